Source: an optimization exercise on an open RTL-to-GDS flow (aim: small area). Production flows keep margins and buffers that such runs may drop.
Where RTL was checked, it was by simulation tests only, not by an equivalence proof against the original.
The runs stand in the order in which they began. Some may have run side by side, so a run need not build on the results above it, and the first need not be the original design.
Some runs may be left out. An edit can pass the tests and still lose a function that they never use.
For runs 1, 2, 5, 6, 11 to 13, 16, 22, 25 and 28, only the layout was checked, not whether the RTL still works.

$ cat constraint.sdc
create_clock -name core_clock -period 12.0 [get_ports {clk}]
set_input_delay 2.4000 -clock core_clock [delete_from_list [all_inputs] [get_ports {clk}]]
set_output_delay 2.4000 -clock core_clock [all_outputs]
set_load 0.01 [all_outputs]
$ cat design.v
module rst_synch(RST_n, clk, rst_n);
input RST_n, clk;
output reg rst_n;
logic q1;  
always_ff @(negedge clk, negedge RST_n) begin
	if(!RST_n) begin
		q1 <= 1'b0;
		rst_n <= 1'b0;
	end
	else	begin
	    q1 <= 1'b1;
		rst_n <= q1;
	end
end
endmodule
module UART_rx(clk, rst_n, RX, clr_rdy, rx_data, rdy);
input clk, rst_n, RX, clr_rdy;
output reg [7:0] rx_data;
output reg rdy;
logic start,shft;  
logic [3:0] bit_cnt;
logic [11:0] baud_cnt;
logic [8:0] rx_shft_reg;  
logic set_rdy;
logic IM_1, IM_2;  
logic recieving;
typedef enum reg[1:0] {IDLE,RECIEVE} state_t;
state_t state, nxt_state;
assign shft = (baud_cnt == 0);
always_ff @(posedge clk) begin
	IM_1 <= RX;
	IM_2 <= IM_1;
end
always_ff @(posedge clk) begin
	if(shft)
		rx_shft_reg <= {IM_2, rx_shft_reg[8:1]};
end
assign rx_data = rx_shft_reg[8:0];
always_ff @(posedge clk) begin
	if(start)
		baud_cnt <= 1303;
	else if(shft)
		baud_cnt <= 2604;
	else if(recieving)
		baud_cnt <= baud_cnt -1;
end
always_ff @(posedge clk) begin
	if(start)
		bit_cnt <= 0;
	else if(shft)
		bit_cnt <= bit_cnt + 1;
end
always_comb begin
	start = 1'b0;
	nxt_state = state;
	set_rdy = 1'b0;
	recieving = 1'b0;
	case (state)
		IDLE: begin
			if(!IM_2) begin
				start = 1'b1;
				nxt_state = RECIEVE;
			end
		end
		RECIEVE: begin
			recieving = 1'b1;
			if(bit_cnt == 10) begin
				set_rdy = 1'b1;
				nxt_state = IDLE;
			end
		end
	endcase
end
always_ff @ (posedge clk, negedge rst_n) begin
	if(!rst_n)
		state <= IDLE;
	else
		state <= nxt_state;
end
always_ff @ (posedge clk, negedge rst_n) begin
	if(!rst_n) 
		rdy <= 1'b0;
	else if(clr_rdy)
		rdy <= 1'b0;
	else if(start)
		rdy <= 1'b0;
	else if(set_rdy)
		rdy <= 1'b1;
end
endmodule
module Auth_blk(clk, rst_n, RX, rider_off, pwr_up);
input clk, rst_n, RX, rider_off;
output reg pwr_up;
logic clr_rx_rdy, rx_rdy;
logic [7:0] rx_data;
UART_rx iUART(.clk, .rst_n, .RX, .clr_rdy(clr_rx_rdy), .rx_data, .rdy(rx_rdy));
typedef enum reg[1:0] {OFF,PWR1,PWR2} state_t;
state_t state, nxt_state;
always_ff @ (posedge clk, negedge rst_n) begin
	if(!rst_n)
		state <= OFF;
	else
		state <= nxt_state;
end
always_comb begin
	pwr_up = 0;
	clr_rx_rdy = 0;
	nxt_state = state;
	case(state)
		OFF:begin
			if(rx_rdy) begin
				if(rx_data == 8'h67) begin
				    pwr_up = 1;
					nxt_state = PWR1;
				end
				clr_rx_rdy = 1;
			end
		end
		PWR1:begin
			pwr_up = 1;
			if(rx_rdy) begin
				if(rx_data == 8'h73) 
					if(rider_off) begin
						nxt_state = OFF;
						pwr_up = 0;
					end
					else begin
						pwr_up = 1;
						nxt_state = PWR2;
					end
				clr_rx_rdy = 1;
			end
		end
		PWR2: begin 
			pwr_up = 1;
			if(rider_off) begin
				pwr_up = 0;
				nxt_state = OFF;
			end
			else if(rx_rdy) begin
				if(rx_data == 8'h67) begin
					pwr_up = 1;
					nxt_state = PWR1;
				end
				clr_rx_rdy = 1;
			end
		end
		default: nxt_state = OFF;
	endcase 
end
endmodule
module SPI_mnrch(clk, rst_n, MISO, wrt, wt_data, SS_n, SCLK, MOSI, done, rd_data);
input clk, rst_n;  
input MISO;
input wrt;  
input [15:0] wt_data;  
output reg SS_n, SCLK, MOSI;
output reg done;  
output [15:0]  rd_data;  
logic shft, smpl, ld_SCLK, init, done15, set_done, shift_im;
logic [3:0] SCLK_div, bit_cntr;
logic MISO_smpl;
logic [15:0] shft_reg;
typedef enum reg[1:0] {IDLE,FRONT_PORCH, WORKHORSE, BACK_PORCH} state_t;
state_t state, nxt_state;
always_ff @(posedge clk) begin
	if(ld_SCLK)
		SCLK_div <= 4'b1011;
	else
		SCLK_div <= SCLK_div + 1;
end
assign SCLK = SCLK_div[3];
assign smpl = (SCLK_div == 4'b0111);
assign shift_im = (SCLK_div == 4'b1111);
always_ff @(posedge clk) begin
	if(smpl)
		MISO_smpl <= MISO;
end
always_ff @(posedge clk) begin	
	if(init)
		shft_reg <= wt_data;
	else if(shft)
		shft_reg <= {shft_reg[14:0], MISO_smpl};
end
assign MOSI = shft_reg[15];
always_ff @(posedge clk) begin
	if(init)
		bit_cntr <= 4'h0;
	else if(shft)
		bit_cntr <= bit_cntr + 1;
end
assign done15 = &bit_cntr;
always_ff @ (posedge clk, negedge rst_n) begin
	if(!rst_n)
		state <= IDLE;
	else
		state <= nxt_state;
end
always_comb begin
	init = 1'b0;
	ld_SCLK = 1'b0;
	set_done = 1'b0;
	shft = 1'b0;
	nxt_state = state;
	case (state)
		IDLE: begin
		    ld_SCLK = 1'b1;
			if(wrt) begin
				init = 1'b1;
				nxt_state = FRONT_PORCH;
			end	
		end
		FRONT_PORCH: begin 
			if(shift_im)
				nxt_state = WORKHORSE;
		end
		WORKHORSE: begin
			shft = shift_im;
			if(done15) begin
				nxt_state = BACK_PORCH;
			end
		end
		BACK_PORCH: begin
			if(shift_im) begin
			    shft = 1'b1;
				ld_SCLK = 1'b1;
				set_done = 1'b1;
			    nxt_state = IDLE;
			end
		end
	endcase
end
always_ff @ (posedge clk, negedge rst_n) begin
	if(!rst_n)
		SS_n <= 1'b1;
	else if(init)
		SS_n <= 1'b0;
	else if(set_done)
		SS_n <= 1'b1;
end
always_ff @ (posedge clk, negedge rst_n) begin
	if(!rst_n)
		done <= 1'b0;
	else if(init)
		done <= 1'b0;
	else if(set_done)
		done <= 1'b1;
end
assign rd_data = shft_reg;
endmodule
module inertial_integrator(clk, rst_n, vld, ptch_rt, AZ, ptch);
input clk, rst_n, vld;
input signed [15:0]ptch_rt;
input signed [15:0]AZ;  
output signed [15:0]ptch;
localparam PTCH_RT_OFFSET = 16'h0050;
localparam AZ_OFFSET = 16'h00A0;
reg signed [26:0]ptch_int;  
logic signed [15:0]ptch_rt_comp;  
logic signed [25:0]ptch_acc_product;
logic signed [15:0]ptch_acc;
logic signed [26:0]fusion_ptch_offset;
logic signed [15:0] AZ_comp;
assign ptch = ptch_int[26:11];
assign ptch_rt_comp = ptch_rt - PTCH_RT_OFFSET;
assign AZ_comp = AZ - AZ_OFFSET;  
assign ptch_acc_product = AZ_comp * $signed(327);  
assign ptch_acc = {{3{ptch_acc_product[25]}}, ptch_acc_product[25:13]};  
always_comb begin  
	if(ptch_acc > ptch)  
		fusion_ptch_offset = 1024;
	else 
		fusion_ptch_offset = -1024;
end
always @(posedge clk, negedge rst_n)
	if(!rst_n)
		ptch_int <= 0;
	else if(vld)
		ptch_int <= ptch_int - {{11{ptch_rt_comp[15]}},ptch_rt_comp} + fusion_ptch_offset;
endmodule
module inert_intf(clk,rst_n,ptch,ptch_rt,vld,SS_n,SCLK,
                  MOSI,MISO,INT);
  parameter fast_sim = 1;
  input clk, rst_n;
  input MISO;					 
  input INT;					 
  output signed [15:0] ptch;	 
  output signed [15:0] ptch_rt;
  output reg vld;				 
  output SS_n,SCLK,MOSI;		 
  reg [15:0] timer;
  reg [7:0] AZh,AZl;
  reg [7:0] ptch_rt_h,ptch_rt_l;
  reg INT_ff1,INT_ff2;
  logic [15:0] cmd;				 
  logic wrt;					 
  logic clr_tmr;
  logic capture_ptchl,capture_ptchh;
  logic capture_AZl,capture_AZh;
  wire done;
  wire [15:0] inert_data;
  wire signed [15:0] ptch_rt_raw;	 
  wire signed [15:0] AZ;
  typedef enum reg [3:0] {INIT1,INIT2,INIT3,INIT4,WAIT,PTCHL,PTCHH,
                          AZL,AZH} state_t;
  state_t state,nxt_state;
  SPI_mnrch iSPI(.clk(clk),.rst_n(rst_n),.SS_n(SS_n),.SCLK(SCLK),
                  .MISO(MISO),.MOSI(MOSI),.wrt(wrt),.done(done),
				  .rd_data(inert_data),.wt_data(cmd));
  inertial_integrator iINT(.clk(clk), .rst_n(rst_n), .vld(vld),
                           .ptch_rt(ptch_rt), .AZ(AZ), .ptch(ptch));
  always_ff @(posedge clk,negedge rst_n)
    if (!rst_n) begin
	  INT_ff1 <= 1'b0;
	  INT_ff2 <= 1'b0;
	end else begin
	  INT_ff1 <= INT;
	  INT_ff2 <= INT_ff1;
	end
  always_ff @(posedge clk,negedge rst_n)
    if (!rst_n)
	  state <= INIT1;
	else
	  state <= nxt_state;
  always_ff @(posedge clk, negedge rst_n)
    if (!rst_n)
	   timer <= 0;
	 else if (clr_tmr)
	   timer <= 0;
	 else
	   timer <= timer + 1;
  always_comb begin
    clr_tmr = 0;
    cmd = 16'hxxxx;
    wrt = 0;				 
	capture_ptchl = 0;
	capture_ptchh = 0;
	capture_AZl = 0;
	capture_AZh = 0;
	vld = 0;
	nxt_state = INIT1;
	 case (state)
	   INIT1 : begin
	     cmd = 16'h0D02;		 
		  if (&timer) begin
		    wrt = 1;
		    nxt_state = INIT2;
		  end
	   end
	   INIT2 : begin
	     cmd = 16'h1053;		 
		  if (&timer[9:0]) begin
		    wrt = 1;
		    nxt_state = INIT3;
		  end else
		    nxt_state = INIT2;
	   end
	   INIT3 : begin
	     cmd = 16'h1150;		 
		  if (&timer[9:0]) begin
		    wrt = 1;
		    nxt_state = INIT4;
		  end else
		    nxt_state = INIT3;
	   end
	   INIT4 : begin
	     cmd = 16'h1460;		 
		  if (&timer[9:0]) begin
		    wrt = 1;
		    nxt_state = WAIT;
		  end else 
		    nxt_state = INIT4;
	   end
	   WAIT : begin			 
	     cmd = 16'hA200;		 
	     if (INT_ff2) begin
		    wrt = 1;
		    clr_tmr = 1;
		    nxt_state = PTCHL;
		  end else
		    nxt_state = WAIT;
	   end
	   PTCHL : begin
	     cmd = 16'hA300;		 
		  capture_ptchl = done;
		  if (&timer[9:0]) begin
		    wrt = 1;
		    nxt_state = PTCHH;
		  end else
		    nxt_state = PTCHL;
      end
	   PTCHH : begin
	     cmd = 16'hAC00;		 
		  capture_ptchh = done;
		  if (&timer[9:0]) begin
		    wrt = 1;
		    nxt_state = AZL;
		  end else
		    nxt_state = PTCHH;
      end
	   AZL : begin
	     cmd = 16'hAD00;		 
		  capture_AZl = done;
		  if (&timer[9:0]) begin
		    wrt = 1;
		    nxt_state = AZH;
		  end else
		    nxt_state = AZL;
      end
	   AZH : begin
		  capture_AZh = done;
		  if (&timer[9:0]) begin
		    vld = 1;
		    nxt_state = WAIT;
		  end else
		    nxt_state = AZH;
      end
	   default : begin
	  	  clr_tmr = 1;
	     nxt_state = INIT1;
	   end
	 endcase
  end
  always_ff @(posedge clk, negedge rst_n)
    if (!rst_n)
	  ptch_rt_l <= 8'h00;
    else if (capture_ptchl)
	  ptch_rt_l <= inert_data[7:0];
  always_ff @(posedge clk, negedge rst_n)
    if (!rst_n)
	  ptch_rt_h <= 8'h00;
    else if (capture_ptchh)
	  ptch_rt_h <= inert_data[7:0];
  always_ff @(posedge clk, negedge rst_n)
    if (!rst_n)
	  AZl <= 8'h00;
    else if (capture_AZl)
	  AZl <= inert_data[7:0];
  always_ff @(posedge clk, negedge rst_n)
    if (!rst_n)
	  AZh <= 8'h00;
    else if (capture_AZh)
	  AZh <= inert_data[7:0];	  
  assign AZ = {AZh,AZl};
  assign ptch_rt_raw = {ptch_rt_h,ptch_rt_l};
  generate if (fast_sim)
    assign ptch_rt = ptch_rt_raw;		 
  else
    assign ptch_rt = (ptch_rt_raw>$signed(16'h1F00)) ? 16'h0000 :
                     (ptch_rt_raw<$signed(-16'h1F00)) ? -16'h0000 :
				     ptch_rt_raw;
  endgenerate
endmodule
module PID(clk, rst_n, vld, pwr_up, rider_off, ptch, ptch_rt, PID_cntrl, ss_tmr);
	parameter fast_sim = 1;
	input clk, rst_n, vld, pwr_up, rider_off;
	input logic signed [15:0]ptch, ptch_rt;
	output logic signed [11:0]PID_cntrl;
	output [7:0]ss_tmr;
	logic signed [9:0] ptch_err_sat;
	localparam P_COEFF = 5'h0C; 
	logic signed [14:0] P_term;
	logic signed [14:0]I_term;
	reg signed [17:0] integrator;
	wire signed [17:0]ptch_err_sat_sext;
	wire signed [17:0]I_mux1_mux2;
	wire signed[17:0]ptch_err_sat_sext_sum;
	wire I_overflow;
	logic signed [12:0]D_term_temp;
	logic signed [12:0]D_term;
	reg [26:0]ss_tmr_27;
	logic [8:0] incrementor;
	logic signed [15:0] P_term_sext, I_term_sext, D_term_sext, PID_sum;
	always_ff @(posedge clk, negedge rst_n)begin
		if(!rst_n)
			ss_tmr_27 <= 27'h0000000;
		else if(!pwr_up)
			ss_tmr_27 <= 27'h0000000;
		else if(!(&ss_tmr_27[26:8]))
			ss_tmr_27 <= ss_tmr_27 + incrementor;
	end
	assign ss_tmr = ss_tmr_27[26:19];
	assign ptch_err_sat = (~ptch[15] && (|ptch[14:9]))?10'h1ff:
								(ptch[15] && !(&ptch[14:9]))? 10'h200:
								{ptch[15], ptch[8:0]};
	assign P_term = ptch_err_sat * $signed(P_COEFF);
	assign ptch_err_sat_sext = {{8{ptch_err_sat[9]}},ptch_err_sat};
	assign ptch_err_sat_sext_sum = ptch_err_sat_sext + integrator;
	assign I_overflow = (ptch_err_sat_sext[17] == integrator[17] && ptch_err_sat_sext_sum[17] != integrator[17])? 1:0;
	always_ff @(posedge clk, negedge rst_n)begin
		if(!rst_n)
			integrator <= 0;
		else if(rider_off)
			integrator <= 0;
		else if(vld && !I_overflow)
			integrator <= ptch_err_sat_sext_sum;
	end
	generate if(fast_sim)begin
		assign incrementor = 256;
		assign I_term = (~integrator[17] && (|integrator[17:15]))? 15'h3fff:
						(integrator[17] && ~&integrator[17:15])? 15'h4000:
						integrator[15:1];
	end
	else begin
		assign incrementor = 1;
		assign I_term = {{3{integrator[17]}}, integrator[17:6]};
	end
	endgenerate
	assign D_term_temp = {{3{ptch_rt[15]}} ,ptch_rt[15:6]};
	assign D_term = ~D_term_temp;
	assign P_term_sext = {P_term[14],P_term};
	assign I_term_sext = {I_term[14],I_term};
	assign D_term_sext = {{3{D_term[12]}},D_term};
	assign PID_sum = P_term_sext + I_term_sext + D_term_sext;
	always_ff @(posedge clk)
		PID_cntrl <= (~PID_sum[15] && (|PID_sum[14:11]))? 12'h7ff:
							(PID_sum[15] && !(&PID_sum[14:11]))? 12'h800:
							{PID_sum[15],PID_sum[10:0]};
endmodule
module SegwayMath(clk, PID_cntrl, ss_tmr,  steer_pot, en_steer, pwr_up, lft_spd, rght_spd, too_fast);
input clk;
input signed [11:0] PID_cntrl;
input [7:0] ss_tmr;
input [11:0] steer_pot;
input en_steer, pwr_up;
output reg signed [11:0]  lft_spd, rght_spd;
output reg too_fast;
localparam MIN_DUTY = 13'h3C0;
localparam LOW_TORQUE_BAND = 8'h3C;
localparam GAIN_MULT = 6'h10;
logic signed [19:0] prod_cntrl_ss;
logic signed [11:0] PID_ss;
logic [11:0] steer_pot_limited;
logic signed [11:0] steer_pot_signed;
logic signed [12:0] steer_pot_signed_eighth;
logic signed [12:0] steer_pot_signed_sixteenth;
logic signed [12:0] steer_pot_scaled;
logic signed [12:0] PID_ss_extended;
logic signed [12:0]  lft_torque, rght_torque;
logic signed [12:0] lft_torque_comp, rght_torque_comp;
logic signed [12:0]  abs_lft_torque, abs_rght_torque;
logic signed [12:0]  lft_torque_adj, rght_torque_adj;
logic signed [12:0]  lft_shaped, rght_shaped;
assign prod_cntrl_ss = PID_cntrl * $signed({1'b0,ss_tmr});
assign PID_ss = prod_cntrl_ss[19:8];
assign PID_ss_extended = {PID_ss[11], PID_ss};
assign steer_pot_limited = (steer_pot < 12'h200) ? 12'h200: 
							(steer_pot > 12'hE00) ? 12'hE00:
							 steer_pot;
assign steer_pot_signed = steer_pot_limited - 12'h7FF;
assign steer_pot_signed_eighth = {{4{steer_pot_signed[11]}}, steer_pot_signed[11:3]};
assign steer_pot_signed_sixteenth = {{5{steer_pot_signed[11]}}, steer_pot_signed[11:4]};
assign steer_pot_scaled = steer_pot_signed_eighth + steer_pot_signed_sixteenth;
assign lft_torque = (en_steer) ? (PID_ss_extended + steer_pot_scaled):
								 PID_ss_extended;
assign rght_torque = (en_steer) ? (PID_ss_extended - steer_pot_scaled):
								  PID_ss_extended;
assign lft_torque_comp = (lft_torque[12]) ? (lft_torque - MIN_DUTY):
											lft_torque + MIN_DUTY;
assign rght_torque_comp = (rght_torque[12]) ? (rght_torque - MIN_DUTY):
											rght_torque + MIN_DUTY;
assign abs_lft_torque = (lft_torque[12]) ? ~lft_torque + 1:
                         lft_torque;
assign abs_rght_torque = (rght_torque[12]) ? ~rght_torque + 1:
                         rght_torque;
assign lft_torque_adj = (abs_lft_torque > LOW_TORQUE_BAND) ? lft_torque_comp:
															  ( lft_torque*$signed(GAIN_MULT));
assign rght_torque_adj = (abs_rght_torque > LOW_TORQUE_BAND) ? rght_torque_comp:
															  ( rght_torque*$signed(GAIN_MULT));
always_ff @(posedge clk) begin
	lft_shaped <= (pwr_up) ? lft_torque_adj:
						13'h0000;
	rght_shaped <= (pwr_up) ? rght_torque_adj:
						13'h0000;
end
assign too_fast = (lft_shaped > $signed(12'd1792) || rght_shaped > $signed(12'd1792)) ? 1'b1:
																						1'b0;
assign lft_spd = (~lft_shaped[12] && (lft_shaped[11])) ? 12'h7FF: 
                              (lft_shaped[12] && !(lft_shaped[11])) ? 12'h800:
						      {lft_shaped[12], lft_shaped[10:0]};
assign rght_spd = (~rght_shaped[12] && (rght_shaped[11])) ? 12'h7FF: 
                              (rght_shaped[12] && !(rght_shaped[11])) ? 12'h800:
						      {rght_shaped[12], rght_shaped[10:0]};
endmodule
module balance_cntrl(clk,rst_n,vld,ptch,ptch_rt,pwr_up,rider_off,steer_pot,en_steer,lft_spd,rght_spd,too_fast);
parameter fast_sim = 1'b1;
input clk,rst_n;   
input vld;   
input [15:0] ptch;   
input [15:0] ptch_rt;   
input pwr_up;   
input rider_off;   
input [11:0] steer_pot;   
input en_steer;  
output signed [11:0] lft_spd;   
output signed [11:0] rght_spd;   
output too_fast;   
logic [11:0] PID_cntrl;
logic [7:0] ss_tmr;
PID #(fast_sim) iPID(.clk(clk),.rst_n(rst_n),.vld(vld),.ptch(ptch),.ptch_rt(ptch_rt), .pwr_up(pwr_up),
					.rider_off(rider_off),.PID_cntrl(PID_cntrl), .ss_tmr(ss_tmr));
SegwayMath iSegwayMath(.clk(clk), .PID_cntrl(PID_cntrl), .ss_tmr(ss_tmr),.steer_pot(steer_pot), .en_steer(en_steer), 
						.pwr_up(pwr_up), .lft_spd(lft_spd), .rght_spd(rght_spd), .too_fast(too_fast));
endmodule
module steer_en_SM(clk,rst_n,tmr_full,sum_gt_min,sum_lt_min,diff_gt_1_4,
                   diff_gt_15_16,clr_tmr,en_steer,rider_off);
 input clk;				 
  input rst_n;				 
  input tmr_full;			 
  input sum_gt_min;			 
  input sum_lt_min;			 
  input diff_gt_1_4;		 
  input diff_gt_15_16;		 
  output logic clr_tmr;		 
  output logic en_steer;	 
  output logic rider_off;	 
  typedef enum reg[1:0] {IDLE, RIDER_ON, STEER_ENABLED} state_t;
	state_t state, nxt_state;
  always_ff @(posedge clk, negedge rst_n) begin  
		if(!rst_n)
			state <= IDLE;
		else
			state <= nxt_state;
	end
  always_comb begin  
	nxt_state = state;
	clr_tmr = 1'b0;
	en_steer = 1'b0;
	rider_off = 1'b1;
	case(state)
		IDLE: begin 
				if(sum_gt_min) begin  
					rider_off = 1'b0;
					nxt_state = RIDER_ON;
					clr_tmr = 1'b1;
				end
			end	
		RIDER_ON: begin 
					if(sum_lt_min) begin  
						nxt_state = IDLE;
					end
					else if(~diff_gt_1_4 && tmr_full) begin 
						nxt_state = STEER_ENABLED;
						rider_off = 1'b0;
						en_steer = 1'b1;
						clr_tmr = 1'b1;
					end
					else if(~diff_gt_1_4) begin
						rider_off = 1'b0;
					end
					else if(tmr_full) begin
						rider_off = 1'b0;
						clr_tmr = 1'b1;
					end
					else begin  
						clr_tmr = 1'b0;
						rider_off = 1'b0;
					end
				end	
		STEER_ENABLED: begin
				if(sum_lt_min) begin  
					nxt_state = IDLE;
				end
				else if(diff_gt_15_16) begin
					nxt_state = RIDER_ON;
					clr_tmr = 1'b1;
					rider_off = 1'b0;
				end
				else begin  
					en_steer = 1'b1;
					rider_off = 1'b0;
				end
			end
		endcase
	end
endmodule
module steer_en(clk, rst_n, lft_ld, rght_ld, en_steer, rider_off);
	parameter fast_sim = 1;
	input clk, rst_n;
	input [11:0] lft_ld, rght_ld;
	output en_steer, rider_off;
	localparam MIN_RIDER_WT = 12'h200;
	localparam WT_HYSTERESIS = 8'h40;
	logic [12:0]sum;
	logic [11:0]diff;
	logic [11:0]abs_diff;
	logic [11:0]sum_15_16;
	logic [10:0]sum_1_4;
	logic clr, full;
	reg [25:0]tmr;
	reg rider_off;
	reg en_steer;
	assign sum = lft_ld + rght_ld;
	assign diff = lft_ld - rght_ld;
	assign abs_diff = (diff[11] == 1)? 1 + ~diff : diff;
	assign sum_lt_min = (sum < MIN_RIDER_WT - WT_HYSTERESIS);
	assign sum_gt_min = (sum > MIN_RIDER_WT + WT_HYSTERESIS);
	assign sum_15_16 = (sum[12:1]  + sum[12:2]   + sum[12:3]   + sum[12:4]  );
	assign sum_1_4 = sum[12:2];
	assign diff_gt_1_4 = (abs_diff > sum_1_4);
	assign diff_gt_15_16 = (abs_diff > sum_15_16);
	always @(posedge clk)
		if(clr)
			tmr <= '0;
		else
			tmr <= tmr + 1;
	generate if(fast_sim)
		assign full = &tmr[14:0];
		else
			assign full = &tmr;
	endgenerate
	steer_en_SM SM(.clk, .rst_n, .clr_tmr(clr), .tmr_full(full), .sum_gt_min, .sum_lt_min, .diff_gt_1_4, .diff_gt_15_16, .rider_off, .en_steer);
endmodule
module PWM11(clk, rst_n, duty, PWM_sig, PWM_synch, OVR_I_blank_n);
input clk, rst_n;
input [10:0] duty;
output reg PWM_sig;
output PWM_synch, OVR_I_blank_n;
logic [10:0] cnt;
logic reset, set;
always_ff @(posedge clk, negedge rst_n) begin
	if(!rst_n) 
		cnt <= 11'h000;
	else 
	    cnt <= cnt + 1;
end
assign reset = (cnt >= duty);
assign set = !(|cnt);
always_ff @(posedge clk, negedge rst_n) begin
	if(!rst_n)
		PWM_sig <= 1'b0;
	else if (reset)
		PWM_sig <= 1'b0;
	else if (set)
		PWM_sig <= 1'b1;
end
assign PWM_synch = &cnt;
assign OVR_I_blank_n = (cnt > 255);
endmodule
module mtr_drv(clk,rst_n,lft_spd,rght_spd,OVR_I_lft,OVR_I_rght,PWM1_lft,
               PWM2_lft,PWM1_rght,PWM2_rght,LED);
  input clk,rst_n;
  input [11:0] lft_spd, rght_spd;	 
  input OVR_I_lft, OVR_I_rght;
  output PWM1_lft, PWM2_lft, PWM1_rght, PWM2_rght;
  output [7:0] LED;
  reg [11:0] lft_spd_synch,rght_spd_synch;
  reg OVR_I_ff1,OVR_I_ff2,OVR_I_ff3;
  reg OVR_I_shtdwn;
  reg [6:0] OVR_I_cnt;
  reg [3:0] PWM_cycle_cnt;
  reg OVR_I_inc_blank_n;
  wire [10:0] lft_mag, rght_mag;	 
  wire PWM_lft,PWM_rght;
  wire PWM_synch;						 
  wire OVR_I_rise;
  assign LED = {OVR_I_shtdwn,7'h00};
  always_ff @(posedge clk, negedge rst_n)
    if (!rst_n) begin
	   lft_spd_synch <= 12'h000;
	   rght_spd_synch <= 12'h000;
	 end else if (PWM_synch) begin
	   lft_spd_synch <= lft_spd;
	   rght_spd_synch <= rght_spd;
	 end
  assign lft_mag = (lft_spd_synch[11]) ? ~lft_spd_synch : lft_spd_synch[10:0];		 
  assign rght_mag = (rght_spd_synch[11]) ? ~rght_spd_synch : rght_spd_synch[10:0];	 
  PWM11 iPWM_lft(.clk(clk), .rst_n(rst_n), .duty(lft_mag), .PWM_synch(PWM_synch), .OVR_I_blank_n(OVR_I_blank_n), .PWM_sig(PWM_lft)); 
  PWM11 iPWM_rght(.clk(clk), .rst_n(rst_n), .duty(rght_mag), .PWM_synch(), .OVR_I_blank_n(), .PWM_sig(PWM_rght));
  always_ff @(posedge clk, negedge rst_n)
    if (!rst_n) begin
	  OVR_I_ff1 <= 1'b0;
	  OVR_I_ff2 <= 1'b0;
	  OVR_I_ff3 <= 1'b0;
	end else begin
	  OVR_I_ff1 <= OVR_I_blank_n & (OVR_I_lft | OVR_I_rght);
	  OVR_I_ff2 <= OVR_I_ff1;
	  OVR_I_ff3 <= OVR_I_ff2;
	end
  assign OVR_I_rise = OVR_I_ff2 & ~OVR_I_ff3;
  always_ff @(posedge clk, negedge rst_n)
    if (!rst_n)
      OVR_I_cnt <= 7'h00;
    else if (OVR_I_rise & OVR_I_inc_blank_n)
      OVR_I_cnt <= OVR_I_cnt + 1;
    else if ((&PWM_cycle_cnt) & PWM_synch & (|OVR_I_cnt))
	  OVR_I_cnt <= OVR_I_cnt - 1;
  always_ff @(posedge clk)
    if (PWM_synch)
	  OVR_I_inc_blank_n <= 1'b1;		 
	else if (OVR_I_rise)
	  OVR_I_inc_blank_n <= 1'b0;
  always_ff @(posedge clk, negedge rst_n)
    if (!rst_n)
	  PWM_cycle_cnt <= 4'h0;
	else if (PWM_synch)
	  PWM_cycle_cnt <= PWM_cycle_cnt + 1;
  always_ff @(posedge clk, negedge rst_n)
    if (!rst_n)
	  OVR_I_shtdwn <= 1'b0;
	else if (&OVR_I_cnt)
	  OVR_I_shtdwn <= 1'b1;
  assign PWM1_lft = (OVR_I_ff2 | ~OVR_I_inc_blank_n | OVR_I_shtdwn) ? 1'b0 :
                    (lft_spd_synch[11]) ? 1'b0 : PWM_lft;
  assign PWM2_lft = (OVR_I_ff2 | ~OVR_I_inc_blank_n | OVR_I_shtdwn) ? 1'b0 :
                    (lft_spd_synch[11]) ? PWM_lft : 1'b0;
  assign PWM1_rght = (OVR_I_ff2 | ~OVR_I_inc_blank_n | OVR_I_shtdwn) ? 1'b0 :
                     (rght_spd_synch[11]) ? 1'b0 : PWM_rght;
  assign PWM2_rght = (OVR_I_ff2 | ~OVR_I_inc_blank_n | OVR_I_shtdwn) ? 1'b0 :
                     (rght_spd_synch[11]) ? PWM_rght : 1'b0; 
endmodule
module A2D_intf(input clk, rst_n, MISO, nxt, 
				output reg[11:0] lft_ld, rght_ld, steer_pot, batt, 
				output SS_n, SCLK, MOSI);
logic wrt, done, update;
logic[15:0] cmd, rd_data;
logic[1:0] counter;
logic en_lft, en_rght, en_steer, en_batt;
SPI_mnrch iSPI(.clk, .rst_n, .MISO, .wrt, .wt_data(cmd), .SCLK, .SS_n, .MOSI, .done, .rd_data);
always_ff @(posedge clk, negedge rst_n) begin
	if(!rst_n) lft_ld <= 12'h000;
	else if(en_lft && update) lft_ld <= rd_data[11:0];
end
always_ff @(posedge clk, negedge rst_n) begin
	if(!rst_n) rght_ld <= 12'h000;
	else if(en_rght && update) rght_ld <= rd_data[11:0];
end
always_ff @(posedge clk, negedge rst_n) begin
	if(!rst_n) steer_pot <= 12'h000;
	else if(en_steer && update) steer_pot <= rd_data[11:0];
end
always_ff @(posedge clk, negedge rst_n) begin
	if(!rst_n) batt <= 12'h000;
	else if(en_batt && update) batt <= rd_data[11:0];
end
always_ff @(posedge clk, negedge rst_n) begin
	if(!rst_n) counter <= 0;
	else if(update) counter <= counter + 1;
end
assign en_lft = (counter == 0);
assign en_rght = (counter == 1);
assign en_steer = (counter == 2);
assign en_batt = (counter == 3);
assign cmd = (counter == 0) ? {2'b0, 3'b000, 11'b0} : 
			 (counter == 1) ? {2'b0, 3'b100, 11'b0} :
			 (counter == 2) ? {2'b0, 3'b101, 11'b0} : 
			 {2'b0, 3'b110, 11'b0};
typedef enum reg[1:0] {IDLE, WRITE, READ, WAIT} state_t;
state_t state, nxt_state;
always_ff @(posedge clk, negedge rst_n) begin
	if(!rst_n) state <= IDLE;
	else state <= nxt_state;
end
always_comb begin
	wrt = 0;
	update = 0;
	nxt_state = state;
	case(state)
		IDLE: begin
			if(nxt) begin
				nxt_state = WRITE;
				wrt = 1;
			end
		end
		WRITE: begin
			if(done) begin
				nxt_state = WAIT;
			end
		end
		WAIT: begin
			wrt = 1;
			nxt_state = READ;
		end
		READ: begin
			if(done) begin
				update = 1;
				nxt_state = IDLE;
			end
		end
	endcase
end
endmodule
module piezo_drv(input clk, input rst_n, input en_steer, input too_fast, input batt_low, output piezo, output piezo_n);
parameter fast_sim = 1'b1;
logic [24:0] note_tmr, note_dur;  
logic [14:0] freq_tmr, freq;  
logic [27:0] repeat_tmr;  
logic note_tmr_full, repeat_full, rst_note_dur;  
logic[6:0] increment; 
typedef enum reg[2:0] {IDLE, NOTE1, NOTE2, NOTE3, NOTE4, NOTE5, NOTE6} state_nm;
state_nm state, nxt_state;
generate  
if(fast_sim) 
	assign increment = 7'h40;
else
	assign increment = 7'h01;
endgenerate
assign repeat_full = (repeat_tmr >= 28'h8F0D180);  
assign note_tmr_full = (note_tmr >= note_dur);
always_ff @(posedge clk, negedge rst_n) begin  
	if(!rst_n)
		repeat_tmr <= '0;
	else if(repeat_full)  
		repeat_tmr <= '0; 
	else
		repeat_tmr <= repeat_tmr + increment;
end
always_ff @(posedge clk, negedge rst_n) begin
	if(!rst_n)
		note_tmr <= '0;
	else if(rst_note_dur)  
		note_tmr <= '0;
	else if(note_tmr_full)
		note_tmr <= '0;
	else
		note_tmr <= note_tmr + increment;
end
always_ff @(posedge clk, negedge rst_n) begin
	if(!rst_n)
		freq_tmr <= '0;
	else if (freq_tmr >= freq || rst_note_dur)  
		freq_tmr <= '0;
	else
		freq_tmr <= freq_tmr + increment;	
end
assign piezo = (freq_tmr > freq[14:1])? 1:0;
assign piezo_n = ~piezo;
always_ff @(posedge clk, negedge rst_n) begin
	if(!rst_n) 
		state <= IDLE;
	else
		state <= nxt_state;
end
always_comb begin
	note_dur = 25'h0800000;
	freq = 15'h4A11;
	nxt_state = state;
	rst_note_dur = 1'b0;  
	case(state)
		IDLE: begin
			if(too_fast)
				nxt_state = NOTE1;
			else if(repeat_full) begin  
				if(batt_low)
					nxt_state = NOTE6;
				else if(en_steer)
					nxt_state = NOTE1;
			end
			rst_note_dur = 1'b1;  
		end
		NOTE1: begin
			freq = 15'h7C90;
			if(note_tmr_full) begin
				if(too_fast)
					nxt_state = NOTE2;
				else if(batt_low)
					nxt_state = IDLE;
				else if(en_steer)
					nxt_state = NOTE2;
				else 
					nxt_state = IDLE;
			end
		end
		NOTE2: begin
			freq = 15'h5D51;
			if(note_tmr_full) begin
				if(too_fast)
					nxt_state = NOTE3;
				else if(batt_low)
					nxt_state = NOTE1;
				else if(en_steer)
					nxt_state = NOTE3;
				else 
					nxt_state = IDLE;
			end
		end
		NOTE3: begin
			if(note_tmr_full) begin
				if(too_fast)
					nxt_state = NOTE1;
				else if(batt_low)
					nxt_state = NOTE2;
				else if(en_steer)
					nxt_state = NOTE4;
				else 
					nxt_state = IDLE;
			end
		end
		NOTE4: begin
			freq = 15'h3E48;
			note_dur = 25'h0C00000;
			if(note_tmr_full) begin
				if(batt_low)
					nxt_state = NOTE3;
				else if(en_steer)
					nxt_state = NOTE5;
				else 
					nxt_state = IDLE;
			end
		end
		NOTE5: begin
			note_dur = 25'h0400000;
			if(note_tmr_full) begin
				if(batt_low)
					nxt_state = NOTE4;
				else if(en_steer)
					nxt_state = NOTE6;
				else 
					nxt_state = IDLE;
			end
		end
		NOTE6: begin
			note_dur = 25'h1000000;
			freq = 15'h3E48;
			if(note_tmr_full) begin
				if(batt_low)
					nxt_state = NOTE5;
				else
					nxt_state = IDLE;
			end
		end
	endcase
end
endmodule
module Segway(clk,RST_n,INERT_SS_n,INERT_MOSI,INERT_SCLK,
              INERT_MISO,INERT_INT,A2D_SS_n,A2D_MOSI,A2D_SCLK,
			  A2D_MISO,PWM1_lft,PWM2_lft,PWM1_rght,PWM2_rght,
			  OVR_I_lft,OVR_I_rght,piezo_n,piezo,RX);
  input clk,RST_n;
  input INERT_MISO;						 
  input A2D_MISO;						 
  input INERT_INT;						 
  input OVR_I_lft,OVR_I_rght;			 
  input RX;								 
  output A2D_SS_n, INERT_SS_n;			 
  output A2D_MOSI, INERT_MOSI;			 
  output A2D_SCLK, INERT_SCLK;			 
  output PWM1_lft, PWM2_lft;  			 
  output PWM1_rght,PWM2_rght;			 
  output piezo_n,piezo;					 
  logic rst_n;							 
  logic vld;								 
  logic [15:0] ptch;						 
  logic [15:0] ptch_rt;
  logic signed [11:0] lft_spd, rght_spd;	 
  logic lft_rev, rght_rev;				 
  logic [11:0] lft_ld, rght_ld;		 
  logic [11:0] batt;						 
  logic [11:0] steer_pot;
  logic norm_mode;						 
  logic en_steer;						 
  logic rider_off;						 
  logic batt_low;
  logic too_fast;
  logic pwr_up;							 
  logic OVR_I_lft,OVR_I_rght;
  localparam BATT_THRES = 12'h800;
  localparam fast_sim = 1;
  Auth_blk iAuth(.clk(clk),.rst_n(rst_n),.RX(RX),.rider_off(rider_off),.pwr_up(pwr_up));
  inert_intf #(fast_sim) iNEMO(.clk(clk),.rst_n(rst_n),.ptch(ptch),.ptch_rt(ptch_rt),
                   .vld(vld),.SS_n(INERT_SS_n),.SCLK(INERT_SCLK),
				   .MOSI(INERT_MOSI),.MISO(INERT_MISO),
				   .INT(INERT_INT));
  balance_cntrl #(fast_sim) iBAL(.clk(clk),.rst_n(rst_n),.vld(vld),.ptch(ptch),
                     .ptch_rt(ptch_rt),.pwr_up(pwr_up),.rider_off(rider_off),
					 .steer_pot(steer_pot),.en_steer(en_steer),.lft_spd(lft_spd),
					 .rght_spd(rght_spd),.too_fast(too_fast));
  steer_en #(fast_sim) iSTR(.clk(clk),.rst_n(rst_n),.lft_ld(lft_ld),
                            .rght_ld(rght_ld),
							.en_steer(en_steer),.rider_off(rider_off));
  mtr_drv iDRV(.clk(clk),.rst_n(rst_n),.lft_spd(lft_spd),
               .rght_spd(rght_spd),.PWM1_lft(PWM1_lft),.PWM2_lft(PWM2_lft),
			   .PWM1_rght(PWM1_rght),.PWM2_rght(PWM2_rght),
			   .OVR_I_lft(OVR_I_lft),.OVR_I_rght(OVR_I_rght));
  A2D_intf iA2D(.clk(clk),.rst_n(rst_n),.nxt(vld),.lft_ld(lft_ld),.rght_ld(rght_ld),
                .batt(batt),.steer_pot(steer_pot),.SS_n(A2D_SS_n),.SCLK(A2D_SCLK),
				.MOSI(A2D_MOSI),.MISO(A2D_MISO));
  assign batt_low = (batt<BATT_THRES) ? 1'b1 : 1'b0;
  piezo_drv #(fast_sim) iBUZZ(.clk(clk),.rst_n(rst_n),.en_steer(en_steer),.too_fast(too_fast),
              .batt_low(batt_low),.piezo(piezo),.piezo_n(piezo_n));
  rst_synch iRST(.clk(clk),.RST_n(RST_n),.rst_n(rst_n));
endmodule
$ cat run.sh
#!/bin/bash
# synth_recipe.tcl (not shown) runs the flow's synth.tcl, then flattens the netlist and writes it again
# the make line also repeats each setting of config.mk as NAME=value (left out here)
make -C /OpenROAD-flow-scripts/flow DESIGN_CONFIG=/design/flow/config.mk WORK_HOME=/design/flow/orfs CLKGATE_MAP_FILE= SYNTH_SCRIPT=/design/flow/synth_recipe.tcl finish
$ cat config.mk
export PLATFORM = sky130hd
export DESIGN_NAME = Segway
export DESIGN_NICKNAME = Segway
export VERILOG_FILES = /design/flow/design.v
export SDC_FILE = /design/flow/constraint.sdc
export NUM_CORES = 4
export LEC_CHECK = 0
export CAP_MARGIN = 20
export CORE_MARGIN = 2
export CORE_UTILIZATION = 40
export SLEW_MARGIN = 20
==> results of run 1 <==
## critical path, delay by kind of cell (launching register included)
kind / cells / cell delay (ps)
compound gates: 17 / 3900
xor+xnor: 4 / 640
fa+ha+maj: 10 / 3730
buf+inv: 7 / 910
flops: 1 / 430
simple gates: 6 / 1380
## cells in the mapped netlist (38+ instances only)
| cell type | instances | area share |
|---|---|---|
| o21ai_0 | 177 | 0.025 |
| dfxtp_1 | 88 | 0.049 |
| xor2_1 | 129 | 0.031 |
| xnor2_1 | 221 | 0.054 |
| nand2_1 | 350 | 0.037 |
| mux2_2 | 65 | 0.020 |
| edfxtp_1 | 43 | 0.036 |
| nand3_1 | 114 | 0.016 |
| nor2_1 | 352 | 0.037 |
| and3_1 | 38 | 0.0066 |
| clkbuf_1 | 87 | 0.0091 |
| nand4_1 | 53 | 0.0092 |
| ha_1 | 418 | 0.15 |
| inv_1 | 443 | 0.046 |
| dfrtp_1 | 287 | 0.20 |
| nor3_1 | 73 | 0.010 |
| a21o_1 | 60 | 0.013 |
| and2_1 | 92 | 0.016 |
| a21oi_1 | 182 | 0.025 |
| fa_1 | 176 | 0.098 |
## through the flow
stage                     utilization  worst slack [ps]  hold WS, ps
after floorplan                     -             -2790          292
after global placement          0.420               742          298
after detailed placement        0.420               513          300
after CTS                       0.439               454          302
after global routing            0.439              32.9          312
final                           0.439               872          300
## metal layers
layer,up-vias,part of all wire,GRT usage
met5,-,0,0
met4,0,0.017,0.0342
met3,86,0.029,0.0200
met2,276,0.44,0.260
met1,12400,0.51,0.232
li1,13400,-,-
## cell families (layout without fill, tap and decap cells)
group,after synthesis,in the layout,synth area share
other,1,2,0.000105
muxes,98,98,0.0299
DFF,422,422,0.288
xor gates and xnor gates,350,350,0.0854
buffers and inverters,558,586,0.0604
AOI/OAI and AO/OA,691,691,0.125
and+or+nand+nor,1255,1255,0.167
adders and majority gates,594,594,0.244
## timing repair
item | CTS | global route
buffers inserted | 0 | 0
setup endpoints to repair | 0 | 4
gates resized for setup | 0 | 5
## worst max path at each step
stage          cells past startpoint                startpoint                                  end
2_1_floorplan                      0      iRST.rst_n$_DFF_NN0_            iA2D.batt[11]$_DFFE_PN0P_
3_3_place_gp                      43  iNEMO.AZl[5]$_DFFE_PN0P_  iNEMO.iINT.ptch_int[26]$_DFFE_PN0P_
3_5_place_dp                      43  iNEMO.AZl[5]$_DFFE_PN0P_  iNEMO.iINT.ptch_int[26]$_DFFE_PN0P_
4_1_cts                           43  iNEMO.AZl[5]$_DFFE_PN0P_  iNEMO.iINT.ptch_int[26]$_DFFE_PN0P_
5_1_grt                           44  iNEMO.AZl[5]$_DFFE_PN0P_  iNEMO.iINT.ptch_int[26]$_DFFE_PN0P_
6_report                          44  iNEMO.AZl[5]$_DFFE_PN0P_  iNEMO.iINT.ptch_int[26]$_DFFE_PN0P_
## area by class of cell
type / count / share of cell area
multi-input combinational: 2989 / 0.602
sequential: 422 / 0.265
inverter: 449 / 0.0433
tap: 1165 / 0.0374
clock buffer: 69 / 0.0350
timing repair buffer: 41 / 0.00977
clock inverter: 27 / 0.00710
antenna: 1 / 0.0000643
==> flow_summary.toml, run 1 <==
[floorplanning]
core_mm2 = 0.0886
start_util = 0.405
boundaryPins = 20
die_area_mm2 = 0.0921
fp.dieH_um = 304
rows = 109
die_x_um = 304

[logic_synthesis]
yosys_warnings = 25
syn_inst = 3969
synth_cell_type_count = 109
syn_area_per_cell_um2 = 9.04
synth_edf_count = 43
synth-async-reset-ratio = 0.690
ys_seq_elements = 422
synthFlopType = "dfrtp_1"
synth_fp_nets = 4571
seq_area_frac_synth = 0.288
syn_area_mm2 = 0.0359

[final_layout]
final_cell_mix = "443 x inv_1, 418 x ha_1, 351 x nor2_1, 350 x nand2_1, 287 x dfrtp_1"
fill_cells = 8623
multiInputGateArea_mm2 = 0.0234
synthToLayoutAreaGrowth_pct = 8.51
stdcell_area_mm2 = 0.0389
largest-register = "iNEMO.iINT.ptch_int"
layout.cells.non_filler = 5163
reg_top3 = "iNEMO.iINT.ptch_int: 27 flops, iBUZZ.repeat_tmr: 22 flops"
final_common_cell = "inv_1"
final_nets = 4556
largest_reg_flops = 27
drive_gt1_frac = 0.0590
seq_area_mm2 = 0.0103

[timing]
setup_tns_ps = 0
hold_viol_final = 0
period_share = 0.927
clock.fmax_mhz = 89.9
finalClockSkew_ps = 36.5
worst-slew-pin-transition_ps = 981
rsz0062_at_grt = "false"
period_minus_slack_ps = 11130
slew_headroom = 0.346
setup_violations = 0
slew_violations = 0

[worst_setup_path]
cp.required_ps = 12480
worstPathArrival_ps = 11610
endpoint_kind = "flop"
crit_top_cell = "ha_1"
cp_slowest_cell = "fa_1"
rr_endpoint = "iNEMO.iINT.ptch_int[26]$_DFFE_PN0P_"
r2r_setup_slack_ps = 870
critPathMaxStageDelay_ps = 540
worstReg2RegStart = "iNEMO.AZl[5]$_DFFE_PN0P_"
path_max_fanout = 13
r2r_cells = 44
startpoint_type = "flop"
critPathKind = "flop to flop"

[placed_design]
dp.cells = 5065
portBuffers = 19
hpwl_um = 55400
gp_congestion = 0.846
placed_area_mm2 = 0.0373

[detailed_routing]
drtIter0Drc = 1446
drc = 0
routed_wl_um = 72600
vias_per_cell = 5.07
vias = 26200
firstDrtPassIters = 5
ant_nets = 0
routedWlPerCell_um = 14.1

[clocking]
cts_hold_buffers = 0
clock-sinks = 422
clk_pin_slew_worst_paths_ps = 60
clk-insertion-delay-late_ps = 620
numCtsBuffers = 51
clockBufferDepth = 3
cts-root-buf = "clkbuf_16"
cts_tree = "yes"
htree_levels = 2

[grt]
antenna_found_initial = 0
overflow = 0
grt_max_degree = 159
track_usage = 0.161
grt_pass1_wl_um = 125000
first_global_vias = 25500

[min_path]
hold_path.class = "flop to flop"
hold-path-cell-count = 0
worstHoldStart = "iRST.q1$_DFF_NN0_"
hold_end = "iRST.rst_n$_DFF_NN0_"

[outcome]
status = "complete, no violations"

[job]
drv_cap = 0
Power of run 1 is not shown: the default activity estimate is doubtful for this run.
==> run 2: changes to the inputs <==
--- a/config.mk
+++ b/config.mk
@@ -6,4 +6,5 @@
 export NUM_CORES = 4
 export LEC_CHECK = 0
+export ABC_AREA = 1
 export CAP_MARGIN = 20
 export CORE_MARGIN = 2
==> flow_summary.toml, run 2 <==
[outcome]
status = "complete, no violations"

[job]
drv_cap = 0

[logic_synthesis]
synth_fp_nets = 5153
synth_compound_area_frac = 0.106
synth_mux_area_frac = 0.000315
syn_area_per_cell_um2 = 7.86
ys_seq_elements = 422
synth_top_family_by_area = "adder cells"
seq_area_frac_synth = 0.289
yosys_warnings = 25
syn_area_mm2 = 0.0358
synth_xor_area_frac = 0.0601
synth-simple-area-share = 0.201
synth_edf_count = 43
synthFlopType = "dfrtp_1"
synth_cell_type_count = 67
synth_top_area_share = 0.201
syn_inst = 4551
synth_top_cell_by_area = "dfrtp_1"
synth_common_cells = "876 x nand2_1, 829 x inv_1, 418 x ha_1, 367 x nor2_1, 287 x dfrtp_1"
yosysMostFrequentCell = "nand2_1"
synth-adder-area-share = 0.245
synth-async-reset-ratio = 0.690
ys_top_cells_by_area = "dfrtp_1 20%, ha_1 15%, fa_1 9.8%"

[timing]
finalClockSkew_ps = 32.1
slew_violations = 0
worst-slew-pin-transition_ps = 1040
setup_violations = 0
period_minus_slack_ps = 10780
whs_ps = 299
period_share = 0.898
hold_viol_final = 0
setup_tns_ps = 0
rsz0062_at_grt = "false"
slew_headroom = 0.305
clock.fmax_mhz = 92.7

[detailed_routing]
firstDrtPassIters = 5
drc = 0
vias_per_cell = 4.82
vias = 27700
ant_nets = 0
routedWlPerCell_um = 12.9
drtIter0Drc = 1279
routed_wl_um = 74400

[placed_design]
portBuffers = 19
placed_area_mm2 = 0.0372
gp_congestion = 0.851
hpwl_um = 58400

[worst_setup_path]
path_buf_inv = 12
critPathMaxStageDelay_ps = 710
cp_slowest_cell = "o311ai_0"
cp.required_ps = 12540
crit_top_cell = "inv_1"
worstPathArrival_ps = 11320
critPathKind = "flop to flop"
path_max_fanout = 16
crit_family = "adder cells"
startpoint_type = "flop"
endpoint_kind = "flop"

[clocking]
clk_pin_slew_worst_paths_ps = 60
ctsResizeCount = 0
clockBufferDepth = 3
htree_levels = 2
cts_hold_buffers = 0
numCtsBuffers = 48
cts_post_setup_buffers_inserted = 0
cts_tree = "yes"
clk-insertion-delay-late_ps = 620
cts-root-buf = "clkbuf_16"
clock-sinks = 422

[final_layout]
largest_reg_flops = 27
stdcell_area_mm2 = 0.0388
fill_cells = 8875
final_cell_mix = "876 x nand2_1, 828 x inv_1, 418 x ha_1, 367 x nor2_1, 287 x dfrtp_1"
drive_gt1_frac = 0.0360
final_common_cell = "nand2_1"
diodes = 0
reg_top3 = "iNEMO.iINT.ptch_int: 27 flops, iBUZZ.repeat_tmr: 22 flops"
synthToLayoutAreaGrowth_pct = 8.47
final_nets = 5149
largest-register = "iNEMO.iINT.ptch_int"

[grt]
grt_pass1_wl_um = 129000
antenna_found_initial = 0
overflow = 0
first_global_vias = 27300
track_usage = 0.167
grt_max_degree = 141

[min_path]
hold_path.class = "flop to flop"

[floorplanning]
die_area_mm2 = 0.0919
fp.dieH_um = 303
rows = 109
core_mm2 = 0.0885
start_util = 0.404
die_x_um = 303
boundaryPins = 20
-- run 2: cell count changes after synthesis, moves of 76 or more --
cell and delta:
nand3_1 +76, inv_1 +386, and2_1 -91, o21ai_0 +76
xnor2_1 -149, nand2_1 +526, a21oi_1 +85
-- run 2: final timing paths --
check	slack [ps]	to	cells after the start	startpoint
max in group asynchronous	4000	iRST.q1$_DFF_NN0_	1	RST_n
worst min-delay path	300	iRST.rst_n$_DFF_NN0_	0	iRST.q1$_DFF_NN0_
min in group asynchronous	6340	iNEMO.timer[1]$_DFF_PN0_	0	iRST.rst_n$_DFF_NN0_
worst max-delay path	1220	iNEMO.iINT.ptch_int[26]$_DFFE_PN0P_	52	iNEMO.AZl[5]$_DFFE_PN0P_
worst max register to register	1220	iNEMO.iINT.ptch_int[26]$_DFFE_PN0P_	52	iNEMO.AZl[5]$_DFFE_PN0P_
worst min register to register	300	iRST.rst_n$_DFF_NN0_	0	iRST.q1$_DFF_NN0_
-- run 2: final cells by class --
type                    count  area, µm²  share of cell area
inverters                 840       3150              0.0812
repair buffers             37        338             0.00870
well taps                1165       1460              0.0375
multi-input cells        3198      21900               0.565
clock buffers              62       1310              0.0338
clock inverters            26        298             0.00767
flip-flops and latches    422      10300               0.266
-- run 2: per-stage QoR --
| stage | setup WS (ps) | cells | util |
|---|---|---|---|
| 2_1_floorplan | -2790 | 4551 | - |
| 3_3_place_gp | 1500 | 5662 | 0.420 |
| 3_5_place_dp | 1330 | 5662 | 0.420 |
| 4_1_cts | 1200 | 5750 | 0.438 |
| 5_1_grt | 178 | 5750 | 0.439 |
| 6_report | 1220 | 5750 | 0.439 |
-- run 2: logic make-up after synthesis --
| family | after synthesis |
|---|---|
| adder cells (fa/ha/maj) | 594 |
| multiplexers | 1 |
| flip-flops | 422 |
| AND/OR/NAND/NOR | 1681 |
| AO/OA/AOI/OAI | 677 |
| XOR/XNOR | 244 |
| buffers and inverters | 931 |
| other | 1 |
-- run 2: per-layer routing --
metal / track usage / share of wire / vias to the layer above
met5: 0 / 0 / -
met4: 0.0364 / 0.016 / 0
met3: 0.0191 / 0.025 / 68
met2: 0.288 / 0.47 / 234
met1: 0.225 / 0.49 / 12900
li1: - / - / 14600
-- run 2: worst register-to-register path: cells and delay by family, from the launching register on --
| kind | cells | cell delay, ps |
|---|---|---|
| AOI/OAI and AO/OA | 16 | 3270 |
| xor gates and xnor gates | 1 | 320 |
| adders and majority gates | 10 | 3780 |
| buffers and inverters | 12 | 1410 |
| DFF | 1 | 430 |
| and+or+nand+nor | 13 | 1480 |
Power of run 2 is not shown: the default activity estimate is doubtful for this run.
==> run 3: changes to the inputs <==
--- a/design.v
+++ b/design.v
@@ -14,17 +14,16 @@
 end
 endmodule
-module UART_rx(clk, rst_n, RX, clr_rdy, rx_data, rdy);
+module UART_rx(clk, rst_n, RX, clr_rdy, is_67, is_73, rdy);
 input clk, rst_n, RX, clr_rdy;
-output reg [7:0] rx_data;
+output reg is_67, is_73;
 output reg rdy;
-logic start,shft;  
+logic start, shft;
 logic [3:0] bit_cnt;
 logic [11:0] baud_cnt;
-logic [8:0] rx_shft_reg;  
-logic set_rdy;
-logic IM_1, IM_2;  
+logic IM_1, IM_2;
 logic recieving;
-typedef enum reg[1:0] {IDLE,RECIEVE} state_t;
-state_t state, nxt_state;
+logic state;			 
+localparam [7:0] B67 = 8'h67;
+localparam [7:0] B73 = 8'h73;
 assign shft = (baud_cnt == 0);
 always_ff @(posedge clk) begin
@@ -32,9 +31,15 @@
 	IM_2 <= IM_1;
 end
+wire [2:0] bidx = bit_cnt[2:0] - 3'd1;
+wire dbit = (bit_cnt != 0) && (bit_cnt <= 8);
 always_ff @(posedge clk) begin
-	if(shft)
-		rx_shft_reg <= {IM_2, rx_shft_reg[8:1]};
+	if (start) begin
+		is_67 <= 1'b1;
+		is_73 <= 1'b1;
+	end else if (shft && dbit) begin
+		is_67 <= is_67 & (IM_2 == B67[bidx]);
+		is_73 <= is_73 & (IM_2 == B73[bidx]);
+	end
 end
-assign rx_data = rx_shft_reg[8:0];
 always_ff @(posedge clk) begin
 	if(start)
@@ -51,30 +56,14 @@
 		bit_cnt <= bit_cnt + 1;
 end
-always_comb begin
-	start = 1'b0;
-	nxt_state = state;
-	set_rdy = 1'b0;
-	recieving = 1'b0;
-	case (state)
-		IDLE: begin
-			if(!IM_2) begin
-				start = 1'b1;
-				nxt_state = RECIEVE;
-			end
-		end
-		RECIEVE: begin
-			recieving = 1'b1;
-			if(bit_cnt == 10) begin
-				set_rdy = 1'b1;
-				nxt_state = IDLE;
-			end
-		end
-	endcase
-end
+assign start = !state & !IM_2;
+assign recieving = state;
+wire set_rdy = state & (bit_cnt == 10);
 always_ff @ (posedge clk, negedge rst_n) begin
 	if(!rst_n)
-		state <= IDLE;
-	else
-		state <= nxt_state;
+		state <= 1'b0;
+	else if (start)
+		state <= 1'b1;
+	else if (set_rdy)
+		state <= 1'b0;
 end
 always_ff @ (posedge clk, negedge rst_n) begin
@@ -93,6 +82,6 @@
 output reg pwr_up;
 logic clr_rx_rdy, rx_rdy;
-logic [7:0] rx_data;
-UART_rx iUART(.clk, .rst_n, .RX, .clr_rdy(clr_rx_rdy), .rx_data, .rdy(rx_rdy));
+logic is_67, is_73;
+UART_rx iUART(.clk, .rst_n, .RX, .clr_rdy(clr_rx_rdy), .is_67, .is_73, .rdy(rx_rdy));
 typedef enum reg[1:0] {OFF,PWR1,PWR2} state_t;
 state_t state, nxt_state;
@@ -110,5 +99,5 @@
 		OFF:begin
 			if(rx_rdy) begin
-				if(rx_data == 8'h67) begin
+				if(is_67) begin
 				    pwr_up = 1;
 					nxt_state = PWR1;
@@ -120,5 +109,5 @@
 			pwr_up = 1;
 			if(rx_rdy) begin
-				if(rx_data == 8'h73) 
+				if(is_73) 
 					if(rider_off) begin
 						nxt_state = OFF;
@@ -139,5 +128,5 @@
 			end
 			else if(rx_rdy) begin
-				if(rx_data == 8'h67) begin
+				if(is_67) begin
 					pwr_up = 1;
 					nxt_state = PWR1;
@@ -150,16 +139,17 @@
 end
 endmodule
-module SPI_mnrch(clk, rst_n, MISO, wrt, wt_data, SS_n, SCLK, MOSI, done, rd_data);
-input clk, rst_n;  
+module SPI_mnrch #(parameter RW = 16) (clk, rst_n, MISO, wrt, SS_n, SCLK, done, rd_data, bit_cntr, init);
+input clk, rst_n;
 input MISO;
-input wrt;  
-input [15:0] wt_data;  
-output reg SS_n, SCLK, MOSI;
-output reg done;  
-output [15:0]  rd_data;  
+input wrt;
+output reg SS_n;
+output SCLK;
+output reg done;
+output reg [RW-1:0] rd_data;
+output reg [3:0] bit_cntr;
+output init;
 logic shft, smpl, ld_SCLK, init, done15, set_done, shift_im;
-logic [3:0] SCLK_div, bit_cntr;
+logic [3:0] SCLK_div;
 logic MISO_smpl;
-logic [15:0] shft_reg;
 typedef enum reg[1:0] {IDLE,FRONT_PORCH, WORKHORSE, BACK_PORCH} state_t;
 state_t state, nxt_state;
@@ -178,10 +168,7 @@
 end
 always_ff @(posedge clk) begin	
-	if(init)
-		shft_reg <= wt_data;
-	else if(shft)
-		shft_reg <= {shft_reg[14:0], MISO_smpl};
+	if(shft)
+		rd_data <= {rd_data[RW-2:0], MISO_smpl};
 end
-assign MOSI = shft_reg[15];
 always_ff @(posedge clk) begin
 	if(init)
@@ -247,35 +234,47 @@
 		done <= 1'b1;
 end
-assign rd_data = shft_reg;
 endmodule
-module inertial_integrator(clk, rst_n, vld, ptch_rt, AZ, ptch);
+module inertial_integrator(clk, rst_n, vld, ptch_rt, AZ, ptch, win, step);
 input clk, rst_n, vld;
 input signed [15:0]ptch_rt;
-input signed [15:0]AZ;  
+input signed [15:0]AZ;
 output signed [15:0]ptch;
+input win;			 
+input [5:0] step;	 
 localparam PTCH_RT_OFFSET = 16'h0050;
-localparam AZ_OFFSET = 16'h00A0;
-reg signed [26:0]ptch_int;  
-logic signed [15:0]ptch_rt_comp;  
-logic signed [25:0]ptch_acc_product;
-logic signed [15:0]ptch_acc;
-logic signed [26:0]fusion_ptch_offset;
-logic signed [15:0] AZ_comp;
+localparam [15:0] AZ_K = 16'hFF60;	 
+reg signed [26:0]ptch_int;
+logic signed [15:0]ptch_rt_comp;
 assign ptch = ptch_int[26:11];
 assign ptch_rt_comp = ptch_rt - PTCH_RT_OFFSET;
-assign AZ_comp = AZ - AZ_OFFSET;  
-assign ptch_acc_product = AZ_comp * $signed(327);  
-assign ptch_acc = {{3{ptch_acc_product[25]}}, ptch_acc_product[25:13]};  
-always_comb begin  
-	if(ptch_acc > ptch)  
-		fusion_ptch_offset = 1024;
-	else 
-		fusion_ptch_offset = -1024;
+reg sc;				 
+reg [8:1] d;		 
+reg [2:0] cy;		 
+reg ybit;			 
+wire lo = (step < 6'd16);
+wire az_b = AZ[step[3:0]];
+wire k_b = AZ_K[step[3:0]];
+wire cur = lo ? (az_b ^ k_b ^ sc) : d[1];
+wire [5:0] pidx = step - 6'd13;
+wire pb = (step < 6'd13) ? 1'b0 : (step > 6'd28) ? ~ptch[15] : ~ptch[pidx[3:0]];
+wire [3:0] col = cur + d[1] + d[2] + d[6] + d[8] + pb + cy;
+always_ff @(posedge clk) begin
+	if (!win) begin
+		sc <= 1'b0;
+		d <= 8'h00;
+		cy <= 3'b000;
+	end else begin
+		sc <= (az_b & k_b) | (az_b & sc) | (k_b & sc);
+		d <= {d[7:1], cur};
+		cy <= col[3:1];
+	end
+	ybit <= col[0];
 end
+wire fus_pos = ~ybit;
 always @(posedge clk, negedge rst_n)
 	if(!rst_n)
 		ptch_int <= 0;
 	else if(vld)
-		ptch_int <= ptch_int - {{11{ptch_rt_comp[15]}},ptch_rt_comp} + fusion_ptch_offset;
+		ptch_int <= ptch_int - {{11{ptch_rt_comp[15]}},ptch_rt_comp} + (fus_pos ? 27'sd1024 : -27'sd1024);
 endmodule
 module inert_intf(clk,rst_n,ptch,ptch_rt,vld,SS_n,SCLK,
@@ -283,31 +282,49 @@
   parameter fast_sim = 1;
   input clk, rst_n;
-  input MISO;					 
-  input INT;					 
-  output signed [15:0] ptch;	 
+  input MISO;
+  input INT;
+  output signed [15:0] ptch;
   output signed [15:0] ptch_rt;
-  output reg vld;				 
-  output SS_n,SCLK,MOSI;		 
+  output reg vld;
+  output SS_n,SCLK,MOSI;
   reg [15:0] timer;
-  reg [7:0] AZh,AZl;
+  reg [7:0] AZl;
   reg [7:0] ptch_rt_h,ptch_rt_l;
   reg INT_ff1,INT_ff2;
-  logic [15:0] cmd;				 
-  logic wrt;					 
+  reg [2:0] cmd_id;			 
+  logic wrt;
   logic clr_tmr;
   logic capture_ptchl,capture_ptchh;
-  logic capture_AZl,capture_AZh;
-  wire done;
-  wire [15:0] inert_data;
-  wire signed [15:0] ptch_rt_raw;	 
+  logic capture_AZl;
+  wire done, init;
+  wire [7:0] inert_data;
+  wire [3:0] bit_cntr;
   wire signed [15:0] AZ;
   typedef enum reg [3:0] {INIT1,INIT2,INIT3,INIT4,WAIT,PTCHL,PTCHH,
                           AZL,AZH} state_t;
   state_t state,nxt_state;
-  SPI_mnrch iSPI(.clk(clk),.rst_n(rst_n),.SS_n(SS_n),.SCLK(SCLK),
-                  .MISO(MISO),.MOSI(MOSI),.wrt(wrt),.done(done),
-				  .rd_data(inert_data),.wt_data(cmd));
+  SPI_mnrch #(8) iSPI(.clk(clk),.rst_n(rst_n),.SS_n(SS_n),.SCLK(SCLK),
+                  .MISO(MISO),.wrt(wrt),.done(done),
+				  .rd_data(inert_data),.bit_cntr(bit_cntr),.init(init));
+  logic [15:0] cmd;
+  always_comb
+    case (cmd_id)
+      3'd0: cmd = 16'h0D02;
+      3'd1: cmd = 16'h1053;
+      3'd2: cmd = 16'h1150;
+      3'd3: cmd = 16'h1460;
+      3'd4: cmd = 16'hA200;
+      3'd5: cmd = 16'hA300;
+      3'd6: cmd = 16'hAC00;
+      default: cmd = 16'hAD00;
+    endcase
+  assign MOSI = cmd[~bit_cntr];
+  always_ff @(posedge clk)
+    if (init)
+      cmd_id <= state[2:0];
+  wire win = (state == AZH) && (&timer[9:6]);
   inertial_integrator iINT(.clk(clk), .rst_n(rst_n), .vld(vld),
-                           .ptch_rt(ptch_rt), .AZ(AZ), .ptch(ptch));
+                           .ptch_rt(ptch_rt), .AZ(AZ), .ptch(ptch),
+                           .win(win), .step(timer[5:0]));
   always_ff @(posedge clk,negedge rst_n)
     if (!rst_n) begin
@@ -332,15 +349,12 @@
   always_comb begin
     clr_tmr = 0;
-    cmd = 16'hxxxx;
-    wrt = 0;				 
+    wrt = 0;
 	capture_ptchl = 0;
 	capture_ptchh = 0;
 	capture_AZl = 0;
-	capture_AZh = 0;
 	vld = 0;
 	nxt_state = INIT1;
 	 case (state)
 	   INIT1 : begin
-	     cmd = 16'h0D02;		 
 		  if (&timer) begin
 		    wrt = 1;
@@ -349,5 +363,4 @@
 	   end
 	   INIT2 : begin
-	     cmd = 16'h1053;		 
 		  if (&timer[9:0]) begin
 		    wrt = 1;
@@ -357,5 +370,4 @@
 	   end
 	   INIT3 : begin
-	     cmd = 16'h1150;		 
 		  if (&timer[9:0]) begin
 		    wrt = 1;
@@ -365,5 +377,4 @@
 	   end
 	   INIT4 : begin
-	     cmd = 16'h1460;		 
 		  if (&timer[9:0]) begin
 		    wrt = 1;
@@ -372,6 +383,5 @@
 		    nxt_state = INIT4;
 	   end
-	   WAIT : begin			 
-	     cmd = 16'hA200;		 
+	   WAIT : begin
 	     if (INT_ff2) begin
 		    wrt = 1;
@@ -382,5 +392,4 @@
 	   end
 	   PTCHL : begin
-	     cmd = 16'hA300;		 
 		  capture_ptchl = done;
 		  if (&timer[9:0]) begin
@@ -391,5 +400,4 @@
       end
 	   PTCHH : begin
-	     cmd = 16'hAC00;		 
 		  capture_ptchh = done;
 		  if (&timer[9:0]) begin
@@ -400,5 +408,4 @@
       end
 	   AZL : begin
-	     cmd = 16'hAD00;		 
 		  capture_AZl = done;
 		  if (&timer[9:0]) begin
@@ -409,5 +416,4 @@
       end
 	   AZH : begin
-		  capture_AZh = done;
 		  if (&timer[9:0]) begin
 		    vld = 1;
@@ -426,29 +432,15 @@
 	  ptch_rt_l <= 8'h00;
     else if (capture_ptchl)
-	  ptch_rt_l <= inert_data[7:0];
+	  ptch_rt_l <= inert_data;
   always_ff @(posedge clk, negedge rst_n)
     if (!rst_n)
 	  ptch_rt_h <= 8'h00;
     else if (capture_ptchh)
-	  ptch_rt_h <= inert_data[7:0];
-  always_ff @(posedge clk, negedge rst_n)
-    if (!rst_n)
-	  AZl <= 8'h00;
-    else if (capture_AZl)
-	  AZl <= inert_data[7:0];
-  always_ff @(posedge clk, negedge rst_n)
-    if (!rst_n)
-	  AZh <= 8'h00;
-    else if (capture_AZh)
-	  AZh <= inert_data[7:0];	  
-  assign AZ = {AZh,AZl};
-  assign ptch_rt_raw = {ptch_rt_h,ptch_rt_l};
-  generate if (fast_sim)
-    assign ptch_rt = ptch_rt_raw;		 
-  else
-    assign ptch_rt = (ptch_rt_raw>$signed(16'h1F00)) ? 16'h0000 :
-                     (ptch_rt_raw<$signed(-16'h1F00)) ? -16'h0000 :
-				     ptch_rt_raw;
-  endgenerate
+	  ptch_rt_h <= inert_data;
+  always_ff @(posedge clk)
+    if (capture_AZl)
+	  AZl <= inert_data;
+  assign AZ = {inert_data,AZl};
+  assign ptch_rt = {ptch_rt_h,ptch_rt_l};
 endmodule
 module PID(clk, rst_n, vld, pwr_up, rider_off, ptch, ptch_rt, PID_cntrl, ss_tmr);
@@ -469,16 +461,16 @@
 	logic signed [12:0]D_term_temp;
 	logic signed [12:0]D_term;
-	reg [26:0]ss_tmr_27;
-	logic [8:0] incrementor;
 	logic signed [15:0] P_term_sext, I_term_sext, D_term_sext, PID_sum;
+	reg [10:0] ss_pre;
+	reg [7:0] ss_cnt;
 	always_ff @(posedge clk, negedge rst_n)begin
 		if(!rst_n)
-			ss_tmr_27 <= 27'h0000000;
+			{ss_cnt, ss_pre} <= 19'h0;
 		else if(!pwr_up)
-			ss_tmr_27 <= 27'h0000000;
-		else if(!(&ss_tmr_27[26:8]))
-			ss_tmr_27 <= ss_tmr_27 + incrementor;
+			{ss_cnt, ss_pre} <= 19'h0;
+		else if(!(&ss_cnt))
+			{ss_cnt, ss_pre} <= {ss_cnt, ss_pre} + 1'b1;
 	end
-	assign ss_tmr = ss_tmr_27[26:19];
+	assign ss_tmr = ss_cnt;
 	assign ptch_err_sat = (~ptch[15] && (|ptch[14:9]))?10'h1ff:
 								(ptch[15] && !(&ptch[14:9]))? 10'h200:
@@ -497,5 +489,4 @@
 	end
 	generate if(fast_sim)begin
-		assign incrementor = 256;
 		assign I_term = (~integrator[17] && (|integrator[17:15]))? 15'h3fff:
 						(integrator[17] && ~&integrator[17:15])? 15'h4000:
@@ -503,5 +494,4 @@
 	end
 	else begin
-		assign incrementor = 1;
 		assign I_term = {{3{integrator[17]}}, integrator[17:6]};
 	end
@@ -518,5 +508,5 @@
 							{PID_sum[15],PID_sum[10:0]};
 endmodule
-module SegwayMath(clk, PID_cntrl, ss_tmr,  steer_pot, en_steer, pwr_up, lft_spd, rght_spd, too_fast);
+module SegwayMath(clk, PID_cntrl, ss_tmr, steer_pot, en_steer, pwr_up, lft_spd, rght_spd, too_fast);
 input clk;
 input signed [11:0] PID_cntrl;
@@ -524,5 +514,5 @@
 input [11:0] steer_pot;
 input en_steer, pwr_up;
-output reg signed [11:0]  lft_spd, rght_spd;
+output signed [11:0]  lft_spd, rght_spd;
 output reg too_fast;
 localparam MIN_DUTY = 13'h3C0;
@@ -568,12 +558,8 @@
 assign rght_torque_adj = (abs_rght_torque > LOW_TORQUE_BAND) ? rght_torque_comp:
 															  ( rght_torque*$signed(GAIN_MULT));
-always_ff @(posedge clk) begin
-	lft_shaped <= (pwr_up) ? lft_torque_adj:
-						13'h0000;
-	rght_shaped <= (pwr_up) ? rght_torque_adj:
-						13'h0000;
-end
-assign too_fast = (lft_shaped > $signed(12'd1792) || rght_shaped > $signed(12'd1792)) ? 1'b1:
-																						1'b0;
+assign lft_shaped = (pwr_up) ? lft_torque_adj: 13'h0000;
+assign rght_shaped = (pwr_up) ? rght_torque_adj: 13'h0000;
+always_ff @(posedge clk)
+	too_fast <= (lft_shaped > $signed(12'd1792) || rght_shaped > $signed(12'd1792));
 assign lft_spd = (~lft_shaped[12] && (lft_shaped[11])) ? 12'h7FF: 
                               (lft_shaped[12] && !(lft_shaped[11])) ? 12'h800:
@@ -604,5 +590,5 @@
 endmodule
 module steer_en_SM(clk,rst_n,tmr_full,sum_gt_min,sum_lt_min,diff_gt_1_4,
-                   diff_gt_15_16,clr_tmr,en_steer,rider_off);
+                   diff_gt_15_16,clr_tmr,en_steer,rider_off,steer_st);
  input clk;				 
   input rst_n;				 
@@ -615,6 +601,8 @@
   output logic en_steer;	 
   output logic rider_off;	 
+  output logic steer_st;	 
   typedef enum reg[1:0] {IDLE, RIDER_ON, STEER_ENABLED} state_t;
 	state_t state, nxt_state;
+	assign steer_st = (state == STEER_ENABLED);
   always_ff @(posedge clk, negedge rst_n) begin  
 		if(!rst_n)
@@ -686,9 +674,8 @@
 	logic [11:0]abs_diff;
 	logic [11:0]sum_15_16;
-	logic [10:0]sum_1_4;
-	logic clr, full;
-	reg [25:0]tmr;
-	reg rider_off;
-	reg en_steer;
+	logic [11:0]thr;
+	logic clr, full, steer_st, diff_gt;
+	logic sum_lt_min, sum_gt_min;
+	reg [14:0]tmr;
 	assign sum = lft_ld + rght_ld;
 	assign diff = lft_ld - rght_ld;
@@ -696,8 +683,7 @@
 	assign sum_lt_min = (sum < MIN_RIDER_WT - WT_HYSTERESIS);
 	assign sum_gt_min = (sum > MIN_RIDER_WT + WT_HYSTERESIS);
-	assign sum_15_16 = (sum[12:1]  + sum[12:2]   + sum[12:3]   + sum[12:4]  );
-	assign sum_1_4 = sum[12:2];
-	assign diff_gt_1_4 = (abs_diff > sum_1_4);
-	assign diff_gt_15_16 = (abs_diff > sum_15_16);
+	assign sum_15_16 = (sum[12:1] + sum[12:2] + sum[12:3] + sum[12:4]);
+	assign thr = steer_st ? sum_15_16 : {1'b0, sum[12:2]};
+	assign diff_gt = (abs_diff > thr);
 	always @(posedge clk)
 		if(clr)
@@ -705,45 +691,29 @@
 		else
 			tmr <= tmr + 1;
-	generate if(fast_sim)
-		assign full = &tmr[14:0];
-		else
-			assign full = &tmr;
-	endgenerate
-	steer_en_SM SM(.clk, .rst_n, .clr_tmr(clr), .tmr_full(full), .sum_gt_min, .sum_lt_min, .diff_gt_1_4, .diff_gt_15_16, .rider_off, .en_steer);
+	assign full = &tmr;
+	steer_en_SM SM(.clk, .rst_n, .clr_tmr(clr), .tmr_full(full), .sum_gt_min, .sum_lt_min,
+	               .diff_gt_1_4(diff_gt), .diff_gt_15_16(diff_gt), .rider_off, .en_steer, .steer_st);
 endmodule
-module PWM11(clk, rst_n, duty, PWM_sig, PWM_synch, OVR_I_blank_n);
+module PWM11(clk, rst_n, cnt, duty, PWM_sig);
 input clk, rst_n;
+input [10:0] cnt;
 input [10:0] duty;
 output reg PWM_sig;
-output PWM_synch, OVR_I_blank_n;
-logic [10:0] cnt;
-logic reset, set;
-always_ff @(posedge clk, negedge rst_n) begin
-	if(!rst_n) 
-		cnt <= 11'h000;
-	else 
-	    cnt <= cnt + 1;
-end
-assign reset = (cnt >= duty);
-assign set = !(|cnt);
 always_ff @(posedge clk, negedge rst_n) begin
 	if(!rst_n)
 		PWM_sig <= 1'b0;
-	else if (reset)
-		PWM_sig <= 1'b0;
-	else if (set)
-		PWM_sig <= 1'b1;
+	else
+		PWM_sig <= (cnt < duty);
 end
-assign PWM_synch = &cnt;
-assign OVR_I_blank_n = (cnt > 255);
 endmodule
 module mtr_drv(clk,rst_n,lft_spd,rght_spd,OVR_I_lft,OVR_I_rght,PWM1_lft,
-               PWM2_lft,PWM1_rght,PWM2_rght,LED);
+               PWM2_lft,PWM1_rght,PWM2_rght);
   input clk,rst_n;
-  input [11:0] lft_spd, rght_spd;	 
+  input [11:0] lft_spd, rght_spd;
   input OVR_I_lft, OVR_I_rght;
   output PWM1_lft, PWM2_lft, PWM1_rght, PWM2_rght;
-  output [7:0] LED;
-  reg [11:0] lft_spd_synch,rght_spd_synch;
+  reg [10:0] cnt;
+  reg [10:0] lft_mag, rght_mag;
+  reg lft_sgn, rght_sgn, lft_sgn_nxt, rght_sgn_nxt;
   reg OVR_I_ff1,OVR_I_ff2,OVR_I_ff3;
   reg OVR_I_shtdwn;
@@ -751,21 +721,39 @@
   reg [3:0] PWM_cycle_cnt;
   reg OVR_I_inc_blank_n;
-  wire [10:0] lft_mag, rght_mag;	 
   wire PWM_lft,PWM_rght;
-  wire PWM_synch;						 
+  wire PWM_synch, pre_synch;
   wire OVR_I_rise;
-  assign LED = {OVR_I_shtdwn,7'h00};
+  wire OVR_I_blank_n;
+  always_ff @(posedge clk, negedge rst_n)
+    if(!rst_n) 
+      cnt <= 11'h000;
+    else 
+      cnt <= cnt + 1;
+  assign PWM_synch = &cnt;
+  assign pre_synch = (cnt == 11'h7FE);
+  assign OVR_I_blank_n = |cnt[10:8];
   always_ff @(posedge clk, negedge rst_n)
     if (!rst_n) begin
-	   lft_spd_synch <= 12'h000;
-	   rght_spd_synch <= 12'h000;
+	   lft_mag <= 11'h000;
+	   rght_mag <= 11'h000;
+	 end else if (pre_synch) begin
+	   lft_mag <= lft_spd[11] ? ~lft_spd[10:0] : lft_spd[10:0];
+	   rght_mag <= rght_spd[11] ? ~rght_spd[10:0] : rght_spd[10:0];
+	 end
+  always_ff @(posedge clk)
+    if (pre_synch) begin
+      lft_sgn_nxt <= lft_spd[11];
+      rght_sgn_nxt <= rght_spd[11];
+    end
+  always_ff @(posedge clk, negedge rst_n)
+    if (!rst_n) begin
+	   lft_sgn <= 1'b0;
+	   rght_sgn <= 1'b0;
 	 end else if (PWM_synch) begin
-	   lft_spd_synch <= lft_spd;
-	   rght_spd_synch <= rght_spd;
+	   lft_sgn <= lft_sgn_nxt;
+	   rght_sgn <= rght_sgn_nxt;
 	 end
-  assign lft_mag = (lft_spd_synch[11]) ? ~lft_spd_synch : lft_spd_synch[10:0];		 
-  assign rght_mag = (rght_spd_synch[11]) ? ~rght_spd_synch : rght_spd_synch[10:0];	 
-  PWM11 iPWM_lft(.clk(clk), .rst_n(rst_n), .duty(lft_mag), .PWM_synch(PWM_synch), .OVR_I_blank_n(OVR_I_blank_n), .PWM_sig(PWM_lft)); 
-  PWM11 iPWM_rght(.clk(clk), .rst_n(rst_n), .duty(rght_mag), .PWM_synch(), .OVR_I_blank_n(), .PWM_sig(PWM_rght));
+  PWM11 iPWM_lft(.clk(clk), .rst_n(rst_n), .cnt(cnt), .duty(lft_mag), .PWM_sig(PWM_lft)); 
+  PWM11 iPWM_rght(.clk(clk), .rst_n(rst_n), .cnt(cnt), .duty(rght_mag), .PWM_sig(PWM_rght));
   always_ff @(posedge clk, negedge rst_n)
     if (!rst_n) begin
@@ -788,5 +776,5 @@
   always_ff @(posedge clk)
     if (PWM_synch)
-	  OVR_I_inc_blank_n <= 1'b1;		 
+	  OVR_I_inc_blank_n <= 1'b1;
 	else if (OVR_I_rise)
 	  OVR_I_inc_blank_n <= 1'b0;
@@ -801,36 +789,34 @@
 	else if (&OVR_I_cnt)
 	  OVR_I_shtdwn <= 1'b1;
-  assign PWM1_lft = (OVR_I_ff2 | ~OVR_I_inc_blank_n | OVR_I_shtdwn) ? 1'b0 :
-                    (lft_spd_synch[11]) ? 1'b0 : PWM_lft;
-  assign PWM2_lft = (OVR_I_ff2 | ~OVR_I_inc_blank_n | OVR_I_shtdwn) ? 1'b0 :
-                    (lft_spd_synch[11]) ? PWM_lft : 1'b0;
-  assign PWM1_rght = (OVR_I_ff2 | ~OVR_I_inc_blank_n | OVR_I_shtdwn) ? 1'b0 :
-                     (rght_spd_synch[11]) ? 1'b0 : PWM_rght;
-  assign PWM2_rght = (OVR_I_ff2 | ~OVR_I_inc_blank_n | OVR_I_shtdwn) ? 1'b0 :
-                     (rght_spd_synch[11]) ? PWM_rght : 1'b0; 
+  wire off = OVR_I_ff2 | ~OVR_I_inc_blank_n | OVR_I_shtdwn;
+  assign PWM1_lft = ~off & ~lft_sgn & PWM_lft;
+  assign PWM2_lft = ~off & lft_sgn & PWM_lft;
+  assign PWM1_rght = ~off & ~rght_sgn & PWM_rght;
+  assign PWM2_rght = ~off & rght_sgn & PWM_rght;
 endmodule
 module A2D_intf(input clk, rst_n, MISO, nxt, 
-				output reg[11:0] lft_ld, rght_ld, steer_pot, batt, 
+				output reg[11:0] lft_ld, rght_ld, steer_pot,
+				output reg batt11,
 				output SS_n, SCLK, MOSI);
-logic wrt, done, update;
-logic[15:0] cmd, rd_data;
+logic wrt, done, update, init;
+logic [11:0] rd_data;
+logic [3:0] bit_cntr;
 logic[1:0] counter;
-logic en_lft, en_rght, en_steer, en_batt;
-SPI_mnrch iSPI(.clk, .rst_n, .MISO, .wrt, .wt_data(cmd), .SCLK, .SS_n, .MOSI, .done, .rd_data);
+SPI_mnrch #(12) iSPI(.clk, .rst_n, .MISO, .wrt, .SCLK, .SS_n, .done, .rd_data, .bit_cntr, .init);
 always_ff @(posedge clk, negedge rst_n) begin
 	if(!rst_n) lft_ld <= 12'h000;
-	else if(en_lft && update) lft_ld <= rd_data[11:0];
+	else if(counter == 0 && update) lft_ld <= rd_data;
 end
 always_ff @(posedge clk, negedge rst_n) begin
 	if(!rst_n) rght_ld <= 12'h000;
-	else if(en_rght && update) rght_ld <= rd_data[11:0];
+	else if(counter == 1 && update) rght_ld <= rd_data;
 end
 always_ff @(posedge clk, negedge rst_n) begin
 	if(!rst_n) steer_pot <= 12'h000;
-	else if(en_steer && update) steer_pot <= rd_data[11:0];
+	else if(counter == 2 && update) steer_pot <= rd_data;
 end
 always_ff @(posedge clk, negedge rst_n) begin
-	if(!rst_n) batt <= 12'h000;
-	else if(en_batt && update) batt <= rd_data[11:0];
+	if(!rst_n) batt11 <= 1'b0;
+	else if(counter == 3 && update) batt11 <= rd_data[11];
 end
 always_ff @(posedge clk, negedge rst_n) begin
@@ -838,12 +824,7 @@
 	else if(update) counter <= counter + 1;
 end
-assign en_lft = (counter == 0);
-assign en_rght = (counter == 1);
-assign en_steer = (counter == 2);
-assign en_batt = (counter == 3);
-assign cmd = (counter == 0) ? {2'b0, 3'b000, 11'b0} : 
-			 (counter == 1) ? {2'b0, 3'b100, 11'b0} :
-			 (counter == 2) ? {2'b0, 3'b101, 11'b0} : 
-			 {2'b0, 3'b110, 11'b0};
+assign MOSI = (bit_cntr == 4'd2) ? (counter != 0) :
+              (bit_cntr == 4'd3) ? (counter == 3) :
+              (bit_cntr == 4'd4) ? (counter == 2) : 1'b0;
 typedef enum reg[1:0] {IDLE, WRITE, READ, WAIT} state_t;
 state_t state, nxt_state;
@@ -883,46 +864,38 @@
 module piezo_drv(input clk, input rst_n, input en_steer, input too_fast, input batt_low, output piezo, output piezo_n);
 parameter fast_sim = 1'b1;
-logic [24:0] note_tmr, note_dur;  
-logic [14:0] freq_tmr, freq;  
-logic [27:0] repeat_tmr;  
-logic note_tmr_full, repeat_full, rst_note_dur;  
-logic[6:0] increment; 
+logic [18:0] note_tmr;		 
+logic [8:0] freq_tmr;		 
+logic [21:0] repeat_tmr;	 
+logic note_tmr_full, repeat_full, rst_note_dur;
+logic freq_full;
+logic [8:0] half;
 typedef enum reg[2:0] {IDLE, NOTE1, NOTE2, NOTE3, NOTE4, NOTE5, NOTE6} state_nm;
 state_nm state, nxt_state;
-generate  
-if(fast_sim) 
-	assign increment = 7'h40;
-else
-	assign increment = 7'h01;
-endgenerate
-assign repeat_full = (repeat_tmr >= 28'h8F0D180);  
-assign note_tmr_full = (note_tmr >= note_dur);
-always_ff @(posedge clk, negedge rst_n) begin  
+assign repeat_full = (repeat_tmr == 22'd2343750);	 
+always_ff @(posedge clk, negedge rst_n) begin
 	if(!rst_n)
 		repeat_tmr <= '0;
-	else if(repeat_full)  
+	else if(repeat_full)
 		repeat_tmr <= '0; 
 	else
-		repeat_tmr <= repeat_tmr + increment;
+		repeat_tmr <= repeat_tmr + 1'b1;
 end
 always_ff @(posedge clk, negedge rst_n) begin
 	if(!rst_n)
 		note_tmr <= '0;
-	else if(rst_note_dur)  
-		note_tmr <= '0;
-	else if(note_tmr_full)
+	else if(rst_note_dur | note_tmr_full)
 		note_tmr <= '0;
 	else
-		note_tmr <= note_tmr + increment;
+		note_tmr <= note_tmr + 1'b1;
 end
 always_ff @(posedge clk, negedge rst_n) begin
 	if(!rst_n)
 		freq_tmr <= '0;
-	else if (freq_tmr >= freq || rst_note_dur)  
+	else if (freq_full || rst_note_dur)
 		freq_tmr <= '0;
 	else
-		freq_tmr <= freq_tmr + increment;	
+		freq_tmr <= freq_tmr + 1'b1;	
 end
-assign piezo = (freq_tmr > freq[14:1])? 1:0;
+assign piezo = (freq_tmr >= half);
 assign piezo_n = ~piezo;
 always_ff @(posedge clk, negedge rst_n) begin
@@ -933,13 +906,14 @@
 end
 always_comb begin
-	note_dur = 25'h0800000;
-	freq = 15'h4A11;
 	nxt_state = state;
-	rst_note_dur = 1'b0;  
+	rst_note_dur = 1'b0;
+	freq_full = (freq_tmr >= 9'd297);
+	half = 9'd149;
+	note_tmr_full = note_tmr[17];
 	case(state)
 		IDLE: begin
 			if(too_fast)
 				nxt_state = NOTE1;
-			else if(repeat_full) begin  
+			else if(repeat_full) begin
 				if(batt_low)
 					nxt_state = NOTE6;
@@ -947,8 +921,9 @@
 					nxt_state = NOTE1;
 			end
-			rst_note_dur = 1'b1;  
+			rst_note_dur = 1'b1;
 		end
 		NOTE1: begin
-			freq = 15'h7C90;
+			freq_full = (freq_tmr >= 9'd499);
+			half = 9'd250;
 			if(note_tmr_full) begin
 				if(too_fast)
@@ -963,5 +938,6 @@
 		end
 		NOTE2: begin
-			freq = 15'h5D51;
+			freq_full = (freq_tmr >= 9'd374);
+			half = 9'd187;
 			if(note_tmr_full) begin
 				if(too_fast)
@@ -988,6 +964,7 @@
 		end
 		NOTE4: begin
-			freq = 15'h3E48;
-			note_dur = 25'h0C00000;
+			freq_full = (freq_tmr >= 9'd250);
+			half = 9'd125;
+			note_tmr_full = note_tmr[17] & note_tmr[16];
 			if(note_tmr_full) begin
 				if(batt_low)
@@ -1000,5 +977,5 @@
 		end
 		NOTE5: begin
-			note_dur = 25'h0400000;
+			note_tmr_full = note_tmr[16];
 			if(note_tmr_full) begin
 				if(batt_low)
@@ -1011,6 +988,7 @@
 		end
 		NOTE6: begin
-			note_dur = 25'h1000000;
-			freq = 15'h3E48;
+			freq_full = (freq_tmr >= 9'd250);
+			half = 9'd125;
+			note_tmr_full = note_tmr[18];
 			if(note_tmr_full) begin
 				if(batt_low)
@@ -1020,4 +998,5 @@
 			end
 		end
+		default: ;
 	endcase
 end
@@ -1046,5 +1025,5 @@
   logic lft_rev, rght_rev;				 
   logic [11:0] lft_ld, rght_ld;		 
-  logic [11:0] batt;						 
+  logic batt11;							 
   logic [11:0] steer_pot;
   logic norm_mode;						 
@@ -1054,5 +1033,4 @@
   logic too_fast;
   logic pwr_up;							 
-  logic OVR_I_lft,OVR_I_rght;
   localparam BATT_THRES = 12'h800;
   localparam fast_sim = 1;
@@ -1074,7 +1052,7 @@
 			   .OVR_I_lft(OVR_I_lft),.OVR_I_rght(OVR_I_rght));
   A2D_intf iA2D(.clk(clk),.rst_n(rst_n),.nxt(vld),.lft_ld(lft_ld),.rght_ld(rght_ld),
-                .batt(batt),.steer_pot(steer_pot),.SS_n(A2D_SS_n),.SCLK(A2D_SCLK),
+                .batt11(batt11),.steer_pot(steer_pot),.SS_n(A2D_SS_n),.SCLK(A2D_SCLK),
 				.MOSI(A2D_MOSI),.MISO(A2D_MISO));
-  assign batt_low = (batt<BATT_THRES) ? 1'b1 : 1'b0;
+  assign batt_low = ~batt11;		 
   piezo_drv #(fast_sim) iBUZZ(.clk(clk),.rst_n(rst_n),.en_steer(en_steer),.too_fast(too_fast),
               .batt_low(batt_low),.piezo(piezo),.piezo_n(piezo_n));
==> flow_summary.toml, run 3 <==
[outcome]
status = "complete, no violations"

[logic_synthesis]
synth_edf_count = 35
syn_area_mm2 = 0.0319
synth_xor_area_frac = 0.0531
yosys_warnings = 15
synth_common_cells = "824 x nand2_1, 782 x inv_1, 387 x nor2_1, 304 x ha_1, 270 x o21ai_0"
synth-simple-area-share = 0.226
synth_mux_area_frac = 0.00208
yosysMostFrequentCell = "nand2_1"
synth-async-reset-ratio = 0.700
seq_area_frac_synth = 0.289
synth_cell_type_count = 69
syn_inst = 4239
synth_top_area_share = 0.204
synth_top_cell_by_area = "dfrtp_1"
synth_top_family_by_area = "simple AND/OR/NAND/NOR gates"
ys_top_cells_by_area = "dfrtp_1 20%, ha_1 12%, nand2_1 9.7%"
synth-adder-area-share = 0.200
synth_compound_area_frac = 0.123
synth_fp_nets = 4680
syn_area_per_cell_um2 = 7.51
synthFlopType = "dfrtp_1"
ys_seq_elements = 377

[worst_setup_path]
endpoint_kind = "flop"
cp_slowest_cell = "xor2_1"
worstReg2RegStart = "iA2D.rght_ld[3]$_DFFE_PN0P_"
r2r_setup_slack_ps = 3310
crit_top_cell = "nand2_1"
r2r_cells = 54
path_max_fanout = 19
rr_endpoint = "iDRV.rght_mag[10]$_DFFE_PN0N_"
startpoint_type = "flop"
critPathKind = "flop to flop"
critPathMaxStageDelay_ps = 530
cp.required_ps = 12460
worstPathArrival_ps = 9150

[final_layout]
reg_top3 = "iNEMO.iINT.ptch_int: 27 flops, iBUZZ.repeat_tmr: 22 flops, iBUZZ.note_tmr: 19 flops"
final_nets = 4685
diodes = 0
drive_gt1_frac = 0.0486
utilization = 0.440
final_common_cell = "nand2_1"
fill_cells = 8047
seq_area_mm2 = 0.00922
final_cell_mix = "824 x nand2_1, 782 x inv_1, 387 x nor2_1, 304 x ha_1, 270 x o21ai_0"
synthToLayoutAreaGrowth_pct = 8.94
multiInputGateArea_mm2 = 0.0193
largest-register = "iNEMO.iINT.ptch_int"
largest_reg_flops = 27

[floorplanning]
fp.dieH_um = 286
die_area_mm2 = 0.0819
core_mm2 = 0.0789
boundaryPins = 20
rows = 103
die_x_um = 286
start_util = 0.404

[placed_design]
pre_cts_ws_ps = 3280
hpwl_um = 52400
portBuffers = 19
gp_congestion = 0.869

[clocking]
clk_pin_slew_worst_paths_ps = 60
cts_post_setup_buffers_inserted = 0
htree_levels = 2
cts-root-buf = "clkbuf_16"
cts_hold_buffers = 0
clock-sinks = 377
numCtsBuffers = 46
clockBufferDepth = 3
ctsResizeCount = 0
cts_tree = "yes"
clk-insertion-delay-late_ps = 640

[min_path]
worstHoldStart = "iRST.q1$_DFF_NN0_"
hold_path.class = "flop to flop"
hold-path-cell-count = 0
hold_end = "iRST.rst_n$_DFF_NN0_"

[detailed_routing]
routedWlPerCell_um = 12.7
vias = 25700
drtIter0Drc = 1284
ant_nets = 0
drc = 0
firstDrtPassIters = 5
vias_per_cell = 4.82
routed_wl_um = 67600

[timing]
finalClockSkew_ps = 65.6
period_share = 0.724
rsz0062_at_grt = "false"
worst_slack_ps = 3310
hold_viol_final = 0
slew_violations = 0
worst-slew-pin-transition_ps = 1060
slew_headroom = 0.288
clock.fmax_mhz = 115
period_minus_slack_ps = 8690
setup_tns_ps = 0
setup_violations = 0

[grt]
antenna_found_initial = 0
use_met3 = 0.0172
track_usage = 0.169
grt_util_met2 = 0.288
met1_usage = 0.230
top_usage_layer = "met2"
first_global_vias = 25300
grt_pass1_wl_um = 119000
overflow = 0
grt_max_degree = 138

[job]
drv_cap = 0
==> run 3: metrics by stage <==
stage / area [µm²] / hold slack [ps] / instances
2_1_floorplan: 31900 / 292 / 4239
3_3_place_gp: 33100 / 303 / 5246
3_5_place_dp: 33100 / 297 / 5246
4_1_cts: 34700 / 310 / 5332
5_1_grt: 34700 / 312 / 5332
6_report: 34700 / 303 / 5332
==> run 3: worst max path at each step <==
stage	end	slack (ps)	from	depth (start not counted)
after floorplan	iA2D.batt11$_DFFE_PN0P_	-1980	iRST.rst_n$_DFF_NN0_	0
after global placement	iRST.rst_n$_DFF_NN0_	3390	RST_n	1
after detailed placement	iDRV.rght_mag[10]$_DFFE_PN0N_	3280	iA2D.rght_ld[3]$_DFFE_PN0P_	54
after CTS	iDRV.rght_mag[10]$_DFFE_PN0N_	3270	iA2D.rght_ld[3]$_DFFE_PN0P_	54
after global routing	iDRV.lft_mag[5]$_DFFE_PN0N_	2180	iA2D.rght_ld[3]$_DFFE_PN0P_	52
final	iDRV.rght_mag[10]$_DFFE_PN0N_	3310	iA2D.rght_ld[3]$_DFFE_PN0P_	54
==> run 3: area by class of cell <==
cell class | count | share of cell area
clock buffer | 58 | 0.0362
clock inverter | 28 | 0.00865
inverter | 797 | 0.0862
multi-input combinational | 2985 | 0.556
sequential | 377 | 0.266
tap | 1050 | 0.0379
timing repair buffer | 37 | 0.00974
==> run 3: kinds of logic (layout without fill, tap and decap cells) <==
group,after synthesis,count (layout)
compound gates,691,691
fa+ha+maj,433,433
mux,6,6
xor+xnor,191,191
simple gates,1663,1663
other cells,1,1
buf+inv,877,920
flops,377,377
==> run 3: worst max-delay path, delay by kind of cell (launching register included) <==
kind / cells / cell delay [ps]
and+or+nand+nor: 33 / 3640
adders and majority gates: 6 / 2140
buffers and inverters: 5 / 560
DFF: 1 / 370
AOI/OAI and AO/OA: 7 / 990
xor gates and xnor gates: 3 / 830
==> run 3: routing by layer <==
layer / routed length [µm] / share of wire
met2: 31200 / 0.46
met4: 1290 / 0.019
met1: 33500 / 0.50
met3: 1570 / 0.023
met5: 0 / 0
Power of run 3 is not shown: the default activity estimate is doubtful for this run.
==> run 4: changes to the inputs <==
==> flow/run.sh (new file) <==
#!/bin/bash
set -euo pipefail
export FLOW_FLOW_DIR=$(cd "$(dirname "${BASH_SOURCE[0]}")" && pwd)
{ cat "$FLOW_FLOW_DIR/abc_override.tcl"; cat synth_recipe.tcl; } > my_synth.tcl
bash standard.sh SYNTH_SCRIPT=$PWD/my_synth.tcl \
  "SYNTH_OPERATIONS_ARGS=-extra-map $FLOW_FLOW_DIR/lcu_ripple.v" \
  ADDER_MAP_FILE= finish > flow.log 2>&1
==> flow/abc_override.tcl (new file) <==
# Map with an area-oriented ABC script instead of the flow's default one.
# Only the combinational mapping changes; the registers are mapped before.
proc abc {args} {
  set i [lsearch -exact $args -script]
  if { $i >= 0 } {
    set args [lreplace $args [expr {$i + 1}] [expr {$i + 1}] $::env(FLOW_FLOW_DIR)/area.abc]
  }
  yosys abc {*}$args
}
==> flow/area.abc (new file) <==
strash
dc2
dch -f
amap
topo
==> flow/lcu_ripple.v (new file) <==
(* techmap_celltype = "$lcu" *)
module _80_lcu_ripple (P, G, CI, CO);
	parameter WIDTH = 2;
	(* force_downto *)
	input [WIDTH-1:0] P, G;
	input CI;
	(* force_downto *)
	output [WIDTH-1:0] CO;
	genvar i;
	generate for (i = 0; i < WIDTH; i = i + 1) begin : g
		if (i == 0)
			assign CO[i] = G[i] | (P[i] & CI);
		else
			assign CO[i] = G[i] | (P[i] & CO[i-1]);
	end endgenerate
endmodule
==> standard.sh (new file) <==
#!/bin/bash
# synth_recipe.tcl (not shown) runs the flow's synth.tcl, then flattens the netlist and writes it again
# the make line also repeats each setting of config.mk as NAME=value (left out here)
make -C /OpenROAD-flow-scripts/flow DESIGN_CONFIG=/design/flow/config.mk WORK_HOME=/design/flow/orfs CLKGATE_MAP_FILE= SYNTH_SCRIPT=/design/flow/synth_recipe.tcl "${@:-finish}"
removed: run.sh
==> flow_summary.toml, run 4 <==
[clocking]
cts-root-buf = "clkbuf_16"
htree_levels = 2
cts_tree = "yes"
clockBufferDepth = 3
numCtsBuffers = 45
clock-sinks = 377
clk_pin_slew_worst_paths_ps = 60
clk-insertion-delay-late_ps = 600
cts_post_setup_buffers_inserted = 0

[worst_setup_path]
r2r_cells = 53
worstPathArrival_ps = 11000
path_buf_inv = 7
path_max_fanout = 18
endpoint_kind = "flop"
worst-path-stages = 53
critPathMaxStageDelay_ps = 660
crit_top_cell = "nor2_1"
startpoint_type = "flop"
cp_slowest_cell = "o21ai_0"
crit_family = "compound AO/OA/AOI/OAI gates"
critPathKind = "flop to flop"
cp.required_ps = 12520

[outcome]
status = "complete, no violations"

[logic_synthesis]
seq_area_frac_synth = 0.379
yosysMostFrequentCell = "nor2_1"
synth_edf_count = 35
syn_inst = 3447
ys_seq_elements = 377
synth_common_cells = "666 x nor2_1, 447 x o21ai_0, 414 x clkinv_1, 402 x nand2_1, 298 x a21oi_1"
yosys_warnings = 15
synth_top_area_share = 0.267
synth_top_cell_by_area = "dfrtp_1"
synthFlopType = "dfrtp_1"
syn_area_mm2 = 0.0243
synth-async-reset-ratio = 0.700
ys_top_cells_by_area = "dfrtp_1 27%, nor2_1 10%, o21ai_0 9.2%"
synth_fp_nets = 3455
syn_area_per_cell_um2 = 7.06
synth_cell_type_count = 61

[timing]
period_share = 0.873
period_minus_slack_ps = 10470
rsz0062_at_grt = "false"
worst-slew-pin-transition_ps = 1110
worst_slack_ps = 1530
finalClockSkew_ps = 27.3
slew_headroom = 0.258
hold_viol_final = 0
clock.fmax_mhz = 95.5
setup_violations = 0
slew_violations = 0

[placed_design]
portBuffers = 19
pre_cts_ws_ps = 1090
placed_area_mm2 = 0.0258
dp.cells = 4281
gp_congestion = 0.881
hpwl_um = 43400

[final_layout]
synthToLayoutAreaGrowth_pct = 12.2
diodes = 0
largest_reg_flops = 27
final_cell_mix = "664 x nor2_1, 442 x o21ai_0, 419 x clkinv_1, 402 x nand2_1, 298 x a21oi_1"
reg_top3 = "iNEMO.iINT.ptch_int: 27 flops, iBUZZ.repeat_tmr: 22 flops, iBUZZ.note_tmr: 19 flops"
final_common_cell = "nor2_1"
drive_gt1_frac = 0.0293
stdcell_area_mm2 = 0.0273
largest-register = "iNEMO.iINT.ptch_int"
final_nets = 3555
layout.cells.non_filler = 4366

[detailed_routing]
routedWlPerCell_um = 13.5
drtIter0Drc = 1439
firstDrtPassIters = 8
vias = 23300
drc = 0
routed_wl_um = 58700
vias_per_cell = 5.34
wl_met1_um = 29700
ant_nets = 0
top_layer = "met4"
wl_met2_um = 25600
wl_met3_um = 2110

[floorplanning]
die_x_um = 251
core_mm2 = 0.0602
start_util = 0.404
die_area_mm2 = 0.0628
rows = 90
boundaryPins = 20
fp.dieH_um = 251

[grt]
grt_pass1_wl_um = 101000
grt_max_degree = 141
track_usage = 0.188
overflow = 0
antenna_found_initial = 0
first_global_vias = 21300

[min_path]
hold_path.class = "flop to flop"
hold-path-cell-count = 0

[job]
drv_cap = 0
-- run 4: cell types whose count changed after synthesis, moves of 177 or more --
| cell | previous run | this run |
|---|---|---|
| inv_1 | 782 | 0 |
| nand2_1 | 824 | 402 |
| clkinv_1 | 2 | 414 |
| ha_1 | 304 | 0 |
| nor2_1 | 387 | 666 |
| nand3_1 | 202 | 18 |
| o21ai_0 | 270 | 447 |
-- run 4: final timing paths --
path                                        startpoint                             to  slack, ps
setup / recovery           iA2D.rght_ld[1]$_DFFE_PN0P_   iDRV.rght_mag[1]$_DFFE_PN0N_       1530
hold / removal                       iRST.q1$_DFF_NN0_           iRST.rst_n$_DFF_NN0_        300
setup reg to reg           iA2D.rght_ld[1]$_DFFE_PN0P_   iDRV.rght_mag[1]$_DFFE_PN0N_       1530
hold reg to reg                      iRST.q1$_DFF_NN0_           iRST.rst_n$_DFF_NN0_        300
max in group asynchronous                        RST_n           iRST.rst_n$_DFF_NN0_       3980
min in group asynchronous         iRST.rst_n$_DFF_NN0_  iAuth.iUART.state$_DFFE_PN0P_       6230
-- run 4: cells by family after synthesis --
group	synth area share
buffers and inverters	0.0638
other	0.000154
DFF	0.379
xor gates and xnor gates	0.000720
and+or+nand+nor	0.228
AOI/OAI and AO/OA	0.328
-- run 4: final cells by class --
class	count	area [µm²]
fillers	6131	32900
multi-input cells	2656	13600
flip-flops and latches	377	9220
inverters	414	1560
clock buffers	68	1280
well taps	782	978
repair buffers	52	454
clock inverters	16	203
repair inverters	1	5.00
-- run 4: what timing repair did --
item,4_1_cts,5_1_grt
gates resized for setup,0,6
hold buffers,0,0
endpoints found under the setup margin,0,23
hold endpoints to repair,0,0
-- run 4: layer usage --
layer  vias to the layer above  track usage
met2                       359        0.302
met4                         0       0.0500
met3                        88       0.0233
met5                         -            0
met1                     10300        0.267
li1                      12600            -
-- run 4: per-stage QoR --
| stage | utilization | setup TNS [ps] | hold slack, ps |
|---|---|---|---|
| 3_3_place_gp | 0.428 | 0 | 297 |
| 3_5_place_dp | 0.428 | 0 | 302 |
| 6_report | 0.453 | 0 | 298 |
| 4_1_cts | 0.453 | 0 | 301 |
| 5_1_grt | 0.453 | 0 | 300 |
| 2_1_floorplan | - | -515470 | 292 |
Power of run 4 is not shown: the default activity estimate is doubtful for this run.
==> run 5: changes to the inputs <==
--- a/design.v
+++ b/design.v
@@ -279,14 +279,15 @@
 endmodule
 module inert_intf(clk,rst_n,ptch,ptch_rt,vld,SS_n,SCLK,
-                  MOSI,MISO,INT);
+                  MOSI,MISO,INT,boot_hi);
   parameter fast_sim = 1;
   input clk, rst_n;
   input MISO;
   input INT;
+  input boot_hi;			 
   output signed [15:0] ptch;
   output signed [15:0] ptch_rt;
   output reg vld;
   output SS_n,SCLK,MOSI;
-  reg [15:0] timer;
+  reg [9:0] timer;			 
   reg [7:0] AZl;
   reg [7:0] ptch_rt_h,ptch_rt_l;
@@ -357,5 +358,5 @@
 	 case (state)
 	   INIT1 : begin
-		  if (&timer) begin
+		  if (&timer && boot_hi) begin
 		    wrt = 1;
 		    nxt_state = INIT2;
@@ -363,5 +364,5 @@
 	   end
 	   INIT2 : begin
-		  if (&timer[9:0]) begin
+		  if (&timer) begin
 		    wrt = 1;
 		    nxt_state = INIT3;
@@ -370,5 +371,5 @@
 	   end
 	   INIT3 : begin
-		  if (&timer[9:0]) begin
+		  if (&timer) begin
 		    wrt = 1;
 		    nxt_state = INIT4;
@@ -377,5 +378,5 @@
 	   end
 	   INIT4 : begin
-		  if (&timer[9:0]) begin
+		  if (&timer) begin
 		    wrt = 1;
 		    nxt_state = WAIT;
@@ -393,5 +394,5 @@
 	   PTCHL : begin
 		  capture_ptchl = done;
-		  if (&timer[9:0]) begin
+		  if (&timer) begin
 		    wrt = 1;
 		    nxt_state = PTCHH;
@@ -401,5 +402,5 @@
 	   PTCHH : begin
 		  capture_ptchh = done;
-		  if (&timer[9:0]) begin
+		  if (&timer) begin
 		    wrt = 1;
 		    nxt_state = AZL;
@@ -409,5 +410,5 @@
 	   AZL : begin
 		  capture_AZl = done;
-		  if (&timer[9:0]) begin
+		  if (&timer) begin
 		    wrt = 1;
 		    nxt_state = AZH;
@@ -416,5 +417,5 @@
       end
 	   AZH : begin
-		  if (&timer[9:0]) begin
+		  if (&timer) begin
 		    vld = 1;
 		    nxt_state = WAIT;
@@ -508,5 +509,5 @@
 							{PID_sum[15],PID_sum[10:0]};
 endmodule
-module SegwayMath(clk, PID_cntrl, ss_tmr, steer_pot, en_steer, pwr_up, lft_spd, rght_spd, too_fast);
+module SegwayMath(clk, PID_cntrl, ss_tmr, steer_pot, en_steer, pwr_up, lft_mag, lft_sgn, rght_mag, rght_sgn, too_fast);
 input clk;
 input signed [11:0] PID_cntrl;
@@ -514,60 +515,43 @@
 input [11:0] steer_pot;
 input en_steer, pwr_up;
-output signed [11:0]  lft_spd, rght_spd;
+output [10:0] lft_mag, rght_mag;
+output lft_sgn, rght_sgn;
 output reg too_fast;
-localparam MIN_DUTY = 13'h3C0;
-localparam LOW_TORQUE_BAND = 8'h3C;
-localparam GAIN_MULT = 6'h10;
 logic signed [19:0] prod_cntrl_ss;
 logic signed [11:0] PID_ss;
 logic [11:0] steer_pot_limited;
-logic signed [11:0] steer_pot_signed;
-logic signed [12:0] steer_pot_signed_eighth;
-logic signed [12:0] steer_pot_signed_sixteenth;
-logic signed [12:0] steer_pot_scaled;
-logic signed [12:0] PID_ss_extended;
-logic signed [12:0]  lft_torque, rght_torque;
-logic signed [12:0] lft_torque_comp, rght_torque_comp;
-logic signed [12:0]  abs_lft_torque, abs_rght_torque;
-logic signed [12:0]  lft_torque_adj, rght_torque_adj;
-logic signed [12:0]  lft_shaped, rght_shaped;
+logic [11:0] m;
+logic signed [7:0] q;
+logic signed [9:0] steer_pot_scaled;
+logic signed [12:0] lft_torque, rght_torque;
+logic lft_fast, rght_fast;
 assign prod_cntrl_ss = PID_cntrl * $signed({1'b0,ss_tmr});
 assign PID_ss = prod_cntrl_ss[19:8];
-assign PID_ss_extended = {PID_ss[11], PID_ss};
-assign steer_pot_limited = (steer_pot < 12'h200) ? 12'h200: 
-							(steer_pot > 12'hE00) ? 12'hE00:
-							 steer_pot;
-assign steer_pot_signed = steer_pot_limited - 12'h7FF;
-assign steer_pot_signed_eighth = {{4{steer_pot_signed[11]}}, steer_pot_signed[11:3]};
-assign steer_pot_signed_sixteenth = {{5{steer_pot_signed[11]}}, steer_pot_signed[11:4]};
-assign steer_pot_scaled = steer_pot_signed_eighth + steer_pot_signed_sixteenth;
-assign lft_torque = (en_steer) ? (PID_ss_extended + steer_pot_scaled):
-								 PID_ss_extended;
-assign rght_torque = (en_steer) ? (PID_ss_extended - steer_pot_scaled):
-								  PID_ss_extended;
-assign lft_torque_comp = (lft_torque[12]) ? (lft_torque - MIN_DUTY):
-											lft_torque + MIN_DUTY;
-assign rght_torque_comp = (rght_torque[12]) ? (rght_torque - MIN_DUTY):
-											rght_torque + MIN_DUTY;
-assign abs_lft_torque = (lft_torque[12]) ? ~lft_torque + 1:
-                         lft_torque;
-assign abs_rght_torque = (rght_torque[12]) ? ~rght_torque + 1:
-                         rght_torque;
-assign lft_torque_adj = (abs_lft_torque > LOW_TORQUE_BAND) ? lft_torque_comp:
-															  ( lft_torque*$signed(GAIN_MULT));
-assign rght_torque_adj = (abs_rght_torque > LOW_TORQUE_BAND) ? rght_torque_comp:
-															  ( rght_torque*$signed(GAIN_MULT));
-assign lft_shaped = (pwr_up) ? lft_torque_adj: 13'h0000;
-assign rght_shaped = (pwr_up) ? rght_torque_adj: 13'h0000;
+assign steer_pot_limited = (steer_pot < 12'h200) ? 12'h200 :
+                           (steer_pot > 12'hE00) ? 12'hE00 :
+                           steer_pot;
+assign m = steer_pot_limited + 12'd1;
+assign q = {~m[11], m[10:4]};
+assign steer_pot_scaled = {q[7], q, 1'b0} + {{2{q[7]}}, q} + m[3];
+wire signed [9:0] sp = en_steer ? steer_pot_scaled : 10'sd0;
+assign lft_torque = PID_ss + sp;
+assign rght_torque = PID_ss - sp;
+shape iSL(.t(lft_torque), .pwr_up(pwr_up), .mag(lft_mag), .sgn(lft_sgn), .fast(lft_fast));
+shape iSR(.t(rght_torque), .pwr_up(pwr_up), .mag(rght_mag), .sgn(rght_sgn), .fast(rght_fast));
 always_ff @(posedge clk)
-	too_fast <= (lft_shaped > $signed(12'd1792) || rght_shaped > $signed(12'd1792));
-assign lft_spd = (~lft_shaped[12] && (lft_shaped[11])) ? 12'h7FF: 
-                              (lft_shaped[12] && !(lft_shaped[11])) ? 12'h800:
-						      {lft_shaped[12], lft_shaped[10:0]};
-assign rght_spd = (~rght_shaped[12] && (rght_shaped[11])) ? 12'h7FF: 
-                              (rght_shaped[12] && !(rght_shaped[11])) ? 12'h800:
-						      {rght_shaped[12], rght_shaped[10:0]};
+	too_fast <= lft_fast | rght_fast;
+endmodule
+module shape(input signed [12:0] t, input pwr_up, output [10:0] mag, output sgn, output fast);
+	wire neg = t[12];
+	wire [11:0] u = t[11:0] ^ {12{neg}};
+	wire big = (u[11:6] != 6'd0) | (u[5:0] > (neg ? 6'd59 : 6'd60));
+	wire [5:0] hi = u[11:6] + 6'd15;
+	wire [10:0] mbig = (u[11:6] >= 6'd17) ? 11'h7FF : {hi[4:0], u[5:0]};
+	wire [10:0] msmall = {u[6:0], {4{neg}}};
+	assign mag = !pwr_up ? 11'h000 : big ? mbig : msmall;
+	assign sgn = pwr_up & neg;
+	assign fast = pwr_up & ~neg & (u > 12'd832);
 endmodule
-module balance_cntrl(clk,rst_n,vld,ptch,ptch_rt,pwr_up,rider_off,steer_pot,en_steer,lft_spd,rght_spd,too_fast);
+module balance_cntrl(clk,rst_n,vld,ptch,ptch_rt,pwr_up,rider_off,steer_pot,en_steer,lft_mag,lft_sgn,rght_mag,rght_sgn,too_fast);
 parameter fast_sim = 1'b1;
 input clk,rst_n;   
@@ -579,6 +563,6 @@
 input [11:0] steer_pot;   
 input en_steer;  
-output signed [11:0] lft_spd;   
-output signed [11:0] rght_spd;   
+output [10:0] lft_mag, rght_mag;   
+output lft_sgn, rght_sgn;   
 output too_fast;   
 logic [11:0] PID_cntrl;
@@ -587,5 +571,5 @@
 					.rider_off(rider_off),.PID_cntrl(PID_cntrl), .ss_tmr(ss_tmr));
 SegwayMath iSegwayMath(.clk(clk), .PID_cntrl(PID_cntrl), .ss_tmr(ss_tmr),.steer_pot(steer_pot), .en_steer(en_steer), 
-						.pwr_up(pwr_up), .lft_spd(lft_spd), .rght_spd(rght_spd), .too_fast(too_fast));
+						.pwr_up(pwr_up), .lft_mag, .lft_sgn, .rght_mag, .rght_sgn, .too_fast(too_fast));
 endmodule
 module steer_en_SM(clk,rst_n,tmr_full,sum_gt_min,sum_lt_min,diff_gt_1_4,
@@ -672,5 +656,4 @@
 	logic [12:0]sum;
 	logic [11:0]diff;
-	logic [11:0]abs_diff;
 	logic [11:0]sum_15_16;
 	logic [11:0]thr;
@@ -680,10 +663,13 @@
 	assign sum = lft_ld + rght_ld;
 	assign diff = lft_ld - rght_ld;
-	assign abs_diff = (diff[11] == 1)? 1 + ~diff : diff;
 	assign sum_lt_min = (sum < MIN_RIDER_WT - WT_HYSTERESIS);
 	assign sum_gt_min = (sum > MIN_RIDER_WT + WT_HYSTERESIS);
-	assign sum_15_16 = (sum[12:1] + sum[12:2] + sum[12:3] + sum[12:4]);
+	wire [3:0] g = sum[3:1] + sum[3:2] + sum[3];
+	assign sum_15_16 = {sum[11:4], g} - {3'b000, sum[12:4]};
 	assign thr = steer_st ? sum_15_16 : {1'b0, sum[12:2]};
-	assign diff_gt = (abs_diff > thr);
+	wire neg = diff[11];
+	wire [11:0] x = diff ^ {12{neg}};
+	wire [12:0] cmp = {1'b0, x} + {1'b0, ~thr} + neg;
+	assign diff_gt = cmp[12];
 	always @(posedge clk)
 		if(clr)
@@ -707,8 +693,9 @@
 end
 endmodule
-module mtr_drv(clk,rst_n,lft_spd,rght_spd,OVR_I_lft,OVR_I_rght,PWM1_lft,
+module mtr_drv(clk,rst_n,lft_mag_in,lft_sgn_in,rght_mag_in,rght_sgn_in,OVR_I_lft,OVR_I_rght,PWM1_lft,
                PWM2_lft,PWM1_rght,PWM2_rght);
   input clk,rst_n;
-  input [11:0] lft_spd, rght_spd;
+  input [10:0] lft_mag_in, rght_mag_in;
+  input lft_sgn_in, rght_sgn_in;
   input OVR_I_lft, OVR_I_rght;
   output PWM1_lft, PWM2_lft, PWM1_rght, PWM2_rght;
@@ -738,11 +725,11 @@
 	   rght_mag <= 11'h000;
 	 end else if (pre_synch) begin
-	   lft_mag <= lft_spd[11] ? ~lft_spd[10:0] : lft_spd[10:0];
-	   rght_mag <= rght_spd[11] ? ~rght_spd[10:0] : rght_spd[10:0];
+	   lft_mag <= lft_mag_in;
+	   rght_mag <= rght_mag_in;
 	 end
   always_ff @(posedge clk)
     if (pre_synch) begin
-      lft_sgn_nxt <= lft_spd[11];
-      rght_sgn_nxt <= rght_spd[11];
+      lft_sgn_nxt <= lft_sgn_in;
+      rght_sgn_nxt <= rght_sgn_in;
     end
   always_ff @(posedge clk, negedge rst_n)
@@ -862,5 +849,5 @@
 end
 endmodule
-module piezo_drv(input clk, input rst_n, input en_steer, input too_fast, input batt_low, output piezo, output piezo_n);
+module piezo_drv(input clk, input rst_n, input en_steer, input too_fast, input batt_low, output piezo, output piezo_n, output boot_hi);
 parameter fast_sim = 1'b1;
 logic [18:0] note_tmr;		 
@@ -873,4 +860,5 @@
 state_nm state, nxt_state;
 assign repeat_full = (repeat_tmr == 22'd2343750);	 
+assign boot_hi = &repeat_tmr[15:10];
 always_ff @(posedge clk, negedge rst_n) begin
 	if(!rst_n)
@@ -1022,5 +1010,6 @@
   logic [15:0] ptch;						 
   logic [15:0] ptch_rt;
-  logic signed [11:0] lft_spd, rght_spd;	 
+  logic [10:0] lft_mag, rght_mag;		 
+  logic lft_sgn, rght_sgn;				 
   logic lft_rev, rght_rev;				 
   logic [11:0] lft_ld, rght_ld;		 
@@ -1032,4 +1021,5 @@
   logic batt_low;
   logic too_fast;
+  logic boot_hi;						 
   logic pwr_up;							 
   localparam BATT_THRES = 12'h800;
@@ -1039,14 +1029,14 @@
                    .vld(vld),.SS_n(INERT_SS_n),.SCLK(INERT_SCLK),
 				   .MOSI(INERT_MOSI),.MISO(INERT_MISO),
-				   .INT(INERT_INT));
+				   .INT(INERT_INT),.boot_hi(boot_hi));
   balance_cntrl #(fast_sim) iBAL(.clk(clk),.rst_n(rst_n),.vld(vld),.ptch(ptch),
                      .ptch_rt(ptch_rt),.pwr_up(pwr_up),.rider_off(rider_off),
-					 .steer_pot(steer_pot),.en_steer(en_steer),.lft_spd(lft_spd),
-					 .rght_spd(rght_spd),.too_fast(too_fast));
+					 .steer_pot(steer_pot),.en_steer(en_steer),.lft_mag(lft_mag),.lft_sgn(lft_sgn),
+					 .rght_mag(rght_mag),.rght_sgn(rght_sgn),.too_fast(too_fast));
   steer_en #(fast_sim) iSTR(.clk(clk),.rst_n(rst_n),.lft_ld(lft_ld),
                             .rght_ld(rght_ld),
 							.en_steer(en_steer),.rider_off(rider_off));
-  mtr_drv iDRV(.clk(clk),.rst_n(rst_n),.lft_spd(lft_spd),
-               .rght_spd(rght_spd),.PWM1_lft(PWM1_lft),.PWM2_lft(PWM2_lft),
+  mtr_drv iDRV(.clk(clk),.rst_n(rst_n),.lft_mag_in(lft_mag),.lft_sgn_in(lft_sgn),
+               .rght_mag_in(rght_mag),.rght_sgn_in(rght_sgn),.PWM1_lft(PWM1_lft),.PWM2_lft(PWM2_lft),
 			   .PWM1_rght(PWM1_rght),.PWM2_rght(PWM2_rght),
 			   .OVR_I_lft(OVR_I_lft),.OVR_I_rght(OVR_I_rght));
@@ -1056,5 +1046,5 @@
   assign batt_low = ~batt11;		 
   piezo_drv #(fast_sim) iBUZZ(.clk(clk),.rst_n(rst_n),.en_steer(en_steer),.too_fast(too_fast),
-              .batt_low(batt_low),.piezo(piezo),.piezo_n(piezo_n));
+              .batt_low(batt_low),.piezo(piezo),.piezo_n(piezo_n),.boot_hi(boot_hi));
   rst_synch iRST(.clk(clk),.RST_n(RST_n),.rst_n(rst_n));
 endmodule
==> flow/run.sh (replaced) <==
#!/bin/bash
set -euo pipefail
export FLOW_FLOW_DIR=$(cd "$(dirname "${BASH_SOURCE[0]}")" && pwd)
{ cat "$FLOW_FLOW_DIR/abc_override.tcl"; cat synth_recipe.tcl; } > my_synth.tcl
bash standard.sh SYNTH_SCRIPT=$PWD/my_synth.tcl \
  "SYNTH_OPERATIONS_ARGS=-booth -extra-map $FLOW_FLOW_DIR/lcu_ripple.v" \
  ADDER_MAP_FILE= finish > flow.log 2>&1
==> flow_summary.toml, run 5 <==
[clocking]
clk-insertion-delay-late_ps = 590
numCtsBuffers = 43
cts-root-buf = "clkbuf_16"
clk_pin_slew_worst_paths_ps = 60
clock-sinks = 371
htree_levels = 2
cts_tree = "yes"
clockBufferDepth = 3

[logic_synthesis]
synth_edf_count = 35
synth_top_cell_by_area = "dfrtp_1"
synth_common_cells = "558 x nor2_1, 402 x clkinv_1, 382 x o21ai_0, 309 x nand2_1, 274 x a21oi_1"
ys_top_cells_by_area = "dfrtp_1 28%, nor2_1 9.3%, o21ai_0 8.5%"
yosys_warnings = 15
synth_fp_nets = 3100
ys_seq_elements = 371
seq_area_frac_synth = 0.404
syn_inst = 3092
synth_top_area_share = 0.283
syn_area_mm2 = 0.0225
synth_cell_type_count = 55
synthFlopType = "dfrtp_1"
synth-async-reset-ratio = 0.695
yosysMostFrequentCell = "nor2_1"
syn_area_per_cell_um2 = 7.27

[worst_setup_path]
startpoint_type = "flop"
path_buf_inv = 10
r2r_setup_slack_ps = 1100
critPathKind = "flop to flop"
cp.required_ps = 12460
endpoint_kind = "flop"
critPathMaxStageDelay_ps = 680
crit_family = "compound AO/OA/AOI/OAI gates"
cp_slowest_cell = "o21ai_0"
worstPathArrival_ps = 11360
path_max_fanout = 9

[timing]
slew_headroom = 0.289
setup_tns_ps = 0
hold_viol_final = 0
rsz0062_at_grt = "true"
period_share = 0.908
whs_ps = 297
slew_violations = 0
setup_violations = 0
clock.fmax_mhz = 91.7
finalClockSkew_ps = 22.6
period_minus_slack_ps = 10900
worst-slew-pin-transition_ps = 1060

[detailed_routing]
routedWlPerCell_um = 13.8
vias = 21500
routed_wl_um = 54600
ant_nets = 0
drc = 0
firstDrtPassIters = 6
vias_per_cell = 5.42
drtIter0Drc = 1349

[final_layout]
fill_cells = 5489
utilization = 0.460
final_nets = 3196
synthToLayoutAreaGrowth_pct = 13.2
largest-register = "iNEMO.iINT.ptch_int"
drive_gt1_frac = 0.0400
reg_top3 = "iNEMO.iINT.ptch_int: 27 flops, iBUZZ.repeat_tmr: 22 flops, iBUZZ.note_tmr: 19 flops"
diodes = 0
final_common_cell = "nor2_1"
largest_reg_flops = 27
final_cell_mix = "555 x nor2_1, 397 x clkinv_1, 375 x o21ai_0, 308 x nand2_1, 273 x a21oi_1"

[placed_design]
portBuffers = 19
hpwl_um = 40200
gp_congestion = 0.878

[job]
drv_cap = 0

[floorplanning]
fp.dieH_um = 241
boundaryPins = 20
rows = 86
core_mm2 = 0.0553
start_util = 0.406
die_area_mm2 = 0.0581
die_x_um = 241

[grt]
grt_max_degree = 167
first_global_vias = 19900
track_usage = 0.189
antenna_found_initial = 0
overflow = 0
grt_pass1_wl_um = 92800

[outcome]
status = "complete, no violations"

[min_path]
hold_path.class = "flop to flop"
-- run 5: changes by cell type after synthesis, sizes merged, moves of 22 or more --
cell	delta
nor2	-108
o21ai	-65
o22a	-22
o22ai	+69
a22oi	-35
nand2	-93
a21oi	-24
o21a	-65
-- run 5: final cells by class --
| type | instances | area [µm²] | area share |
|---|---|---|---|
| clock buffers | 65 | 1260 | 0.0494 |
| clock inverters | 14 | 171 | 0.00673 |
| flip-flops and latches | 371 | 9070 | 0.356 |
| inverters | 402 | 1520 | 0.0598 |
| well taps | 748 | 936 | 0.0368 |
| multi-input cells | 2319 | 12000 | 0.473 |
| repair buffers | 51 | 447 | 0.0175 |
-- run 5: layer usage --
layer	wire, µm	track usage
met1	26600	0.257
met4	1010	0.0464
met5	0	0
met2	24800	0.315
met3	2150	0.0287
-- run 5: worst paths after layout --
path | start | to | cells after the start
hold reg to reg | iRST.q1$_DFF_NN0_ | iRST.rst_n$_DFF_NN0_ | 0
min in group asynchronous | iRST.rst_n$_DFF_NN0_ | iA2D.rght_ld[2]$_DFFE_PN0P_ | 0
max in group asynchronous | RST_n | iRST.rst_n$_DFF_NN0_ | 1
hold / removal | iRST.q1$_DFF_NN0_ | iRST.rst_n$_DFF_NN0_ | 0
setup reg to reg | iA2D.lft_ld[1]$_DFFE_PN0P_ | iDRV.lft_mag[7]$_DFFE_PN0N_ | 68
setup / recovery | iA2D.lft_ld[1]$_DFFE_PN0P_ | iDRV.lft_mag[7]$_DFFE_PN0N_ | 68
-- run 5: worst register-to-register path, delay by kind of cell, from the launching register on --
family	cells	cell delay, ps
compound gates	35	6740
simple gates	23	2130
buf+inv	10	1550
flops	1	360
-- run 5: cell families (layout without fill, tap and decap cells) --
family | after synthesis | after routing | synth area share
AO/OA/AOI/OAI | 1186 | 1186 | 0.316
XOR/XNOR | 2 | 2 | 0.000779
buffers and inverters | 402 | 532 | 0.0671
flip-flops | 371 | 371 | 0.404
other | 1 | 1 | 0.000167
AND/OR/NAND/NOR | 1130 | 1130 | 0.212
-- run 5: timing repair --
item                                    in CTS  in global routing
hold buffers                                 0                  0
endpoints found under the setup margin      19                 23
gates resized for setup                      2                 32
setup buffers                                0                  7
gates cloned                                 0                  0
pin swaps                                    0                  1
-- run 5: stage by stage --
stage	worst slack (ps)	cells	instance area (µm²)
after detailed placement	-238	3884	23800
final	1100	3970	25500
after global routing	-99.2	3970	25500
after CTS	67.6	3963	25300
after global placement	493	3884	23800
after floorplan	-1800	3092	22500
Power of run 5 is not shown: the default activity estimate is doubtful for this run.
==> run 6: changes to the inputs <==
--- a/design.v
+++ b/design.v
@@ -20,5 +20,5 @@
 logic start, shft;
 logic [3:0] bit_cnt;
-logic [11:0] baud_cnt;
+logic [11:0] baud_cnt;	 
 logic IM_1, IM_2;
 logic recieving;
@@ -26,5 +26,5 @@
 localparam [7:0] B67 = 8'h67;
 localparam [7:0] B73 = 8'h73;
-assign shft = (baud_cnt == 0);
+assign shft = (baud_cnt == 12'h1B1);
 always_ff @(posedge clk) begin
 	IM_1 <= RX;
@@ -44,9 +44,9 @@
 always_ff @(posedge clk) begin
 	if(start)
-		baud_cnt <= 1303;
+		baud_cnt <= 12'hE77;
 	else if(shft)
-		baud_cnt <= 2604;
+		baud_cnt <= 12'h000;
 	else if(recieving)
-		baud_cnt <= baud_cnt -1;
+		baud_cnt <= {baud_cnt[10:0], ~(baud_cnt[11] ^ baud_cnt[5] ^ baud_cnt[3] ^ baud_cnt[0])};
 end
 always_ff @(posedge clk) begin
@@ -279,10 +279,10 @@
 endmodule
 module inert_intf(clk,rst_n,ptch,ptch_rt,vld,SS_n,SCLK,
-                  MOSI,MISO,INT,boot_hi);
+                  MOSI,MISO,INT,boot);
   parameter fast_sim = 1;
   input clk, rst_n;
   input MISO;
   input INT;
-  input boot_hi;			 
+  input boot;				 
   output signed [15:0] ptch;
   output signed [15:0] ptch_rt;
@@ -328,9 +328,5 @@
                            .ptch_rt(ptch_rt), .AZ(AZ), .ptch(ptch),
                            .win(win), .step(timer[5:0]));
-  always_ff @(posedge clk,negedge rst_n)
-    if (!rst_n) begin
-	  INT_ff1 <= 1'b0;
-	  INT_ff2 <= 1'b0;
-	end else begin
+  always_ff @(posedge clk) begin
 	  INT_ff1 <= INT;
 	  INT_ff2 <= INT_ff1;
@@ -358,5 +354,5 @@
 	 case (state)
 	   INIT1 : begin
-		  if (&timer && boot_hi) begin
+		  if (boot) begin
 		    wrt = 1;
 		    nxt_state = INIT2;
@@ -463,13 +459,16 @@
 	logic signed [12:0]D_term;
 	logic signed [15:0] P_term_sext, I_term_sext, D_term_sext, PID_sum;
-	reg [10:0] ss_pre;
+	reg [11:0] ss_pre;
 	reg [7:0] ss_cnt;
-	always_ff @(posedge clk, negedge rst_n)begin
-		if(!rst_n)
-			{ss_cnt, ss_pre} <= 19'h0;
-		else if(!pwr_up)
-			{ss_cnt, ss_pre} <= 19'h0;
-		else if(!(&ss_cnt))
-			{ss_cnt, ss_pre} <= {ss_cnt, ss_pre} + 1'b1;
+	wire pre_wrap = (ss_pre == 12'h23F);
+	always_ff @(posedge clk)begin
+		if(!pwr_up) begin
+			ss_cnt <= 8'h00;
+			ss_pre <= 12'h000;
+		end else if(!(&ss_cnt)) begin
+			ss_pre <= pre_wrap ? 12'h000 : {ss_pre[10:0], ~(ss_pre[11] ^ ss_pre[5] ^ ss_pre[3] ^ ss_pre[0])};
+			if (pre_wrap)
+				ss_cnt <= ss_cnt + 1'b1;
+		end
 	end
 	assign ss_tmr = ss_cnt;
@@ -481,8 +480,6 @@
 	assign ptch_err_sat_sext_sum = ptch_err_sat_sext + integrator;
 	assign I_overflow = (ptch_err_sat_sext[17] == integrator[17] && ptch_err_sat_sext_sum[17] != integrator[17])? 1:0;
-	always_ff @(posedge clk, negedge rst_n)begin
-		if(!rst_n)
-			integrator <= 0;
-		else if(rider_off)
+	always_ff @(posedge clk)begin
+		if(rider_off)
 			integrator <= 0;
 		else if(vld && !I_overflow)
@@ -660,5 +657,5 @@
 	logic clr, full, steer_st, diff_gt;
 	logic sum_lt_min, sum_gt_min;
-	reg [14:0]tmr;
+	reg [15:0]tmr;		 
 	assign sum = lft_ld + rght_ld;
 	assign diff = lft_ld - rght_ld;
@@ -676,6 +673,6 @@
 			tmr <= '0;
 		else
-			tmr <= tmr + 1;
-	assign full = &tmr;
+			tmr <= {tmr[14:0], ~(tmr[15] ^ tmr[14] ^ tmr[12] ^ tmr[3])};
+	assign full = (tmr == 16'hD577);
 	steer_en_SM SM(.clk, .rst_n, .clr_tmr(clr), .tmr_full(full), .sum_gt_min, .sum_lt_min,
 	               .diff_gt_1_4(diff_gt), .diff_gt_15_16(diff_gt), .rider_off, .en_steer, .steer_st);
@@ -686,10 +683,6 @@
 input [10:0] duty;
 output reg PWM_sig;
-always_ff @(posedge clk, negedge rst_n) begin
-	if(!rst_n)
-		PWM_sig <= 1'b0;
-	else
-		PWM_sig <= (cnt < duty);
-end
+always_ff @(posedge clk)
+	PWM_sig <= (cnt < duty);
 endmodule
 module mtr_drv(clk,rst_n,lft_mag_in,lft_sgn_in,rght_mag_in,rght_sgn_in,OVR_I_lft,OVR_I_rght,PWM1_lft,
@@ -849,5 +842,5 @@
 end
 endmodule
-module piezo_drv(input clk, input rst_n, input en_steer, input too_fast, input batt_low, output piezo, output piezo_n, output boot_hi);
+module piezo_drv(input clk, input rst_n, input en_steer, input too_fast, input batt_low, output piezo, output piezo_n, output boot);
 parameter fast_sim = 1'b1;
 logic [18:0] note_tmr;		 
@@ -859,6 +852,7 @@
 typedef enum reg[2:0] {IDLE, NOTE1, NOTE2, NOTE3, NOTE4, NOTE5, NOTE6} state_nm;
 state_nm state, nxt_state;
-assign repeat_full = (repeat_tmr == 22'd2343750);	 
-assign boot_hi = &repeat_tmr[15:10];
+wire [21:0] repeat_nxt = {repeat_tmr[20:0], ~(repeat_tmr[21] ^ repeat_tmr[20])};
+assign repeat_full = (repeat_tmr == 22'h38C82B);
+assign boot = (repeat_tmr == 22'h3878F7);
 always_ff @(posedge clk, negedge rst_n) begin
 	if(!rst_n)
@@ -867,18 +861,14 @@
 		repeat_tmr <= '0; 
 	else
-		repeat_tmr <= repeat_tmr + 1'b1;
+		repeat_tmr <= repeat_nxt;
 end
-always_ff @(posedge clk, negedge rst_n) begin
-	if(!rst_n)
-		note_tmr <= '0;
-	else if(rst_note_dur | note_tmr_full)
+always_ff @(posedge clk) begin
+	if(rst_note_dur | note_tmr_full)
 		note_tmr <= '0;
 	else
 		note_tmr <= note_tmr + 1'b1;
 end
-always_ff @(posedge clk, negedge rst_n) begin
-	if(!rst_n)
-		freq_tmr <= '0;
-	else if (freq_full || rst_note_dur)
+always_ff @(posedge clk) begin
+	if (freq_full || rst_note_dur)
 		freq_tmr <= '0;
 	else
@@ -1021,5 +1011,5 @@
   logic batt_low;
   logic too_fast;
-  logic boot_hi;						 
+  logic boot;							 
   logic pwr_up;							 
   localparam BATT_THRES = 12'h800;
@@ -1029,5 +1019,5 @@
                    .vld(vld),.SS_n(INERT_SS_n),.SCLK(INERT_SCLK),
 				   .MOSI(INERT_MOSI),.MISO(INERT_MISO),
-				   .INT(INERT_INT),.boot_hi(boot_hi));
+				   .INT(INERT_INT),.boot(boot));
   balance_cntrl #(fast_sim) iBAL(.clk(clk),.rst_n(rst_n),.vld(vld),.ptch(ptch),
                      .ptch_rt(ptch_rt),.pwr_up(pwr_up),.rider_off(rider_off),
@@ -1046,5 +1036,5 @@
   assign batt_low = ~batt11;		 
   piezo_drv #(fast_sim) iBUZZ(.clk(clk),.rst_n(rst_n),.en_steer(en_steer),.too_fast(too_fast),
-              .batt_low(batt_low),.piezo(piezo),.piezo_n(piezo_n),.boot_hi(boot_hi));
+              .batt_low(batt_low),.piezo(piezo),.piezo_n(piezo_n),.boot(boot));
   rst_synch iRST(.clk(clk),.RST_n(RST_n),.rst_n(rst_n));
 endmodule
--- a/config.mk
+++ b/config.mk
@@ -9,4 +9,6 @@
 export CAP_MARGIN = 20
 export CORE_MARGIN = 2
-export CORE_UTILIZATION = 40
+export CORE_UTILIZATION = 60
+export CTS_BUF_LIST = sky130_fd_sc_hd__clkbuf_8
+export CTS_CLUSTER_SIZE = 20
 export SLEW_MARGIN = 20
==> flow_summary.toml, run 6 <==
[floorplanning]
fp.dieH_um = 196
core_mm2 = 0.0365
boundaryPins = 20
rows = 70
start_util = 0.607
die_area_mm2 = 0.0385
die_x_um = 196

[placed_design]
placed_area_mm2 = 0.0231
hpwl_um = 38900
gp_congestion = 0.867
dp.cells = 3573
portBuffers = 19

[worst_setup_path]
startpoint = "iA2D.lft_ld[1]$_DFFE_PN0P_"
path_max_fanout = 16
crit_top_cell = "o21ai_0"
crit_end = "iBAL.iSegwayMath.too_fast$_DFF_P_"
cp.required_ps = 12510
critPathMaxStageDelay_ps = 500
endpoint_kind = "flop"
r2r_setup_slack_ps = 1410
rr_endpoint = "iBAL.iSegwayMath.too_fast$_DFF_P_"
worstReg2RegStart = "iA2D.lft_ld[1]$_DFFE_PN0P_"
startpoint_type = "flop"
worstPathArrival_ps = 11110
critPathKind = "flop to flop"
r2r_cells = 70
cp_slowest_cell = "or4_1"

[timing]
period_share = 0.883
period_minus_slack_ps = 10590
worst-slew-pin-transition_ps = 1090
finalClockSkew_ps = 70.6
slew_violations = 0
setup_violations = 0
slew_headroom = 0.272
clock.fmax_mhz = 94.4
hold_viol_final = 0

[clocking]
clockBufferDepth = 3
clk_pin_slew_worst_paths_ps = 60
clk-insertion-delay-late_ps = 660
htree_levels = 2
numCtsBuffers = 61
clock-sinks = 373
cts_tree = "yes"
cts-root-buf = "clkbuf_8"
cts_hold_buffers = 0

[logic_synthesis]
synth_edf_count = 35
syn_area_per_cell_um2 = 7.20
synth_fp_nets = 3088
syn_area_mm2 = 0.0222
yosysMostFrequentCell = "nor2_1"
yosys_warnings = 15
ys_seq_elements = 373
synth_top_area_share = 0.209
synth_top_cell_by_area = "dfrtp_1"
ys_top_cells_by_area = "dfrtp_1 21%, dfxtp_1 13%, nor2_1 9.3%"
synth_common_cells = "552 x nor2_1, 410 x clkinv_1, 367 x o21ai_0, 293 x nand2_1, 269 x a21oi_1"
synthFlopType = "dfrtp_1"
syn_inst = 3080
synth_cell_type_count = 58
seq_area_frac_synth = 0.395
synth-async-reset-ratio = 0.507

[final_layout]
layout.cells.non_filler = 3700
final_nets = 3187
reg_top3 = "iNEMO.iINT.ptch_int: 27 flops, iBUZZ.repeat_tmr: 22 flops, iBUZZ.note_tmr: 19 flops"
synthToLayoutAreaGrowth_pct = 11.1
drive_gt1_frac = 0.0476
final_cell_mix = "549 x nor2_1, 403 x clkinv_1, 364 x o21ai_0, 293 x nand2_1, 263 x a21oi_1"
diodes = 0
utilization = 0.674
largest-register = "iNEMO.iINT.ptch_int"
final_common_cell = "nor2_1"
stdcell_area_mm2 = 0.0246
largest_reg_flops = 27

[min_path]
hold_path.class = "flop to flop"

[detailed_routing]
vias_per_cell = 5.88
routed_wl_um = 53300
ant_nets = 0
vias = 21800
drc = 0
firstDrtPassIters = 6
routedWlPerCell_um = 14.4
drtIter0Drc = 1406

[grt]
track_usage = 0.275
first_global_vias = 19600
overflow = 0
use_met3 = 0.0378
grt_pass1_wl_um = 89600
grt_max_degree = 188
grt_util_met2 = 0.445
antenna_found_initial = 0
top_usage_layer = "met2"
met1_usage = 0.381

[job]
drv_cap = 0

[outcome]
status = "complete, no violations"
## run 6: cell types whose count changed after synthesis, moves of 14 or more
cell	delta
nand2_1	-16
o21a_1	+19
o21ai_0	-15
dfrtp_1	-69
dfxtp_1	+71
a22oi_1	+14
and3_1	-18
## run 6: stage by stage
| step | setup slack, ps | hold WS (ps) | setup TNS [ps] |
|---|---|---|---|
| after global routing | -119 | 300 | -342 |
| after CTS | 331 | 300 | 0 |
| after floorplan | 269 | 292 | 0 |
| final | 1410 | 298 | 0 |
| after detailed placement | 397 | 308 | 0 |
| after global placement | 874 | 293 | 0 |
## run 6: cells by family (layout without fill, tap and decap cells)
group           count (synthesis)  count (layout)  share of synthesized area
compound gates               1180            1180                      0.322
xor+xnor                        3               3                    0.00119
buf+inv                       422             574                     0.0715
flops                         373             373                      0.395
other cells                     1               1                   0.000169
simple gates                 1101            1101                      0.210
## run 6: critical path: cells and delay by family (launching register included)
family          cells  cell delay, ps
flops               1             410
buf+inv             8            1320
simple gates       25            2970
compound gates     37            5750
## run 6: final cells by class
type                    instances  area (µm²)
fillers                      3115       11900
clock buffers                  82        1130
repair buffers                 48         440
inverters                     410        1550
clock inverters                34         186
well taps                     468         586
flip-flops and latches        373        8770
multi-input cells            2285       12000
## run 6: what timing repair did
action                                  in CTS  in global routing
endpoints found under the setup margin       0                 23
gates resized for setup                      0                 38
setup buffers                                0                 10
## run 6: worst min-delay path by stage
stage	endpoint	depth (start not counted)	from
6_report	iRST.rst_n$_DFF_NN0_	0	iRST.q1$_DFF_NN0_
3_5_place_dp	iRST.rst_n$_DFF_NN0_	0	iRST.q1$_DFF_NN0_
4_1_cts	iRST.rst_n$_DFF_NN0_	0	iRST.q1$_DFF_NN0_
2_1_floorplan	iRST.rst_n$_DFF_NN0_	0	iRST.q1$_DFF_NN0_
5_1_grt	iRST.rst_n$_DFF_NN0_	0	iRST.q1$_DFF_NN0_
3_3_place_gp	iRST.rst_n$_DFF_NN0_	0	iRST.q1$_DFF_NN0_
## run 6: per-layer routing
metal  wire length, µm  vias up
met5                 0        -
met4              1340        0
met3              2670       95
met2             24100      506
met1             25200     9867
li1                  -    11300
Power of run 6 is not shown: the default activity estimate is doubtful for this run.
==> run 7: changes to the inputs <==
--- a/design.v
+++ b/design.v
@@ -242,10 +242,7 @@
 input win;			 
 input [5:0] step;	 
-localparam PTCH_RT_OFFSET = 16'h0050;
 localparam [15:0] AZ_K = 16'hFF60;	 
 reg signed [26:0]ptch_int;
-logic signed [15:0]ptch_rt_comp;
 assign ptch = ptch_int[26:11];
-assign ptch_rt_comp = ptch_rt - PTCH_RT_OFFSET;
 reg sc;				 
 reg [8:1] d;		 
@@ -272,9 +269,12 @@
 end
 wire fus_pos = ~ybit;
+wire w = ptch_rt[15] & ~|ptch_rt[14:7] & (ptch_rt[6:0] < 7'h50);
+wire [26:0] nb = ~{{11{ptch_rt[15]}}, ptch_rt};
+wire [26:0] kk = {{10{~fus_pos | w}}, ~fus_pos ^ w, {5{~fus_pos}}, 11'h451};
 always @(posedge clk, negedge rst_n)
 	if(!rst_n)
 		ptch_int <= 0;
 	else if(vld)
-		ptch_int <= ptch_int - {{11{ptch_rt_comp[15]}},ptch_rt_comp} + (fus_pos ? 27'sd1024 : -27'sd1024);
+		ptch_int <= ptch_int + nb + kk;
 endmodule
 module inert_intf(clk,rst_n,ptch,ptch_rt,vld,SS_n,SCLK,
@@ -678,11 +678,12 @@
 	               .diff_gt_1_4(diff_gt), .diff_gt_15_16(diff_gt), .rider_off, .en_steer, .steer_st);
 endmodule
-module PWM11(clk, rst_n, cnt, duty, PWM_sig);
+module PWM11(clk, rst_n, cnt, duty, en, PWM_sig);
 input clk, rst_n;
 input [10:0] cnt;
 input [10:0] duty;
+input en;			 
 output reg PWM_sig;
 always_ff @(posedge clk)
-	PWM_sig <= (cnt < duty);
+	PWM_sig <= en & (cnt < duty);
 endmodule
 module mtr_drv(clk,rst_n,lft_mag_in,lft_sgn_in,rght_mag_in,rght_sgn_in,OVR_I_lft,OVR_I_rght,PWM1_lft,
@@ -696,4 +697,5 @@
   reg [10:0] lft_mag, rght_mag;
   reg lft_sgn, rght_sgn, lft_sgn_nxt, rght_sgn_nxt;
+  reg spd_vld;
   reg OVR_I_ff1,OVR_I_ff2,OVR_I_ff3;
   reg OVR_I_shtdwn;
@@ -714,26 +716,22 @@
   assign OVR_I_blank_n = |cnt[10:8];
   always_ff @(posedge clk, negedge rst_n)
-    if (!rst_n) begin
-	   lft_mag <= 11'h000;
-	   rght_mag <= 11'h000;
-	 end else if (pre_synch) begin
-	   lft_mag <= lft_mag_in;
-	   rght_mag <= rght_mag_in;
-	 end
+    if (!rst_n)
+      spd_vld <= 1'b0;
+    else if (pre_synch)
+      spd_vld <= 1'b1;
   always_ff @(posedge clk)
     if (pre_synch) begin
+	   lft_mag <= lft_mag_in;
+	   rght_mag <= rght_mag_in;
       lft_sgn_nxt <= lft_sgn_in;
       rght_sgn_nxt <= rght_sgn_in;
     end
-  always_ff @(posedge clk, negedge rst_n)
-    if (!rst_n) begin
-	   lft_sgn <= 1'b0;
-	   rght_sgn <= 1'b0;
-	 end else if (PWM_synch) begin
+  always_ff @(posedge clk)
+    if (PWM_synch) begin
 	   lft_sgn <= lft_sgn_nxt;
 	   rght_sgn <= rght_sgn_nxt;
 	 end
-  PWM11 iPWM_lft(.clk(clk), .rst_n(rst_n), .cnt(cnt), .duty(lft_mag), .PWM_sig(PWM_lft)); 
-  PWM11 iPWM_rght(.clk(clk), .rst_n(rst_n), .cnt(cnt), .duty(rght_mag), .PWM_sig(PWM_rght));
+  PWM11 iPWM_lft(.clk(clk), .rst_n(rst_n), .cnt(cnt), .duty(lft_mag), .en(spd_vld), .PWM_sig(PWM_lft)); 
+  PWM11 iPWM_rght(.clk(clk), .rst_n(rst_n), .cnt(cnt), .duty(rght_mag), .en(spd_vld), .PWM_sig(PWM_rght));
   always_ff @(posedge clk, negedge rst_n)
     if (!rst_n) begin
--- a/config.mk
+++ b/config.mk
@@ -9,6 +9,7 @@
 export CAP_MARGIN = 20
 export CORE_MARGIN = 2
-export CORE_UTILIZATION = 60
+export CORE_UTILIZATION = 40
 export CTS_BUF_LIST = sky130_fd_sc_hd__clkbuf_8
-export CTS_CLUSTER_SIZE = 20
+export CTS_CLUSTER_DIAMETER = 50
+export CTS_CLUSTER_SIZE = 12
 export SLEW_MARGIN = 20
==> flow_summary.toml, run 7 <==
[grt]
grt_pass1_wl_um = 91000
first_global_vias = 19500
antenna_found_initial = 1
track_usage = 0.188
overflow = 0
grt_max_degree = 69

[detailed_routing]
drc = 0
wl_met1_um = 25900
top_layer = "met4"
routed_wl_um = 53700
firstDrtPassIters = 7
vias_per_cell = 5.49
vias = 21300
ant_nets = 0
routedWlPerCell_um = 13.8
wl_met2_um = 24900
drtIter0Drc = 1191
wl_met3_um = 1970

[floorplanning]
core_mm2 = 0.0549
die_area_mm2 = 0.0571
boundaryPins = 20
start_util = 0.402
rows = 86
die_x_um = 239
fp.dieH_um = 239

[logic_synthesis]
syn_area_mm2 = 0.0221
yosys_warnings = 15
synth_top_cell_by_area = "dfrtp_1"
yosysMostFrequentCell = "nor2_1"
synth_cell_type_count = 59
synth_top_area_share = 0.184
synth_edf_count = 59
seq_area_frac_synth = 0.404
ys_top_cells_by_area = "dfrtp_1 18%, dfxtp_1 14%, nor2_1 9.5%"
synth_common_cells = "558 x nor2_1, 371 x clkinv_1, 358 x o21ai_0, 330 x nand2_1, 271 x a21oi_1"
synth_fp_nets = 3050
synthFlopType = "dfrtp_1"
synth-async-reset-ratio = 0.444
syn_area_per_cell_um2 = 7.26
syn_inst = 3042
ys_seq_elements = 374

[timing]
clock.fmax_mhz = 94.2
period_minus_slack_ps = 10620
slew_headroom = 0.320
slew_violations = 0
period_share = 0.885
hold_viol_final = 0
setup_violations = 0
worst-slew-pin-transition_ps = 1020
finalClockSkew_ps = 60.8

[clocking]
cts-root-buf = "clkbuf_8"
cts_tree = "yes"
clockBufferDepth = 3
cts_hold_buffers = 0
clk-insertion-delay-late_ps = 650
htree_levels = 2
clock-sinks = 374
clk_pin_slew_worst_paths_ps = 80
numCtsBuffers = 51

[final_layout]
largest-register = "iNEMO.iINT.ptch_int"
final_nets = 3148
largest_reg_flops = 27
reg_top3 = "iNEMO.iINT.ptch_int: 27 flops, iBUZZ.repeat_tmr: 22 flops, iBUZZ.note_tmr: 19 flops"
stdcell_area_mm2 = 0.0245
synthToLayoutAreaGrowth_pct = 11.1
final_cell_mix = "555 x nor2_1, 372 x clkinv_1, 348 x o21ai_0, 330 x nand2_1, 267 x a21oi_1"
drive_gt1_frac = 0.0437
final_common_cell = "nor2_1"

[worst_setup_path]
critPathMaxStageDelay_ps = 530
crit_top_cell = "o21ai_0"
cp.required_ps = 12500
path_max_fanout = 14
startpoint_type = "flop"
critPathKind = "flop to flop"
endpoint_kind = "flop"
cp_slowest_cell = "or4_1"
worstPathArrival_ps = 11110

[outcome]
status = "complete, no violations"

[placed_design]
placed_area_mm2 = 0.0233
gp_congestion = 0.878
hpwl_um = 39500
portBuffers = 19

[job]
drv_cap = 0

[min_path]
hold_path.class = "flop to flop"
## run 7: changes by cell type after synthesis, moves of 8 or more
cell / delta
edfxtp_1: +24
a21o_1: -15
clkinv_1: -39
nand2_1: +37
o22ai_1: -19
dfrtp_1: -23
nor3_1: -8
o21ai_0: -9
o221a_1: +18
## run 7: final cells by class
| type | instances | area, µm² |
|---|---|---|
| Antenna cell | 1 | 2.50 |
| Clock buffer | 53 | 729 |
| Clock inverter | 42 | 314 |
| Fill cell | 5493 | 30300 |
| Inverter | 371 | 1400 |
| Multi-Input combinational cell | 2285 | 11800 |
| Sequential cell | 374 | 8910 |
| Tap cell | 704 | 881 |
| Timing Repair Buffer | 57 | 475 |
## run 7: per-stage QoR
step / hold slack, ps / setup WS [ps] / instances / util / TNS (ps)
floorplan: 292 / 959 / 3042 / - / 0
global placement: 292 / 1300 / 3780 / 0.425 / 0
detailed placement: 301 / 476 / 3780 / 0.425 / 0
CTS: 302 / 400 / 3875 / 0.444 / 0
global route: 299 / -22.4 / 3887 / 0.447 / -22.4
finish: 298 / 1380 / 3887 / 0.447 / 0
## run 7: final timing paths
check | start | endpoint | slack (ps) | cells after the start
worst max-delay path | iA2D.lft_ld[1]$_DFFE_PN0P_ | iBAL.iSegwayMath.too_fast$_DFF_P_ | 1380 | 68
worst min-delay path | iRST.q1$_DFF_NN0_ | iRST.rst_n$_DFF_NN0_ | 300 | 0
worst max register to register | iA2D.lft_ld[1]$_DFFE_PN0P_ | iBAL.iSegwayMath.too_fast$_DFF_P_ | 1380 | 68
worst min register to register | iRST.q1$_DFF_NN0_ | iRST.rst_n$_DFF_NN0_ | 300 | 0
max in group asynchronous | RST_n | iRST.rst_n$_DFF_NN0_ | 3980 | 1
min in group asynchronous | iRST.rst_n$_DFF_NN0_ | iA2D.lft_ld[1]$_DFFE_PN0P_ | 6120 | 0
## run 7: cell families after synthesis
logic type | count (synthesis) | synth area share
other | 1 | 0.000170
buffers and inverters | 383 | 0.0651
flip-flops | 374 | 0.404
AND/OR/NAND/NOR | 1140 | 0.217
XOR/XNOR | 4 | 0.00159
AO/OA/AOI/OAI | 1140 | 0.313
## run 7: critical path: cells and delay by family, from the launching register on
| family | cells | cell delay (ps) |
|---|---|---|
| AO/OA/AOI/OAI | 38 | 5970 |
| AND/OR/NAND/NOR | 22 | 2730 |
| buffers and inverters | 8 | 1380 |
| flip-flops | 1 | 380 |
## run 7: what timing repair did
action	CTS	global route
setup endpoints to repair	0	23
buffers inserted	0	11
resized for setup	0	25
## run 7: layer usage
metal / GRT usage / vias up
met5: 0 / -
met2: 0.313 / 365
met1: 0.252 / 9728
met4: 0.0498 / 0
met3: 0.0296 / 75
li1: - / 11200
Power of run 7 is not shown: the default activity estimate is doubtful for this run.
==> run 8: changes to the inputs <==
--- a/config.mk
+++ b/config.mk
@@ -11,5 +11,5 @@
 export CORE_UTILIZATION = 40
 export CTS_BUF_LIST = sky130_fd_sc_hd__clkbuf_8
-export CTS_CLUSTER_DIAMETER = 50
-export CTS_CLUSTER_SIZE = 12
+export CTS_CLUSTER_DIAMETER = 60
+export CTS_CLUSTER_SIZE = 15
 export SLEW_MARGIN = 20
==> flow_summary.toml, run 8 <==
[timing]
setup_tns_ps = 0
finalClockSkew_ps = 63.5
whs_ps = 298
period_minus_slack_ps = 10650
clock.fmax_mhz = 93.9
worst-slew-pin-transition_ps = 989
setup_violations = 0
period_share = 0.887
hold_viol_final = 0
slew_headroom = 0.338
worst_slack_ps = 1350
slew_violations = 0

[detailed_routing]
drc = 0
routedWlPerCell_um = 13.8
drtIter0Drc = 1219
vias_per_cell = 5.49
ant_nets = 0
vias = 21200
routed_wl_um = 53400
firstDrtPassIters = 5

[final_layout]
fill_cells = 5492
stdcell_area_mm2 = 0.0244
final_nets = 3137
synthToLayoutAreaGrowth_pct = 10.3
final_cell_mix = "555 x nor2_1, 368 x clkinv_1, 349 x o21ai_0, 330 x nand2_1, 267 x a21oi_1"
multiInputGateArea_mm2 = 0.0118
seq_area_mm2 = 0.00891
final_common_cell = "nor2_1"
largest_reg_flops = 27
drive_gt1_frac = 0.0395
reg_top3 = "iNEMO.iINT.ptch_int: 27 flops, iBUZZ.repeat_tmr: 22 flops, iBUZZ.note_tmr: 19 flops"
largest-register = "iNEMO.iINT.ptch_int"

[grt]
grt_max_degree = 69
antenna_found_initial = 1
met1_usage = 0.251
top_usage_layer = "met2"
track_usage = 0.186
use_met3 = 0.0234
grt_util_met2 = 0.312
grt_pass1_wl_um = 90300
overflow = 0
first_global_vias = 19400

[worst_setup_path]
crit_top_cell = "o21ai_0"
endpoint_kind = "flop"
cp.required_ps = 12500
critPathKind = "flop to flop"
crit_family = "compound AO/OA/AOI/OAI gates"
critPathMaxStageDelay_ps = 520
path_max_fanout = 14
worstPathArrival_ps = 11150
path_buf_inv = 8
startpoint = "iA2D.lft_ld[1]$_DFFE_PN0P_"
cp_slowest_cell = "or4_1"
worstReg2RegStart = "iA2D.lft_ld[1]$_DFFE_PN0P_"
startpoint_type = "flop"

[logic_synthesis]
yosys_warnings = 15
ys_seq_elements = 374
synth_cell_type_count = 59
synth_top_area_share = 0.184
yosysMostFrequentCell = "nor2_1"
synth_edf_count = 59
syn_area_mm2 = 0.0221
syn_area_per_cell_um2 = 7.26
syn_inst = 3042
synth-async-reset-ratio = 0.444
synth_top_cell_by_area = "dfrtp_1"
ys_top_cells_by_area = "dfrtp_1 18%, dfxtp_1 14%, nor2_1 9.5%"
synth_common_cells = "558 x nor2_1, 371 x clkinv_1, 358 x o21ai_0, 330 x nand2_1, 271 x a21oi_1"
synth_fp_nets = 3050
seq_area_frac_synth = 0.404
synthFlopType = "dfrtp_1"

[job]
drv_cap = 0

[clocking]
clockBufferDepth = 3
clock-sinks = 374
cts-root-buf = "clkbuf_8"
cts_tree = "yes"
clk-insertion-delay-late_ps = 640
numCtsBuffers = 40
htree_levels = 2
clk_pin_slew_worst_paths_ps = 100

[floorplanning]
boundaryPins = 20
rows = 86
start_util = 0.402
core_mm2 = 0.0549
fp.dieH_um = 239
die_x_um = 239
die_area_mm2 = 0.0571

[placed_design]
portBuffers = 19
placed_area_mm2 = 0.0233
pre_cts_ws_ps = 476
gp_congestion = 0.878
hpwl_um = 39500

[min_path]
worstHoldStart = "iRST.q1$_DFF_NN0_"
hold_path.class = "flop to flop"

[outcome]
status = "complete, no violations"
[run 8: cell counts after synthesis]
No cell type changed its count.
[run 8: through the flow]
stage | utilization | instances
after floorplan | - | 3042
after global placement | 0.425 | 3780
after detailed placement | 0.425 | 3780
after CTS | 0.441 | 3854
after global routing | 0.444 | 3866
final | 0.444 | 3866
[run 8: path summary, 6_finish.rpt]
kind / end / slack (ps) / cells after the start
hold / removal: iRST.rst_n$_DFF_NN0_ / 300 / 0
hold reg to reg: iRST.rst_n$_DFF_NN0_ / 300 / 0
setup / recovery: iBAL.iSegwayMath.too_fast$_DFF_P_ / 1350 / 68
setup reg to reg: iBAL.iSegwayMath.too_fast$_DFF_P_ / 1350 / 68
max in group asynchronous: iRST.q1$_DFF_NN0_ / 3990 / 1
min in group asynchronous: iA2D.lft_ld[0]$_DFFE_PN0P_ / 6120 / 0
[run 8: cell type report]
| cell class | instances | share of cell area |
|---|---|---|
| inverters | 371 | 0.0575 |
| well taps | 704 | 0.0362 |
| clock buffers | 43 | 0.0243 |
| flip-flops and latches | 374 | 0.366 |
| repair buffers | 57 | 0.0195 |
| multi-input cells | 2285 | 0.485 |
| clock inverters | 31 | 0.0116 |
| diodes | 1 | 0.000103 |
[run 8: logic make-up after synthesis]
| group | after synthesis | share of synthesized area |
|---|---|---|
| other | 1 | 0.000170 |
| AOI/OAI and AO/OA | 1140 | 0.313 |
| DFF | 374 | 0.404 |
| and+or+nand+nor | 1140 | 0.217 |
| xor gates and xnor gates | 4 | 0.00159 |
| buffers and inverters | 383 | 0.0651 |
[run 8: layer usage]
| metal | vias to the layer above | part of all wire |
|---|---|---|
| li1 | 11100 | - |
| met1 | 9670 | 0.48 |
| met2 | 366 | 0.46 |
| met3 | 68 | 0.035 |
| met4 | 0 | 0.021 |
| met5 | - | 0 |
[run 8: repair_timing]
action                                  4_1_cts  5_1_grt
resized for setup                             0       23
buffers inserted                              0       11
hold buffers                                  0        0
endpoints found under the setup margin        0       23
Power of run 8 is not shown: the default activity estimate is doubtful for this run.
==> run 9: changes to the inputs <==
==> flow/run.sh (replaced) <==
#!/bin/bash
set -euo pipefail
export FLOW_FLOW_DIR=$(cd "$(dirname "${BASH_SOURCE[0]}")" && pwd)
CTS_SIZE=${CTS_SIZE:-18}
CTS_DIAM=${CTS_DIAM:-70}
{ cat "$FLOW_FLOW_DIR/abc_override.tcl"; cat synth_recipe.tcl; } > my_synth.tcl
bash standard.sh SYNTH_SCRIPT=$PWD/my_synth.tcl \
  "SYNTH_OPERATIONS_ARGS=-booth -extra-map $FLOW_FLOW_DIR/lcu_ripple.v" \
  ADDER_MAP_FILE= \
  "CTS_ARGS=-sink_clustering_enable -repair_clock_nets -sink_clustering_size $CTS_SIZE -sink_clustering_max_diameter $CTS_DIAM -buf_list sky130_fd_sc_hd__clkbuf_8 -dont_use_dummy_load" \
  finish > flow.log 2>&1
==> flow/area.abc (replaced) <==
strash
dc2
dch -f
amap
strash
dc2
dch -f
amap
topo
--- a/config.mk
+++ b/config.mk
@@ -10,6 +10,3 @@
 export CORE_MARGIN = 2
 export CORE_UTILIZATION = 40
-export CTS_BUF_LIST = sky130_fd_sc_hd__clkbuf_8
-export CTS_CLUSTER_DIAMETER = 60
-export CTS_CLUSTER_SIZE = 15
 export SLEW_MARGIN = 20
==> flow_summary.toml, run 9 <==
[outcome]
status = "complete, no violations"

[logic_synthesis]
synth_fp_nets = 3006
synth_common_cells = "529 x nor2_1, 378 x clkinv_1, 335 x o21ai_0, 333 x nand2_1, 242 x a21oi_1"
ys_seq_elements = 374
synth_edf_count = 59
yosys_warnings = 15
yosysMostFrequentCell = "nor2_1"
syn_area_per_cell_um2 = 7.33
synth_cell_type_count = 62
synth_top_cell_by_area = "dfrtp_1"
syn_inst = 2998
synthFlopType = "dfrtp_1"
seq_area_frac_synth = 0.406
synth_top_area_share = 0.185
ys_top_cells_by_area = "dfrtp_1 18%, dfxtp_1 14%, nor2_1 9.0%"
synth-async-reset-ratio = 0.444
syn_area_mm2 = 0.0220

[worst_setup_path]
crit_end = "iBAL.iSegwayMath.too_fast$_DFF_P_"
crit_top_cell = "o21ai_0"
endpoint_kind = "flop"
path_max_fanout = 13
worstReg2RegStart = "iA2D.lft_ld[1]$_DFFE_PN0P_"
path_buf_inv = 10
cp_slowest_cell = "or4_1"
startpoint_type = "flop"
critPathKind = "flop to flop"
cp.required_ps = 12400
crit_family = "compound AO/OA/AOI/OAI gates"
worstPathArrival_ps = 11030
startpoint = "iA2D.lft_ld[1]$_DFFE_PN0P_"
rr_endpoint = "iBAL.iSegwayMath.too_fast$_DFF_P_"
worst-path-stages = 71
r2r_cells = 71
r2r_setup_slack_ps = 1380
critPathMaxStageDelay_ps = 500

[grt]
first_global_vias = 19300
track_usage = 0.186
antenna_found_initial = 0
grt_pass1_wl_um = 90500
overflow = 0
grt_max_degree = 165

[placed_design]
portBuffers = 19
gp_congestion = 0.885
placed_area_mm2 = 0.0232
hpwl_um = 39500
pre_cts_ws_ps = 207

[clocking]
cts_tree = "yes"
clk-insertion-delay-late_ps = 660
clk_pin_slew_worst_paths_ps = 110
clockBufferDepth = 3
clock-sinks = 374
htree_levels = 1
cts-root-buf = "clkbuf_8"
numCtsBuffers = 29

[final_layout]
synthToLayoutAreaGrowth_pct = 8.14
final_nets = 3075
drive_gt1_frac = 0.0290
stdcell_area_mm2 = 0.0238
largest-register = "iNEMO.iINT.ptch_int"
final_cell_mix = "524 x nor2_1, 374 x clkinv_1, 333 x o21ai_0, 332 x nand2_1, 236 x a21oi_1"
final_common_cell = "nor2_1"
diodes = 0
utilization = 0.440
reg_top3 = "iNEMO.iINT.ptch_int: 27 flops, iBUZZ.repeat_tmr: 22 flops, iBUZZ.note_tmr: 19 flops"
largest_reg_flops = 27

[timing]
setup_tns_ps = 0
hold_viol_final = 0
clock.fmax_mhz = 94.1
worst-slew-pin-transition_ps = 1080
slew_violations = 0
setup_violations = 0
finalClockSkew_ps = 95.8
period_share = 0.885
slew_headroom = 0.277
period_minus_slack_ps = 10620
worst_slack_ps = 1380

[min_path]
hold_path.class = "flop to flop"

[detailed_routing]
wl_met3_um = 1840
drc = 0
top_layer = "met4"
wl_met2_um = 24700
routedWlPerCell_um = 14.1
vias = 20900
wl_met1_um = 25500
routed_wl_um = 53100
vias_per_cell = 5.57
drtIter0Drc = 1354
firstDrtPassIters = 6
ant_nets = 0

[floorplanning]
die_x_um = 238
die_area_mm2 = 0.0568
start_util = 0.407
core_mm2 = 0.0540
rows = 85
boundaryPins = 20
fp.dieH_um = 238

[job]
drv_cap = 0
run 9: cell count changes in the layout (fill, tap and decap cells not counted), sizes merged, moves of 4 or more:
cell    previous run  this run
a21oi            271       242
nor2             558       529
o21ai            358       335
inv               22         2
o21a              79        99
clkbuf            43        29
a221oi            14        25
buf               38        31
o22ai            194       188
a221o              5         0
o221a             18        13
nor3              91        95
o31ai              7        11
o41ai              1         5
run 9: worst min path at each step:
stage / start / to / slack (ps) / depth (start not counted)
after detailed placement: iRST.q1$_DFF_NN0_ / iRST.rst_n$_DFF_NN0_ / 310 / 0
after CTS: iRST.q1$_DFF_NN0_ / iRST.rst_n$_DFF_NN0_ / 320 / 0
after global routing: iRST.q1$_DFF_NN0_ / iRST.rst_n$_DFF_NN0_ / 320 / 0
after floorplan: iRST.q1$_DFF_NN0_ / iRST.rst_n$_DFF_NN0_ / 290 / 0
final: iRST.q1$_DFF_NN0_ / iRST.rst_n$_DFF_NN0_ / 320 / 0
after global placement: iRST.q1$_DFF_NN0_ / iRST.rst_n$_DFF_NN0_ / 300 / 0
run 9: per-stage QoR:
stage               hold WS, ps  std cells
finish                      315       3761
CTS                         319       3754
global placement            299       3725
global route                322       3761
floorplan                   292       2998
detailed placement          310       3725
run 9: metal layers:
| metal | up-vias | track usage |
|---|---|---|
| li1 | 10900 | - |
| met1 | 9589 | 0.256 |
| met2 | 381 | 0.317 |
| met3 | 72 | 0.0175 |
| met4 | 0 | 0.0379 |
| met5 | - | 0 |
run 9: worst register-to-register path: cells and delay by family (launching register included):
kind,cells,cell delay [ps]
compound gates,39,5700
buf+inv,10,1570
flops,1,380
simple gates,22,2750
run 9: cell families after synthesis:
group / after synthesis / share of synthesized area
flops: 374 / 0.406
other cells: 1 / 0.000171
compound gates: 1115 / 0.313
xor+xnor: 1 / 0.000399
simple gates: 1117 / 0.214
buf+inv: 390 / 0.0666
run 9: what timing repair did:
item	CTS	global route
setup endpoints to repair	0	23
gates resized for setup	0	28
hold buffers	0	0
setup buffers	0	7
run 9: layout make-up:
cell class / count / area, µm²
fill: 5446 / 30300
timing repair buffer: 50 / 435
sequential: 374 / 8910
tap: 696 / 871
inverter: 378 / 1430
multi-input combinational: 2234 / 11700
clock buffer: 29 / 399
Power of run 9 is not shown: the default activity estimate is doubtful for this run.
==> run 10: changes to the inputs <==
--- a/config.mk
+++ b/config.mk
@@ -10,3 +10,4 @@
 export CORE_MARGIN = 2
 export CORE_UTILIZATION = 40
+export GPL_TIMING_DRIVEN = 0
 export SLEW_MARGIN = 20
==> flow_summary.toml, run 10 <==
[outcome]
status = "complete, no violations"

[timing]
period_minus_slack_ps = 10970
setup_violations = 0
period_share = 0.914
slew_headroom = 0.279
hold_viol_final = 0
clock.fmax_mhz = 91.2
slew_violations = 0
worst-slew-pin-transition_ps = 1080
finalClockSkew_ps = 151

[grt]
first_global_vias = 19000
grt_pass1_wl_um = 88500
track_usage = 0.182
grt_max_degree = 38
antenna_found_initial = 0
overflow = 0

[clocking]
numCtsBuffers = 28
cts_tree = "yes"
clk_pin_slew_worst_paths_ps = 100
clockBufferDepth = 3
cts-root-buf = "clkbuf_8"
clk-insertion-delay-late_ps = 700
htree_levels = 1
clock-sinks = 374

[worst_setup_path]
path_buf_inv = 8
path_max_fanout = 12
cp_slowest_cell = "dfrtp_1"
crit_family = "compound AO/OA/AOI/OAI gates"
critPathKind = "flop to flop"
startpoint_type = "flop"
cp.required_ps = 12360
critPathMaxStageDelay_ps = 440
crit_top_cell = "nand2_1"
rr_endpoint = "iDRV.lft_mag[2]$_SDFFCE_PN0N_"
r2r_setup_slack_ps = 1030
worst-path-stages = 74
worstReg2RegStart = "iA2D.rght_ld[1]$_DFFE_PN0P_"
r2r_cells = 74
endpoint_kind = "flop"
worstPathArrival_ps = 11330

[floorplanning]
die_x_um = 238
core_mm2 = 0.0540
boundaryPins = 20
fp.dieH_um = 238
start_util = 0.407
rows = 85
die_area_mm2 = 0.0568

[logic_synthesis]
synth_fp_nets = 3006
synth-async-reset-ratio = 0.444
synthFlopType = "dfrtp_1"
yosysMostFrequentCell = "nor2_1"
syn_area_per_cell_um2 = 7.33
synth_cell_type_count = 62
syn_inst = 2998
synth_top_cell_by_area = "dfrtp_1"
synth_common_cells = "529 x nor2_1, 378 x clkinv_1, 335 x o21ai_0, 333 x nand2_1, 242 x a21oi_1"
synth_top_area_share = 0.185
syn_area_mm2 = 0.0220
ys_top_cells_by_area = "dfrtp_1 18%, dfxtp_1 14%, nor2_1 9.0%"
synth_edf_count = 59
seq_area_frac_synth = 0.406
ys_seq_elements = 374
yosys_warnings = 15

[final_layout]
synthToLayoutAreaGrowth_pct = 9.18
largest_reg_flops = 27
final_common_cell = "nor2_1"
reg_top3 = "iNEMO.iINT.ptch_int: 27 flops, iBUZZ.repeat_tmr: 22 flops, iBUZZ.note_tmr: 19 flops"
utilization = 0.444
largest-register = "iNEMO.iINT.ptch_int"
final_cell_mix = "522 x nor2_1, 371 x clkinv_1, 332 x nand2_1, 324 x o21ai_0, 234 x a21oi_1"
final_nets = 3084
fill_cells = 5422
diodes = 0
drive_gt1_frac = 0.0332

[detailed_routing]
routed_wl_um = 52200
vias_per_cell = 5.50
firstDrtPassIters = 5
routedWlPerCell_um = 13.9
vias = 20700
ant_nets = 0
drtIter0Drc = 1190
drc = 0

[placed_design]
gp_congestion = 0.869
portBuffers = 19
hpwl_um = 39200

[min_path]
hold_end = "iRST.rst_n$_DFF_NN0_"
hold-path-cell-count = 0
hold_path.class = "flop to flop"
worstHoldStart = "iRST.q1$_DFF_NN0_"

[job]
drv_cap = 0
run 10: through the flow:
stage | instance area [µm²] | std cells | hold slack (ps) | setup WS [ps] | setup TNS [ps]
after floorplan | 22000 | 2998 | 292 | 959 | 0
after global placement | 23000 | 3713 | 297 | -1540 | -217830
after detailed placement | 23300 | 3732 | 305 | -1140 | -19470
after CTS | 23800 | 3760 | 305 | 53.5 | 0
after global routing | 24000 | 3770 | 312 | -150 | -1220
final | 24000 | 3770 | 304 | 1030 | 0
run 10: worst max-delay path by stage:
stage,end,start
after global placement,iDRV.lft_mag[4]$_SDFFCE_PN0N_,iA2D.lft_ld[1]$_DFFE_PN0P_
after detailed placement,iDRV.rght_mag[4]$_SDFFCE_PN0N_,iA2D.rght_ld[1]$_DFFE_PN0P_
after global routing,iDRV.lft_mag[0]$_SDFFCE_PN0N_,iA2D.rght_ld[1]$_DFFE_PN0P_
after floorplan,iA2D.batt11$_DFFE_PN0P_,iRST.rst_n$_DFF_NN0_
after CTS,iDRV.rght_mag[4]$_SDFFCE_PN0N_,iA2D.lft_ld[1]$_DFFE_PN0P_
final,iDRV.lft_mag[2]$_SDFFCE_PN0N_,iA2D.rght_ld[1]$_DFFE_PN0P_
run 10: logic make-up after synthesis:
kind of cell | synth area share
AOI/OAI and AO/OA | 0.313
other | 0.000171
buffers and inverters | 0.0666
xor gates and xnor gates | 0.000399
and+or+nand+nor | 0.214
DFF | 0.406
run 10: final cells by class:
cell class              count  area, µm²  share of cell area
multi-input cells        2234      11800               0.492
flip-flops and latches    374       8910               0.372
inverters                 378       1430              0.0595
well taps                 696        871              0.0363
repair buffers             48        542              0.0226
clock buffers              28        385              0.0161
plain buffers              12       45.0             0.00188
run 10: timing repair:
action | in CTS | in global routing
resized for setup | 10 | 38
endpoints found under the setup margin | 23 | 23
buffers inserted | 0 | 10
gates cloned | 0 | 0
pin swaps | 0 | 7
hold buffers | 0 | 0
run 10: routing by layer:
metal | vias to the layer above | track usage | share of wire
met5 | - | 0 | 0
met4 | 0 | 0.0449 | 0.021
met3 | 79 | 0.0208 | 0.041
met2 | 408 | 0.305 | 0.46
met1 | 9314 | 0.251 | 0.48
li1 | 10900 | - | -
run 10: worst reg2reg max path, delay by kind of cell (launching register included):
family | cells | cell delay (ps)
simple gates | 33 | 3840
buf+inv | 8 | 1210
flops | 1 | 440
compound gates | 33 | 5260
Power of run 10 is not shown: the default activity estimate is doubtful for this run.
==> run 11: changes to the inputs <==
--- a/design.v
+++ b/design.v
@@ -255,10 +255,10 @@
 wire [5:0] pidx = step - 6'd13;
 wire pb = (step < 6'd13) ? 1'b0 : (step > 6'd28) ? ~ptch[15] : ~ptch[pidx[3:0]];
-wire [3:0] col = cur + d[1] + d[2] + d[6] + d[8] + pb + cy;
+wire [3:0] col = !cur + d[3] + d[6] + d[8] + pb + cy;
 always_ff @(posedge clk) begin
 	if (!win) begin
 		sc <= 1'b0;
 		d <= 8'h00;
-		cy <= 3'b000;
+		cy <= 3'b001;
 	end else begin
 		sc <= (az_b & k_b) | (az_b & sc) | (k_b & sc);
@@ -448,6 +448,4 @@
 	output [7:0]ss_tmr;
 	logic signed [9:0] ptch_err_sat;
-	localparam P_COEFF = 5'h0C; 
-	logic signed [14:0] P_term;
 	logic signed [14:0]I_term;
 	reg signed [17:0] integrator;
@@ -458,5 +456,5 @@
 	logic signed [12:0]D_term_temp;
 	logic signed [12:0]D_term;
-	logic signed [15:0] P_term_sext, I_term_sext, D_term_sext, PID_sum;
+	logic signed [15:0] I_term_sext, D_term_sext, PID_sum;
 	reg [11:0] ss_pre;
 	reg [7:0] ss_cnt;
@@ -476,5 +474,4 @@
 								(ptch[15] && !(&ptch[14:9]))? 10'h200:
 								{ptch[15], ptch[8:0]};
-	assign P_term = ptch_err_sat * $signed(P_COEFF);
 	assign ptch_err_sat_sext = {{8{ptch_err_sat[9]}},ptch_err_sat};
 	assign ptch_err_sat_sext_sum = ptch_err_sat_sext + integrator;
@@ -497,8 +494,7 @@
 	assign D_term_temp = {{3{ptch_rt[15]}} ,ptch_rt[15:6]};
 	assign D_term = ~D_term_temp;
-	assign P_term_sext = {P_term[14],P_term};
 	assign I_term_sext = {I_term[14],I_term};
 	assign D_term_sext = {{3{D_term[12]}},D_term};
-	assign PID_sum = P_term_sext + I_term_sext + D_term_sext;
+	assign PID_sum = {{6{ptch_err_sat[9]}}, ptch_err_sat} * 16'sd12 + I_term_sext + D_term_sext;
 	always_ff @(posedge clk)
 		PID_cntrl <= (~PID_sum[15] && (|PID_sum[14:11]))? 12'h7ff:
--- a/config.mk
+++ b/config.mk
@@ -10,4 +10,3 @@
 export CORE_MARGIN = 2
 export CORE_UTILIZATION = 40
-export GPL_TIMING_DRIVEN = 0
 export SLEW_MARGIN = 20
==> flow_summary.toml, run 11 <==
[grt]
grt_max_degree = 165
antenna_found_initial = 1
first_global_vias = 19100
track_usage = 0.184
overflow = 0
grt_pass1_wl_um = 89200

[logic_synthesis]
yosysMostFrequentCell = "nor2_1"
ys_seq_elements = 374
synth_edf_count = 59
syn_area_per_cell_um2 = 7.27
synth_top_cell_by_area = "dfrtp_1"
synthFlopType = "dfrtp_1"
synth_fp_nets = 3036
yosys_warnings = 15
ys_top_cells_by_area = "dfrtp_1 18%, dfxtp_1 14%, nor2_1 9.1%"
synth_cell_type_count = 59
syn_area_mm2 = 0.0220
synth-async-reset-ratio = 0.444
synth_top_area_share = 0.184
seq_area_frac_synth = 0.405
syn_inst = 3028
synth_common_cells = "536 x nor2_1, 398 x clkinv_1, 367 x nand2_1, 354 x o21ai_0, 212 x a21oi_1"

[final_layout]
final_nets = 3103
largest_reg_flops = 27
final_cell_mix = "533 x nor2_1, 395 x clkinv_1, 367 x nand2_1, 348 x o21ai_0, 209 x a21oi_1"
final_common_cell = "nor2_1"
utilization = 0.435
synthToLayoutAreaGrowth_pct = 8.19
drive_gt1_frac = 0.0255
largest-register = "iNEMO.iINT.ptch_int"
reg_top3 = "iNEMO.iINT.ptch_int: 27 flops, iBUZZ.repeat_tmr: 22 flops, iBUZZ.note_tmr: 19 flops"
fill_cells = 5456

[floorplanning]
boundaryPins = 20
rows = 86
start_util = 0.402
fp.dieH_um = 239
die_x_um = 239
die_area_mm2 = 0.0569
core_mm2 = 0.0548

[clocking]
clk-insertion-delay-late_ps = 630
cts_tree = "yes"
cts-root-buf = "clkbuf_8"
cts_hold_buffers = 0
numCtsBuffers = 34
clk_pin_slew_worst_paths_ps = 60
htree_levels = 2
clock-sinks = 374
clockBufferDepth = 3

[detailed_routing]
drc = 0
wl_met1_um = 25600
top_layer = "met4"
ant_nets = 0
vias = 20900
routedWlPerCell_um = 13.9
wl_met3_um = 2170
firstDrtPassIters = 8
drtIter0Drc = 1422
vias_per_cell = 5.50
wl_met2_um = 23900
routed_wl_um = 52800

[outcome]
status = "complete, no violations"

[timing]
setup_violations = 0
clock.fmax_mhz = 92.7
slew_headroom = 0.310
period_minus_slack_ps = 10790
hold_viol_final = 0
finalClockSkew_ps = 76.6
period_share = 0.899
worst-slew-pin-transition_ps = 1030
slew_violations = 0
rsz0062_at_grt = "true"

[worst_setup_path]
cp.required_ps = 12330
critPathKind = "flop to flop"
path_max_fanout = 17
startpoint_type = "flop"
worstPathArrival_ps = 11120
critPathMaxStageDelay_ps = 450
endpoint_kind = "flop"
crit_top_cell = "nand2_1"
cp_slowest_cell = "or3_1"

[job]
drv_cap = 0

[min_path]
hold_path.class = "flop to flop"

[placed_design]
gp_congestion = 0.877
hpwl_um = 38600
portBuffers = 19
## run 11: cell types whose count changed in the layout (fill, tap and decap cells not counted), moves of 7 or more
cell and change:
a211oi_1 +7, buf_8 -7, nor2_1 +11, a31o_1 +7
buf_1 -12, o32ai_1 +8, o21ai_0 +24, a21oi_1 -25
clkinv_1 +24, nor3_1 -9, nand2_1 +35
## run 11: worst max-delay path, delay by kind of cell, from the launching register on
kind / cells / cell delay, ps
and+or+nand+nor: 33 / 4540
AOI/OAI and AO/OA: 29 / 4310
buffers and inverters: 8 / 1270
DFF: 1 / 380
## run 11: kinds of logic (layout without fill, tap and decap cells)
group	after synthesis	count (layout)	share of synthesized area
flops	374	374	0.405
xor+xnor	1	1	0.000398
compound gates	1103	1103	0.309
simple gates	1139	1139	0.216
other cells	1	2	0.000170
buf+inv	410	475	0.0699
## run 11: layout make-up
cell class | count | area (µm²) | share of cell area
antenna | 1 | 2.50 | 0.000105
clock buffer | 34 | 468 | 0.0196
inverter | 398 | 1500 | 0.0631
tap | 704 | 881 | 0.0370
sequential | 374 | 8910 | 0.374
multi-input combinational | 2244 | 11700 | 0.490
timing repair buffer | 43 | 387 | 0.0162
## run 11: worst paths after layout
path / start / end / slack, ps / cells after the start
hold / removal: iRST.q1$_DFF_NN0_ / iRST.rst_n$_DFF_NN0_ / 300 / 0
max in group asynchronous: RST_n / iRST.q1$_DFF_NN0_ / 3970 / 1
hold reg to reg: iRST.q1$_DFF_NN0_ / iRST.rst_n$_DFF_NN0_ / 300 / 0
setup reg to reg: iA2D.rght_ld[1]$_DFFE_PN0P_ / iDRV.rght_mag[4]$_SDFFCE_PN0N_ / 1210 / 70
min in group asynchronous: iRST.rst_n$_DFF_NN0_ / iAuth.state[0]$_DFFE_PN0P_ / 6410 / 1
setup / recovery: iA2D.rght_ld[1]$_DFFE_PN0P_ / iDRV.rght_mag[4]$_SDFFCE_PN0N_ / 1210 / 70
## run 11: what timing repair did
| item | 4_1_cts | 5_1_grt |
|---|---|---|
| endpoints found under the setup margin | 0 | 23 |
| buffers inserted | 0 | 2 |
| endpoints found under the hold margin | 0 | 0 |
| gates resized for setup | 0 | 27 |
## run 11: layer usage
| layer | vias to the layer above | track usage |
|---|---|---|
| li1 | 10900 | - |
| met1 | 9465 | 0.248 |
| met2 | 409 | 0.305 |
| met3 | 75 | 0.0251 |
| met4 | 0 | 0.0576 |
| met5 | - | 0 |
## run 11: metrics by stage
stage / cells / setup WS (ps) / TNS [ps] / hold WS [ps] / area (µm²)
final: 3798 / 1210 / 0 / 298 / 23800
after global routing: 3798 / -69.0 / -318 / 307 / 23800
after CTS: 3795 / 64.4 / 0 / 303 / 23700
after detailed placement: 3761 / 157 / 0 / 303 / 23200
after global placement: 3761 / 602 / 0 / 293 / 23200
after floorplan: 3028 / 959 / 0 / 292 / 22000
Power of run 11 is not shown: the default activity estimate is doubtful for this run.
==> run 12: changes to the inputs <==
--- a/design.v
+++ b/design.v
@@ -502,9 +502,9 @@
 							{PID_sum[15],PID_sum[10:0]};
 endmodule
-module SegwayMath(clk, PID_cntrl, ss_tmr, steer_pot, en_steer, pwr_up, lft_mag, lft_sgn, rght_mag, rght_sgn, too_fast);
+module SegwayMath(clk, PID_cntrl, ss_tmr, steer_sc, en_steer, pwr_up, lft_mag, lft_sgn, rght_mag, rght_sgn, too_fast);
 input clk;
 input signed [11:0] PID_cntrl;
 input [7:0] ss_tmr;
-input [11:0] steer_pot;
+input signed [9:0] steer_sc;	 
 input en_steer, pwr_up;
 output [10:0] lft_mag, rght_mag;
@@ -513,19 +513,9 @@
 logic signed [19:0] prod_cntrl_ss;
 logic signed [11:0] PID_ss;
-logic [11:0] steer_pot_limited;
-logic [11:0] m;
-logic signed [7:0] q;
-logic signed [9:0] steer_pot_scaled;
 logic signed [12:0] lft_torque, rght_torque;
 logic lft_fast, rght_fast;
 assign prod_cntrl_ss = PID_cntrl * $signed({1'b0,ss_tmr});
 assign PID_ss = prod_cntrl_ss[19:8];
-assign steer_pot_limited = (steer_pot < 12'h200) ? 12'h200 :
-                           (steer_pot > 12'hE00) ? 12'hE00 :
-                           steer_pot;
-assign m = steer_pot_limited + 12'd1;
-assign q = {~m[11], m[10:4]};
-assign steer_pot_scaled = {q[7], q, 1'b0} + {{2{q[7]}}, q} + m[3];
-wire signed [9:0] sp = en_steer ? steer_pot_scaled : 10'sd0;
+wire signed [9:0] sp = en_steer ? steer_sc : 10'sd0;
 assign lft_torque = PID_ss + sp;
 assign rght_torque = PID_ss - sp;
@@ -546,5 +536,5 @@
 	assign fast = pwr_up & ~neg & (u > 12'd832);
 endmodule
-module balance_cntrl(clk,rst_n,vld,ptch,ptch_rt,pwr_up,rider_off,steer_pot,en_steer,lft_mag,lft_sgn,rght_mag,rght_sgn,too_fast);
+module balance_cntrl(clk,rst_n,vld,ptch,ptch_rt,pwr_up,rider_off,steer_sc,en_steer,lft_mag,lft_sgn,rght_mag,rght_sgn,too_fast);
 parameter fast_sim = 1'b1;
 input clk,rst_n;   
@@ -554,5 +544,5 @@
 input pwr_up;   
 input rider_off;   
-input [11:0] steer_pot;   
+input signed [9:0] steer_sc;   
 input en_steer;  
 output [10:0] lft_mag, rght_mag;   
@@ -563,5 +553,5 @@
 PID #(fast_sim) iPID(.clk(clk),.rst_n(rst_n),.vld(vld),.ptch(ptch),.ptch_rt(ptch_rt), .pwr_up(pwr_up),
 					.rider_off(rider_off),.PID_cntrl(PID_cntrl), .ss_tmr(ss_tmr));
-SegwayMath iSegwayMath(.clk(clk), .PID_cntrl(PID_cntrl), .ss_tmr(ss_tmr),.steer_pot(steer_pot), .en_steer(en_steer), 
+SegwayMath iSegwayMath(.clk(clk), .PID_cntrl(PID_cntrl), .ss_tmr(ss_tmr),.steer_sc(steer_sc), .en_steer(en_steer), 
 						.pwr_up(pwr_up), .lft_mag, .lft_sgn, .rght_mag, .rght_sgn, .too_fast(too_fast));
 endmodule
@@ -770,5 +760,6 @@
 endmodule
 module A2D_intf(input clk, rst_n, MISO, nxt, 
-				output reg[11:0] lft_ld, rght_ld, steer_pot,
+				output reg[11:0] lft_ld, rght_ld,
+				output reg signed [9:0] steer_sc,
 				output reg batt11,
 				output SS_n, SCLK, MOSI);
@@ -777,4 +768,13 @@
 logic [3:0] bit_cntr;
 logic[1:0] counter;
+logic [11:0] steer_pot_limited, m;
+logic signed [7:0] q;
+logic signed [9:0] steer_scaled;
+assign steer_pot_limited = (rd_data < 12'h200) ? 12'h200 :
+                           (rd_data > 12'hE00) ? 12'hE00 :
+                           rd_data;
+assign m = steer_pot_limited + 12'd1;
+assign q = {~m[11], m[10:4]};
+assign steer_scaled = {q[7], q, 1'b0} + {{2{q[7]}}, q} + m[3];
 SPI_mnrch #(12) iSPI(.clk, .rst_n, .MISO, .wrt, .SCLK, .SS_n, .done, .rd_data, .bit_cntr, .init);
 always_ff @(posedge clk, negedge rst_n) begin
@@ -787,6 +787,6 @@
 end
 always_ff @(posedge clk, negedge rst_n) begin
-	if(!rst_n) steer_pot <= 12'h000;
-	else if(counter == 2 && update) steer_pot <= rd_data;
+	if(!rst_n) steer_sc <= -10'sd288;		 
+	else if(counter == 2 && update) steer_sc <= steer_scaled;
 end
 always_ff @(posedge clk, negedge rst_n) begin
@@ -999,5 +999,5 @@
   logic [11:0] lft_ld, rght_ld;		 
   logic batt11;							 
-  logic [11:0] steer_pot;
+  logic signed [9:0] steer_sc;			 
   logic norm_mode;						 
   logic en_steer;						 
@@ -1016,5 +1016,5 @@
   balance_cntrl #(fast_sim) iBAL(.clk(clk),.rst_n(rst_n),.vld(vld),.ptch(ptch),
                      .ptch_rt(ptch_rt),.pwr_up(pwr_up),.rider_off(rider_off),
-					 .steer_pot(steer_pot),.en_steer(en_steer),.lft_mag(lft_mag),.lft_sgn(lft_sgn),
+					 .steer_sc(steer_sc),.en_steer(en_steer),.lft_mag(lft_mag),.lft_sgn(lft_sgn),
 					 .rght_mag(rght_mag),.rght_sgn(rght_sgn),.too_fast(too_fast));
   steer_en #(fast_sim) iSTR(.clk(clk),.rst_n(rst_n),.lft_ld(lft_ld),
@@ -1026,5 +1026,5 @@
 			   .OVR_I_lft(OVR_I_lft),.OVR_I_rght(OVR_I_rght));
   A2D_intf iA2D(.clk(clk),.rst_n(rst_n),.nxt(vld),.lft_ld(lft_ld),.rght_ld(rght_ld),
-                .batt11(batt11),.steer_pot(steer_pot),.SS_n(A2D_SS_n),.SCLK(A2D_SCLK),
+                .batt11(batt11),.steer_sc(steer_sc),.SS_n(A2D_SS_n),.SCLK(A2D_SCLK),
 				.MOSI(A2D_MOSI),.MISO(A2D_MISO));
   assign batt_low = ~batt11;		 
--- a/config.mk
+++ b/config.mk
@@ -9,4 +9,4 @@
 export CAP_MARGIN = 20
 export CORE_MARGIN = 2
-export CORE_UTILIZATION = 40
+export CORE_UTILIZATION = 55
 export SLEW_MARGIN = 20
==> flow_summary.toml, run 12 <==
[final_layout]
synthToLayoutAreaGrowth_pct = 7.38
largest-register = "iNEMO.iINT.ptch_int"
seq_area_mm2 = 0.00887
diodes = 0
largest_reg_flops = 27
fill_cells = 3688
final_common_cell = "nor2_1"
drive_gt1_frac = 0.0302
final_cell_mix = "513 x nor2_1, 357 x o21ai_0, 354 x clkinv_1, 343 x nand2_1, 219 x a21oi_1"
reg_top3 = "iNEMO.iINT.ptch_int: 27 flops, iBUZZ.repeat_tmr: 22 flops, iBUZZ.note_tmr: 19 flops"
final_nets = 3060
multiInputGateArea_mm2 = 0.0117

[logic_synthesis]
synth-adder-area-share = 0
syn_area_mm2 = 0.0218
yosys_warnings = 15
synth-simple-area-share = 0.208
synth_fp_nets = 2985
syn_inst = 2977
ys_top_cells_by_area = "dfrtp_1 18%, dfxtp_1 14%, nor2_1 8.9%"
synth_top_area_share = 0.179
seq_area_frac_synth = 0.406
synth_mux_area_frac = 0
synth-async-reset-ratio = 0.441
synth_top_cell_by_area = "dfrtp_1"
synth_cell_type_count = 57
synth_top_family_by_area = "compound AO/OA/AOI/OAI gates"
synth_xor_area_frac = 0
yosysMostFrequentCell = "nor2_1"
synth_compound_area_frac = 0.322
synthFlopType = "dfrtp_1"
synth_common_cells = "517 x nor2_1, 362 x o21ai_0, 360 x clkinv_1, 343 x nand2_1, 221 x a21oi_1"
synth_edf_count = 59
ys_seq_elements = 372
syn_area_per_cell_um2 = 7.34

[timing]
clock.fmax_mhz = 93.7
whs_ps = 296
setup_violations = 0
worst-slew-pin-transition_ps = 1080
period_minus_slack_ps = 10680
finalClockSkew_ps = 109
hold_viol_final = 0
period_share = 0.890
slew_headroom = 0.276
slew_violations = 0

[grt]
track_usage = 0.246
grt_pass1_wl_um = 87100
antenna_found_initial = 0
first_global_vias = 18800
overflow = 0
grt_max_degree = 76

[placed_design]
gp_congestion = 0.886
portBuffers = 19
hpwl_um = 37600

[detailed_routing]
vias = 20800
firstDrtPassIters = 6
vias_per_cell = 5.81
ant_nets = 0
drc = 0
routedWlPerCell_um = 14.2
routed_wl_um = 50800
drtIter0Drc = 1366

[worst_setup_path]
worstPathArrival_ps = 11020
path_buf_inv = 6
critPathKind = "flop to flop"
crit_family = "compound AO/OA/AOI/OAI gates"
cp.required_ps = 12340
endpoint_kind = "flop"
critPathMaxStageDelay_ps = 470
startpoint_type = "flop"
cp_slowest_cell = "o21ai_0"
path_max_fanout = 15
crit_top_cell = "nand2_1"

[outcome]
status = "complete, no violations"

[clocking]
htree_levels = 1
cts_hold_buffers = 0
clockBufferDepth = 3
clock-sinks = 372
clk_pin_slew_worst_paths_ps = 100
cts-root-buf = "clkbuf_8"
numCtsBuffers = 28
cts_tree = "yes"
clk-insertion-delay-late_ps = 650

[floorplanning]
boundaryPins = 20
rows = 73
start_util = 0.554
fp.dieH_um = 203
die_area_mm2 = 0.0413
die_x_um = 203
core_mm2 = 0.0395

[min_path]
hold_path.class = "flop to flop"

[job]
drv_cap = 0
[run 12: cell count changes after synthesis, sizes merged, moves of 7 or more]
cell    before  now
clkinv     398  360
a21o        17   41
nand2      367  343
nor2       536  517
o32ai       31   13
a31oi       17   28
o221ai       9   19
a21oi      212  221
o21ai      354  362
a31o         8    1
a32oi        2    9
o22ai      180  187
[run 12: per-stage QoR]
step,cell area (µm²),std cells,utilization,worst slack [ps],TNS (ps)
final,23500,3575,0.595,1320,0
after global routing,23500,3575,0.595,-89.6,-145
after CTS,23200,3562,0.589,134,0
after detailed placement,22900,3534,0.579,-59.9,-195
after global placement,22900,3534,0.579,554,0
after floorplan,21800,2977,-,781,0
[run 12: worst paths after layout]
check,endpoint,startpoint,depth (start not counted),slack [ps]
setup / recovery,iDRV.lft_mag[0]$_SDFFCE_PN0N_,iA2D.rght_ld[1]$_DFFE_PN0P_,71,1320
hold / removal,iRST.rst_n$_DFF_NN0_,iRST.q1$_DFF_NN0_,0,300
setup reg to reg,iDRV.lft_mag[0]$_SDFFCE_PN0N_,iA2D.rght_ld[1]$_DFFE_PN0P_,71,1320
min in group asynchronous,iA2D.iSPI.done$_DFFE_PN0P_,iRST.rst_n$_DFF_NN0_,0,6360
max in group asynchronous,iRST.rst_n$_DFF_NN0_,RST_n,1,4000
hold reg to reg,iRST.rst_n$_DFF_NN0_,iRST.q1$_DFF_NN0_,0,300
[run 12: kinds of logic (layout without fill, tap and decap cells)]
kind of cell | Yosys count | count (layout)
buffers and inverters | 372 | 445
flip-flops | 372 | 372
AO/OA/AOI/OAI | 1144 | 1144
AND/OR/NAND/NOR | 1088 | 1088
other | 1 | 1
[run 12: timing repair]
item                       CTS  global route
gates resized for setup      2            24
buffers inserted             0            11
setup endpoints to repair    5            23
[run 12: layout make-up]
class | count | share of cell area
Multi-Input combinational cell | 2233 | 0.497
Tap cell | 525 | 0.0280
Sequential cell | 372 | 0.378
Inverter | 360 | 0.0582
Timing Repair Buffer | 57 | 0.0220
Clock buffer | 28 | 0.0164
[run 12: routing by layer]
metal / GRT usage / up-vias / wire, µm
met5: 0 / - / 0
met4: 0.0657 / 0 / 1330
met3: 0.0238 / 76 / 1710
met2: 0.421 / 392 / 23600
met1: 0.334 / 9418 / 24100
li1: - / 10900 / -
Power of run 12 is not shown: the default activity estimate is doubtful for this run.
==> run 13: changes to the inputs <==
--- a/flow/run.sh
+++ b/flow/run.sh
@@ -9,3 +9,4 @@
   ADDER_MAP_FILE= \
   "CTS_ARGS=-sink_clustering_enable -repair_clock_nets -sink_clustering_size $CTS_SIZE -sink_clustering_max_diameter $CTS_DIAM -buf_list sky130_fd_sc_hd__clkbuf_8 -dont_use_dummy_load" \
+  "BUFFER_PORTS_ARGS=-buffer_cell sky130_fd_sc_hd__buf_1" \
   finish > flow.log 2>&1
--- a/config.mk
+++ b/config.mk
@@ -9,4 +9,4 @@
 export CAP_MARGIN = 20
 export CORE_MARGIN = 2
-export CORE_UTILIZATION = 55
+export CORE_UTILIZATION = 40
 export SLEW_MARGIN = 20
==> flow_summary.toml, run 13 <==
[floorplanning]
start_util = 0.405
fp.dieH_um = 238
die_area_mm2 = 0.0565
boundaryPins = 20
core_mm2 = 0.0539
die_x_um = 238
rows = 85

[logic_synthesis]
synth-simple-area-share = 0.208
synth_top_cell_by_area = "dfrtp_1"
seq_area_frac_synth = 0.406
synthFlopType = "dfrtp_1"
synth_top_area_share = 0.179
synth_top_family_by_area = "compound AO/OA/AOI/OAI gates"
synth_edf_count = 59
synth_mux_area_frac = 0
syn_inst = 2977
synth_fp_nets = 2985
synth_compound_area_frac = 0.322
ys_seq_elements = 372
ys_top_cells_by_area = "dfrtp_1 18%, dfxtp_1 14%, nor2_1 8.9%"
synth-adder-area-share = 0
syn_area_mm2 = 0.0218
synth_common_cells = "517 x nor2_1, 362 x o21ai_0, 360 x clkinv_1, 343 x nand2_1, 221 x a21oi_1"
synth_cell_type_count = 57
syn_area_per_cell_um2 = 7.34
yosys_warnings = 15
yosysMostFrequentCell = "nor2_1"
synth_xor_area_frac = 0
synth-async-reset-ratio = 0.441

[worst_setup_path]
cp_slowest_cell = "dfrtp_1"
r2r_setup_slack_ps = 1480
critPathKind = "flop to flop"
crit_top_cell = "nand2_1"
r2r_cells = 79
startpoint_type = "flop"
cp.required_ps = 12280
critPathMaxStageDelay_ps = 400
crit_end = "iDRV.lft_mag[2]$_SDFFCE_PN0N_"
endpoint_kind = "flop"
worstReg2RegStart = "iA2D.rght_ld[1]$_DFFE_PN0P_"
rr_endpoint = "iDRV.lft_mag[2]$_SDFFCE_PN0N_"
path_max_fanout = 15
startpoint = "iA2D.rght_ld[1]$_DFFE_PN0P_"
worstPathArrival_ps = 10810

[grt]
top_usage_layer = "met2"
track_usage = 0.182
antenna_found_initial = 1
first_global_vias = 18600
grt_util_met2 = 0.306
grt_pass1_wl_um = 87900
grt_max_degree = 163
met1_usage = 0.247
overflow = 0
use_met3 = 0.0213

[detailed_routing]
routedWlPerCell_um = 13.9
drc = 0
vias_per_cell = 5.49
ant_nets = 0
vias = 20600
drtIter0Drc = 1040
routed_wl_um = 52100
firstDrtPassIters = 5

[final_layout]
synthToLayoutAreaGrowth_pct = 7.89
final_cell_mix = "512 x nor2_1, 356 x o21ai_0, 354 x clkinv_1, 343 x nand2_1, 218 x a21oi_1"
final_common_cell = "nor2_1"
largest_reg_flops = 27
final_nets = 3064
drive_gt1_frac = 0.0324
largest-register = "iNEMO.iINT.ptch_int"
fill_cells = 5403
reg_top3 = "iNEMO.iINT.ptch_int: 27 flops, iBUZZ.repeat_tmr: 22 flops, iBUZZ.note_tmr: 19 flops"
diodes = 0

[timing]
period_minus_slack_ps = 10520
worst_slack_ps = 1480
period_share = 0.877
slew_violations = 0
hold_viol_final = 0
setup_violations = 0
setup_tns_ps = 0
slew_headroom = 0.350
worst-slew-pin-transition_ps = 968
finalClockSkew_ps = 128
clock.fmax_mhz = 95.0

[job]
drv_cap = 0

[min_path]
hold_path.class = "flop to flop"

[clocking]
clockBufferDepth = 3
cts_hold_buffers = 0
htree_levels = 1
numCtsBuffers = 30
clock-sinks = 372
cts_tree = "yes"
clk_pin_slew_worst_paths_ps = 80
clk-insertion-delay-late_ps = 680
cts-root-buf = "clkbuf_8"

[placed_design]
pre_cts_ws_ps = 271
gp_congestion = 0.873
hpwl_um = 38900
portBuffers = 19

[outcome]
status = "complete, no violations"
==> run 13: worst min-delay path by stage <==
stage | slack [ps] | depth (start not counted) | from | to
finish | 320 | 0 | iRST.q1$_DFF_NN0_ | iRST.rst_n$_DFF_NN0_
global route | 330 | 0 | iRST.q1$_DFF_NN0_ | iRST.rst_n$_DFF_NN0_
global placement | 300 | 0 | iRST.q1$_DFF_NN0_ | iRST.rst_n$_DFF_NN0_
CTS | 320 | 0 | iRST.q1$_DFF_NN0_ | iRST.rst_n$_DFF_NN0_
detailed placement | 300 | 0 | iRST.q1$_DFF_NN0_ | iRST.rst_n$_DFF_NN0_
floorplan | 290 | 0 | iRST.q1$_DFF_NN0_ | iRST.rst_n$_DFF_NN0_
==> run 13: per-layer routing <==
metal,wire [µm],part of all wire,up-vias
met5,13,0.00025,-
met4,1370,0.026,2
met3,1900,0.036,83
met2,23700,0.46,356
met1,25100,0.48,9275
li1,-,-,10900
==> run 13: timing repair <==
action / 4_1_cts / 5_1_grt
setup buffers: 0 / 11
setup endpoints to repair: 0 / 23
gates resized for setup: 0 / 26
==> run 13: logic make-up after synthesis <==
logic type,count (synthesis)
compound gates,1144
buf+inv,372
flops,372
other cells,1
simple gates,1088
==> run 13: final cells by class <==
class | count | area (µm²) | share of cell area
clock buffer | 30 | 413 | 0.0175
inverter | 360 | 1370 | 0.0580
multi-input combinational | 2233 | 11700 | 0.495
sequential | 372 | 8870 | 0.376
tap | 696 | 871 | 0.0369
timing repair buffer | 59 | 384 | 0.0163
==> run 13: worst max-delay path: cells and delay by family, from the launching register on <==
kind	cells	cell delay [ps]
AND/OR/NAND/NOR	33	3540
flip-flops	1	400
buffers and inverters	7	1170
AO/OA/AOI/OAI	39	5010
==> run 13: stage by stage <==
stage | instance area (µm²) | hold WS [ps] | utilization | instances
final | 23600 | 318 | 0.437 | 3750
after global routing | 23600 | 329 | 0.437 | 3750
after CTS | 23400 | 323 | 0.434 | 3739
after detailed placement | 23000 | 298 | 0.426 | 3709
after global placement | 23000 | 298 | 0.426 | 3709
after floorplan | 21800 | 292 | - | 2977
Power of run 13 is not shown: the default activity estimate is doubtful for this run.
==> run 14: changes to the inputs <==
--- a/design.v
+++ b/design.v
@@ -515,5 +515,21 @@
 logic signed [12:0] lft_torque, rght_torque;
 logic lft_fast, rght_fast;
-assign prod_cntrl_ss = PID_cntrl * $signed({1'b0,ss_tmr});
+wire [10:0] bx = {2'b00, ss_tmr, 1'b0};
+wire [12:0] a1 = {PID_cntrl[11], PID_cntrl};
+wire [12:0] a2 = {PID_cntrl, 1'b0};
+wire [19:0] pp [0:4];
+wire [4:0] ng;
+genvar k;
+generate for (k = 0; k < 5; k = k + 1) begin : booth
+	wire b2 = bx[2*k+2], b1 = bx[2*k+1], b0 = bx[2*k];
+	wire one = b1 ^ b0;
+	wire two = (b2 & ~b1 & ~b0) | (~b2 & b1 & b0);
+	assign ng[k] = b2 & ~(b1 & b0);
+	wire [12:0] m = ({13{one}} & a1) | ({13{two}} & a2);
+	wire [12:0] x = m ^ {13{ng[k]}};
+	assign pp[k] = {{7{x[12]}}, x} << (2*k);
+end endgenerate
+wire [19:0] negs = {11'd0, ng[4], 1'b0, ng[3], 1'b0, ng[2], 1'b0, ng[1], 1'b0, ng[0]};
+assign prod_cntrl_ss = pp[0] + pp[1] + pp[2] + pp[3] + pp[4] + negs;
 assign PID_ss = prod_cntrl_ss[19:8];
 wire signed [9:0] sp = en_steer ? steer_sc : 10'sd0;
--- a/flow/run.sh
+++ b/flow/run.sh
@@ -6,5 +6,5 @@
 { cat "$FLOW_FLOW_DIR/abc_override.tcl"; cat synth_recipe.tcl; } > my_synth.tcl
 bash standard.sh SYNTH_SCRIPT=$PWD/my_synth.tcl \
-  "SYNTH_OPERATIONS_ARGS=-booth -extra-map $FLOW_FLOW_DIR/lcu_ripple.v" \
+  "SYNTH_OPERATIONS_ARGS=-extra-map $FLOW_FLOW_DIR/lcu_ripple.v" \
   ADDER_MAP_FILE= \
   "CTS_ARGS=-sink_clustering_enable -repair_clock_nets -sink_clustering_size $CTS_SIZE -sink_clustering_max_diameter $CTS_DIAM -buf_list sky130_fd_sc_hd__clkbuf_8 -dont_use_dummy_load" \
==> flow_summary.toml, run 14 <==
[final_layout]
largest-register = "iNEMO.iINT.ptch_int"
utilization = 0.438
reg_top3 = "iNEMO.iINT.ptch_int: 27 flops, iBUZZ.repeat_tmr: 22 flops, iBUZZ.note_tmr: 19 flops"
drive_gt1_frac = 0.0342
synthToLayoutAreaGrowth_pct = 8.06
final_common_cell = "nor2_1"
stdcell_area_mm2 = 0.0237
final_cell_mix = "530 x nor2_1, 384 x clkinv_1, 369 x nand2_1, 331 x o21ai_0, 223 x a21oi_1"
final_nets = 3105
largest_reg_flops = 27
layout.cells.non_filler = 3792

[logic_synthesis]
ys_top_cells_by_area = "dfrtp_1 18%, dfxtp_1 14%, nor2_1 9.2%"
synth_top_cell_by_area = "dfrtp_1"
yosysMostFrequentCell = "nor2_1"
seq_area_frac_synth = 0.405
synth-async-reset-ratio = 0.441
ys_seq_elements = 372
syn_area_per_cell_um2 = 7.25
synth_fp_nets = 3029
yosys_warnings = 15
synth_common_cells = "538 x nor2_1, 389 x clkinv_1, 370 x nand2_1, 340 x o21ai_0, 228 x a21oi_1"
synth_edf_count = 59
synth_cell_type_count = 61
syn_area_mm2 = 0.0219
syn_inst = 3021
synthFlopType = "dfrtp_1"
synth_top_area_share = 0.178

[placed_design]
hpwl_um = 37800
gp_congestion = 0.858
placed_area_mm2 = 0.0230
portBuffers = 19
dp.cells = 3753

[detailed_routing]
routedWlPerCell_um = 13.6
drc = 0
ant_nets = 0
routed_wl_um = 51400
vias = 20600
drtIter0Drc = 1124
vias_per_cell = 5.43
firstDrtPassIters = 5

[worst_setup_path]
path_buf_inv = 8
critPathMaxStageDelay_ps = 400
r2r_setup_slack_ps = 1610
path_max_fanout = 14
worstPathArrival_ps = 10740
crit_top_cell = "nand2_1"
crit_family = "simple AND/OR/NAND/NOR gates"
rr_endpoint = "iDRV.lft_mag[3]$_SDFFCE_PN0N_"
startpoint_type = "flop"
crit_end = "iDRV.lft_mag[3]$_SDFFCE_PN0N_"
startpoint = "iA2D.lft_ld[1]$_DFFE_PN0P_"
critPathKind = "flop to flop"
endpoint_kind = "flop"
cp.required_ps = 12350
cp_slowest_cell = "o21ai_0"
worst-path-stages = 70
r2r_cells = 70
worstReg2RegStart = "iA2D.lft_ld[1]$_DFFE_PN0P_"

[min_path]
hold-path-cell-count = 0
hold_path.class = "flop to flop"

[outcome]
status = "complete, no violations"

[clocking]
clock-sinks = 372
cts-root-buf = "clkbuf_8"
clockBufferDepth = 3
numCtsBuffers = 31
clk-insertion-delay-late_ps = 690
htree_levels = 1
cts_tree = "yes"
cts_hold_buffers = 0
clk_pin_slew_worst_paths_ps = 100

[floorplanning]
start_util = 0.406
rows = 85
die_area_mm2 = 0.0567
fp.dieH_um = 238
core_mm2 = 0.0540
boundaryPins = 20
die_x_um = 238

[timing]
clock.fmax_mhz = 96.2
setup_violations = 0
setup_tns_ps = 0
slew_violations = 0
period_share = 0.866
finalClockSkew_ps = 126
hold_viol_final = 0
worst-slew-pin-transition_ps = 1020
period_minus_slack_ps = 10390
slew_headroom = 0.316

[grt]
grt_pass1_wl_um = 87100
overflow = 0
track_usage = 0.179
first_global_vias = 18900
antenna_found_initial = 1
grt_max_degree = 163

[job]
drv_cap = 0
## run 14: changes by cell type in the layout (fill, tap and decap cells not counted), sizes merged, moves of 21 or more
cell,delta
nor2,+21
o21ai,-22
clkinv,+30
nand2,+27
o21a,+24
a21o,-25
## run 14: worst min-delay path by stage
stage / from / end / slack (ps)
global placement: iRST.q1$_DFF_NN0_ / iRST.rst_n$_DFF_NN0_ / 300
finish: iRST.q1$_DFF_NN0_ / iRST.rst_n$_DFF_NN0_ / 300
floorplan: iRST.q1$_DFF_NN0_ / iRST.rst_n$_DFF_NN0_ / 290
global route: iRST.q1$_DFF_NN0_ / iRST.rst_n$_DFF_NN0_ / 310
CTS: iRST.q1$_DFF_NN0_ / iRST.rst_n$_DFF_NN0_ / 310
detailed placement: iRST.q1$_DFF_NN0_ / iRST.rst_n$_DFF_NN0_ / 300
## run 14: final cells by class
| class | count | area (µm²) |
|---|---|---|
| Fill cell | 5376 | 30300 |
| Multi-Input combinational cell | 2248 | 11700 |
| Sequential cell | 372 | 8870 |
| Inverter | 389 | 1470 |
| Tap cell | 696 | 871 |
| Clock buffer | 31 | 427 |
| Timing Repair Buffer | 54 | 350 |
| Timing Repair inverter | 1 | 5.00 |
| Antenna cell | 1 | 2.50 |
## run 14: logic make-up after synthesis
group           share of synthesized area
compound gates                      0.305
xor+xnor                         0.000400
buf+inv                            0.0687
flops                               0.405
other cells                      0.000171
simple gates                        0.221
## run 14: metal layers
metal	wire, µm	global-route usage	part of all wire	vias up
met4	988	0.0424	0.019	0
met2	23700	0.307	0.46	321
met3	1720	0.0208	0.033	66
li1	-	-	-	10900
met1	25000	0.241	0.49	9288
met5	0	0	0	-
## run 14: stage by stage
stage,hold WS [ps],worst slack (ps)
floorplan,292,1030
global placement,301,747
detailed placement,304,205
CTS,305,65.6
global route,313,-82.4
finish,303,1610
## run 14: what timing repair did
item	CTS	global route
setup buffers	0	6
setup endpoints to repair	0	24
resized for setup	0	44
Power of run 14 is not shown: the default activity estimate is doubtful for this run.
==> run 15: changes to the inputs <==
--- a/config.mk
+++ b/config.mk
@@ -9,4 +9,4 @@
 export CAP_MARGIN = 20
 export CORE_MARGIN = 2
-export CORE_UTILIZATION = 40
+export CORE_UTILIZATION = 55
 export SLEW_MARGIN = 20
==> flow_summary.toml, run 15 <==
[worst_setup_path]
worstPathArrival_ps = 11100
critPathMaxStageDelay_ps = 400
cp.required_ps = 12450
path_max_fanout = 21
endpoint_kind = "flop"
startpoint = "iA2D.rght_ld[1]$_DFFE_PN0P_"
r2r_cells = 73
critPathKind = "flop to flop"
startpoint_type = "flop"
rr_endpoint = "iDRV.rght_mag[2]$_SDFFCE_PN0N_"
r2r_setup_slack_ps = 1350
worstReg2RegStart = "iA2D.rght_ld[1]$_DFFE_PN0P_"
cp_slowest_cell = "dfrtp_1"

[timing]
hold_viol_final = 0
slew_violations = 0
worst-slew-pin-transition_ps = 1010
setup_tns_ps = 0
whs_ps = 303
period_minus_slack_ps = 10650
setup_violations = 0
slew_headroom = 0.318
clock.fmax_mhz = 93.9
finalClockSkew_ps = 73.7
period_share = 0.887

[logic_synthesis]
synth_top_area_share = 0.178
ys_seq_elements = 372
synth_mux_area_frac = 0
synth_compound_area_frac = 0.305
synth_xor_area_frac = 0.000400
syn_area_per_cell_um2 = 7.25
synth_top_cell_by_area = "dfrtp_1"
synth-async-reset-ratio = 0.441
ys_top_cells_by_area = "dfrtp_1 18%, dfxtp_1 14%, nor2_1 9.2%"
syn_inst = 3021
synth_fp_nets = 3029
synth_cell_type_count = 61
synth_common_cells = "538 x nor2_1, 389 x clkinv_1, 370 x nand2_1, 340 x o21ai_0, 228 x a21oi_1"
syn_area_mm2 = 0.0219
synth_edf_count = 59
synth_top_family_by_area = "compound AO/OA/AOI/OAI gates"
synth-simple-area-share = 0.221
yosysMostFrequentCell = "nor2_1"
yosys_warnings = 15
synth-adder-area-share = 0
seq_area_frac_synth = 0.405
synthFlopType = "dfrtp_1"

[min_path]
hold_end = "iRST.rst_n$_DFF_NN0_"
hold-path-cell-count = 0
hold_path.class = "flop to flop"
worstHoldStart = "iRST.q1$_DFF_NN0_"

[detailed_routing]
routedWlPerCell_um = 13.9
firstDrtPassIters = 5
ant_nets = 0
vias = 20700
drc = 0
vias_per_cell = 5.71
drtIter0Drc = 1386
routed_wl_um = 50400

[clocking]
htree_levels = 1
numCtsBuffers = 30
clk-insertion-delay-late_ps = 650
cts_tree = "yes"
clock-sinks = 372
cts-root-buf = "clkbuf_8"
clockBufferDepth = 3
cts_hold_buffers = 0
clk_pin_slew_worst_paths_ps = 80

[final_layout]
final_common_cell = "nor2_1"
final_cell_mix = "533 x nor2_1, 385 x clkinv_1, 370 x nand2_1, 332 x o21ai_0, 224 x a21oi_1"
reg_top3 = "iNEMO.iINT.ptch_int: 27 flops, iBUZZ.repeat_tmr: 22 flops, iBUZZ.note_tmr: 19 flops"
fill_cells = 3661
diodes = 0
largest_reg_flops = 27
final_nets = 3104
largest-register = "iNEMO.iINT.ptch_int"
drive_gt1_frac = 0.0304
synthToLayoutAreaGrowth_pct = 6.77

[grt]
first_global_vias = 18900
track_usage = 0.244
antenna_found_initial = 0
overflow = 0
grt_pass1_wl_um = 86400
grt_max_degree = 163

[floorplanning]
boundaryPins = 20
core_mm2 = 0.0395
start_util = 0.554
fp.dieH_um = 204
rows = 73
die_x_um = 204
die_area_mm2 = 0.0415

[placed_design]
portBuffers = 19
gp_congestion = 0.894
hpwl_um = 37300

[job]
drv_cap = 0

[outcome]
status = "complete, no violations"
[run 15: cell counts after synthesis]
No cell type changed its count.
[run 15: through the flow]
step | instance area, µm² | cells | setup WS (ps) | util
after floorplan | 21900 | 3021 | 1030 | -
after global placement | 22800 | 3580 | 821 | 0.577
after detailed placement | 22800 | 3580 | 231 | 0.577
after CTS | 23200 | 3610 | 135 | 0.587
after global routing | 23400 | 3619 | -79.1 | 0.592
final | 23400 | 3619 | 1350 | 0.592
[run 15: critical path, delay by kind of cell (launching register included)]
family,cells,cell delay (ps)
DFF,1,400
AOI/OAI and AO/OA,39,5780
buffers and inverters,11,1640
and+or+nand+nor,23,2590
[run 15: cells by family (layout without fill, tap and decap cells)]
| kind of cell | Yosys count | in the layout |
|---|---|---|
| AOI/OAI and AO/OA | 1091 | 1091 |
| xor gates and xnor gates | 1 | 1 |
| buffers and inverters | 401 | 474 |
| DFF | 372 | 372 |
| other | 1 | 1 |
| and+or+nand+nor | 1155 | 1155 |
[run 15: area by class of cell]
class,count,area (µm²),area share
Multi-Input combinational cell,2248,11600,0.497
Timing Repair Buffer,55,358,0.0153
Sequential cell,372,8870,0.379
Tap cell,525,657,0.0281
Inverter,389,1470,0.0627
Clock buffer,30,413,0.0176
[run 15: how the worst max path moves through the flow]
stage	endpoint	slack (ps)	cells after the start
after floorplan	iA2D.batt11$_DFFE_PN0P_	1030	0
after global placement	iDRV.lft_mag[4]$_SDFFCE_PN0N_	820	73
final	iDRV.rght_mag[2]$_SDFFCE_PN0N_	1350	73
after detailed placement	iDRV.lft_mag[4]$_SDFFCE_PN0N_	230	73
after global routing	iDRV.lft_mag[2]$_SDFFCE_PN0N_	-80	75
after CTS	iDRV.lft_mag[4]$_SDFFCE_PN0N_	140	73
[run 15: layer usage]
layer  wire length, µm  part of all wire  global-route usage  vias up
met5                 0                 0                   0        -
met4               988             0.020              0.0534        0
met3              1820             0.036              0.0249       59
met2             23200              0.46               0.420      351
met1             24400              0.48               0.333     9345
li1                  -                 -                   -    10900
[run 15: timing repair]
action                                  in CTS  in global routing
endpoints found under the setup margin       0                 23
hold endpoints to repair                     0                  0
resized for setup                            0                 29
buffers inserted                             0                  9
Power of run 15 is not shown: the default activity estimate is doubtful for this run.
==> run 16: changes to the inputs <==
--- a/design.v
+++ b/design.v
@@ -139,8 +139,9 @@
 end
 endmodule
-module SPI_mnrch #(parameter RW = 16) (clk, rst_n, MISO, wrt, SS_n, SCLK, done, rd_data, bit_cntr, init);
+module SPI_mnrch #(parameter RW = 16) (clk, rst_n, MISO, wrt, SS_n, SCLK, done, rd_data, bit_cntr, init, bw, bin);
 input clk, rst_n;
 input MISO;
 input wrt;
+input bw, bin;
 output reg SS_n;
 output SCLK;
@@ -168,6 +169,6 @@
 end
 always_ff @(posedge clk) begin	
-	if(shft)
-		rd_data <= {rd_data[RW-2:0], MISO_smpl};
+	if(shft | bw)
+		rd_data <= {rd_data[RW-2:0], bw ? bin : MISO_smpl};
 end
 always_ff @(posedge clk) begin
@@ -235,5 +236,5 @@
 end
 endmodule
-module inertial_integrator(clk, rst_n, vld, ptch_rt, AZ, ptch, win, step);
+module inertial_integrator(clk, rst_n, vld, ptch_rt, AZ, ptch, win, step, cur, dl);
 input clk, rst_n, vld;
 input signed [15:0]ptch_rt;
@@ -242,9 +243,10 @@
 input win;			 
 input [5:0] step;	 
+output cur;			 
+input [7:0] dl;		 
 localparam [15:0] AZ_K = 16'hFF60;	 
 reg signed [26:0]ptch_int;
 assign ptch = ptch_int[26:11];
 reg sc;				 
-reg [8:1] d;		 
 reg [2:0] cy;		 
 reg ybit;			 
@@ -252,16 +254,18 @@
 wire az_b = AZ[step[3:0]];
 wire k_b = AZ_K[step[3:0]];
-wire cur = lo ? (az_b ^ k_b ^ sc) : d[1];
+wire d1 = dl[0];
+wire d3 = dl[2] & ((|step[5:2]) | (step[1] & step[0]));
+wire d6 = dl[5] & ((|step[5:3]) | (step[2] & step[1]));
+wire d8 = dl[7] & (|step[5:3]);
+assign cur = lo ? (az_b ^ k_b ^ sc) : d1;
 wire [5:0] pidx = step - 6'd13;
 wire pb = (step < 6'd13) ? 1'b0 : (step > 6'd28) ? ~ptch[15] : ~ptch[pidx[3:0]];
-wire [3:0] col = !cur + d[3] + d[6] + d[8] + pb + cy;
+wire [3:0] col = !cur + d3 + d6 + d8 + pb + cy;
 always_ff @(posedge clk) begin
 	if (!win) begin
 		sc <= 1'b0;
-		d <= 8'h00;
 		cy <= 3'b001;
 	end else begin
 		sc <= (az_b & k_b) | (az_b & sc) | (k_b & sc);
-		d <= {d[7:1], cur};
 		cy <= col[3:1];
 	end
@@ -279,9 +283,12 @@
 endmodule
 module inert_intf(clk,rst_n,ptch,ptch_rt,vld,SS_n,SCLK,
-                  MOSI,MISO,INT,boot);
+                  MOSI,MISO,INT,boot,win,dl_in,dl);
   parameter fast_sim = 1;
   input clk, rst_n;
   input MISO;
   input INT;
+  output win;				 
+  output dl_in;			 
+  input [7:0] dl;			 
   input boot;				 
   output signed [15:0] ptch;
@@ -307,5 +314,6 @@
   SPI_mnrch #(8) iSPI(.clk(clk),.rst_n(rst_n),.SS_n(SS_n),.SCLK(SCLK),
                   .MISO(MISO),.wrt(wrt),.done(done),
-				  .rd_data(inert_data),.bit_cntr(bit_cntr),.init(init));
+				  .rd_data(inert_data),.bit_cntr(bit_cntr),.init(init),
+				  .bw(1'b0),.bin(1'b0));
   logic [15:0] cmd;
   always_comb
@@ -324,8 +332,8 @@
     if (init)
       cmd_id <= state[2:0];
-  wire win = (state == AZH) && (&timer[9:6]);
+  assign win = (state == AZH) && (&timer[9:6]);
   inertial_integrator iINT(.clk(clk), .rst_n(rst_n), .vld(vld),
                            .ptch_rt(ptch_rt), .AZ(AZ), .ptch(ptch),
-                           .win(win), .step(timer[5:0]));
+                           .win(win), .step(timer[5:0]), .cur(dl_in), .dl(dl));
   always_ff @(posedge clk) begin
 	  INT_ff1 <= INT;
@@ -775,5 +783,6 @@
   assign PWM2_rght = ~off & rght_sgn & PWM_rght;
 endmodule
-module A2D_intf(input clk, rst_n, MISO, nxt, 
+module A2D_intf(input clk, rst_n, MISO, nxt, dl_en, dl_in,
+				output [7:0] dl,
 				output reg[11:0] lft_ld, rght_ld,
 				output reg signed [9:0] steer_sc,
@@ -793,5 +802,7 @@
 assign q = {~m[11], m[10:4]};
 assign steer_scaled = {q[7], q, 1'b0} + {{2{q[7]}}, q} + m[3];
-SPI_mnrch #(12) iSPI(.clk, .rst_n, .MISO, .wrt, .SCLK, .SS_n, .done, .rd_data, .bit_cntr, .init);
+SPI_mnrch #(12) iSPI(.clk, .rst_n, .MISO, .wrt, .SCLK, .SS_n, .done, .rd_data, .bit_cntr, .init,
+                     .bw(dl_en), .bin(dl_in));
+assign dl = rd_data[7:0];
 always_ff @(posedge clk, negedge rst_n) begin
 	if(!rst_n) lft_ld <= 12'h000;
@@ -1021,4 +1032,6 @@
   logic batt_low;
   logic too_fast;
+  logic fus_win, fus_bit;				 
+  logic [7:0] fus_dl;					 
   logic boot;							 
   logic pwr_up;							 
@@ -1029,5 +1042,5 @@
                    .vld(vld),.SS_n(INERT_SS_n),.SCLK(INERT_SCLK),
 				   .MOSI(INERT_MOSI),.MISO(INERT_MISO),
-				   .INT(INERT_INT),.boot(boot));
+				   .INT(INERT_INT),.boot(boot),.win(fus_win),.dl_in(fus_bit),.dl(fus_dl));
   balance_cntrl #(fast_sim) iBAL(.clk(clk),.rst_n(rst_n),.vld(vld),.ptch(ptch),
                      .ptch_rt(ptch_rt),.pwr_up(pwr_up),.rider_off(rider_off),
@@ -1041,5 +1054,5 @@
 			   .PWM1_rght(PWM1_rght),.PWM2_rght(PWM2_rght),
 			   .OVR_I_lft(OVR_I_lft),.OVR_I_rght(OVR_I_rght));
-  A2D_intf iA2D(.clk(clk),.rst_n(rst_n),.nxt(vld),.lft_ld(lft_ld),.rght_ld(rght_ld),
+  A2D_intf iA2D(.clk(clk),.rst_n(rst_n),.nxt(vld),.dl_en(fus_win),.dl_in(fus_bit),.dl(fus_dl),.lft_ld(lft_ld),.rght_ld(rght_ld),
                 .batt11(batt11),.steer_sc(steer_sc),.SS_n(A2D_SS_n),.SCLK(A2D_SCLK),
 				.MOSI(A2D_MOSI),.MISO(A2D_MISO));
--- a/config.mk
+++ b/config.mk
@@ -9,4 +9,4 @@
 export CAP_MARGIN = 20
 export CORE_MARGIN = 2
-export CORE_UTILIZATION = 55
+export CORE_UTILIZATION = 40
 export SLEW_MARGIN = 20
==> flow_summary.toml, run 16 <==
[outcome]
status = "complete, no violations"

[logic_synthesis]
synthFlopType = "dfrtp_1"
synth_common_cells = "533 x nor2_1, 367 x nand2_1, 362 x o21ai_0, 356 x clkinv_1, 221 x a21oi_1"
seq_area_frac_synth = 0.402
syn_area_mm2 = 0.0216
synth_top_cell_by_area = "dfrtp_1"
synth-async-reset-ratio = 0.451
yosys_warnings = 15
synth_cell_type_count = 55
syn_area_per_cell_um2 = 7.24
yosysMostFrequentCell = "nor2_1"
syn_inst = 2991
ys_seq_elements = 364
synth_fp_nets = 2999
synth_top_area_share = 0.180
synth_edf_count = 59
ys_top_cells_by_area = "dfrtp_1 18%, dfxtp_1 13%, nor2_1 9.2%"

[grt]
grt_max_degree = 68
overflow = 0
first_global_vias = 18700
track_usage = 0.185
antenna_found_initial = 1
grt_pass1_wl_um = 89100

[final_layout]
synthToLayoutAreaGrowth_pct = 7.25
largest-register = "iNEMO.iINT.ptch_int"
final_nets = 3066
utilization = 0.432
final_cell_mix = "531 x nor2_1, 366 x nand2_1, 354 x clkinv_1, 353 x o21ai_0, 220 x a21oi_1"
reg_top3 = "iNEMO.iINT.ptch_int: 27 flops, iBUZZ.repeat_tmr: 22 flops, iBUZZ.note_tmr: 19 flops"
drive_gt1_frac = 0.0239
stdcell_area_mm2 = 0.0232
final_common_cell = "nor2_1"
largest_reg_flops = 27

[floorplanning]
core_mm2 = 0.0537
fp.dieH_um = 237
die_area_mm2 = 0.0560
die_x_um = 237
boundaryPins = 20
start_util = 0.403
rows = 85

[detailed_routing]
vias = 20800
drc = 0
routed_wl_um = 52100
top_layer = "met4"
drtIter0Drc = 1324
vias_per_cell = 5.53
wl_met3_um = 1740
routedWlPerCell_um = 13.9
ant_nets = 0
wl_met2_um = 24000
firstDrtPassIters = 5
wl_met1_um = 25500

[clocking]
clockBufferDepth = 3
clk_pin_slew_worst_paths_ps = 110
clock-sinks = 364
clk-insertion-delay-late_ps = 650
numCtsBuffers = 30
cts_tree = "yes"
htree_levels = 1
cts-root-buf = "clkbuf_8"

[worst_setup_path]
cp.required_ps = 12340
critPathKind = "flop to flop"
path_buf_inv = 6
endpoint_kind = "flop"
path_max_fanout = 12
startpoint_type = "flop"
crit_family = "simple AND/OR/NAND/NOR gates"
crit_top_cell = "nand2_1"
worstPathArrival_ps = 10780
cp_slowest_cell = "dfrtp_1"
critPathMaxStageDelay_ps = 410

[timing]
setup_tns_ps = 0
slew_violations = 0
rsz0062_at_grt = "false"
setup_violations = 0
period_share = 0.870
period_minus_slack_ps = 10440
clock.fmax_mhz = 95.8
worst_slack_ps = 1560
finalClockSkew_ps = 80.5
hold_viol_final = 0
worst-slew-pin-transition_ps = 998
slew_headroom = 0.327

[placed_design]
hpwl_um = 39100
portBuffers = 19
gp_congestion = 0.860
placed_area_mm2 = 0.0227
pre_cts_ws_ps = 424

[min_path]
hold_path.class = "flop to flop"

[job]
drv_cap = 0
==> run 16: worst paths after layout <==
check / start / endpoint / slack, ps / cells after the start
max in group asynchronous: RST_n / iRST.rst_n$_DFF_NN0_ / 4340 / 1
hold reg to reg: iRST.q1$_DFF_NN0_ / iRST.rst_n$_DFF_NN0_ / 320 / 0
setup / recovery: iA2D.rght_ld[1]$_DFFE_PN0P_ / iDRV.rght_mag[0]$_SDFFCE_PN0N_ / 1560 / 70
hold / removal: iRST.q1$_DFF_NN0_ / iRST.rst_n$_DFF_NN0_ / 320 / 0
min in group asynchronous: iRST.rst_n$_DFF_NN0_ / iBUZZ.repeat_tmr[18]$_DFF_PN0_ / 6270 / 1
setup reg to reg: iA2D.rght_ld[1]$_DFFE_PN0P_ / iDRV.rght_mag[0]$_SDFFCE_PN0N_ / 1560 / 70
==> run 16: logic make-up after synthesis <==
kind of cell | after synthesis | share of synthesized area
and+or+nand+nor | 1149 | 0.223
AOI/OAI and AO/OA | 1107 | 0.310
buffers and inverters | 368 | 0.0638
DFF | 364 | 0.402
xor gates and xnor gates | 2 | 0.000809
other | 1 | 0.000173
==> run 16: area by class of cell <==
cell class                 instances  area [µm²]
inverter                         356        1340
sequential                       364        8710
fill                            5486       30500
antenna                            1        2.50
multi-input combinational       2259       11600
clock buffer                      30         413
timing repair buffer              47         282
tap                              696         871
==> run 16: per-stage QoR <==
step | hold slack [ps] | std cells
floorplan | 292 | 2991
global placement | 297 | 3718
detailed placement | 311 | 3718
CTS | 318 | 3748
global route | 334 | 3753
finish | 318 | 3753
==> run 16: timing repair <==
action | CTS | global route
endpoints found under the hold margin | 0 | 0
hold buffers | 0 | 0
resized for setup | 0 | 17
setup buffers | 0 | 3
endpoints found under the setup margin | 0 | 22
==> run 16: routing by layer <==
metal	vias up	GRT usage
met5	-	0
met4	0	0.0395
met3	44	0.0168
met2	338	0.313
met1	9538	0.257
li1	10800	-
Power of run 16 is not shown: the default activity estimate is doubtful for this run.
==> run 17: changes to the inputs <==
--- a/design.v
+++ b/design.v
@@ -139,9 +139,11 @@
 end
 endmodule
-module SPI_mnrch #(parameter RW = 16) (clk, rst_n, MISO, wrt, SS_n, SCLK, done, rd_data, bit_cntr, init, bw, bin);
+module SPI_mnrch #(parameter RW = 16) (clk, rst_n, MISO, wrt, SS_n, SCLK, done, rd_data, bit_cntr, init, bw, bin, bl, bld);
 input clk, rst_n;
 input MISO;
 input wrt;
 input bw, bin;
+input bl;
+input [7:0] bld;
 output reg SS_n;
 output SCLK;
@@ -168,11 +170,17 @@
 		MISO_smpl <= MISO;
 end
-always_ff @(posedge clk) begin	
+always_ff @(posedge clk)
 	if(shft | bw)
-		rd_data <= {rd_data[RW-2:0], bw ? bin : MISO_smpl};
-end
+		rd_data[7:0] <= {rd_data[6:0], bw ? bin : MISO_smpl};
+generate if (RW > 8) begin : hi
+	always_ff @(posedge clk)
+		if(shft | bl)
+			rd_data[RW-1:8] <= bl ? bld[RW-5:4] : rd_data[RW-2:7];
+end endgenerate
 always_ff @(posedge clk) begin
 	if(init)
 		bit_cntr <= 4'h0;
+	else if(bl)
+		bit_cntr <= bld[3:0];
 	else if(shft)
 		bit_cntr <= bit_cntr + 1;
@@ -283,5 +291,5 @@
 endmodule
 module inert_intf(clk,rst_n,ptch,ptch_rt,vld,SS_n,SCLK,
-                  MOSI,MISO,INT,boot,win,dl_in,dl);
+                  MOSI,MISO,INT,boot,win,dl_in,dl,azl_ld,azl_d,azl_q);
   parameter fast_sim = 1;
   input clk, rst_n;
@@ -291,4 +299,7 @@
   output dl_in;			 
   input [7:0] dl;			 
+  output azl_ld;			 
+  output [7:0] azl_d;
+  input [7:0] azl_q;		 
   input boot;				 
   output signed [15:0] ptch;
@@ -297,5 +308,4 @@
   output SS_n,SCLK,MOSI;
   reg [9:0] timer;			 
-  reg [7:0] AZl;
   reg [7:0] ptch_rt_h,ptch_rt_l;
   reg INT_ff1,INT_ff2;
@@ -315,5 +325,5 @@
                   .MISO(MISO),.wrt(wrt),.done(done),
 				  .rd_data(inert_data),.bit_cntr(bit_cntr),.init(init),
-				  .bw(1'b0),.bin(1'b0));
+				  .bw(1'b0),.bin(1'b0),.bl(1'b0),.bld(8'h00));
   logic [15:0] cmd;
   always_comb
@@ -443,8 +453,7 @@
     else if (capture_ptchh)
 	  ptch_rt_h <= inert_data;
-  always_ff @(posedge clk)
-    if (capture_AZl)
-	  AZl <= inert_data;
-  assign AZ = {inert_data,AZl};
+  assign azl_ld = capture_AZl;
+  assign azl_d = inert_data;
+  assign AZ = {inert_data,azl_q};
   assign ptch_rt = {ptch_rt_h,ptch_rt_l};
 endmodule
@@ -783,6 +792,7 @@
   assign PWM2_rght = ~off & rght_sgn & PWM_rght;
 endmodule
-module A2D_intf(input clk, rst_n, MISO, nxt, dl_en, dl_in,
-				output [7:0] dl,
+module A2D_intf(input clk, rst_n, MISO, nxt, dl_en, dl_in, bl,
+				input [7:0] bld,
+				output [7:0] dl, bq,
 				output reg[11:0] lft_ld, rght_ld,
 				output reg signed [9:0] steer_sc,
@@ -803,6 +813,7 @@
 assign steer_scaled = {q[7], q, 1'b0} + {{2{q[7]}}, q} + m[3];
 SPI_mnrch #(12) iSPI(.clk, .rst_n, .MISO, .wrt, .SCLK, .SS_n, .done, .rd_data, .bit_cntr, .init,
-                     .bw(dl_en), .bin(dl_in));
+                     .bw(dl_en), .bin(dl_in), .bl(bl), .bld(bld));
 assign dl = rd_data[7:0];
+assign bq = {rd_data[11:8], bit_cntr};
 always_ff @(posedge clk, negedge rst_n) begin
 	if(!rst_n) lft_ld <= 12'h000;
@@ -1034,4 +1045,7 @@
   logic fus_win, fus_bit;				 
   logic [7:0] fus_dl;					 
+  logic azl_ld;							 
+  logic [7:0] azl_q;					 
+  logic [7:0] inert_byte;				 
   logic boot;							 
   logic pwr_up;							 
@@ -1042,5 +1056,6 @@
                    .vld(vld),.SS_n(INERT_SS_n),.SCLK(INERT_SCLK),
 				   .MOSI(INERT_MOSI),.MISO(INERT_MISO),
-				   .INT(INERT_INT),.boot(boot),.win(fus_win),.dl_in(fus_bit),.dl(fus_dl));
+				   .INT(INERT_INT),.boot(boot),.win(fus_win),.dl_in(fus_bit),.dl(fus_dl),
+				   .azl_ld(azl_ld),.azl_d(inert_byte),.azl_q(azl_q));
   balance_cntrl #(fast_sim) iBAL(.clk(clk),.rst_n(rst_n),.vld(vld),.ptch(ptch),
                      .ptch_rt(ptch_rt),.pwr_up(pwr_up),.rider_off(rider_off),
@@ -1054,5 +1069,6 @@
 			   .PWM1_rght(PWM1_rght),.PWM2_rght(PWM2_rght),
 			   .OVR_I_lft(OVR_I_lft),.OVR_I_rght(OVR_I_rght));
-  A2D_intf iA2D(.clk(clk),.rst_n(rst_n),.nxt(vld),.dl_en(fus_win),.dl_in(fus_bit),.dl(fus_dl),.lft_ld(lft_ld),.rght_ld(rght_ld),
+  A2D_intf iA2D(.clk(clk),.rst_n(rst_n),.nxt(vld),.dl_en(fus_win),.dl_in(fus_bit),.dl(fus_dl),
+                .bl(azl_ld),.bld(inert_byte),.bq(azl_q),.lft_ld(lft_ld),.rght_ld(rght_ld),
                 .batt11(batt11),.steer_sc(steer_sc),.SS_n(A2D_SS_n),.SCLK(A2D_SCLK),
 				.MOSI(A2D_MOSI),.MISO(A2D_MISO));
--- a/config.mk
+++ b/config.mk
@@ -9,4 +9,4 @@
 export CAP_MARGIN = 20
 export CORE_MARGIN = 2
-export CORE_UTILIZATION = 40
+export CORE_UTILIZATION = 55
 export SLEW_MARGIN = 20
==> flow_summary.toml, run 17 <==
[logic_synthesis]
ys_top_cells_by_area = "dfrtp_1 18%, dfxtp_1 13%, nor2_1 9.4%"
yosys_warnings = 15
ys_seq_elements = 356
synthFlopType = "dfrtp_1"
synth_common_cells = "535 x nor2_1, 356 x o21ai_0, 355 x clkinv_1, 351 x nand2_1, 233 x a21oi_1"
syn_area_mm2 = 0.0214
synth_cell_type_count = 58
synth_top_area_share = 0.182
synth_edf_count = 51
syn_area_per_cell_um2 = 7.22
syn_inst = 2962
synth_fp_nets = 2970
yosysMostFrequentCell = "nor2_1"
synth-async-reset-ratio = 0.461
synth_top_cell_by_area = "dfrtp_1"
seq_area_frac_synth = 0.396

[timing]
finalClockSkew_ps = 68.3
slew_violations = 0
clock.fmax_mhz = 92.8
setup_violations = 0
slew_headroom = 0.324
period_minus_slack_ps = 10780
hold_viol_final = 0
worst-slew-pin-transition_ps = 1010
period_share = 0.898
setup_tns_ps = 0

[placed_design]
gp_congestion = 0.898
portBuffers = 19
dp.cells = 3515
hpwl_um = 38300

[clocking]
cts_tree = "yes"
clock-sinks = 356
cts_hold_buffers = 0
clockBufferDepth = 3
cts-root-buf = "clkbuf_8"
clk_pin_slew_worst_paths_ps = 90
htree_levels = 1
numCtsBuffers = 28
clk-insertion-delay-late_ps = 630

[detailed_routing]
vias = 20700
routed_wl_um = 51500
routedWlPerCell_um = 14.5
firstDrtPassIters = 8
drtIter0Drc = 1302
drc = 0
ant_nets = 0
vias_per_cell = 5.84

[floorplanning]
start_util = 0.555
fp.dieH_um = 201
die_x_um = 201
die_area_mm2 = 0.0405
core_mm2 = 0.0386
rows = 72
boundaryPins = 20

[final_layout]
largest_reg_flops = 27
reg_top3 = "iNEMO.iINT.ptch_int: 27 flops, iBUZZ.repeat_tmr: 22 flops, iBUZZ.note_tmr: 19 flops"
final_common_cell = "nor2_1"
final_cell_mix = "532 x nor2_1, 352 x clkinv_1, 351 x nand2_1, 351 x o21ai_0, 231 x a21oi_1"
fill_cells = 3706
diodes = 0
largest-register = "iNEMO.iINT.ptch_int"
synthToLayoutAreaGrowth_pct = 6.40
layout.cells.non_filler = 3549
drive_gt1_frac = 0.0264
final_nets = 3041
utilization = 0.591

[worst_setup_path]
endpoint_kind = "flop"
cp_slowest_cell = "dfrtp_1"
cp.required_ps = 12300
crit_top_cell = "nand2_1"
worstPathArrival_ps = 11090
critPathMaxStageDelay_ps = 400
critPathKind = "flop to flop"
path_max_fanout = 12
startpoint_type = "flop"
r2r_setup_slack_ps = 1220

[grt]
overflow = 0
grt_pass1_wl_um = 87000
first_global_vias = 19000
grt_max_degree = 163
track_usage = 0.251
antenna_found_initial = 0

[job]
drv_cap = 0

[min_path]
hold_path.class = "flop to flop"

[outcome]
status = "complete, no violations"
[run 17: logic make-up after synthesis]
| logic type | Yosys count | share of synthesized area |
|---|---|---|
| AOI/OAI and AO/OA | 1135 | 0.325 |
| DFF | 356 | 0.396 |
| other | 1 | 0.000175 |
| buffers and inverters | 367 | 0.0644 |
| xor gates and xnor gates | 4 | 0.00164 |
| and+or+nand+nor | 1099 | 0.213 |
[run 17: metal layers]
layer  global-route usage  wire length (µm)  up-vias
li1                     -                 -    10800
met4               0.0620               930        0
met3               0.0277              2270       86
met2                0.433             24100      416
met1                0.337             24200     9430
met5                    0                 0        -
[run 17: path summary, 6_finish.rpt]
| path | end | cells past startpoint | start |
|---|---|---|---|
| max in group asynchronous | iRST.rst_n$_DFF_NN0_ | 1 | RST_n |
| setup / recovery | iDRV.rght_mag[4]$_SDFFCE_PN0N_ | 74 | iA2D.rght_ld[1]$_DFFE_PN0P_ |
| min in group asynchronous | iBUZZ.repeat_tmr[10]$_DFF_PN0_ | 1 | iRST.rst_n$_DFF_NN0_ |
| setup reg to reg | iDRV.rght_mag[4]$_SDFFCE_PN0N_ | 74 | iA2D.rght_ld[1]$_DFFE_PN0P_ |
| hold / removal | iRST.rst_n$_DFF_NN0_ | 0 | iRST.q1$_DFF_NN0_ |
| hold reg to reg | iRST.rst_n$_DFF_NN0_ | 0 | iRST.q1$_DFF_NN0_ |
[run 17: cell type report]
class	count	area [µm²]	area share
inverters	355	1340	0.0589
flip-flops and latches	356	8470	0.372
repair buffers	52	332	0.0146
clock buffers	28	385	0.0169
multi-input cells	2239	11600	0.509
repair inverters	1	5.00	0.000220
well taps	518	648	0.0285
[run 17: per-stage QoR]
| step | hold WS, ps | area [µm²] | setup WS [ps] |
|---|---|---|---|
| 2_1_floorplan | 292 | 21400 | 1030 |
| 3_3_place_gp | 304 | 22300 | 631 |
| 3_5_place_dp | 308 | 22300 | 4.55 |
| 4_1_cts | 308 | 22700 | 248 |
| 5_1_grt | 311 | 22800 | -69.6 |
| 6_report | 310 | 22800 | 1220 |
[run 17: repair_timing]
| action | CTS | global route |
|---|---|---|
| setup buffers | 0 | 5 |
| endpoints found under the hold margin | 0 | 0 |
| pin swaps | 0 | 1 |
| resized for setup | 1 | 13 |
| setup endpoints to repair | 6 | 22 |
| cloned | 0 | 1 |
[run 17: critical path: cells and delay by family, from the launching register on]
family	cells	cell delay (ps)
flip-flops	1	400
AO/OA/AOI/OAI	38	5680
buffers and inverters	8	1370
AND/OR/NAND/NOR	28	2980
Power of run 17 is not shown: the default activity estimate is doubtful for this run.
==> run 18: changes to the inputs <==
--- a/config.mk
+++ b/config.mk
@@ -7,6 +7,6 @@
 export LEC_CHECK = 0
 export ABC_AREA = 1
-export CAP_MARGIN = 20
+export CAP_MARGIN = 5
 export CORE_MARGIN = 2
 export CORE_UTILIZATION = 55
-export SLEW_MARGIN = 20
+export SLEW_MARGIN = 5
==> flow_summary.toml, run 18 <==
[outcome]
status = "complete, no violations"

[final_layout]
diodes = 0
synthToLayoutAreaGrowth_pct = 6.40
layout.cells.non_filler = 3549
fill_cells = 3706
largest-register = "iNEMO.iINT.ptch_int"
utilization = 0.591
final_nets = 3041
multiInputGateArea_mm2 = 0.0116
largest_reg_flops = 27
final_common_cell = "nor2_1"
reg_top3 = "iNEMO.iINT.ptch_int: 27 flops, iBUZZ.repeat_tmr: 22 flops, iBUZZ.note_tmr: 19 flops"
seq_area_mm2 = 0.00847
final_cell_mix = "532 x nor2_1, 352 x clkinv_1, 351 x nand2_1, 351 x o21ai_0, 231 x a21oi_1"
drive_gt1_frac = 0.0264

[logic_synthesis]
syn_inst = 2962
yosysMostFrequentCell = "nor2_1"
ys_top_cells_by_area = "dfrtp_1 18%, dfxtp_1 13%, nor2_1 9.4%"
seq_area_frac_synth = 0.396
synth_top_area_share = 0.182
synth_fp_nets = 2970
yosys_warnings = 15
synth_cell_type_count = 58
synth_edf_count = 51
synthFlopType = "dfrtp_1"
synth_top_cell_by_area = "dfrtp_1"
syn_area_per_cell_um2 = 7.22
synth_common_cells = "535 x nor2_1, 356 x o21ai_0, 355 x clkinv_1, 351 x nand2_1, 233 x a21oi_1"
ys_seq_elements = 356
synth-async-reset-ratio = 0.461
syn_area_mm2 = 0.0214

[placed_design]
dp.cells = 3515
gp_congestion = 0.898
portBuffers = 19
hpwl_um = 38300
pre_cts_ws_ps = 4.55

[grt]
overflow = 0
grt_pass1_wl_um = 87000
track_usage = 0.251
first_global_vias = 19000
grt_max_degree = 163
antenna_found_initial = 0

[timing]
clock.fmax_mhz = 92.8
period_share = 0.898
slew_violations = 0
setup_violations = 0
finalClockSkew_ps = 68.3
hold_viol_final = 0
worst_slack_ps = 1220
slew_headroom = 0.324
setup_tns_ps = 0
worst-slew-pin-transition_ps = 1010
period_minus_slack_ps = 10780

[detailed_routing]
vias = 20700
drtIter0Drc = 1302
vias_per_cell = 5.84
firstDrtPassIters = 8
routed_wl_um = 51500
drc = 0
ant_nets = 0
routedWlPerCell_um = 14.5

[clocking]
clk_pin_slew_worst_paths_ps = 90
numCtsBuffers = 28
htree_levels = 1
cts_hold_buffers = 0
clk-insertion-delay-late_ps = 630
cts_tree = "yes"
clockBufferDepth = 3
cts-root-buf = "clkbuf_8"
clock-sinks = 356

[worst_setup_path]
endpoint_kind = "flop"
cp.required_ps = 12300
critPathMaxStageDelay_ps = 400
path_max_fanout = 12
startpoint_type = "flop"
cp_slowest_cell = "dfrtp_1"
critPathKind = "flop to flop"
crit_top_cell = "nand2_1"
worstPathArrival_ps = 11090

[floorplanning]
rows = 72
die_x_um = 201
die_area_mm2 = 0.0405
boundaryPins = 20
start_util = 0.555
fp.dieH_um = 201
core_mm2 = 0.0386

[min_path]
hold_path.class = "flop to flop"

[job]
drv_cap = 0
[run 18: cell counts after synthesis]
No cell type changed its count.
[run 18: path summary, 6_finish.rpt]
path | from | to | slack (ps) | cells past startpoint
min in group asynchronous | iRST.rst_n$_DFF_NN0_ | iBUZZ.repeat_tmr[10]$_DFF_PN0_ | 6410 | 1
max in group asynchronous | RST_n | iRST.rst_n$_DFF_NN0_ | 4370 | 1
worst max-delay path | iA2D.rght_ld[1]$_DFFE_PN0P_ | iDRV.rght_mag[4]$_SDFFCE_PN0N_ | 1220 | 74
worst min register to register | iRST.q1$_DFF_NN0_ | iRST.rst_n$_DFF_NN0_ | 310 | 0
worst max register to register | iA2D.rght_ld[1]$_DFFE_PN0P_ | iDRV.rght_mag[4]$_SDFFCE_PN0N_ | 1220 | 74
worst min-delay path | iRST.q1$_DFF_NN0_ | iRST.rst_n$_DFF_NN0_ | 310 | 0
[run 18: final cells by class]
type | instances | area share
clock buffers | 28 | 0.0169
flip-flops and latches | 356 | 0.372
multi-input cells | 2239 | 0.509
inverters | 355 | 0.0589
repair inverters | 1 | 0.000220
well taps | 518 | 0.0285
repair buffers | 52 | 0.0146
[run 18: critical path, delay by kind of cell (launching register included)]
kind,cells,cell delay [ps]
AO/OA/AOI/OAI,38,5680
buffers and inverters,8,1370
AND/OR/NAND/NOR,28,2980
flip-flops,1,400
[run 18: stage by stage]
stage               hold slack (ps)  cell area (µm²)
finish                          310            22800
global route                    311            22800
detailed placement              308            22300
global placement                304            22300
CTS                             308            22700
floorplan                       292            21400
[run 18: what timing repair did]
item                       in CTS  in global routing
resized for setup               1                 13
buffers inserted                0                  5
pin swaps                       0                  1
cloned                          0                  1
setup endpoints to repair       6                 22
[run 18: cells by family after synthesis]
kind of cell / share of synthesized area
simple gates: 0.213
other cells: 0.000175
xor+xnor: 0.00164
buf+inv: 0.0644
compound gates: 0.325
flops: 0.396
[run 18: metal layers]
metal,track usage,share of wire
met3,0.0277,0.044
met4,0.0620,0.018
met2,0.433,0.47
met1,0.337,0.47
met5,0,0
Power of run 18 is not shown: the default activity estimate is doubtful for this run.
==> run 19: changes to the inputs <==
--- a/config.mk
+++ b/config.mk
@@ -7,6 +7,6 @@
 export LEC_CHECK = 0
 export ABC_AREA = 1
-export CAP_MARGIN = 5
+export CAP_MARGIN = 20
 export CORE_MARGIN = 2
-export CORE_UTILIZATION = 55
-export SLEW_MARGIN = 5
+export CORE_UTILIZATION = 65
+export SLEW_MARGIN = 20
==> flow_summary.toml, run 19 <==
[logic_synthesis]
syn_inst = 2962
ys_seq_elements = 356
synth_fp_nets = 2970
synth-async-reset-ratio = 0.461
seq_area_frac_synth = 0.396
synth_common_cells = "535 x nor2_1, 356 x o21ai_0, 355 x clkinv_1, 351 x nand2_1, 233 x a21oi_1"
syn_area_per_cell_um2 = 7.22
synthFlopType = "dfrtp_1"
ys_top_cells_by_area = "dfrtp_1 18%, dfxtp_1 13%, nor2_1 9.4%"
synth_cell_type_count = 58
synth_top_cell_by_area = "dfrtp_1"
synth_edf_count = 51
yosysMostFrequentCell = "nor2_1"
synth_top_area_share = 0.182
syn_area_mm2 = 0.0214
yosys_warnings = 15

[clocking]
numCtsBuffers = 28
htree_levels = 1
clockBufferDepth = 3
clk_pin_slew_worst_paths_ps = 80
clk-insertion-delay-late_ps = 600
cts_hold_buffers = 0
clock-sinks = 356
cts-root-buf = "clkbuf_8"
cts_tree = "yes"

[grt]
overflow = 0
first_global_vias = 19200
track_usage = 0.292
grt_max_degree = 163
antenna_found_initial = 0
grt_pass1_wl_um = 84900

[final_layout]
largest_reg_flops = 27
final_cell_mix = "530 x nor2_1, 351 x nand2_1, 350 x clkinv_1, 350 x o21ai_0, 229 x a21oi_1"
fill_cells = 2780
final_common_cell = "nor2_1"
largest-register = "iNEMO.iINT.ptch_int"
synthToLayoutAreaGrowth_pct = 5.92
diodes = 0
drive_gt1_frac = 0.0278
final_nets = 3037
reg_top3 = "iNEMO.iINT.ptch_int: 27 flops, iBUZZ.repeat_tmr: 22 flops, iBUZZ.note_tmr: 19 flops"

[worst_setup_path]
crit_end = "iDRV.rght_mag[5]$_SDFFCE_PN0N_"
rr_endpoint = "iDRV.rght_mag[5]$_SDFFCE_PN0N_"
critPathKind = "flop to flop"
endpoint_kind = "flop"
startpoint = "iA2D.lft_ld[1]$_DFFE_PN0P_"
r2r_setup_slack_ps = 1310
worstReg2RegStart = "iA2D.lft_ld[1]$_DFFE_PN0P_"
r2r_cells = 73
path_max_fanout = 16
crit_top_cell = "nand2_1"
critPathMaxStageDelay_ps = 440
startpoint_type = "flop"
cp.required_ps = 12320
cp_slowest_cell = "o21ai_0"
worstPathArrival_ps = 11000

[timing]
hold_viol_final = 0
clock.fmax_mhz = 93.6
period_share = 0.891
slew_violations = 0
finalClockSkew_ps = 63.8
setup_violations = 0
period_minus_slack_ps = 10690
worst-slew-pin-transition_ps = 1070
slew_headroom = 0.283
worst_slack_ps = 1310

[floorplanning]
die_x_um = 185
fp.dieH_um = 185
die_area_mm2 = 0.0344
core_mm2 = 0.0325
rows = 66
boundaryPins = 20
start_util = 0.659

[detailed_routing]
vias = 21000
drc = 0
routed_wl_um = 50600
routedWlPerCell_um = 14.6
ant_nets = 0
drtIter0Drc = 1568
vias_per_cell = 6.06
firstDrtPassIters = 5

[placed_design]
portBuffers = 19
gp_congestion = 0.906
hpwl_um = 37700
pre_cts_ws_ps = -287

[outcome]
status = "complete, no violations"

[min_path]
hold_path.class = "flop to flop"

[job]
drv_cap = 0
-- run 19: logic make-up (layout without fill, tap and decap cells) --
group | count (synthesis) | count (layout) | share of synthesized area
buffers and inverters | 367 | 432 | 0.0644
other | 1 | 1 | 0.000175
and+or+nand+nor | 1099 | 1099 | 0.213
AOI/OAI and AO/OA | 1135 | 1135 | 0.325
xor gates and xnor gates | 4 | 4 | 0.00164
DFF | 356 | 356 | 0.396
-- run 19: area by class of cell --
type	count	area, µm²	share of cell area
Sequential cell	356	8470	0.374
Multi-Input combinational cell	2239	11600	0.512
Tap cell	442	553	0.0244
Timing Repair Buffer	49	309	0.0136
Clock buffer	28	385	0.0170
Inverter	355	1340	0.0591
-- run 19: worst min path at each step --
| stage | from | endpoint | depth (start not counted) |
|---|---|---|---|
| detailed placement | iRST.q1$_DFF_NN0_ | iRST.rst_n$_DFF_NN0_ | 0 |
| CTS | iRST.q1$_DFF_NN0_ | iRST.rst_n$_DFF_NN0_ | 0 |
| floorplan | iRST.q1$_DFF_NN0_ | iRST.rst_n$_DFF_NN0_ | 0 |
| global placement | iRST.q1$_DFF_NN0_ | iRST.rst_n$_DFF_NN0_ | 0 |
| global route | iRST.q1$_DFF_NN0_ | iRST.rst_n$_DFF_NN0_ | 0 |
| finish | iRST.q1$_DFF_NN0_ | iRST.rst_n$_DFF_NN0_ | 0 |
-- run 19: stage by stage --
step	setup TNS [ps]	std cells	util	instance area (µm²)	hold slack (ps)
after floorplan	0	2962	-	21400	292
after global placement	0	3436	0.684	22200	301
after detailed placement	-1560	3436	0.684	22200	309
after CTS	0	3464	0.696	22600	309
after global routing	-19.9	3469	0.698	22700	318
final	0	3469	0.698	22700	308
-- run 19: worst max-delay path, delay by kind of cell (launching register included) --
kind / cells / cell delay (ps)
simple gates: 34 / 4300
compound gates: 31 / 4540
flops: 1 / 390
buf+inv: 8 / 1180
-- run 19: repair_timing --
item,CTS,global route
gates resized for setup,2,22
pin swaps,0,1
setup endpoints to repair,8,23
hold endpoints to repair,0,0
setup buffers,0,5
-- run 19: layer usage --
layer  part of all wire  global-route usage  up-vias
li1                   -                   -    10800
met3              0.049              0.0283      102
met4              0.023              0.0838        0
met5                  0                   0        -
met1               0.45               0.383     9584
met2               0.48               0.515      592
Power of run 19 is not shown: the default activity estimate is doubtful for this run.
==> run 20: changes to the inputs <==
==> flow/area.abc (replaced) <==
strash
dc2
dch -f
amap
strash
&get -n
&deepsyn -T 180
&put
dch -f
amap
topo
--- a/config.mk
+++ b/config.mk
@@ -9,4 +9,4 @@
 export CAP_MARGIN = 20
 export CORE_MARGIN = 2
-export CORE_UTILIZATION = 65
+export CORE_UTILIZATION = 55
 export SLEW_MARGIN = 20
==> flow_summary.toml, run 20 <==
[placed_design]
hpwl_um = 39000
dp.cells = 3368
gp_congestion = 0.941
portBuffers = 19

[logic_synthesis]
synth-simple-area-share = 0.227
synth_compound_area_frac = 0.290
synth_common_cells = "596 x nor2_1, 392 x clkinv_1, 265 x o21ai_0, 242 x nand2_1, 230 x a21oi_1"
synthFlopType = "dfrtp_1"
synth_top_cell_by_area = "dfrtp_1"
synth_fp_nets = 2841
ys_seq_elements = 356
synth-async-reset-ratio = 0.461
syn_area_per_cell_um2 = 7.31
synth_mux_area_frac = 0
seq_area_frac_synth = 0.409
synth_top_area_share = 0.189
syn_inst = 2833
synth_edf_count = 51
synth_xor_area_frac = 0.000846
yosysMostFrequentCell = "nor2_1"
synth_top_family_by_area = "compound AO/OA/AOI/OAI gates"
synth-adder-area-share = 0
syn_area_mm2 = 0.0207
yosys_warnings = 15
ys_top_cells_by_area = "dfrtp_1 19%, dfxtp_1 14%, nor2_1 11%"
synth_cell_type_count = 57

[final_layout]
reg_top3 = "iNEMO.iINT.ptch_int: 27 flops, iBUZZ.repeat_tmr: 22 flops, iBUZZ.note_tmr: 19 flops"
final_nets = 2905
largest-register = "iNEMO.iINT.ptch_int"
final_cell_mix = "592 x nor2_1, 388 x clkinv_1, 256 x o21ai_0, 241 x nand2_1, 228 x a21oi_1"
diodes = 0
largest_reg_flops = 27
layout.cells.non_filler = 3406
synthToLayoutAreaGrowth_pct = 6.60
drive_gt1_frac = 0.0283
fill_cells = 3542
final_common_cell = "nor2_1"

[job]
drv_cap = 0

[worst_setup_path]
cp_slowest_cell = "dfrtp_1"
path_max_fanout = 17
critPathKind = "flop to flop"
crit_family = "compound AO/OA/AOI/OAI gates"
cp.required_ps = 12390
worstPathArrival_ps = 11070
startpoint_type = "flop"
rr_endpoint = "iDRV.rght_mag[5]$_SDFFCE_PN0N_"
r2r_cells = 69
path_buf_inv = 13
worstReg2RegStart = "iA2D.lft_ld[1]$_DFFE_PN0P_"
endpoint_kind = "flop"
crit_top_cell = "o21ai_0"
r2r_setup_slack_ps = 1320
critPathMaxStageDelay_ps = 440

[detailed_routing]
vias = 20000
ant_nets = 0
routedWlPerCell_um = 15.1
routed_wl_um = 51500
drtIter0Drc = 1389
drc = 0
firstDrtPassIters = 5
vias_per_cell = 5.86

[clocking]
clock-sinks = 356
cts_hold_buffers = 0
cts-root-buf = "clkbuf_8"
htree_levels = 1
numCtsBuffers = 30
clk-insertion-delay-late_ps = 630
clockBufferDepth = 3
cts_tree = "yes"
clk_pin_slew_worst_paths_ps = 110

[grt]
use_met3 = 0.0278
overflow = 0
top_usage_layer = "met2"
track_usage = 0.261
antenna_found_initial = 0
grt_max_degree = 163
grt_pass1_wl_um = 85000
met1_usage = 0.358
grt_util_met2 = 0.442
first_global_vias = 18000

[floorplanning]
die_x_um = 198
fp.dieH_um = 198
boundaryPins = 20
rows = 71
die_area_mm2 = 0.0392
core_mm2 = 0.0374
start_util = 0.554

[timing]
worst-slew-pin-transition_ps = 925
setup_violations = 0
hold_viol_final = 0
slew_headroom = 0.381
whs_ps = 309
period_minus_slack_ps = 10680
slew_violations = 0
finalClockSkew_ps = 63.7
period_share = 0.890
clock.fmax_mhz = 93.6

[min_path]
hold_end = "iRST.rst_n$_DFF_NN0_"
hold_path.class = "flop to flop"
worstHoldStart = "iRST.q1$_DFF_NN0_"
hold-path-cell-count = 0

[outcome]
status = "complete, no violations"
-- run 20: stage by stage --
stage / setup TNS, ps / setup slack, ps / area (µm²) / utilization
after floorplan: 0 / 1010 / 20700 / -
after global placement: 0 / 901 / 21500 / 0.576
after detailed placement: 0 / 330 / 21500 / 0.576
after CTS: 0 / 280 / 21900 / 0.587
after global routing: -10.4 / -10.4 / 22100 / 0.590
final: 0 / 1320 / 22100 / 0.590
-- run 20: worst max-delay path by stage --
stage               cells past startpoint  slack (ps)                       start                             end
floorplan                              70        1010  iA2D.lft_ld[1]$_DFFE_PN0P_  iDRV.rght_mag[5]$_SDFFCE_PN0N_
global placement                       71         900  iA2D.lft_ld[1]$_DFFE_PN0P_  iDRV.rght_mag[5]$_SDFFCE_PN0N_
detailed placement                     72         330  iA2D.lft_ld[1]$_DFFE_PN0P_   iDRV.lft_mag[4]$_SDFFCE_PN0N_
CTS                                    72         280  iA2D.lft_ld[1]$_DFFE_PN0P_   iDRV.lft_mag[4]$_SDFFCE_PN0N_
global route                           70         -10  iA2D.lft_ld[1]$_DFFE_PN0P_  iDRV.rght_mag[5]$_SDFFCE_PN0N_
finish                                 69        1320  iA2D.lft_ld[1]$_DFFE_PN0P_  iDRV.rght_mag[5]$_SDFFCE_PN0N_
-- run 20: area by class of cell --
type,instances,area [µm²],area share
multi-input cells,2073,10800,0.490
flip-flops and latches,356,8470,0.383
inverters,392,1480,0.0670
well taps,511,639,0.0290
clock buffers,30,413,0.0187
repair buffers,44,272,0.0123
-- run 20: kinds of logic (layout without fill, tap and decap cells) --
group | count (synthesis) | count (layout)
buffers and inverters | 404 | 466
other | 1 | 1
XOR/XNOR | 2 | 2
flip-flops | 356 | 356
AND/OR/NAND/NOR | 1108 | 1108
AO/OA/AOI/OAI | 962 | 962
-- run 20: routing by layer --
| metal | part of all wire | wire length [µm] | vias to the layer above |
|---|---|---|---|
| li1 | - | - | 10300 |
| met1 | 0.47 | 24000 | 9125 |
| met2 | 0.46 | 23900 | 443 |
| met3 | 0.047 | 2410 | 74 |
| met4 | 0.022 | 1120 | 0 |
| met5 | 0 | 0 | - |
-- run 20: timing repair --
item | in CTS | in global routing
setup buffers | 0 | 8
setup endpoints to repair | 0 | 23
resized for setup | 0 | 29
hold endpoints to repair | 0 | 0
Power of run 20 is not shown: the default activity estimate is doubtful for this run.
==> run 21: changes to the inputs <==
==> flow/area.abc (replaced) <==
strash
dc2
dch -f
amap
strash
&get -n
&deepsyn -T 60
&put
dch -f
amap
topo
==> flow_summary.toml, run 21 <==
[logic_synthesis]
synth_compound_area_frac = 0.287
yosys_warnings = 15
synth-simple-area-share = 0.241
synth-async-reset-ratio = 0.461
synth_top_family_by_area = "compound AO/OA/AOI/OAI gates"
synth_top_cell_by_area = "dfrtp_1"
yosysMostFrequentCell = "nor2_1"
ys_top_cells_by_area = "dfrtp_1 19%, dfxtp_1 14%, nor2_1 12%"
synth_common_cells = "649 x nor2_1, 329 x clkinv_1, 293 x o21ai_0, 260 x a21oi_1, 254 x nand2_1"
synth_top_area_share = 0.188
syn_area_mm2 = 0.0207
synth_xor_area_frac = 0.00127
synthFlopType = "dfrtp_1"
syn_area_per_cell_um2 = 7.26
synth_mux_area_frac = 0
seq_area_frac_synth = 0.408
synth_fp_nets = 2864
syn_inst = 2856
synth_edf_count = 51
ys_seq_elements = 356
synth-adder-area-share = 0
synth_cell_type_count = 57

[placed_design]
hpwl_um = 38300
gp_congestion = 0.932
placed_area_mm2 = 0.0216
portBuffers = 19

[clocking]
clock-sinks = 356
cts-root-buf = "clkbuf_8"
htree_levels = 1
clk_pin_slew_worst_paths_ps = 100
cts_tree = "yes"
numCtsBuffers = 27
clk-insertion-delay-late_ps = 640
clockBufferDepth = 3

[detailed_routing]
firstDrtPassIters = 6
routedWlPerCell_um = 14.7
drtIter0Drc = 1300
drc = 0
ant_nets = 0
vias_per_cell = 5.76
vias = 19700
routed_wl_um = 50400

[timing]
setup_tns_ps = 0
finalClockSkew_ps = 120
worst-slew-pin-transition_ps = 929
period_minus_slack_ps = 10730
setup_violations = 0
hold_viol_final = 0
clock.fmax_mhz = 93.2
rsz0062_at_grt = "false"
period_share = 0.894
slew_violations = 0
whs_ps = 307
slew_headroom = 0.381

[final_layout]
fill_cells = 3497
synthToLayoutAreaGrowth_pct = 6.14
final_nets = 2921
reg_top3 = "iNEMO.iINT.ptch_int: 27 flops, iBUZZ.repeat_tmr: 22 flops, iBUZZ.note_tmr: 19 flops"
seq_area_mm2 = 0.00847
final_common_cell = "nor2_1"
stdcell_area_mm2 = 0.0220
largest_reg_flops = 27
final_cell_mix = "648 x nor2_1, 326 x clkinv_1, 286 x o21ai_0, 257 x a21oi_1, 254 x nand2_1"
largest-register = "iNEMO.iINT.ptch_int"
diodes = 0
multiInputGateArea_mm2 = 0.0110
utilization = 0.588
drive_gt1_frac = 0.0240

[min_path]
hold_path.class = "flop to flop"

[grt]
grt_max_degree = 163
antenna_found_initial = 0
overflow = 0
track_usage = 0.255
first_global_vias = 17600
grt_pass1_wl_um = 83400

[floorplanning]
rows = 71
die_area_mm2 = 0.0393
start_util = 0.554
fp.dieH_um = 198
boundaryPins = 20
core_mm2 = 0.0374
die_x_um = 198

[worst_setup_path]
path_max_fanout = 13
worstPathArrival_ps = 11060
startpoint_type = "flop"
critPathMaxStageDelay_ps = 360
cp_slowest_cell = "dfrtp_1"
endpoint_kind = "flop"
critPathKind = "flop to flop"
crit_top_cell = "nor2_1"
cp.required_ps = 12330

[outcome]
status = "complete, no violations"

[job]
drv_cap = 0
## run 21: cell types whose count changed in the layout (fill, tap and decap cells not counted), moves of 9 or more
cell,delta
o22ai_1,-25
a222oi_1,-9
nand2_1,+13
o22a_1,+9
a21oi_1,+29
o221ai_1,-18
clkinv_1,-62
nor2_1,+56
o21ai_0,+30
a211oi_1,-9
## run 21: worst max-delay path: cells and delay by family, from the launching register on
kind,cells,cell delay (ps)
AND/OR/NAND/NOR,33,4370
flip-flops,1,360
buffers and inverters,7,1190
AO/OA/AOI/OAI,28,4480
## run 21: kinds of logic after synthesis
logic type,count (synthesis)
flip-flops,356
other,1
buffers and inverters,341
AO/OA/AOI/OAI,974
AND/OR/NAND/NOR,1181
XOR/XNOR,3
## run 21: stage by stage
stage | worst slack (ps) | instances
3_3_place_gp | 1230 | 3392
5_1_grt | 36.6 | 3422
2_1_floorplan | 1030 | 2856
4_1_cts | 450 | 3419
3_5_place_dp | 635 | 3392
6_report | 1270 | 3422
## run 21: area by class of cell
type / count / area share
inverters: 329 / 0.0565
repair buffers: 40 / 0.0110
multi-input cells: 2159 / 0.502
flip-flops and latches: 356 / 0.385
well taps: 511 / 0.0291
clock buffers: 27 / 0.0169
## run 21: final timing paths
path | from | to | slack (ps) | depth (start not counted)
max | iA2D.rght_ld[1]$_DFFE_PN0P_ | iDRV.rght_mag[4]$_SDFFCE_PN0N_ | 1270 | 68
min | iRST.q1$_DFF_NN0_ | iRST.rst_n$_DFF_NN0_ | 310 | 0
max reg2reg | iA2D.rght_ld[1]$_DFFE_PN0P_ | iDRV.rght_mag[4]$_SDFFCE_PN0N_ | 1270 | 68
min reg2reg | iRST.q1$_DFF_NN0_ | iRST.rst_n$_DFF_NN0_ | 310 | 0
max in group asynchronous | RST_n | iRST.q1$_DFF_NN0_ | 4380 | 1
min in group asynchronous | iRST.rst_n$_DFF_NN0_ | iNEMO.iSPI.state[0]$_DFFE_PN0P_ | 6460 | 1
## run 21: repair_timing
item / CTS / global route
endpoints found under the setup margin: 0 / 23
buffers inserted: 0 / 3
gates resized for setup: 0 / 21
hold buffers: 0 / 0
## run 21: metal layers
layer  wire length (µm)  part of all wire  GRT usage
met4               1130             0.022     0.0624
met3               2280             0.045     0.0273
met2              23500              0.47      0.442
met1              23400              0.46      0.342
met5                  0                 0          0
Power of run 21 is not shown: the default activity estimate is doubtful for this run.
==> run 22: changes to the inputs <==
--- a/design.v
+++ b/design.v
@@ -310,5 +310,5 @@
   reg [7:0] ptch_rt_h,ptch_rt_l;
   reg INT_ff1,INT_ff2;
-  reg [2:0] cmd_id;			 
+  reg race;					 
   logic wrt;
   logic clr_tmr;
@@ -328,12 +328,12 @@
   logic [15:0] cmd;
   always_comb
-    case (cmd_id)
-      3'd0: cmd = 16'h0D02;
-      3'd1: cmd = 16'h1053;
-      3'd2: cmd = 16'h1150;
-      3'd3: cmd = 16'h1460;
-      3'd4: cmd = 16'hA200;
-      3'd5: cmd = 16'hA300;
-      3'd6: cmd = 16'hAC00;
+    case (race ? WAIT : state)
+      INIT2: cmd = 16'h0D02;
+      INIT3: cmd = 16'h1053;
+      INIT4: cmd = 16'h1150;
+      WAIT:  cmd = 16'h1460;
+      PTCHL: cmd = 16'hA200;
+      PTCHH: cmd = 16'hA300;
+      AZL:   cmd = 16'hAC00;
       default: cmd = 16'hAD00;
     endcase
@@ -341,5 +341,7 @@
   always_ff @(posedge clk)
     if (init)
-      cmd_id <= state[2:0];
+      race <= 1'b0;
+    else if (wrt)
+      race <= 1'b1;
   assign win = (state == AZH) && (&timer[9:6]);
   inertial_integrator iINT(.clk(clk), .rst_n(rst_n), .vld(vld),
==> flow_summary.toml, run 22 <==
[logic_synthesis]
synth_edf_count = 48
synth_mux_area_frac = 0
ys_top_cells_by_area = "dfrtp_1 19%, dfxtp_1 14%, nor2_1 11%"
yosysMostFrequentCell = "nor2_1"
syn_inst = 2920
synth_common_cells = "611 x nor2_1, 397 x clkinv_1, 296 x o21ai_0, 270 x nand2_1, 233 x a21oi_1"
synth-simple-area-share = 0.236
synth-adder-area-share = 0
synth_cell_type_count = 57
synth_top_area_share = 0.186
synth_top_cell_by_area = "dfrtp_1"
synth_top_family_by_area = "compound AO/OA/AOI/OAI gates"
synth_fp_nets = 2928
syn_area_per_cell_um2 = 7.18
ys_seq_elements = 354
syn_area_mm2 = 0.0210
synthFlopType = "dfrtp_1"
synth-async-reset-ratio = 0.463
yosys_warnings = 15
synth_xor_area_frac = 0.000835
seq_area_frac_synth = 0.400
synth_compound_area_frac = 0.289

[worst_setup_path]
critPathKind = "flop to flop"
endpoint_kind = "flop"
crit_top_cell = "nand2_1"
startpoint_type = "flop"
cp_slowest_cell = "dfrtp_1"
critPathMaxStageDelay_ps = 400
worstPathArrival_ps = 11220
cp.required_ps = 12420
path_max_fanout = 11

[detailed_routing]
routed_wl_um = 55700
drc = 0
firstDrtPassIters = 6
vias = 20800
vias_per_cell = 5.95
drtIter0Drc = 1686
ant_nets = 0
routedWlPerCell_um = 15.9

[final_layout]
reg_top3 = "iNEMO.iINT.ptch_int: 27 flops, iBUZZ.repeat_tmr: 22 flops, iBUZZ.note_tmr: 19 flops"
final_common_cell = "nor2_1"
final_cell_mix = "602 x nor2_1, 389 x clkinv_1, 283 x o21ai_0, 270 x nand2_1, 230 x a21oi_1"
diodes = 0
synthToLayoutAreaGrowth_pct = 6.84
stdcell_area_mm2 = 0.0224
drive_gt1_frac = 0.0345
largest-register = "iNEMO.iINT.ptch_int"
largest_reg_flops = 27
final_nets = 2993
layout.cells.non_filler = 3494

[floorplanning]
rows = 71
die_x_um = 199
core_mm2 = 0.0376
start_util = 0.558
boundaryPins = 20
die_area_mm2 = 0.0397
fp.dieH_um = 199

[placed_design]
hpwl_um = 42100
placed_area_mm2 = 0.0218
portBuffers = 19
dp.cells = 3460
gp_congestion = 0.956

[grt]
track_usage = 0.280
first_global_vias = 18900
overflow = 0
antenna_found_initial = 0
grt_pass1_wl_um = 91600
grt_max_degree = 73

[timing]
setup_violations = 0
worst-slew-pin-transition_ps = 992
hold_viol_final = 0
period_share = 0.900
period_minus_slack_ps = 10800
finalClockSkew_ps = 88.2
slew_headroom = 0.321
slew_violations = 0
whs_ps = 323
clock.fmax_mhz = 92.6

[clocking]
cts_tree = "yes"
numCtsBuffers = 29
clk-insertion-delay-late_ps = 650
cts-root-buf = "clkbuf_8"
htree_levels = 1
clk_pin_slew_worst_paths_ps = 100
clockBufferDepth = 3
cts_hold_buffers = 0
clock-sinks = 354

[outcome]
status = "complete, no violations"

[job]
drv_cap = 0

[min_path]
hold_path.class = "flop to flop"
[run 22: changes by cell type in the layout (fill, tap and decap cells not counted), moves of 8 or more]
cell      change
clkinv_1     +63
nand3_1      +12
o221a_1       -8
nor3_1       +12
a221oi_1     +10
a21oi_1      -27
nand2_1      +16
nor2_1       -46
o22ai_1      +22
o221ai_1     +12
[run 22: layer usage]
| metal | part of all wire | global-route usage | wire length, µm | vias up |
|---|---|---|---|---|
| met3 | 0.052 | 0.0295 | 2890 | 142 |
| met1 | 0.45 | 0.379 | 25300 | 9479 |
| met4 | 0.037 | 0.0943 | 2060 | 0 |
| met5 | 0 | 0 | 0 | - |
| li1 | - | - | - | 10500 |
| met2 | 0.46 | 0.469 | 25500 | 619 |
[run 22: final timing paths]
kind	start	to	slack (ps)	cells past startpoint
min reg2reg	iRST.q1$_DFF_NN0_	iRST.rst_n$_DFF_NN0_	320	0
min	iRST.q1$_DFF_NN0_	iRST.rst_n$_DFF_NN0_	320	0
max reg2reg	iA2D.lft_ld[0]$_DFFE_PN0P_	iDRV.rght_mag[5]$_SDFFCE_PN0N_	1200	73
max in group asynchronous	RST_n	iRST.q1$_DFF_NN0_	4350	1
min in group asynchronous	iRST.rst_n$_DFF_NN0_	iAuth.state[0]$_DFFE_PN0P_	6180	0
max	iA2D.lft_ld[0]$_DFFE_PN0P_	iDRV.rght_mag[5]$_SDFFCE_PN0N_	1200	73
[run 22: per-stage QoR]
stage	utilization	setup WS (ps)	TNS (ps)
after CTS	0.591	76.3	0
after global routing	0.596	-19.9	-59.4
after detailed placement	0.580	-476	-3020
after floorplan	-	1030	0
final	0.596	1200	0
after global placement	0.580	143	0
[run 22: final cells by class]
class                           count  area, µm²
Tap cell                          511        639
Timing Repair Buffer               46        282
Inverter                          397       1500
Multi-Input combinational cell   2157      11200
Clock buffer                       29        399
Fill cell                        3551      15200
Sequential cell                   354       8400
[run 22: cells by family (layout without fill, tap and decap cells)]
kind of cell	count (synthesis)	count (layout)
AND/OR/NAND/NOR	1172	1172
XOR/XNOR	2	2
buffers and inverters	409	472
AO/OA/AOI/OAI	982	982
other	1	1
flip-flops	354	354
[run 22: worst max-delay path, delay by kind of cell (launching register included)]
family / cells / cell delay [ps]
AO/OA/AOI/OAI: 28 / 4810
AND/OR/NAND/NOR: 32 / 3780
flip-flops: 1 / 400
buffers and inverters: 12 / 1370
XOR/XNOR: 1 / 180
[run 22: what timing repair did]
| item | CTS | global route |
|---|---|---|
| resized for setup | 7 | 45 |
| setup endpoints to repair | 9 | 23 |
| pin swaps | 0 | 2 |
| setup buffers | 0 | 4 |
Power of run 22 is not shown: the default activity estimate is doubtful for this run.
==> run 23: changes to the inputs <==
--- a/design.v
+++ b/design.v
@@ -310,5 +310,5 @@
   reg [7:0] ptch_rt_h,ptch_rt_l;
   reg INT_ff1,INT_ff2;
-  reg race;					 
+  reg [2:0] cmd_id;			 
   logic wrt;
   logic clr_tmr;
@@ -328,12 +328,12 @@
   logic [15:0] cmd;
   always_comb
-    case (race ? WAIT : state)
-      INIT2: cmd = 16'h0D02;
-      INIT3: cmd = 16'h1053;
-      INIT4: cmd = 16'h1150;
-      WAIT:  cmd = 16'h1460;
-      PTCHL: cmd = 16'hA200;
-      PTCHH: cmd = 16'hA300;
-      AZL:   cmd = 16'hAC00;
+    case (cmd_id)
+      3'd0: cmd = 16'h0D02;
+      3'd1: cmd = 16'h1053;
+      3'd2: cmd = 16'h1150;
+      3'd3: cmd = 16'h1460;
+      3'd4: cmd = 16'hA200;
+      3'd5: cmd = 16'hA300;
+      3'd6: cmd = 16'hAC00;
       default: cmd = 16'hAD00;
     endcase
@@ -341,7 +341,5 @@
   always_ff @(posedge clk)
     if (init)
-      race <= 1'b0;
-    else if (wrt)
-      race <= 1'b1;
+      cmd_id <= state[2:0];
   assign win = (state == AZH) && (&timer[9:6]);
   inertial_integrator iINT(.clk(clk), .rst_n(rst_n), .vld(vld),
==> flow_summary.toml, run 23 <==
[outcome]
status = "complete, no violations"

[worst_setup_path]
startpoint_type = "flop"
critPathKind = "flop to flop"
crit_top_cell = "nor2_1"
cp.required_ps = 12330
path_max_fanout = 13
critPathMaxStageDelay_ps = 360
worstPathArrival_ps = 11060
endpoint_kind = "flop"
cp_slowest_cell = "dfrtp_1"

[logic_synthesis]
synthFlopType = "dfrtp_1"
ys_top_cells_by_area = "dfrtp_1 19%, dfxtp_1 14%, nor2_1 12%"
synth_top_cell_by_area = "dfrtp_1"
synth_edf_count = 51
ys_seq_elements = 356
yosysMostFrequentCell = "nor2_1"
synth_fp_nets = 2864
synth_top_area_share = 0.188
syn_inst = 2856
synth-async-reset-ratio = 0.461
yosys_warnings = 15
synth_cell_type_count = 57
syn_area_mm2 = 0.0207
seq_area_frac_synth = 0.408
synth_common_cells = "649 x nor2_1, 329 x clkinv_1, 293 x o21ai_0, 260 x a21oi_1, 254 x nand2_1"
syn_area_per_cell_um2 = 7.26

[final_layout]
largest_reg_flops = 27
largest-register = "iNEMO.iINT.ptch_int"
drive_gt1_frac = 0.0240
layout.cells.non_filler = 3422
reg_top3 = "iNEMO.iINT.ptch_int: 27 flops, iBUZZ.repeat_tmr: 22 flops, iBUZZ.note_tmr: 19 flops"
diodes = 0
final_nets = 2921
utilization = 0.588
final_common_cell = "nor2_1"
fill_cells = 3497
final_cell_mix = "648 x nor2_1, 326 x clkinv_1, 286 x o21ai_0, 257 x a21oi_1, 254 x nand2_1"
synthToLayoutAreaGrowth_pct = 6.14

[floorplanning]
die_x_um = 198
start_util = 0.554
fp.dieH_um = 198
core_mm2 = 0.0374
rows = 71
die_area_mm2 = 0.0393
boundaryPins = 20

[placed_design]
portBuffers = 19
gp_congestion = 0.932
hpwl_um = 38300
dp.cells = 3392
pre_cts_ws_ps = 635

[grt]
use_met3 = 0.0273
top_usage_layer = "met2"
met1_usage = 0.342
overflow = 0
grt_max_degree = 163
grt_pass1_wl_um = 83400
first_global_vias = 17600
antenna_found_initial = 0
grt_util_met2 = 0.442
track_usage = 0.255

[timing]
slew_headroom = 0.381
hold_viol_final = 0
slew_violations = 0
worst_slack_ps = 1270
clock.fmax_mhz = 93.2
worst-slew-pin-transition_ps = 929
rsz0062_at_grt = "false"
setup_violations = 0
setup_tns_ps = 0
period_minus_slack_ps = 10730
period_share = 0.894
finalClockSkew_ps = 120

[detailed_routing]
firstDrtPassIters = 6
ant_nets = 0
drc = 0
vias_per_cell = 5.76
vias = 19700
routedWlPerCell_um = 14.7
routed_wl_um = 50400
drtIter0Drc = 1300

[clocking]
clk-insertion-delay-late_ps = 640
htree_levels = 1
clockBufferDepth = 3
clk_pin_slew_worst_paths_ps = 100
numCtsBuffers = 27
cts_hold_buffers = 0
cts-root-buf = "clkbuf_8"
clock-sinks = 356
cts_tree = "yes"

[min_path]
hold_path.class = "flop to flop"

[job]
drv_cap = 0
==> run 23: cell types whose count changed after synthesis, moves of 6 or more <==
| cell | before | now |
|---|---|---|
| o221ai_1 | 22 | 10 |
| nor4_1 | 23 | 16 |
| o22ai_1 | 147 | 121 |
| o21bai_1 | 2 | 8 |
| a21oi_1 | 233 | 260 |
| nor3_1 | 106 | 93 |
| a221oi_1 | 26 | 15 |
| clkinv_1 | 397 | 329 |
| nor2_1 | 611 | 649 |
| nand2_1 | 270 | 254 |
| o221a_1 | 7 | 15 |
| nand3_1 | 38 | 26 |
==> run 23: cell type report <==
cell class                 count  area, µm²  area share
sequential                   356       8470       0.385
tap                          511        639      0.0291
inverter                     329       1240      0.0565
clock buffer                  27        372      0.0169
multi-input combinational   2159      11000       0.502
timing repair buffer          40        241      0.0110
==> run 23: cells by family (layout without fill, tap and decap cells) <==
logic type / after synthesis / count (layout) / share of synthesized area
flops: 356 / 356 / 0.408
simple gates: 1181 / 1181 / 0.241
other cells: 1 / 1 / 0.000181
buf+inv: 341 / 396 / 0.0617
xor+xnor: 3 / 3 / 0.00127
compound gates: 974 / 974 / 0.287
==> run 23: metal layers <==
layer,routed length [µm],up-vias
met5,0,-
met4,1130,0
met3,2280,71
met2,23500,454
met1,23400,8911
li1,-,10300
==> run 23: path summary, 6_finish.rpt <==
check,from,end,slack (ps),depth (start not counted)
min in group asynchronous,iRST.rst_n$_DFF_NN0_,iNEMO.iSPI.state[0]$_DFFE_PN0P_,6460,1
max in group asynchronous,RST_n,iRST.q1$_DFF_NN0_,4380,1
worst min-delay path,iRST.q1$_DFF_NN0_,iRST.rst_n$_DFF_NN0_,310,0
worst min register to register,iRST.q1$_DFF_NN0_,iRST.rst_n$_DFF_NN0_,310,0
worst max register to register,iA2D.rght_ld[1]$_DFFE_PN0P_,iDRV.rght_mag[4]$_SDFFCE_PN0N_,1270,68
worst max-delay path,iA2D.rght_ld[1]$_DFFE_PN0P_,iDRV.rght_mag[4]$_SDFFCE_PN0N_,1270,68
==> run 23: metrics by stage <==
step / instance area (µm²) / hold WS (ps)
after floorplan: 20700 / 292
after global placement: 21600 / 299
after detailed placement: 21600 / 308
after CTS: 21900 / 309
after global routing: 22000 / 309
final: 22000 / 307
==> run 23: worst max-delay path, delay by kind of cell, from the launching register on <==
family                 cells  cell delay (ps)
and+or+nand+nor           33             4370
DFF                        1              360
AOI/OAI and AO/OA         28             4480
buffers and inverters      7             1190
==> run 23: what timing repair did <==
item	4_1_cts	5_1_grt
hold endpoints to repair	0	0
endpoints found under the setup margin	0	23
gates resized for setup	0	21
buffers inserted	0	3
Power of run 23 is not shown: the default activity estimate is doubtful for this run.
==> run 24: changes to the inputs <==
--- a/flow/run.sh
+++ b/flow/run.sh
@@ -2,6 +2,6 @@
 set -euo pipefail
 export FLOW_FLOW_DIR=$(cd "$(dirname "${BASH_SOURCE[0]}")" && pwd)
-CTS_SIZE=${CTS_SIZE:-18}
-CTS_DIAM=${CTS_DIAM:-70}
+CTS_SIZE=${CTS_SIZE:-16}
+CTS_DIAM=${CTS_DIAM:-60}
 { cat "$FLOW_FLOW_DIR/abc_override.tcl"; cat synth_recipe.tcl; } > my_synth.tcl
 bash standard.sh SYNTH_SCRIPT=$PWD/my_synth.tcl \
==> flow_summary.toml, run 24 <==
[grt]
overflow = 0
antenna_found_initial = 0
grt_max_degree = 163
first_global_vias = 17700
grt_pass1_wl_um = 83600
track_usage = 0.258

[logic_synthesis]
synth_top_area_share = 0.188
synth-async-reset-ratio = 0.461
synth_fp_nets = 2864
synthFlopType = "dfrtp_1"
synth_common_cells = "649 x nor2_1, 329 x clkinv_1, 293 x o21ai_0, 260 x a21oi_1, 254 x nand2_1"
synth_top_cell_by_area = "dfrtp_1"
yosys_warnings = 15
ys_seq_elements = 356
yosysMostFrequentCell = "nor2_1"
synth_edf_count = 51
syn_area_mm2 = 0.0207
syn_area_per_cell_um2 = 7.26
ys_top_cells_by_area = "dfrtp_1 19%, dfxtp_1 14%, nor2_1 12%"
synth_cell_type_count = 57
seq_area_frac_synth = 0.408
syn_inst = 2856

[final_layout]
largest-register = "iNEMO.iINT.ptch_int"
diodes = 0
drive_gt1_frac = 0.0264
final_cell_mix = "648 x nor2_1, 326 x clkinv_1, 287 x o21ai_0, 257 x a21oi_1, 254 x nand2_1"
stdcell_area_mm2 = 0.0221
largest_reg_flops = 27
final_common_cell = "nor2_1"
reg_top3 = "iNEMO.iINT.ptch_int: 27 flops, iBUZZ.repeat_tmr: 22 flops, iBUZZ.note_tmr: 19 flops"
synthToLayoutAreaGrowth_pct = 6.61
layout.cells.non_filler = 3429
final_nets = 2928

[detailed_routing]
firstDrtPassIters = 6
vias = 19700
vias_per_cell = 5.76
ant_nets = 0
drtIter0Drc = 1411
routedWlPerCell_um = 14.8
drc = 0
routed_wl_um = 50700

[clocking]
clk-insertion-delay-late_ps = 600
htree_levels = 2
clk_pin_slew_worst_paths_ps = 90
numCtsBuffers = 34
cts_hold_buffers = 0
cts_tree = "yes"
clockBufferDepth = 3
clock-sinks = 356
cts-root-buf = "clkbuf_8"

[worst_setup_path]
path_max_fanout = 13
critPathKind = "flop to flop"
cp_slowest_cell = "dfrtp_1"
cp.required_ps = 12290
startpoint_type = "flop"
endpoint_kind = "flop"
crit_top_cell = "nor2_1"
critPathMaxStageDelay_ps = 360
worstPathArrival_ps = 10910

[placed_design]
pre_cts_ws_ps = 635
gp_congestion = 0.932
portBuffers = 19
hpwl_um = 38300
dp.cells = 3392
placed_area_mm2 = 0.0216

[timing]
clock.fmax_mhz = 94.1
period_share = 0.886
whs_ps = 305
slew_headroom = 0.378
setup_violations = 0
slew_violations = 0
worst_slack_ps = 1370
worst-slew-pin-transition_ps = 933
period_minus_slack_ps = 10630
finalClockSkew_ps = 102
hold_viol_final = 0

[min_path]
hold_path.class = "flop to flop"

[floorplanning]
rows = 71
core_mm2 = 0.0374
fp.dieH_um = 198
die_area_mm2 = 0.0393
die_x_um = 198
boundaryPins = 20
start_util = 0.554

[job]
drv_cap = 0

[outcome]
status = "complete, no violations"
-- run 24: stage by stage --
step            util  setup TNS, ps
2_1_floorplan      -              0
3_3_place_gp   0.576              0
3_5_place_dp   0.576              0
4_1_cts        0.589              0
5_1_grt        0.591          -10.4
6_report       0.591              0
-- run 24: worst max-delay path, delay by kind of cell, from the launching register on --
| family | cells | cell delay [ps] |
|---|---|---|
| AO/OA/AOI/OAI | 29 | 4530 |
| buffers and inverters | 6 | 1060 |
| flip-flops | 1 | 360 |
| AND/OR/NAND/NOR | 33 | 4380 |
-- run 24: cell type report --
type | count | area (µm²)
multi-input combinational | 2159 | 11000
clock buffer | 34 | 468
tap | 511 | 639
timing repair buffer | 40 | 241
inverter | 329 | 1240
fill | 3493 | 15300
sequential | 356 | 8470
-- run 24: path summary, 6_finish.rpt --
kind,from,depth (start not counted),slack (ps),end
min reg2reg,iRST.q1$_DFF_NN0_,0,310,iRST.rst_n$_DFF_NN0_
max,iA2D.rght_ld[1]$_DFFE_PN0P_,68,1370,iDRV.rght_mag[1]$_SDFFCE_PN0N_
max in group asynchronous,RST_n,1,4350,iRST.q1$_DFF_NN0_
max reg2reg,iA2D.rght_ld[1]$_DFFE_PN0P_,68,1370,iDRV.rght_mag[1]$_SDFFCE_PN0N_
min,iRST.q1$_DFF_NN0_,0,310,iRST.rst_n$_DFF_NN0_
min in group asynchronous,iRST.rst_n$_DFF_NN0_,1,6460,iNEMO.iSPI.state[0]$_DFFE_PN0P_
-- run 24: kinds of logic (layout without fill, tap and decap cells) --
logic type	count (synthesis)	after routing	share of synthesized area
AO/OA/AOI/OAI	974	974	0.287
XOR/XNOR	3	3	0.00127
AND/OR/NAND/NOR	1181	1181	0.241
buffers and inverters	341	403	0.0617
flip-flops	356	356	0.408
other	1	1	0.000181
-- run 24: per-layer routing --
metal  up-vias  track usage  share of wire
met5         -            0              0
met4         0       0.0763          0.023
met2       467        0.442           0.47
li1      10300            -              -
met3        75       0.0356          0.051
met1      8896        0.341           0.46
-- run 24: repair_timing --
item | 4_1_cts | 5_1_grt
hold endpoints to repair | 0 | 0
setup endpoints to repair | 0 | 23
resized for setup | 0 | 20
setup buffers | 0 | 3
Power of run 24 is not shown: the default activity estimate is doubtful for this run.
==> run 25: changes to the inputs <==
--- a/design.v
+++ b/design.v
@@ -310,5 +310,5 @@
   reg [7:0] ptch_rt_h,ptch_rt_l;
   reg INT_ff1,INT_ff2;
-  reg [2:0] cmd_id;			 
+  reg race;					 
   logic wrt;
   logic clr_tmr;
@@ -328,12 +328,12 @@
   logic [15:0] cmd;
   always_comb
-    case (cmd_id)
-      3'd0: cmd = 16'h0D02;
-      3'd1: cmd = 16'h1053;
-      3'd2: cmd = 16'h1150;
-      3'd3: cmd = 16'h1460;
-      3'd4: cmd = 16'hA200;
-      3'd5: cmd = 16'hA300;
-      3'd6: cmd = 16'hAC00;
+    case (race ? WAIT : state)
+      INIT2: cmd = 16'h0D02;
+      INIT3: cmd = 16'h1053;
+      INIT4: cmd = 16'h1150;
+      WAIT:  cmd = 16'h1460;
+      PTCHL: cmd = 16'hA200;
+      PTCHH: cmd = 16'hA300;
+      AZL:   cmd = 16'hAC00;
       default: cmd = 16'hAD00;
     endcase
@@ -341,5 +341,7 @@
   always_ff @(posedge clk)
     if (init)
-      cmd_id <= state[2:0];
+      race <= 1'b0;
+    else if (wrt)
+      race <= 1'b1;
   assign win = (state == AZH) && (&timer[9:6]);
   inertial_integrator iINT(.clk(clk), .rst_n(rst_n), .vld(vld),
@@ -511,11 +513,11 @@
 	assign D_term_temp = {{3{ptch_rt[15]}} ,ptch_rt[15:6]};
 	assign D_term = ~D_term_temp;
-	assign I_term_sext = {I_term[14],I_term};
-	assign D_term_sext = {{3{D_term[12]}},D_term};
-	assign PID_sum = {{6{ptch_err_sat[9]}}, ptch_err_sat} * 16'sd12 + I_term_sext + D_term_sext;
+	wire signed [17:0] PID_sum18 = {{8{ptch_err_sat[9]}}, ptch_err_sat} * 18'sd12 +
+	                               {integrator[17], integrator[17:1]} +
+	                               {{5{D_term[12]}}, D_term};
 	always_ff @(posedge clk)
-		PID_cntrl <= (~PID_sum[15] && (|PID_sum[14:11]))? 12'h7ff:
-							(PID_sum[15] && !(&PID_sum[14:11]))? 12'h800:
-							{PID_sum[15],PID_sum[10:0]};
+		PID_cntrl <= (~PID_sum18[17] && (|PID_sum18[16:11]))? 12'h7ff:
+							(PID_sum18[17] && !(&PID_sum18[16:11]))? 12'h800:
+							{PID_sum18[17],PID_sum18[10:0]};
 endmodule
 module SegwayMath(clk, PID_cntrl, ss_tmr, steer_sc, en_steer, pwr_up, lft_mag, lft_sgn, rght_mag, rght_sgn, too_fast);
--- a/flow/run.sh
+++ b/flow/run.sh
@@ -2,6 +2,6 @@
 set -euo pipefail
 export FLOW_FLOW_DIR=$(cd "$(dirname "${BASH_SOURCE[0]}")" && pwd)
-CTS_SIZE=${CTS_SIZE:-16}
-CTS_DIAM=${CTS_DIAM:-60}
+CTS_SIZE=${CTS_SIZE:-18}
+CTS_DIAM=${CTS_DIAM:-70}
 { cat "$FLOW_FLOW_DIR/abc_override.tcl"; cat synth_recipe.tcl; } > my_synth.tcl
 bash standard.sh SYNTH_SCRIPT=$PWD/my_synth.tcl \
==> flow_summary.toml, run 25 <==
[outcome]
status = "complete, no violations"

[logic_synthesis]
synth_cell_type_count = 59
synth_top_family_by_area = "compound AO/OA/AOI/OAI gates"
ys_top_cells_by_area = "dfrtp_1 19%, dfxtp_1 14%, nor2_1 11%"
syn_area_per_cell_um2 = 7.23
synth_xor_area_frac = 0.000418
ys_seq_elements = 354
synthFlopType = "dfrtp_1"
yosys_warnings = 15
synth_fp_nets = 2903
synth_edf_count = 48
synth_compound_area_frac = 0.296
synth-adder-area-share = 0
synth-async-reset-ratio = 0.463
syn_inst = 2895
synth_top_area_share = 0.186
synth-simple-area-share = 0.237
seq_area_frac_synth = 0.401
syn_area_mm2 = 0.0209
synth_top_cell_by_area = "dfrtp_1"
yosysMostFrequentCell = "nor2_1"
synth_common_cells = "621 x nor2_1, 352 x clkinv_1, 288 x o21ai_0, 273 x nand2_1, 255 x a21oi_1"
synth_mux_area_frac = 0

[floorplanning]
boundaryPins = 20
rows = 71
fp.dieH_um = 199
core_mm2 = 0.0376
die_x_um = 199
die_area_mm2 = 0.0396
start_util = 0.557

[grt]
track_usage = 0.279
top_usage_layer = "met2"
overflow = 0
first_global_vias = 18600
grt_util_met2 = 0.472
met1_usage = 0.374
grt_pass1_wl_um = 90500
antenna_found_initial = 0
use_met3 = 0.0251
grt_max_degree = 163

[timing]
period_minus_slack_ps = 10640
setup_violations = 0
slew_headroom = 0.318
worst_slack_ps = 1360
worst-slew-pin-transition_ps = 1020
slew_violations = 0
finalClockSkew_ps = 108
hold_viol_final = 0
period_share = 0.886
clock.fmax_mhz = 94.0

[worst_setup_path]
critPathKind = "flop to flop"
worstPathArrival_ps = 11000
path_max_fanout = 12
r2r_cells = 66
endpoint_kind = "flop"
rr_endpoint = "iDRV.lft_mag[5]$_SDFFCE_PN0N_"
r2r_setup_slack_ps = 1360
crit_end = "iDRV.lft_mag[5]$_SDFFCE_PN0N_"
critPathMaxStageDelay_ps = 390
startpoint = "iA2D.rght_ld[1]$_DFFE_PN0P_"
startpoint_type = "flop"
crit_top_cell = "o21ai_0"
worstReg2RegStart = "iA2D.rght_ld[1]$_DFFE_PN0P_"
cp.required_ps = 12360
cp_slowest_cell = "or3_1"

[placed_design]
portBuffers = 19
gp_congestion = 0.926
dp.cells = 3433
pre_cts_ws_ps = 392
hpwl_um = 42000
placed_area_mm2 = 0.0218

[final_layout]
drive_gt1_frac = 0.0271
utilization = 0.593
fill_cells = 3487
seq_area_mm2 = 0.00840
reg_top3 = "iNEMO.iINT.ptch_int: 27 flops, iBUZZ.repeat_tmr: 22 flops, iBUZZ.note_tmr: 19 flops"
synthToLayoutAreaGrowth_pct = 6.49
largest-register = "iNEMO.iINT.ptch_int"
stdcell_area_mm2 = 0.0223
largest_reg_flops = 27
diodes = 0
final_nets = 2966
multiInputGateArea_mm2 = 0.0112
layout.cells.non_filler = 3467
final_cell_mix = "618 x nor2_1, 347 x clkinv_1, 277 x o21ai_0, 273 x nand2_1, 253 x a21oi_1"
final_common_cell = "nor2_1"

[clocking]
clockBufferDepth = 3
numCtsBuffers = 30
cts_hold_buffers = 0
htree_levels = 1
cts-root-buf = "clkbuf_8"
clk_pin_slew_worst_paths_ps = 110
clock-sinks = 354
clk-insertion-delay-late_ps = 660
cts_tree = "yes"

[detailed_routing]
drtIter0Drc = 1597
routed_wl_um = 54900
ant_nets = 0
firstDrtPassIters = 6
vias_per_cell = 5.90
vias = 20400
drc = 0
routedWlPerCell_um = 15.8

[min_path]
hold_path.class = "flop to flop"

[job]
drv_cap = 0
run 25: cells by family after synthesis:
| logic type | count (synthesis) |
|---|---|
| flops | 354 |
| buf+inv | 364 |
| other cells | 1 |
| xor+xnor | 1 |
| compound gates | 1000 |
| simple gates | 1175 |
run 25: per-layer routing:
metal  vias up  routed length [µm]  share of wire
li1      10500                   -              -
met5         -                   0              0
met3       105                2500          0.045
met4         0                1910          0.035
met1      9313               25200           0.46
met2       522               25300           0.46
run 25: area by class of cell:
class | count | area share
clock buffers | 30 | 0.0185
inverters | 352 | 0.0598
multi-input cells | 2177 | 0.505
flip-flops and latches | 354 | 0.377
well taps | 511 | 0.0287
repair buffers | 43 | 0.0117
run 25: worst min-delay path by stage:
stage | startpoint | endpoint | slack (ps) | cells after the start
2_1_floorplan | iRST.q1$_DFF_NN0_ | iRST.rst_n$_DFF_NN0_ | 290 | 0
3_3_place_gp | iRST.q1$_DFF_NN0_ | iRST.rst_n$_DFF_NN0_ | 300 | 0
3_5_place_dp | iRST.q1$_DFF_NN0_ | iRST.rst_n$_DFF_NN0_ | 300 | 0
4_1_cts | iRST.q1$_DFF_NN0_ | iRST.rst_n$_DFF_NN0_ | 320 | 0
5_1_grt | iRST.q1$_DFF_NN0_ | iRST.rst_n$_DFF_NN0_ | 320 | 0
6_report | iRST.q1$_DFF_NN0_ | iRST.rst_n$_DFF_NN0_ | 310 | 0
run 25: metrics by stage:
step	hold WS [ps]	TNS, ps
2_1_floorplan	292	0
3_5_place_dp	301	0
3_3_place_gp	305	0
6_report	311	0
5_1_grt	315	-8.70
4_1_cts	315	0
run 25: what timing repair did:
item | CTS | global route
gates resized for setup | 0 | 32
buffers inserted | 0 | 4
setup endpoints to repair | 0 | 23
run 25: worst max-delay path: cells and delay by family (launching register included):
family                 cells  cell delay, ps
buffers and inverters     10            1480
AND/OR/NAND/NOR           28            3680
AO/OA/AOI/OAI             28            4830
flip-flops                 1             380
Power of run 25 is not shown: the default activity estimate is doubtful for this run.
==> run 26: changes to the inputs <==
--- a/design.v
+++ b/design.v
@@ -310,5 +310,5 @@
   reg [7:0] ptch_rt_h,ptch_rt_l;
   reg INT_ff1,INT_ff2;
-  reg race;					 
+  reg [2:0] cmd_id;			 
   logic wrt;
   logic clr_tmr;
@@ -328,12 +328,12 @@
   logic [15:0] cmd;
   always_comb
-    case (race ? WAIT : state)
-      INIT2: cmd = 16'h0D02;
-      INIT3: cmd = 16'h1053;
-      INIT4: cmd = 16'h1150;
-      WAIT:  cmd = 16'h1460;
-      PTCHL: cmd = 16'hA200;
-      PTCHH: cmd = 16'hA300;
-      AZL:   cmd = 16'hAC00;
+    case (cmd_id)
+      3'd0: cmd = 16'h0D02;
+      3'd1: cmd = 16'h1053;
+      3'd2: cmd = 16'h1150;
+      3'd3: cmd = 16'h1460;
+      3'd4: cmd = 16'hA200;
+      3'd5: cmd = 16'hA300;
+      3'd6: cmd = 16'hAC00;
       default: cmd = 16'hAD00;
     endcase
@@ -341,7 +341,5 @@
   always_ff @(posedge clk)
     if (init)
-      race <= 1'b0;
-    else if (wrt)
-      race <= 1'b1;
+      cmd_id <= state[2:0];
   assign win = (state == AZH) && (&timer[9:6]);
   inertial_integrator iINT(.clk(clk), .rst_n(rst_n), .vld(vld),
@@ -513,11 +511,11 @@
 	assign D_term_temp = {{3{ptch_rt[15]}} ,ptch_rt[15:6]};
 	assign D_term = ~D_term_temp;
-	wire signed [17:0] PID_sum18 = {{8{ptch_err_sat[9]}}, ptch_err_sat} * 18'sd12 +
-	                               {integrator[17], integrator[17:1]} +
-	                               {{5{D_term[12]}}, D_term};
+	assign I_term_sext = {I_term[14],I_term};
+	assign D_term_sext = {{3{D_term[12]}},D_term};
+	assign PID_sum = {{6{ptch_err_sat[9]}}, ptch_err_sat} * 16'sd12 + I_term_sext + D_term_sext;
 	always_ff @(posedge clk)
-		PID_cntrl <= (~PID_sum18[17] && (|PID_sum18[16:11]))? 12'h7ff:
-							(PID_sum18[17] && !(&PID_sum18[16:11]))? 12'h800:
-							{PID_sum18[17],PID_sum18[10:0]};
+		PID_cntrl <= (~PID_sum[15] && (|PID_sum[14:11]))? 12'h7ff:
+							(PID_sum[15] && !(&PID_sum[14:11]))? 12'h800:
+							{PID_sum[15],PID_sum[10:0]};
 endmodule
 module SegwayMath(clk, PID_cntrl, ss_tmr, steer_sc, en_steer, pwr_up, lft_mag, lft_sgn, rght_mag, rght_sgn, too_fast);
--- a/config.mk
+++ b/config.mk
@@ -10,3 +10,4 @@
 export CORE_MARGIN = 2
 export CORE_UTILIZATION = 55
+export GPL_TIMING_DRIVEN = 0
 export SLEW_MARGIN = 20
==> flow_summary.toml, run 26 <==
[logic_synthesis]
yosysMostFrequentCell = "nor2_1"
synthFlopType = "dfrtp_1"
synth_top_area_share = 0.188
syn_area_per_cell_um2 = 7.26
ys_top_cells_by_area = "dfrtp_1 19%, dfxtp_1 14%, nor2_1 12%"
ys_seq_elements = 356
seq_area_frac_synth = 0.408
yosys_warnings = 15
synth_top_cell_by_area = "dfrtp_1"
synth_edf_count = 51
syn_inst = 2856
synth_cell_type_count = 57
synth_fp_nets = 2864
synth-async-reset-ratio = 0.461
syn_area_mm2 = 0.0207
synth_common_cells = "649 x nor2_1, 329 x clkinv_1, 293 x o21ai_0, 260 x a21oi_1, 254 x nand2_1"

[detailed_routing]
ant_nets = 0
firstDrtPassIters = 8
drtIter0Drc = 1242
vias_per_cell = 5.77
routed_wl_um = 50500
drc = 0
vias = 19900
routedWlPerCell_um = 14.7

[min_path]
hold_end = "iRST.rst_n$_DFF_NN0_"
worstHoldStart = "iRST.q1$_DFF_NN0_"
hold-path-cell-count = 0
hold_path.class = "flop to flop"

[floorplanning]
die_area_mm2 = 0.0393
start_util = 0.554
boundaryPins = 20
core_mm2 = 0.0374
fp.dieH_um = 198
rows = 71
die_x_um = 198

[clocking]
clk-insertion-delay-late_ps = 660
htree_levels = 1
clock-sinks = 356
clk_pin_slew_worst_paths_ps = 110
cts_tree = "yes"
numCtsBuffers = 27
cts-root-buf = "clkbuf_8"
clockBufferDepth = 3

[worst_setup_path]
startpoint_type = "flop"
r2r_setup_slack_ps = 1270
worstReg2RegStart = "iA2D.rght_ld[1]$_DFFE_PN0P_"
crit_family = "compound AO/OA/AOI/OAI gates"
cp.required_ps = 12350
r2r_cells = 65
cp_slowest_cell = "a211oi_1"
rr_endpoint = "iDRV.lft_mag[5]$_SDFFCE_PN0N_"
path_max_fanout = 15
endpoint_kind = "flop"
worstPathArrival_ps = 11080
critPathKind = "flop to flop"
path_buf_inv = 7
critPathMaxStageDelay_ps = 380
crit_top_cell = "nand2_1"

[timing]
period_share = 0.894
slew_violations = 0
worst-slew-pin-transition_ps = 913
setup_violations = 0
period_minus_slack_ps = 10730
finalClockSkew_ps = 127
setup_tns_ps = 0
hold_viol_final = 0
slew_headroom = 0.388
clock.fmax_mhz = 93.2

[grt]
overflow = 0
antenna_found_initial = 0
grt_pass1_wl_um = 84500
track_usage = 0.258
grt_max_degree = 28
first_global_vias = 18100

[final_layout]
reg_top3 = "iNEMO.iINT.ptch_int: 27 flops, iBUZZ.repeat_tmr: 22 flops, iBUZZ.note_tmr: 19 flops"
final_common_cell = "nor2_1"
final_nets = 2944
synthToLayoutAreaGrowth_pct = 7.42
largest_reg_flops = 27
diodes = 0
final_cell_mix = "647 x nor2_1, 324 x clkinv_1, 278 x o21ai_0, 257 x a21oi_1, 253 x nand2_1"
stdcell_area_mm2 = 0.0223
drive_gt1_frac = 0.0303
utilization = 0.595
layout.cells.non_filler = 3445
largest-register = "iNEMO.iINT.ptch_int"

[placed_design]
dp.cells = 3403
gp_congestion = 0.911
portBuffers = 19
placed_area_mm2 = 0.0217
hpwl_um = 39100

[outcome]
status = "complete, no violations"

[job]
drv_cap = 0
[run 26: cell types whose count changed after synthesis, sizes merged, moves of 11 or more]
cell	previous run	this run
o221ai	21	10
clkinv	352	329
nor3	104	93
a221oi	27	15
nand2	273	254
nor2	621	649
[run 26: worst max-delay path by stage]
stage,from,endpoint,slack [ps],depth (start not counted)
after CTS,iA2D.rght_ld[1]$_DFFE_PN0P_,iDRV.lft_mag[5]$_SDFFCE_PN0N_,60,65
after global routing,iA2D.rght_ld[1]$_DFFE_PN0P_,iDRV.lft_mag[4]$_SDFFCE_PN0N_,-0.3,66
after floorplan,iRST.rst_n$_DFF_NN0_,iA2D.batt11$_DFFE_PN0P_,1030,0
final,iA2D.rght_ld[1]$_DFFE_PN0P_,iDRV.lft_mag[5]$_SDFFCE_PN0N_,1270,65
after detailed placement,iA2D.rght_ld[1]$_DFFE_PN0P_,iDRV.rght_mag[4]$_SDFFCE_PN0N_,-700,66
after global placement,iRST.rst_n$_DFF_NN0_,iDRV.cnt[0]$_DFF_PN0_,-1040,0
[run 26: routing by layer]
metal,GRT usage,vias to the layer above,wire length (µm)
met4,0.0599,0,1110
li1,-,10300,-
met5,0,-,0
met1,0.345,9070,23400
met2,0.452,434,23800
met3,0.0262,72,2230
[run 26: logic make-up after synthesis]
group / Yosys count / share of synthesized area
DFF: 356 / 0.408
AOI/OAI and AO/OA: 974 / 0.287
and+or+nand+nor: 1181 / 0.241
other: 1 / 0.000181
xor gates and xnor gates: 3 / 0.00127
buffers and inverters: 341 / 0.0617
[run 26: stage by stage]
| stage | hold WS, ps | setup slack, ps |
|---|---|---|
| 3_3_place_gp | 297 | -1040 |
| 6_report | 295 | 1270 |
| 4_1_cts | 298 | 62.3 |
| 2_1_floorplan | 292 | 1030 |
| 5_1_grt | 306 | -0.347 |
| 3_5_place_dp | 297 | -700 |
[run 26: cell type report]
cell class / count / area, µm²
buffer: 12 / 45.0
clock buffer: 27 / 372
fill: 3506 / 15100
inverter: 329 / 1240
multi-input combinational: 2159 / 11100
sequential: 356 / 8470
tap: 511 / 639
timing repair buffer: 50 / 414
timing repair inverter: 1 / 5.00
[run 26: timing repair]
action | 4_1_cts | 5_1_grt
resized for setup | 3 | 34
pin swaps | 0 | 3
endpoints found under the setup margin | 18 | 23
cloned | 0 | 1
hold buffers | 0 | 0
setup buffers | 0 | 14
Power of run 26 is not shown: the default activity estimate is doubtful for this run.
==> run 27: changes to the inputs <==
--- a/config.mk
+++ b/config.mk
@@ -10,4 +10,4 @@
 export CORE_MARGIN = 2
 export CORE_UTILIZATION = 55
-export GPL_TIMING_DRIVEN = 0
+export GPL_ROUTABILITY_DRIVEN = 0
 export SLEW_MARGIN = 20
==> flow_summary.toml, run 27 <==
[outcome]
status = "complete, no violations"

[worst_setup_path]
startpoint = "iA2D.rght_ld[1]$_DFFE_PN0P_"
cp.required_ps = 12370
critPathMaxStageDelay_ps = 360
cp_slowest_cell = "dfrtp_1"
worstReg2RegStart = "iA2D.rght_ld[1]$_DFFE_PN0P_"
path_max_fanout = 13
endpoint_kind = "flop"
worstPathArrival_ps = 11140
critPathKind = "flop to flop"
startpoint_type = "flop"
crit_top_cell = "nor2_1"

[detailed_routing]
drtIter0Drc = 1653
vias_per_cell = 5.73
routedWlPerCell_um = 14.6
drc = 0
firstDrtPassIters = 8
vias = 19600
routed_wl_um = 49900
ant_nets = 0

[clocking]
clockBufferDepth = 3
clk_pin_slew_worst_paths_ps = 100
numCtsBuffers = 27
htree_levels = 1
clock-sinks = 356
cts_tree = "yes"
clk-insertion-delay-late_ps = 660
cts-root-buf = "clkbuf_8"
cts_hold_buffers = 0

[logic_synthesis]
syn_inst = 2856
syn_area_mm2 = 0.0207
synth_cell_type_count = 57
synth_top_area_share = 0.188
synth_top_cell_by_area = "dfrtp_1"
synth-async-reset-ratio = 0.461
ys_seq_elements = 356
seq_area_frac_synth = 0.408
synthFlopType = "dfrtp_1"
ys_top_cells_by_area = "dfrtp_1 19%, dfxtp_1 14%, nor2_1 12%"
synth_edf_count = 51
syn_area_per_cell_um2 = 7.26
synth_common_cells = "649 x nor2_1, 329 x clkinv_1, 293 x o21ai_0, 260 x a21oi_1, 254 x nand2_1"
yosys_warnings = 15
yosysMostFrequentCell = "nor2_1"
synth_fp_nets = 2864

[grt]
track_usage = 0.259
overflow = 0
grt_max_degree = 163
use_met3 = 0.0252
top_usage_layer = "met2"
grt_util_met2 = 0.438
first_global_vias = 17700
antenna_found_initial = 0
met1_usage = 0.359
grt_pass1_wl_um = 84800

[placed_design]
placed_area_mm2 = 0.0216
pre_cts_ws_ps = 681
portBuffers = 19
hpwl_um = 38000

[floorplanning]
fp.dieH_um = 198
boundaryPins = 20
core_mm2 = 0.0374
die_area_mm2 = 0.0393
die_x_um = 198
start_util = 0.554
rows = 71

[min_path]
worstHoldStart = "iRST.q1$_DFF_NN0_"
hold_path.class = "flop to flop"

[final_layout]
multiInputGateArea_mm2 = 0.0110
fill_cells = 3474
largest_reg_flops = 27
largest-register = "iNEMO.iINT.ptch_int"
synthToLayoutAreaGrowth_pct = 6.14
stdcell_area_mm2 = 0.0220
final_nets = 2921
final_cell_mix = "649 x nor2_1, 326 x clkinv_1, 289 x o21ai_0, 258 x a21oi_1, 254 x nand2_1"
drive_gt1_frac = 0.0230
diodes = 0
final_common_cell = "nor2_1"
reg_top3 = "iNEMO.iINT.ptch_int: 27 flops, iBUZZ.repeat_tmr: 22 flops, iBUZZ.note_tmr: 19 flops"
seq_area_mm2 = 0.00847

[timing]
finalClockSkew_ps = 96.9
worst-slew-pin-transition_ps = 1060
period_minus_slack_ps = 10770
worst_slack_ps = 1230
hold_viol_final = 0
setup_violations = 0
rsz0062_at_grt = "false"
clock.fmax_mhz = 92.9
setup_tns_ps = 0
slew_violations = 0
slew_headroom = 0.291
period_share = 0.897

[job]
drv_cap = 0
-- run 27: per-layer routing --
metal | share of wire | vias to the layer above
met5 | 0 | -
li1 | - | 10300
met3 | 0.048 | 59
met4 | 0.017 | 0
met1 | 0.47 | 8817
met2 | 0.46 | 454
-- run 27: worst max-delay path, delay by kind of cell (launching register included) --
kind            cells  cell delay [ps]
compound gates     30             4510
simple gates       31             4190
flops               1              360
buf+inv             9             1450
-- run 27: area by class of cell --
| cell class | count | area share |
|---|---|---|
| repair buffers | 40 | 0.0110 |
| clock buffers | 27 | 0.0169 |
| multi-input cells | 2159 | 0.502 |
| flip-flops and latches | 356 | 0.385 |
| inverters | 329 | 0.0565 |
| well taps | 511 | 0.0291 |
-- run 27: cells by family after synthesis --
| kind of cell | Yosys count | synth area share |
|---|---|---|
| flops | 356 | 0.408 |
| buf+inv | 341 | 0.0617 |
| xor+xnor | 3 | 0.00127 |
| other cells | 1 | 0.000181 |
| simple gates | 1181 | 0.241 |
| compound gates | 974 | 0.287 |
-- run 27: final timing paths --
| check | endpoint | slack, ps | depth (start not counted) |
|---|---|---|---|
| max | iDRV.rght_mag[1]$_SDFFCE_PN0N_ | 1230 | 70 |
| max reg2reg | iDRV.rght_mag[1]$_SDFFCE_PN0N_ | 1230 | 70 |
| max in group asynchronous | iRST.rst_n$_DFF_NN0_ | 4380 | 1 |
| min reg2reg | iRST.rst_n$_DFF_NN0_ | 310 | 0 |
| min in group asynchronous | iNEMO.iSPI.state[1]$_DFFE_PN0P_ | 6330 | 1 |
| min | iRST.rst_n$_DFF_NN0_ | 310 | 0 |
-- run 27: what timing repair did --
action / 4_1_cts / 5_1_grt
setup buffers: 0 / 3
resized for setup: 0 / 18
setup endpoints to repair: 0 / 23
-- run 27: through the flow --
stage | instances | hold WS, ps | util
6_report | 3422 | 308 | 0.588
5_1_grt | 3422 | 317 | 0.588
4_1_cts | 3419 | 311 | 0.586
3_5_place_dp | 3392 | 310 | 0.576
3_3_place_gp | 3392 | 297 | 0.576
2_1_floorplan | 2856 | 292 | -
Power of run 27 is not shown: the default activity estimate is doubtful for this run.
==> run 28: changes to the inputs <==
--- a/design.v
+++ b/design.v
@@ -254,5 +254,6 @@
 input [7:0] dl;		 
 localparam [15:0] AZ_K = 16'hFF60;	 
-reg signed [26:0]ptch_int;
+reg [26:0]ptch_int_n;
+wire [26:0]ptch_int = ~ptch_int_n;
 assign ptch = ptch_int[26:11];
 reg sc;				 
@@ -286,7 +287,7 @@
 always @(posedge clk, negedge rst_n)
 	if(!rst_n)
-		ptch_int <= 0;
+		ptch_int_n <= 27'h7FFFFFF;
 	else if(vld)
-		ptch_int <= ptch_int + nb + kk;
+		ptch_int_n <= ~(ptch_int + nb + kk);
 endmodule
 module inert_intf(clk,rst_n,ptch,ptch_rt,vld,SS_n,SCLK,
@@ -462,9 +463,12 @@
 	input clk, rst_n, vld, pwr_up, rider_off;
 	input logic signed [15:0]ptch, ptch_rt;
-	output logic signed [11:0]PID_cntrl;
+	output signed [11:0]PID_cntrl;
+	reg [11:0] PID_cntrl_n;
+	assign PID_cntrl = ~PID_cntrl_n;
 	output [7:0]ss_tmr;
 	logic signed [9:0] ptch_err_sat;
 	logic signed [14:0]I_term;
-	reg signed [17:0] integrator;
+	reg [17:0] integrator_n;
+	wire signed [17:0] integrator = ~integrator_n;
 	wire signed [17:0]ptch_err_sat_sext;
 	wire signed [17:0]I_mux1_mux2;
@@ -474,15 +478,17 @@
 	logic signed [12:0]D_term;
 	logic signed [15:0] I_term_sext, D_term_sext, PID_sum;
-	reg [11:0] ss_pre;
-	reg [7:0] ss_cnt;
+	reg [11:0] ss_pre_n;
+	reg [7:0] ss_cnt_n;
+	wire [11:0] ss_pre = ~ss_pre_n;
+	wire [7:0] ss_cnt = ~ss_cnt_n;
 	wire pre_wrap = (ss_pre == 12'h23F);
 	always_ff @(posedge clk)begin
 		if(!pwr_up) begin
-			ss_cnt <= 8'h00;
-			ss_pre <= 12'h000;
+			ss_cnt_n <= 8'hFF;
+			ss_pre_n <= 12'hFFF;
 		end else if(!(&ss_cnt)) begin
-			ss_pre <= pre_wrap ? 12'h000 : {ss_pre[10:0], ~(ss_pre[11] ^ ss_pre[5] ^ ss_pre[3] ^ ss_pre[0])};
+			ss_pre_n <= ~(pre_wrap ? 12'h000 : {ss_pre[10:0], ~(ss_pre[11] ^ ss_pre[5] ^ ss_pre[3] ^ ss_pre[0])});
 			if (pre_wrap)
-				ss_cnt <= ss_cnt + 1'b1;
+				ss_cnt_n <= ~(ss_cnt + 1'b1);
 		end
 	end
@@ -496,7 +502,7 @@
 	always_ff @(posedge clk)begin
 		if(rider_off)
-			integrator <= 0;
+			integrator_n <= 18'h3FFFF;
 		else if(vld && !I_overflow)
-			integrator <= ptch_err_sat_sext_sum;
+			integrator_n <= ~ptch_err_sat_sext_sum;
 	end
 	generate if(fast_sim)begin
@@ -515,7 +521,7 @@
 	assign PID_sum = {{6{ptch_err_sat[9]}}, ptch_err_sat} * 16'sd12 + I_term_sext + D_term_sext;
 	always_ff @(posedge clk)
-		PID_cntrl <= (~PID_sum[15] && (|PID_sum[14:11]))? 12'h7ff:
+		PID_cntrl_n <= ~((~PID_sum[15] && (|PID_sum[14:11]))? 12'h7ff:
 							(PID_sum[15] && !(&PID_sum[14:11]))? 12'h800:
-							{PID_sum[15],PID_sum[10:0]};
+							{PID_sum[15],PID_sum[10:0]});
 endmodule
 module SegwayMath(clk, PID_cntrl, ss_tmr, steer_sc, en_steer, pwr_up, lft_mag, lft_sgn, rght_mag, rght_sgn, too_fast);
@@ -713,5 +719,5 @@
   input OVR_I_lft, OVR_I_rght;
   output PWM1_lft, PWM2_lft, PWM1_rght, PWM2_rght;
-  reg [10:0] cnt;
+  wire [10:0] cnt;
   reg [10:0] lft_mag, rght_mag;
   reg lft_sgn, rght_sgn, lft_sgn_nxt, rght_sgn_nxt;
@@ -726,9 +732,11 @@
   wire OVR_I_rise;
   wire OVR_I_blank_n;
+  reg [10:0] cnt_n;
   always_ff @(posedge clk, negedge rst_n)
     if(!rst_n) 
-      cnt <= 11'h000;
+      cnt_n <= 11'h7FF;
     else 
-      cnt <= cnt + 1;
+      cnt_n <= ~(cnt + 1'b1);
+  assign cnt = ~cnt_n;
   assign PWM_synch = &cnt;
   assign pre_synch = (cnt == 11'h7FE);
--- a/config.mk
+++ b/config.mk
@@ -10,4 +10,3 @@
 export CORE_MARGIN = 2
 export CORE_UTILIZATION = 55
-export GPL_ROUTABILITY_DRIVEN = 0
 export SLEW_MARGIN = 20
==> flow_summary.toml, run 28 <==
[grt]
overflow = 0
use_met3 = 0.0231
grt_max_degree = 163
track_usage = 0.256
grt_util_met2 = 0.446
grt_pass1_wl_um = 85100
met1_usage = 0.343
top_usage_layer = "met2"
antenna_found_initial = 0
first_global_vias = 18400

[logic_synthesis]
synth_top_cell_by_area = "dfrtp_1"
yosysMostFrequentCell = "nor2_1"
syn_inst = 2869
syn_area_mm2 = 0.0210
yosys_warnings = 15
ys_top_cells_by_area = "dfrtp_1 14%, dfxtp_1 13%, nor2_1 9.9%"
synth-async-reset-ratio = 0.461
synth_fp_nets = 2877
syn_area_per_cell_um2 = 7.30
synth_cell_type_count = 59
synth_edf_count = 51
synth_common_cells = "550 x nor2_1, 361 x o21ai_0, 330 x nand2_1, 300 x clkinv_1, 263 x a21oi_1"
ys_seq_elements = 356
synth_top_area_share = 0.141
synthFlopType = "dfxtp_1"
seq_area_frac_synth = 0.406

[clocking]
htree_levels = 1
clk-insertion-delay-late_ps = 650
cts-root-buf = "clkbuf_8"
numCtsBuffers = 30
clockBufferDepth = 3
clock-sinks = 356
cts_tree = "yes"
cts_hold_buffers = 0
clk_pin_slew_worst_paths_ps = 90

[placed_design]
dp.cells = 3415
portBuffers = 19
hpwl_um = 37700
gp_congestion = 0.903

[timing]
setup_violations = 0
period_share = 0.906
clock.fmax_mhz = 92.0
finalClockSkew_ps = 76.1
slew_headroom = 0.243
setup_tns_ps = 0
period_minus_slack_ps = 10870
worst-slew-pin-transition_ps = 1120
slew_violations = 0
hold_viol_final = 0

[final_layout]
final_nets = 2957
largest-register = "iNEMO.iINT.ptch_int_n"
drive_gt1_frac = 0.0523
layout.cells.non_filler = 3458
diodes = 0
final_cell_mix = "542 x nor2_1, 341 x o21ai_0, 330 x nand2_1, 293 x clkinv_1, 256 x a21oi_1"
reg_top3 = "iNEMO.iINT.ptch_int_n: 27 flops, iBUZZ.repeat_tmr: 22 flops, iBUZZ.note_tmr: 19 flops"
final_common_cell = "nor2_1"
largest_reg_flops = 27
synthToLayoutAreaGrowth_pct = 7.36

[detailed_routing]
routedWlPerCell_um = 14.5
vias_per_cell = 5.76
ant_nets = 0
vias = 19900
firstDrtPassIters = 5
drtIter0Drc = 1386
drc = 0
routed_wl_um = 50300

[worst_setup_path]
cp_slowest_cell = "dfxtp_4"
critPathKind = "flop to flop"
startpoint_type = "flop"
r2r_cells = 77
cp.required_ps = 12350
worstReg2RegStart = "iBAL.iPID.ss_cnt_n[1]$_SDFFE_PN1P_"
endpoint_kind = "flop"
worstPathArrival_ps = 11230
path_max_fanout = 15
crit_top_cell = "nor2_1"
rr_endpoint = "iDRV.rght_mag[4]$_SDFFCE_PN0N_"
critPathMaxStageDelay_ps = 400
r2r_setup_slack_ps = 1130

[outcome]
status = "complete, no violations"

[min_path]
hold_path.class = "flop to flop"
worstHoldStart = "iRST.q1$_DFF_NN0_"
hold-path-cell-count = 0
hold_end = "iRST.rst_n$_DFF_NN0_"

[job]
drv_cap = 0

[floorplanning]
boundaryPins = 20
fp.dieH_um = 199
rows = 71
start_util = 0.558
die_area_mm2 = 0.0397
die_x_um = 199
core_mm2 = 0.0376
run 28: area by class of cell:
class                           count  area (µm²)
Fill cell                        3567       15100
Tap cell                          511         639
Inverter                          300        1130
Timing Repair inverter              1        5.00
Timing Repair Buffer               59         384
Multi-Input combinational cell   2201       11400
Sequential cell                   356        8520
Clock buffer                       30         413
run 28: what timing repair did:
action                                  4_1_cts  5_1_grt
endpoints found under the setup margin        0       24
gates resized for setup                       0       54
buffers inserted                              0       12
run 28: cell families after synthesis:
family                 count (synthesis)  share of synthesized area
AND/OR/NAND/NOR                     1134                      0.228
buffers and inverters                312                     0.0559
other                                  1                   0.000179
XOR/XNOR                               1                   0.000418
AO/OA/AOI/OAI                       1065                      0.309
flip-flops                           356                      0.406
run 28: worst max-delay path by stage:
| stage | from | endpoint | slack (ps) | cells past startpoint |
|---|---|---|---|---|
| after detailed placement | iBAL.iPID.ss_cnt_n[1]$_SDFFE_PN1P_ | iDRV.lft_mag[6]$_SDFFCE_PN0N_ | 80 | 74 |
| final | iBAL.iPID.ss_cnt_n[1]$_SDFFE_PN1P_ | iDRV.rght_mag[4]$_SDFFCE_PN0N_ | 1130 | 77 |
| after floorplan | iBAL.iPID.ss_cnt_n[1]$_SDFFE_PN1P_ | iDRV.lft_mag[4]$_SDFFCE_PN0N_ | 180 | 69 |
| after CTS | iBAL.iPID.ss_cnt_n[1]$_SDFFE_PN1P_ | iDRV.lft_mag[6]$_SDFFCE_PN0N_ | 10 | 74 |
| after global placement | iBAL.iPID.ss_cnt_n[1]$_SDFFE_PN1P_ | iDRV.lft_mag[4]$_SDFFCE_PN0N_ | 570 | 74 |
| after global routing | iBAL.iPID.ss_cnt_n[1]$_SDFFE_PN1P_ | iDRV.rght_mag[4]$_SDFFCE_PN0N_ | -60 | 76 |
run 28: critical path, delay by kind of cell (launching register included):
family	cells	cell delay [ps]
buf+inv	5	780
simple gates	35	4020
flops	1	400
compound gates	37	5380
run 28: per-stage QoR:
stage | hold WS [ps] | worst slack, ps | instance area [µm²] | utilization
after floorplan | 292 | 184 | 21000 | -
after global placement | 298 | 567 | 21900 | 0.582
after detailed placement | 307 | 79.7 | 21900 | 0.582
after CTS | 308 | 11.2 | 22300 | 0.593
after global routing | 307 | -56.4 | 22500 | 0.599
final | 305 | 1130 | 22500 | 0.599
run 28: layer usage:
layer | share of wire | wire [µm] | vias up
li1 | - | - | 10400
met1 | 0.47 | 23900 | 9034
met3 | 0.033 | 1670 | 84
met5 | 0 | 0 | -
met4 | 0.023 | 1170 | 0
met2 | 0.47 | 23600 | 370
Power of run 28 is not shown: the default activity estimate is doubtful for this run.
==> run 29: changes to the inputs <==
==> design.v: back to that of run 17 <==
==> flow/run.sh (replaced) <==
#!/bin/bash
set -euo pipefail
export FLOW_FLOW_DIR=$(cd "$(dirname "${BASH_SOURCE[0]}")" && pwd)
CTS_SIZE=${CTS_SIZE:-32}
CTS_DIAM=${CTS_DIAM:-90}
{ cat "$FLOW_FLOW_DIR/abc_override.tcl"; cat synth_recipe.tcl; } > my_synth.tcl
bash standard.sh SYNTH_SCRIPT=$PWD/my_synth.tcl \
  "SYNTH_OPERATIONS_ARGS=-extra-map $FLOW_FLOW_DIR/lcu_ripple.v" \
  ADDER_MAP_FILE= \
  "CTS_ARGS=-sink_clustering_enable -repair_clock_nets -sink_clustering_size $CTS_SIZE -sink_clustering_max_diameter $CTS_DIAM -buf_list sky130_fd_sc_hd__clkbuf_16 -dont_use_dummy_load" \
  "BUFFER_PORTS_ARGS=-buffer_cell sky130_fd_sc_hd__buf_1" \
  finish > flow.log 2>&1
==> flow_summary.toml, run 29 <==
[timing]
finalClockSkew_ps = 120
clock.fmax_mhz = 93.4
worst-slew-pin-transition_ps = 935
slew_violations = 0
setup_tns_ps = 0
hold_viol_final = 0
slew_headroom = 0.377
period_share = 0.892
period_minus_slack_ps = 10710
rsz0062_at_grt = "false"
setup_violations = 0

[detailed_routing]
firstDrtPassIters = 6
vias = 19600
routed_wl_um = 50400
drc = 0
vias_per_cell = 5.76
routedWlPerCell_um = 14.8
ant_nets = 0
drtIter0Drc = 1551

[grt]
track_usage = 0.256
overflow = 0
first_global_vias = 17600
grt_pass1_wl_um = 83500
antenna_found_initial = 0
grt_max_degree = 163

[worst_setup_path]
worstPathArrival_ps = 10990
path_max_fanout = 13
path_buf_inv = 7
startpoint_type = "flop"
critPathKind = "flop to flop"
cp.required_ps = 12280
crit_family = "compound AO/OA/AOI/OAI gates"
critPathMaxStageDelay_ps = 360
crit_top_cell = "nor2_1"
endpoint_kind = "flop"
cp_slowest_cell = "dfrtp_1"

[job]
drv_cap = 0

[final_layout]
final_nets = 2912
reg_top3 = "iNEMO.iINT.ptch_int: 27 flops, iBUZZ.repeat_tmr: 22 flops, iBUZZ.note_tmr: 19 flops"
multiInputGateArea_mm2 = 0.0110
utilization = 0.590
largest_reg_flops = 27
final_cell_mix = "648 x nor2_1, 326 x clkinv_1, 287 x o21ai_0, 257 x a21oi_1, 254 x nand2_1"
drive_gt1_frac = 0.0203
diodes = 0
final_common_cell = "nor2_1"
synthToLayoutAreaGrowth_pct = 6.48
fill_cells = 3484
seq_area_mm2 = 0.00847
largest-register = "iNEMO.iINT.ptch_int"

[clocking]
clk-insertion-delay-late_ps = 580
clockBufferDepth = 3
clock-sinks = 356
numCtsBuffers = 18
clk_pin_slew_worst_paths_ps = 110
cts_tree = "yes"
cts-root-buf = "clkbuf_16"
htree_levels = 1

[logic_synthesis]
synth-async-reset-ratio = 0.461
synth_fp_nets = 2864
synth_top_cell_by_area = "dfrtp_1"
synthFlopType = "dfrtp_1"
ys_top_cells_by_area = "dfrtp_1 19%, dfxtp_1 14%, nor2_1 12%"
synth_edf_count = 51
ys_seq_elements = 356
seq_area_frac_synth = 0.408
yosys_warnings = 15
yosysMostFrequentCell = "nor2_1"
syn_area_mm2 = 0.0207
synth_common_cells = "649 x nor2_1, 329 x clkinv_1, 293 x o21ai_0, 260 x a21oi_1, 254 x nand2_1"
syn_area_per_cell_um2 = 7.26
synth_cell_type_count = 57
synth_top_area_share = 0.188
syn_inst = 2856

[floorplanning]
core_mm2 = 0.0374
start_util = 0.554
rows = 71
die_x_um = 198
fp.dieH_um = 198
die_area_mm2 = 0.0393
boundaryPins = 20

[min_path]
hold_path.class = "flop to flop"

[outcome]
status = "complete, no violations"

[placed_design]
gp_congestion = 0.932
portBuffers = 19
hpwl_um = 38300
-- run 29: path summary, 6_finish.rpt --
| check | startpoint | endpoint | slack (ps) | depth (start not counted) |
|---|---|---|---|---|
| hold reg to reg | iRST.q1$_DFF_NN0_ | iRST.rst_n$_DFF_NN0_ | 310 | 0 |
| max in group asynchronous | RST_n | iRST.q1$_DFF_NN0_ | 4370 | 1 |
| setup / recovery | iA2D.rght_ld[1]$_DFFE_PN0P_ | iDRV.rght_mag[4]$_SDFFCE_PN0N_ | 1290 | 68 |
| setup reg to reg | iA2D.rght_ld[1]$_DFFE_PN0P_ | iDRV.rght_mag[4]$_SDFFCE_PN0N_ | 1290 | 68 |
| min in group asynchronous | iRST.rst_n$_DFF_NN0_ | iNEMO.iSPI.state[0]$_DFFE_PN0P_ | 6490 | 1 |
| hold / removal | iRST.q1$_DFF_NN0_ | iRST.rst_n$_DFF_NN0_ | 310 | 0 |
-- run 29: cell families after synthesis --
group                  Yosys count  share of synthesized area
AO/OA/AOI/OAI                  974                      0.287
XOR/XNOR                         3                    0.00127
buffers and inverters          341                     0.0617
flip-flops                     356                      0.408
other                            1                   0.000181
AND/OR/NAND/NOR               1181                      0.241
-- run 29: timing repair --
action                     4_1_cts  5_1_grt
resized for setup                0       18
hold buffers                     0        0
setup endpoints to repair        0       23
buffers inserted                 0        3
-- run 29: cell type report --
class / instances / area share
Timing Repair Buffer: 40 / 0.0109
Inverter: 329 / 0.0563
Multi-Input combinational cell: 2159 / 0.500
Clock buffer: 18 / 0.0204
Sequential cell: 356 / 0.384
Tap cell: 511 / 0.0290
-- run 29: per-layer routing --
layer	vias to the layer above	global-route usage	part of all wire
li1	10300	-	-
met1	8894	0.341	0.46
met2	403	0.445	0.47
met3	78	0.0283	0.046
met4	0	0.0646	0.023
met5	-	0	0
-- run 29: stage by stage --
step	cell area, µm²	setup slack, ps	cells	hold slack (ps)
after detailed placement	21600	635	3392	308
after floorplan	20700	1030	2856	292
after global routing	22100	26.6	3413	309
final	22100	1290	3413	309
after CTS	22000	487	3410	309
after global placement	21600	1230	3392	299
Power of run 29 is not shown: the default activity estimate is doubtful for this run.
==> run 30: changes to the inputs <==
--- a/flow/run.sh
+++ b/flow/run.sh
@@ -2,6 +2,6 @@
 set -euo pipefail
 export FLOW_FLOW_DIR=$(cd "$(dirname "${BASH_SOURCE[0]}")" && pwd)
-CTS_SIZE=${CTS_SIZE:-32}
-CTS_DIAM=${CTS_DIAM:-90}
+CTS_SIZE=${CTS_SIZE:-25}
+CTS_DIAM=${CTS_DIAM:-80}
 { cat "$FLOW_FLOW_DIR/abc_override.tcl"; cat synth_recipe.tcl; } > my_synth.tcl
 bash standard.sh SYNTH_SCRIPT=$PWD/my_synth.tcl \
==> flow_summary.toml, run 30 <==
[outcome]
status = "complete, no violations"

[clocking]
clk_pin_slew_worst_paths_ps = 90
clk-insertion-delay-late_ps = 570
clock-sinks = 356
htree_levels = 1
cts_tree = "yes"
cts-root-buf = "clkbuf_16"
clockBufferDepth = 3
cts_hold_buffers = 0
numCtsBuffers = 23

[logic_synthesis]
synth-async-reset-ratio = 0.461
synth_cell_type_count = 57
yosys_warnings = 15
yosysMostFrequentCell = "nor2_1"
synth_common_cells = "649 x nor2_1, 329 x clkinv_1, 293 x o21ai_0, 260 x a21oi_1, 254 x nand2_1"
synth_top_area_share = 0.188
syn_area_per_cell_um2 = 7.26
syn_inst = 2856
syn_area_mm2 = 0.0207
synth_edf_count = 51
seq_area_frac_synth = 0.408
synthFlopType = "dfrtp_1"
synth_top_cell_by_area = "dfrtp_1"
ys_seq_elements = 356
ys_top_cells_by_area = "dfrtp_1 19%, dfxtp_1 14%, nor2_1 12%"
synth_fp_nets = 2864

[min_path]
hold_path.class = "flop to flop"
worstHoldStart = "iRST.q1$_DFF_NN0_"
hold_end = "iRST.rst_n$_DFF_NN0_"
hold-path-cell-count = 0

[final_layout]
reg_top3 = "iNEMO.iINT.ptch_int: 27 flops, iBUZZ.repeat_tmr: 22 flops, iBUZZ.note_tmr: 19 flops"
largest-register = "iNEMO.iINT.ptch_int"
final_cell_mix = "648 x nor2_1, 326 x clkinv_1, 287 x o21ai_0, 257 x a21oi_1, 254 x nand2_1"
drive_gt1_frac = 0.0227
diodes = 0
final_common_cell = "nor2_1"
multiInputGateArea_mm2 = 0.0110
fill_cells = 3472
utilization = 0.594
largest_reg_flops = 27
seq_area_mm2 = 0.00847
synthToLayoutAreaGrowth_pct = 7.13
final_nets = 2917

[timing]
finalClockSkew_ps = 78.6
worst-slew-pin-transition_ps = 957
clock.fmax_mhz = 93.9
hold_viol_final = 0
rsz0062_at_grt = "false"
setup_tns_ps = 0
slew_violations = 0
slew_headroom = 0.362
setup_violations = 0
whs_ps = 307
worst_slack_ps = 1350
period_minus_slack_ps = 10650
period_share = 0.887

[worst_setup_path]
worstReg2RegStart = "iA2D.rght_ld[1]$_DFFE_PN0P_"
r2r_cells = 68
path_max_fanout = 13
cp_slowest_cell = "dfrtp_1"
endpoint_kind = "flop"
critPathKind = "flop to flop"
critPathMaxStageDelay_ps = 360
cp.required_ps = 12250
r2r_setup_slack_ps = 1350
startpoint_type = "flop"
worstPathArrival_ps = 10900
path_buf_inv = 6
crit_family = "compound AO/OA/AOI/OAI gates"
rr_endpoint = "iDRV.rght_mag[1]$_SDFFCE_PN0N_"
crit_top_cell = "nor2_1"

[floorplanning]
start_util = 0.554
core_mm2 = 0.0374
boundaryPins = 20
fp.dieH_um = 198
rows = 71
die_area_mm2 = 0.0393
die_x_um = 198

[grt]
overflow = 0
track_usage = 0.256
grt_max_degree = 163
first_global_vias = 17600
grt_pass1_wl_um = 83600
antenna_found_initial = 0

[placed_design]
gp_congestion = 0.932
pre_cts_ws_ps = 635
hpwl_um = 38300
portBuffers = 19

[detailed_routing]
firstDrtPassIters = 6
routed_wl_um = 50600
vias_per_cell = 5.77
drtIter0Drc = 1371
ant_nets = 0
drc = 0
routedWlPerCell_um = 14.8
vias = 19700

[job]
drv_cap = 0
run 30: changes by cell type in the layout (fill, tap and decap cells not counted), sizes merged:
cell | before | now
clkbuf | 18 | 23
run 30: logic make-up (layout without fill, tap and decap cells):
logic type,Yosys count,in the layout,synth area share
AND/OR/NAND/NOR,1181,1181,0.241
flip-flops,356,356,0.408
AO/OA/AOI/OAI,974,974,0.287
other,1,1,0.000181
buffers and inverters,341,392,0.0617
XOR/XNOR,3,3,0.00127
run 30: repair_timing:
action	CTS	global route
resized for setup	0	20
endpoints found under the setup margin	0	23
buffers inserted	0	3
run 30: layer usage:
metal  routed length, µm  track usage  vias to the layer above  part of all wire
met4                1030       0.0657                        0             0.020
met2               23800        0.442                      437              0.47
met5                   0            0                        -                 0
met1               23500        0.344                     8949              0.46
li1                    -            -                    10300                 -
met3                2260       0.0245                       62             0.045
run 30: layout make-up:
class	count	share of cell area
tap	511	0.0288
timing repair buffer	40	0.0109
sequential	356	0.381
inverter	329	0.0559
clock buffer	23	0.0259
multi-input combinational	2159	0.497
run 30: worst max path at each step:
stage | start | endpoint | slack, ps | cells past startpoint
after global placement | iA2D.rght_ld[1]$_DFFE_PN0P_ | iDRV.rght_mag[5]$_SDFFCE_PN0N_ | 1230 | 77
after detailed placement | iA2D.rght_ld[1]$_DFFE_PN0P_ | iDRV.rght_mag[4]$_SDFFCE_PN0N_ | 640 | 68
after CTS | iA2D.rght_ld[1]$_DFFE_PN0P_ | iDRV.rght_mag[1]$_SDFFCE_PN0N_ | 480 | 68
after floorplan | iRST.rst_n$_DFF_NN0_ | iA2D.batt11$_DFFE_PN0P_ | 1030 | 0
after global routing | iBAL.iPID.ss_cnt[1]$_SDFFE_PN0P_ | iDRV.lft_mag[5]$_SDFFCE_PN0N_ | 4 | 55
final | iA2D.rght_ld[1]$_DFFE_PN0P_ | iDRV.rght_mag[1]$_SDFFCE_PN0N_ | 1350 | 68
run 30: through the flow:
step           instance area [µm²]  std cells
5_1_grt                      22200       3418
3_3_place_gp                 21600       3392
2_1_floorplan                20700       2856
3_5_place_dp                 21600       3392
4_1_cts                      22100       3415
6_report                     22200       3418
Power of run 30 is not shown: the default activity estimate is doubtful for this run.
